From an optimization exercise on the open Yosys and OpenROAD flow, aimed at a short achievable clock period and few clock cycles per item; shortcuts taken in it are not production practice.
RTL that was checked went through simulation tests only; none was proved equivalent to the original.
Order is by start time. A run may have started before the one above it ended, and the first run may already hold edits.
The series may have gaps, and a smaller design here may also do less where the tests do not look.
Function not checked in runs 1 to 6, 10 to 13, 15 to 20, 22, 23 and 25 to 29: the RTL went through the layout flow alone.
The clock cells of runs 28 to 31 come from the design's own scripts or RTL, not from TritonCTS.
The flow treats the clock pin as an ideal source. Dropping or thinning the clock tree relies on that and would not hold on a real chip.
Power is estimated from default activity; no workload was simulated.

**config.mk**
```make
export PLATFORM = sky130hd
export DESIGN_NAME = uiFDMA
export DESIGN_NICKNAME = uiFDMA
export VERILOG_FILES = /design/flow/design.v
export SDC_FILE = /design/flow/constraint.sdc
export NUM_CORES = 4
export LEC_CHECK = 0
export ABC_CLOCK_PERIOD_IN_PS = 1700
export CAP_MARGIN = 20
export CORE_AREA = 10 10 290 290
export DIE_AREA = 0 0 300 300
export SETUP_SLACK_MARGIN = 1.6
export SLEW_MARGIN = 20
```
**constraint.sdc**
```tcl
create_clock -name core_clock -period 3.3 [get_ports {M_AXI_ACLK}]
set_input_delay 0.6600 -clock core_clock [delete_from_list [all_inputs] [get_ports {M_AXI_ACLK}]]
set_output_delay 0.6600 -clock core_clock [all_outputs]
set_load 0.01 [all_outputs]
```
**design.v**
```verilog
`timescale 1ns / 1ns
module uiFDMA_bgen (
    input  wire        clk,
    input  wire        rstn,
    input  wire        start,
    input  wire [31:0] start_addr,
    input  wire [15:0] start_size,
    input  wire        ready,
    output reg         valid,
    output reg  [31:0] addr,
    output reg  [7:0]  len
);
    reg  [15:0] rem;      
    reg  [5:0]  lm1;      
    reg         more;     
    wire        s_gt64 = (|start_size[15:7]) | (start_size[6] & (|start_size[5:0]));
    wire [5:0]  s_lm1  = start_size[5:0] - 6'd1;
    wire        gt128  = (|rem[15:8]) | (rem[7] & (|rem[6:0]));
    always @(posedge clk) begin
        if (!rstn) begin
            valid <= 1'b0;
            more  <= 1'b0;
        end else if (start) begin
            valid <= 1'b1;
            more  <= s_gt64;
        end else if (valid & ready) begin
            valid <= more;
            more  <= gt128;
        end
        if (start) begin
            addr <= start_addr;
            rem  <= start_size;
            lm1  <= s_lm1;
            len  <= {2'b00, s_lm1 | {6{s_gt64}}};
        end else if (valid & ready) begin
            addr       <= addr + 32'd1024;
            rem[15:6]  <= rem[15:6] - 10'd1;
            len        <= {2'b00, lm1 | {6{gt128}}};
        end
    end
endmodule
module uiFDMA_buf #(
    parameter integer W     = 130,
    parameter integer DEPTH = 4,
    parameter integer AW    = 2
) (
    input  wire         clk,
    input  wire         rstn,
    input  wire         push,
    input  wire [W-1:0] din,
    input  wire         pop,       
    output reg          hv,
    output reg  [W-1:0] hd
);
    reg [W-1:0]  mem [0:DEPTH-1];
    reg [AW-1:0] wp, rp;
    reg [AW:0]   cnt;
    wire         empty = (cnt == 0);
    wire         hload = ~hv | pop;
    wire         to_head = hload & empty;
    wire         f_push = push & ~to_head;
    wire         f_pop  = hload & ~empty;
    always @(posedge clk) begin
        if (!rstn) begin
            hv  <= 1'b0;
            wp  <= 0;
            rp  <= 0;
            cnt <= 0;
        end else begin
            if (hload) hv <= ~empty | push;
            if (f_push) wp <= wp + 1'b1;
            if (f_pop)  rp <= rp + 1'b1;
            cnt <= cnt + f_push - f_pop;
        end
        if (push) mem[wp] <= din;
        if (hload) hd <= empty ? din : mem[rp];
    end
endmodule
module uiFDMA#
(
parameter  integer         M_AXI_ID_WIDTH			= 3		    ,
parameter  integer         M_AXI_ID			        = 0		    ,
parameter  integer         M_AXI_ADDR_WIDTH			= 32		,
parameter  integer         M_AXI_DATA_WIDTH			= 128		,
parameter  integer		  M_AXI_MAX_BURST_LEN       = 64
)
(
input   wire [M_AXI_ADDR_WIDTH-1 : 0]      fdma_waddr          ,
input                                      fdma_wareq          ,
input   wire [15 : 0]                      fdma_wsize          ,
output                                     fdma_wbusy          ,
input   wire [M_AXI_DATA_WIDTH-1 :0]       fdma_wdata		   ,
output  wire                               fdma_wvalid         ,
input	wire                               fdma_wready		   ,
input   wire [M_AXI_ADDR_WIDTH-1 : 0]      fdma_raddr          ,
input                                      fdma_rareq          ,
input   wire [15 : 0]                      fdma_rsize          ,
output                                     fdma_rbusy          ,
output  wire [M_AXI_DATA_WIDTH-1 :0]       fdma_rdata		   ,
output  wire                               fdma_rvalid         ,
input	wire                               fdma_rready		   ,
input 	wire  								M_AXI_ACLK			,
input 	wire  								M_AXI_ARESETN		,
output 	wire [M_AXI_ID_WIDTH-1 : 0]		    M_AXI_AWID			,
output 	wire [M_AXI_ADDR_WIDTH-1 : 0] 	    M_AXI_AWADDR		,
output 	wire [7 : 0]						M_AXI_AWLEN			,
output 	wire [2 : 0] 						M_AXI_AWSIZE		,
output 	wire [1 : 0] 						M_AXI_AWBURST		,
output 	wire  								M_AXI_AWLOCK		,
output 	wire [3 : 0] 						M_AXI_AWCACHE		,
output 	wire [2 : 0] 						M_AXI_AWPROT		,
output 	wire [3 : 0] 						M_AXI_AWQOS			,
output 	wire  								M_AXI_AWVALID		,
input	wire  								M_AXI_AWREADY		,
output  wire [M_AXI_ID_WIDTH-1 : 0] 		M_AXI_WID			,
output  wire [M_AXI_DATA_WIDTH-1 : 0] 	    M_AXI_WDATA			,
output  wire [M_AXI_DATA_WIDTH/8-1 : 0] 	M_AXI_WSTRB			,
output  wire  								M_AXI_WLAST			,
output  wire  								M_AXI_WVALID		,
input   wire  								M_AXI_WREADY		,
input   wire [M_AXI_ID_WIDTH-1 : 0] 		M_AXI_BID			,
input   wire [1 : 0] 						M_AXI_BRESP			,
input   wire  								M_AXI_BVALID		,
output  wire  								M_AXI_BREADY		,
output  wire [M_AXI_ID_WIDTH-1 : 0] 		M_AXI_ARID			,
output  wire [M_AXI_ADDR_WIDTH-1 : 0] 	    M_AXI_ARADDR		,
output  wire [7 : 0] 						M_AXI_ARLEN			,
output  wire [2 : 0] 						M_AXI_ARSIZE		,
output  wire [1 : 0] 						M_AXI_ARBURST		,
output  wire  								M_AXI_ARLOCK		,
output  wire [3 : 0] 						M_AXI_ARCACHE		,
output  wire [2 : 0] 						M_AXI_ARPROT		,
output  wire [3 : 0] 						M_AXI_ARQOS			,
output  wire  								M_AXI_ARVALID		,
input   wire  								M_AXI_ARREADY		,
input   wire [M_AXI_ID_WIDTH-1 : 0] 		M_AXI_RID			,
input   wire [M_AXI_DATA_WIDTH-1 : 0] 	    M_AXI_RDATA			,
input   wire [1 : 0] 						M_AXI_RRESP			,
input   wire  								M_AXI_RLAST			,
input   wire  								M_AXI_RVALID		,
output  wire  								M_AXI_RREADY
	);
localparam integer FD  = 4;    
localparam integer FAW = 2;
wire clk  = M_AXI_ACLK;
wire rstn = M_AXI_ARESETN;
assign M_AXI_AWID    = M_AXI_ID;
assign M_AXI_AWSIZE  = 3'd4;
assign M_AXI_AWBURST = 2'b01;
assign M_AXI_AWLOCK  = 1'b0;
assign M_AXI_AWCACHE = 4'b0010;
assign M_AXI_AWPROT  = 3'h0;
assign M_AXI_AWQOS   = 4'h0;
assign M_AXI_WID     = M_AXI_ID;
assign M_AXI_WSTRB   = {(M_AXI_DATA_WIDTH/8){1'b1}};
assign M_AXI_BREADY  = 1'b1;
assign M_AXI_ARID    = M_AXI_ID;
assign M_AXI_ARSIZE  = 3'd4;
assign M_AXI_ARBURST = 2'b01;
assign M_AXI_ARLOCK  = 1'b0;
assign M_AXI_ARCACHE = 4'b0010;
assign M_AXI_ARPROT  = 3'h0;
assign M_AXI_ARQOS   = 4'h0;
reg  wbusy;
wire wstart = fdma_wareq & ~wbusy;
assign fdma_wbusy = wbusy;
uiFDMA_bgen aw_gen (
    .clk(clk), .rstn(rstn), .start(wstart), .start_addr(fdma_waddr),
    .start_size(fdma_wsize), .ready(M_AXI_AWREADY),
    .valid(M_AXI_AWVALID), .addr(M_AXI_AWADDR), .len(M_AXI_AWLEN));
reg  [15:0] u_rem;
reg  [5:0]  u_idx;
reg         take_ok;             
reg  [2:0]  w_cnt;               
assign fdma_wvalid = fdma_wready & take_ok;
wire tk     = fdma_wready & take_ok;
wire u_last = (u_rem == 16'd1);
wire u_lb   = u_last | (u_idx == 6'd63);
wire         wh_v;
wire [129:0] wh_d;
wire         w_hs = wh_v & M_AXI_WREADY;
uiFDMA_buf #(.W(130), .DEPTH(FD), .AW(FAW)) wbuf (
    .clk(clk), .rstn(rstn), .push(tk), .din({u_last, u_lb, fdma_wdata}),
    .pop(w_hs), .hv(wh_v), .hd(wh_d));
assign M_AXI_WVALID = wh_v;
assign M_AXI_WLAST  = wh_d[128];
assign M_AXI_WDATA  = wh_d[127:0];
wire [2:0] w_cnt_nx = w_cnt + tk - w_hs;
always @(posedge clk) begin
    if (!rstn) begin
        wbusy   <= 1'b0;
        u_rem   <= 16'd0;
        take_ok <= 1'b0;
        w_cnt   <= 3'd0;
    end else begin
        if (wstart) wbusy <= 1'b1;
        else if (w_hs & wh_d[129]) wbusy <= 1'b0;
        if (wstart) u_rem <= fdma_wsize;
        else if (tk) u_rem <= u_rem - 16'd1;
        w_cnt   <= w_cnt_nx;
        take_ok <= wstart | ((tk ? ~u_last : (u_rem != 16'd0)) & (w_cnt_nx <= FD));
    end
    if (wstart) u_idx <= 6'd0;
    else if (tk) u_idx <= u_idx + 6'd1;
end
reg  rbusy;
wire rstart = fdma_rareq & ~rbusy;
assign fdma_rbusy = rbusy;
uiFDMA_bgen ar_gen (
    .clk(clk), .rstn(rstn), .start(rstart), .start_addr(fdma_raddr),
    .start_size(fdma_rsize), .ready(M_AXI_ARREADY),
    .valid(M_AXI_ARVALID), .addr(M_AXI_ARADDR), .len(M_AXI_ARLEN));
reg         rready;
reg  [2:0]  r_cnt;               
reg  [15:0] d_rem;               
wire        r_hs = M_AXI_RVALID & rready;
wire        rh_v;
wire [127:0] rh_d;
wire        dlv = fdma_rready & rh_v;
assign M_AXI_RREADY = rready;
assign fdma_rvalid  = fdma_rready & rh_v;
assign fdma_rdata   = rh_d;
uiFDMA_buf #(.W(128), .DEPTH(FD), .AW(FAW)) rbuf (
    .clk(clk), .rstn(rstn), .push(r_hs), .din(M_AXI_RDATA),
    .pop(dlv), .hv(rh_v), .hd(rh_d));
wire [2:0] r_cnt_nx = r_cnt + r_hs - dlv;
always @(posedge clk) begin
    if (!rstn) begin
        rbusy  <= 1'b0;
        rready <= 1'b0;
        r_cnt  <= 3'd0;
        d_rem  <= 16'd0;
    end else begin
        if (rstart) rbusy <= 1'b1;
        else if (dlv & (d_rem == 16'd1)) rbusy <= 1'b0;
        if (rstart) d_rem <= fdma_rsize;
        else if (dlv) d_rem <= d_rem - 16'd1;
        r_cnt  <= r_cnt_nx;
        rready <= (r_cnt_nx <= FD);
    end
end
endmodule
```
**run.sh**
```bash
#!/bin/bash
# synth_recipe.tcl (not shown) runs the flow's synth.tcl, then flattens the netlist and writes it again
# the make line also repeats each setting of config.mk as NAME=value (left out here)
make -C /OpenROAD-flow-scripts/flow DESIGN_CONFIG=/design/flow/config.mk WORK_HOME=/design/flow/orfs CLKGATE_MAP_FILE= SYNTH_SCRIPT=/design/flow/synth_recipe.tcl finish
```
==> impl_results.rst, run 1 <==
.. list-table::
   :header-rows: 1

   * - Metric
     - Value
   * - Cell area after synthesis
     - ~59000 um^2
   * - Post-synthesis cell count
     - 3281
   * - Clk sink count
     - 1482
   * - Largest cells by area after synthesis
     - sky130_fd_sc_hd__edfxtp_1 (72%), sky130_fd_sc_hd__mux4_2 (9.9%), sky130_fd_sc_hd__nand2_1 (2.9%), sky130_fd_sc_hd__buf_4 (2.5%), sky130_fd_sc_hd__dfxtp_1 (2.5%)
   * - CTS H-tree depth
     - 4
   * - Setup repair bufs after CTS
     - 210
   * - FF+latch count, synth
     - 1482
   * - Seq/Total Area, Yosys
     - 74.5%
   * - Number of port buffers
     - 702
   * - Die X
     - 300 um
   * - Gpl congestion
     - 0.870
   * - EDFF count, synth
     - about 1400
   * - Clock root buffer master
     - sky130_fd_sc_hd__clkbuf_16
   * - Maximum number of buffers from clock root to sink
     - 3
   * - Fraction of registers with async set/reset
     - 0%
   * - Post-synthesis area per instance
     - 17.9 um^2
   * - Initial Utilization
     - approximately three quarters
   * - Post-CTS Hold Fix Bufs
     - 0
   * - Cell taking the most area after synthesis
     - sky130_fd_sc_hd__edfxtp_1
   * - Halt point of the flow
     - clock tree synthesis (4_1_cts)
   * - Cell Rows
     - 102
   * - Number of CTS-inserted buffers
     - between 100 and 150
   * - Warnings, synthesis
     - 4
   * - I/O pins
     - a little under 800
   * - Number of resized instances in the post-cts repair step
     - 2029
   * - Placement Setup Slack
     - 0.277 ns
   * - Dominant register cell in the synthesized netlist
     - sky130_fd_sc_hd__edfxtp_1
   * - Die Ht
     - 300 um
   * - DP Wirelength
     - approximately 99 mm
   * - Status
     - did not finish
   * - Area share of the largest cell type after synthesis
     - 72.1%
   * - Tool error
     - [ERROR DPL-0033] detailed placement checks failed during check placement.
   * - Synth cell types
     - 56
## kinds of logic after synthesis
logic type,count (synthesis),share of synthesized area (%)
fa+ha+maj,33,0.754
buf+inv,376,3.64
compound gates,164,1.72
simple gates,752,5.70
flops,1482,74.5
other cells,2,0.0128
xor+xnor,84,1.25
mux,388,12.4
## metrics by stage
stage	std cells	cell area, um^2	util [%]	hold WS [ns]
after floorplan	3343	59100	-	0.417
after detailed placement	4826	66400	85.5	0.456
after global placement	4825	66400	85.5	0.440
## cell usage after synthesis (29+ instances only)
cell,number
sky130_fd_sc_hd__ha_1,29
sky130_fd_sc_hd__clkbuf_1,93
sky130_fd_sc_hd__and2_1,32
sky130_fd_sc_hd__mux2_2,128
sky130_fd_sc_hd__buf_1,38
sky130_fd_sc_hd__xnor2_1,50
sky130_fd_sc_hd__nand3_1,29
sky130_fd_sc_hd__nand2_1,456
sky130_fd_sc_hd__edfxtp_1,1410
sky130_fd_sc_hd__mux4_2,258
sky130_fd_sc_hd__o21ai_0,48
sky130_fd_sc_hd__inv_1,48
sky130_fd_sc_hd__dfxtp_1,72
sky130_fd_sc_hd__buf_4,193
sky130_fd_sc_hd__xor2_1,34
sky130_fd_sc_hd__a21oi_1,36
sky130_fd_sc_hd__nor2_1,94
## power groups by stage
stage / clock network, mW / registers (mW) / logic, mW
2_1_floorplan: 0 / 26.0 / 9.43
3_3_place_gp: 0 / 26.2 / 15.3
3_5_place_dp: 0 / 26.3 / 15.9
## worst max path at each step
stage,startpoint,endpoint
after detailed placement,fdma_rready,rbuf.cnt[2]
after global placement,fdma_rready,rbuf.cnt[2]
after floorplan,M_AXI_WREADY,wbuf.cnt[2]
==> inputs of run 2 (changes only) <==
--- a/config.mk
+++ b/config.mk
@@ -5,9 +5,7 @@
 export SDC_FILE = /design/flow/constraint.sdc
 export NUM_CORES = 4
 export LEC_CHECK = 0
-export ABC_CLOCK_PERIOD_IN_PS = 1700
 export CAP_MARGIN = 20
 export CORE_AREA = 10 10 290 290
 export DIE_AREA = 0 0 300 300
-export SETUP_SLACK_MARGIN = 1.6
 export SLEW_MARGIN = 20
==> impl_results.rst, run 2 <==
.. list-table::
   :header-rows: 1

   * - Metric
     - Value
   * - FF+latch count, synth
     - 1482 (unchanged)
   * - Routed Antenna Nets
     - 0
   * - Largest cells by area after synthesis
     - sky130_fd_sc_hd__edfxtp_1 (72%), sky130_fd_sc_hd__mux4_2 (9.9%), sky130_fd_sc_hd__nand2_1 (2.9%), sky130_fd_sc_hd__buf_4 (2.5%), sky130_fd_sc_hd__dfxtp_1 (2.5%)
   * - Final critical-path share of the clock period
     - 96.0%
   * - Detailed Routing Iterations Pass 1
     - 6
   * - Die X
     - 300 um (unchanged)
   * - Leading cell type in the layout, fill and taps excluded
     - sky130_fd_sc_hd__edfxtp_1
   * - Iteration-0 DRC count of the detailed router
     - roughly 6000
   * - Post-CTS Hold Fix Bufs
     - 0 (unchanged)
   * - Via count normalized by instance count
     - 7.28
   * - Cell area after synthesis
     - 58700 um^2 (unchanged)
   * - Registers with the highest flip-flop counts
     - wbuf.mem x520, rbuf.mem x512, wbuf.hd x130
   * - Overall via count from detail_route
     - 37400
   * - Post-synthesis cell count
     - 3281 (unchanged)
   * - Share of cells above drive strength 1
     - 16.8%
   * - Worst endpoint data arrival time
     - 2.51 ns
   * - Setup repair bufs after CTS
     - 0 (-100%)
   * - Synth cell types
     - 56 (unchanged)
   * - Final count of pins violating max slew
     - 0
   * - Commonest cells after routing, fill and taps aside
     - sky130_fd_sc_hd__edfxtp_1 (1410), sky130_fd_sc_hd__clkdlybuf4s50_1 (702), sky130_fd_sc_hd__nand2_1 (456)
   * - Setup repair after global routing missed its margin
     - no
   * - Total track usage
     - around two fifths
   * - Maximum number of buffers from clock root to sink
     - 3 (unchanged)
   * - CTS H-tree depth
     - 4 (unchanged)
   * - Tmin final
     - 3.17 ns
   * - Number of flip-flops in the largest register
     - 520
   * - Register share of total power
     - a little over two fifths
   * - Maximum clock skew at final layout
     - 0.0500 ns
   * - Cell taking the most area after synthesis
     - sky130_fd_sc_hd__edfxtp_1
   * - Transition time at the pin with the least slew margin
     - 0.960 ns
   * - Clock latency (worst-skew pair)
     - 0.78 ns
   * - Clock input transition at the sequential cells of the worst setup and hold paths
     - 0.07 ns
   * - Number of antenna violations at the first check in global routing
     - 61
   * - Gpl congestion
     - 0.864 (-0.71%)
   * - Die footprint
     - 90000 um^2
   * - Most used standard cell by instance count after synthesis
     - sky130_fd_sc_hd__edfxtp_1
   * - I/O pins
     - 779 (unchanged)
   * - Final routed wirelength across all metal layers
     - ~200 mm
   * - Required time of the worst setup path
     - about 2.6 ns
   * - P per Cell Area
     - around 860 nW/um^2
   * - Fraction of power spent switching nets
     - 31.6%
   * - Number of resized instances in the post-cts repair step
     - 0 (-100%)
   * - Commonest cells post-synth
     - sky130_fd_sc_hd__edfxtp_1 (1410), sky130_fd_sc_hd__nand2_1 (456), sky130_fd_sc_hd__mux4_2 (258), sky130_fd_sc_hd__buf_4 (193), sky130_fd_sc_hd__mux2_2 (128)
   * - Clk sink count
     - 1482 (unchanged)
   * - Max-cap check violation count
     - 0
   * - Status
     - complete, no violations
   * - Clock root buffer master
     - sky130_fd_sc_hd__clkbuf_16
   * - Final Hold Vio Count
     - 0
   * - Leak Pwr
     - approximately 24 nW
   * - Internal power contribution
     - 41.6 mW
   * - Seq/Total Area, Yosys
     - 74.5% (unchanged)
   * - Hold Path Class
     - reg2reg
   * - Total power after layout
     - 60.8 mW
   * - Routed wirelength normalized by instance count
     - about 38 um
   * - Max frequency
     - between 300 and 400 MHz
   * - Total congestion overflow
     - 0
   * - Die Ht
     - 300 um (unchanged)
   * - Total negative slack for setup checks
     - 0 ns
   * - Initial Utilization
     - 75.7% (unchanged)
   * - Fraction of registers with async set/reset
     - 0% (unchanged)
   * - EDFF count, synth
     - 1410 (unchanged)
   * - Type of destination of the critical path
     - primary output
   * - Post-synthesis area per instance
     - 17.9 um^2 (unchanged)
   * - Final Setup Violations
     - 0
   * - Via count of the first global-routing pass
     - between 30000 and 40000
   * - Fraction of power consumed by the clock network
     - 27.7%
   * - Clock tree from TritonCTS
     - yes
   * - Cell Rows
     - 102 (unchanged)
   * - Maximum number of pins on one net before global-route repair
     - 133
   * - Core region area
     - 77600 um^2
   * - Number of port buffers
     - 702 (unchanged)
   * - Number of design rule violations left after detail routing
     - 0
   * - Final net count
     - 4342
   * - Area share of the largest cell type after synthesis
     - 72.1% (unchanged)
   * - Dominant register cell in the synthesized netlist
     - sky130_fd_sc_hd__edfxtp_1
   * - P_sw
     - 19.2 mW
   * - Worst slew margin
     - 36.0%
   * - Part of the total power dissipated in combinational logic
     - 28.4%
   * - DP Wirelength
     - 98.8 mm (-0.24%)
   * - Register with the highest flop count
     - wbuf.mem
   * - Wire length of the first global-routing pass
     - between 200 and 300 mm
   * - Critical path startpoint category
     - register
   * - Number of CTS-inserted buffers
     - 143 (+1.4%)
   * - Area added between synthesis and finish
     - 21.0%
   * - Worst VDD drop
     - between 1 and 1.5 mV
   * - Largest fanout on the critical path
     - 7
   * - Warnings, synthesis
     - 4 (unchanged)
   * - Start-to-end type of the worst setup path
     - reg2out
## run 2: cell counts after synthesis
No cell type changed its count.
## run 2: routing by layer
layer / GRT usage [%] / wire length (um) / vias to the layer above
met5: 0 / 209 / -
met4: 25.6 / 17800 / 32
met3: 11.6 / 25000 / 1080
met2: 69.2 / 97000 / 4217
met1: 46.8 / 56200 / 18300
li1: - / - / 13800
## run 2: power groups by stage
stage | Clock (mW) | Combinational, mW | Sequential [mW]
after floorplan | 0 | 9.35 | 26.1
after global placement | 0 | 15.2 | 26.4
after detailed placement | 0 | 15.7 | 26.5
after CTS | 16.6 | 16.9 | 26.5
after global routing | 17.4 | 17.8 | 26.8
final | 16.8 | 17.3 | 26.7
## run 2: stage by stage
step                util, %  instance area (um^2)  setup WS (ns)  hold WS (ns)  std cells
global route           91.6                 71100          0.143         0.506       5130
detailed placement     85.5                 66400          0.306         0.452       4830
floorplan                 -                 59000         0.0724         0.417       3343
finish                 91.6                 71100          0.132         0.461       5143
CTS                    91.4                 70900          0.223         0.473       5084
global placement       85.5                 66400          0.340         0.450       4830
## run 2: logic make-up after synthesis
group           count (synthesis)  share of synthesized area (%)
simple gates                  752                           5.70
flops                        1482                           74.5
mux                           388                           12.4
other cells                     2                         0.0128
xor+xnor                       84                           1.25
compound gates                164                           1.72
fa+ha+maj                      33                          0.754
buf+inv                       376                           3.64
## run 2: critical path, stage by stage (launching register included)
cell and delay, ns:
sky130_fd_sc_hd__dfxtp_1 0.60, sky130_fd_sc_hd__nand2_1 0.35, sky130_fd_sc_hd__inv_1 0.22, sky130_fd_sc_hd__clkdlybuf4s50_1 0.59
## run 2: final cells by class
class                   count  area, um^2
fillers                  2250        6500
diodes                     59         148
well taps                1040        1300
clock inverters            75         813
inverters                  49         184
repair buffers            774        7970
flip-flops and latches   1482       43800
clock buffers             179        3770
multi-input cells        1485       13100
## run 2: final timing paths
| path | start | to | slack (ns) | cells past startpoint |
|---|---|---|---|---|
| hold reg to reg | wbuf.hd[129] | wbusy | 0.46 | 1 |
| setup / recovery | take_ok | fdma_wvalid | 0.13 | 3 |
| setup reg to reg | take_ok | take_ok | 0.46 | 8 |
| hold / removal | wbuf.hd[129] | wbusy | 0.46 | 1 |
==> inputs of run 3 (changes only) <==
--- a/design.v
+++ b/design.v
@@ -68,8 +68,8 @@
             cnt <= 0;
         end else begin
             if (hload) hv <= ~empty | push;
-            if (f_push) wp <= wp + 1'b1;
-            if (f_pop)  rp <= rp + 1'b1;
+            if (f_push) wp <= (wp == DEPTH-1) ? {AW{1'b0}} : wp + 1'b1;
+            if (f_pop)  rp <= (rp == DEPTH-1) ? {AW{1'b0}} : rp + 1'b1;
             cnt <= cnt + f_push - f_pop;
         end
         if (push) mem[wp] <= din;
--- a/config.mk
+++ b/config.mk
@@ -5,7 +5,9 @@
 export SDC_FILE = /design/flow/constraint.sdc
 export NUM_CORES = 4
 export LEC_CHECK = 0
+export ABC_CLOCK_PERIOD_IN_PS = 1700
 export CAP_MARGIN = 20
-export CORE_AREA = 10 10 290 290
-export DIE_AREA = 0 0 300 300
+export CORE_AREA = 10 10 390 390
+export DIE_AREA = 0 0 400 400
+export SETUP_SLACK_MARGIN = 1.5
 export SLEW_MARGIN = 20
==> impl_results.rst, run 3 <==
.. list-table::
   :header-rows: 1

   * - Metric
     - Value
   * - Status
     - complete, no violations
   * - Maximum clock skew at final layout
     - 0.0425 ns (-0.00753 ns)
   * - Start-to-end type of the worst setup path
     - reg2out
   * - Via count normalized by instance count
     - 5.15 (-29%)
   * - Core region area
     - 143000 um^2 (+85%)
   * - Iteration-0 DRC count of the detailed router
     - 2278 (-62%)
   * - Type of destination of the critical path
     - primary output
   * - Clock tree from TritonCTS
     - yes
   * - FF+latch count, synth
     - 1482 (unchanged)
   * - Commonest cells post-synth
     - sky130_fd_sc_hd__edfxtp_1 (1410), sky130_fd_sc_hd__nand2_1 (450), sky130_fd_sc_hd__mux4_2 (258), sky130_fd_sc_hd__buf_4 (192), sky130_fd_sc_hd__mux2_2 (128)
   * - CTS H-tree depth
     - 4 (unchanged)
   * - DP Wirelength
     - 95.3 mm (-3.6%)
   * - Util after Layout
     - 52.3% (-39 points)
   * - Warnings, synthesis
     - 4 (unchanged)
   * - Synth cell types
     - 56 (unchanged)
   * - Area added between synthesis and finish
     - 27.7%
   * - Clock latency (worst-skew pair)
     - 0.77 ns (about the same)
   * - Die Ht
     - 400 um (+33%)
   * - Register with the highest flop count
     - wbuf.mem
   * - Worst Path Buf+Inv
     - 1 (-1)
   * - Number of port buffers
     - 702 (unchanged)
   * - Crit path max-delay family
     - flip-flops
   * - Largest cells by area after synthesis
     - sky130_fd_sc_hd__edfxtp_1 (72%), sky130_fd_sc_hd__mux4_2 (9.9%), sky130_fd_sc_hd__nand2_1 (2.9%), sky130_fd_sc_hd__dfxtp_1 (2.5%), sky130_fd_sc_hd__buf_4 (2.5%)
   * - P per Cell Area
     - 835 nW/um^2 (-2.5%)
   * - Number of antenna violations at the first check in global routing
     - 43 (-30%)
   * - Number of flip-flops in the largest register
     - 520 (unchanged)
   * - Post-CTS Hold Fix Bufs
     - 0 (unchanged)
   * - Clock input transition at the sequential cells of the worst setup and hold paths
     - 0.06 ns (about the same)
   * - Share of cells above drive strength 1
     - 31.9% (+15 points)
   * - Cell Rows
     - 139 (+36%)
   * - EDFF count, synth
     - 1410 (unchanged)
   * - Total track usage
     - 18.7% (-23 points)
   * - Total negative slack for setup checks
     - 0 ns (unchanged)
   * - Final routed wirelength across all metal layers
     - 154 mm (-22%)
   * - Detailed Routing Iterations Pass 1
     - 5 (-1)
   * - Leading cell type in the layout, fill and taps excluded
     - sky130_fd_sc_hd__edfxtp_1
   * - Hold Path Class
     - in2reg
   * - Routed wirelength normalized by instance count
     - 24.8 um (-35%)
   * - Final Setup Violations
     - 0 (unchanged)
   * - Clock root buffer master
     - sky130_fd_sc_hd__clkbuf_16
   * - Critical Path, Cell by Cell
     - buf_6
   * - Count of fill cells added during filler insertion
     - 11700 (+420%)
   * - Die footprint
     - 160000 um^2 (+78%)
   * - Final net count
     - 4576 (+5.4%)
   * - Wire length of the first global-routing pass
     - 222 mm (-17%)
   * - Area share of the largest cell type after synthesis
     - 72.0% (about the same)
   * - Routed Antenna Nets
     - 0 (unchanged)
   * - Maximum number of buffers from clock root to sink
     - 3 (unchanged)
   * - Cell taking the most area after synthesis
     - sky130_fd_sc_hd__edfxtp_1
   * - Post-synthesis cell count
     - 3282 (+0.030%)
   * - Number of CTS-inserted buffers
     - 158 (+10%)
   * - Max-cap check violation count
     - 0 (unchanged)
   * - Number of design rule violations left after detail routing
     - 0 (unchanged)
   * - Required time of the worst setup path
     - 2.64 ns (about the same)
   * - Critical path startpoint category
     - register
   * - I/O pins
     - 779 (unchanged)
   * - Initial Utilization
     - 41.0% (-35 points)
   * - Clk sink count
     - 1482 (unchanged)
   * - Tmin final
     - 2.21 ns (-0.955 ns)
   * - Seq/Total Area, Yosys
     - 74.5% (about the same)
   * - Dominant register cell in the synthesized netlist
     - sky130_fd_sc_hd__edfxtp_1
   * - Worst endpoint data arrival time
     - 1.55 ns (-0.96 ns)
   * - Critical-path top delay cell
     - sky130_fd_sc_hd__edfxtp_1
   * - Setup repair after global routing missed its margin
     - yes
   * - Placed instance area
     - 67700 um^2 (+2.1%)
   * - Registers with the highest flip-flop counts
     - wbuf.mem x520, rbuf.mem x512, wbuf.hd x130
   * - Final Hold Vio Count
     - 0 (unchanged)
   * - Largest fanout on the critical path
     - 1 (-6)
   * - Transition time at the pin with the least slew margin
     - 0.934 ns (-0.0259 ns)
   * - Maximum number of pins on one net before global-route repair
     - 127 (-4.5%)
   * - Die X
     - 400 um (+33%)
   * - Max frequency
     - 452 MHz (+43%)
   * - Final count of pins violating max slew
     - 0 (unchanged)
   * - Leak Pwr
     - 26.2 nW (+9.5%)
   * - Final critical-path share of the clock period
     - 67.1% (-29 points)
   * - Total congestion overflow
     - 0 (unchanged)
   * - Most used standard cell by instance count after synthesis
     - sky130_fd_sc_hd__edfxtp_1
   * - Gpl congestion
     - 0.768 (-11%)
   * - Cell area after synthesis
     - 58800 um^2 (about the same)
   * - Maximum single-stage delay on the critical path
     - 0.57 ns (-0.03 ns)
   * - Commonest cells after routing, fill and taps aside
     - sky130_fd_sc_hd__edfxtp_1 (1410), sky130_fd_sc_hd__nand2_1 (447), sky130_fd_sc_hd__clkdlybuf4s50_1 (353)
   * - Worst slew margin
     - 37.8% (+1.7 points)
   * - Post-synthesis area per instance
     - 17.9 um^2 (about the same)
   * - Overall via count from detail_route
     - 32000 (-15%)
   * - Via count of the first global-routing pass
     - 32800 (-11%)
   * - Worst VDD drop
     - 0.534 mV (-49%)
   * - Fraction of registers with async set/reset
     - 0% (unchanged)
   * - Final standard cell area without fillers
     - 75000 um^2 (+5.5%)
run 3: changes by cell type after synthesis, sizes merged, moves of 5 or more:
cell | previous run | this run
nor4 | 27 | 15
xnor2 | 50 | 38
o22a | 0 | 9
o22ai | 7 | 0
clkbuf | 93 | 99
mux2i | 2 | 8
nand2 | 456 | 450
nand4 | 15 | 20
or4 | 15 | 20
run 3: layout make-up:
type | instances | area (um^2) | share of cell area (%)
Tap cell | 1903 | 2380 | 3.17
Clock buffer | 199 | 4210 | 5.61
Inverter | 45 | 176 | 0.235
Timing Repair Buffer | 996 | 9620 | 12.8
Antenna cell | 15 | 37.5 | 0.0500
Sequential cell | 1482 | 43800 | 58.4
Clock inverter | 83 | 821 | 1.09
Multi-Input combinational cell | 1485 | 14000 | 18.6
run 3: per-stage QoR:
stage          cells  hold slack (ns)  total power, mW  worst slack (ns)
2_1_floorplan   3344            0.416             36.5             0.191
3_3_place_gp    5703            0.459             43.6             0.399
5_1_grt         6205            0.144             65.7              1.03
3_5_place_dp    5703            0.476             43.7             0.384
4_1_cts         6128            0.236             62.4              1.03
6_report        6208            0.198             62.6              1.09
run 3: final timing paths:
| kind | startpoint | end | slack [ns] | depth (start not counted) |
|---|---|---|---|---|
| min | fdma_wsize[4] | aw_gen.rem[4] | 0.20 | 1 |
| max reg2reg | d_rem[6] | d_rem[13] | 1.09 | 4 |
| max | wbuf.hd[23] | M_AXI_WDATA[23] | 1.09 | 1 |
| min reg2reg | wbuf.hd[129] | wbusy | 0.48 | 1 |
run 3: layer usage:
metal	GRT usage, %	share of wire (%)	vias to the layer above
li1	-	-	14300
met1	24.1	40	16200
met2	29.9	48	1138
met3	6.06	8.8	266
met4	5.82	2.6	46
met5	0	0.20	-
run 3: cell families after synthesis:
logic type	count (synthesis)	share of synthesized area, %
other cells	2	0.0128
simple gates	747	5.66
flops	1482	74.5
compound gates	172	1.85
buf+inv	378	3.64
mux	394	12.5
xor+xnor	73	1.09
fa+ha+maj	34	0.775
run 3: repair_timing:
action	4_1_cts	5_1_grt
pin swaps	32	50
endpoints found under the setup margin	721	687
setup buffers	117	62
resized for setup	1643	163
gates cloned	26	3
endpoints found under the hold margin	0	0
run 3: power by group:
part | switching [mW] | internal (mW)
clock network | 7.32 | 9.79
logic | 9.79 | 9.91
registers | 1.33 | 24.5
==> inputs of run 4 (changes only) <==
--- a/design.v
+++ b/design.v
@@ -140,8 +140,8 @@
 input   wire  								M_AXI_RVALID		,
 output  wire  								M_AXI_RREADY
 	);
-localparam integer FD  = 4;    
-localparam integer FAW = 2;
+localparam integer FD  = 2;    
+localparam integer FAW = 1;
 wire clk  = M_AXI_ACLK;
 wire rstn = M_AXI_ARESETN;
 assign M_AXI_AWID    = M_AXI_ID;
--- a/config.mk
+++ b/config.mk
@@ -7,7 +7,7 @@
 export LEC_CHECK = 0
 export ABC_CLOCK_PERIOD_IN_PS = 1700
 export CAP_MARGIN = 20
-export CORE_AREA = 10 10 390 390
-export DIE_AREA = 0 0 400 400
+export CORE_AREA = 10 10 350 350
+export DIE_AREA = 0 0 360 360
 export SETUP_SLACK_MARGIN = 1.5
 export SLEW_MARGIN = 20
==> impl_results.rst, run 4 <==
.. list-table::
   :header-rows: 1

   * - Metric
     - Value
   * - Part of the total power dissipated in combinational logic
     - 26.5% (-5.0 points)
   * - Die footprint
     - 130000 um^2 (-19%)
   * - Fraction of registers with async set/reset
     - 0% (unchanged)
   * - Number of CTS-inserted buffers
     - 103 (-35%)
   * - Busiest grt layer
     - met2
   * - Leading cell type in the layout, fill and taps excluded
     - sky130_fd_sc_hd__edfxtp_1
   * - Clk sink count
     - 958 (-35%)
   * - Warnings, synthesis
     - 4 (unchanged)
   * - FF+latch count, synth
     - 958 (-35%)
   * - Via count normalized by instance count
     - 4.66 (-9.6%)
   * - Clock latency (worst-skew pair)
     - 0.69 ns (-0.08 ns)
   * - Core region area
     - 115000 um^2 (-20%)
   * - Total track usage
     - 16.3% (-2.3 points)
   * - Met1 GRT Util
     - 18.8% (-5.3 points)
   * - Start-to-end type of the worst setup path
     - reg2reg
   * - Final count of pins violating max slew
     - 0 (unchanged)
   * - Wire length of the first global-routing pass
     - 160 mm (-28%)
   * - Die X
     - 360 um (-10%)
   * - Post-synthesis area per instance
     - 14.3 um^2 (-20%)
   * - Max-cap check violation count
     - 0 (unchanged)
   * - Final Hold Vio Count
     - 0 (unchanged)
   * - Final routed wirelength across all metal layers
     - 112 mm (-27%)
   * - P per Cell Area
     - 774 nW/um^2 (-7.3%)
   * - Via count of the first global-routing pass
     - 23700 (-28%)
   * - Tmin final
     - 2.14 ns (-0.0748 ns)
   * - Commonest cells after routing, fill and taps aside
     - sky130_fd_sc_hd__edfxtp_1 (894), sky130_fd_sc_hd__clkdlybuf4s50_1 (347), sky130_fd_sc_hd__nand2_1 (330)
   * - Registers with the highest flip-flop counts
     - wbuf.mem x260, rbuf.mem x256, wbuf.hd x130
   * - Initial Utilization
     - 34.1% (-6.9 points)
   * - Worst slew margin
     - 42.0% (+4.3 points)
   * - Type of destination of the critical path
     - register
   * - Area share of the largest cell type after synthesis
     - 68.8% (-3.2 points)
   * - DP Wirelength
     - 78.0 mm (-18%)
   * - Number of flip-flops in the largest register
     - 260 (-50%)
   * - Die Ht
     - 360 um (-10%)
   * - Maximum number of buffers from clock root to sink
     - 3 (unchanged)
   * - Iteration-0 DRC count of the detailed router
     - 1406 (-38%)
   * - Number of antenna violations at the first check in global routing
     - 36 (-16%)
   * - Maximum single-stage delay on the critical path
     - 0.55 ns (-0.02 ns)
   * - Met3 routing resource usage after global routing
     - 4.97% (-1.1 points)
   * - Status
     - complete, no violations
   * - Clock root buffer master
     - sky130_fd_sc_hd__clkbuf_16
   * - Seq/Total Area, Yosys
     - 72.1% (-2.4 points)
   * - Maximum number of pins on one net before global-route repair
     - 117 (-7.9%)
   * - Post-synthesis cell count
     - 2724 (-17%)
   * - Routed wirelength normalized by instance count
     - 21.9 um (-11%)
   * - Placed instance area
     - 47400 um^2 (-30%)
   * - Dominant register cell in the synthesized netlist
     - sky130_fd_sc_hd__edfxtp_1
   * - Number of design rule violations left after detail routing
     - 0 (unchanged)
   * - Final standard cell area without fillers
     - 51400 um^2 (-32%)
   * - Total negative slack for setup checks
     - 0 ns (unchanged)
   * - Fraction of power spent switching nets
     - 30.4% (+0.95 points)
   * - Placement Setup Slack
     - 0.267 ns (-0.117 ns)
   * - Largest fanout on the critical path
     - 5 (+4)
   * - Clock tree from TritonCTS
     - yes
   * - Worst VDD drop
     - 0.484 mV (-9.4%)
   * - Critical Path, Cell by Cell
     - or4_4 -> or3_4 -> or4b_1 -> a311oi_1
   * - Final worst setup slack
     - 1.16 ns (+0.0748 ns)
   * - Hold Path Class
     - in2reg
   * - Final critical-path share of the clock period
     - 64.8% (-2.3 points)
   * - Share of cells above drive strength 1
     - 22.8% (-9.2 points)
   * - EDFF count, synth
     - 894 (-37%)
   * - Cell Rows
     - 124 (-11%)
   * - Register share of total power
     - 45.0% (+3.8 points)
   * - Area added between synthesis and finish
     - 31.7%
   * - Post-route worst hold slack
     - 0.282 ns (+0.0844 ns)
   * - Overall via count from detail_route
     - 23700 (-26%)
   * - Final net count
     - 3873 (-15%)
   * - Synth cell types
     - 62 (+11%)
   * - Gpl congestion
     - 0.799 (+4.1%)
   * - Number of port buffers
     - 702 (unchanged)
   * - Detailed Routing Iterations Pass 1
     - 5 (unchanged)
   * - Fraction of power consumed by the clock network
     - 28.5% (+1.2 points)
   * - Leak Pwr
     - 18.6 nW (-29%)
   * - Maximum clock skew at final layout
     - 0.0481 ns (+0.00560 ns)
   * - Cell area after synthesis
     - 39000 um^2 (-34%)
   * - Total congestion overflow
     - 0 (unchanged)
   * - Cell taking the most area after synthesis
     - sky130_fd_sc_hd__edfxtp_1
   * - Worst endpoint data arrival time
     - 2.70 ns (+1.15 ns)
   * - Final Setup Violations
     - 0 (unchanged)
   * - Commonest cells post-synth
     - sky130_fd_sc_hd__edfxtp_1 (894), sky130_fd_sc_hd__nand2_1 (334), sky130_fd_sc_hd__o21ai_0 (292), sky130_fd_sc_hd__mux2i_1 (258), sky130_fd_sc_hd__buf_4 (192)
   * - Count of fill cells added during filler insertion
     - 10300 (-12%)
   * - Most used standard cell by instance count after synthesis
     - sky130_fd_sc_hd__edfxtp_1
   * - Clock input transition at the sequential cells of the worst setup and hold paths
     - 0.06 ns (about the same)
   * - Critical-path top delay cell
     - sky130_fd_sc_hd__or4_4
   * - I/O pins
     - 779 (unchanged)
   * - Required time of the worst setup path
     - 3.86 ns (+1.22 ns)
   * - Register with the highest flop count
     - wbuf.mem
   * - Max frequency
     - 468 MHz (+3.5%)
   * - CTS H-tree depth
     - 3 (-1)
   * - Met2 layer usage reported by global route
     - 28.4% (-1.5 points)
   * - Transition time at the pin with the least slew margin
     - 0.870 ns (-0.0639 ns)
   * - Critical path startpoint category
     - register
   * - Routed Antenna Nets
     - 0 (unchanged)
   * - P_sw
     - 12.1 mW (-34%)
   * - Largest cells by area after synthesis
     - sky130_fd_sc_hd__edfxtp_1 (69%), sky130_fd_sc_hd__mux2i_1 (6.6%), sky130_fd_sc_hd__o21ai_0 (3.7%), sky130_fd_sc_hd__buf_4 (3.7%), sky130_fd_sc_hd__dfxtp_1 (3.3%)
   * - Internal power contribution
     - 27.7 mW (-37%)
   * - Setup repair after global routing missed its margin
     - yes
==> run 4: path summary, 6_finish.rpt <==
kind,from,endpoint,slack [ns],depth (start not counted)
worst max-delay path,d_rem[6],d_rem[14],1.16,4
worst min-delay path,fdma_wsize[3],aw_gen.rem[3],0.28,1
worst max register to register,d_rem[6],d_rem[14],1.16,4
worst min register to register,u_idx[1],u_idx[1],0.47,2
==> run 4: layout make-up <==
| type | count | area (um^2) | share of cell area (%) |
|---|---|---|---|
| Clock buffer | 124 | 2660 | 5.17 |
| Inverter | 44 | 193 | 0.375 |
| Tap cell | 1512 | 1890 | 3.68 |
| Clock inverter | 64 | 676 | 1.32 |
| Sequential cell | 958 | 28200 | 54.8 |
| Multi-Input combinational cell | 1471 | 9750 | 19.0 |
| Timing Repair Buffer | 897 | 7970 | 15.5 |
| Antenna cell | 23 | 57.6 | 0.112 |
==> run 4: cell families after synthesis <==
group,Yosys count,share of synthesized area (%)
DFF,958,72.1
AOI/OAI and AO/OA,418,5.99
and+or+nand+nor,617,7.19
buffers and inverters,360,5.31
xor gates and xnor gates,87,1.95
adders and majority gates,24,0.808
other,2,0.0193
muxes,258,6.62
==> run 4: power by group through the flow <==
stage | Combinational, mW | Sequential, mW | Clock [mW]
finish | 10.5 | 17.9 | 11.3
global route | 11.5 | 18.1 | 12.1
CTS | 10.4 | 17.9 | 11.7
detailed placement | 11.1 | 18.2 | 0
global placement | 11.0 | 18.2 | 0
floorplan | 5.75 | 18.1 | 0
==> run 4: through the flow <==
stage | total power, mW | utilization [%] | instances
floorplan | 23.9 | - | 2786
global placement | 29.2 | 41.4 | 4756
detailed placement | 29.3 | 41.4 | 4756
CTS | 40.0 | 44.0 | 5025
global route | 41.7 | 44.9 | 5092
finish | 39.8 | 44.9 | 5093
==> run 4: metal layers <==
metal  up-vias  wire (um)
met1     11500      44100
li1      11400          -
met3       180       7120
met2       586      57100
met5         -        132
met4        20       3270
==> run 4: critical path: cells and delay by family, from the launching register on <==
kind / cells / cell delay, ns
compound gates: 1 / 0.26
flops: 1 / 0.33
simple gates: 3 / 1.44
==> run 4: timing repair <==
item / in CTS / in global routing
hold buffers: 0 / 0
buffers inserted: 78 / 42
pin swaps: 26 / 46
resized for setup: 1608 / 120
cloned: 3 / 3
endpoints found under the setup margin: 553 / 528
==> inputs of run 5 (changes only) <==
--- a/design.v
+++ b/design.v
@@ -10,70 +10,119 @@
     output reg  [31:0] addr,
     output reg  [7:0]  len
 );
-    reg  [15:0] rem;      
-    reg  [5:0]  lm1;      
-    reg         more;     
-    wire        s_gt64 = (|start_size[15:7]) | (start_size[6] & (|start_size[5:0]));
-    wire [5:0]  s_lm1  = start_size[5:0] - 6'd1;
-    wire        gt128  = (|rem[15:8]) | (rem[7] & (|rem[6:0]));
+    reg  [9:0]  nfull;      
+    reg  [9:0]  nf_m1;      
+    reg         nf_nz;      
+    reg         part;       
+    reg  [5:0]  lm1;        
+    reg  [21:0] a_inc;      
+    reg  [1:0]  seq;
+    wire [5:0]  s_lm1 = start_size[5:0] - 6'd1;
+    wire        s_full = |start_size[15:6];
+    always @(posedge clk) begin
+        a_inc <= addr[31:10] + 22'd1;
+        nf_m1 <= nfull - 10'd1;
+        nf_nz <= |nfull;
+        if (!rstn) begin
+            valid <= 1'b0;
+            seq   <= 2'd0;
+        end else if (start) begin
+            valid <= 1'b1;
+            seq   <= 2'd0;
+        end else if (valid & ready) begin
+            valid <= 1'b0;
+            seq   <= 2'd1;
+        end else if (seq != 2'd0) begin
+            seq   <= seq + 2'd1;
+            if (seq == 2'd3) valid <= nf_nz | part;
+        end
+        if (start) begin
+            addr  <= start_addr;
+            nfull <= start_size[15:6];
+            part  <= |start_size[5:0];
+            lm1   <= s_lm1;
+            len   <= {2'b00, s_full ? 6'h3f : s_lm1};
+        end else if (seq == 2'd1) begin
+            addr[31:10] <= a_inc;
+            if (nf_nz) nfull <= nf_m1;
+            else part <= 1'b0;
+        end else if (seq == 2'd3) begin
+            len   <= {2'b00, nf_nz ? 6'h3f : lm1};
+        end
+    end
+endmodule
+module uiFDMA_dcnt (
+    input  wire        clk,
+    input  wire        rstn,
+    input  wire        load,
+    input  wire [15:0] val,
+    input  wire        dec,
+    output wire        one,      
+    output wire        nz        
+);
+    reg  [5:0] lo;
+    reg  [9:0] hi;
+    reg  [9:0] hi_m1;
+    wire       hi_z = (hi == 10'd0);
+    assign one = hi_z & (lo == 6'd1);
+    assign nz  = ~hi_z | (lo != 6'd0);
     always @(posedge clk) begin
         if (!rstn) begin
-            valid <= 1'b0;
-            more  <= 1'b0;
-        end else if (start) begin
-            valid <= 1'b1;
-            more  <= s_gt64;
-        end else if (valid & ready) begin
-            valid <= more;
-            more  <= gt128;
-        end
-        if (start) begin
-            addr <= start_addr;
-            rem  <= start_size;
-            lm1  <= s_lm1;
-            len  <= {2'b00, s_lm1 | {6{s_gt64}}};
-        end else if (valid & ready) begin
-            addr       <= addr + 32'd1024;
-            rem[15:6]  <= rem[15:6] - 10'd1;
-            len        <= {2'b00, lm1 | {6{gt128}}};
-        end
+            lo <= 6'd0;
+            hi <= 10'd0;
+        end else if (load) begin
+            lo <= val[5:0];
+            hi <= val[15:6];
+        end else if (dec) begin
+            lo <= lo - 6'd1;
+            if (lo == 6'd0) hi <= hi_m1;
+        end
+        hi_m1 <= (load ? val[15:6] : hi) - 10'd1;
     end
 endmodule
 module uiFDMA_buf #(
     parameter integer W     = 130,
-    parameter integer DEPTH = 4,
+    parameter integer DEPTH = 3,
     parameter integer AW    = 2
 ) (
     input  wire         clk,
     input  wire         rstn,
     input  wire         push,
     input  wire [W-1:0] din,
-    input  wire         pop,       
+    input  wire         pop,
     output reg          hv,
-    output reg  [W-1:0] hd
+    output reg  [W-1:0] hd,
+    output wire         room_nx
 );
     reg [W-1:0]  mem [0:DEPTH-1];
-    reg [AW-1:0] wp, rp;
+    reg [AW-1:0] wp, rp, rp1;
     reg [AW:0]   cnt;
-    wire         empty = (cnt == 0);
-    wire         hload = ~hv | pop;
-    wire         to_head = hload & empty;
-    wire         f_push = push & ~to_head;
-    wire         f_pop  = hload & ~empty;
+    reg          c0, c1;             
+    wire [AW:0]  cnt_nx = cnt + push - pop;
+    wire         from_din = push & (c0 | (pop & c1));
+    assign room_nx = (cnt_nx < DEPTH);
     always @(posedge clk) begin
         if (!rstn) begin
             hv  <= 1'b0;
-            wp  <= 0;
-            rp  <= 0;
+            wp  <= {AW{1'b0}};
+            rp  <= {AW{1'b0}};
+            rp1 <= (DEPTH > 1) ? 1 : 0;
             cnt <= 0;
+            c0  <= 1'b1;
+            c1  <= 1'b0;
         end else begin
-            if (hload) hv <= ~empty | push;
-            if (f_push) wp <= (wp == DEPTH-1) ? {AW{1'b0}} : wp + 1'b1;
-            if (f_pop)  rp <= (rp == DEPTH-1) ? {AW{1'b0}} : rp + 1'b1;
-            cnt <= cnt + f_push - f_pop;
+            hv  <= (cnt_nx != 0);
+            cnt <= cnt_nx;
+            c0  <= (cnt_nx == 0);
+            c1  <= (cnt_nx == 1);
+            if (push) wp <= (wp == DEPTH-1) ? {AW{1'b0}} : wp + 1'b1;
+            if (pop) begin
+                rp  <= rp1;
+                rp1 <= (rp1 == DEPTH-1) ? {AW{1'b0}} : rp1 + 1'b1;
+            end
         end
         if (push) mem[wp] <= din;
-        if (hload) hd <= empty ? din : mem[rp];
+        hd <= from_din ? din : (pop ? mem[rp1] : mem[rp]);
     end
 endmodule
 module uiFDMA#
@@ -140,8 +189,8 @@
 input   wire  								M_AXI_RVALID		,
 output  wire  								M_AXI_RREADY
 	);
-localparam integer FD  = 2;    
-localparam integer FAW = 1;
+localparam integer WD  = 3;    
+localparam integer RD  = 3;    
 wire clk  = M_AXI_ACLK;
 wire rstn = M_AXI_ARESETN;
 assign M_AXI_AWID    = M_AXI_ID;
@@ -168,37 +217,33 @@
     .clk(clk), .rstn(rstn), .start(wstart), .start_addr(fdma_waddr),
     .start_size(fdma_wsize), .ready(M_AXI_AWREADY),
     .valid(M_AXI_AWVALID), .addr(M_AXI_AWADDR), .len(M_AXI_AWLEN));
-reg  [15:0] u_rem;
+reg         take_ok;             
 reg  [5:0]  u_idx;
-reg         take_ok;             
-reg  [2:0]  w_cnt;               
+wire        u_one, u_nz;
 assign fdma_wvalid = fdma_wready & take_ok;
-wire tk     = fdma_wready & take_ok;
-wire u_last = (u_rem == 16'd1);
-wire u_lb   = u_last | (u_idx == 6'd63);
+wire tk   = fdma_wready & take_ok;
+wire u_lb = u_one | (u_idx == 6'd63);
+uiFDMA_dcnt u_cnt (
+    .clk(clk), .rstn(rstn), .load(wstart), .val(fdma_wsize), .dec(tk),
+    .one(u_one), .nz(u_nz));
 wire         wh_v;
 wire [129:0] wh_d;
+wire         w_room;
 wire         w_hs = wh_v & M_AXI_WREADY;
-uiFDMA_buf #(.W(130), .DEPTH(FD), .AW(FAW)) wbuf (
-    .clk(clk), .rstn(rstn), .push(tk), .din({u_last, u_lb, fdma_wdata}),
-    .pop(w_hs), .hv(wh_v), .hd(wh_d));
+uiFDMA_buf #(.W(130), .DEPTH(WD), .AW(2)) wbuf (
+    .clk(clk), .rstn(rstn), .push(tk), .din({u_one, u_lb, fdma_wdata}),
+    .pop(w_hs), .hv(wh_v), .hd(wh_d), .room_nx(w_room));
 assign M_AXI_WVALID = wh_v;
 assign M_AXI_WLAST  = wh_d[128];
 assign M_AXI_WDATA  = wh_d[127:0];
-wire [2:0] w_cnt_nx = w_cnt + tk - w_hs;
 always @(posedge clk) begin
     if (!rstn) begin
         wbusy   <= 1'b0;
-        u_rem   <= 16'd0;
         take_ok <= 1'b0;
-        w_cnt   <= 3'd0;
     end else begin
         if (wstart) wbusy <= 1'b1;
         else if (w_hs & wh_d[129]) wbusy <= 1'b0;
-        if (wstart) u_rem <= fdma_wsize;
-        else if (tk) u_rem <= u_rem - 16'd1;
-        w_cnt   <= w_cnt_nx;
-        take_ok <= wstart | ((tk ? ~u_last : (u_rem != 16'd0)) & (w_cnt_nx <= FD));
+        take_ok <= wstart | ((tk ? ~u_one : u_nz) & w_room);
     end
     if (wstart) u_idx <= 6'd0;
     else if (tk) u_idx <= u_idx + 6'd1;
@@ -210,33 +255,30 @@
     .clk(clk), .rstn(rstn), .start(rstart), .start_addr(fdma_raddr),
     .start_size(fdma_rsize), .ready(M_AXI_ARREADY),
     .valid(M_AXI_ARVALID), .addr(M_AXI_ARADDR), .len(M_AXI_ARLEN));
-reg         rready;
-reg  [2:0]  r_cnt;               
-reg  [15:0] d_rem;               
-wire        r_hs = M_AXI_RVALID & rready;
-wire        rh_v;
+reg          rready;
+wire         r_hs = M_AXI_RVALID & rready;
+wire         rh_v;
 wire [127:0] rh_d;
-wire        dlv = fdma_rready & rh_v;
+wire         r_room;
+wire         dlv = fdma_rready & rh_v;
+wire         d_one, d_nz;
 assign M_AXI_RREADY = rready;
 assign fdma_rvalid  = fdma_rready & rh_v;
 assign fdma_rdata   = rh_d;
-uiFDMA_buf #(.W(128), .DEPTH(FD), .AW(FAW)) rbuf (
+uiFDMA_buf #(.W(128), .DEPTH(RD), .AW(2)) rbuf (
     .clk(clk), .rstn(rstn), .push(r_hs), .din(M_AXI_RDATA),
-    .pop(dlv), .hv(rh_v), .hd(rh_d));
-wire [2:0] r_cnt_nx = r_cnt + r_hs - dlv;
+    .pop(dlv), .hv(rh_v), .hd(rh_d), .room_nx(r_room));
+uiFDMA_dcnt d_cnt (
+    .clk(clk), .rstn(rstn), .load(rstart), .val(fdma_rsize), .dec(dlv),
+    .one(d_one), .nz(d_nz));
 always @(posedge clk) begin
     if (!rstn) begin
         rbusy  <= 1'b0;
         rready <= 1'b0;
-        r_cnt  <= 3'd0;
-        d_rem  <= 16'd0;
     end else begin
         if (rstart) rbusy <= 1'b1;
-        else if (dlv & (d_rem == 16'd1)) rbusy <= 1'b0;
-        if (rstart) d_rem <= fdma_rsize;
-        else if (dlv) d_rem <= d_rem - 16'd1;
-        r_cnt  <= r_cnt_nx;
-        rready <= (r_cnt_nx <= FD);
+        else if (dlv & d_one) rbusy <= 1'b0;
+        rready <= r_room;
     end
 end
 endmodule
==> impl_results.rst, run 5 <==
.. list-table::
   :header-rows: 1

   * - Metric
     - Value
   * - Status
     - complete, no violations
   * - Clock tree from TritonCTS
     - yes
   * - Util after Layout
     - 60.7% (+16 points)
   * - Seq/Total Area, Yosys
     - 73.6% (+1.5 points)
   * - Share of cells above drive strength 1
     - 36.9% (+14 points)
   * - Worst slew margin
     - 46.2% (+4.2 points)
   * - Maximum clock skew at final layout
     - 0.0318 ns (-0.0163 ns)
   * - Number of antenna violations at the first check in global routing
     - 23 (-36%)
   * - Amount of wire on met2 after detailed routing
     - 74.7 mm (+31%)
   * - Worst endpoint data arrival time
     - 2.95 ns (+0.25 ns)
   * - Maximum number of pins on one net before global-route repair
     - 65 (-44%)
   * - FF+latch count, synth
     - 1308 (+37%)
   * - Initial Utilization
     - 41.6% (+7.5 points)
   * - Clock root buffer master
     - sky130_fd_sc_hd__clkbuf_16
   * - Leading cell type in the layout, fill and taps excluded
     - sky130_fd_sc_hd__edfxtp_1
   * - Last element of the critical path
     - wbuf.hd[86]
   * - Critical path startpoint category
     - register
   * - Reg-to-reg critical path startpoint
     - wbuf.hv
   * - EDFF count, synth
     - 884 (-1.1%)
   * - Core region area
     - 115000 um^2 (unchanged)
   * - Routed Antenna Nets
     - 0 (unchanged)
   * - Dominant register cell in the synthesized netlist
     - sky130_fd_sc_hd__edfxtp_1
   * - Number of CTS-inserted buffers
     - 138 (+34%)
   * - CTS H-tree depth
     - 4 (+1)
   * - Clk sink count
     - 1308 (+37%)
   * - Fraction of registers with async set/reset
     - 0% (unchanged)
   * - Multi-input gate area
     - 14300 um^2 (+46%)
   * - Hold Path Class
     - in2reg
   * - Clock latency (worst-skew pair)
     - 0.75 ns (+0.06 ns)
   * - Count of fill cells added during filler insertion
     - 8555 (-17%)
   * - P per Cell Area
     - 825 nW/um^2 (+6.6%)
   * - Area share of the largest cell type after synthesis
     - 55.8% (-13 points)
   * - Cell area after synthesis
     - 47600 um^2 (+22%)
   * - Number of flip-flops in the largest register
     - 390 (+50%)
   * - Maximum number of buffers from clock root to sink
     - 3 (unchanged)
   * - Registers with the highest flip-flop counts
     - wbuf.mem x390, rbuf.mem x384, wbuf.hd x130
   * - Total met3 wirelength after detailed routing
     - 11.4 mm (+61%)
   * - Final net count
     - 4894 (+26%)
   * - Area added between synthesis and finish
     - 45.9%
   * - Worst setup slack for register-to-register paths
     - 1.0 ns (-0.16 ns)
   * - Top metal layer carrying routed signals
     - met5
   * - Detailed Routing Iterations Pass 1
     - 5 (unchanged)
   * - Placed instance area
     - 56200 um^2 (+19%)
   * - Type of destination of the critical path
     - register
   * - Number of port buffers
     - 702 (unchanged)
   * - Synth cell types
     - 56 (-9.7%)
   * - Largest cells by area after synthesis
     - sky130_fd_sc_hd__edfxtp_1 (56%), sky130_fd_sc_hd__dfxtp_1 (18%), sky130_fd_sc_hd__nand2_1 (4.3%), sky130_fd_sc_hd__o31ai_1 (4.0%), sky130_fd_sc_hd__o22ai_1 (3.4%)
   * - Largest fanout on the critical path
     - 8 (+3)
   * - Die footprint
     - 130000 um^2 (unchanged)
   * - Cell taking the most area after synthesis
     - sky130_fd_sc_hd__edfxtp_1
   * - Overall via count from detail_route
     - 31700 (+34%)
   * - Die Ht
     - 360 um (unchanged)
   * - Final critical-path share of the clock period
     - 69.8% (+5.0 points)
   * - Final count of pins violating max slew
     - 0 (unchanged)
   * - Sequential Area
     - 35400 um^2 (+26%)
   * - Final Hold Vio Count
     - 0 (unchanged)
   * - I/O pins
     - 779 (unchanged)
   * - Total congestion overflow
     - 0 (unchanged)
   * - Final standard cell area without fillers
     - 69500 um^2 (+35%)
   * - Post-synthesis cell count
     - 3533 (+30%)
   * - Routed wirelength normalized by instance count
     - 23.9 um (+9.1%)
   * - Post-route worst hold slack
     - 0.334 ns (+0.0521 ns)
   * - Total track usage
     - 21.2% (+4.9 points)
   * - Iteration-0 DRC count of the detailed router
     - 2450 (+74%)
   * - Final Setup Violations
     - 0 (unchanged)
   * - Crit path max-delay family
     - buffers and inverters
   * - Gpl congestion
     - 0.803 (+0.51%)
   * - Total power after layout
     - 57.3 mW (+44%)
   * - Setup repair after global routing missed its margin
     - yes
   * - Post-synthesis area per instance
     - 13.5 um^2 (-5.9%)
   * - Number of design rule violations left after detail routing
     - 0 (unchanged)
   * - Count of cell instances traversed by the critical path
     - 14 (+10)
   * - Via count normalized by instance count
     - 5.16 (+11%)
   * - Cell Rows
     - 124 (unchanged)
   * - Most used standard cell by instance count after synthesis
     - sky130_fd_sc_hd__edfxtp_1
   * - Start-to-end type of the worst setup path
     - reg2reg
   * - Final routed wirelength across all metal layers
     - 147 mm (+31%)
   * - Die X
     - 360 um (unchanged)
   * - Register with the highest flop count
     - wbuf.mem
   * - Reg2reg end
     - wbuf.hd[86]
   * - Worst Path Buf+Inv
     - 10 (+10)
   * - Tmin final
     - 2.30 ns (+0.164 ns)
   * - DP Wirelength
     - 84.7 mm (+8.6%)
   * - Warnings, synthesis
     - 5 (+1)
   * - Leak Pwr
     - 25.3 nW (+36%)
   * - Number of cells traversed by the worst register-to-register path
     - 14 (+10)
   * - Startpoint of the most critical setup path
     - wbuf.hv
   * - Wire length of the first global-routing pass
     - 209 mm (+31%)
   * - Max frequency
     - 434 MHz (-7.1%)
   * - Routed length on met1
     - 57.0 mm (+29%)
   * - Critical Path, Cell by Cell
     - nand2_2 -> buf_4 -> buf_4 -> buf_4 -> buf_8 -> buf_12 -> a21boi_4 -> buf_12 -> buf_16 -> buf_12 -> buf_8 -> buf_4 -> o22ai_4 -> o31ai_2
   * - Clock input transition at the sequential cells of the worst setup and hold paths
     - 0.06 ns (about the same)
   * - Transition time at the pin with the least slew margin
     - 0.806 ns (-0.0634 ns)
   * - Most prevalent standard cell on the critical path
     - sky130_fd_sc_hd__buf_4
   * - Via count of the first global-routing pass
     - 31400 (+33%)
   * - Commonest cells post-synth
     - sky130_fd_sc_hd__edfxtp_1 (884), sky130_fd_sc_hd__nand2_1 (545), sky130_fd_sc_hd__dfxtp_1 (424), sky130_fd_sc_hd__nor2_1 (319), sky130_fd_sc_hd__o31ai_1 (256)
   * - Required time of the worst setup path
     - 3.95 ns (+0.09 ns)
   * - Max-cap check violation count
     - 0 (unchanged)
   * - Maximum single-stage delay on the critical path
     - 0.35 ns (-0.20 ns)
   * - Worst VDD drop
     - 0.511 mV (+5.5%)
   * - Critical-path top delay cell
     - sky130_fd_sc_hd__dfxtp_4
   * - Commonest cells after routing, fill and taps aside
     - sky130_fd_sc_hd__edfxtp_1 (884), sky130_fd_sc_hd__nand2_1 (535), sky130_fd_sc_hd__clkdlybuf4s50_1 (352)
==> run 5: cell types whose count changed after synthesis, sizes merged, moves of 96 or more <==
cell   change
buf       +96
nor2     +228
o21ai    -267
mux2i    -222
o31ai    +248
dfxtp    +360
o22ai    +252
nand2    +212
==> run 5: stage by stage <==
step,TNS (ns),std cells,worst slack [ns]
after floorplan,-902.45,3595,-1.33
after global placement,0,5564,0.0537
after detailed placement,0,5564,0.0599
after CTS,0,6026,1.04
after global routing,0,6124,0.940
final,0,6132,0.997
==> run 5: cell type report <==
| cell class | instances | share of cell area (%) |
|---|---|---|
| Antenna cell | 14 | 0.0504 |
| Timing Repair Buffer | 1127 | 18.9 |
| Multi-Input combinational cell | 1859 | 20.5 |
| Clock buffer | 198 | 5.80 |
| Inverter | 59 | 0.337 |
| Tap cell | 1512 | 2.72 |
| Sequential cell | 1308 | 50.9 |
| Clock inverter | 55 | 0.764 |
==> run 5: how the worst min path moves through the flow <==
stage	slack, ns	from	cells after the start	to
after global placement	0.46	aw_gen.nfull[0]	1	aw_gen.nf_m1[0]
after CTS	0.40	fdma_waddr[1]	1	aw_gen.addr[1]
after floorplan	0.43	aw_gen.nfull[0]	1	aw_gen.nf_m1[0]
after global routing	0.30	fdma_rareq	3	rbusy
final	0.33	fdma_rareq	3	rbusy
after detailed placement	0.46	aw_gen.nfull[0]	1	aw_gen.nf_m1[0]
==> run 5: worst reg2reg max path, cell delays in order, from the launching register on <==
cell and delay [ns]:
sky130_fd_sc_hd__dfxtp_4 0.35, sky130_fd_sc_hd__nand2_2 0.06, sky130_fd_sc_hd__buf_4 0.13, sky130_fd_sc_hd__buf_4 0.12, sky130_fd_sc_hd__buf_4 0.13, sky130_fd_sc_hd__buf_8 0.13, sky130_fd_sc_hd__buf_12 0.12, sky130_fd_sc_hd__a21boi_4 0.20
sky130_fd_sc_hd__buf_12 0.17, sky130_fd_sc_hd__buf_16 0.16, sky130_fd_sc_hd__buf_12 0.14, sky130_fd_sc_hd__buf_8 0.12, sky130_fd_sc_hd__buf_4 0.12, sky130_fd_sc_hd__o22ai_4 0.06, sky130_fd_sc_hd__o31ai_2 0.23
==> run 5: metal layers <==
| metal | GRT usage, % | vias to the layer above |
|---|---|---|
| met5 | 0 | - |
| li1 | - | 14600 |
| met4 | 6.30 | 22 |
| met2 | 36.4 | 1173 |
| met1 | 26.0 | 15700 |
| met3 | 5.70 | 236 |
==> run 5: cells by family (layout without fill, tap and decap cells) <==
group | count (synthesis) | after routing | share of synthesized area [%]
flip-flops | 1308 | 1308 | 73.6
XOR/XNOR | 104 | 104 | 1.91
AND/OR/NAND/NOR | 1013 | 1013 | 8.78
other | 2 | 78 | 0.0158
AO/OA/AOI/OAI | 610 | 610 | 8.77
adder cells (fa/ha/maj) | 27 | 27 | 0.741
multiplexers | 41 | 41 | 0.936
buffers and inverters | 428 | 1439 | 5.24
==> run 5: where the power goes <==
group	switching [mW]	internal (mW)	total [mW]
logic	9.12	10.1	19.2
registers	1.66	20.9	22.6
clock network	6.39	9.15	15.5
==> run 5: timing repair <==
item,4_1_cts,5_1_grt
setup endpoints to repair,1053,860
pin swaps,156,189
cloned,59,7
buffers inserted,150,85
hold buffers,0,0
gates resized for setup,2402,464
==> inputs of run 6 (changes only) <==
--- a/design.v
+++ b/design.v
@@ -255,30 +255,27 @@
     .clk(clk), .rstn(rstn), .start(rstart), .start_addr(fdma_raddr),
     .start_size(fdma_rsize), .ready(M_AXI_ARREADY),
     .valid(M_AXI_ARVALID), .addr(M_AXI_ARADDR), .len(M_AXI_ARLEN));
-reg          rready;
+wire         rready = ~rh_q | fdma_rready;
+reg          rh_q;
+reg  [127:0] rh_d;
 wire         r_hs = M_AXI_RVALID & rready;
-wire         rh_v;
-wire [127:0] rh_d;
-wire         r_room;
-wire         dlv = fdma_rready & rh_v;
+wire         dlv = fdma_rready & rh_q;
 wire         d_one, d_nz;
 assign M_AXI_RREADY = rready;
-assign fdma_rvalid  = fdma_rready & rh_v;
+assign fdma_rvalid  = fdma_rready & rh_q;
 assign fdma_rdata   = rh_d;
-uiFDMA_buf #(.W(128), .DEPTH(RD), .AW(2)) rbuf (
-    .clk(clk), .rstn(rstn), .push(r_hs), .din(M_AXI_RDATA),
-    .pop(dlv), .hv(rh_v), .hd(rh_d), .room_nx(r_room));
 uiFDMA_dcnt d_cnt (
     .clk(clk), .rstn(rstn), .load(rstart), .val(fdma_rsize), .dec(dlv),
     .one(d_one), .nz(d_nz));
 always @(posedge clk) begin
     if (!rstn) begin
         rbusy  <= 1'b0;
-        rready <= 1'b0;
+        rh_q   <= 1'b0;
     end else begin
         if (rstart) rbusy <= 1'b1;
         else if (dlv & d_one) rbusy <= 1'b0;
-        rready <= r_room;
-    end
+        rh_q <= r_hs | (rh_q & ~fdma_rready);
+    end
+    if (r_hs) rh_d <= M_AXI_RDATA;
 end
 endmodule
--- a/config.mk
+++ b/config.mk
@@ -7,7 +7,7 @@
 export LEC_CHECK = 0
 export ABC_CLOCK_PERIOD_IN_PS = 1700
 export CAP_MARGIN = 20
-export CORE_AREA = 10 10 350 350
-export DIE_AREA = 0 0 360 360
+export CORE_AREA = 10 10 290 290
+export DIE_AREA = 0 0 300 300
 export SETUP_SLACK_MARGIN = 1.5
 export SLEW_MARGIN = 20
==> impl_results.rst, run 6 <==
.. list-table::
   :header-rows: 1

   * - Metric
     - Value
   * - Part of the total power dissipated in combinational logic
     - 29.6% (-3.9 points)
   * - Cell area after synthesis
     - 33600 um^2 (-29%)
   * - Final count of pins violating max slew
     - 0 (unchanged)
   * - Register share of total power
     - 41.8% (+2.4 points)
   * - Maximum number of buffers from clock root to sink
     - 3 (unchanged)
   * - Clock input transition at the sequential cells of the worst setup and hold paths
     - 0.06 ns (about the same)
   * - Core region area
     - 77600 um^2 (-32%)
   * - Worst setup slack for register-to-register paths
     - 1.16 ns (+0.16 ns)
   * - Fraction of power consumed by the clock network
     - 28.6% (+1.5 points)
   * - Max frequency
     - 467 MHz (+7.6%)
   * - Fraction of registers with async set/reset
     - 0% (unchanged)
   * - Cell Rows
     - 102 (-18%)
   * - Hold Crit Endpoint
     - d_cnt.hi[4]
   * - Register with the highest flop count
     - wbuf.mem
   * - Number of CTS-inserted buffers
     - 95 (-31%)
   * - Clock tree from TritonCTS
     - yes
   * - Worst endpoint data arrival time
     - 2.66 ns (-0.29 ns)
   * - Maximum clock skew at final layout
     - 0.0303 ns (-0.00143 ns)
   * - Area share of the largest cell type after synthesis
     - 56.1% (+0.28 points)
   * - Required time of the worst setup path
     - 3.82 ns (-0.13 ns)
   * - Fraction of power spent switching nets
     - 29.5% (-0.51 points)
   * - Hold Path Class
     - in2reg
   * - DP Wirelength
     - 68.3 mm (-19%)
   * - Reg2reg end
     - wbuf.hv
   * - Detailed Routing Iterations Pass 1
     - 6 (+1)
   * - Initial Utilization
     - 43.4% (+1.8 points)
   * - Via count normalized by instance count
     - 5.16 (-0.11%)
   * - Number of antenna violations at the first check in global routing
     - 23 (unchanged)
   * - P_sw
     - 10.7 mW (-38%)
   * - Most used standard cell by instance count after synthesis
     - sky130_fd_sc_hd__edfxtp_1
   * - Status
     - complete, no violations
   * - Number of cells traversed by the worst register-to-register path
     - 10 (-4)
   * - Die Ht
     - 300 um (-17%)
   * - Type of destination of the critical path
     - register
   * - Placed instance area
     - 41300 um^2 (-27%)
   * - Hold path start
     - fdma_rsize[10]
   * - Dominant register cell in the synthesized netlist
     - sky130_fd_sc_hd__edfxtp_1
   * - Critical path startpoint category
     - register
   * - Leak Pwr
     - 18.4 nW (-27%)
   * - Die X
     - 300 um (-17%)
   * - Registers with the highest flip-flop counts
     - wbuf.mem x390, wbuf.hd x130, rh_d x128
   * - Final net count
     - 3720 (-24%)
   * - Cell taking the most area after synthesis
     - sky130_fd_sc_hd__edfxtp_1
   * - Post-synthesis cell count
     - 2494 (-29%)
   * - Via count of the first global-routing pass
     - 22600 (-28%)
   * - Number of flip-flops in the largest register
     - 390 (unchanged)
   * - Overall via count from detail_route
     - 23000 (-27%)
   * - Commonest cells post-synth
     - sky130_fd_sc_hd__edfxtp_1 (628), sky130_fd_sc_hd__nand2_1 (404), sky130_fd_sc_hd__dfxtp_1 (280), sky130_fd_sc_hd__buf_4 (195), sky130_fd_sc_hd__nor2_1 (185)
   * - Final routed wirelength across all metal layers
     - 112 mm (-24%)
   * - CTS H-tree depth
     - 3 (-1)
   * - Final standard cell area without fillers
     - 48200 um^2 (-31%)
   * - Transition time at the pin with the least slew margin
     - 0.488 ns (-0.319 ns)
   * - P per Cell Area
     - 753 nW/um^2 (-8.7%)
   * - Start-to-end type of the worst setup path
     - reg2reg
   * - Max-cap check violation count
     - 0 (unchanged)
   * - EDFF count, synth
     - 628 (-29%)
   * - Wire length of the first global-routing pass
     - 146 mm (-30%)
   * - Post-synthesis area per instance
     - 13.5 um^2 (+0.12%)
   * - Final critical-path share of the clock period
     - 64.9% (-4.9 points)
   * - Tmin final
     - 2.14 ns (-0.162 ns)
   * - Final Hold Vio Count
     - 0 (unchanged)
   * - Gpl congestion
     - 0.925 (+15%)
   * - Number of design rule violations left after detail routing
     - 0 (unchanged)
   * - Share of cells above drive strength 1
     - 30.6% (-6.3 points)
   * - Final Setup Violations
     - 0 (unchanged)
   * - Internal power contribution
     - 25.6 mW (-36%)
   * - Post-CTS Hold Fix Bufs
     - 0 (unchanged)
   * - Warnings, synthesis
     - 4 (-1)
   * - Total track usage
     - 21.5% (+0.26 points)
   * - I/O pins
     - 779 (unchanged)
   * - Synth cell types
     - 59 (+5.4%)
   * - Worst VDD drop
     - 0.507 mV (-0.64%)
   * - Seq/Total Area, Yosys
     - 72.7% (-0.89 points)
   * - Number of port buffers
     - 702 (unchanged)
   * - FF+latch count, synth
     - 908 (-31%)
   * - Area added between synthesis and finish
     - 43.4%
   * - Leading cell type in the layout, fill and taps excluded
     - sky130_fd_sc_hd__edfxtp_1
   * - Routed Antenna Nets
     - 0 (unchanged)
   * - Setup repair after global routing missed its margin
     - yes
   * - Worst slew margin
     - 67.2% (+21 points)
   * - Clock latency (worst-skew pair)
     - 0.66 ns (-0.09 ns)
   * - Reg-to-reg critical path startpoint
     - wbuf.hv
   * - Routed wirelength normalized by instance count
     - 25.1 um (+4.7%)
   * - Hold path depth
     - 2 (-1)
   * - Total congestion overflow
     - 0 (unchanged)
   * - Largest fanout on the critical path
     - 2 (-6)
   * - Total power after layout
     - 36.3 mW (-37%)
   * - Commonest cells after routing, fill and taps aside
     - sky130_fd_sc_hd__edfxtp_1 (628), sky130_fd_sc_hd__nand2_1 (382), sky130_fd_sc_hd__clkdlybuf4s50_1 (354)
   * - Iteration-0 DRC count of the detailed router
     - 1636 (-33%)
   * - Die footprint
     - 90000 um^2 (-31%)
   * - Maximum number of pins on one net before global-route repair
     - 60 (-7.7%)
   * - Clk sink count
     - 908 (-31%)
   * - Clock root buffer master
     - sky130_fd_sc_hd__clkbuf_16
   * - Largest cells by area after synthesis
     - sky130_fd_sc_hd__edfxtp_1 (56%), sky130_fd_sc_hd__dfxtp_1 (17%), sky130_fd_sc_hd__nand2_1 (4.5%), sky130_fd_sc_hd__buf_4 (4.4%), sky130_fd_sc_hd__o31ai_1 (2.9%)
==> run 6: cell count changes in the layout (fill, tap and decap cells not counted), sizes merged, moves of 14 or more <==
cell / before / now
inv: 65 / 51
dfxtp: 424 / 280
o22ai: 255 / 128
nor2: 320 / 185
o31ai: 256 / 131
buf: 760 / 563
edfxtp: 884 / 628
nand2: 546 / 404
clkbuf: 203 / 162
==> run 6: logic make-up (layout without fill, tap and decap cells) <==
| family | after synthesis | count (layout) | share of synthesized area (%) |
|---|---|---|---|
| DFF | 908 | 908 | 72.7 |
| xor gates and xnor gates | 100 | 100 | 2.60 |
| other | 2 | 74 | 0.0223 |
| adders and majority gates | 24 | 24 | 0.915 |
| muxes | 37 | 37 | 1.17 |
| buffers and inverters | 345 | 1192 | 6.12 |
| AOI/OAI and AO/OA | 351 | 351 | 7.28 |
| and+or+nand+nor | 727 | 727 | 9.17 |
==> run 6: worst max-delay path by stage <==
stage	start	depth (start not counted)	slack, ns	to
2_1_floorplan	fdma_wready	2	-1.23	wbuf.mem[1][0]
3_3_place_gp	M_AXI_WREADY	11	0.24	wbuf.hv
3_5_place_dp	M_AXI_WREADY	11	0.22	wbuf.hv
4_1_cts	wbuf.hv	10	1.17	wbuf.hv
5_1_grt	wbuf.hv	10	1.09	wbuf.hv
6_report	wbuf.hv	10	1.16	wbuf.hv
==> run 6: repair_timing <==
action | 4_1_cts | 5_1_grt
gates cloned | 10 | 57
pin swaps | 17 | 106
buffers inserted | 71 | 70
gates resized for setup | 1702 | 360
setup endpoints to repair | 912 | 478
==> run 6: final cells by class <==
type | instances | area [um^2]
Antenna cell | 10 | 25.0
Clock buffer | 124 | 2590
Clock inverter | 54 | 472
Fill cell | 5943 | 29400
Inverter | 47 | 204
Multi-Input combinational cell | 1303 | 8910
Sequential cell | 908 | 24600
Tap cell | 1040 | 1300
Timing Repair Buffer | 964 | 10100
Timing Repair inverter | 3 | 26.3
==> run 6: critical path, cell delays in order, from the launching register on <==
cell                       delay (ns)
sky130_fd_sc_hd__dfxtp_2         0.34
sky130_fd_sc_hd__nand2_2         0.07
sky130_fd_sc_hd__xnor2_2         0.12
sky130_fd_sc_hd__ha_2            0.19
sky130_fd_sc_hd__inv_2           0.04
sky130_fd_sc_hd__fa_2            0.36
sky130_fd_sc_hd__xor2_2          0.15
sky130_fd_sc_hd__xnor2_1         0.20
sky130_fd_sc_hd__nand2b_1        0.15
sky130_fd_sc_hd__inv_2           0.05
sky130_fd_sc_hd__or3_4           0.34
==> run 6: per-stage QoR <==
step	std cells	utilization [%]	worst slack, ns	hold WS (ns)	TNS (ns)
final	4453	62.2	1.16	0.431	0
after global routing	4452	62.2	1.09	0.398	0
after detailed placement	4057	53.2	0.223	0.469	0
after floorplan	2556	-	-1.23	0.440	-441.62
after global placement	4057	53.2	0.238	0.458	0
after CTS	4316	57.5	1.17	0.472	0
==> run 6: power groups by stage <==
stage | Clock [mW] | Combinational, mW | Sequential (mW)
global placement | 0 | 7.45 | 15.1
finish | 10.4 | 10.7 | 15.2
detailed placement | 0 | 7.55 | 15.1
CTS | 10.6 | 7.96 | 15.1
floorplan | 0 | 4.61 | 15.0
global route | 11.1 | 11.4 | 15.3
==> run 6: metal layers <==
| layer | wire length [um] | vias up | track usage [%] |
|---|---|---|---|
| li1 | - | 10400 | - |
| met1 | 43800 | 11500 | 26.3 |
| met2 | 54600 | 896 | 35.0 |
| met3 | 10000 | 193 | 7.59 |
| met4 | 3100 | 22 | 7.14 |
| met5 | 146 | - | 0 |
==> inputs of run 7 (changes only) <==
--- a/design.v
+++ b/design.v
@@ -10,45 +10,51 @@
     output reg  [31:0] addr,
     output reg  [7:0]  len
 );
+    reg  [31:0] a_q;        
+    reg  [21:0] a_inc;      
     reg  [9:0]  nfull;      
     reg  [9:0]  nf_m1;      
     reg         nf_nz;      
     reg         part;       
+    reg         full_q;     
     reg  [5:0]  lm1;        
-    reg  [21:0] a_inc;      
-    reg  [1:0]  seq;
-    wire [5:0]  s_lm1 = start_size[5:0] - 6'd1;
+    reg  [1:0]  seq;        
+    wire [5:0]  s_lm1  = start_size[5:0] - 6'd1;
     wire        s_full = |start_size[15:6];
+    wire        seq1   = (seq == 2'd1);
+    wire        seq3   = (seq == 2'd3);
     always @(posedge clk) begin
-        a_inc <= addr[31:10] + 22'd1;
+        a_inc <= a_q[31:10] + 22'd1;
         nf_m1 <= nfull - 10'd1;
         nf_nz <= |nfull;
         if (!rstn) begin
-            valid <= 1'b0;
-            seq   <= 2'd0;
+            a_q    <= 32'd0;
+            nfull  <= 10'd0;
+            part   <= 1'b0;
+            full_q <= 1'b0;
+            lm1    <= 6'd0;
+            seq    <= 2'd0;
         end else if (start) begin
-            valid <= 1'b1;
-            seq   <= 2'd0;
+            a_q    <= start_addr;
+            nfull  <= start_size[15:6];
+            part   <= |start_size[5:0];
+            full_q <= s_full;
+            lm1    <= s_lm1;
+            seq    <= 2'd0;
         end else if (valid & ready) begin
-            valid <= 1'b0;
-            seq   <= 2'd1;
+            seq    <= 2'd1;
         end else if (seq != 2'd0) begin
-            seq   <= seq + 2'd1;
-            if (seq == 2'd3) valid <= nf_nz | part;
-        end
-        if (start) begin
-            addr  <= start_addr;
-            nfull <= start_size[15:6];
-            part  <= |start_size[5:0];
-            lm1   <= s_lm1;
-            len   <= {2'b00, s_full ? 6'h3f : s_lm1};
-        end else if (seq == 2'd1) begin
-            addr[31:10] <= a_inc;
-            if (nf_nz) nfull <= nf_m1;
-            else part <= 1'b0;
-        end else if (seq == 2'd3) begin
-            len   <= {2'b00, nf_nz ? 6'h3f : lm1};
-        end
+            seq    <= seq + 2'd1;
+            if (seq1) begin
+                a_q[31:10] <= a_inc;
+                if (nf_nz) nfull <= nf_m1;
+                else part <= 1'b0;
+            end
+            if (seq3) full_q <= nf_nz;
+        end
+        valid <= rstn & (start | (valid & ~ready) | (seq3 & (nf_nz | part)));
+        addr  <= start ? start_addr : {(seq1 ? a_inc : a_q[31:10]), a_q[9:0]};
+        len   <= {2'b00, start ? (s_lm1 | {6{s_full}}) : (lm1 | {6{seq3 ? nf_nz : full_q}})};
     end
 endmodule
 module uiFDMA_dcnt (
@@ -82,47 +88,58 @@
 endmodule
 module uiFDMA_buf #(
     parameter integer W     = 130,
-    parameter integer DEPTH = 3,
-    parameter integer AW    = 2
+    parameter integer DEPTH = 3
 ) (
     input  wire         clk,
     input  wire         rstn,
     input  wire         push,
+    input  wire         pop,
+    input  wire         d_push,
+    input  wire         d_pop,
     input  wire [W-1:0] din,
-    input  wire         pop,
     output reg          hv,
     output reg  [W-1:0] hd,
     output wire         room_nx
 );
-    reg [W-1:0]  mem [0:DEPTH-1];
-    reg [AW-1:0] wp, rp, rp1;
-    reg [AW:0]   cnt;
-    reg          c0, c1;             
-    wire [AW:0]  cnt_nx = cnt + push - pop;
-    wire         from_din = push & (c0 | (pop & c1));
-    assign room_nx = (cnt_nx < DEPTH);
+    reg  [W-1:0]     mem [0:DEPTH-1];
+    reg  [DEPTH-1:0] wpo;           
+    reg  [DEPTH-1:0] rp0, rp1;      
+    reg  [DEPTH:0]   occ;           
+    wire             up = push & ~pop;
+    wire             dn = pop & ~push;
+    wire [DEPTH:0]   occ_nx = up ? {occ[DEPTH-1:0], 1'b0} :
+                              dn ? {1'b0, occ[DEPTH:1]} : occ;
+    wire [DEPTH-1:0] wsel = wpo & {DEPTH{~occ[DEPTH]}};
+    wire             from_din = d_push & (occ[0] | (d_pop & occ[1]));
+    reg  [W-1:0]     m0, m1;
+    integer          i;
+    always @* begin
+        m0 = {W{1'b0}};
+        m1 = {W{1'b0}};
+        for (i = 0; i < DEPTH; i = i + 1) begin
+            m0 = m0 | (mem[i] & {W{rp0[i]}});
+            m1 = m1 | (mem[i] & {W{rp1[i]}});
+        end
+    end
+    assign room_nx = ~occ_nx[DEPTH];
     always @(posedge clk) begin
         if (!rstn) begin
-            hv  <= 1'b0;
-            wp  <= {AW{1'b0}};
-            rp  <= {AW{1'b0}};
-            rp1 <= (DEPTH > 1) ? 1 : 0;
-            cnt <= 0;
-            c0  <= 1'b1;
-            c1  <= 1'b0;
+            occ <= {{DEPTH{1'b0}}, 1'b1};
+            wpo <= {{(DEPTH-1){1'b0}}, 1'b1};
+            rp0 <= {{(DEPTH-1){1'b0}}, 1'b1};
+            rp1 <= (DEPTH > 1) ? {{(DEPTH-1){1'b0}}, 1'b1} << 1 : {{(DEPTH-1){1'b0}}, 1'b1};
         end else begin
-            hv  <= (cnt_nx != 0);
-            cnt <= cnt_nx;
-            c0  <= (cnt_nx == 0);
-            c1  <= (cnt_nx == 1);
-            if (push) wp <= (wp == DEPTH-1) ? {AW{1'b0}} : wp + 1'b1;
+            occ <= occ_nx;
+            if (push) wpo <= {wpo[DEPTH-2:0], wpo[DEPTH-1]};
             if (pop) begin
-                rp  <= rp1;
-                rp1 <= (rp1 == DEPTH-1) ? {AW{1'b0}} : rp1 + 1'b1;
+                rp0 <= rp1;
+                rp1 <= {rp1[DEPTH-2:0], rp1[DEPTH-1]};
             end
         end
-        if (push) mem[wp] <= din;
-        hd <= from_din ? din : (pop ? mem[rp1] : mem[rp]);
+        hv <= rstn & ~occ_nx[0];
+        for (i = 0; i < DEPTH; i = i + 1)
+            if (d_push & wsel[i]) mem[i] <= din;
+        hd <= from_din ? din : (d_pop ? m1 : m0);
     end
 endmodule
 module uiFDMA#
@@ -230,21 +247,17 @@
 wire [129:0] wh_d;
 wire         w_room;
 wire         w_hs = wh_v & M_AXI_WREADY;
-uiFDMA_buf #(.W(130), .DEPTH(WD), .AW(2)) wbuf (
-    .clk(clk), .rstn(rstn), .push(tk), .din({u_one, u_lb, fdma_wdata}),
-    .pop(w_hs), .hv(wh_v), .hd(wh_d), .room_nx(w_room));
+uiFDMA_buf #(.W(130), .DEPTH(WD)) wbuf (
+    .clk(clk), .rstn(rstn), .push(tk), .pop(w_hs),
+    .d_push(fdma_wready), .d_pop(M_AXI_WREADY),
+    .din({u_one, u_lb, fdma_wdata}),
+    .hv(wh_v), .hd(wh_d), .room_nx(w_room));
 assign M_AXI_WVALID = wh_v;
 assign M_AXI_WLAST  = wh_d[128];
 assign M_AXI_WDATA  = wh_d[127:0];
 always @(posedge clk) begin
-    if (!rstn) begin
-        wbusy   <= 1'b0;
-        take_ok <= 1'b0;
-    end else begin
-        if (wstart) wbusy <= 1'b1;
-        else if (w_hs & wh_d[129]) wbusy <= 1'b0;
-        take_ok <= wstart | ((tk ? ~u_one : u_nz) & w_room);
-    end
+    wbusy   <= rstn & (wstart | (wbusy & ~(w_hs & wh_d[129])));
+    take_ok <= rstn & (wstart | ((tk ? ~u_one : u_nz) & w_room));
     if (wstart) u_idx <= 6'd0;
     else if (tk) u_idx <= u_idx + 6'd1;
 end
@@ -255,27 +268,26 @@
     .clk(clk), .rstn(rstn), .start(rstart), .start_addr(fdma_raddr),
     .start_size(fdma_rsize), .ready(M_AXI_ARREADY),
     .valid(M_AXI_ARVALID), .addr(M_AXI_ARADDR), .len(M_AXI_ARLEN));
-wire         rready = ~rh_q | fdma_rready;
-reg          rh_q;
-reg  [127:0] rh_d;
+reg          rready;
 wire         r_hs = M_AXI_RVALID & rready;
-wire         dlv = fdma_rready & rh_q;
+wire         rh_v;
+wire [127:0] rh_d;
+wire         r_room;
+wire         dlv = fdma_rready & rh_v;
 wire         d_one, d_nz;
 assign M_AXI_RREADY = rready;
-assign fdma_rvalid  = fdma_rready & rh_q;
+assign fdma_rvalid  = fdma_rready & rh_v;
 assign fdma_rdata   = rh_d;
+uiFDMA_buf #(.W(128), .DEPTH(RD)) rbuf (
+    .clk(clk), .rstn(rstn), .push(r_hs), .pop(dlv),
+    .d_push(M_AXI_RVALID), .d_pop(fdma_rready),
+    .din(M_AXI_RDATA),
+    .hv(rh_v), .hd(rh_d), .room_nx(r_room));
 uiFDMA_dcnt d_cnt (
     .clk(clk), .rstn(rstn), .load(rstart), .val(fdma_rsize), .dec(dlv),
     .one(d_one), .nz(d_nz));
 always @(posedge clk) begin
-    if (!rstn) begin
-        rbusy  <= 1'b0;
-        rh_q   <= 1'b0;
-    end else begin
-        if (rstart) rbusy <= 1'b1;
-        else if (dlv & d_one) rbusy <= 1'b0;
-        rh_q <= r_hs | (rh_q & ~fdma_rready);
-    end
-    if (r_hs) rh_d <= M_AXI_RDATA;
+    rbusy  <= rstn & (rstart | (rbusy & ~(dlv & d_one)));
+    rready <= rstn & r_room;
 end
 endmodule
==> config.mk (replaced) <==
export PLATFORM = sky130hd
export DESIGN_NAME = uiFDMA
export DESIGN_NICKNAME = uiFDMA
export VERILOG_FILES = /design/flow/design.v
export SDC_FILE = /design/flow/constraint.sdc
export NUM_CORES = 4
export LEC_CHECK = 0
export ABC_CLOCK_PERIOD_IN_PS = 1500
export CAP_MARGIN = 20
export CORE_AREA = 10 10 350 350
export DIE_AREA = 0 0 360 360
export PLACE_DENSITY = 0.75
export SETUP_SLACK_MARGIN = 1.7
export SLEW_MARGIN = 20
==> impl_results.rst, run 7 <==
.. list-table::
   :header-rows: 1

   * - Metric
     - Value
   * - Status
     - complete, no violations
   * - Synth cell types
     - 59 (unchanged)
   * - Leading cell type in the layout, fill and taps excluded
     - sky130_fd_sc_hd__edfxtp_1
   * - Clock input transition at the sequential cells of the worst setup and hold paths
     - 0.06 ns (about the same)
   * - Type of destination of the critical path
     - register
   * - Overall via count from detail_route
     - 38900 (+69%)
   * - Die Ht
     - 360 um (+20%)
   * - Max-cap check violation count
     - 0 (unchanged)
   * - Area added between synthesis and finish
     - 27.3%
   * - P per Cell Area
     - 575 nW/um^2 (-24%)
   * - Count of fill cells added during filler insertion
     - 8085 (+36%)
   * - Number of flip-flops in the largest register
     - 390 (unchanged)
   * - Commonest cells after routing, fill and taps aside
     - sky130_fd_sc_hd__edfxtp_1 (774), sky130_fd_sc_hd__mux2_2 (737), sky130_fd_sc_hd__a21oi_1 (369)
   * - DP Wirelength
     - 96.2 mm (+41%)
   * - Final Setup Violations
     - 0 (unchanged)
   * - Warnings, synthesis
     - 7 (+3)
   * - Transition time at the pin with the least slew margin
     - 0.799 ns (+0.312 ns)
   * - Worst slew margin
     - 46.7% (-20 points)
   * - Number of design rule violations left after detail routing
     - 0 (unchanged)
   * - Share of cells above drive strength 1
     - 38.6% (+8.0 points)
   * - Via count of the first global-routing pass
     - 38900 (+72%)
   * - Iteration-0 DRC count of the detailed router
     - 3819 (+130%)
   * - Met3 routing resource usage after global routing
     - 4.60% (-3.0 points)
   * - Max frequency
     - 499 MHz (+6.8%)
   * - Total track usage
     - 22.4% (+0.97 points)
   * - Core region area
     - 115000 um^2 (+48%)
   * - Worst endpoint data arrival time
     - 2.61 ns (-0.05 ns)
   * - Die footprint
     - 130000 um^2 (+44%)
   * - Routed wirelength normalized by instance count
     - 23.3 um (-7.0%)
   * - Final count of pins violating max slew
     - 0 (unchanged)
   * - Final standard cell area without fillers
     - 73300 um^2 (+52%)
   * - Final critical-path share of the clock period
     - 60.7% (-4.2 points)
   * - Clock latency (worst-skew pair)
     - 0.75 ns (+0.09 ns)
   * - Cell Rows
     - 124 (+22%)
   * - Registers with the highest flip-flop counts
     - wbuf.mem x390, rbuf.mem x384, wbuf.hd x130
   * - Final routed wirelength across all metal layers
     - 158 mm (+41%)
   * - Number of antenna violations at the first check in global routing
     - 28 (+22%)
   * - Clk sink count
     - 1364 (+50%)
   * - Cell taking the most area after synthesis
     - sky130_fd_sc_hd__edfxtp_1
   * - Placed instance area
     - 65500 um^2 (+59%)
   * - Die X
     - 360 um (+20%)
   * - Total congestion overflow
     - 0 (unchanged)
   * - Maximum clock skew at final layout
     - 0.0266 ns (-0.00376 ns)
   * - Routed Antenna Nets
     - 0 (unchanged)
   * - Start-to-end type of the worst setup path
     - in2reg
   * - Area share of the largest cell type after synthesis
     - 40.4% (-16 points)
   * - Dominant register cell in the synthesized netlist
     - sky130_fd_sc_hd__edfxtp_1
   * - Via count normalized by instance count
     - 5.75 (+11%)
   * - Wire length of the first global-routing pass
     - 231 mm (+58%)
   * - Critical path startpoint category
     - input port
   * - Setup repair after global routing missed its margin
     - yes
   * - EDFF count, synth
     - 774 (+23%)
   * - Fraction of registers with async set/reset
     - 0% (unchanged)
   * - FF+latch count, synth
     - 1364 (+50%)
   * - Post-synthesis area per instance
     - 12.9 um^2 (-4.6%)
   * - I/O pins
     - 779 (unchanged)
   * - Initial Utilization
     - 50.3% (+6.9 points)
   * - Cell area after synthesis
     - 57600 um^2 (+71%)
   * - Met2 layer usage reported by global route
     - 39.3% (+4.3 points)
   * - Number of port buffers
     - 702 (unchanged)
   * - Commonest cells post-synth
     - sky130_fd_sc_hd__edfxtp_1 (774), sky130_fd_sc_hd__mux2_2 (774), sky130_fd_sc_hd__dfxtp_1 (590), sky130_fd_sc_hd__a21oi_1 (411), sky130_fd_sc_hd__nor2_1 (351)
   * - Gpl congestion
     - 0.817 (-12%)
   * - Busiest grt layer
     - met2
   * - Final Hold Vio Count
     - 0 (unchanged)
   * - Final net count
     - 5510 (+48%)
   * - Met1 GRT Util
     - 26.7% (+0.37 points)
   * - Seq/Total Area, Yosys
     - 60.9% (-12 points)
   * - Hold Path Class
     - in2reg
   * - Maximum number of buffers from clock root to sink
     - 3 (unchanged)
   * - Post-synthesis cell count
     - 4474 (+79%)
   * - Largest cells by area after synthesis
     - sky130_fd_sc_hd__edfxtp_1 (40%), sky130_fd_sc_hd__dfxtp_1 (21%), sky130_fd_sc_hd__mux2_2 (15%), sky130_fd_sc_hd__a222oi_1 (4.5%), sky130_fd_sc_hd__a21oi_1 (3.6%)
   * - Clock root buffer master
     - sky130_fd_sc_hd__clkbuf_16
   * - Required time of the worst setup path
     - 3.91 ns (+0.09 ns)
   * - Clock tree from TritonCTS
     - yes
   * - Maximum number of pins on one net before global-route repair
     - 112 (+87%)
   * - Total negative slack for setup checks
     - 0 ns (unchanged)
   * - Tmin final
     - 2.00 ns (-0.137 ns)
   * - Detailed Routing Iterations Pass 1
     - 10 (+4)
   * - CTS H-tree depth
     - 4 (+1)
   * - Largest fanout on the critical path
     - 63 (+61)
   * - Leak Pwr
     - 26.7 nW (+45%)
   * - Number of CTS-inserted buffers
     - 142 (+49%)
   * - Register with the highest flop count
     - wbuf.mem
   * - Worst VDD drop
     - 0.475 mV (-6.4%)
==> run 7: where the power goes <==
group / leakage (nW) / switching [mW] / internal, mW / total [mW]
clock: 2.36 / 6.66 / 9.69 / 16.3
combinational: 12.2 / 2.85 / 2.93 / 5.78
sequential: 12.1 / 0.708 / 19.3 / 20.0
==> run 7: worst max-delay path: stages <==
cell,delay [ns]
sky130_fd_sc_hd__buf_8,0.20
sky130_fd_sc_hd__buf_4,0.66
sky130_fd_sc_hd__mux2_2,0.43
sky130_fd_sc_hd__a222oi_1,0.46
sky130_fd_sc_hd__a21oi_1,0.12
==> run 7: path summary, 6_finish.rpt <==
path                                startpoint              end  slack [ns]  cells after the start
worst max-delay path               fdma_rready     rbuf.hd[124]        1.30                      5
worst min-delay path             fdma_rsize[9]  ar_gen.nfull[3]        0.41                      3
worst max register to register           wbusy   u_cnt.hi_m1[4]        1.44                     10
worst min register to register  ar_gen.a_q[10]  ar_gen.a_inc[0]        0.42                      1
==> run 7: layer usage <==
layer  wire [um]  up-vias
met5         114        -
li1            -    17800
met4        5500       20
met3       10100      318
met2       80900     1440
met1       61100    19200
==> run 7: cells by family after synthesis <==
logic type / Yosys count / synth area share (%)
XOR/XNOR: 99 / 1.51
other: 2 / 0.0130
flip-flops: 1364 / 60.9
AO/OA/AOI/OAI: 803 / 9.54
adder cells (fa/ha/maj): 29 / 0.630
buffers and inverters: 525 / 5.07
multiplexers: 847 / 16.4
AND/OR/NAND/NOR: 805 / 5.92
==> run 7: final cells by class <==
| class | count | area [um^2] | share of cell area (%) |
|---|---|---|---|
| Inverter | 31 | 129 | 0.176 |
| Clock buffer | 213 | 4180 | 5.70 |
| Clock inverter | 52 | 647 | 0.883 |
| Multi-Input combinational cell | 2657 | 21100 | 28.7 |
| Antenna cell | 19 | 47.5 | 0.0649 |
| Timing Repair Buffer | 911 | 9820 | 13.4 |
| Tap cell | 1512 | 1890 | 2.58 |
| Sequential cell | 1364 | 35500 | 48.5 |
==> run 7: through the flow <==
stage	total power, mW	hold slack, ns	cells	util (%)	setup slack, ns
2_1_floorplan	23.1	0.401	4536	-	1.13
3_3_place_gp	25.2	0.423	6360	57.2	0.403
3_5_place_dp	25.4	0.428	6360	57.2	0.355
4_1_cts	41.9	0.414	6696	62.4	1.27
5_1_grt	43.6	0.402	6756	64.0	1.27
6_report	42.1	0.411	6759	64.0	1.30
==> run 7: repair_timing <==
action	CTS	global route
buffers inserted	52	31
endpoints found under the setup margin	1391	870
hold buffers	0	0
hold endpoints to repair	0	0
gates resized for setup	1937	377
pin swaps	21	84
gates cloned	19	13
Testbench counts for the RTL of run 7, summed over its fixed seeds: cycles 60,473, beats 98,576.
==> inputs of run 8 (changes only) <==
==> config.mk (replaced) <==
export PLATFORM = sky130hd
export DESIGN_NAME = uiFDMA
export DESIGN_NICKNAME = uiFDMA
export VERILOG_FILES = /design/flow/design.v
export SDC_FILE = /design/flow/constraint.sdc
export NUM_CORES = 4
export LEC_CHECK = 0
export ABC_CLOCK_PERIOD_IN_PS = 1700
export CAP_MARGIN = 20
export CORE_AREA = 10 10 350 350
export DIE_AREA = 0 0 360 360
export SETUP_SLACK_MARGIN = 1.5
export SLEW_MARGIN = 20
==> impl_results.rst, run 8 <==
.. list-table::
   :header-rows: 1

   * - Metric
     - Value
   * - Max-cap check violation count
     - 0 (unchanged)
   * - Number of CTS-inserted buffers
     - 148 (+4.2%)
   * - Final Hold Vio Count
     - 0 (unchanged)
   * - Transition time at the pin with the least slew margin
     - 0.857 ns (+0.0572 ns)
   * - Die Ht
     - 360 um (unchanged)
   * - Status
     - complete, no violations
   * - Post-CTS Hold Fix Bufs
     - 0 (unchanged)
   * - Total congestion overflow
     - 0 (unchanged)
   * - Clock root buffer master
     - sky130_fd_sc_hd__clkbuf_16
   * - Die footprint
     - 130000 um^2 (unchanged)
   * - Via count normalized by instance count
     - 5.59 (-2.8%)
   * - Seq/Total Area, Yosys
     - 60.9% (unchanged)
   * - Share of cells above drive strength 1
     - 34.9% (-3.7 points)
   * - Type of destination of the critical path
     - primary output
   * - Clock tree from TritonCTS
     - yes
   * - Maximum single-stage delay on the critical path
     - 0.32 ns (-0.34 ns)
   * - Critical path startpoint category
     - register
   * - Synth cell types
     - 59 (unchanged)
   * - Iteration-0 DRC count of the detailed router
     - 2982 (-22%)
   * - Area share of the largest cell type after synthesis
     - 40.4% (unchanged)
   * - Register with the highest flop count
     - wbuf.mem
   * - Largest cells by area after synthesis
     - sky130_fd_sc_hd__edfxtp_1 (40%), sky130_fd_sc_hd__dfxtp_1 (21%), sky130_fd_sc_hd__mux2_2 (15%), sky130_fd_sc_hd__a222oi_1 (4.5%), sky130_fd_sc_hd__a21oi_1 (3.6%)
   * - Post-synthesis area per instance
     - 12.9 um^2 (unchanged)
   * - Wire length of the first global-routing pass
     - 228 mm (-1.2%)
   * - FF+latch count, synth
     - 1364 (unchanged)
   * - Warnings, synthesis
     - 7 (unchanged)
   * - Maximum number of buffers from clock root to sink
     - 3 (unchanged)
   * - Worst slew margin
     - 42.9% (-3.8 points)
   * - Hold Path Class
     - in2reg
   * - Number of flip-flops in the largest register
     - 390 (unchanged)
   * - Routed Antenna Nets
     - 0 (unchanged)
   * - Leak Pwr
     - 25.7 nW (-3.8%)
   * - Die X
     - 360 um (unchanged)
   * - Setup repair after global routing missed its margin
     - yes
   * - Start-to-end type of the worst setup path
     - reg2out
   * - Leading cell type in the layout, fill and taps excluded
     - sky130_fd_sc_hd__edfxtp_1
   * - Cell Rows
     - 124 (unchanged)
   * - Worst VDD drop
     - 0.453 mV (-4.6%)
   * - Commonest cells after routing, fill and taps aside
     - sky130_fd_sc_hd__edfxtp_1 (774), sky130_fd_sc_hd__mux2_2 (773), sky130_fd_sc_hd__a21oi_1 (404)
   * - Max frequency
     - 507 MHz (+1.6%)
   * - Final net count
     - 5435 (-1.4%)
   * - Number of design rule violations left after detail routing
     - 0 (unchanged)
   * - Maximum clock skew at final layout
     - 0.0217 ns (-0.00482 ns)
   * - Critical-path top delay cell
     - sky130_fd_sc_hd__dfxtp_2
   * - Via count of the first global-routing pass
     - 37000 (-4.7%)
   * - Final routed wirelength across all metal layers
     - 154 mm (-2.3%)
   * - Overall via count from detail_route
     - 37400 (-3.8%)
   * - EDFF count, synth
     - 774 (unchanged)
   * - Number of port buffers
     - 702 (unchanged)
   * - Total track usage
     - 22.5% (+0.058 points)
   * - Critical Path, Cell by Cell
     - nand2_4 -> clkinv_4 -> buf_6
   * - Fraction of registers with async set/reset
     - 0% (unchanged)
   * - Clk sink count
     - 1364 (unchanged)
   * - Number of antenna violations at the first check in global routing
     - 66 (+140%)
   * - Area added between synthesis and finish
     - 24.0%
   * - P per Cell Area
     - 583 nW/um^2 (+1.4%)
   * - Detailed Routing Iterations Pass 1
     - 9 (-1)
   * - Final worst setup slack
     - 1.33 ns (+0.0325 ns)
   * - Gpl congestion
     - 0.757 (-7.3%)
   * - Clock latency (worst-skew pair)
     - 0.74 ns (about the same)
   * - Post-synthesis cell count
     - 4474 (unchanged)
   * - Registers with the highest flip-flop counts
     - wbuf.mem x390, rbuf.mem x384, wbuf.hd x130
   * - Cell area after synthesis
     - 57600 um^2 (unchanged)
   * - Dominant register cell in the synthesized netlist
     - sky130_fd_sc_hd__edfxtp_1
   * - Maximum number of pins on one net before global-route repair
     - 127 (+13%)
   * - DP Wirelength
     - 102 mm (+5.6%)
   * - Total negative slack for setup checks
     - 0 ns (unchanged)
   * - I/O pins
     - 779 (unchanged)
   * - Clock input transition at the sequential cells of the worst setup and hold paths
     - 0.06 ns (about the same)
   * - CTS H-tree depth
     - 4 (unchanged)
   * - Required time of the worst setup path
     - 2.64 ns (-1.27 ns)
   * - Initial Utilization
     - 50.3% (unchanged)
   * - Final critical-path share of the clock period
     - 59.7% (-0.98 points)
   * - Placement Setup Slack
     - 0.488 ns (+0.133 ns)
   * - Tmin final
     - 1.97 ns (-0.0325 ns)
   * - Final count of pins violating max slew
     - 0 (unchanged)
   * - Commonest cells post-synth
     - sky130_fd_sc_hd__edfxtp_1 (774), sky130_fd_sc_hd__mux2_2 (774), sky130_fd_sc_hd__dfxtp_1 (590), sky130_fd_sc_hd__a21oi_1 (411), sky130_fd_sc_hd__nor2_1 (351)
   * - Worst endpoint data arrival time
     - 1.31 ns (-1.30 ns)
   * - Final Setup Violations
     - 0 (unchanged)
   * - Core region area
     - 115000 um^2 (unchanged)
   * - Cell taking the most area after synthesis
     - sky130_fd_sc_hd__edfxtp_1
   * - Routed wirelength normalized by instance count
     - 23.0 um (-1.3%)
   * - Largest fanout on the critical path
     - 2 (-97%)
==> run 8: cell counts after synthesis <==
Identical to the previous run, type by type.
==> run 8: path summary, 6_finish.rpt <==
check | start | endpoint | slack, ns | depth (start not counted)
max reg2reg | wbuf.occ[1] | wbuf.hd[78] | 1.50 | 6
min | fdma_rareq | rbusy | 0.32 | 3
min reg2reg | ar_gen.a_q[7] | ar_gen.addr[7] | 0.44 | 2
max | rbuf.hv | fdma_rvalid | 1.33 | 3
==> run 8: report_power, final <==
group	switching (mW)	internal (mW)	total, mW	leakage, nW
Combinational	2.62	2.69	5.31	11.2
Clock	6.48	9.81	16.3	2.38
Sequential	0.718	19.3	20.0	12.1
Total	9.82	31.8	41.6	25.7
==> run 8: critical path, delay by kind of cell (launching register included) <==
kind / cells / cell delay [ns]
buffers and inverters: 2 / 0.18
flip-flops: 1 / 0.32
AND/OR/NAND/NOR: 1 / 0.07
==> run 8: through the flow <==
stage | instances | cell area (um^2) | hold slack (ns) | utilization [%] | power (mW)
final | 6692 | 71300 | 0.324 | 62.3 | 41.6
after global routing | 6688 | 71300 | 0.324 | 62.3 | 43.2
after CTS | 6646 | 70400 | 0.421 | 61.5 | 41.7
after detailed placement | 6360 | 65500 | 0.430 | 57.2 | 25.4
after global placement | 6360 | 65500 | 0.423 | 57.2 | 25.4
after floorplan | 4536 | 58200 | 0.401 | - | 23.0
==> run 8: per-layer routing <==
metal  GRT usage [%]  part of all wire, %
met4            9.63                  3.4
met1            27.0                   40
met2            37.1                   49
met5               0                 0.22
met3            7.15                  7.8
==> run 8: what timing repair did <==
action | in CTS | in global routing
pin swaps | 7 | 5
gates cloned | 2 | 4
buffers inserted | 13 | 15
endpoints found under the hold margin | 0 | 0
gates resized for setup | 1903 | 172
setup endpoints to repair | 627 | 587
==> run 8: cell type report <==
cell class / count / area (um^2)
Clock buffer: 225 / 4410
Antenna cell: 27 / 67.6
Multi-Input combinational cell: 2650 / 20100
Tap cell: 1512 / 1890
Fill cell: 8884 / 43200
Timing Repair Buffer: 837 / 8760
Clock inverter: 46 / 424
Sequential cell: 1364 / 35500
Inverter: 31 / 129
==> run 8: cell families (layout without fill, tap and decap cells) <==
family | Yosys count | in the layout | synth area share [%]
buf+inv | 525 | 1139 | 5.07
other cells | 2 | 91 | 0.0130
flops | 1364 | 1364 | 60.9
fa+ha+maj | 29 | 29 | 0.630
mux | 847 | 847 | 16.4
simple gates | 805 | 808 | 5.92
xor+xnor | 99 | 99 | 1.51
compound gates | 803 | 803 | 9.54
==> inputs of run 9 (changes only) <==
--- a/config.mk
+++ b/config.mk
@@ -8,6 +8,7 @@
 export ABC_CLOCK_PERIOD_IN_PS = 1700
 export CAP_MARGIN = 20
 export CORE_AREA = 10 10 350 350
+export CTS_BUF_LIST = sky130_fd_sc_hd__clkbuf_8
 export DIE_AREA = 0 0 360 360
 export SETUP_SLACK_MARGIN = 1.5
 export SLEW_MARGIN = 20
==> impl_results.rst, run 9 <==
.. list-table::
   :header-rows: 1

   * - Metric
     - Value
   * - Status
     - complete, no violations
   * - Setup repair after global routing missed its margin
     - yes
   * - Cell Rows
     - 124 (unchanged)
   * - Cell area after synthesis
     - 57600 um^2 (unchanged)
   * - Count of fill cells added during filler insertion
     - 9067 (+2.1%)
   * - DP Wirelength
     - 102 mm (unchanged)
   * - Placed instance area
     - 65500 um^2 (unchanged)
   * - Largest cells by area after synthesis
     - sky130_fd_sc_hd__edfxtp_1 (40%), sky130_fd_sc_hd__dfxtp_1 (21%), sky130_fd_sc_hd__mux2_2 (15%), sky130_fd_sc_hd__a222oi_1 (4.5%), sky130_fd_sc_hd__a21oi_1 (3.6%)
   * - Post-route worst hold slack
     - 0.336 ns (+0.0123 ns)
   * - Via count normalized by instance count
     - 5.54 (-0.92%)
   * - Final net count
     - 5503 (+1.3%)
   * - Commonest cells after routing, fill and taps aside
     - sky130_fd_sc_hd__edfxtp_1 (774), sky130_fd_sc_hd__mux2_2 (773), sky130_fd_sc_hd__a21oi_1 (404)
   * - Clock tree from TritonCTS
     - yes
   * - Maximum number of buffers from clock root to sink
     - 3 (unchanged)
   * - Final Setup Violations
     - 0 (unchanged)
   * - Transition time at the pin with the least slew margin
     - 0.915 ns (+0.0583 ns)
   * - Area added between synthesis and finish
     - 23.3%
   * - Post-synthesis cell count
     - 4474 (unchanged)
   * - Max-cap check violation count
     - 0 (unchanged)
   * - Post-synthesis area per instance
     - 12.9 um^2 (unchanged)
   * - Final critical-path share of the clock period
     - 63.7% (+4.0 points)
   * - Leak Pwr
     - 25.9 nW (+0.94%)
   * - Hold Path Class
     - in2reg
   * - Final worst setup slack
     - 1.20 ns (-0.132 ns)
   * - Core region area
     - 115000 um^2 (unchanged)
   * - Registers with the highest flip-flop counts
     - wbuf.mem x390, rbuf.mem x384, wbuf.hd x130
   * - Part of the total power dissipated in combinational logic
     - 13.3% (+0.5 points)
   * - Die footprint
     - 130000 um^2 (unchanged)
   * - Clock root buffer master
     - sky130_fd_sc_hd__clkbuf_8
   * - Post-CTS Hold Fix Bufs
     - 0 (unchanged)
   * - Dominant register cell in the synthesized netlist
     - sky130_fd_sc_hd__edfxtp_1
   * - Routed wirelength normalized by instance count
     - 22.5 um (-2.2%)
   * - Largest fanout on the critical path
     - 2 (unchanged)
   * - Total negative slack for setup checks
     - 0 ns (unchanged)
   * - Leading cell type in the layout, fill and taps excluded
     - sky130_fd_sc_hd__edfxtp_1
   * - Final standard cell area without fillers
     - 70900 um^2 (-0.56%)
   * - Worst endpoint data arrival time
     - 1.44 ns (+0.13 ns)
   * - Reg2reg end
     - u_cnt.hi_m1[7]
   * - FF+latch count, synth
     - 1364 (unchanged)
   * - Tmin final
     - 2.10 ns (+0.132 ns)
   * - Number of antenna violations at the first check in global routing
     - 51 (-23%)
   * - Critical path startpoint category
     - register
   * - Max frequency
     - 476 MHz (-6.3%)
   * - Die Ht
     - 360 um (unchanged)
   * - Critical Path, Cell by Cell
     - nand2_4 -> clkinv_4 -> buf_6
   * - Fraction of registers with async set/reset
     - 0% (unchanged)
   * - Warnings, synthesis
     - 7 (unchanged)
   * - Util after Layout
     - 62.0% (-0.35 points)
   * - Total congestion overflow
     - 0 (unchanged)
   * - Count of placed standard cells in the final layout, fillers left out
     - 6828 (+2.0%)
   * - P_sw
     - 9.95 mW (+1.4%)
   * - Via count of the first global-routing pass
     - 37700 (+1.8%)
   * - Number of design rule violations left after detail routing
     - 0 (unchanged)
   * - Start-to-end type of the worst setup path
     - reg2out
   * - P per Cell Area
     - 562 nW/um^2 (-3.5%)
   * - Clk sink count
     - 1364 (unchanged)
   * - Hold path start
     - fdma_waddr[1]
   * - EDFF count, synth
     - 774 (unchanged)
   * - Critical-path top delay cell
     - sky130_fd_sc_hd__dfxtp_2
   * - Detailed Routing Iterations Pass 1
     - 10 (+1)
   * - Share of cells above drive strength 1
     - 35.9% (+1.0 points)
   * - Clock input transition at the sequential cells of the worst setup and hold paths
     - 0.06 ns (about the same)
   * - Register share of total power
     - 50.1% (+2.0 points)
   * - Final routed wirelength across all metal layers
     - 154 mm (-0.26%)
   * - Reg-to-reg critical path startpoint
     - wbusy
   * - Maximum number of pins on one net before global-route repair
     - 127 (unchanged)
   * - Number of flip-flops in the largest register
     - 390 (unchanged)
   * - Total track usage
     - 22.6% (+0.078 points)
   * - Number of port buffers
     - 702 (unchanged)
   * - Worst slew margin
     - 39.0% (-3.9 points)
   * - Fraction of power consumed by the clock network
     - 36.6% (-2.6 points)
   * - Iteration-0 DRC count of the detailed router
     - 3061 (+2.6%)
   * - Final count of pins violating max slew
     - 0 (unchanged)
   * - Overall via count from detail_route
     - 37800 (+1.1%)
   * - Wire length of the first global-routing pass
     - 230 mm (+0.75%)
   * - Cell taking the most area after synthesis
     - sky130_fd_sc_hd__edfxtp_1
   * - Seq/Total Area, Yosys
     - 60.9% (unchanged)
   * - Hold path depth
     - 3 (unchanged)
   * - Maximum single-stage delay on the critical path
     - 0.32 ns (about the same)
   * - Placement Setup Slack
     - 0.488 ns (unchanged)
   * - Die X
     - 360 um (unchanged)
   * - Fraction of power spent switching nets
     - 25.0% (+1.3 points)
   * - Worst Path Buf+Inv
     - 2 (unchanged)
   * - Crit path max-delay family
     - flip-flops
   * - Total power after layout
     - 39.9 mW (-4.1%)
   * - Maximum clock skew at final layout
     - 0.0279 ns (+0.00619 ns)
   * - Synth cell types
     - 59 (unchanged)
   * - CTS H-tree depth
     - 4 (unchanged)
   * - Worst setup slack for register-to-register paths
     - 1.44 ns (-0.06 ns)
   * - Type of destination of the critical path
     - primary output
   * - I/O pins
     - 779 (unchanged)
   * - Final Hold Vio Count
     - 0 (unchanged)
   * - Routed Antenna Nets
     - 0 (unchanged)
   * - Clock latency (worst-skew pair)
     - 0.87 ns (+0.13 ns)
   * - Required time of the worst setup path
     - 2.64 ns (about the same)
   * - Gpl congestion
     - 0.757 (unchanged)
   * - Worst VDD drop
     - 0.375 mV (-17%)
   * - Number of CTS-inserted buffers
     - 223 (+51%)
   * - Internal power contribution
     - 29.9 mW (-5.8%)
   * - Hold Crit Endpoint
     - aw_gen.addr[1]
   * - Commonest cells post-synth
     - sky130_fd_sc_hd__edfxtp_1 (774), sky130_fd_sc_hd__mux2_2 (774), sky130_fd_sc_hd__dfxtp_1 (590), sky130_fd_sc_hd__a21oi_1 (411), sky130_fd_sc_hd__nor2_1 (351)
   * - Number of cells traversed by the worst register-to-register path
     - 7 (+1)
   * - Number of cells in the design after placement
     - 6360 (unchanged)
   * - Area share of the largest cell type after synthesis
     - 40.4% (unchanged)
   * - Initial Utilization
     - 50.3% (unchanged)
   * - Register with the highest flop count
     - wbuf.mem
## run 9: worst max-delay path by stage
stage                      startpoint        endpoint  slack [ns]  cells past startpoint
after global routing          rbuf.hv     fdma_rvalid        1.11                      3
after detailed placement   fdma_wareq  u_cnt.hi_m1[6]        0.49                      9
after global placement     fdma_wareq  u_cnt.hi_m1[6]        0.54                      9
after floorplan           fdma_wready  wbuf.mem[0][0]        1.13                      2
final                         rbuf.hv     fdma_rvalid        1.20                      3
after CTS                     rbuf.hv     fdma_rvalid        1.10                      3
## run 9: worst register-to-register path, stage by stage (launching register included)
cell and delay (ns):
sky130_fd_sc_hd__dfxtp_4 0.36, sky130_fd_sc_hd__buf_8 0.14, sky130_fd_sc_hd__nand2b_4 0.19, sky130_fd_sc_hd__buf_6 0.15, sky130_fd_sc_hd__buf_6 0.11, sky130_fd_sc_hd__a2111oi_4 0.40
sky130_fd_sc_hd__a21bo_1 0.26, sky130_fd_sc_hd__xor2_1 0.14
## run 9: routing by layer
layer  global-route usage, %  share of wire [%]  up-vias
met5                       0               0.19        -
met4                    8.69                3.2       42
met3                    6.50                7.7      293
met2                    37.8                 49     1188
met1                    27.4                 40    18400
li1                        -                  -    17900
## run 9: cell type report
| class | count | area [um^2] | area share [%] |
|---|---|---|---|
| clock inverter | 145 | 764 | 1.08 |
| tap | 1512 | 1890 | 2.67 |
| sequential | 1364 | 35500 | 50.1 |
| multi-input combinational | 2649 | 20100 | 28.4 |
| inverter | 31 | 129 | 0.182 |
| timing repair buffer | 831 | 8630 | 12.2 |
| antenna | 20 | 50.0 | 0.0705 |
| clock buffer | 276 | 3800 | 5.35 |
## run 9: power by group through the flow
| stage | Combinational, mW | Sequential (mW) | Clock [mW] |
|---|---|---|---|
| 6_report | 5.29 | 20.0 | 14.6 |
| 5_1_grt | 5.75 | 20.1 | 15.8 |
| 4_1_cts | 5.18 | 19.9 | 15.0 |
| 3_5_place_dp | 5.25 | 20.2 | 0 |
| 3_3_place_gp | 5.20 | 20.2 | 0 |
| 2_1_floorplan | 3.02 | 20.0 | 0 |
## run 9: kinds of logic after synthesis
family                   synth area share [%]
flip-flops                               60.9
adder cells (fa/ha/maj)                 0.630
XOR/XNOR                                 1.51
other                                  0.0130
AND/OR/NAND/NOR                          5.92
AO/OA/AOI/OAI                            9.54
multiplexers                             16.4
buffers and inverters                    5.07
## run 9: what timing repair did
item / CTS / global route
setup buffers: 15 / 8
resized for setup: 1907 / 173
hold endpoints to repair: 0 / 0
gates cloned: 1 / 3
endpoints found under the setup margin: 464 / 434
pin swaps: 3 / 7
==> inputs of run 10 (changes only) <==
--- a/design.v
+++ b/design.v
@@ -98,6 +98,7 @@
     input  wire         d_pop,
     input  wire [W-1:0] din,
     output reg          hv,
+    output reg          hvn,           
     output reg  [W-1:0] hd,
     output wire         room_nx
 );
@@ -136,7 +137,8 @@
                 rp1 <= {rp1[DEPTH-2:0], rp1[DEPTH-1]};
             end
         end
-        hv <= rstn & ~occ_nx[0];
+        hv  <= rstn & ~occ_nx[0];
+        hvn <= ~rstn | occ_nx[0];
         for (i = 0; i < DEPTH; i = i + 1)
             if (d_push & wsel[i]) mem[i] <= din;
         hd <= from_din ? din : (d_pop ? m1 : m0);
@@ -234,11 +236,11 @@
     .clk(clk), .rstn(rstn), .start(wstart), .start_addr(fdma_waddr),
     .start_size(fdma_wsize), .ready(M_AXI_AWREADY),
     .valid(M_AXI_AWVALID), .addr(M_AXI_AWADDR), .len(M_AXI_AWLEN));
-reg         take_ok;             
+reg         take_n;              
 reg  [5:0]  u_idx;
 wire        u_one, u_nz;
-assign fdma_wvalid = fdma_wready & take_ok;
-wire tk   = fdma_wready & take_ok;
+assign fdma_wvalid = ~(take_n | ~fdma_wready);
+wire tk   = ~(take_n | ~fdma_wready);
 wire u_lb = u_one | (u_idx == 6'd63);
 uiFDMA_dcnt u_cnt (
     .clk(clk), .rstn(rstn), .load(wstart), .val(fdma_wsize), .dec(tk),
@@ -251,13 +253,13 @@
     .clk(clk), .rstn(rstn), .push(tk), .pop(w_hs),
     .d_push(fdma_wready), .d_pop(M_AXI_WREADY),
     .din({u_one, u_lb, fdma_wdata}),
-    .hv(wh_v), .hd(wh_d), .room_nx(w_room));
+    .hv(wh_v), .hvn(), .hd(wh_d), .room_nx(w_room));
 assign M_AXI_WVALID = wh_v;
 assign M_AXI_WLAST  = wh_d[128];
 assign M_AXI_WDATA  = wh_d[127:0];
 always @(posedge clk) begin
     wbusy   <= rstn & (wstart | (wbusy & ~(w_hs & wh_d[129])));
-    take_ok <= rstn & (wstart | ((tk ? ~u_one : u_nz) & w_room));
+    take_n  <= ~(rstn & (wstart | ((tk ? ~u_one : u_nz) & w_room)));
     if (wstart) u_idx <= 6'd0;
     else if (tk) u_idx <= u_idx + 6'd1;
 end
@@ -270,19 +272,19 @@
     .valid(M_AXI_ARVALID), .addr(M_AXI_ARADDR), .len(M_AXI_ARLEN));
 reg          rready;
 wire         r_hs = M_AXI_RVALID & rready;
-wire         rh_v;
+wire         rh_vn;
 wire [127:0] rh_d;
 wire         r_room;
-wire         dlv = fdma_rready & rh_v;
+wire         dlv = ~(rh_vn | ~fdma_rready);
 wire         d_one, d_nz;
 assign M_AXI_RREADY = rready;
-assign fdma_rvalid  = fdma_rready & rh_v;
+assign fdma_rvalid  = ~(rh_vn | ~fdma_rready);
 assign fdma_rdata   = rh_d;
 uiFDMA_buf #(.W(128), .DEPTH(RD)) rbuf (
     .clk(clk), .rstn(rstn), .push(r_hs), .pop(dlv),
     .d_push(M_AXI_RVALID), .d_pop(fdma_rready),
     .din(M_AXI_RDATA),
-    .hv(rh_v), .hd(rh_d), .room_nx(r_room));
+    .hv(), .hvn(rh_vn), .hd(rh_d), .room_nx(r_room));
 uiFDMA_dcnt d_cnt (
     .clk(clk), .rstn(rstn), .load(rstart), .val(fdma_rsize), .dec(dlv),
     .one(d_one), .nz(d_nz));
--- a/config.mk
+++ b/config.mk
@@ -8,7 +8,6 @@
 export ABC_CLOCK_PERIOD_IN_PS = 1700
 export CAP_MARGIN = 20
 export CORE_AREA = 10 10 350 350
-export CTS_BUF_LIST = sky130_fd_sc_hd__clkbuf_8
 export DIE_AREA = 0 0 360 360
 export SETUP_SLACK_MARGIN = 1.5
 export SLEW_MARGIN = 20
==> impl_results.rst, run 10 <==
.. list-table::
   :header-rows: 1

   * - Metric
     - Value
   * - Status
     - complete, no violations
   * - Hold path depth
     - 2 (-1)
   * - Hold Path Class
     - reg2reg
   * - Die Ht
     - 360 um (unchanged)
   * - Post-route worst hold slack
     - 0.440 ns (+0.104 ns)
   * - Final Hold Vio Count
     - 0 (unchanged)
   * - Cell taking the most area after synthesis
     - sky130_fd_sc_hd__edfxtp_1
   * - Maximum number of pins on one net before global-route repair
     - 127 (unchanged)
   * - I/O pins
     - 779 (unchanged)
   * - Die X
     - 360 um (unchanged)
   * - Gpl congestion
     - 0.781 (+3.2%)
   * - Total track usage
     - 23.0% (+0.39 points)
   * - Clock latency (worst-skew pair)
     - 0.75 ns (-0.12 ns)
   * - Iteration-0 DRC count of the detailed router
     - 2983 (-2.5%)
   * - Setup repair after global routing missed its margin
     - yes
   * - Initial Utilization
     - 50.3% (about the same)
   * - Synth cell types
     - 56 (-5.1%)
   * - Fraction of registers with async set/reset
     - 0% (unchanged)
   * - Sequential Area
     - 35500 um^2 (-0.18%)
   * - Seq/Total Area, Yosys
     - 60.9% (about the same)
   * - Final count of pins violating max slew
     - 0 (unchanged)
   * - Post-synthesis cell count
     - 4490 (+0.36%)
   * - Number of port buffers
     - 702 (unchanged)
   * - Leak Pwr
     - 25.7 nW (-0.99%)
   * - FF+latch count, synth
     - 1364 (unchanged)
   * - Dominant register cell in the synthesized netlist
     - sky130_fd_sc_hd__edfxtp_1
   * - Number of cells traversed by the worst register-to-register path
     - 8 (+1)
   * - Routed wirelength normalized by instance count
     - 23.4 um (+3.9%)
   * - Warnings, synthesis
     - 7 (unchanged)
   * - DP Wirelength
     - 102 mm (+0.13%)
   * - Worst slew margin
     - 49.6% (+11 points)
   * - Multi-input gate area
     - 20300 um^2 (+0.57%)
   * - Final Setup Violations
     - 0 (unchanged)
   * - Registers with the highest flip-flop counts
     - wbuf.mem x390, rbuf.mem x384, wbuf.hd x130
   * - Max-cap check violation count
     - 0 (unchanged)
   * - Final critical-path share of the clock period
     - 62.1% (-1.7 points)
   * - Overall via count from detail_route
     - 37700 (-0.32%)
   * - Final routed wirelength across all metal layers
     - 156 mm (+1.8%)
   * - Maximum clock skew at final layout
     - 0.0257 ns (-0.00224 ns)
   * - Clk sink count
     - 1364 (unchanged)
   * - Share of cells above drive strength 1
     - 34.9% (-0.98 points)
   * - Final worst setup slack
     - 1.25 ns (+0.0545 ns)
   * - Type of destination of the critical path
     - primary output
   * - Tmin final
     - 2.05 ns (-0.0545 ns)
   * - Commonest cells post-synth
     - sky130_fd_sc_hd__edfxtp_1 (774), sky130_fd_sc_hd__mux2_2 (774), sky130_fd_sc_hd__dfxtp_1 (590), sky130_fd_sc_hd__a21oi_1 (414), sky130_fd_sc_hd__nor2_1 (351)
   * - Final net count
     - 5442 (-1.1%)
   * - Post-CTS Hold Fix Bufs
     - 0 (unchanged)
   * - Total congestion overflow
     - 0 (unchanged)
   * - Number of antenna violations at the first check in global routing
     - 42 (-18%)
   * - Cell area after synthesis
     - 57600 um^2 (about the same)
   * - Clock input transition at the sequential cells of the worst setup and hold paths
     - 0.06 ns (about the same)
   * - Maximum number of buffers from clock root to sink
     - 3 (unchanged)
   * - Core region area
     - 115000 um^2 (unchanged)
   * - Transition time at the pin with the least slew margin
     - 0.756 ns (-0.159 ns)
   * - Area added between synthesis and finish
     - 23.8%
   * - Required time of the worst setup path
     - 2.64 ns (about the same)
   * - Post-synthesis area per instance
     - 12.8 um^2 (-0.31%)
   * - Area share of the largest cell type after synthesis
     - 40.4% (about the same)
   * - Commonest cells after routing, fill and taps aside
     - sky130_fd_sc_hd__edfxtp_1 (774), sky130_fd_sc_hd__mux2_2 (769), sky130_fd_sc_hd__a21oi_1 (406)
   * - Die footprint
     - 130000 um^2 (unchanged)
   * - Total negative slack for setup checks
     - 0 ns (unchanged)
   * - Clock root buffer master
     - sky130_fd_sc_hd__clkbuf_16
   * - Count of fill cells added during filler insertion
     - 8914 (-1.7%)
   * - Number of CTS-inserted buffers
     - 148 (-34%)
   * - Routed Antenna Nets
     - 0 (unchanged)
   * - Max frequency
     - 488 MHz (+2.7%)
   * - Number of flip-flops in the largest register
     - 390 (unchanged)
   * - Via count normalized by instance count
     - 5.63 (+1.7%)
   * - Register with the highest flop count
     - wbuf.mem
   * - Cell Rows
     - 124 (unchanged)
   * - Via count of the first global-routing pass
     - 37500 (-0.59%)
   * - CTS H-tree depth
     - 4 (unchanged)
   * - EDFF count, synth
     - 774 (unchanged)
   * - Critical path startpoint category
     - register
   * - Wire length of the first global-routing pass
     - 233 mm (+1.4%)
   * - Leading cell type in the layout, fill and taps excluded
     - sky130_fd_sc_hd__edfxtp_1
   * - P per Cell Area
     - 585 nW/um^2 (+4.0%)
   * - Largest cells by area after synthesis
     - sky130_fd_sc_hd__edfxtp_1 (40%), sky130_fd_sc_hd__dfxtp_1 (21%), sky130_fd_sc_hd__mux2_2 (15%), sky130_fd_sc_hd__a222oi_1 (4.5%), sky130_fd_sc_hd__a21oi_1 (3.6%)
   * - Start-to-end type of the worst setup path
     - reg2out
   * - Largest fanout on the critical path
     - 2 (unchanged)
   * - Detailed Routing Iterations Pass 1
     - 7 (-3)
   * - Number of design rule violations left after detail routing
     - 0 (unchanged)
   * - Clock tree from TritonCTS
     - yes
   * - Placement Setup Slack
     - 0.388 ns (-0.100 ns)
   * - Worst endpoint data arrival time
     - 1.39 ns (-0.05 ns)
   * - Worst VDD drop
     - 0.445 mV (+19%)
[run 10: cell count changes in the layout (fill, tap and decap cells not counted), sizes merged, moves of 5 or more]
cell    previous run  this run
nand2            304       316
mux2i             73        65
diode             20        15
clkbuf           277       225
inv              116        38
clkinv            50        33
[run 10: power breakdown]
group	switching, mW	internal, mW	total [mW]
logic	2.73	2.71	5.44
registers	0.664	19.3	19.9
clock network	6.69	9.61	16.3
total	10.1	31.6	41.7
[run 10: timing repair]
item                                     CTS  global route
gates cloned                               1             6
resized for setup                       1887           192
setup buffers                             20             7
pin swaps                                 12            19
endpoints found under the setup margin   530           561
[run 10: area by class of cell]
class	count	area share, %
multi-input cells	2661	28.4
repair buffers	834	12.2
well taps	1512	2.65
diodes	15	0.0527
flip-flops and latches	1364	49.8
clock inverters	54	0.767
clock buffers	221	5.99
inverters	30	0.169
[run 10: routing by layer]
metal | GRT usage [%] | part of all wire [%] | up-vias | wire [um]
li1 | - | - | 17800 | -
met1 | 27.4 | 40 | 18600 | 62200
met2 | 39.4 | 50 | 1067 | 78100
met3 | 6.26 | 7.0 | 253 | 11000
met4 | 8.57 | 3.1 | 40 | 4790
met5 | 0 | 0.17 | - | 263
[run 10: critical path, stage by stage (launching register included)]
cell                       delay, ns
sky130_fd_sc_hd__dfxtp_2        0.32
sky130_fd_sc_hd__nand2b_4       0.15
sky130_fd_sc_hd__inv_4          0.09
sky130_fd_sc_hd__buf_6          0.10
[run 10: kinds of logic (layout without fill, tap and decap cells)]
kind of cell	after synthesis	in the layout	share of synthesized area, %
fa+ha+maj	29	29	0.630
buf+inv	529	1139	5.06
flops	1364	1364	60.9
compound gates	809	809	9.60
mux	840	840	16.3
xor+xnor	98	98	1.49
other cells	2	79	0.0130
simple gates	819	821	6.05
[run 10: per-stage QoR]
| stage | util (%) | total power [mW] | std cells | area (um^2) |
|---|---|---|---|---|
| final | 62.2 | 41.7 | 6691 | 71300 |
| after global routing | 62.2 | 43.3 | 6686 | 71200 |
| after CTS | 61.4 | 41.8 | 6663 | 70300 |
| after global placement | 57.0 | 25.4 | 6366 | 65300 |
| after floorplan | - | 23.1 | 4552 | 58200 |
| after detailed placement | 57.0 | 25.5 | 6367 | 65300 |
[run 10: final timing paths]
kind	slack [ns]	endpoint	startpoint
setup / recovery	1.25	fdma_wvalid	take_n
hold / removal	0.44	aw_gen.addr[2]	aw_gen.a_q[2]
setup reg to reg	1.36	u_cnt.hi_m1[6]	wbusy
hold reg to reg	0.44	aw_gen.addr[2]	aw_gen.a_q[2]
==> inputs of run 11 (changes only) <==
--- a/config.mk
+++ b/config.mk
@@ -7,7 +7,7 @@
 export LEC_CHECK = 0
 export ABC_CLOCK_PERIOD_IN_PS = 1700
 export CAP_MARGIN = 20
-export CORE_AREA = 10 10 350 350
-export DIE_AREA = 0 0 360 360
-export SETUP_SLACK_MARGIN = 1.5
+export CORE_AREA = 10 10 320 320
+export DIE_AREA = 0 0 330 330
+export SETUP_SLACK_MARGIN = 1.4
 export SLEW_MARGIN = 20
==> impl_results.rst, run 11 <==
.. list-table::
   :header-rows: 1

   * - Metric
     - Value
   * - Fraction of registers with async set/reset
     - 0% (unchanged)
   * - Critical path startpoint category
     - input port
   * - Max frequency
     - 484 MHz (-0.79%)
   * - Die X
     - 330 um (-8.3%)
   * - Start-to-end type of the worst setup path
     - in2out
   * - Status
     - complete, no violations
   * - Xor-xnor portion of the synthesized cell area
     - 1.49% (unchanged)
   * - Total congestion overflow
     - 0 (unchanged)
   * - Largest fanout on the critical path
     - 3 (+1)
   * - Registers with the highest flip-flop counts
     - wbuf.mem x390, rbuf.mem x384, wbuf.hd x130
   * - Largest cells by area after synthesis
     - sky130_fd_sc_hd__edfxtp_1 (40%), sky130_fd_sc_hd__dfxtp_1 (21%), sky130_fd_sc_hd__mux2_2 (15%), sky130_fd_sc_hd__a222oi_1 (4.5%), sky130_fd_sc_hd__a21oi_1 (3.6%)
   * - Maximum number of pins on one net before global-route repair
     - 103 (-19%)
   * - Via count normalized by instance count
     - 5.87 (+4.2%)
   * - Clock root buffer master
     - sky130_fd_sc_hd__clkbuf_16
   * - Die Ht
     - 330 um (-8.3%)
   * - Main combinational cell family by area after synthesis
     - multiplexers
   * - Die footprint
     - 109000 um^2 (-16%)
   * - Number of CTS-inserted buffers
     - 143 (-3.4%)
   * - Maximum single-stage delay on the critical path
     - 0.47 ns (+0.15 ns)
   * - Final worst setup slack
     - 1.24 ns (-0.0163 ns)
   * - Via count of the first global-routing pass
     - 37400 (-0.13%)
   * - Area added between synthesis and finish
     - 20.5%
   * - Detailed Routing Iterations Pass 1
     - 6 (-1)
   * - Warnings, synthesis
     - 7 (unchanged)
   * - Part of the total power dissipated in combinational logic
     - 12.5% (-0.6 points)
   * - Final count of pins violating max slew
     - 0 (unchanged)
   * - Maximum number of buffers from clock root to sink
     - 3 (unchanged)
   * - Hold Path Class
     - in2reg
   * - Cell area after synthesis
     - 57600 um^2 (unchanged)
   * - Final Setup Violations
     - 0 (unchanged)
   * - Leak Pwr
     - 25.2 nW (-2.0%)
   * - Count of placed standard cells in the final layout, fillers left out
     - 6431 (-3.9%)
   * - EDFF count, synth
     - 774 (unchanged)
   * - Post-route worst hold slack
     - 0.423 ns (-0.0166 ns)
   * - Share of cells above drive strength 1
     - 31.4% (-3.4 points)
   * - Final standard cell area without fillers
     - 69400 um^2 (-2.6%)
   * - Fraction of power consumed by the clock network
     - 38.6% (-0.5 points)
   * - Total track usage
     - 26.4% (+3.5 points)
   * - Tmin final
     - 2.06 ns (+0.0163 ns)
   * - Clk sink count
     - 1364 (unchanged)
   * - Total negative slack for setup checks
     - 0 ns (unchanged)
   * - Final net count
     - 5431 (-0.20%)
   * - Multiplexer share of the synthesized area
     - 16.3% (unchanged)
   * - Seq/Total Area, Yosys
     - 60.9% (unchanged)
   * - Area fraction in compound gates after synthesis
     - 9.60% (unchanged)
   * - Overall via count from detail_route
     - 37800 (+0.19%)
   * - Max-cap check violation count
     - 0 (unchanged)
   * - Setup repair after global routing missed its margin
     - yes
   * - Count of fill cells added during filler insertion
     - 6534 (-27%)
   * - Core region area
     - 95200 um^2 (-17%)
   * - Worst Path Buf+Inv
     - 3 (+1)
   * - Post-CTS Hold Fix Bufs
     - 0 (unchanged)
   * - Placement Setup Slack
     - 0.345 ns (-0.0430 ns)
   * - Critical-path top delay cell
     - sky130_fd_sc_hd__dlygate4sd2_1
   * - Post-synthesis cell count
     - 4490 (unchanged)
   * - Fraction of power spent switching nets
     - 23.9% (-0.28 points)
   * - Type of destination of the critical path
     - primary output
   * - Area fraction in and, or, nand and nor cells after synthesis
     - 6.05% (unchanged)
   * - Wire length of the first global-routing pass
     - 224 mm (-4.0%)
   * - CTS H-tree depth
     - 4 (unchanged)
   * - Synth cell types
     - 56 (unchanged)
   * - Required time of the worst setup path
     - 2.64 ns (about the same)
   * - Final Hold Vio Count
     - 0 (unchanged)
   * - Internal power contribution
     - 30.9 mW (-2.2%)
   * - Register with the highest flop count
     - wbuf.mem
   * - Maximum clock skew at final layout
     - 0.0199 ns (-0.00576 ns)
   * - Worst endpoint data arrival time
     - 1.40 ns (about the same)
   * - Transition time at the pin with the least slew margin
     - 0.815 ns (+0.0596 ns)
   * - Placed instance area
     - 65100 um^2 (-0.40%)
   * - Number of design rule violations left after detail routing
     - 0 (unchanged)
   * - FF+latch count, synth
     - 1364 (unchanged)
   * - Commonest cells post-synth
     - sky130_fd_sc_hd__edfxtp_1 (774), sky130_fd_sc_hd__mux2_2 (774), sky130_fd_sc_hd__dfxtp_1 (590), sky130_fd_sc_hd__a21oi_1 (414), sky130_fd_sc_hd__nor2_1 (351)
   * - Worst slew margin
     - 45.6% (-4.0 points)
   * - Final critical-path share of the clock period
     - 62.6% (+0.49 points)
   * - Routed Antenna Nets
     - 0 (unchanged)
   * - Gpl congestion
     - 0.828 (+6.0%)
   * - Number of cells in the design after placement
     - 6116 (-3.9%)
   * - Critical Path, Cell by Cell
     - dlygate4sd2_1 -> nand2b_4 -> inv_4 -> buf_6
   * - Commonest cells after routing, fill and taps aside
     - sky130_fd_sc_hd__mux2_2 (774), sky130_fd_sc_hd__edfxtp_1 (774), sky130_fd_sc_hd__dfxtp_1 (471)
   * - Iteration-0 DRC count of the detailed router
     - 3552 (+19%)
   * - Clock input transition at the sequential cells of the worst setup and hold paths
     - 0.06 ns (about the same)
   * - Dominant register cell in the synthesized netlist
     - sky130_fd_sc_hd__edfxtp_1
   * - Clock tree from TritonCTS
     - yes
   * - DP Wirelength
     - 100 mm (-1.5%)
   * - Post-synthesis area per instance
     - 12.8 um^2 (unchanged)
   * - P_sw
     - 9.71 mW (-3.7%)
   * - Cell taking the most area after synthesis
     - sky130_fd_sc_hd__edfxtp_1
   * - Cell Rows
     - 113 (-8.9%)
   * - Final routed wirelength across all metal layers
     - 151 mm (-3.5%)
   * - Clock latency (worst-skew pair)
     - 0.75 ns (about the same)
   * - Register share of total power
     - 48.9% (+1.1 points)
   * - Initial Utilization
     - 60.5% (+10 points)
   * - Number of flip-flops in the largest register
     - 390 (unchanged)
   * - P per Cell Area
     - 585 nW/um^2 (about the same)
   * - I/O pins
     - 779 (unchanged)
   * - Worst VDD drop
     - 0.505 mV (+13%)
   * - Adder and majority cell fraction of the synthesized area
     - 0.630% (unchanged)
   * - Routed wirelength normalized by instance count
     - 23.5 um (+0.40%)
   * - Number of antenna violations at the first check in global routing
     - 36 (-14%)
   * - Number of port buffers
     - 702 (unchanged)
   * - Area share of the largest cell type after synthesis
     - 40.4% (unchanged)
   * - Crit path max-delay family
     - buffers and inverters
## run 11: cell counts after synthesis
No cell type changed its count.
## run 11: logic make-up after synthesis
family | Yosys count
adders and majority gates | 29
DFF | 1364
xor gates and xnor gates | 98
AOI/OAI and AO/OA | 809
muxes | 840
buffers and inverters | 529
and+or+nand+nor | 819
other | 2
## run 11: tightest hold or removal path, cell delays in order
cell                      delay (ns)
sky130_fd_sc_hd__buf_8          0.17
sky130_fd_sc_hd__nand2_4        0.14
sky130_fd_sc_hd__nand2_1        0.05
sky130_fd_sc_hd__nand3_1        0.06
## run 11: repair_timing
item,4_1_cts,5_1_grt
pin swaps,4,10
gates resized for setup,1663,46
endpoints found under the setup margin,468,221
cloned,0,1
buffers inserted,16,15
## run 11: final timing paths
| kind | from | endpoint | slack [ns] | depth (start not counted) |
|---|---|---|---|---|
| max | fdma_wready | fdma_wvalid | 1.24 | 4 |
| min | M_AXI_WREADY | wbuf.rp1[1] | 0.42 | 4 |
| max reg2reg | wbusy | u_cnt.hi_m1[6] | 1.36 | 9 |
| min reg2reg | ar_gen.a_q[10] | ar_gen.a_inc[0] | 0.44 | 1 |
## run 11: metal layers
metal | wire [um] | global-route usage, % | up-vias
li1 | - | - | 17700
met1 | 57900 | 32.1 | 18500
met5 | 181 | 0 | -
met2 | 75700 | 44.5 | 1241
met4 | 5500 | 12.2 | 32
met3 | 11500 | 6.18 | 283
## run 11: power groups by stage
stage / clock network, mW / registers, mW / logic [mW]
2_1_floorplan: 0 / 20.0 / 3.04
3_3_place_gp: 0 / 20.1 / 5.19
3_5_place_dp: 0 / 20.1 / 5.25
4_1_cts: 15.9 / 19.8 / 5.04
5_1_grt: 16.6 / 19.9 / 5.49
6_report: 15.7 / 19.8 / 5.08
## run 11: layout make-up
cell class	instances	area, um^2	area share (%)
flip-flops and latches	1364	35300	50.8
multi-input cells	2660	20100	29.0
repair buffers	829	7670	11.0
clock buffers	223	4300	6.19
well taps	1265	1580	2.28
clock inverters	40	309	0.445
inverters	30	120	0.173
diodes	20	50.0	0.0721
## run 11: stage by stage
| step | utilization [%] | total power, mW |
|---|---|---|
| 2_1_floorplan | - | 23.1 |
| 3_3_place_gp | 68.4 | 25.3 |
| 3_5_place_dp | 68.4 | 25.4 |
| 4_1_cts | 72.6 | 40.8 |
| 5_1_grt | 72.9 | 42.0 |
| 6_report | 72.9 | 40.6 |
==> inputs of run 12 (changes only) <==
--- a/design.v
+++ b/design.v
@@ -86,64 +86,6 @@
         hi_m1 <= (load ? val[15:6] : hi) - 10'd1;
     end
 endmodule
-module uiFDMA_buf #(
-    parameter integer W     = 130,
-    parameter integer DEPTH = 3
-) (
-    input  wire         clk,
-    input  wire         rstn,
-    input  wire         push,
-    input  wire         pop,
-    input  wire         d_push,
-    input  wire         d_pop,
-    input  wire [W-1:0] din,
-    output reg          hv,
-    output reg          hvn,           
-    output reg  [W-1:0] hd,
-    output wire         room_nx
-);
-    reg  [W-1:0]     mem [0:DEPTH-1];
-    reg  [DEPTH-1:0] wpo;           
-    reg  [DEPTH-1:0] rp0, rp1;      
-    reg  [DEPTH:0]   occ;           
-    wire             up = push & ~pop;
-    wire             dn = pop & ~push;
-    wire [DEPTH:0]   occ_nx = up ? {occ[DEPTH-1:0], 1'b0} :
-                              dn ? {1'b0, occ[DEPTH:1]} : occ;
-    wire [DEPTH-1:0] wsel = wpo & {DEPTH{~occ[DEPTH]}};
-    wire             from_din = d_push & (occ[0] | (d_pop & occ[1]));
-    reg  [W-1:0]     m0, m1;
-    integer          i;
-    always @* begin
-        m0 = {W{1'b0}};
-        m1 = {W{1'b0}};
-        for (i = 0; i < DEPTH; i = i + 1) begin
-            m0 = m0 | (mem[i] & {W{rp0[i]}});
-            m1 = m1 | (mem[i] & {W{rp1[i]}});
-        end
-    end
-    assign room_nx = ~occ_nx[DEPTH];
-    always @(posedge clk) begin
-        if (!rstn) begin
-            occ <= {{DEPTH{1'b0}}, 1'b1};
-            wpo <= {{(DEPTH-1){1'b0}}, 1'b1};
-            rp0 <= {{(DEPTH-1){1'b0}}, 1'b1};
-            rp1 <= (DEPTH > 1) ? {{(DEPTH-1){1'b0}}, 1'b1} << 1 : {{(DEPTH-1){1'b0}}, 1'b1};
-        end else begin
-            occ <= occ_nx;
-            if (push) wpo <= {wpo[DEPTH-2:0], wpo[DEPTH-1]};
-            if (pop) begin
-                rp0 <= rp1;
-                rp1 <= {rp1[DEPTH-2:0], rp1[DEPTH-1]};
-            end
-        end
-        hv  <= rstn & ~occ_nx[0];
-        hvn <= ~rstn | occ_nx[0];
-        for (i = 0; i < DEPTH; i = i + 1)
-            if (d_push & wsel[i]) mem[i] <= din;
-        hd <= from_din ? din : (d_pop ? m1 : m0);
-    end
-endmodule
 module uiFDMA#
 (
 parameter  integer         M_AXI_ID_WIDTH			= 3		    ,
@@ -208,8 +150,6 @@
 input   wire  								M_AXI_RVALID		,
 output  wire  								M_AXI_RREADY
 	);
-localparam integer WD  = 3;    
-localparam integer RD  = 3;    
 wire clk  = M_AXI_ACLK;
 wire rstn = M_AXI_ARESETN;
 assign M_AXI_AWID    = M_AXI_ID;
@@ -236,30 +176,26 @@
     .clk(clk), .rstn(rstn), .start(wstart), .start_addr(fdma_waddr),
     .start_size(fdma_wsize), .ready(M_AXI_AWREADY),
     .valid(M_AXI_AWVALID), .addr(M_AXI_AWADDR), .len(M_AXI_AWLEN));
-reg         take_n;              
+reg         w_more;              
 reg  [5:0]  u_idx;
 wire        u_one, u_nz;
-assign fdma_wvalid = ~(take_n | ~fdma_wready);
-wire tk   = ~(take_n | ~fdma_wready);
+assign fdma_wvalid = fdma_wready & w_more & (~wh_v | M_AXI_WREADY);
+wire tk   = fdma_wready & w_more & (~wh_v | M_AXI_WREADY);
 wire u_lb = u_one | (u_idx == 6'd63);
 uiFDMA_dcnt u_cnt (
     .clk(clk), .rstn(rstn), .load(wstart), .val(fdma_wsize), .dec(tk),
     .one(u_one), .nz(u_nz));
-wire         wh_v;
-wire [129:0] wh_d;
-wire         w_room;
+reg          wh_v;                
+reg  [129:0] wh_d;                
 wire         w_hs = wh_v & M_AXI_WREADY;
-uiFDMA_buf #(.W(130), .DEPTH(WD)) wbuf (
-    .clk(clk), .rstn(rstn), .push(tk), .pop(w_hs),
-    .d_push(fdma_wready), .d_pop(M_AXI_WREADY),
-    .din({u_one, u_lb, fdma_wdata}),
-    .hv(wh_v), .hvn(), .hd(wh_d), .room_nx(w_room));
 assign M_AXI_WVALID = wh_v;
 assign M_AXI_WLAST  = wh_d[128];
 assign M_AXI_WDATA  = wh_d[127:0];
 always @(posedge clk) begin
     wbusy   <= rstn & (wstart | (wbusy & ~(w_hs & wh_d[129])));
-    take_n  <= ~(rstn & (wstart | ((tk ? ~u_one : u_nz) & w_room)));
+    w_more  <= rstn & (wstart | (tk ? ~u_one : u_nz));
+    wh_v    <= rstn & (tk | (wh_v & ~M_AXI_WREADY));
+    if (tk) wh_d <= {u_one, u_lb, fdma_wdata};
     if (wstart) u_idx <= 6'd0;
     else if (tk) u_idx <= u_idx + 6'd1;
 end
@@ -270,26 +206,21 @@
     .clk(clk), .rstn(rstn), .start(rstart), .start_addr(fdma_raddr),
     .start_size(fdma_rsize), .ready(M_AXI_ARREADY),
     .valid(M_AXI_ARVALID), .addr(M_AXI_ARADDR), .len(M_AXI_ARLEN));
-reg          rready;
+reg          rh_v;                
+reg  [127:0] rh_d;
+wire         rready = ~rh_v | fdma_rready;
 wire         r_hs = M_AXI_RVALID & rready;
-wire         rh_vn;
-wire [127:0] rh_d;
-wire         r_room;
-wire         dlv = ~(rh_vn | ~fdma_rready);
+wire         dlv = fdma_rready & rh_v;
 wire         d_one, d_nz;
 assign M_AXI_RREADY = rready;
-assign fdma_rvalid  = ~(rh_vn | ~fdma_rready);
+assign fdma_rvalid  = fdma_rready & rh_v;
 assign fdma_rdata   = rh_d;
-uiFDMA_buf #(.W(128), .DEPTH(RD)) rbuf (
-    .clk(clk), .rstn(rstn), .push(r_hs), .pop(dlv),
-    .d_push(M_AXI_RVALID), .d_pop(fdma_rready),
-    .din(M_AXI_RDATA),
-    .hv(), .hvn(rh_vn), .hd(rh_d), .room_nx(r_room));
 uiFDMA_dcnt d_cnt (
     .clk(clk), .rstn(rstn), .load(rstart), .val(fdma_rsize), .dec(dlv),
     .one(d_one), .nz(d_nz));
 always @(posedge clk) begin
-    rbusy  <= rstn & (rstart | (rbusy & ~(dlv & d_one)));
-    rready <= rstn & r_room;
+    rbusy <= rstn & (rstart | (rbusy & ~(dlv & d_one)));
+    rh_v  <= rstn & (r_hs | (rh_v & ~fdma_rready));
+    if (r_hs) rh_d <= M_AXI_RDATA;
 end
 endmodule
--- a/config.mk
+++ b/config.mk
@@ -7,7 +7,7 @@
 export LEC_CHECK = 0
 export ABC_CLOCK_PERIOD_IN_PS = 1700
 export CAP_MARGIN = 20
-export CORE_AREA = 10 10 320 320
-export DIE_AREA = 0 0 330 330
-export SETUP_SLACK_MARGIN = 1.4
+export CORE_AREA = 10 10 270 270
+export DIE_AREA = 0 0 280 280
+export SETUP_SLACK_MARGIN = 1.6
 export SLEW_MARGIN = 20
==> impl_results.rst, run 12 <==
.. list-table::
   :header-rows: 1

   * - Metric
     - Value
   * - Die X
     - 280 um (-15%)
   * - I/O pins
     - 779 (unchanged)
   * - Met3 routing resource usage after global routing
     - 9.64% (+3.5 points)
   * - Worst VDD drop
     - 0.420 mV (-17%)
   * - Final Hold Vio Count
     - 0 (unchanged)
   * - Wire length of the first global-routing pass
     - 113 mm (-50%)
   * - Area share of the largest cell type after synthesis
     - 36.2% (-4.2 points)
   * - Registers with the highest flip-flop counts
     - wh_d x130, rh_d x128
   * - Met2 layer usage reported by global route
     - 32.6% (-12 points)
   * - Register with the highest flop count
     - wh_d
   * - Most used standard cell by instance count after synthesis
     - sky130_fd_sc_hd__dfxtp_1
   * - Total congestion overflow
     - 0 (unchanged)
   * - Core region area
     - 67000 um^2 (-30%)
   * - Largest cells by area after synthesis
     - sky130_fd_sc_hd__edfxtp_1 (36%), sky130_fd_sc_hd__dfxtp_1 (29%), sky130_fd_sc_hd__buf_4 (6.8%), sky130_fd_sc_hd__nand2_1 (5.1%), sky130_fd_sc_hd__a21oi_1 (3.0%)
   * - Hold path depth
     - 1 (-3)
   * - Dominant register cell in the synthesized netlist
     - sky130_fd_sc_hd__dfxtp_1
   * - Detailed Routing Iterations Pass 1
     - 5 (-1)
   * - Post-CTS Hold Fix Bufs
     - 0 (unchanged)
   * - Critical path startpoint category
     - input port
   * - Clk sink count
     - 569 (-58%)
   * - Total power after layout
     - 17.8 mW (-56%)
   * - Cell taking the most area after synthesis
     - sky130_fd_sc_hd__edfxtp_1
   * - Worst endpoint data arrival time
     - 1.30 ns (-0.10 ns)
   * - Count of cell instances traversed by the critical path
     - 4 (unchanged)
   * - Count of fill cells added during filler insertion
     - 6178 (-5.4%)
   * - Worst Path Buf+Inv
     - 2 (-1)
   * - DP Wirelength
     - 65.1 mm (-35%)
   * - Clock tree from TritonCTS
     - yes
   * - Number of CTS-inserted buffers
     - 66 (-54%)
   * - Total track usage
     - 19.8% (-6.7 points)
   * - Number of port buffers
     - 702 (unchanged)
   * - Routed wirelength normalized by instance count
     - 24.2 um (+3.2%)
   * - Cell area after synthesis
     - 21400 um^2 (-63%)
   * - Commonest cells after routing, fill and taps aside
     - sky130_fd_sc_hd__clkdlybuf4s50_1 (349), sky130_fd_sc_hd__nand2_1 (280), sky130_fd_sc_hd__edfxtp_1 (258)
   * - Worst setup slack for register-to-register paths
     - 1.55 ns (+0.19 ns)
   * - Iteration-0 DRC count of the detailed router
     - 1103 (-69%)
   * - Sequential Area
     - 14100 um^2 (-60%)
   * - Commonest cells post-synth
     - sky130_fd_sc_hd__dfxtp_1 (311), sky130_fd_sc_hd__nand2_1 (288), sky130_fd_sc_hd__edfxtp_1 (258), sky130_fd_sc_hd__buf_4 (194), sky130_fd_sc_hd__a21oi_1 (129)
   * - Share of cells above drive strength 1
     - 26.7% (-4.7 points)
   * - Maximum single-stage delay on the critical path
     - 0.25 ns (-0.22 ns)
   * - Cell Rows
     - 95 (-16%)
   * - Startpoint of the most critical setup path
     - M_AXI_WREADY
   * - Clock root buffer master
     - sky130_fd_sc_hd__clkbuf_16
   * - Max frequency
     - 510 MHz (+5.3%)
   * - Synth cell types
     - 57 (+1.8%)
   * - Routed Antenna Nets
     - 0 (unchanged)
   * - Initial Utilization
     - 31.9% (-29 points)
   * - Clock latency (worst-skew pair)
     - 0.60 ns (-0.15 ns)
   * - Start-to-end type of the worst setup path
     - in2out
   * - Total negative slack for setup checks
     - 0 ns (unchanged)
   * - CTS H-tree depth
     - 3 (-1)
   * - Number of antenna violations at the first check in global routing
     - 70 (+94%)
   * - Overall via count from detail_route
     - 15700 (-58%)
   * - Leading cell type in the layout, fill and taps excluded
     - sky130_fd_sc_hd__clkdlybuf4s50_1
   * - Final count of pins violating max slew
     - 0 (unchanged)
   * - Die footprint
     - 78400 um^2 (-28%)
   * - Hold Path Class
     - reg2reg
   * - Busiest grt layer
     - met2
   * - Area added between synthesis and finish
     - 42.9%
   * - Setup repair after global routing missed its margin
     - yes
   * - Die Ht
     - 280 um (-15%)
   * - Gpl congestion
     - 0.925 (+12%)
   * - Critical-path top delay cell
     - sky130_fd_sc_hd__dlygate4sd2_1
   * - EDFF count, synth
     - 258 (-67%)
   * - Reg2reg end
     - d_cnt.hi_m1[4]
   * - Maximum clock skew at final layout
     - 0.0187 ns (-0.00120 ns)
   * - Met1 GRT Util
     - 21.6% (-11 points)
   * - Tmin final
     - 1.96 ns (-0.104 ns)
   * - FF+latch count, synth
     - 569 (-58%)
   * - Via count normalized by instance count
     - 4.61 (-21%)
   * - Final net count
     - 2865 (-47%)
   * - Maximum number of buffers from clock root to sink
     - 3 (unchanged)
   * - Worst slew margin
     - 55.3% (+9.7 points)
   * - Leak Pwr
     - 12.1 nW (-52%)
   * - Type of destination of the critical path
     - primary output
   * - Max-cap check violation count
     - 0 (unchanged)
   * - Number of design rule violations left after detail routing
     - 0 (unchanged)
   * - Crit path max-delay family
     - buffers and inverters
   * - Seq/Total Area, Yosys
     - 65.3% (+4.4 points)
   * - Status
     - complete, no violations
   * - P per Cell Area
     - 583 nW/um^2 (-0.34%)
   * - Transition time at the pin with the least slew margin
     - 0.670 ns (-0.145 ns)
   * - Number of flip-flops in the largest register
     - 130 (-67%)
   * - Last element of the critical path
     - fdma_wvalid
   * - Maximum number of pins on one net before global-route repair
     - 111 (+7.8%)
   * - Multi-input gate area
     - 6250 um^2 (-69%)
   * - Required time of the worst setup path
     - 2.64 ns (about the same)
   * - Post-synthesis cell count
     - 1821 (-59%)
   * - Warnings, synthesis
     - 3 (-4)
   * - Via count of the first global-routing pass
     - 15700 (-58%)
   * - Fraction of registers with async set/reset
     - 0% (unchanged)
   * - Final Setup Violations
     - 0 (unchanged)
   * - Critical Path, Cell by Cell
     - dlygate4sd2_1 -> nand2b_4 -> nor2b_4 -> buf_6
   * - Final routed wirelength across all metal layers
     - 82.6 mm (-45%)
   * - Largest fanout on the critical path
     - 2 (-1)
   * - Number of cells traversed by the worst register-to-register path
     - 9 (unchanged)
   * - Reg-to-reg critical path startpoint
     - rbusy
   * - Clock input transition at the sequential cells of the worst setup and hold paths
     - 0.05 ns (about the same)
   * - Post-synthesis area per instance
     - 11.8 um^2 (-8.3%)
   * - Final critical-path share of the clock period
     - 59.4% (-3.1 points)
[run 12: cell count changes after synthesis, sizes merged, moves of 7 or more]
cell | before | now
edfxtp | 774 | 258
dfxtp | 590 | 311
nor3b | 11 | 4
a21oi | 414 | 129
mux2 | 775 | 5
clkbuf | 169 | 29
a222oi | 260 | 0
nor2 | 352 | 88
a31oi | 6 | 14
nand2 | 314 | 288
buf | 330 | 234
[run 12: timing repair]
item | CTS | global route
hold endpoints to repair | 0 | 0
setup buffers | 15 | 25
gates resized for setup | 1607 | 157
endpoints found under the setup margin | 709 | 554
pin swaps | 9 | 11
gates cloned | 3 | 4
[run 12: cells by family after synthesis]
kind of cell | after synthesis | share of synthesized area (%)
other | 2 | 0.0351
XOR/XNOR | 98 | 4.01
AND/OR/NAND/NOR | 512 | 10.7
adder cells (fa/ha/maj) | 24 | 1.40
AO/OA/AOI/OAI | 262 | 6.78
flip-flops | 569 | 65.3
multiplexers | 65 | 3.09
buffers and inverters | 289 | 8.68
[run 12: metal layers]
layer | wire, um | vias up
met1 | 29900 | 7474
li1 | - | 7359
met4 | 2600 | 34
met2 | 40100 | 686
met3 | 9680 | 183
met5 | 239 | -
[run 12: how the worst min path moves through the flow]
stage | start | slack, ns | end
6_report | aw_gen.nfull[0] | 0.44 | aw_gen.nf_m1[0]
5_1_grt | fdma_wsize[9] | 0.45 | aw_gen.nfull[3]
4_1_cts | aw_gen.nfull[0] | 0.44 | aw_gen.nf_m1[0]
3_5_place_dp | aw_gen.nfull[0] | 0.43 | aw_gen.nf_m1[0]
3_3_place_gp | aw_gen.a_q[10] | 0.42 | aw_gen.a_inc[0]
2_1_floorplan | ar_gen.a_q[10] | 0.40 | ar_gen.a_inc[0]
[run 12: worst register-to-register path: cells and delay by family, from the launching register on]
family	cells	cell delay (ns)
compound gates	3	0.49
xor+xnor	1	0.13
fa+ha+maj	1	0.21
buf+inv	1	0.04
flops	1	0.40
simple gates	3	0.34
[run 12: area by class of cell]
type / count / share of cell area, %
Clock buffer: 96 / 6.24
Tap cell: 873 / 3.57
Timing Repair Buffer: 775 / 22.5
Multi-Input combinational cell: 1029 / 20.4
Inverter: 26 / 0.327
Clock inverter: 22 / 0.728
Sequential cell: 569 / 46.0
Antenna cell: 20 / 0.164
[run 12: stage by stage]
step	setup WS (ns)	cell area, um^2	instances	util [%]	hold slack, ns
finish	1.34	30600	3410	45.6	0.441
global route	1.31	30600	3403	45.6	0.450
CTS	1.33	29700	3361	44.3	0.442
detailed placement	0.416	28400	3225	42.4	0.429
global placement	0.412	28400	3225	42.4	0.421
floorplan	1.05	21800	1883	-	0.401
[run 12: power by group]
group	leakage, nW	internal (mW)	switching [mW]
registers	5.04	7.98	0.297
clock network	1.05	4.28	2.92
logic	5.96	1.17	1.18
total	12.1	13.4	4.40
==> inputs of run 13 (changes only) <==
--- a/config.mk
+++ b/config.mk
@@ -7,7 +7,7 @@
 export LEC_CHECK = 0
 export ABC_CLOCK_PERIOD_IN_PS = 1700
 export CAP_MARGIN = 20
-export CORE_AREA = 10 10 270 270
-export DIE_AREA = 0 0 280 280
+export CORE_AREA = 10 10 230 230
+export DIE_AREA = 0 0 240 240
 export SETUP_SLACK_MARGIN = 1.6
 export SLEW_MARGIN = 20
==> impl_results.rst, run 13 <==
.. list-table::
   :header-rows: 1

   * - Metric
     - Value
   * - Status
     - complete, no violations
   * - Required time of the worst setup path
     - 2.64 ns (about the same)
   * - Overall via count from detail_route
     - 15800 (+0.27%)
   * - Worst slew margin
     - 50.8% (-4.5 points)
   * - Start-to-end type of the worst setup path
     - reg2out
   * - Final routed wirelength across all metal layers
     - 85.3 mm (+3.3%)
   * - Clock tree from TritonCTS
     - yes
   * - Die footprint
     - 57600 um^2 (-27%)
   * - I/O pins
     - 779 (unchanged)
   * - Total met3 wirelength after detailed routing
     - 10.6 mm (+9.9%)
   * - Startpoint of the most critical setup path
     - wh_d[60]
   * - P per Cell Area
     - 575 nW/um^2 (-1.2%)
   * - Seq/Total Area, Yosys
     - 65.3% (unchanged)
   * - Maximum clock skew at final layout
     - 0.00990 ns (-0.00883 ns)
   * - Clock root buffer master
     - sky130_fd_sc_hd__clkbuf_16
   * - Wire length of the first global-routing pass
     - 116 mm (+3.2%)
   * - Count of fill cells added during filler insertion
     - 3877 (-37%)
   * - Largest cells by area after synthesis
     - sky130_fd_sc_hd__edfxtp_1 (36%), sky130_fd_sc_hd__dfxtp_1 (29%), sky130_fd_sc_hd__buf_4 (6.8%), sky130_fd_sc_hd__nand2_1 (5.1%), sky130_fd_sc_hd__a21oi_1 (3.0%)
   * - Reg-to-reg critical path startpoint
     - wbusy
   * - Dominant register cell in the synthesized netlist
     - sky130_fd_sc_hd__dfxtp_1
   * - Amount of wire on met2 after detailed routing
     - 39.1 mm (-2.4%)
   * - Clock latency (worst-skew pair)
     - 0.61 ns (about the same)
   * - Max frequency
     - 506 MHz (-0.84%)
   * - Total track usage
     - 28.1% (+8.4 points)
   * - Routed wirelength normalized by instance count
     - 27.1 um (+12%)
   * - Clk sink count
     - 569 (unchanged)
   * - Number of port buffers
     - 702 (unchanged)
   * - Area added between synthesis and finish
     - 41.9%
   * - Top metal layer carrying routed signals
     - met5
   * - Total power after layout
     - 17.5 mW (-1.9%)
   * - Util after Layout
     - 63.5% (+18 points)
   * - Leading cell type in the layout, fill and taps excluded
     - sky130_fd_sc_hd__clkdlybuf4s50_1
   * - Worst setup slack for register-to-register paths
     - 1.55 ns (about the same)
   * - Number of flip-flops in the largest register
     - 130 (unchanged)
   * - Die Ht
     - 240 um (-14%)
   * - Leak Pwr
     - 12.1 nW (+0.72%)
   * - Total negative slack for setup checks
     - 0 ns (unchanged)
   * - Largest fanout on the critical path
     - 1 (-1)
   * - Total congestion overflow
     - 0 (unchanged)
   * - Post-route worst hold slack
     - 0.426 ns (-0.0144 ns)
   * - Fraction of registers with async set/reset
     - 0% (unchanged)
   * - Commonest cells post-synth
     - sky130_fd_sc_hd__dfxtp_1 (311), sky130_fd_sc_hd__nand2_1 (288), sky130_fd_sc_hd__edfxtp_1 (258), sky130_fd_sc_hd__buf_4 (194), sky130_fd_sc_hd__a21oi_1 (129)
   * - Count of cell instances traversed by the critical path
     - 1 (-3)
   * - Number of cells traversed by the worst register-to-register path
     - 9 (unchanged)
   * - FF+latch count, synth
     - 569 (unchanged)
   * - Critical path startpoint category
     - register
   * - Maximum single-stage delay on the critical path
     - 0.52 ns (+0.27 ns)
   * - Number of CTS-inserted buffers
     - 58 (-12%)
   * - Post-synthesis area per instance
     - 11.8 um^2 (unchanged)
   * - Last element of the critical path
     - M_AXI_WDATA[60]
   * - Crit path max-delay family
     - flip-flops
   * - Routed length on met1
     - 34.0 mm (+14%)
   * - CTS H-tree depth
     - 2 (-1)
   * - Synth cell types
     - 57 (unchanged)
   * - Final Hold Vio Count
     - 0 (unchanged)
   * - Number of design rule violations left after detail routing
     - 0 (unchanged)
   * - Commonest cells after routing, fill and taps aside
     - sky130_fd_sc_hd__clkdlybuf4s50_1 (343), sky130_fd_sc_hd__nand2_1 (280), sky130_fd_sc_hd__edfxtp_1 (258)
   * - Cell area after synthesis
     - 21400 um^2 (unchanged)
   * - Tmin final
     - 1.98 ns (+0.0165 ns)
   * - Max-cap check violation count
     - 0 (unchanged)
   * - Final critical-path share of the clock period
     - 59.9% (+0.50 points)
   * - Maximum number of pins on one net before global-route repair
     - 73 (-34%)
   * - Critical Path, Cell by Cell
     - buf_6
   * - Die X
     - 240 um (-14%)
   * - Via count normalized by instance count
     - 5.02 (+8.8%)
   * - Worst endpoint data arrival time
     - 1.32 ns (+0.02 ns)
   * - Reg2reg end
     - u_cnt.hi_m1[9]
   * - Final net count
     - 2866 (+0.035%)
   * - DP Wirelength
     - 67.5 mm (+3.7%)
   * - Initial Utilization
     - 44.7% (+13 points)
   * - Count of placed standard cells in the final layout, fillers left out
     - 3144 (-7.8%)
   * - Number of cells in the design after placement
     - 2966 (-8.0%)
   * - Routed Antenna Nets
     - 0 (unchanged)
   * - Area share of the largest cell type after synthesis
     - 36.2% (unchanged)
   * - Post-synthesis cell count
     - 1821 (unchanged)
   * - Cell taking the most area after synthesis
     - sky130_fd_sc_hd__edfxtp_1
   * - Final count of pins violating max slew
     - 0 (unchanged)
   * - Gpl congestion
     - 0.914 (-1.2%)
   * - Detailed Routing Iterations Pass 1
     - 5 (unchanged)
   * - Transition time at the pin with the least slew margin
     - 0.737 ns (+0.0662 ns)
   * - Iteration-0 DRC count of the detailed router
     - 1254 (+14%)
   * - Most used standard cell by instance count after synthesis
     - sky130_fd_sc_hd__dfxtp_1
   * - Number of antenna violations at the first check in global routing
     - 43 (-39%)
   * - Registers with the highest flip-flop counts
     - wh_d x130, rh_d x128
   * - Final Setup Violations
     - 0 (unchanged)
   * - Type of destination of the critical path
     - primary output
   * - Core region area
     - 47800 um^2 (-29%)
   * - Hold path depth
     - 1 (unchanged)
   * - Worst VDD drop
     - 0.435 mV (+3.6%)
   * - Setup repair after global routing missed its margin
     - yes
   * - Critical-path top delay cell
     - sky130_fd_sc_hd__edfxtp_1
   * - Cell Rows
     - 80 (-16%)
   * - Clock input transition at the sequential cells of the worst setup and hold paths
     - 0.06 ns (about the same)
   * - Maximum number of buffers from clock root to sink
     - 3 (unchanged)
   * - Hold Path Class
     - reg2reg
   * - Register with the highest flop count
     - wh_d
   * - EDFF count, synth
     - 258 (unchanged)
   * - Worst Path Buf+Inv
     - 1 (-1)
   * - Share of cells above drive strength 1
     - 27.1% (+0.33 points)
   * - Warnings, synthesis
     - 3 (unchanged)
   * - Via count of the first global-routing pass
     - 15500 (-0.96%)
## run 13: area by class of cell
cell class | count | area [um^2] | share of cell area [%]
tap | 615 | 769 | 2.53
multi-input combinational | 1031 | 6280 | 20.7
clock inverter | 23 | 225 | 0.741
clock buffer | 85 | 1750 | 5.75
sequential | 569 | 14100 | 46.3
timing repair buffer | 782 | 7150 | 23.5
antenna | 13 | 32.5 | 0.107
inverter | 26 | 103 | 0.338
## run 13: power breakdown
part / total [mW] / switching [mW] / internal (mW)
registers: 8.28 / 0.306 / 7.98
logic: 2.44 / 1.23 / 1.21
clock network: 6.77 / 2.79 / 3.98
total: 17.5 / 4.33 / 13.2
## run 13: per-stage QoR
step           worst slack [ns]  instance area (um^2)
6_report                   1.32                 30400
5_1_grt                    1.29                 30400
2_1_floorplan              1.05                 21800
4_1_cts                    1.30                 29500
3_5_place_dp              0.435                 28000
3_3_place_gp              0.475                 28000
## run 13: worst min path at each step
stage / start / to / slack (ns)
3_3_place_gp: ar_gen.a_q[10] / ar_gen.a_inc[0] / 0.42
6_report: ar_gen.a_q[10] / ar_gen.a_inc[0] / 0.43
5_1_grt: ar_gen.a_q[10] / ar_gen.a_inc[0] / 0.45
4_1_cts: aw_gen.a_q[4] / aw_gen.addr[4] / 0.45
2_1_floorplan: ar_gen.a_q[10] / ar_gen.a_inc[0] / 0.40
3_5_place_dp: ar_gen.a_q[2] / ar_gen.addr[2] / 0.43
## run 13: kinds of logic after synthesis
| group | synth area share [%] |
|---|---|
| xor gates and xnor gates | 4.01 |
| buffers and inverters | 8.68 |
| other | 0.0351 |
| muxes | 3.09 |
| adders and majority gates | 1.40 |
| DFF | 65.3 |
| AOI/OAI and AO/OA | 6.78 |
| and+or+nand+nor | 10.7 |
## run 13: timing repair
item	4_1_cts	5_1_grt
pin swaps	12	20
cloned	4	6
resized for setup	1696	149
hold buffers	0	0
endpoints found under the setup margin	638	493
buffers inserted	15	32
## run 13: per-layer routing
layer / up-vias / track usage (%)
li1: 7339 / -
met1: 7678 / 35.5
met2: 606 / 43.8
met3: 116 / 12.9
met4: 40 / 5.33
met5: - / 0
==> inputs of run 14 (changes only) <==
==> design.v: back to that of run 7 <==
==> flow/run.sh (new file) <==
#!/bin/bash
# The standard ORFS layout (standard.sh), with the port buffers that
# buffer_ports inserts made plain buf_4 cells instead of the library's
# smallest buffer (a delay cell), so that the paths through them start fast.
set -euo pipefail
bash standard.sh "BUFFER_PORTS_ARGS=-buffer_cell sky130_fd_sc_hd__buf_4" finish > standard_flow.log 2>&1
==> standard.sh (new file) <==
#!/bin/bash
# synth_recipe.tcl (not shown) runs the flow's synth.tcl, then flattens the netlist and writes it again
# the make line also repeats each setting of config.mk as NAME=value (left out here)
make -C /OpenROAD-flow-scripts/flow DESIGN_CONFIG=/design/flow/config.mk WORK_HOME=/design/flow/orfs CLKGATE_MAP_FILE= SYNTH_SCRIPT=/design/flow/synth_recipe.tcl "${@:-finish}"
--- a/config.mk
+++ b/config.mk
@@ -7,7 +7,7 @@
 export LEC_CHECK = 0
 export ABC_CLOCK_PERIOD_IN_PS = 1700
 export CAP_MARGIN = 20
-export CORE_AREA = 10 10 230 230
-export DIE_AREA = 0 0 240 240
-export SETUP_SLACK_MARGIN = 1.6
+export CORE_AREA = 10 10 350 350
+export DIE_AREA = 0 0 360 360
+export SETUP_SLACK_MARGIN = 1.5
 export SLEW_MARGIN = 20
removed: run.sh
==> impl_results.rst, run 14 <==
.. list-table::
   :header-rows: 1

   * - Metric
     - Value
   * - EDFF count, synth
     - 774 (+200%)
   * - Number of CTS-inserted buffers
     - 148 (+160%)
   * - Synth cell types
     - 59 (+3.5%)
   * - Number of port buffers
     - 702 (unchanged)
   * - Clock latency (worst-skew pair)
     - 0.74 ns (+0.13 ns)
   * - Count of fill cells added during filler insertion
     - 8988 (+130%)
   * - Clock root buffer master
     - sky130_fd_sc_hd__clkbuf_16
   * - Dominant register cell in the synthesized netlist
     - sky130_fd_sc_hd__edfxtp_1
   * - Hold path start
     - fdma_wdata[27]
   * - Final Setup Violations
     - 0 (unchanged)
   * - Routed Antenna Nets
     - 0 (unchanged)
   * - Max-cap check violation count
     - 0 (unchanged)
   * - Largest fanout on the critical path
     - 2 (+1)
   * - Die footprint
     - 130000 um^2 (+130%)
   * - Die Ht
     - 360 um (+50%)
   * - Tmin final
     - 2.07 ns (+0.0883 ns)
   * - DP Wirelength
     - 99.2 mm (+47%)
   * - Fraction of registers with async set/reset
     - 0% (unchanged)
   * - FF+latch count, synth
     - 1364 (+140%)
   * - P per Cell Area
     - 588 nW/um^2 (+2.2%)
   * - Maximum single-stage delay on the critical path
     - 0.32 ns (-0.20 ns)
   * - Worst Path Buf+Inv
     - 2 (+1)
   * - Number of flip-flops in the largest register
     - 390 (+200%)
   * - Type of destination of the critical path
     - primary output
   * - Total power after layout
     - 41.6 mW (+140%)
   * - Final worst setup slack
     - 1.23 ns (-0.0883 ns)
   * - Core region area
     - 115000 um^2 (+140%)
   * - Worst VDD drop
     - 0.450 mV (+3.3%)
   * - Total track usage
     - 22.4% (-5.8 points)
   * - Crit path max-delay family
     - flip-flops
   * - Register with the highest flop count
     - wbuf.mem
   * - Warnings, synthesis
     - 7 (+4)
   * - Maximum clock skew at final layout
     - 0.0201 ns (+0.0102 ns)
   * - Required time of the worst setup path
     - 2.64 ns (about the same)
   * - Initial Utilization
     - 50.3% (+5.5 points)
   * - Placed instance area
     - 63500 um^2 (+130%)
   * - Total congestion overflow
     - 0 (unchanged)
   * - Overall via count from detail_route
     - 37500 (+140%)
   * - Reg-to-reg critical path startpoint
     - wbusy
   * - Via count of the first global-routing pass
     - 37600 (+140%)
   * - Commonest cells post-synth
     - sky130_fd_sc_hd__edfxtp_1 (774), sky130_fd_sc_hd__mux2_2 (774), sky130_fd_sc_hd__dfxtp_1 (590), sky130_fd_sc_hd__a21oi_1 (411), sky130_fd_sc_hd__nor2_1 (351)
   * - Post-route worst hold slack
     - 0.116 ns (-0.311 ns)
   * - Detailed Routing Iterations Pass 1
     - 9 (+4)
   * - Final Hold Vio Count
     - 0 (unchanged)
   * - Maximum number of pins on one net before global-route repair
     - 84 (+15%)
   * - Max frequency
     - 484 MHz (-4.3%)
   * - Largest cells by area after synthesis
     - sky130_fd_sc_hd__edfxtp_1 (40%), sky130_fd_sc_hd__dfxtp_1 (21%), sky130_fd_sc_hd__mux2_2 (15%), sky130_fd_sc_hd__a222oi_1 (4.5%), sky130_fd_sc_hd__a21oi_1 (3.6%)
   * - Cell area after synthesis
     - 57600 um^2 (+170%)
   * - Final routed wirelength across all metal layers
     - 152 mm (+79%)
   * - Share of cells above drive strength 1
     - 43.2% (+16 points)
   * - Gpl congestion
     - 0.773 (-15%)
   * - Seq/Total Area, Yosys
     - 60.9% (-4.4 points)
   * - Registers with the highest flip-flop counts
     - wbuf.mem x390, rbuf.mem x384, wbuf.hd x130
   * - Cell Rows
     - 124 (+55%)
   * - Cell taking the most area after synthesis
     - sky130_fd_sc_hd__edfxtp_1
   * - Transition time at the pin with the least slew margin
     - 0.646 ns (-0.0908 ns)
   * - Maximum number of buffers from clock root to sink
     - 3 (unchanged)
   * - Leading cell type in the layout, fill and taps excluded
     - sky130_fd_sc_hd__edfxtp_1
   * - Critical path startpoint category
     - register
   * - Worst endpoint data arrival time
     - 1.41 ns (+0.09 ns)
   * - Hold Path Class
     - in2reg
   * - Leak Pwr
     - 26.0 nW (+110%)
   * - Start-to-end type of the worst setup path
     - reg2out
   * - Startpoint of the most critical setup path
     - take_ok
   * - Commonest cells after routing, fill and taps aside
     - sky130_fd_sc_hd__edfxtp_1 (774), sky130_fd_sc_hd__mux2_2 (773), sky130_fd_sc_hd__buf_4 (427)
   * - Total negative slack for setup checks
     - 0 ns (unchanged)
   * - Via count normalized by instance count
     - 5.61 (+12%)
   * - Final critical-path share of the clock period
     - 62.6% (+2.7 points)
   * - Post-synthesis area per instance
     - 12.9 um^2 (+9.4%)
   * - Clock input transition at the sequential cells of the worst setup and hold paths
     - 0.06 ns (about the same)
   * - Area share of the largest cell type after synthesis
     - 40.4% (+4.2 points)
   * - Critical-path top delay cell
     - sky130_fd_sc_hd__dfxtp_2
   * - Worst slew margin
     - 56.9% (+6.1 points)
   * - CTS H-tree depth
     - 4 (+2)
   * - I/O pins
     - 779 (unchanged)
   * - Setup repair after global routing missed its margin
     - yes
   * - Status
     - complete, no violations
   * - Routed wirelength normalized by instance count
     - 22.8 um (-16%)
   * - Iteration-0 DRC count of the detailed router
     - 3169 (+150%)
   * - Final net count
     - 5422 (+89%)
   * - Die X
     - 360 um (+50%)
   * - Critical Path, Cell by Cell
     - nand2_4 -> clkinvlp_4 -> buf_6
   * - Number of design rule violations left after detail routing
     - 0 (unchanged)
   * - Post-CTS Hold Fix Bufs
     - 0 (unchanged)
   * - Number of antenna violations at the first check in global routing
     - 41 (-4.7%)
   * - Final standard cell area without fillers
     - 70700 um^2 (+130%)
   * - Area added between synthesis and finish
     - 22.8%
   * - Final count of pins violating max slew
     - 0 (unchanged)
   * - Placement Setup Slack
     - 0.728 ns (+0.293 ns)
   * - Clock tree from TritonCTS
     - yes
   * - Post-synthesis cell count
     - 4474 (+150%)
   * - Wire length of the first global-routing pass
     - 228 mm (+96%)
   * - Clk sink count
     - 1364 (+140%)
[run 14: cell types whose count changed after synthesis, moves of 259 or more]
cell and change:
sky130_fd_sc_hd__a21oi_1 +282, sky130_fd_sc_hd__a222oi_1 +259, sky130_fd_sc_hd__dfxtp_1 +279, sky130_fd_sc_hd__edfxtp_1 +516
sky130_fd_sc_hd__mux2_2 +770, sky130_fd_sc_hd__nor2_1 +265
[run 14: area by class of cell]
type	instances	area, um^2	area share, %
clock inverters	54	474	0.671
multi-input cells	2653	20100	28.5
repair buffers	821	8050	11.4
well taps	1512	1890	2.68
diodes	22	55.1	0.0779
flip-flops and latches	1364	35600	50.3
clock buffers	224	4370	6.18
inverters	31	133	0.188
[run 14: path summary, 6_finish.rpt]
kind / endpoint / slack [ns] / cells past startpoint
worst min-delay path: wbuf.mem[0][27] / 0.12 / 1
worst max-delay path: fdma_wvalid / 1.23 / 3
worst min register to register: ar_gen.addr[9] / 0.44 / 2
worst max register to register: u_cnt.hi_m1[7] / 1.52 / 6
[run 14: repair_timing]
item | 4_1_cts | 5_1_grt
pin swaps | 4 | 2
resized for setup | 684 | 75
buffers inserted | 14 | 9
endpoints found under the setup margin | 539 | 475
cloned | 1 | 6
[run 14: per-layer routing]
metal	part of all wire (%)	GRT usage, %	vias up
li1	-	-	17700
met1	40	27.3	18400
met2	49	37.4	1125
met3	7.5	6.47	240
met4	3.0	8.57	36
met5	0.17	0	-
[run 14: where the power goes]
group	leakage [nW]	total, mW	switching, mW	internal [mW]
logic	11.5	5.29	2.61	2.68
clock network	2.36	16.3	6.66	9.63
registers	12.1	20.0	0.739	19.3
total	26.0	41.6	10.0	31.6
[run 14: cell families after synthesis]
logic type      after synthesis  share of synthesized area [%]
flops                      1364                           60.9
buf+inv                     525                           5.07
compound gates              803                           9.54
mux                         847                           16.4
xor+xnor                     99                           1.51
fa+ha+maj                    29                          0.630
simple gates                805                           5.92
other cells                   2                         0.0130
[run 14: through the flow]
step | std cells | util, %
after floorplan | 4536 | -
after global placement | 6351 | 55.5
after detailed placement | 6351 | 55.5
after CTS | 6644 | 61.4
after global routing | 6676 | 61.7
final | 6681 | 61.7
Testbench counts for the RTL of run 14, summed over its fixed seeds: cycles 60,473, beats 98,576.
==> inputs of run 15 (changes only) <==
--- a/design.v
+++ b/design.v
@@ -86,62 +86,6 @@
         hi_m1 <= (load ? val[15:6] : hi) - 10'd1;
     end
 endmodule
-module uiFDMA_buf #(
-    parameter integer W     = 130,
-    parameter integer DEPTH = 3
-) (
-    input  wire         clk,
-    input  wire         rstn,
-    input  wire         push,
-    input  wire         pop,
-    input  wire         d_push,
-    input  wire         d_pop,
-    input  wire [W-1:0] din,
-    output reg          hv,
-    output reg  [W-1:0] hd,
-    output wire         room_nx
-);
-    reg  [W-1:0]     mem [0:DEPTH-1];
-    reg  [DEPTH-1:0] wpo;           
-    reg  [DEPTH-1:0] rp0, rp1;      
-    reg  [DEPTH:0]   occ;           
-    wire             up = push & ~pop;
-    wire             dn = pop & ~push;
-    wire [DEPTH:0]   occ_nx = up ? {occ[DEPTH-1:0], 1'b0} :
-                              dn ? {1'b0, occ[DEPTH:1]} : occ;
-    wire [DEPTH-1:0] wsel = wpo & {DEPTH{~occ[DEPTH]}};
-    wire             from_din = d_push & (occ[0] | (d_pop & occ[1]));
-    reg  [W-1:0]     m0, m1;
-    integer          i;
-    always @* begin
-        m0 = {W{1'b0}};
-        m1 = {W{1'b0}};
-        for (i = 0; i < DEPTH; i = i + 1) begin
-            m0 = m0 | (mem[i] & {W{rp0[i]}});
-            m1 = m1 | (mem[i] & {W{rp1[i]}});
-        end
-    end
-    assign room_nx = ~occ_nx[DEPTH];
-    always @(posedge clk) begin
-        if (!rstn) begin
-            occ <= {{DEPTH{1'b0}}, 1'b1};
-            wpo <= {{(DEPTH-1){1'b0}}, 1'b1};
-            rp0 <= {{(DEPTH-1){1'b0}}, 1'b1};
-            rp1 <= (DEPTH > 1) ? {{(DEPTH-1){1'b0}}, 1'b1} << 1 : {{(DEPTH-1){1'b0}}, 1'b1};
-        end else begin
-            occ <= occ_nx;
-            if (push) wpo <= {wpo[DEPTH-2:0], wpo[DEPTH-1]};
-            if (pop) begin
-                rp0 <= rp1;
-                rp1 <= {rp1[DEPTH-2:0], rp1[DEPTH-1]};
-            end
-        end
-        hv <= rstn & ~occ_nx[0];
-        for (i = 0; i < DEPTH; i = i + 1)
-            if (d_push & wsel[i]) mem[i] <= din;
-        hd <= from_din ? din : (d_pop ? m1 : m0);
-    end
-endmodule
 module uiFDMA#
 (
 parameter  integer         M_AXI_ID_WIDTH			= 3		    ,
@@ -206,8 +150,6 @@
 input   wire  								M_AXI_RVALID		,
 output  wire  								M_AXI_RREADY
 	);
-localparam integer WD  = 3;    
-localparam integer RD  = 3;    
 wire clk  = M_AXI_ACLK;
 wire rstn = M_AXI_ARESETN;
 assign M_AXI_AWID    = M_AXI_ID;
@@ -234,30 +176,30 @@
     .clk(clk), .rstn(rstn), .start(wstart), .start_addr(fdma_waddr),
     .start_size(fdma_wsize), .ready(M_AXI_AWREADY),
     .valid(M_AXI_AWVALID), .addr(M_AXI_AWADDR), .len(M_AXI_AWLEN));
-reg         take_ok;             
+reg         w_more;              
 reg  [5:0]  u_idx;
 wire        u_one, u_nz;
-assign fdma_wvalid = fdma_wready & take_ok;
-wire tk   = fdma_wready & take_ok;
+assign fdma_wvalid = fdma_wready & w_more & (~wh_v | M_AXI_WREADY);
+wire tk   = fdma_wready & w_more & (~wh_v | M_AXI_WREADY);
 wire u_lb = u_one | (u_idx == 6'd63);
 uiFDMA_dcnt u_cnt (
     .clk(clk), .rstn(rstn), .load(wstart), .val(fdma_wsize), .dec(tk),
     .one(u_one), .nz(u_nz));
-wire         wh_v;
-wire [129:0] wh_d;
-wire         w_room;
+reg          wh_v;                
+reg  [129:0] wh_i;                
+reg  [128:0] wh_d;                
 wire         w_hs = wh_v & M_AXI_WREADY;
-uiFDMA_buf #(.W(130), .DEPTH(WD)) wbuf (
-    .clk(clk), .rstn(rstn), .push(tk), .pop(w_hs),
-    .d_push(fdma_wready), .d_pop(M_AXI_WREADY),
-    .din({u_one, u_lb, fdma_wdata}),
-    .hv(wh_v), .hd(wh_d), .room_nx(w_room));
+wire [129:0] w_new = {u_one, u_lb, fdma_wdata};
 assign M_AXI_WVALID = wh_v;
 assign M_AXI_WLAST  = wh_d[128];
 assign M_AXI_WDATA  = wh_d[127:0];
 always @(posedge clk) begin
-    wbusy   <= rstn & (wstart | (wbusy & ~(w_hs & wh_d[129])));
-    take_ok <= rstn & (wstart | ((tk ? ~u_one : u_nz) & w_room));
+    wbusy   <= rstn & (wstart | (wbusy & ~(w_hs & wh_i[129])));
+    w_more  <= rstn & (wstart | (tk ? ~u_one : u_nz));
+    wh_v    <= rstn & (tk | (wh_v & ~M_AXI_WREADY));
+    if (!rstn) wh_i <= 130'd0;
+    else if (tk) wh_i <= w_new;
+    wh_d <= tk ? w_new[128:0] : wh_i[128:0];
     if (wstart) u_idx <= 6'd0;
     else if (tk) u_idx <= u_idx + 6'd1;
 end
@@ -268,26 +210,24 @@
     .clk(clk), .rstn(rstn), .start(rstart), .start_addr(fdma_raddr),
     .start_size(fdma_rsize), .ready(M_AXI_ARREADY),
     .valid(M_AXI_ARVALID), .addr(M_AXI_ARADDR), .len(M_AXI_ARLEN));
-reg          rready;
+reg          rh_v;                
+reg  [127:0] rh_i;
+reg  [127:0] rh_d;                
+wire         rready = ~rh_v | fdma_rready;
 wire         r_hs = M_AXI_RVALID & rready;
-wire         rh_v;
-wire [127:0] rh_d;
-wire         r_room;
 wire         dlv = fdma_rready & rh_v;
 wire         d_one, d_nz;
 assign M_AXI_RREADY = rready;
 assign fdma_rvalid  = fdma_rready & rh_v;
 assign fdma_rdata   = rh_d;
-uiFDMA_buf #(.W(128), .DEPTH(RD)) rbuf (
-    .clk(clk), .rstn(rstn), .push(r_hs), .pop(dlv),
-    .d_push(M_AXI_RVALID), .d_pop(fdma_rready),
-    .din(M_AXI_RDATA),
-    .hv(rh_v), .hd(rh_d), .room_nx(r_room));
 uiFDMA_dcnt d_cnt (
     .clk(clk), .rstn(rstn), .load(rstart), .val(fdma_rsize), .dec(dlv),
     .one(d_one), .nz(d_nz));
 always @(posedge clk) begin
-    rbusy  <= rstn & (rstart | (rbusy & ~(dlv & d_one)));
-    rready <= rstn & r_room;
+    rbusy <= rstn & (rstart | (rbusy & ~(dlv & d_one)));
+    rh_v  <= rstn & (r_hs | (rh_v & ~fdma_rready));
+    if (!rstn) rh_i <= 128'd0;
+    else if (r_hs) rh_i <= M_AXI_RDATA;
+    rh_d <= r_hs ? M_AXI_RDATA : rh_i;
 end
 endmodule
==> run.sh (new file) <==
#!/bin/bash
# synth_recipe.tcl (not shown) runs the flow's synth.tcl, then flattens the netlist and writes it again
# the make line also repeats each setting of config.mk as NAME=value (left out here)
make -C /OpenROAD-flow-scripts/flow DESIGN_CONFIG=/design/flow/config.mk WORK_HOME=/design/flow/orfs CLKGATE_MAP_FILE= SYNTH_SCRIPT=/design/flow/synth_recipe.tcl finish
--- a/config.mk
+++ b/config.mk
@@ -7,7 +7,7 @@
 export LEC_CHECK = 0
 export ABC_CLOCK_PERIOD_IN_PS = 1700
 export CAP_MARGIN = 20
-export CORE_AREA = 10 10 350 350
-export DIE_AREA = 0 0 360 360
-export SETUP_SLACK_MARGIN = 1.5
+export CORE_AREA = 10 10 270 270
+export DIE_AREA = 0 0 280 280
+export SETUP_SLACK_MARGIN = 1.6
 export SLEW_MARGIN = 20
removed: flow/run.sh
removed: standard.sh
==> impl_results.rst, run 15 <==
.. list-table::
   :header-rows: 1

   * - Metric
     - Value
   * - Max-cap check violation count
     - 0 (unchanged)
   * - Most used standard cell by instance count after synthesis
     - sky130_fd_sc_hd__dfxtp_1
   * - Number of port buffers
     - 702 (unchanged)
   * - Via count normalized by instance count
     - 4.85 (-13%)
   * - Overall via count from detail_route
     - 21800 (-42%)
   * - Number of flip-flops in the largest register
     - 130 (-67%)
   * - Registers with the highest flip-flop counts
     - wh_i x130, wh_d x129
   * - Clock root buffer master
     - sky130_fd_sc_hd__clkbuf_16
   * - Total congestion overflow
     - 0 (unchanged)
   * - Xor-xnor portion of the synthesized cell area
     - 3.11% (+1.6 points)
   * - Final routed wirelength across all metal layers
     - 94.0 mm (-38%)
   * - Share of cells above drive strength 1
     - 29.8% (-13 points)
   * - Cell taking the most area after synthesis
     - sky130_fd_sc_hd__dfxtp_1
   * - Synth cell types
     - 51 (-14%)
   * - Number of CTS-inserted buffers
     - 86 (-42%)
   * - Critical path startpoint category
     - input port
   * - Post-synthesis cell count
     - 2786 (-38%)
   * - Final Setup Violations
     - 0 (unchanged)
   * - Number of design rule violations left after detail routing
     - 0 (unchanged)
   * - Warnings, synthesis
     - 3 (-4)
   * - Area added between synthesis and finish
     - 45.9%
   * - Wire length of the first global-routing pass
     - 133 mm (-42%)
   * - Post-synthesis area per instance
     - 9.91 um^2 (-23%)
   * - Seq/Total Area, Yosys
     - 59.9% (-1.0 points)
   * - Type of destination of the critical path
     - primary output
   * - Total track usage
     - 22.0% (-0.38 points)
   * - Routed wirelength normalized by instance count
     - 20.9 um (-8.2%)
   * - Detailed Routing Iterations Pass 1
     - 5 (-4)
   * - Largest fanout on the critical path
     - 2 (unchanged)
   * - Required time of the worst setup path
     - 2.64 ns (about the same)
   * - Register with the highest flop count
     - wh_i
   * - Area share of the largest cell type after synthesis
     - 59.9% (+19 points)
   * - Maximum clock skew at final layout
     - 0.0243 ns (+0.00422 ns)
   * - Cell Rows
     - 95 (-23%)
   * - Start-to-end type of the worst setup path
     - in2out
   * - Die Ht
     - 280 um (-22%)
   * - Final worst setup slack
     - 1.33 ns (+0.0927 ns)
   * - Number of cells in the design after placement
     - 4246 (-33%)
   * - Dominant register cell in the synthesized netlist
     - sky130_fd_sc_hd__dfxtp_1
   * - Maximum single-stage delay on the critical path
     - 0.25 ns (-0.07 ns)
   * - Leak Pwr
     - 17.4 nW (-33%)
   * - Initial Utilization
     - 41.2% (-9.1 points)
   * - Via count of the first global-routing pass
     - 21300 (-43%)
   * - Largest cells by area after synthesis
     - sky130_fd_sc_hd__dfxtp_1 (60%), sky130_fd_sc_hd__nand2_1 (9.1%), sky130_fd_sc_hd__mux2_2 (5.3%), sky130_fd_sc_hd__a21oi_1 (4.6%), sky130_fd_sc_hd__and2_1 (3.2%)
   * - CTS H-tree depth
     - 3 (-1)
   * - Die footprint
     - 78400 um^2 (-40%)
   * - Tmin final
     - 1.97 ns (-0.0927 ns)
   * - Clock input transition at the sequential cells of the worst setup and hold paths
     - 0.06 ns (about the same)
   * - Max frequency
     - 507 MHz (+4.7%)
   * - Clk sink count
     - 826 (-39%)
   * - Setup repair after global routing missed its margin
     - yes
   * - Total power after layout
     - 24.8 mW (-40%)
   * - Maximum number of pins on one net before global-route repair
     - 140 (+67%)
   * - Placement Setup Slack
     - 0.370 ns (-0.358 ns)
   * - Core region area
     - 67000 um^2 (-41%)
   * - Cell area after synthesis
     - 27600 um^2 (-52%)
   * - Adder and majority cell fraction of the synthesized area
     - 1.13% (+0.50 points)
   * - Final critical-path share of the clock period
     - 59.8% (-2.8 points)
   * - Fraction of registers with async set/reset
     - 0% (unchanged)
   * - Main combinational cell family by area after synthesis
     - simple AND/OR/NAND/NOR gates
   * - Worst endpoint data arrival time
     - 1.31 ns (-0.10 ns)
   * - Die X
     - 280 um (-22%)
   * - EDFF count, synth
     - 0 (-100%)
   * - P per Cell Area
     - 615 nW/um^2 (+4.5%)
   * - Gpl congestion
     - 0.828 (+7.1%)
   * - Final net count
     - 3918 (-28%)
   * - Hold Path Class
     - in2reg
   * - Status
     - complete, no violations
   * - Clock tree from TritonCTS
     - yes
   * - Count of fill cells added during filler insertion
     - 5655 (-37%)
   * - Final count of pins violating max slew
     - 0 (unchanged)
   * - FF+latch count, synth
     - 826 (-39%)
   * - Iteration-0 DRC count of the detailed router
     - 1067 (-66%)
   * - Post-CTS Hold Fix Bufs
     - 0 (unchanged)
   * - Total negative slack for setup checks
     - 0 ns (unchanged)
   * - Transition time at the pin with the least slew margin
     - 0.746 ns (+0.101 ns)
   * - Clock latency (worst-skew pair)
     - 0.62 ns (-0.12 ns)
   * - Critical-path top delay cell
     - sky130_fd_sc_hd__dlygate4sd2_1
   * - Leading cell type in the layout, fill and taps excluded
     - sky130_fd_sc_hd__nand2_1
   * - DP Wirelength
     - 65.7 mm (-34%)
   * - I/O pins
     - 779 (unchanged)
   * - Commonest cells after routing, fill and taps aside
     - sky130_fd_sc_hd__nand2_1 (663), sky130_fd_sc_hd__dfxtp_1 (535), sky130_fd_sc_hd__clkdlybuf4s50_1 (346)
   * - Multiplexer share of the synthesized area
     - 7.65% (-8.8 points)
   * - Worst slew margin
     - 50.2% (-6.7 points)
   * - Critical Path, Cell by Cell
     - dlygate4sd2_1 -> nand2b_4 -> nand3_4 -> inv_6 -> buf_6
   * - Routed Antenna Nets
     - 0 (unchanged)
   * - Area fraction in compound gates after synthesis
     - 7.60% (-1.9 points)
   * - Commonest cells post-synth
     - sky130_fd_sc_hd__dfxtp_1 (826), sky130_fd_sc_hd__nand2_1 (667), sky130_fd_sc_hd__a21oi_1 (255), sky130_fd_sc_hd__and2_1 (140), sky130_fd_sc_hd__mux2_2 (129)
   * - Area fraction in and, or, nand and nor cells after synthesis
     - 16.4% (+10 points)
   * - Worst VDD drop
     - 0.387 mV (-14%)
   * - Final Hold Vio Count
     - 0 (unchanged)
   * - Number of antenna violations at the first check in global routing
     - 35 (-15%)
   * - Count of placed standard cells in the final layout, fillers left out
     - 4489 (-33%)
   * - Maximum number of buffers from clock root to sink
     - 3 (unchanged)
-- run 15: repair_timing --
| action | CTS | global route |
|---|---|---|
| gates resized for setup | 2047 | 208 |
| cloned | 4 | 11 |
| endpoints found under the setup margin | 789 | 485 |
| buffers inserted | 20 | 23 |
| pin swaps | 16 | 19 |
-- run 15: critical path, delay by kind of cell --
kind | cells | cell delay [ns]
buf+inv | 3 | 0.40
simple gates | 2 | 0.24
-- run 15: power breakdown --
group / leakage, nW / internal (mW) / switching, mW
logic: 9.07 / 1.84 / 1.66
registers: 6.90 / 10.9 / 0.401
clock network: 1.47 / 5.98 / 4.01
-- run 15: kinds of logic after synthesis --
family,Yosys count
muxes,195
other,2
xor gates and xnor gates,98
buffers and inverters,235
and+or+nand+nor,1019
DFF,826
AOI/OAI and AO/OA,386
adders and majority gates,25
-- run 15: final cells by class --
type | instances | area [um^2] | share of cell area [%]
Sequential cell | 826 | 16900 | 42.0
Multi-Input combinational cell | 1792 | 11100 | 27.5
Timing Repair Buffer | 785 | 8040 | 20.0
Clock buffer | 123 | 2570 | 6.37
Tap cell | 873 | 1090 | 2.71
Clock inverter | 37 | 403 | 1.00
Inverter | 28 | 118 | 0.292
Antenna cell | 25 | 62.6 | 0.155
-- run 15: routing by layer --
layer | up-vias | wire length, um | global-route usage, %
met1 | 10400 | 36700 | 24.6
met3 | 174 | 7250 | 7.28
li1 | 10500 | - | -
met2 | 662 | 46800 | 37.9
met4 | 20 | 3210 | 9.15
met5 | - | 116 | 0
-- run 15: path summary, 6_finish.rpt --
check / cells past startpoint / slack (ns) / end / startpoint
worst max-delay path: 5 / 1.33 / fdma_wvalid / M_AXI_WREADY
worst min-delay path: 3 / 0.38 / d_cnt.lo[1] / fdma_rsize[1]
worst max register to register: 8 / 1.38 / u_cnt.hi_m1[6] / wbusy
worst min register to register: 2 / 0.44 / wh_d[101] / wh_i[101]
-- run 15: metrics by stage --
stage / utilization, % / area, um^2 / hold slack [ns]
CTS: 58.5 / 39200 / 0.439
global placement: 53.4 / 35800 / 0.421
finish: 60.1 / 40300 / 0.382
detailed placement: 53.4 / 35800 / 0.428
global route: 60.1 / 40300 / 0.374
floorplan: - / 28700 / 0.401
==> inputs of run 16 (changes only) <==
--- a/design.v
+++ b/design.v
@@ -19,6 +19,7 @@
     reg         full_q;     
     reg  [5:0]  lm1;        
     reg  [1:0]  seq;        
+    reg         idle;       
     wire [5:0]  s_lm1  = start_size[5:0] - 6'd1;
     wire        s_full = |start_size[15:6];
     wire        seq1   = (seq == 2'd1);
@@ -41,7 +42,7 @@
             full_q <= s_full;
             lm1    <= s_lm1;
             seq    <= 2'd0;
-        end else if (valid & ready) begin
+        end else if (~idle & ready) begin
             seq    <= 2'd1;
         end else if (seq != 2'd0) begin
             seq    <= seq + 2'd1;
@@ -52,7 +53,8 @@
             end
             if (seq3) full_q <= nf_nz;
         end
-        valid <= rstn & (start | (valid & ~ready) | (seq3 & (nf_nz | part)));
+        valid <= rstn & (start | (~idle & ~ready) | (seq3 & (nf_nz | part)));
+        idle  <= ~(rstn & (start | (~idle & ~ready) | (seq3 & (nf_nz | part))));
         addr  <= start ? start_addr : {(seq1 ? a_inc : a_q[31:10]), a_q[9:0]};
         len   <= {2'b00, start ? (s_lm1 | {6{s_full}}) : (lm1 | {6{seq3 ? nf_nz : full_q}})};
     end
@@ -83,7 +85,7 @@
             lo <= lo - 6'd1;
             if (lo == 6'd0) hi <= hi_m1;
         end
-        hi_m1 <= (load ? val[15:6] : hi) - 10'd1;
+        hi_m1 <= load ? val[15:6] - 10'd1 : hi - 10'd1;
     end
 endmodule
 module uiFDMA#
@@ -169,42 +171,49 @@
 assign M_AXI_ARCACHE = 4'b0010;
 assign M_AXI_ARPROT  = 3'h0;
 assign M_AXI_ARQOS   = 4'h0;
-reg  wbusy;
-wire wstart = fdma_wareq & ~wbusy;
+reg  wbusy;                       
+reg  widle;                       
+wire wstart = fdma_wareq & widle;
 assign fdma_wbusy = wbusy;
 uiFDMA_bgen aw_gen (
     .clk(clk), .rstn(rstn), .start(wstart), .start_addr(fdma_waddr),
     .start_size(fdma_wsize), .ready(M_AXI_AWREADY),
     .valid(M_AXI_AWVALID), .addr(M_AXI_AWADDR), .len(M_AXI_AWLEN));
 reg         w_more;              
+reg         w_take0;             
 reg  [5:0]  u_idx;
 wire        u_one, u_nz;
-assign fdma_wvalid = fdma_wready & w_more & (~wh_v | M_AXI_WREADY);
-wire tk   = fdma_wready & w_more & (~wh_v | M_AXI_WREADY);
+assign fdma_wvalid = (fdma_wready & w_take0) | (fdma_wready & M_AXI_WREADY & w_more);
+wire tk   = (fdma_wready & w_take0) | (fdma_wready & M_AXI_WREADY & w_more);
 wire u_lb = u_one | (u_idx == 6'd63);
 uiFDMA_dcnt u_cnt (
     .clk(clk), .rstn(rstn), .load(wstart), .val(fdma_wsize), .dec(tk),
     .one(u_one), .nz(u_nz));
 reg          wh_v;                
+reg          wh_e;                
 reg  [129:0] wh_i;                
 reg  [128:0] wh_d;                
-wire         w_hs = wh_v & M_AXI_WREADY;
+wire         w_hs = ~wh_e & M_AXI_WREADY;
 wire [129:0] w_new = {u_one, u_lb, fdma_wdata};
 assign M_AXI_WVALID = wh_v;
 assign M_AXI_WLAST  = wh_d[128];
 assign M_AXI_WDATA  = wh_d[127:0];
 always @(posedge clk) begin
-    wbusy   <= rstn & (wstart | (wbusy & ~(w_hs & wh_i[129])));
+    wbusy   <= rstn & (wstart | (~widle & ~(w_hs & wh_i[129])));
+    widle   <= ~(rstn & (wstart | (~widle & ~(w_hs & wh_i[129]))));
     w_more  <= rstn & (wstart | (tk ? ~u_one : u_nz));
-    wh_v    <= rstn & (tk | (wh_v & ~M_AXI_WREADY));
+    w_take0 <= rstn & (wstart | (tk ? ~u_one : u_nz)) & ~(tk | (~wh_e & ~M_AXI_WREADY));
+    wh_v    <= rstn & (tk | (~wh_e & ~M_AXI_WREADY));
+    wh_e    <= ~(rstn & (tk | (~wh_e & ~M_AXI_WREADY)));
     if (!rstn) wh_i <= 130'd0;
     else if (tk) wh_i <= w_new;
     wh_d <= tk ? w_new[128:0] : wh_i[128:0];
     if (wstart) u_idx <= 6'd0;
     else if (tk) u_idx <= u_idx + 6'd1;
 end
-reg  rbusy;
-wire rstart = fdma_rareq & ~rbusy;
+reg  rbusy;                       
+reg  ridle;                       
+wire rstart = fdma_rareq & ridle;
 assign fdma_rbusy = rbusy;
 uiFDMA_bgen ar_gen (
     .clk(clk), .rstn(rstn), .start(rstart), .start_addr(fdma_raddr),
@@ -224,7 +233,8 @@
     .clk(clk), .rstn(rstn), .load(rstart), .val(fdma_rsize), .dec(dlv),
     .one(d_one), .nz(d_nz));
 always @(posedge clk) begin
-    rbusy <= rstn & (rstart | (rbusy & ~(dlv & d_one)));
+    rbusy <= rstn & (rstart | (~ridle & ~(dlv & d_one)));
+    ridle <= ~(rstn & (rstart | (~ridle & ~(dlv & d_one))));
     rh_v  <= rstn & (r_hs | (rh_v & ~fdma_rready));
     if (!rstn) rh_i <= 128'd0;
     else if (r_hs) rh_i <= M_AXI_RDATA;
==> impl_results.rst, run 16 <==
.. list-table::
   :header-rows: 1

   * - Metric
     - Value
   * - Status
     - complete, no violations
   * - Reg-to-reg critical path startpoint
     - w_more
   * - DP Wirelength
     - 68.6 mm (+4.4%)
   * - Maximum number of buffers from clock root to sink
     - 3 (unchanged)
   * - Util after Layout
     - 60.0% (-0.097 points)
   * - Transition time at the pin with the least slew margin
     - 0.967 ns (+0.220 ns)
   * - Hold path start
     - wh_i[94]
   * - Die footprint
     - 78400 um^2 (unchanged)
   * - Maximum number of pins on one net before global-route repair
     - 156 (+11%)
   * - Hold Crit Endpoint
     - wh_d[94]
   * - Most used standard cell by instance count after synthesis
     - sky130_fd_sc_hd__dfxtp_1
   * - Worst VDD drop
     - 0.424 mV (+9.7%)
   * - Fraction of registers with async set/reset
     - 0% (unchanged)
   * - Commonest cells after routing, fill and taps aside
     - sky130_fd_sc_hd__nand2_1 (629), sky130_fd_sc_hd__dfxtp_1 (535), sky130_fd_sc_hd__clkdlybuf4s50_1 (349)
   * - Final routed wirelength across all metal layers
     - 95.4 mm (+1.4%)
   * - Cell taking the most area after synthesis
     - sky130_fd_sc_hd__dfxtp_1
   * - Number of cells traversed by the worst register-to-register path
     - 7 (-1)
   * - Clk sink count
     - 832 (+0.73%)
   * - Dominant register cell in the synthesized netlist
     - sky130_fd_sc_hd__dfxtp_1
   * - Die Ht
     - 280 um (unchanged)
   * - FF+latch count, synth
     - 832 (+0.73%)
   * - Share of cells above drive strength 1
     - 29.4% (-0.35 points)
   * - Gpl congestion
     - 0.842 (+1.7%)
   * - Core region area
     - 67000 um^2 (unchanged)
   * - Clock tree from TritonCTS
     - yes
   * - Tmin final
     - 1.99 ns (+0.0158 ns)
   * - Wire length of the first global-routing pass
     - 138 mm (+3.4%)
   * - Critical Path, Cell by Cell
     - clkdlybuf4s15_1 -> a21o_1 -> nand2_4 -> inv_4 -> buf_6
   * - Reg2reg end
     - u_cnt.lo[4]
   * - Worst endpoint data arrival time
     - 1.33 ns (+0.02 ns)
   * - Final Hold Vio Count
     - 0 (unchanged)
   * - Critical-path top delay cell
     - sky130_fd_sc_hd__a21o_1
   * - Final critical-path share of the clock period
     - 60.3% (+0.48 points)
   * - Routed wirelength normalized by instance count
     - 21.3 um (+1.8%)
   * - Post-synthesis area per instance
     - 9.97 um^2 (+0.62%)
   * - Final count of pins violating max slew
     - 0 (unchanged)
   * - Critical path startpoint category
     - input port
   * - CTS H-tree depth
     - 3 (unchanged)
   * - Initial Utilization
     - 41.7% (+0.48 points)
   * - P per Cell Area
     - 620 nW/um^2 (+0.90%)
   * - Maximum single-stage delay on the critical path
     - 0.22 ns (-0.03 ns)
   * - Cell Rows
     - 95 (unchanged)
   * - Leading cell type in the layout, fill and taps excluded
     - sky130_fd_sc_hd__nand2_1
   * - Clock latency (worst-skew pair)
     - 0.62 ns (about the same)
   * - Synth cell types
     - 64 (+25%)
   * - Worst Path Buf+Inv
     - 3 (unchanged)
   * - Final net count
     - 3924 (+0.15%)
   * - Required time of the worst setup path
     - 2.64 ns (about the same)
   * - Die X
     - 280 um (unchanged)
   * - Total congestion overflow
     - 0 (unchanged)
   * - Setup repair after global routing missed its margin
     - yes
   * - Worst setup slack for register-to-register paths
     - 1.54 ns (+0.16 ns)
   * - Maximum clock skew at final layout
     - 0.0160 ns (-0.00829 ns)
   * - Start-to-end type of the worst setup path
     - in2out
   * - Post-synthesis cell count
     - 2801 (+0.54%)
   * - Total negative slack for setup checks
     - 0 ns (unchanged)
   * - Detailed Routing Iterations Pass 1
     - 5 (unchanged)
   * - Hold Path Class
     - reg2reg
   * - Hold path depth
     - 2 (-1)
   * - Post-CTS Hold Fix Bufs
     - 0 (unchanged)
   * - Worst slew margin
     - 35.5% (-15 points)
   * - Number of port buffers
     - 702 (unchanged)
   * - Max frequency
     - 503 MHz (-0.79%)
   * - Commonest cells post-synth
     - sky130_fd_sc_hd__dfxtp_1 (832), sky130_fd_sc_hd__nand2_1 (632), sky130_fd_sc_hd__a21oi_1 (271), sky130_fd_sc_hd__and2_1 (136), sky130_fd_sc_hd__mux2_2 (129)
   * - Area added between synthesis and finish
     - 44.0%
   * - EDFF count, synth
     - 0 (unchanged)
   * - Area share of the largest cell type after synthesis
     - 59.6% (-0.26 points)
   * - Number of flip-flops in the largest register
     - 130 (unchanged)
   * - Cell area after synthesis
     - 27900 um^2 (+1.2%)
   * - Seq/Total Area, Yosys
     - 59.6% (-0.26 points)
   * - Warnings, synthesis
     - 3 (unchanged)
   * - Via count of the first global-routing pass
     - 21400 (+0.047%)
   * - Number of CTS-inserted buffers
     - 87 (+1.2%)
   * - I/O pins
     - 779 (unchanged)
   * - Final Setup Violations
     - 0 (unchanged)
   * - Type of destination of the critical path
     - primary output
   * - Leak Pwr
     - 17.4 nW (about the same)
   * - Max-cap check violation count
     - 0 (unchanged)
   * - Via count normalized by instance count
     - 4.84 (-0.30%)
   * - Total track usage
     - 22.8% (+0.84 points)
   * - Clock input transition at the sequential cells of the worst setup and hold paths
     - 0.06 ns (about the same)
   * - Iteration-0 DRC count of the detailed router
     - 1026 (-3.8%)
   * - Routed Antenna Nets
     - 0 (unchanged)
   * - Largest cells by area after synthesis
     - sky130_fd_sc_hd__dfxtp_1 (60%), sky130_fd_sc_hd__nand2_1 (8.5%), sky130_fd_sc_hd__mux2_2 (5.2%), sky130_fd_sc_hd__a21oi_1 (4.9%), sky130_fd_sc_hd__and2_1 (3.0%)
   * - Number of design rule violations left after detail routing
     - 0 (unchanged)
   * - Crit path max-delay family
     - buffers and inverters
   * - Number of antenna violations at the first check in global routing
     - 20 (-43%)
   * - Count of fill cells added during filler insertion
     - 5644 (-0.19%)
   * - Registers with the highest flip-flop counts
     - wh_i x130, wh_d x129
   * - Overall via count from detail_route
     - 21700 (-0.64%)
   * - Largest fanout on the critical path
     - 3 (+1)
   * - Register with the highest flop count
     - wh_i
   * - Clock root buffer master
     - sky130_fd_sc_hd__clkbuf_16
[run 16: report_power, final]
group	switching, mW	total (mW)	internal (mW)
sequential	0.421	11.4	11.0
combinational	1.79	3.70	1.91
clock	4.02	9.81	5.79
[run 16: per-stage QoR]
step	cells	hold WS [ns]	setup WS (ns)	total power [mW]	area, um^2
after floorplan	2863	0.405	1.06	13.2	28900
after global placement	4263	0.422	0.453	14.9	36000
after detailed placement	4263	0.425	0.421	15.0	36000
after CTS	4436	0.430	1.26	25.0	39300
after global routing	4472	0.455	1.26	25.9	40200
final	4474	0.433	1.31	24.9	40200
[run 16: cells by family (layout without fill, tap and decap cells)]
logic type                 Yosys count  count (layout)  share of synthesized area [%]
and+or+nand+nor                   1002            1008                           16.1
DFF                                832             832                           59.6
AOI/OAI and AO/OA                  408             410                           8.04
buffers and inverters              243             965                           4.64
muxes                              192             192                           7.46
xor gates and xnor gates            97              97                           3.04
adders and majority gates           25              25                           1.12
other                                2              72                         0.0269
[run 16: worst max-delay path by stage]
stage	start	to	slack, ns	depth (start not counted)
2_1_floorplan	fdma_wareq	u_cnt.hi_m1[6]	1.06	11
3_3_place_gp	fdma_rready	fdma_rvalid	0.45	4
3_5_place_dp	fdma_wareq	aw_gen.full_q	0.42	7
4_1_cts	w_more	fdma_wvalid	1.26	4
5_1_grt	w_more	fdma_wvalid	1.26	4
6_report	M_AXI_WREADY	fdma_wvalid	1.31	5
[run 16: area by class of cell]
| cell class | instances | area [um^2] | share of cell area (%) |
|---|---|---|---|
| flip-flops and latches | 832 | 17000 | 42.4 |
| repair buffers | 773 | 7930 | 19.7 |
| well taps | 873 | 1090 | 2.72 |
| inverters | 35 | 149 | 0.370 |
| clock buffers | 128 | 2560 | 6.37 |
| diodes | 8 | 20.0 | 0.0498 |
| clock inverters | 29 | 344 | 0.856 |
| multi-input cells | 1796 | 11100 | 27.6 |
[run 16: worst register-to-register path, cell delays in order (launching register included)]
cell	delay (ns)
sky130_fd_sc_hd__dfxtp_1	0.31
sky130_fd_sc_hd__a21o_1	0.14
sky130_fd_sc_hd__nand2_4	0.06
sky130_fd_sc_hd__inv_4	0.07
sky130_fd_sc_hd__buf_12	0.37
sky130_fd_sc_hd__nand3_1	0.39
sky130_fd_sc_hd__xor2_1	0.18
sky130_fd_sc_hd__a21oi_1	0.16
[run 16: per-layer routing]
metal	track usage [%]	routed length, um	share of wire (%)
met5	0	82	0.086
met1	25.6	37000	39
met4	7.05	2560	2.7
met3	7.23	7040	7.4
met2	40.7	48700	51
[run 16: what timing repair did]
item / in CTS / in global routing
endpoints found under the setup margin: 1009 / 514
pin swaps: 11 / 29
cloned: 5 / 6
gates resized for setup: 2082 / 183
buffers inserted: 11 / 24
==> inputs of run 17 (changes only) <==
==> flow/run.sh (new file) <==
#!/bin/bash
# The standard ORFS layout (standard.sh), with the port buffers that
# buffer_ports inserts made plain buf_4 cells instead of the library's
# smallest buffer (a delay cell), so that the paths through them start fast.
set -euo pipefail
bash standard.sh "BUFFER_PORTS_ARGS=-buffer_cell sky130_fd_sc_hd__buf_4" finish > standard_flow.log 2>&1
==> standard.sh (new file) <==
#!/bin/bash
# synth_recipe.tcl (not shown) runs the flow's synth.tcl, then flattens the netlist and writes it again
# the make line also repeats each setting of config.mk as NAME=value (left out here)
make -C /OpenROAD-flow-scripts/flow DESIGN_CONFIG=/design/flow/config.mk WORK_HOME=/design/flow/orfs CLKGATE_MAP_FILE= SYNTH_SCRIPT=/design/flow/synth_recipe.tcl "${@:-finish}"
removed: run.sh
==> impl_results.rst, run 17 <==
.. list-table::
   :header-rows: 1

   * - Metric
     - Value
   * - Post-route worst hold slack
     - 0.235 ns (-0.198 ns)
   * - Total congestion overflow
     - 0 (unchanged)
   * - Clock latency (worst-skew pair)
     - 0.63 ns (about the same)
   * - Number of cells traversed by the worst register-to-register path
     - 8 (+1)
   * - Multiplexer share of the synthesized area
     - 7.46% (unchanged)
   * - Worst slew margin
     - 57.5% (+22 points)
   * - Part of the total power dissipated in combinational logic
     - 14.9% (about the same)
   * - Area share of the largest cell type after synthesis
     - 59.6% (unchanged)
   * - Required time of the worst setup path
     - 2.64 ns (about the same)
   * - Share of cells above drive strength 1
     - 41.0% (+12 points)
   * - Gpl congestion
     - 0.856 (+1.7%)
   * - Synth cell types
     - 64 (unchanged)
   * - Cell taking the most area after synthesis
     - sky130_fd_sc_hd__dfxtp_1
   * - Start-to-end type of the worst setup path
     - reg2out
   * - Overall via count from detail_route
     - 22200 (+2.3%)
   * - EDFF count, synth
     - 0 (unchanged)
   * - Area added between synthesis and finish
     - 43.7%
   * - Register with the highest flop count
     - wh_i
   * - Tmin final
     - 2.03 ns (+0.0432 ns)
   * - Commonest cells after routing, fill and taps aside
     - sky130_fd_sc_hd__nand2_1 (626), sky130_fd_sc_hd__dfxtp_1 (487), sky130_fd_sc_hd__buf_4 (412)
   * - Initial Utilization
     - 41.7% (unchanged)
   * - Hold path depth
     - 3 (+1)
   * - Maximum number of buffers from clock root to sink
     - 3 (unchanged)
   * - Maximum clock skew at final layout
     - 0.0235 ns (+0.00743 ns)
   * - Warnings, synthesis
     - 3 (unchanged)
   * - Leak Pwr
     - 18.0 nW (+3.3%)
   * - Dominant register cell in the synthesized netlist
     - sky130_fd_sc_hd__dfxtp_1
   * - Via count of the first global-routing pass
     - 22000 (+3.1%)
   * - Number of port buffers
     - 702 (unchanged)
   * - Fraction of power consumed by the clock network
     - 39.8% (+0.4 points)
   * - Registers with the highest flip-flop counts
     - wh_i x130, wh_d x129
   * - Clock root buffer master
     - sky130_fd_sc_hd__clkbuf_16
   * - Hold path start
     - fdma_wdata[35]
   * - Number of flip-flops in the largest register
     - 130 (unchanged)
   * - Reg2reg end
     - u_cnt.hi_m1[6]
   * - Area fraction in and, or, nand and nor cells after synthesis
     - 16.1% (unchanged)
   * - Leading cell type in the layout, fill and taps excluded
     - sky130_fd_sc_hd__nand2_1
   * - Seq/Total Area, Yosys
     - 59.6% (unchanged)
   * - Setup repair after global routing missed its margin
     - yes
   * - Final routed wirelength across all metal layers
     - 95.5 mm (+0.11%)
   * - Post-synthesis cell count
     - 2801 (unchanged)
   * - Post-synthesis area per instance
     - 9.97 um^2 (unchanged)
   * - Total negative slack for setup checks
     - 0 ns (unchanged)
   * - Cell Rows
     - 95 (unchanged)
   * - P per Cell Area
     - 630 nW/um^2 (+1.6%)
   * - Die footprint
     - 78400 um^2 (unchanged)
   * - Maximum number of pins on one net before global-route repair
     - 129 (-17%)
   * - Wire length of the first global-routing pass
     - 137 mm (-0.14%)
   * - Number of antenna violations at the first check in global routing
     - 21 (+5.0%)
   * - Clock input transition at the sequential cells of the worst setup and hold paths
     - 0.06 ns (about the same)
   * - Die X
     - 280 um (unchanged)
   * - Cell area after synthesis
     - 27900 um^2 (unchanged)
   * - Number of design rule violations left after detail routing
     - 0 (unchanged)
   * - Multi-input gate area
     - 11100 um^2 (+0.24%)
   * - FF+latch count, synth
     - 832 (unchanged)
   * - Clock tree from TritonCTS
     - yes
   * - Largest cells by area after synthesis
     - sky130_fd_sc_hd__dfxtp_1 (60%), sky130_fd_sc_hd__nand2_1 (8.5%), sky130_fd_sc_hd__mux2_2 (5.2%), sky130_fd_sc_hd__a21oi_1 (4.9%), sky130_fd_sc_hd__and2_1 (3.0%)
   * - Critical path startpoint category
     - register
   * - Worst VDD drop
     - 0.516 mV (+22%)
   * - CTS H-tree depth
     - 3 (unchanged)
   * - P_sw
     - 6.36 mW (+2.0%)
   * - Via count normalized by instance count
     - 4.92 (+1.6%)
   * - Type of destination of the critical path
     - primary output
   * - Core region area
     - 67000 um^2 (unchanged)
   * - Final count of pins violating max slew
     - 0 (unchanged)
   * - Largest fanout on the critical path
     - 2 (-1)
   * - Max frequency
     - 492 MHz (-2.1%)
   * - Hold Path Class
     - in2reg
   * - Final critical-path share of the clock period
     - 61.6% (+1.3 points)
   * - Fraction of registers with async set/reset
     - 0% (unchanged)
   * - Total track usage
     - 22.6% (-0.20 points)
   * - Status
     - complete, no violations
   * - Routed Antenna Nets
     - 0 (unchanged)
   * - Commonest cells post-synth
     - sky130_fd_sc_hd__dfxtp_1 (832), sky130_fd_sc_hd__nand2_1 (632), sky130_fd_sc_hd__a21oi_1 (271), sky130_fd_sc_hd__and2_1 (136), sky130_fd_sc_hd__mux2_2 (129)
   * - Area fraction in compound gates after synthesis
     - 8.04% (unchanged)
   * - Fraction of power spent switching nets
     - 25.1% (+0.14 points)
   * - Internal power contribution
     - 18.9 mW (+1.2%)
   * - Reg-to-reg critical path startpoint
     - widle
   * - Final net count
     - 3946 (+0.56%)
   * - Detailed Routing Iterations Pass 1
     - 5 (unchanged)
   * - Routed wirelength normalized by instance count
     - 21.2 um (-0.63%)
   * - Transition time at the pin with the least slew margin
     - 0.637 ns (-0.330 ns)
   * - Register share of total power
     - 45.3% (-0.5 points)
   * - DP Wirelength
     - 66.5 mm (-3.1%)
   * - Worst endpoint data arrival time
     - 1.37 ns (+0.04 ns)
   * - Hold Crit Endpoint
     - wh_d[35]
   * - Most used standard cell by instance count after synthesis
     - sky130_fd_sc_hd__dfxtp_1
   * - Max-cap check violation count
     - 0 (unchanged)
   * - Iteration-0 DRC count of the detailed router
     - 1081 (+5.4%)
   * - I/O pins
     - 779 (unchanged)
   * - Worst setup slack for register-to-register paths
     - 1.52 ns (-0.02 ns)
   * - Sequential Area
     - 17100 um^2 (+0.37%)
   * - Final Hold Vio Count
     - 0 (unchanged)
   * - Clk sink count
     - 832 (unchanged)
   * - Main combinational cell family by area after synthesis
     - simple AND/OR/NAND/NOR gates
   * - Xor-xnor portion of the synthesized cell area
     - 3.04% (unchanged)
   * - Adder and majority cell fraction of the synthesized area
     - 1.12% (unchanged)
   * - Die Ht
     - 280 um (unchanged)
   * - Count of fill cells added during filler insertion
     - 5684 (+0.71%)
   * - Number of CTS-inserted buffers
     - 88 (+1.1%)
   * - Final Setup Violations
     - 0 (unchanged)
[run 17: cell counts after synthesis]
No cell type changed its count.
[run 17: power groups by stage]
stage / registers [mW] / clock network (mW) / logic (mW)
after CTS: 11.4 / 10.3 / 3.65
final: 11.5 / 10.1 / 3.77
after floorplan: 11.6 / 0 / 1.60
after global routing: 11.5 / 10.7 / 4.05
after global placement: 11.5 / 0 / 3.18
after detailed placement: 11.5 / 0 / 3.23
[run 17: area by class of cell]
type / count / area share [%]
diodes: 18 / 0.112
clock buffers: 128 / 6.31
clock inverters: 31 / 1.04
inverters: 35 / 0.405
multi-input cells: 1798 / 27.7
flip-flops and latches: 832 / 42.6
well taps: 873 / 2.72
repair buffers: 790 / 19.1
repair inverters: 2 / 0.0623
[run 17: how the worst max path moves through the flow]
stage	slack (ns)	depth (start not counted)	endpoint	start
3_5_place_dp	0.88	9	u_cnt.hi_m1[6]	fdma_wareq
3_3_place_gp	0.91	9	u_cnt.hi_m1[6]	fdma_wareq
6_report	1.27	4	fdma_wvalid	w_more
5_1_grt	1.22	4	fdma_wvalid	w_more
4_1_cts	1.21	4	fdma_wvalid	w_more
2_1_floorplan	1.06	11	u_cnt.hi_m1[6]	fdma_wareq
[run 17: per-layer routing]
metal / up-vias / GRT usage [%] / wire [um] / part of all wire [%]
met2: 712 / 39.3 / 47200 / 49
met5: - / 0 / 50 / 0.052
met1: 10600 / 25.2 / 37400 / 39
li1: 10600 / - / - / -
met3: 172 / 7.06 / 7340 / 7.7
met4: 8 / 9.63 / 3460 / 3.6
[run 17: through the flow]
| stage | std cells | setup WS [ns] | utilization (%) | instance area (um^2) | power [mW] |
|---|---|---|---|---|---|
| floorplan | 2863 | 1.06 | - | 28900 | 13.2 |
| global placement | 4257 | 0.910 | 51.1 | 34200 | 14.7 |
| detailed placement | 4257 | 0.876 | 51.1 | 34200 | 14.7 |
| CTS | 4457 | 1.21 | 58.9 | 39500 | 25.4 |
| global route | 4502 | 1.22 | 59.9 | 40100 | 26.2 |
| finish | 4507 | 1.27 | 59.9 | 40100 | 25.3 |
[run 17: cells by family after synthesis]
family	Yosys count
DFF	832
and+or+nand+nor	1002
buffers and inverters	243
AOI/OAI and AO/OA	408
xor gates and xnor gates	97
muxes	192
adders and majority gates	25
other	2
[run 17: what timing repair did]
action,4_1_cts,5_1_grt
pin swaps,17,31
setup endpoints to repair,702,481
cloned,14,9
resized for setup,682,101
hold buffers,0,0
buffers inserted,27,23
[run 17: critical path, stage by stage, from the launching register on]
cell and delay (ns):
sky130_fd_sc_hd__dfxtp_2 0.31, sky130_fd_sc_hd__a21o_1 0.17, sky130_fd_sc_hd__nand2_4 0.12, sky130_fd_sc_hd__inv_16 0.04
sky130_fd_sc_hd__buf_6 0.11
==> inputs of run 18 (changes only) <==
--- a/design.v
+++ b/design.v
@@ -183,31 +183,40 @@
 reg         w_take0;             
 reg  [5:0]  u_idx;
 wire        u_one, u_nz;
-assign fdma_wvalid = (fdma_wready & w_take0) | (fdma_wready & M_AXI_WREADY & w_more);
-wire tk   = (fdma_wready & w_take0) | (fdma_wready & M_AXI_WREADY & w_more);
+assign fdma_wvalid = fdma_wready & w_take0;
+wire tk   = fdma_wready & w_take0;
 wire u_lb = u_one | (u_idx == 6'd63);
 uiFDMA_dcnt u_cnt (
     .clk(clk), .rstn(rstn), .load(wstart), .val(fdma_wsize), .dec(tk),
     .one(u_one), .nz(u_nz));
 reg          wh_v;                
 reg          wh_e;                
+reg          ws_v;                
 reg  [129:0] wh_i;                
 reg  [128:0] wh_d;                
+reg  [129:0] ws_i;                
 wire         w_hs = ~wh_e & M_AXI_WREADY;
 wire [129:0] w_new = {u_one, u_lb, fdma_wdata};
+wire         wh_ld = wh_e | M_AXI_WREADY;           
+wire [129:0] wh_nx = ws_v ? ws_i : w_new;
 assign M_AXI_WVALID = wh_v;
 assign M_AXI_WLAST  = wh_d[128];
 assign M_AXI_WDATA  = wh_d[127:0];
+wire w_c1 = (ws_v & w_hs & ~tk) | (~wh_e & ~ws_v & (tk ~^ w_hs)) | (wh_e & tk);
+wire w_c2 = (ws_v & (tk | ~w_hs)) | (~wh_e & ~ws_v & tk & ~w_hs);
+wire w_more_nx = rstn & (wstart | (tk ? ~u_one : u_nz));
 always @(posedge clk) begin
     wbusy   <= rstn & (wstart | (~widle & ~(w_hs & wh_i[129])));
     widle   <= ~(rstn & (wstart | (~widle & ~(w_hs & wh_i[129]))));
-    w_more  <= rstn & (wstart | (tk ? ~u_one : u_nz));
-    w_take0 <= rstn & (wstart | (tk ? ~u_one : u_nz)) & ~(tk | (~wh_e & ~M_AXI_WREADY));
-    wh_v    <= rstn & (tk | (~wh_e & ~M_AXI_WREADY));
-    wh_e    <= ~(rstn & (tk | (~wh_e & ~M_AXI_WREADY)));
+    w_more  <= w_more_nx;
+    w_take0 <= w_more_nx & ~(rstn & w_c2);
+    wh_v    <= rstn & (w_c1 | w_c2);
+    wh_e    <= ~(rstn & (w_c1 | w_c2));
+    ws_v    <= rstn & w_c2;
     if (!rstn) wh_i <= 130'd0;
-    else if (tk) wh_i <= w_new;
-    wh_d <= tk ? w_new[128:0] : wh_i[128:0];
+    else if (wh_ld) wh_i <= wh_nx;
+    wh_d <= wh_ld ? wh_nx[128:0] : wh_i[128:0];
+    if (~ws_v | wh_ld) ws_i <= w_new;
     if (wstart) u_idx <= 6'd0;
     else if (tk) u_idx <= u_idx + 6'd1;
 end
@@ -220,11 +229,16 @@
     .start_size(fdma_rsize), .ready(M_AXI_ARREADY),
     .valid(M_AXI_ARVALID), .addr(M_AXI_ARADDR), .len(M_AXI_ARLEN));
 reg          rh_v;                
+reg          rs_v;                
+reg          r_nf;                
 reg  [127:0] rh_i;
 reg  [127:0] rh_d;                
-wire         rready = ~rh_v | fdma_rready;
+reg  [127:0] rs_i;                
+wire         rready = r_nf | fdma_rready;
 wire         r_hs = M_AXI_RVALID & rready;
 wire         dlv = fdma_rready & rh_v;
+wire         rh_ld = ~rh_v | fdma_rready;           
+wire [127:0] rh_nx = rs_v ? rs_i : M_AXI_RDATA;
 wire         d_one, d_nz;
 assign M_AXI_RREADY = rready;
 assign fdma_rvalid  = fdma_rready & rh_v;
@@ -232,12 +246,17 @@
 uiFDMA_dcnt d_cnt (
     .clk(clk), .rstn(rstn), .load(rstart), .val(fdma_rsize), .dec(dlv),
     .one(d_one), .nz(d_nz));
+wire r_c1 = (rs_v & dlv & ~r_hs) | (rh_v & ~rs_v & (r_hs ~^ dlv)) | (~rh_v & r_hs);
+wire r_c2 = (rs_v & (r_hs | ~dlv)) | (rh_v & ~rs_v & r_hs & ~dlv);
 always @(posedge clk) begin
     rbusy <= rstn & (rstart | (~ridle & ~(dlv & d_one)));
     ridle <= ~(rstn & (rstart | (~ridle & ~(dlv & d_one))));
-    rh_v  <= rstn & (r_hs | (rh_v & ~fdma_rready));
+    rh_v  <= rstn & (r_c1 | r_c2);
+    rs_v  <= rstn & r_c2;
+    r_nf  <= ~(rstn & r_c2);
     if (!rstn) rh_i <= 128'd0;
-    else if (r_hs) rh_i <= M_AXI_RDATA;
-    rh_d <= r_hs ? M_AXI_RDATA : rh_i;
+    else if (rh_ld) rh_i <= rh_nx;
+    rh_d <= rh_ld ? rh_nx : rh_i;
+    if (~rs_v | rh_ld) rs_i <= M_AXI_RDATA;
 end
 endmodule
==> run.sh (new file) <==
#!/bin/bash
# synth_recipe.tcl (not shown) runs the flow's synth.tcl, then flattens the netlist and writes it again
# the make line also repeats each setting of config.mk as NAME=value (left out here)
make -C /OpenROAD-flow-scripts/flow DESIGN_CONFIG=/design/flow/config.mk WORK_HOME=/design/flow/orfs CLKGATE_MAP_FILE= SYNTH_SCRIPT=/design/flow/synth_recipe.tcl finish
removed: flow/run.sh
removed: standard.sh
==> impl_results.rst, run 18 <==
.. list-table::
   :header-rows: 1

   * - Metric
     - Value
   * - Critical-path top delay cell
     - sky130_fd_sc_hd__dfxtp_1
   * - Status
     - complete, no violations
   * - Maximum clock skew at final layout
     - 0.0235 ns (+0.0000174 ns)
   * - Core region area
     - 67000 um^2 (unchanged)
   * - Synth cell types
     - 63 (-1.6%)
   * - Number of CTS-inserted buffers
     - 107 (+22%)
   * - I/O pins
     - 779 (unchanged)
   * - Final Hold Vio Count
     - 0 (unchanged)
   * - Most used standard cell by instance count after synthesis
     - sky130_fd_sc_hd__dfxtp_1
   * - Final Setup Violations
     - 0 (unchanged)
   * - Count of fill cells added during filler insertion
     - 4412 (-22%)
   * - Die Ht
     - 280 um (unchanged)
   * - Util after Layout
     - 76.2% (+16 points)
   * - Total track usage
     - 27.2% (+4.6 points)
   * - EDFF count, synth
     - 258 (+258)
   * - Final routed wirelength across all metal layers
     - 114 mm (+19%)
   * - Maximum single-stage delay on the critical path
     - 0.30 ns (about the same)
   * - Clk sink count
     - 1092 (+31%)
   * - Clock input transition at the sequential cells of the worst setup and hold paths
     - 0.06 ns (about the same)
   * - Die footprint
     - 78400 um^2 (unchanged)
   * - Met3 routing resource usage after global routing
     - 7.92% (+0.86 points)
   * - Count of placed standard cells in the final layout, fillers left out
     - 5082 (+13%)
   * - Leak Pwr
     - 19.9 nW (+10%)
   * - Final worst setup slack
     - 1.33 ns (+0.0659 ns)
   * - Via count normalized by instance count
     - 5.32 (+8.2%)
   * - Maximum number of buffers from clock root to sink
     - 3 (unchanged)
   * - Cell taking the most area after synthesis
     - sky130_fd_sc_hd__dfxtp_1
   * - Max frequency
     - 509 MHz (+3.4%)
   * - Critical path startpoint category
     - register
   * - Commonest cells after routing, fill and taps aside
     - sky130_fd_sc_hd__nand2_1 (534), sky130_fd_sc_hd__dfxtp_1 (522), sky130_fd_sc_hd__clkdlybuf4s50_1 (355)
   * - Hold Path Class
     - reg2reg
   * - Worst VDD drop
     - 0.437 mV (-15%)
   * - Leading cell type in the layout, fill and taps excluded
     - sky130_fd_sc_hd__nand2_1
   * - Tmin final
     - 1.97 ns (-0.0659 ns)
   * - Wire length of the first global-routing pass
     - 165 mm (+20%)
   * - Critical Path, Cell by Cell
     - or2_4 -> buf_6
   * - Post-synthesis cell count
     - 3374 (+20%)
   * - Worst slew margin
     - 18.9% (-39 points)
   * - Total congestion overflow
     - 0 (unchanged)
   * - Clock tree from TritonCTS
     - yes
   * - Max-cap check violation count
     - 0 (unchanged)
   * - CTS H-tree depth
     - 3 (unchanged)
   * - Type of destination of the critical path
     - primary output
   * - Routed Antenna Nets
     - 0 (unchanged)
   * - Worst endpoint data arrival time
     - 1.31 ns (-0.06 ns)
   * - Hold path start
     - ar_gen.a_q[10]
   * - Worst Path Buf+Inv
     - 1 (-1)
   * - Cell area after synthesis
     - 38000 um^2 (+36%)
   * - DP Wirelength
     - 77.1 mm (+16%)
   * - Number of cells in the design after placement
     - 4804 (+13%)
   * - Overall via count from detail_route
     - 27000 (+22%)
   * - Met1 GRT Util
     - 31.0% (+5.7 points)
   * - Area share of the largest cell type after synthesis
     - 43.9% (-16 points)
   * - Warnings, synthesis
     - 3 (unchanged)
   * - Maximum number of pins on one net before global-route repair
     - 238 (+84%)
   * - Final count of pins violating max slew
     - 0 (unchanged)
   * - Fraction of registers with async set/reset
     - 0% (unchanged)
   * - Number of antenna violations at the first check in global routing
     - 38 (+81%)
   * - Post-CTS Hold Fix Bufs
     - 0 (unchanged)
   * - Final critical-path share of the clock period
     - 59.6% (-2.0 points)
   * - Cell Rows
     - 95 (unchanged)
   * - Start-to-end type of the worst setup path
     - reg2out
   * - Area added between synthesis and finish
     - 34.3%
   * - Number of port buffers
     - 702 (unchanged)
   * - Clock latency (worst-skew pair)
     - 0.66 ns (+0.03 ns)
   * - Dominant register cell in the synthesized netlist
     - sky130_fd_sc_hd__dfxtp_1
   * - Post-synthesis area per instance
     - 11.3 um^2 (+13%)
   * - Clock root buffer master
     - sky130_fd_sc_hd__clkbuf_16
   * - Number of design rule violations left after detail routing
     - 0 (unchanged)
   * - Total negative slack for setup checks
     - 0 ns (unchanged)
   * - Registers with the highest flip-flop counts
     - wh_i x130, ws_i x130, wh_d x129
   * - Busiest grt layer
     - met2
   * - Met2 layer usage reported by global route
     - 47.4% (+8.0 points)
   * - Seq/Total Area, Yosys
     - 64.3% (+4.6 points)
   * - Via count of the first global-routing pass
     - 27100 (+23%)
   * - Detailed Routing Iterations Pass 1
     - 5 (unchanged)
   * - Routed wirelength normalized by instance count
     - 22.4 um (+5.6%)
   * - Transition time at the pin with the least slew margin
     - 1.22 ns (+0.580 ns)
   * - Die X
     - 280 um (unchanged)
   * - Initial Utilization
     - 56.7% (+15 points)
   * - P per Cell Area
     - 624 nW/um^2 (-0.95%)
   * - Largest fanout on the critical path
     - 2 (unchanged)
   * - Crit path max-delay family
     - flip-flops
   * - Post-route worst hold slack
     - 0.427 ns (+0.192 ns)
   * - Setup repair after global routing missed its margin
     - yes
   * - Final net count
     - 4494 (+14%)
   * - Commonest cells post-synth
     - sky130_fd_sc_hd__dfxtp_1 (834), sky130_fd_sc_hd__nand2_1 (540), sky130_fd_sc_hd__mux2i_1 (334), sky130_fd_sc_hd__o21ai_0 (334), sky130_fd_sc_hd__and2_1 (263)
   * - Largest cells by area after synthesis
     - sky130_fd_sc_hd__dfxtp_1 (44%), sky130_fd_sc_hd__edfxtp_1 (20%), sky130_fd_sc_hd__mux2i_1 (8.8%), sky130_fd_sc_hd__nand2_1 (5.3%), sky130_fd_sc_hd__o21ai_0 (4.4%)
   * - Iteration-0 DRC count of the detailed router
     - 1889 (+75%)
   * - Share of cells above drive strength 1
     - 23.9% (-17 points)
   * - Placement Setup Slack
     - 0.438 ns (-0.439 ns)
   * - Startpoint of the most critical setup path
     - r_nf
   * - Required time of the worst setup path
     - 2.64 ns (about the same)
   * - Gpl congestion
     - 0.871 (+1.8%)
   * - Reg-to-reg critical path startpoint
     - widle
   * - FF+latch count, synth
     - 1092 (+31%)
-- run 18: layer usage --
layer | part of all wire, % | vias to the layer above
met2 | 50 | 735
li1 | - | 12900
met5 | 0.26 | -
met1 | 39 | 13200
met3 | 7.1 | 200
met4 | 3.5 | 42
-- run 18: per-stage QoR --
stage	area, um^2	power [mW]
floorplan	38500	17.2
global placement	45700	19.1
detailed placement	45700	19.2
CTS	50000	31.8
global route	51000	33.0
finish	51100	31.9
-- run 18: path summary, 6_finish.rpt --
path,to,cells past startpoint,slack [ns]
setup / recovery,M_AXI_RREADY,2,1.33
hold / removal,ar_gen.a_inc[0],1,0.43
setup reg to reg,u_cnt.hi_m1[6],8,1.56
hold reg to reg,ar_gen.a_inc[0],1,0.43
-- run 18: final cells by class --
class                   instances  area (um^2)  area share (%)
diodes                         23         57.6           0.113
clock inverters                55          594            1.16
multi-input cells            2065        12900            25.2
flip-flops and latches       1092        24900            48.7
clock buffers                 146         3060            5.99
well taps                     873         1090            2.14
repair buffers                791         8400            16.5
inverters                      37          140           0.274
-- run 18: logic make-up (layout without fill, tap and decap cells) --
group           Yosys count  count (layout)  synth area share, %
compound gates          511             512                 7.14
xor+xnor                 99              99                 2.28
other cells               2              87               0.0197
simple gates           1023            1028                 12.8
flops                  1092            1092                 64.3
fa+ha+maj                26              26                0.855
buf+inv                 285            1029                 3.75
mux                     336             336                 8.85
-- run 18: what timing repair did --
item | CTS | global route
pin swaps | 10 | 15
cloned | 6 | 8
setup endpoints to repair | 1128 | 641
gates resized for setup | 2075 | 173
buffers inserted | 19 | 21
-- run 18: power by group --
part / internal [mW] / total, mW / switching [mW] / leakage, nW
logic: 1.97 / 3.89 / 1.91 / 8.36
clock network: 7.36 / 12.5 / 5.14 / 1.80
registers: 14.9 / 15.5 / 0.558 / 9.72
==> inputs of run 19 (changes only) <==
--- a/design.v
+++ b/design.v
@@ -183,8 +183,8 @@
 reg         w_take0;             
 reg  [5:0]  u_idx;
 wire        u_one, u_nz;
-assign fdma_wvalid = fdma_wready & w_take0;
-wire tk   = fdma_wready & w_take0;
+assign fdma_wvalid = (fdma_wready & w_take0) | (fdma_wready & M_AXI_WREADY & w_more);
+wire tk   = (fdma_wready & w_take0) | (fdma_wready & M_AXI_WREADY & w_more);
 wire u_lb = u_one | (u_idx == 6'd63);
 uiFDMA_dcnt u_cnt (
     .clk(clk), .rstn(rstn), .load(wstart), .val(fdma_wsize), .dec(tk),
==> impl_results.rst, run 19 <==
.. list-table::
   :header-rows: 1

   * - Metric
     - Value
   * - Status
     - complete, no violations
   * - Maximum single-stage delay on the critical path
     - 0.31 ns (about the same)
   * - Final routed wirelength across all metal layers
     - 116 mm (+2.4%)
   * - Commonest cells after routing, fill and taps aside
     - sky130_fd_sc_hd__nand2_1 (559), sky130_fd_sc_hd__dfxtp_1 (538), sky130_fd_sc_hd__clkdlybuf4s50_1 (348)
   * - P_sw
     - 7.75 mW (+1.8%)
   * - Total track usage
     - 27.7% (+0.48 points)
   * - Synth cell types
     - 65 (+3.2%)
   * - Largest fanout on the critical path
     - 2 (unchanged)
   * - Registers with the highest flip-flop counts
     - wh_i x130, ws_i x130, wh_d x129
   * - Routed wirelength normalized by instance count
     - 22.8 um (+1.7%)
   * - Tmin final
     - 2.02 ns (+0.0549 ns)
   * - Critical path startpoint category
     - register
   * - Hold path start
     - fdma_rsize[10]
   * - Clock input transition at the sequential cells of the worst setup and hold paths
     - 0.06 ns (about the same)
   * - Overall via count from detail_route
     - 27500 (+1.7%)
   * - Critical Path, Cell by Cell
     - a21o_1 -> nand2_4 -> inv_4 -> buf_6
   * - Total congestion overflow
     - 0 (unchanged)
   * - Final worst setup slack
     - 1.28 ns (-0.0549 ns)
   * - Fraction of power consumed by the clock network
     - 38.4% (-0.8 points)
   * - Wire length of the first global-routing pass
     - 168 mm (+1.7%)
   * - Seq/Total Area, Yosys
     - 63.7% (-0.55 points)
   * - Number of port buffers
     - 702 (unchanged)
   * - Maximum number of pins on one net before global-route repair
     - 121 (-49%)
   * - Hold Crit Endpoint
     - d_cnt.hi[4]
   * - Cell area after synthesis
     - 38400 um^2 (+0.94%)
   * - Start-to-end type of the worst setup path
     - reg2out
   * - Maximum clock skew at final layout
     - 0.0123 ns (-0.0112 ns)
   * - Iteration-0 DRC count of the detailed router
     - 2267 (+20%)
   * - Number of antenna violations at the first check in global routing
     - 35 (-7.9%)
   * - Final net count
     - 4532 (+0.85%)
   * - Die X
     - 280 um (unchanged)
   * - FF+latch count, synth
     - 1093 (+0.092%)
   * - Post-synthesis cell count
     - 3408 (+1.0%)
   * - Worst slew margin
     - 43.9% (+25 points)
   * - Number of CTS-inserted buffers
     - 106 (-0.93%)
   * - Clk sink count
     - 1093 (+0.092%)
   * - DP Wirelength
     - 75.5 mm (-2.1%)
   * - Routed Antenna Nets
     - 0 (unchanged)
   * - Type of destination of the critical path
     - primary output
   * - Detailed Routing Iterations Pass 1
     - 5 (unchanged)
   * - P per Cell Area
     - 625 nW/um^2 (+0.17%)
   * - Max-cap check violation count
     - 0 (unchanged)
   * - Area added between synthesis and finish
     - 33.9%
   * - Count of placed standard cells in the final layout, fillers left out
     - 5115 (+0.65%)
   * - Post-CTS Hold Fix Bufs
     - 0 (unchanged)
   * - Post-synthesis area per instance
     - 11.3 um^2 (about the same)
   * - Final Hold Vio Count
     - 0 (unchanged)
   * - Number of design rule violations left after detail routing
     - 0 (unchanged)
   * - Clock tree from TritonCTS
     - yes
   * - Part of the total power dissipated in combinational logic
     - 13.0% (+0.8 points)
   * - Transition time at the pin with the least slew margin
     - 0.842 ns (-0.375 ns)
   * - Worst VDD drop
     - 0.437 mV (about the same)
   * - Warnings, synthesis
     - 3 (unchanged)
   * - Worst setup slack for register-to-register paths
     - 1.55 ns (about the same)
   * - Cell Rows
     - 95 (unchanged)
   * - Number of cells in the design after placement
     - 4828 (+0.50%)
   * - EDFF count, synth
     - 258 (unchanged)
   * - Dominant register cell in the synthesized netlist
     - sky130_fd_sc_hd__dfxtp_1
   * - Reg-to-reg critical path startpoint
     - widle
   * - Internal power contribution
     - 24.4 mW (+0.51%)
   * - Max frequency
     - 495 MHz (-2.7%)
   * - Total negative slack for setup checks
     - 0 ns (unchanged)
   * - Gpl congestion
     - 0.857 (-1.6%)
   * - Leading cell type in the layout, fill and taps excluded
     - sky130_fd_sc_hd__nand2_1
   * - Maximum number of buffers from clock root to sink
     - 3 (unchanged)
   * - Cell taking the most area after synthesis
     - sky130_fd_sc_hd__dfxtp_1
   * - Via count of the first global-routing pass
     - 27700 (+2.2%)
   * - Core region area
     - 67000 um^2 (unchanged)
   * - Die footprint
     - 78400 um^2 (unchanged)
   * - Crit path max-delay family
     - flip-flops
   * - Register share of total power
     - 48.5% (about the same)
   * - Most used standard cell by instance count after synthesis
     - sky130_fd_sc_hd__dfxtp_1
   * - Final Setup Violations
     - 0 (unchanged)
   * - Final count of pins violating max slew
     - 0 (unchanged)
   * - Hold Path Class
     - in2reg
   * - Clock latency (worst-skew pair)
     - 0.65 ns (about the same)
   * - Hold path depth
     - 3 (+2)
   * - I/O pins
     - 779 (unchanged)
   * - Placement Setup Slack
     - 0.252 ns (-0.186 ns)
   * - Worst Path Buf+Inv
     - 2 (+1)
   * - Initial Utilization
     - 57.3% (+0.53 points)
   * - Fraction of power spent switching nets
     - 24.1% (+0.23 points)
   * - Via count normalized by instance count
     - 5.37 (+1.0%)
   * - Reg2reg end
     - u_cnt.hi_m1[8]
   * - Leak Pwr
     - 20.1 nW (+1.3%)
   * - Worst endpoint data arrival time
     - 1.36 ns (+0.05 ns)
   * - Die Ht
     - 280 um (unchanged)
   * - Count of fill cells added during filler insertion
     - 4367 (-1.0%)
   * - Fraction of registers with async set/reset
     - 0% (unchanged)
   * - Count of cell instances traversed by the critical path
     - 4 (+2)
   * - Area share of the largest cell type after synthesis
     - 43.5% (-0.36 points)
   * - CTS H-tree depth
     - 3 (unchanged)
   * - Final critical-path share of the clock period
     - 61.2% (+1.7 points)
   * - Critical-path top delay cell
     - sky130_fd_sc_hd__dfxtp_2
   * - Setup repair after global routing missed its margin
     - yes
   * - Clock root buffer master
     - sky130_fd_sc_hd__clkbuf_16
   * - Commonest cells post-synth
     - sky130_fd_sc_hd__dfxtp_1 (835), sky130_fd_sc_hd__nand2_1 (567), sky130_fd_sc_hd__o21ai_0 (331), sky130_fd_sc_hd__mux2i_1 (316), sky130_fd_sc_hd__and2_1 (288)
   * - Number of cells traversed by the worst register-to-register path
     - 7 (-1)
   * - Largest cells by area after synthesis
     - sky130_fd_sc_hd__dfxtp_1 (44%), sky130_fd_sc_hd__edfxtp_1 (20%), sky130_fd_sc_hd__mux2i_1 (8.2%), sky130_fd_sc_hd__nand2_1 (5.5%), sky130_fd_sc_hd__and2_1 (4.7%)
   * - Share of cells above drive strength 1
     - 24.0% (+0.12 points)
   * - Required time of the worst setup path
     - 2.64 ns (about the same)
[run 19: cell types whose count changed in the layout (fill, tap and decap cells not counted), sizes merged, moves of 17 or more]
cell / delta
a21boi: +45
and2: +25
nand2: +22
a21oi: -57
mux2i: -17
a211oi: -22
o211a: +21
[run 19: power groups by stage]
stage                     Clock, mW  Combinational [mW]  Sequential [mW]
after floorplan                   0                1.68             15.8
after global placement            0                3.71             15.7
after global routing           13.0                4.50             15.7
final                          12.3                4.18             15.6
after CTS                      12.5                3.96             15.5
after detailed placement          0                3.80             15.7
[run 19: worst max path at each step]
stage | start | end | slack, ns
floorplan | fdma_wareq | u_cnt.hi_m1[6] | 0.91
finish | w_more | fdma_wvalid | 1.28
CTS | w_more | fdma_wvalid | 1.24
global placement | fdma_wareq | u_cnt.hi_m1[6] | 0.32
global route | w_take0 | fdma_wvalid | 1.23
detailed placement | fdma_wareq | aw_gen.a_q[28] | 0.25
[run 19: kinds of logic after synthesis]
group	synth area share, %
other	0.0196
AO/OA/AOI/OAI	7.66
adder cells (fa/ha/maj)	0.847
buffers and inverters	3.93
XOR/XNOR	2.19
AND/OR/NAND/NOR	13.3
multiplexers	8.33
flip-flops	63.7
[run 19: final cells by class]
type | count | area (um^2) | area share (%)
Multi-Input combinational cell | 2090 | 13100 | 25.5
Timing Repair Buffer | 804 | 8520 | 16.6
Sequential cell | 1093 | 24900 | 48.4
Tap cell | 873 | 1090 | 2.13
Antenna cell | 22 | 55.1 | 0.107
Clock buffer | 153 | 3170 | 6.16
Inverter | 37 | 144 | 0.280
Clock inverter | 43 | 434 | 0.845
[run 19: per-stage QoR]
stage               utilization [%]  hold WS, ns  power (mW)  instance area [um^2]
floorplan                         -        0.394        17.4                 38900
global placement               68.6        0.412        19.4                 46000
detailed placement             68.6        0.419        19.5                 46000
CTS                            75.1        0.419        32.0                 50300
global route                   76.6        0.445        33.2                 51400
finish                         76.7        0.435        32.1                 51400
[run 19: layer usage]
layer	wire [um]	vias to the layer above	global-route usage, %
li1	-	12900	-
met1	45400	13400	33.2
met2	58700	909	46.9
met3	8260	202	6.93
met4	3830	24	11.9
met5	159	-	0
[run 19: tightest hold or removal path: cells and delay by family]
kind	cells	cell delay, ns
buf+inv	1	0.16
compound gates	2	0.22
[run 19: repair_timing]
item	in CTS	in global routing
buffers inserted	23	29
endpoints found under the setup margin	1106	604
pin swaps	13	16
cloned	8	9
gates resized for setup	2035	191
==> inputs of run 20 (changes only) <==
--- a/design.v
+++ b/design.v
@@ -181,10 +181,11 @@
     .valid(M_AXI_AWVALID), .addr(M_AXI_AWADDR), .len(M_AXI_AWLEN));
 reg         w_more;              
 reg         w_take0;             
+reg         w_take0_n;           
 reg  [5:0]  u_idx;
 wire        u_one, u_nz;
-assign fdma_wvalid = (fdma_wready & w_take0) | (fdma_wready & M_AXI_WREADY & w_more);
-wire tk   = (fdma_wready & w_take0) | (fdma_wready & M_AXI_WREADY & w_more);
+assign fdma_wvalid = fdma_wready & w_take0;
+wire tk   = fdma_wready & ~w_take0_n;
 wire u_lb = u_one | (u_idx == 6'd63);
 uiFDMA_dcnt u_cnt (
     .clk(clk), .rstn(rstn), .load(wstart), .val(fdma_wsize), .dec(tk),
@@ -210,6 +211,7 @@
     widle   <= ~(rstn & (wstart | (~widle & ~(w_hs & wh_i[129]))));
     w_more  <= w_more_nx;
     w_take0 <= w_more_nx & ~(rstn & w_c2);
+    w_take0_n <= ~(w_more_nx & ~(rstn & w_c2));
     wh_v    <= rstn & (w_c1 | w_c2);
     wh_e    <= ~(rstn & (w_c1 | w_c2));
     ws_v    <= rstn & w_c2;
@@ -229,6 +231,7 @@
     .start_size(fdma_rsize), .ready(M_AXI_ARREADY),
     .valid(M_AXI_ARVALID), .addr(M_AXI_ARADDR), .len(M_AXI_ARLEN));
 reg          rh_v;                
+reg          rh_e;                
 reg          rs_v;                
 reg          r_nf;                
 reg  [127:0] rh_i;
@@ -236,8 +239,8 @@
 reg  [127:0] rs_i;                
 wire         rready = r_nf | fdma_rready;
 wire         r_hs = M_AXI_RVALID & rready;
-wire         dlv = fdma_rready & rh_v;
-wire         rh_ld = ~rh_v | fdma_rready;           
+wire         dlv = fdma_rready & ~rh_e;
+wire         rh_ld = rh_e | fdma_rready;            
 wire [127:0] rh_nx = rs_v ? rs_i : M_AXI_RDATA;
 wire         d_one, d_nz;
 assign M_AXI_RREADY = rready;
@@ -246,12 +249,13 @@
 uiFDMA_dcnt d_cnt (
     .clk(clk), .rstn(rstn), .load(rstart), .val(fdma_rsize), .dec(dlv),
     .one(d_one), .nz(d_nz));
-wire r_c1 = (rs_v & dlv & ~r_hs) | (rh_v & ~rs_v & (r_hs ~^ dlv)) | (~rh_v & r_hs);
-wire r_c2 = (rs_v & (r_hs | ~dlv)) | (rh_v & ~rs_v & r_hs & ~dlv);
+wire r_c1 = (rs_v & dlv & ~r_hs) | (~rh_e & ~rs_v & (r_hs ~^ dlv)) | (rh_e & r_hs);
+wire r_c2 = (rs_v & (r_hs | ~dlv)) | (~rh_e & ~rs_v & r_hs & ~dlv);
 always @(posedge clk) begin
     rbusy <= rstn & (rstart | (~ridle & ~(dlv & d_one)));
     ridle <= ~(rstn & (rstart | (~ridle & ~(dlv & d_one))));
     rh_v  <= rstn & (r_c1 | r_c2);
+    rh_e  <= ~(rstn & (r_c1 | r_c2));
     rs_v  <= rstn & r_c2;
     r_nf  <= ~(rstn & r_c2);
     if (!rstn) rh_i <= 128'd0;
==> impl_results.rst, run 20 <==
.. list-table::
   :header-rows: 1

   * - Metric
     - Value
   * - Status
     - complete, no violations
   * - Number of design rule violations left after detail routing
     - 0 (unchanged)
   * - Max frequency
     - 504 MHz (+1.9%)
   * - Area added between synthesis and finish
     - 33.5%
   * - Worst setup slack for register-to-register paths
     - 1.43 ns (-0.12 ns)
   * - Largest cells by area after synthesis
     - sky130_fd_sc_hd__dfxtp_1 (44%), sky130_fd_sc_hd__edfxtp_1 (20%), sky130_fd_sc_hd__mux2i_1 (8.9%), sky130_fd_sc_hd__nand2_1 (5.4%), sky130_fd_sc_hd__o21ai_0 (4.4%)
   * - Maximum number of pins on one net before global-route repair
     - 190 (+57%)
   * - Number of CTS-inserted buffers
     - 108 (+1.9%)
   * - Area fraction in compound gates after synthesis
     - 7.05% (-0.61 points)
   * - Util after Layout
     - 76.1% (-0.57 points)
   * - Iteration-0 DRC count of the detailed router
     - 1748 (-23%)
   * - Clock latency (worst-skew pair)
     - 0.66 ns (about the same)
   * - Leading cell type in the layout, fill and taps excluded
     - sky130_fd_sc_hd__nand2_1
   * - Die X
     - 280 um (unchanged)
   * - Setup repair after global routing missed its margin
     - yes
   * - Clk sink count
     - 1094 (+0.091%)
   * - DP Wirelength
     - 75.9 mm (+0.60%)
   * - Final worst setup slack
     - 1.32 ns (+0.0383 ns)
   * - Area fraction in and, or, nand and nor cells after synthesis
     - 12.8% (-0.51 points)
   * - Seq/Total Area, Yosys
     - 64.1% (+0.36 points)
   * - Multi-input gate area
     - 12900 um^2 (-2.0%)
   * - Leak Pwr
     - 19.8 nW (-1.7%)
   * - Routed wirelength normalized by instance count
     - 22.1 um (-2.7%)
   * - Synth cell types
     - 60 (-7.7%)
   * - Commonest cells after routing, fill and taps aside
     - sky130_fd_sc_hd__nand2_1 (547), sky130_fd_sc_hd__dfxtp_1 (538), sky130_fd_sc_hd__clkdlybuf4s50_1 (351)
   * - Placement Setup Slack
     - 0.368 ns (+0.116 ns)
   * - Area share of the largest cell type after synthesis
     - 43.8% (+0.26 points)
   * - Detailed Routing Iterations Pass 1
     - 7 (+2)
   * - Routed Antenna Nets
     - 0 (unchanged)
   * - Largest fanout on the critical path
     - 2 (unchanged)
   * - Cell taking the most area after synthesis
     - sky130_fd_sc_hd__dfxtp_1
   * - Clock root buffer master
     - sky130_fd_sc_hd__clkbuf_16
   * - Reg-to-reg critical path startpoint
     - ridle
   * - Core region area
     - 67000 um^2 (unchanged)
   * - Critical path startpoint category
     - register
   * - Max-cap check violation count
     - 0 (unchanged)
   * - Transition time at the pin with the least slew margin
     - 0.798 ns (-0.0439 ns)
   * - Tmin final
     - 1.98 ns (-0.0383 ns)
   * - Final Hold Vio Count
     - 0 (unchanged)
   * - Commonest cells post-synth
     - sky130_fd_sc_hd__dfxtp_1 (836), sky130_fd_sc_hd__nand2_1 (553), sky130_fd_sc_hd__mux2i_1 (339), sky130_fd_sc_hd__o21ai_0 (336), sky130_fd_sc_hd__and2_1 (265)
   * - Initial Utilization
     - 57.0% (-0.28 points)
   * - EDFF count, synth
     - 258 (unchanged)
   * - Required time of the worst setup path
     - 2.64 ns (about the same)
   * - Via count normalized by instance count
     - 5.32 (-1.0%)
   * - Dominant register cell in the synthesized netlist
     - sky130_fd_sc_hd__dfxtp_1
   * - Reg2reg end
     - d_cnt.hi_m1[8]
   * - Total track usage
     - 27.1% (-0.61 points)
   * - Fraction of registers with async set/reset
     - 0% (unchanged)
   * - Hold Path Class
     - in2reg
   * - Type of destination of the critical path
     - primary output
   * - Total congestion overflow
     - 0 (unchanged)
   * - Number of cells traversed by the worst register-to-register path
     - 7 (unchanged)
   * - Adder and majority cell fraction of the synthesized area
     - 0.884% (+0.037 points)
   * - Die footprint
     - 78400 um^2 (unchanged)
   * - Total negative slack for setup checks
     - 0 ns (unchanged)
   * - Count of placed standard cells in the final layout, fillers left out
     - 5078 (-0.72%)
   * - Gpl congestion
     - 0.834 (-2.7%)
   * - Share of cells above drive strength 1
     - 23.5% (-0.51 points)
   * - Sequential Area
     - 24900 um^2 (about the same)
   * - Clock input transition at the sequential cells of the worst setup and hold paths
     - 0.06 ns (about the same)
   * - Final critical-path share of the clock period
     - 60.1% (-1.2 points)
   * - Overall via count from detail_route
     - 27000 (-1.8%)
   * - Number of port buffers
     - 702 (unchanged)
   * - Final routed wirelength across all metal layers
     - 112 mm (-3.4%)
   * - Final Setup Violations
     - 0 (unchanged)
   * - Start-to-end type of the worst setup path
     - reg2out
   * - FF+latch count, synth
     - 1094 (+0.091%)
   * - Wire length of the first global-routing pass
     - 164 mm (-2.4%)
   * - Cell Rows
     - 95 (unchanged)
   * - CTS H-tree depth
     - 3 (unchanged)
   * - Registers with the highest flip-flop counts
     - wh_i x130, ws_i x130, wh_d x129
   * - Maximum clock skew at final layout
     - 0.0233 ns (+0.0110 ns)
   * - Count of fill cells added during filler insertion
     - 4421 (+1.2%)
   * - Hold path start
     - M_AXI_ARESETN
   * - Worst VDD drop
     - 0.388 mV (-11%)
   * - Number of cells in the design after placement
     - 4807 (-0.43%)
   * - Most used standard cell by instance count after synthesis
     - sky130_fd_sc_hd__dfxtp_1
   * - Final count of pins violating max slew
     - 0 (unchanged)
   * - Clock tree from TritonCTS
     - yes
   * - Xor-xnor portion of the synthesized cell area
     - 2.29% (+0.10 points)
   * - Main combinational cell family by area after synthesis
     - simple AND/OR/NAND/NOR gates
   * - Maximum number of buffers from clock root to sink
     - 3 (unchanged)
   * - Hold Crit Endpoint
     - ridle
   * - I/O pins
     - 779 (unchanged)
   * - Final net count
     - 4486 (-1.0%)
   * - Post-synthesis area per instance
     - 11.3 um^2 (+0.37%)
   * - Number of antenna violations at the first check in global routing
     - 43 (+23%)
   * - Hold path depth
     - 2 (-1)
   * - Post-synthesis cell count
     - 3379 (-0.85%)
   * - Cell area after synthesis
     - 38200 um^2 (-0.48%)
   * - Warnings, synthesis
     - 3 (unchanged)
   * - Worst endpoint data arrival time
     - 1.32 ns (-0.04 ns)
   * - Worst slew margin
     - 46.8% (+2.9 points)
   * - Die Ht
     - 280 um (unchanged)
   * - Multiplexer share of the synthesized area
     - 8.97% (+0.64 points)
   * - P per Cell Area
     - 621 nW/um^2 (-0.64%)
   * - Via count of the first global-routing pass
     - 27000 (-2.9%)
-- run 20: report_power, final --
| group | total [mW] | internal, mW | switching [mW] |
|---|---|---|---|
| clock | 12.5 | 7.31 | 5.15 |
| combinational | 3.76 | 1.90 | 1.86 |
| sequential | 15.5 | 14.9 | 0.545 |
| total | 31.7 | 24.1 | 7.55 |
-- run 20: worst max path at each step --
stage	start	endpoint	slack, ns	depth (start not counted)
after floorplan	fdma_rareq	d_cnt.hi_m1[6]	0.94	11
after CTS	r_nf	M_AXI_RREADY	1.31	2
after global placement	fdma_rready	M_AXI_RREADY	0.38	3
final	r_nf	M_AXI_RREADY	1.32	2
after detailed placement	fdma_rready	M_AXI_RREADY	0.37	3
after global routing	r_nf	M_AXI_RREADY	1.29	2
-- run 20: cells by family (layout without fill, tap and decap cells) --
family | Yosys count | in the layout
compound gates | 502 | 502
xor+xnor | 100 | 100
fa+ha+maj | 27 | 27
buf+inv | 290 | 1025
flops | 1094 | 1094
mux | 342 | 342
other cells | 2 | 90
simple gates | 1022 | 1025
-- run 20: per-layer routing --
metal | vias to the layer above | global-route usage, % | wire (um)
li1 | 12800 | - | -
met1 | 13100 | 31.5 | 43300
met2 | 794 | 46.6 | 57300
met3 | 206 | 7.15 | 7910
met4 | 42 | 11.8 | 3680
met5 | - | 0 | 253
-- run 20: cell type report --
type / instances / area share [%]
flip-flops and latches: 1094 / 48.8
multi-input cells: 2060 / 25.2
repair buffers: 776 / 16.2
clock buffers: 155 / 6.35
well taps: 873 / 2.14
clock inverters: 49 / 0.868
inverters: 45 / 0.336
diodes: 26 / 0.128
-- run 20: stage by stage --
stage | area [um^2] | hold slack, ns | power [mW]
after global routing | 51000 | 0.359 | 32.7
after floorplan | 38600 | 0.389 | 17.2
after global placement | 45800 | 0.411 | 19.0
after detailed placement | 45800 | 0.418 | 19.1
after CTS | 50200 | 0.323 | 31.7
final | 51000 | 0.358 | 31.7
-- run 20: critical path, cell delays in order (launching register included) --
cell,delay (ns)
sky130_fd_sc_hd__dfxtp_1,0.30
sky130_fd_sc_hd__or2_4,0.24
sky130_fd_sc_hd__buf_6,0.14
-- run 20: repair_timing --
action | in CTS | in global routing
gates resized for setup | 2091 | 155
buffers inserted | 15 | 15
cloned | 7 | 4
setup endpoints to repair | 1177 | 584
pin swaps | 9 | 13
hold buffers | 0 | 0
==> inputs of run 21 (changes only) <==
--- a/design.v
+++ b/design.v
@@ -232,16 +232,16 @@
     .valid(M_AXI_ARVALID), .addr(M_AXI_ARADDR), .len(M_AXI_ARLEN));
 reg          rh_v;                
 reg          rh_e;                
-reg          rs_v;                
-reg          r_nf;                
+reg          rs_e;                
+reg          r_full;              
 reg  [127:0] rh_i;
 reg  [127:0] rh_d;                
 reg  [127:0] rs_i;                
-wire         rready = r_nf | fdma_rready;
+wire         rready = ~(r_full & ~fdma_rready);
 wire         r_hs = M_AXI_RVALID & rready;
 wire         dlv = fdma_rready & ~rh_e;
 wire         rh_ld = rh_e | fdma_rready;            
-wire [127:0] rh_nx = rs_v ? rs_i : M_AXI_RDATA;
+wire [127:0] rh_nx = rs_e ? M_AXI_RDATA : rs_i;
 wire         d_one, d_nz;
 assign M_AXI_RREADY = rready;
 assign fdma_rvalid  = fdma_rready & rh_v;
@@ -249,18 +249,18 @@
 uiFDMA_dcnt d_cnt (
     .clk(clk), .rstn(rstn), .load(rstart), .val(fdma_rsize), .dec(dlv),
     .one(d_one), .nz(d_nz));
-wire r_c1 = (rs_v & dlv & ~r_hs) | (~rh_e & ~rs_v & (r_hs ~^ dlv)) | (rh_e & r_hs);
-wire r_c2 = (rs_v & (r_hs | ~dlv)) | (~rh_e & ~rs_v & r_hs & ~dlv);
+wire r_c1 = (~rs_e & dlv & ~r_hs) | (~rh_e & rs_e & (r_hs ~^ dlv)) | (rh_e & r_hs);
+wire r_c2 = (~rs_e & (r_hs | ~dlv)) | (~rh_e & rs_e & r_hs & ~dlv);
 always @(posedge clk) begin
     rbusy <= rstn & (rstart | (~ridle & ~(dlv & d_one)));
     ridle <= ~(rstn & (rstart | (~ridle & ~(dlv & d_one))));
     rh_v  <= rstn & (r_c1 | r_c2);
     rh_e  <= ~(rstn & (r_c1 | r_c2));
-    rs_v  <= rstn & r_c2;
-    r_nf  <= ~(rstn & r_c2);
+    rs_e  <= ~(rstn & r_c2);
+    r_full <= rstn & r_c2;
     if (!rstn) rh_i <= 128'd0;
     else if (rh_ld) rh_i <= rh_nx;
     rh_d <= rh_ld ? rh_nx : rh_i;
-    if (~rs_v | rh_ld) rs_i <= M_AXI_RDATA;
+    if (rs_e | rh_ld) rs_i <= M_AXI_RDATA;
 end
 endmodule
==> flow/run.sh (new file) <==
#!/bin/bash
# The standard ORFS layout (standard.sh), with the port buffers that
# buffer_ports inserts made plain buf_4 cells instead of the library's
# smallest buffer (a delay cell), so that the paths through them start fast.
set -euo pipefail
bash standard.sh "BUFFER_PORTS_ARGS=-buffer_cell sky130_fd_sc_hd__buf_4" finish > standard_flow.log 2>&1
==> standard.sh (new file) <==
#!/bin/bash
# synth_recipe.tcl (not shown) runs the flow's synth.tcl, then flattens the netlist and writes it again
# the make line also repeats each setting of config.mk as NAME=value (left out here)
make -C /OpenROAD-flow-scripts/flow DESIGN_CONFIG=/design/flow/config.mk WORK_HOME=/design/flow/orfs CLKGATE_MAP_FILE= SYNTH_SCRIPT=/design/flow/synth_recipe.tcl "${@:-finish}"
removed: run.sh
==> impl_results.rst, run 21 <==
.. list-table::
   :header-rows: 1

   * - Metric
     - Value
   * - Share of cells above drive strength 1
     - 32.7% (+9.2 points)
   * - Maximum number of buffers from clock root to sink
     - 3 (unchanged)
   * - Tmin final
     - 1.87 ns (-0.113 ns)
   * - Clk sink count
     - 1094 (unchanged)
   * - Count of placed standard cells in the final layout, fillers left out
     - 5075 (-0.059%)
   * - Gpl congestion
     - 0.842 (+0.93%)
   * - Clock latency (worst-skew pair)
     - 0.66 ns (about the same)
   * - Number of design rule violations left after detail routing
     - 0 (unchanged)
   * - Routed Antenna Nets
     - 0 (unchanged)
   * - Largest fanout on the critical path
     - 1 (-1)
   * - Leading cell type in the layout, fill and taps excluded
     - sky130_fd_sc_hd__nand2_1
   * - Seq/Total Area, Yosys
     - 64.2% (+0.10 points)
   * - Sequential Area
     - 24900 um^2 (+0.25%)
   * - Cell taking the most area after synthesis
     - sky130_fd_sc_hd__dfxtp_1
   * - Commonest cells after routing, fill and taps aside
     - sky130_fd_sc_hd__nand2_1 (520), sky130_fd_sc_hd__dfxtp_1 (490), sky130_fd_sc_hd__buf_4 (399)
   * - Clock input transition at the sequential cells of the worst setup and hold paths
     - 0.07 ns (about the same)
   * - Number of port buffers
     - 702 (unchanged)
   * - Warnings, synthesis
     - 3 (unchanged)
   * - Post-synthesis cell count
     - 3385 (+0.18%)
   * - Area share of the largest cell type after synthesis
     - 43.9% (+0.069 points)
   * - Die footprint
     - 78400 um^2 (unchanged)
   * - Total negative slack for setup checks
     - 0 ns (unchanged)
   * - Crit path max-delay family
     - flip-flops
   * - Overall via count from detail_route
     - 27200 (+0.60%)
   * - Maximum number of pins on one net before global-route repair
     - 187 (-1.6%)
   * - Commonest cells post-synth
     - sky130_fd_sc_hd__dfxtp_1 (836), sky130_fd_sc_hd__nand2_1 (524), sky130_fd_sc_hd__o21ai_0 (335), sky130_fd_sc_hd__mux2i_1 (333), sky130_fd_sc_hd__and2_1 (264)
   * - I/O pins
     - 779 (unchanged)
   * - Die Ht
     - 280 um (unchanged)
   * - Worst endpoint data arrival time
     - 1.21 ns (-0.11 ns)
   * - Max frequency
     - 535 MHz (+6.0%)
   * - Setup repair after global routing missed its margin
     - yes
   * - FF+latch count, synth
     - 1094 (unchanged)
   * - Max-cap check violation count
     - 0 (unchanged)
   * - Start-to-end type of the worst setup path
     - reg2out
   * - Cell Rows
     - 95 (unchanged)
   * - Critical Path, Cell by Cell
     - and2_4 -> buf_6
   * - Final critical-path share of the clock period
     - 56.7% (-3.4 points)
   * - Total congestion overflow
     - 0 (unchanged)
   * - P per Cell Area
     - 629 nW/um^2 (+1.2%)
   * - Area added between synthesis and finish
     - 31.8%
   * - Via count normalized by instance count
     - 5.35 (+0.66%)
   * - Clock tree from TritonCTS
     - yes
   * - Final count of pins violating max slew
     - 0 (unchanged)
   * - Critical-path top delay cell
     - sky130_fd_sc_hd__dfxtp_2
   * - Initial Utilization
     - 56.9% (-0.090 points)
   * - Post-synthesis area per instance
     - 11.3 um^2 (-0.33%)
   * - EDFF count, synth
     - 258 (unchanged)
   * - Worst slew margin
     - 50.4% (+3.7 points)
   * - Hold Path Class
     - in2reg
   * - Most used standard cell by instance count after synthesis
     - sky130_fd_sc_hd__dfxtp_1
   * - Worst VDD drop
     - 0.426 mV (+9.8%)
   * - Final routed wirelength across all metal layers
     - 113 mm (+0.52%)
   * - Status
     - complete, no violations
   * - Wire length of the first global-routing pass
     - 166 mm (+1.2%)
   * - Core region area
     - 67000 um^2 (unchanged)
   * - Util after Layout
     - 75.0% (-1.1 points)
   * - Number of cells in the design after placement
     - 4800 (-0.15%)
   * - Startpoint of the most critical setup path
     - w_take0
   * - Number of antenna violations at the first check in global routing
     - 42 (-2.3%)
   * - Required time of the worst setup path
     - 2.64 ns (about the same)
   * - Iteration-0 DRC count of the detailed router
     - 2101 (+20%)
   * - Worst Path Buf+Inv
     - 1 (unchanged)
   * - Dominant register cell in the synthesized netlist
     - sky130_fd_sc_hd__dfxtp_1
   * - CTS H-tree depth
     - 3 (unchanged)
   * - Largest cells by area after synthesis
     - sky130_fd_sc_hd__dfxtp_1 (44%), sky130_fd_sc_hd__edfxtp_1 (20%), sky130_fd_sc_hd__mux2i_1 (8.7%), sky130_fd_sc_hd__nand2_1 (5.2%), sky130_fd_sc_hd__o21ai_0 (4.4%)
   * - Final net count
     - 4489 (+0.067%)
   * - Maximum single-stage delay on the critical path
     - 0.31 ns (about the same)
   * - Die X
     - 280 um (unchanged)
   * - DP Wirelength
     - 73.1 mm (-3.8%)
   * - Detailed Routing Iterations Pass 1
     - 6 (-1)
   * - Leak Pwr
     - 21.1 nW (+6.7%)
   * - Total track usage
     - 27.4% (+0.25 points)
   * - Final Hold Vio Count
     - 0 (unchanged)
   * - Multi-input gate area
     - 12900 um^2 (about the same)
   * - Final Setup Violations
     - 0 (unchanged)
   * - Type of destination of the critical path
     - primary output
   * - Via count of the first global-routing pass
     - 27600 (+2.4%)
   * - Critical path startpoint category
     - register
   * - Reg-to-reg critical path startpoint
     - ridle
   * - Post-CTS Hold Fix Bufs
     - 0 (unchanged)
   * - Total power after layout
     - 31.6 mW (-0.22%)
   * - Transition time at the pin with the least slew margin
     - 0.743 ns (-0.0548 ns)
   * - Registers with the highest flip-flop counts
     - wh_i x130, ws_i x130, wh_d x129
   * - Hold path start
     - fdma_wdata[112]
   * - Routed wirelength normalized by instance count
     - 22.3 um (+0.58%)
   * - Count of fill cells added during filler insertion
     - 4589 (+3.8%)
   * - Fraction of registers with async set/reset
     - 0% (unchanged)
   * - Cell area after synthesis
     - 38100 um^2 (-0.16%)
   * - Synth cell types
     - 62 (+3.3%)
   * - Maximum clock skew at final layout
     - 0.0167 ns (-0.00668 ns)
   * - Number of CTS-inserted buffers
     - 106 (-1.9%)
   * - Clock root buffer master
     - sky130_fd_sc_hd__clkbuf_16
-- run 21: cell types whose count changed after synthesis, sizes merged, moves of 6 or more --
cell	delta
nand2	-28
a21oi	+22
and3	+14
nor2	+14
a31oi	-10
a211oi	+7
nor3	+7
clkbuf	+6
-- run 21: logic make-up (layout without fill, tap and decap cells) --
| family | after synthesis | count (layout) | synth area share, % |
|---|---|---|---|
| flops | 1094 | 1094 | 64.2 |
| simple gates | 1016 | 1020 | 12.7 |
| compound gates | 522 | 524 | 7.25 |
| mux | 335 | 335 | 8.80 |
| buf+inv | 292 | 1017 | 3.96 |
| xor+xnor | 98 | 98 | 2.25 |
| fa+ha+maj | 26 | 26 | 0.853 |
| other cells | 2 | 88 | 0.0197 |
-- run 21: where the power goes --
part	internal, mW	leakage [nW]	switching (mW)
clock	7.15	1.74	5.09
sequential	15.0	9.73	0.576
combinational	1.92	9.65	1.91
total	24.0	21.1	7.58
-- run 21: final cells by class --
cell class / count / area share (%)
clock inverters: 45 / 1.03
inverters: 44 / 0.353
diodes: 24 / 0.119
multi-input cells: 2067 / 25.6
repair buffers: 776 / 15.2
well taps: 873 / 2.17
flip-flops and latches: 1094 / 49.6
clock buffers: 152 / 6.01
-- run 21: per-layer routing --
layer	track usage [%]	routed length, um
met5	0	244
met4	13.0	4530
met3	7.90	8870
met2	46.3	56800
met1	31.5	42500
-- run 21: repair_timing --
item	CTS	global route
gates cloned	13	4
pin swaps	11	17
gates resized for setup	701	109
setup endpoints to repair	1178	594
setup buffers	17	20
-- run 21: per-stage QoR --
stage                     instance area, um^2  hold WS, ns  worst slack [ns]
final                                   50300        0.180              1.43
after global placement                  43800        0.421             0.832
after detailed placement                43800        0.432             0.714
after global routing                    50300        0.158              1.39
after floorplan                         38600        0.402              1.09
after CTS                               49700        0.156              1.40
-- run 21: path summary, 6_finish.rpt --
| check | to | slack [ns] | cells after the start |
|---|---|---|---|
| worst max-delay path | fdma_wvalid | 1.43 | 2 |
| worst min-delay path | ws_i[112] | 0.18 | 1 |
| worst max register to register | d_cnt.hi_m1[4] | 1.57 | 8 |
| worst min register to register | aw_gen.a_inc[0] | 0.43 | 1 |
Testbench counts for the RTL of run 21, summed over its fixed seeds: cycles 60,917, beats 98,576.
==> inputs of run 22 (changes only) <==
--- a/design.v
+++ b/design.v
@@ -192,33 +192,43 @@
     .one(u_one), .nz(u_nz));
 reg          wh_v;                
 reg          wh_e;                
-reg          ws_v;                
+reg          w1_v, w2_v;          
 reg  [129:0] wh_i;                
 reg  [128:0] wh_d;                
-reg  [129:0] ws_i;                
+reg  [129:0] w1_i, w2_i;          
 wire         w_hs = ~wh_e & M_AXI_WREADY;
 wire [129:0] w_new = {u_one, u_lb, fdma_wdata};
 wire         wh_ld = wh_e | M_AXI_WREADY;           
-wire [129:0] wh_nx = ws_v ? ws_i : w_new;
+wire [129:0] wh_nx = w1_v ? w1_i : w_new;
 assign M_AXI_WVALID = wh_v;
 assign M_AXI_WLAST  = wh_d[128];
 assign M_AXI_WDATA  = wh_d[127:0];
-wire w_c1 = (ws_v & w_hs & ~tk) | (~wh_e & ~ws_v & (tk ~^ w_hs)) | (wh_e & tk);
-wire w_c2 = (ws_v & (tk | ~w_hs)) | (~wh_e & ~ws_v & tk & ~w_hs);
+wire w_n0 = wh_e;
+wire w_n1 = ~wh_e & ~w1_v;
+wire w_n2 = w1_v & ~w2_v;
+wire w_n3 = w2_v;
+wire w_up = tk & ~w_hs;
+wire w_dn = w_hs & ~tk;
+wire w_c1 = (w_n0 & w_up) | (w_n1 & ~w_up & ~w_dn) | (w_n2 & w_dn);
+wire w_c2 = (w_n1 & w_up) | (w_n2 & ~w_up & ~w_dn) | (w_n3 & w_dn);
+wire w_c3 = (w_n2 & w_up) | (w_n3 & ~w_dn);
 wire w_more_nx = rstn & (wstart | (tk ? ~u_one : u_nz));
 always @(posedge clk) begin
     wbusy   <= rstn & (wstart | (~widle & ~(w_hs & wh_i[129])));
     widle   <= ~(rstn & (wstart | (~widle & ~(w_hs & wh_i[129]))));
     w_more  <= w_more_nx;
-    w_take0 <= w_more_nx & ~(rstn & w_c2);
-    w_take0_n <= ~(w_more_nx & ~(rstn & w_c2));
-    wh_v    <= rstn & (w_c1 | w_c2);
-    wh_e    <= ~(rstn & (w_c1 | w_c2));
-    ws_v    <= rstn & w_c2;
+    w_take0 <= w_more_nx & ~(rstn & w_c3);
+    w_take0_n <= ~(w_more_nx & ~(rstn & w_c3));
+    wh_v    <= rstn & (w_c1 | w_c2 | w_c3);
+    wh_e    <= ~(rstn & (w_c1 | w_c2 | w_c3));
+    w1_v    <= rstn & (w_c2 | w_c3);
+    w2_v    <= rstn & w_c3;
     if (!rstn) wh_i <= 130'd0;
     else if (wh_ld) wh_i <= wh_nx;
     wh_d <= wh_ld ? wh_nx[128:0] : wh_i[128:0];
-    if (~ws_v | wh_ld) ws_i <= w_new;
+    if (wh_ld) w1_i <= w2_v ? w2_i : w_new;
+    else if (~w1_v) w1_i <= w_new;
+    if (wh_ld | ~w2_v) w2_i <= w_new;
     if (wstart) u_idx <= 6'd0;
     else if (tk) u_idx <= u_idx + 6'd1;
 end
==> impl_results.rst, run 22 <==
.. list-table::
   :header-rows: 1

   * - Metric
     - Value
   * - Status
     - complete, no violations
   * - Share of cells above drive strength 1
     - 29.4% (-3.3 points)
   * - Cell taking the most area after synthesis
     - sky130_fd_sc_hd__dfxtp_1
   * - Internal power contribution
     - 26.6 mW (+11%)
   * - Commonest cells after routing, fill and taps aside
     - sky130_fd_sc_hd__dfxtp_1 (621), sky130_fd_sc_hd__nand2_1 (530), sky130_fd_sc_hd__buf_4 (401)
   * - Seq/Total Area, Yosys
     - 63.1% (-1.0 points)
   * - Area added between synthesis and finish
     - 29.1%
   * - Reg2reg end
     - w1_i[121]
   * - Critical path startpoint category
     - register
   * - Setup repair after global routing missed its margin
     - yes
   * - Worst endpoint data arrival time
     - 1.23 ns (+0.02 ns)
   * - Iteration-0 DRC count of the detailed router
     - 2656 (+26%)
   * - Detailed Routing Iterations Pass 1
     - 5 (-1)
   * - Sequential Area
     - 27600 um^2 (+11%)
   * - Routed wirelength normalized by instance count
     - 22.9 um (+3.0%)
   * - Maximum number of pins on one net before global-route repair
     - 148 (-21%)
   * - Wire length of the first global-routing pass
     - 185 mm (+11%)
   * - Last element of the critical path
     - fdma_rvalid
   * - P per Cell Area
     - 627 nW/um^2 (-0.19%)
   * - Final Hold Vio Count
     - 0 (unchanged)
   * - Dominant register cell in the synthesized netlist
     - sky130_fd_sc_hd__dfxtp_1
   * - Total negative slack for setup checks
     - 0 ns (unchanged)
   * - P_sw
     - 8.18 mW (+7.9%)
   * - Util after Layout
     - 82.6% (+7.6 points)
   * - DP Wirelength
     - 78.3 mm (+7.2%)
   * - Cell Rows
     - 95 (unchanged)
   * - Multi-input gate area
     - 14700 um^2 (+14%)
   * - Max-cap check violation count
     - 0 (unchanged)
   * - Number of antenna violations at the first check in global routing
     - 43 (+2.4%)
   * - Leading cell type in the layout, fill and taps excluded
     - sky130_fd_sc_hd__dfxtp_1
   * - Die X
     - 280 um (unchanged)
   * - Required time of the worst setup path
     - 2.64 ns (about the same)
   * - Largest fanout on the critical path
     - 1 (unchanged)
   * - Number of CTS-inserted buffers
     - 118 (+11%)
   * - CTS H-tree depth
     - 3 (unchanged)
   * - Tmin final
     - 1.89 ns (+0.0237 ns)
   * - Synth cell types
     - 71 (+15%)
   * - Post-CTS Hold Fix Bufs
     - 0 (unchanged)
   * - Number of design rule violations left after detail routing
     - 0 (unchanged)
   * - Core region area
     - 67000 um^2 (unchanged)
   * - FF+latch count, synth
     - 1225 (+12%)
   * - Clock root buffer master
     - sky130_fd_sc_hd__clkbuf_16
   * - Final routed wirelength across all metal layers
     - 130 mm (+15%)
   * - Clk sink count
     - 1225 (+12%)
   * - Overall via count from detail_route
     - 31500 (+16%)
   * - Registers with the highest flip-flop counts
     - w1_i x130, w2_i x130, wh_i x130
   * - Via count of the first global-routing pass
     - 30600 (+11%)
   * - Initial Utilization
     - 64.0% (+7.1 points)
   * - Reg-to-reg critical path startpoint
     - wh_e
   * - Clock input transition at the sequential cells of the worst setup and hold paths
     - 0.06 ns (about the same)
   * - Register share of total power
     - 49.5% (+0.4 points)
   * - Number of port buffers
     - 702 (unchanged)
   * - Final count of pins violating max slew
     - 0 (unchanged)
   * - Fraction of registers with async set/reset
     - 0% (unchanged)
   * - Worst setup slack for register-to-register paths
     - 1.57 ns (about the same)
   * - EDFF count, synth
     - 258 (unchanged)
   * - Post-synthesis cell count
     - 3959 (+17%)
   * - Warnings, synthesis
     - 3 (unchanged)
   * - Hold Path Class
     - in2reg
   * - Total congestion overflow
     - 0 (unchanged)
   * - I/O pins
     - 779 (unchanged)
   * - Count of fill cells added during filler insertion
     - 3951 (-14%)
   * - Final net count
     - 5044 (+12%)
   * - Part of the total power dissipated in combinational logic
     - 10.9% (-1.2 points)
   * - Number of cells traversed by the worst register-to-register path
     - 7 (-1)
   * - Via count normalized by instance count
     - 5.57 (+4.1%)
   * - Fraction of power consumed by the clock network
     - 39.5% (+0.8 points)
   * - Die Ht
     - 280 um (unchanged)
   * - Gpl congestion
     - 0.849 (+0.76%)
   * - Clock tree from TritonCTS
     - yes
   * - Max frequency
     - 528 MHz (-1.3%)
   * - Maximum clock skew at final layout
     - 0.0149 ns (-0.00176 ns)
   * - Worst VDD drop
     - 0.484 mV (+14%)
   * - Clock latency (worst-skew pair)
     - 0.68 ns (+0.02 ns)
   * - Total power after layout
     - 34.8 mW (+10%)
   * - Largest cells by area after synthesis
     - sky130_fd_sc_hd__dfxtp_1 (45%), sky130_fd_sc_hd__edfxtp_1 (18%), sky130_fd_sc_hd__mux2i_1 (7.8%), sky130_fd_sc_hd__nand2_1 (4.7%), sky130_fd_sc_hd__and2_1 (3.8%)
   * - Final Setup Violations
     - 0 (unchanged)
   * - Leak Pwr
     - 23.2 nW (+9.6%)
   * - Post-synthesis area per instance
     - 10.8 um^2 (-3.8%)
   * - Total track usage
     - 30.3% (+2.9 points)
   * - Startpoint of the most critical setup path
     - rh_v
   * - Commonest cells post-synth
     - sky130_fd_sc_hd__dfxtp_1 (967), sky130_fd_sc_hd__nand2_1 (536), sky130_fd_sc_hd__nor2_1 (341), sky130_fd_sc_hd__mux2i_1 (333), sky130_fd_sc_hd__o21ai_0 (327)
   * - Area share of the largest cell type after synthesis
     - 45.1% (+1.2 points)
   * - Most used standard cell by instance count after synthesis
     - sky130_fd_sc_hd__dfxtp_1
   * - Die footprint
     - 78400 um^2 (unchanged)
   * - Worst slew margin
     - 51.8% (+1.4 points)
   * - Final critical-path share of the clock period
     - 57.4% (+0.72 points)
   * - Transition time at the pin with the least slew margin
     - 0.723 ns (-0.0209 ns)
   * - Cell area after synthesis
     - 42900 um^2 (+13%)
   * - Maximum number of buffers from clock root to sink
     - 3 (unchanged)
   * - Fraction of power spent switching nets
     - 23.5% (-0.44 points)
   * - Start-to-end type of the worst setup path
     - reg2out
   * - Routed Antenna Nets
     - 0 (unchanged)
   * - Type of destination of the critical path
     - primary output
run 22: final cells by class:
| cell class | count | area share, % |
|---|---|---|
| Sequential cell | 1225 | 49.7 |
| Multi-Input combinational cell | 2471 | 26.5 |
| Timing Repair Buffer | 787 | 14.2 |
| Clock buffer | 176 | 6.11 |
| Tap cell | 873 | 1.97 |
| Clock inverter | 48 | 1.06 |
| Inverter | 41 | 0.280 |
| Antenna cell | 31 | 0.140 |
run 22: worst min path at each step:
stage	from	end	slack, ns	depth (start not counted)
3_5_place_dp	aw_gen.a_q[8]	aw_gen.addr[8]	0.43	2
6_report	M_AXI_RDATA[47]	rs_i[47]	0.17	1
3_3_place_gp	aw_gen.a_q[1]	aw_gen.addr[1]	0.42	2
5_1_grt	M_AXI_RDATA[47]	rs_i[47]	0.15	1
4_1_cts	M_AXI_RDATA[103]	rs_i[103]	0.15	1
2_1_floorplan	aw_gen.a_q[10]	aw_gen.a_inc[0]	0.40	1
run 22: power by group through the flow:
| stage | combinational (mW) | clock, mW | sequential (mW) |
|---|---|---|---|
| 6_report | 3.80 | 13.7 | 17.2 |
| 5_1_grt | 4.10 | 14.4 | 17.3 |
| 4_1_cts | 3.69 | 13.8 | 17.2 |
| 3_5_place_dp | 3.31 | 0 | 17.3 |
| 3_3_place_gp | 3.24 | 0 | 17.3 |
| 2_1_floorplan | 1.60 | 0 | 17.4 |
run 22: per-stage QoR:
stage / cells / setup slack (ns) / area (um^2) / hold slack (ns)
after floorplan: 4021 / 1.29 / 43300 / 0.405
after global placement: 5337 / 0.549 / 48500 / 0.423
after detailed placement: 5337 / 0.494 / 48500 / 0.432
after CTS: 5592 / 1.38 / 54700 / 0.145
after global routing: 5647 / 1.38 / 55400 / 0.153
final: 5652 / 1.41 / 55400 / 0.168
run 22: critical path: stages, from the launching register on:
cell and delay, ns:
sky130_fd_sc_hd__dfxtp_1 0.30, sky130_fd_sc_hd__and2_4 0.15, sky130_fd_sc_hd__buf_6 0.11
run 22: logic make-up after synthesis:
logic type / after synthesis / share of synthesized area [%]
buf+inv: 336 / 4.18
compound gates: 653 / 8.37
other cells: 2 / 0.0175
flops: 1225 / 63.1
simple gates: 1284 / 13.7
xor+xnor: 99 / 2.02
fa+ha+maj: 26 / 0.758
mux: 334 / 7.79
run 22: layer usage:
metal  GRT usage [%]  part of all wire (%)  vias up  routed length (um)
li1                -                     -    14800                   -
met1            34.8                    38    15300               49300
met2            51.0                    49     1119               64100
met3            9.25                   8.2      249               10600
met4            14.4                   4.1       32                5360
met5               0                  0.17        -                 226
run 22: timing repair:
action / CTS / global route
setup endpoints to repair: 1287 / 675
resized for setup: 679 / 96
pin swaps: 9 / 17
cloned: 13 / 14
setup buffers: 18 / 15
==> inputs of run 23 (changes only) <==
--- a/design.v
+++ b/design.v
@@ -184,8 +184,8 @@
 reg         w_take0_n;           
 reg  [5:0]  u_idx;
 wire        u_one, u_nz;
-assign fdma_wvalid = fdma_wready & w_take0;
-wire tk   = fdma_wready & ~w_take0_n;
+assign fdma_wvalid = ~(w_take0_n | ~fdma_wready);
+wire tk   = fdma_wready & w_take0;
 wire u_lb = u_one | (u_idx == 6'd63);
 uiFDMA_dcnt u_cnt (
     .clk(clk), .rstn(rstn), .load(wstart), .val(fdma_wsize), .dec(tk),
@@ -249,18 +249,18 @@
 reg  [127:0] rs_i;                
 wire         rready = ~(r_full & ~fdma_rready);
 wire         r_hs = M_AXI_RVALID & rready;
-wire         dlv = fdma_rready & ~rh_e;
-wire         rh_ld = rh_e | fdma_rready;            
+wire         dlv = fdma_rready & rh_v;
+wire         rh_ld = ~rh_v | fdma_rready;           
 wire [127:0] rh_nx = rs_e ? M_AXI_RDATA : rs_i;
 wire         d_one, d_nz;
 assign M_AXI_RREADY = rready;
-assign fdma_rvalid  = fdma_rready & rh_v;
+assign fdma_rvalid  = ~(rh_e | ~fdma_rready);
 assign fdma_rdata   = rh_d;
 uiFDMA_dcnt d_cnt (
     .clk(clk), .rstn(rstn), .load(rstart), .val(fdma_rsize), .dec(dlv),
     .one(d_one), .nz(d_nz));
-wire r_c1 = (~rs_e & dlv & ~r_hs) | (~rh_e & rs_e & (r_hs ~^ dlv)) | (rh_e & r_hs);
-wire r_c2 = (~rs_e & (r_hs | ~dlv)) | (~rh_e & rs_e & r_hs & ~dlv);
+wire r_c1 = (~rs_e & dlv & ~r_hs) | (rh_v & rs_e & (r_hs ~^ dlv)) | (~rh_v & r_hs);
+wire r_c2 = (~rs_e & (r_hs | ~dlv)) | (rh_v & rs_e & r_hs & ~dlv);
 always @(posedge clk) begin
     rbusy <= rstn & (rstart | (~ridle & ~(dlv & d_one)));
     ridle <= ~(rstn & (rstart | (~ridle & ~(dlv & d_one))));
==> impl_results.rst, run 23 <==
.. list-table::
   :header-rows: 1

   * - Metric
     - Value
   * - Maximum single-stage delay on the critical path
     - 0.60 ns (+0.30 ns)
   * - Clock input transition at the sequential cells of the worst setup and hold paths
     - 0.07 ns (about the same)
   * - Required time of the worst setup path
     - 3.89 ns (+1.25 ns)
   * - Max frequency
     - 519 MHz (-1.8%)
   * - Final Setup Violations
     - 0 (unchanged)
   * - Iteration-0 DRC count of the detailed router
     - 2640 (-0.60%)
   * - Commonest cells after routing, fill and taps aside
     - sky130_fd_sc_hd__dfxtp_1 (618), sky130_fd_sc_hd__nand2_1 (511), sky130_fd_sc_hd__buf_4 (406)
   * - Multi-input gate area
     - 14900 um^2 (+1.3%)
   * - Type of destination of the critical path
     - register
   * - Largest fanout on the critical path
     - 5 (+4)
   * - DP Wirelength
     - 77.4 mm (-1.1%)
   * - Number of cells in the design after placement
     - 5351 (+0.26%)
   * - Overall via count from detail_route
     - 31500 (+0.16%)
   * - Number of CTS-inserted buffers
     - 116 (-1.7%)
   * - Critical Path, Cell by Cell
     - or4_1 -> or4_4 -> o21ai_4 -> o211ai_4 -> a21oi_2
   * - Clock root buffer master
     - sky130_fd_sc_hd__clkbuf_16
   * - Total congestion overflow
     - 0 (unchanged)
   * - Leading cell type in the layout, fill and taps excluded
     - sky130_fd_sc_hd__dfxtp_1
   * - Final Hold Vio Count
     - 0 (unchanged)
   * - Transition time at the pin with the least slew margin
     - 0.840 ns (+0.117 ns)
   * - Commonest cells post-synth
     - sky130_fd_sc_hd__dfxtp_1 (967), sky130_fd_sc_hd__nand2_1 (522), sky130_fd_sc_hd__nor2_1 (349), sky130_fd_sc_hd__mux2i_1 (324), sky130_fd_sc_hd__o21ai_0 (299)
   * - Via count normalized by instance count
     - 5.56 (-0.21%)
   * - Wire length of the first global-routing pass
     - 183 mm (-0.63%)
   * - Die X
     - 280 um (unchanged)
   * - Post-synthesis area per instance
     - 10.8 um^2 (-0.77%)
   * - Fraction of registers with async set/reset
     - 0% (unchanged)
   * - Routed wirelength normalized by instance count
     - 22.2 um (-3.0%)
   * - Setup repair after global routing missed its margin
     - yes
   * - Maximum number of pins on one net before global-route repair
     - 167 (+13%)
   * - Post-synthesis cell count
     - 3972 (+0.33%)
   * - Hold Path Class
     - in2reg
   * - Gpl congestion
     - 0.825 (-2.7%)
   * - I/O pins
     - 779 (unchanged)
   * - Area share of the largest cell type after synthesis
     - 45.3% (+0.20 points)
   * - Dominant register cell in the synthesized netlist
     - sky130_fd_sc_hd__dfxtp_1
   * - Critical-path top delay cell
     - sky130_fd_sc_hd__or4_1
   * - Seq/Total Area, Yosys
     - 63.4% (+0.28 points)
   * - Total negative slack for setup checks
     - 0 ns (unchanged)
   * - Post-CTS Hold Fix Bufs
     - 0 (unchanged)
   * - Total track usage
     - 30.0% (-0.29 points)
   * - CTS H-tree depth
     - 3 (unchanged)
   * - Clock tree from TritonCTS
     - yes
   * - Worst slew margin
     - 44.0% (-7.8 points)
   * - Routed Antenna Nets
     - 0 (unchanged)
   * - Status
     - complete, no violations
   * - Maximum number of buffers from clock root to sink
     - 3 (unchanged)
   * - Core region area
     - 67000 um^2 (unchanged)
   * - Final net count
     - 5064 (+0.40%)
   * - Worst endpoint data arrival time
     - 2.52 ns (+1.29 ns)
   * - Sequential Area
     - 27600 um^2 (+0.11%)
   * - Leak Pwr
     - 23.3 nW (+0.48%)
   * - Cell Rows
     - 95 (unchanged)
   * - EDFF count, synth
     - 258 (unchanged)
   * - Start-to-end type of the worst setup path
     - reg2reg
   * - Clock latency (worst-skew pair)
     - 0.68 ns (about the same)
   * - Initial Utilization
     - 63.7% (-0.29 points)
   * - Die footprint
     - 78400 um^2 (unchanged)
   * - Area added between synthesis and finish
     - 30.0%
   * - Max-cap check violation count
     - 0 (unchanged)
   * - Synth cell types
     - 62 (-13%)
   * - Critical path startpoint category
     - register
   * - Final critical-path share of the clock period
     - 58.4% (+1.0 points)
   * - Count of fill cells added during filler insertion
     - 3937 (-0.35%)
   * - Count of placed standard cells in the final layout, fillers left out
     - 5673 (+0.37%)
   * - Worst VDD drop
     - 0.528 mV (+9.0%)
   * - Via count of the first global-routing pass
     - 30800 (+0.59%)
   * - Clk sink count
     - 1225 (unchanged)
   * - Number of port buffers
     - 702 (unchanged)
   * - Largest cells by area after synthesis
     - sky130_fd_sc_hd__dfxtp_1 (45%), sky130_fd_sc_hd__edfxtp_1 (18%), sky130_fd_sc_hd__mux2i_1 (7.6%), sky130_fd_sc_hd__nand2_1 (4.6%), sky130_fd_sc_hd__and2_1 (3.9%)
   * - Registers with the highest flip-flop counts
     - w1_i x130, w2_i x130, wh_i x130
   * - Detailed Routing Iterations Pass 1
     - 7 (+2)
   * - Tmin final
     - 1.93 ns (+0.0344 ns)
   * - Most used standard cell by instance count after synthesis
     - sky130_fd_sc_hd__dfxtp_1
   * - Final routed wirelength across all metal layers
     - 126 mm (-2.6%)
   * - Cell area after synthesis
     - 42700 um^2 (-0.45%)
   * - Number of design rule violations left after detail routing
     - 0 (unchanged)
   * - Maximum clock skew at final layout
     - 0.0252 ns (+0.0103 ns)
   * - Cell taking the most area after synthesis
     - sky130_fd_sc_hd__dfxtp_1
   * - P per Cell Area
     - 617 nW/um^2 (-1.7%)
   * - Die Ht
     - 280 um (unchanged)
   * - Number of antenna violations at the first check in global routing
     - 38 (-12%)
   * - Share of cells above drive strength 1
     - 30.0% (+0.69 points)
   * - Final count of pins violating max slew
     - 0 (unchanged)
   * - FF+latch count, synth
     - 1225 (unchanged)
   * - Warnings, synthesis
     - 3 (unchanged)
==> run 23: logic make-up after synthesis <==
group           after synthesis  synth area share [%]
mux                         326                  7.64
buf+inv                     332                  3.64
simple gates               1294                  13.9
xor+xnor                     95                  1.95
compound gates              673                  8.74
fa+ha+maj                    25                 0.732
flops                      1225                  63.4
other cells                   2                0.0176
==> run 23: what timing repair did <==
action / 4_1_cts / 5_1_grt
endpoints found under the setup margin: 1149 / 782
cloned: 10 / 14
pin swaps: 18 / 15
endpoints found under the hold margin: 0 / 0
buffers inserted: 24 / 21
resized for setup: 697 / 103
==> run 23: final timing paths <==
path / cells past startpoint / start / endpoint / slack [ns]
worst max register to register: 5 / u_cnt.hi[5] / wh_i[128] / 1.37
worst min-delay path: 1 / fdma_wdata[92] / w2_i[92] / 0.17
worst max-delay path: 5 / u_cnt.hi[5] / wh_i[128] / 1.37
worst min register to register: 2 / wh_i[59] / wh_d[59] / 0.43
==> run 23: area by class of cell <==
class,instances,area share [%]
Timing Repair Buffer,799,14.3
Tap cell,873,1.97
Sequential cell,1225,49.6
Clock inverter,44,0.684
Inverter,33,0.227
Multi-Input combinational cell,2490,26.7
Antenna cell,34,0.153
Clock buffer,175,6.28
==> run 23: per-layer routing <==
layer  wire (um)  share of wire [%]  track usage [%]  up-vias
met5         133               0.11                0        -
met4        5170                4.1             13.2       18
met3       10400                8.2             8.50      263
met2       62700                 50             50.2     1132
met1       47800                 38             35.6    15300
li1            -                  -                -    14900
==> run 23: per-stage QoR <==
| stage | cell area [um^2] | power (mW) | hold slack, ns | util (%) | worst slack, ns |
|---|---|---|---|---|---|
| final | 55600 | 34.3 | 0.165 | 82.9 | 1.37 |
| after global routing | 55600 | 35.4 | 0.137 | 82.9 | 1.33 |
| after CTS | 54800 | 34.2 | 0.135 | 81.8 | 1.35 |
| after detailed placement | 48600 | 20.6 | 0.426 | 72.6 | 0.671 |
| after global placement | 48600 | 20.5 | 0.422 | 72.6 | 0.696 |
| after floorplan | 43300 | 19.0 | 0.401 | - | 0.909 |
==> run 23: power breakdown <==
group / total, mW / internal (mW) / switching, mW
combinational: 3.80 / 1.90 / 1.90
sequential: 17.2 / 16.6 / 0.605
clock: 13.3 / 7.68 / 5.63
total: 34.3 / 26.1 / 8.13
==> run 23: critical path, delay by kind of cell, from the launching register on <==
kind	cells	cell delay [ns]
compound gates	3	0.36
flops	1	0.36
simple gates	2	1.12
==> inputs of run 24 (changes only) <==
==> design.v: back to that of run 21 <==
--- a/config.mk
+++ b/config.mk
@@ -8,6 +8,8 @@
 export ABC_CLOCK_PERIOD_IN_PS = 1700
 export CAP_MARGIN = 20
 export CORE_AREA = 10 10 270 270
+export CTS_CLUSTER_DIAMETER = 100
+export CTS_CLUSTER_SIZE = 30
 export DIE_AREA = 0 0 280 280
 export SETUP_SLACK_MARGIN = 1.6
 export SLEW_MARGIN = 20
==> impl_results.rst, run 24 <==
.. list-table::
   :header-rows: 1

   * - Metric
     - Value
   * - Status
     - complete, no violations
   * - Seq/Total Area, Yosys
     - 64.2% (+0.75 points)
   * - Post-synthesis area per instance
     - 11.3 um^2 (+4.7%)
   * - Cell area after synthesis
     - 38100 um^2 (-11%)
   * - Total power after layout
     - 25.9 mW (-24%)
   * - Total negative slack for setup checks
     - 0 ns (unchanged)
   * - Gpl congestion
     - 0.842 (+2.0%)
   * - Final count of pins violating max slew
     - 0 (unchanged)
   * - Overall via count from detail_route
     - 26600 (-16%)
   * - Largest cells by area after synthesis
     - sky130_fd_sc_hd__dfxtp_1 (44%), sky130_fd_sc_hd__edfxtp_1 (20%), sky130_fd_sc_hd__mux2i_1 (8.7%), sky130_fd_sc_hd__nand2_1 (5.2%), sky130_fd_sc_hd__o21ai_0 (4.4%)
   * - Number of design rule violations left after detail routing
     - 0 (unchanged)
   * - Max frequency
     - 531 MHz (+2.4%)
   * - I/O pins
     - 779 (unchanged)
   * - Maximum number of buffers from clock root to sink
     - 3 (unchanged)
   * - FF+latch count, synth
     - 1094 (-11%)
   * - Critical-path top delay cell
     - sky130_fd_sc_hd__dfxtp_2
   * - Warnings, synthesis
     - 3 (unchanged)
   * - Iteration-0 DRC count of the detailed router
     - 1974 (-25%)
   * - Worst VDD drop
     - 0.474 mV (-10%)
   * - Final net count
     - 4433 (-12%)
   * - Area added between synthesis and finish
     - 26.1%
   * - Commonest cells after routing, fill and taps aside
     - sky130_fd_sc_hd__nand2_1 (520), sky130_fd_sc_hd__dfxtp_1 (487), sky130_fd_sc_hd__buf_4 (404)
   * - Die X
     - 280 um (unchanged)
   * - Worst slew margin
     - 49.7% (+5.7 points)
   * - Die Ht
     - 280 um (unchanged)
   * - Final critical-path share of the clock period
     - 57.0% (-1.4 points)
   * - Count of placed standard cells in the final layout, fillers left out
     - 4958 (-13%)
   * - Detailed Routing Iterations Pass 1
     - 5 (-2)
   * - Final Setup Violations
     - 0 (unchanged)
   * - Required time of the worst setup path
     - 2.64 ns (-1.25 ns)
   * - Dominant register cell in the synthesized netlist
     - sky130_fd_sc_hd__dfxtp_1
   * - Start-to-end type of the worst setup path
     - reg2out
   * - Tmin final
     - 1.88 ns (-0.0454 ns)
   * - Maximum clock skew at final layout
     - 0.0277 ns (+0.00249 ns)
   * - Share of cells above drive strength 1
     - 31.0% (+0.97 points)
   * - Synth cell types
     - 62 (unchanged)
   * - Leak Pwr
     - 20.0 nW (-14%)
   * - Crit path max-delay family
     - flip-flops
   * - Number of antenna violations at the first check in global routing
     - 41 (+7.9%)
   * - Critical path startpoint category
     - register
   * - Clock input transition at the sequential cells of the worst setup and hold paths
     - 0.12 ns (+0.05 ns)
   * - Clock latency (worst-skew pair)
     - 0.62 ns (-0.06 ns)
   * - EDFF count, synth
     - 258 (unchanged)
   * - Post-synthesis cell count
     - 3385 (-15%)
   * - Final Hold Vio Count
     - 0 (unchanged)
   * - Critical Path, Cell by Cell
     - and2_4 -> buf_6
   * - DP Wirelength
     - 73.1 mm (-5.7%)
   * - Routed wirelength normalized by instance count
     - 22.4 um (+0.66%)
   * - Setup repair after global routing missed its margin
     - yes
   * - Die footprint
     - 78400 um^2 (unchanged)
   * - Largest fanout on the critical path
     - 1 (-4)
   * - Total congestion overflow
     - 0 (unchanged)
   * - Clock root buffer master
     - sky130_fd_sc_hd__clkbuf_16
   * - Cell Rows
     - 95 (unchanged)
   * - Final routed wirelength across all metal layers
     - 111 mm (-12%)
   * - Total track usage
     - 26.4% (-3.6 points)
   * - Max-cap check violation count
     - 0 (unchanged)
   * - Leading cell type in the layout, fill and taps excluded
     - sky130_fd_sc_hd__nand2_1
   * - Area share of the largest cell type after synthesis
     - 43.9% (-1.4 points)
   * - Most used standard cell by instance count after synthesis
     - sky130_fd_sc_hd__dfxtp_1
   * - Wire length of the first global-routing pass
     - 161 mm (-12%)
   * - Cell taking the most area after synthesis
     - sky130_fd_sc_hd__dfxtp_1
   * - Via count of the first global-routing pass
     - 26400 (-14%)
   * - Worst Path Buf+Inv
     - 1 (+1)
   * - Fraction of registers with async set/reset
     - 0% (unchanged)
   * - Maximum single-stage delay on the critical path
     - 0.33 ns (-0.27 ns)
   * - Number of cells in the design after placement
     - 4800 (-10%)
   * - Via count normalized by instance count
     - 5.37 (-3.5%)
   * - Transition time at the pin with the least slew margin
     - 0.754 ns (-0.0857 ns)
   * - Clk sink count
     - 1094 (-11%)
   * - Number of CTS-inserted buffers
     - 42 (-64%)
   * - P per Cell Area
     - 540 nW/um^2 (-13%)
   * - Initial Utilization
     - 56.9% (-6.8 points)
   * - Registers with the highest flip-flop counts
     - wh_i x130, ws_i x130, wh_d x129
   * - Routed Antenna Nets
     - 0 (unchanged)
   * - Type of destination of the critical path
     - primary output
   * - Post-CTS Hold Fix Bufs
     - 0 (unchanged)
   * - Clock tree from TritonCTS
     - yes
   * - Worst endpoint data arrival time
     - 1.22 ns (-1.30 ns)
   * - CTS H-tree depth
     - 2 (-1)
   * - Number of port buffers
     - 702 (unchanged)
   * - Hold Path Class
     - in2reg
   * - Maximum number of pins on one net before global-route repair
     - 187 (+12%)
   * - Commonest cells post-synth
     - sky130_fd_sc_hd__dfxtp_1 (836), sky130_fd_sc_hd__nand2_1 (524), sky130_fd_sc_hd__o21ai_0 (335), sky130_fd_sc_hd__mux2i_1 (333), sky130_fd_sc_hd__and2_1 (264)
   * - Core region area
     - 67000 um^2 (unchanged)
[run 24: cells by family (layout without fill, tap and decap cells)]
kind of cell,count (synthesis),after routing,share of synthesized area [%]
other cells,2,87,0.0197
simple gates,1016,1021,12.7
compound gates,522,523,7.25
fa+ha+maj,26,26,0.853
buf+inv,292,901,3.96
flops,1094,1094,64.2
mux,335,335,8.80
xor+xnor,98,98,2.25
[run 24: per-layer routing]
metal  routed length (um)  track usage [%]  share of wire, %  vias up
met4                 4010             10.5               3.6       38
li1                     -                -                 -    12600
met2                56100             45.2                51      810
met5                  238                0              0.21        -
met3                 7910             6.48               7.1      200
met1                42700             31.6                38    12900
[run 24: worst paths after layout]
check,startpoint,end,slack (ns),cells past startpoint
setup reg to reg,widle,u_cnt.hi_m1[6],1.61,8
hold / removal,M_AXI_RDATA[101],rs_i[101],0.21,1
setup / recovery,w_take0,fdma_wvalid,1.42,2
hold reg to reg,rh_i[40],rh_d[40],0.44,2
[run 24: layout make-up]
type,instances,area [um^2]
well taps,873,1090
repair buffers,784,7730
clock inverters,1,16.3
flip-flops and latches,1094,24900
diodes,23,57.6
multi-input cells,2067,12900
clock buffers,72,1230
inverters,44,175
fillers,4918,18900
[run 24: per-stage QoR]
step	utilization, %	setup WS [ns]	area [um^2]	hold WS (ns)
after global placement	65.4	0.832	43800	0.421
after floorplan	-	1.09	38600	0.402
after CTS	70.7	1.40	47400	0.178
after global routing	71.7	1.38	48100	0.181
after detailed placement	65.4	0.714	43800	0.432
final	71.7	1.42	48100	0.209
[run 24: timing repair]
item,4_1_cts,5_1_grt
endpoints found under the setup margin,1178,619
hold endpoints to repair,0,0
cloned,13,8
pin swaps,11,11
gates resized for setup,708,96
buffers inserted,14,27
[run 24: power by group]
part / leakage, nW / switching (mW) / total [mW] / internal (mW)
Combinational: 9.68 / 1.91 / 3.83 / 1.93
Clock: 0.594 / 4.01 / 6.61 / 2.60
Sequential: 9.74 / 0.571 / 15.5 / 14.9
Total: 20.0 / 6.48 / 25.9 / 19.5
Testbench counts for the RTL of run 24, summed over its fixed seeds: cycles 60,917, beats 98,576.
==> inputs of run 25 (changes only) <==
--- a/design.v
+++ b/design.v
@@ -11,9 +11,7 @@
     output reg  [7:0]  len
 );
     reg  [31:0] a_q;        
-    reg  [21:0] a_inc;      
     reg  [9:0]  nfull;      
-    reg  [9:0]  nf_m1;      
     reg         nf_nz;      
     reg         part;       
     reg         full_q;     
@@ -24,9 +22,8 @@
     wire        s_full = |start_size[15:6];
     wire        seq1   = (seq == 2'd1);
     wire        seq3   = (seq == 2'd3);
+    wire [21:0] a_inc  = a_q[31:10] + 22'd1;
     always @(posedge clk) begin
-        a_inc <= a_q[31:10] + 22'd1;
-        nf_m1 <= nfull - 10'd1;
         nf_nz <= |nfull;
         if (!rstn) begin
             a_q    <= 32'd0;
@@ -48,7 +45,7 @@
             seq    <= seq + 2'd1;
             if (seq1) begin
                 a_q[31:10] <= a_inc;
-                if (nf_nz) nfull <= nf_m1;
+                if (nf_nz) nfull <= nfull - 10'd1;
                 else part <= 1'b0;
             end
             if (seq3) full_q <= nf_nz;
@@ -65,27 +62,37 @@
     input  wire        load,
     input  wire [15:0] val,
     input  wire        dec,
-    output wire        one,      
-    output wire        nz        
+    output reg         one,      
+    output reg         nz        
 );
     reg  [5:0] lo;
     reg  [9:0] hi;
-    reg  [9:0] hi_m1;
-    wire       hi_z = (hi == 10'd0);
-    assign one = hi_z & (lo == 6'd1);
-    assign nz  = ~hi_z | (lo != 6'd0);
+    reg        hi_z;             
+    reg        hi_1;             
+    wire       wrap = (lo == 6'd0);
     always @(posedge clk) begin
         if (!rstn) begin
-            lo <= 6'd0;
-            hi <= 10'd0;
+            lo   <= 6'd0;
+            hi   <= 10'd0;
+            hi_z <= 1'b1;
+            one  <= 1'b0;
+            nz   <= 1'b0;
         end else if (load) begin
-            lo <= val[5:0];
-            hi <= val[15:6];
+            lo   <= val[5:0];
+            hi   <= val[15:6];
+            hi_z <= (val[15:6] == 10'd0);
+            one  <= (val == 16'd1);
+            nz   <= (val != 16'd0);
         end else if (dec) begin
-            lo <= lo - 6'd1;
-            if (lo == 6'd0) hi <= hi_m1;
+            lo   <= lo - 6'd1;
+            if (wrap) begin
+                hi   <= hi - 10'd1;
+                hi_z <= hi_1;
+            end
+            one  <= hi_z & (lo == 6'd2);
+            nz   <= ~one;
         end
-        hi_m1 <= load ? val[15:6] - 10'd1 : hi - 10'd1;
+        hi_1 <= load ? (val[15:6] == 10'd1) : (hi == 10'd1);
     end
 endmodule
 module uiFDMA#
@@ -184,43 +191,55 @@
 reg         w_take0_n;           
 reg  [5:0]  u_idx;
 wire        u_one, u_nz;
-assign fdma_wvalid = fdma_wready & w_take0;
-wire tk   = fdma_wready & ~w_take0_n;
-wire u_lb = u_one | (u_idx == 6'd63);
+assign fdma_wvalid = ~(w_take0_n | ~fdma_wready);
+wire tk   = fdma_wready & w_take0;
+reg  u_i63;                        
+wire u_lb = u_one | u_i63;
 uiFDMA_dcnt u_cnt (
     .clk(clk), .rstn(rstn), .load(wstart), .val(fdma_wsize), .dec(tk),
     .one(u_one), .nz(u_nz));
 reg          wh_v;                
 reg          wh_e;                
-reg          ws_v;                
+reg          w1_v, w2_v;          
 reg  [129:0] wh_i;                
 reg  [128:0] wh_d;                
-reg  [129:0] ws_i;                
+reg  [129:0] w1_i, w2_i;          
 wire         w_hs = ~wh_e & M_AXI_WREADY;
 wire [129:0] w_new = {u_one, u_lb, fdma_wdata};
 wire         wh_ld = wh_e | M_AXI_WREADY;           
-wire [129:0] wh_nx = ws_v ? ws_i : w_new;
+wire [129:0] wh_nx = w1_v ? w1_i : w_new;
 assign M_AXI_WVALID = wh_v;
 assign M_AXI_WLAST  = wh_d[128];
 assign M_AXI_WDATA  = wh_d[127:0];
-wire w_c1 = (ws_v & w_hs & ~tk) | (~wh_e & ~ws_v & (tk ~^ w_hs)) | (wh_e & tk);
-wire w_c2 = (ws_v & (tk | ~w_hs)) | (~wh_e & ~ws_v & tk & ~w_hs);
+wire w_n0 = wh_e;
+wire w_n1 = ~wh_e & ~w1_v;
+wire w_n2 = w1_v & ~w2_v;
+wire w_n3 = w2_v;
+wire w_up = tk & ~w_hs;
+wire w_dn = w_hs & ~tk;
+wire w_c1 = (w_n0 & w_up) | (w_n1 & ~w_up & ~w_dn) | (w_n2 & w_dn);
+wire w_c2 = (w_n1 & w_up) | (w_n2 & ~w_up & ~w_dn) | (w_n3 & w_dn);
+wire w_c3 = (w_n2 & w_up) | (w_n3 & ~w_dn);
 wire w_more_nx = rstn & (wstart | (tk ? ~u_one : u_nz));
 always @(posedge clk) begin
     wbusy   <= rstn & (wstart | (~widle & ~(w_hs & wh_i[129])));
     widle   <= ~(rstn & (wstart | (~widle & ~(w_hs & wh_i[129]))));
     w_more  <= w_more_nx;
-    w_take0 <= w_more_nx & ~(rstn & w_c2);
-    w_take0_n <= ~(w_more_nx & ~(rstn & w_c2));
-    wh_v    <= rstn & (w_c1 | w_c2);
-    wh_e    <= ~(rstn & (w_c1 | w_c2));
-    ws_v    <= rstn & w_c2;
+    w_take0 <= w_more_nx & ~(rstn & w_c3);
+    w_take0_n <= ~(w_more_nx & ~(rstn & w_c3));
+    wh_v    <= rstn & (w_c1 | w_c2 | w_c3);
+    wh_e    <= ~(rstn & (w_c1 | w_c2 | w_c3));
+    w1_v    <= rstn & (w_c2 | w_c3);
+    w2_v    <= rstn & w_c3;
     if (!rstn) wh_i <= 130'd0;
     else if (wh_ld) wh_i <= wh_nx;
     wh_d <= wh_ld ? wh_nx[128:0] : wh_i[128:0];
-    if (~ws_v | wh_ld) ws_i <= w_new;
+    if (wh_ld) w1_i <= w2_v ? w2_i : w_new;
+    else if (~w1_v) w1_i <= w_new;
+    if (wh_ld | ~w2_v) w2_i <= w_new;
     if (wstart) u_idx <= 6'd0;
     else if (tk) u_idx <= u_idx + 6'd1;
+    u_i63 <= ~wstart & (tk ? (u_idx == 6'd62) : u_i63);
 end
 reg  rbusy;                       
 reg  ridle;                       
@@ -239,18 +258,18 @@
 reg  [127:0] rs_i;                
 wire         rready = ~(r_full & ~fdma_rready);
 wire         r_hs = M_AXI_RVALID & rready;
-wire         dlv = fdma_rready & ~rh_e;
-wire         rh_ld = rh_e | fdma_rready;            
+wire         dlv = fdma_rready & rh_v;
+wire         rh_ld = ~rh_v | fdma_rready;           
 wire [127:0] rh_nx = rs_e ? M_AXI_RDATA : rs_i;
 wire         d_one, d_nz;
 assign M_AXI_RREADY = rready;
-assign fdma_rvalid  = fdma_rready & rh_v;
+assign fdma_rvalid  = ~(rh_e | ~fdma_rready);
 assign fdma_rdata   = rh_d;
 uiFDMA_dcnt d_cnt (
     .clk(clk), .rstn(rstn), .load(rstart), .val(fdma_rsize), .dec(dlv),
     .one(d_one), .nz(d_nz));
-wire r_c1 = (~rs_e & dlv & ~r_hs) | (~rh_e & rs_e & (r_hs ~^ dlv)) | (rh_e & r_hs);
-wire r_c2 = (~rs_e & (r_hs | ~dlv)) | (~rh_e & rs_e & r_hs & ~dlv);
+wire r_c1 = (~rs_e & dlv & ~r_hs) | (rh_v & rs_e & (r_hs ~^ dlv)) | (~rh_v & r_hs);
+wire r_c2 = (~rs_e & (r_hs | ~dlv)) | (rh_v & rs_e & r_hs & ~dlv);
 always @(posedge clk) begin
     rbusy <= rstn & (rstart | (~ridle & ~(dlv & d_one)));
     ridle <= ~(rstn & (rstart | (~ridle & ~(dlv & d_one))));
--- a/config.mk
+++ b/config.mk
@@ -8,8 +8,6 @@
 export ABC_CLOCK_PERIOD_IN_PS = 1700
 export CAP_MARGIN = 20
 export CORE_AREA = 10 10 270 270
-export CTS_CLUSTER_DIAMETER = 100
-export CTS_CLUSTER_SIZE = 30
 export DIE_AREA = 0 0 280 280
 export SETUP_SLACK_MARGIN = 1.6
 export SLEW_MARGIN = 20
==> impl_results.rst, run 25 <==
.. list-table::
   :header-rows: 1

   * - Metric
     - Value
   * - Post-synthesis cell count
     - 3775 (+12%)
   * - Routed Antenna Nets
     - 0 (unchanged)
   * - P per Cell Area
     - 595 nW/um^2 (+10%)
   * - Transition time at the pin with the least slew margin
     - 0.785 ns (+0.0312 ns)
   * - Crit path max-delay family
     - simple AND/OR/NAND/NOR gates
   * - Die footprint
     - 78400 um^2 (unchanged)
   * - Tmin final
     - 1.92 ns (+0.0354 ns)
   * - Last element of the critical path
     - ar_gen.addr[26]
   * - P_sw
     - 7.65 mW (+18%)
   * - Total track usage
     - 29.7% (+3.3 points)
   * - Final standard cell area without fillers
     - 54500 um^2 (+13%)
   * - Total congestion overflow
     - 0 (unchanged)
   * - Final Setup Violations
     - 0 (unchanged)
   * - Count of fill cells added during filler insertion
     - 4093 (-17%)
   * - Critical-path top delay cell
     - sky130_fd_sc_hd__dfxtp_1
   * - Critical path startpoint category
     - register
   * - EDFF count, synth
     - 258 (unchanged)
   * - Final routed wirelength across all metal layers
     - 127 mm (+15%)
   * - Multiplexer share of the synthesized area
     - 6.55% (-2.2 points)
   * - Register share of total power
     - 49.7% (-10 points)
   * - Util after Layout
     - 81.2% (+9.5 points)
   * - Fraction of registers with async set/reset
     - 0% (unchanged)
   * - Routed wirelength normalized by instance count
     - 23.2 um (+3.5%)
   * - Detailed Routing Iterations Pass 1
     - 5 (unchanged)
   * - Clock input transition at the sequential cells of the worst setup and hold paths
     - 0.06 ns (-0.06 ns)
   * - Internal power contribution
     - 24.8 mW (+27%)
   * - Dominant register cell in the synthesized netlist
     - sky130_fd_sc_hd__dfxtp_1
   * - Seq/Total Area, Yosys
     - 62.7% (-1.5 points)
   * - Commonest cells after routing, fill and taps aside
     - sky130_fd_sc_hd__dfxtp_1 (525), sky130_fd_sc_hd__buf_4 (423), sky130_fd_sc_hd__nand2_1 (400)
   * - Final critical-path share of the clock period
     - 58.1% (+1.1 points)
   * - Area added between synthesis and finish
     - 33.3%
   * - Clock tree from TritonCTS
     - yes
   * - DP Wirelength
     - 76.4 mm (+4.5%)
   * - Maximum number of buffers from clock root to sink
     - 3 (unchanged)
   * - Number of cells traversed by the worst register-to-register path
     - 7 (-1)
   * - Reg2reg end
     - ar_gen.addr[26]
   * - Overall via count from detail_route
     - 30700 (+15%)
   * - Via count normalized by instance count
     - 5.57 (+3.9%)
   * - Part of the total power dissipated in combinational logic
     - 10.8% (-4.0 points)
   * - Number of port buffers
     - 702 (unchanged)
   * - Number of CTS-inserted buffers
     - 110 (+160%)
   * - Critical Path, Cell by Cell
     - nand4_4 -> buf_4 -> nor4_4 -> buf_4 -> nand3_2 -> xor2_1 -> a21oi_1
   * - Max-cap check violation count
     - 0 (unchanged)
   * - Clock root buffer master
     - sky130_fd_sc_hd__clkbuf_16
   * - Post-CTS Hold Fix Bufs
     - 0 (unchanged)
   * - Die X
     - 280 um (unchanged)
   * - Cell area after synthesis
     - 40800 um^2 (+7.0%)
   * - Post-synthesis area per instance
     - 10.8 um^2 (-4.0%)
   * - Worst slew margin
     - 47.7% (-2.1 points)
   * - Placed instance area
     - 46700 um^2 (+6.6%)
   * - Count of cell instances traversed by the critical path
     - 7 (+5)
   * - Worst VDD drop
     - 0.503 mV (+6.1%)
   * - Start-to-end type of the worst setup path
     - reg2reg
   * - Worst endpoint data arrival time
     - 2.44 ns (+1.22 ns)
   * - Leading cell type in the layout, fill and taps excluded
     - sky130_fd_sc_hd__dfxtp_1
   * - Largest fanout on the critical path
     - 6 (+5)
   * - FF+latch count, synth
     - 1149 (+5.0%)
   * - Clk sink count
     - 1149 (+5.0%)
   * - Commonest cells post-synth
     - sky130_fd_sc_hd__dfxtp_1 (891), sky130_fd_sc_hd__nand2_1 (414), sky130_fd_sc_hd__nor2_1 (367), sky130_fd_sc_hd__o21ai_0 (309)
   * - Area fraction in and, or, nand and nor cells after synthesis
     - 14.6% (+1.9 points)
   * - Area fraction in compound gates after synthesis
     - 8.86% (+1.6 points)
   * - Registers with the highest flip-flop counts
     - w1_i x130, w2_i x130, wh_i x130
   * - Worst setup slack for register-to-register paths
     - 1.38 ns (-0.23 ns)
   * - Clock latency (worst-skew pair)
     - 0.66 ns (+0.04 ns)
   * - Maximum number of pins on one net before global-route repair
     - 147 (-21%)
   * - CTS H-tree depth
     - 3 (+1)
   * - Final net count
     - 4902 (+11%)
   * - Gpl congestion
     - 0.835 (-0.89%)
   * - Main combinational cell family by area after synthesis
     - simple AND/OR/NAND/NOR gates
   * - Fraction of power consumed by the clock network
     - 39.5% (+14 points)
   * - Cell Rows
     - 95 (unchanged)
   * - Worst Path Buf+Inv
     - 2 (+1)
   * - Wire length of the first global-routing pass
     - 181 mm (+12%)
   * - Number of antenna violations at the first check in global routing
     - 52 (+27%)
   * - Startpoint of the most critical setup path
     - ar_gen.a_q[18]
   * - Synth cell types
     - 67 (+8.1%)
   * - Number of design rule violations left after detail routing
     - 0 (unchanged)
   * - Die Ht
     - 280 um (unchanged)
   * - Warnings, synthesis
     - 3 (unchanged)
   * - Via count of the first global-routing pass
     - 29900 (+13%)
   * - Iteration-0 DRC count of the detailed router
     - 2310 (+17%)
   * - Fraction of power spent switching nets
     - 23.6% (-1.4 points)
   * - Share of cells above drive strength 1
     - 33.6% (+2.6 points)
   * - Type of destination of the critical path
     - register
   * - Maximum clock skew at final layout
     - 0.0242 ns (-0.00347 ns)
   * - Setup repair after global routing missed its margin
     - yes
   * - Xor-xnor portion of the synthesized cell area
     - 2.70% (+0.45 points)
   * - Core region area
     - 67000 um^2 (unchanged)
   * - Final count of pins violating max slew
     - 0 (unchanged)
   * - Largest cells by area after synthesis
     - sky130_fd_sc_hd__dfxtp_1 (44%), sky130_fd_sc_hd__edfxtp_1 (19%), sky130_fd_sc_hd__mux2i_1 (6.5%), sky130_fd_sc_hd__and2_1 (4.0%), sky130_fd_sc_hd__nand2_1 (3.8%)
   * - Cell taking the most area after synthesis
     - sky130_fd_sc_hd__dfxtp_1
   * - Required time of the worst setup path
     - 3.82 ns (+1.18 ns)
   * - Hold path depth
     - 1 (unchanged)
   * - Total negative slack for setup checks
     - 0 ns (unchanged)
   * - Area share of the largest cell type after synthesis
     - 43.7% (-0.19 points)
   * - Leak Pwr
     - 22.7 nW (+13%)
   * - Max frequency
     - 521 MHz (-1.8%)
   * - Hold Path Class
     - in2reg
   * - Most prevalent standard cell on the critical path
     - sky130_fd_sc_hd__buf_4
   * - Maximum single-stage delay on the critical path
     - 0.49 ns (+0.16 ns)
   * - Final Hold Vio Count
     - 0 (unchanged)
   * - Adder and majority cell fraction of the synthesized area
     - 0.858% (+0.0051 points)
   * - Most used standard cell by instance count after synthesis
     - sky130_fd_sc_hd__dfxtp_1
   * - I/O pins
     - 779 (unchanged)
   * - Status
     - complete, no violations
   * - Initial Utilization
     - 60.9% (+4.0 points)
   * - Reg-to-reg critical path startpoint
     - ar_gen.a_q[18]
[run 25: layout make-up]
| class | count | area (um^2) | share of cell area (%) |
|---|---|---|---|
| clock buffers | 163 | 3310 | 6.08 |
| clock inverters | 44 | 414 | 0.761 |
| multi-input cells | 2373 | 15100 | 27.6 |
| diodes | 33 | 82.6 | 0.152 |
| inverters | 32 | 124 | 0.227 |
| flip-flops and latches | 1149 | 26100 | 47.9 |
| repair buffers | 834 | 8300 | 15.2 |
| well taps | 873 | 1090 | 2.01 |
[run 25: logic make-up (layout without fill, tap and decap cells)]
| logic type | count (synthesis) | count (layout) |
|---|---|---|
| other | 2 | 97 |
| AND/OR/NAND/NOR | 1243 | 1247 |
| multiplexers | 267 | 267 |
| XOR/XNOR | 126 | 126 |
| adder cells (fa/ha/maj) | 28 | 28 |
| flip-flops | 1149 | 1149 |
| AO/OA/AOI/OAI | 641 | 641 |
| buffers and inverters | 319 | 1073 |
[run 25: power groups by stage]
stage | Clock, mW | Sequential (mW) | Combinational (mW)
floorplan | 0 | 16.3 | 1.39
global placement | 0 | 16.2 | 2.94
detailed placement | 0 | 16.2 | 2.99
CTS | 12.9 | 16.0 | 3.38
global route | 13.5 | 16.2 | 3.79
finish | 12.8 | 16.1 | 3.51
[run 25: worst min-delay path by stage]
stage	startpoint	slack, ns	end
detailed placement	aw_gen.a_q[6]	0.43	aw_gen.addr[6]
global placement	ar_gen.a_q[5]	0.42	ar_gen.addr[5]
global route	M_AXI_RDATA[70]	0.16	rs_i[70]
finish	M_AXI_RDATA[50]	0.18	rs_i[50]
CTS	M_AXI_RDATA[50]	0.15	rs_i[50]
floorplan	ar_gen.a_q[0]	0.42	ar_gen.addr[0]
[run 25: what timing repair did]
| item | CTS | global route |
|---|---|---|
| setup endpoints to repair | 1233 | 886 |
| cloned | 11 | 10 |
| gates resized for setup | 741 | 199 |
| pin swaps | 48 | 77 |
| setup buffers | 54 | 30 |
[run 25: worst register-to-register path, stage by stage, from the launching register on]
cell                      delay, ns
sky130_fd_sc_hd__dfxtp_1       0.49
sky130_fd_sc_hd__nand4_4       0.25
sky130_fd_sc_hd__buf_4         0.23
sky130_fd_sc_hd__nor4_4        0.27
sky130_fd_sc_hd__buf_4         0.21
sky130_fd_sc_hd__nand3_2       0.08
sky130_fd_sc_hd__xor2_1        0.18
sky130_fd_sc_hd__a21oi_1       0.08
[run 25: metrics by stage]
| stage | cells | hold slack [ns] | power, mW | setup slack, ns |
|---|---|---|---|---|
| after floorplan | 3837 | 0.417 | 17.6 | 0.932 |
| after global placement | 5156 | 0.423 | 19.1 | 0.287 |
| after detailed placement | 5156 | 0.431 | 19.2 | 0.244 |
| after CTS | 5428 | 0.152 | 32.3 | 1.36 |
| after global routing | 5497 | 0.164 | 33.5 | 1.32 |
| final | 5501 | 0.178 | 32.4 | 1.38 |
[run 25: metal layers]
layer / vias up / share of wire [%] / GRT usage, %
met1: 14900 / 37 / 34.1
met2: 1118 / 50 / 49.9
met3: 277 / 8.8 / 9.61
met4: 42 / 4.1 / 13.4
met5: - / 0.21 / 0
li1: 14300 / - / -
==> inputs of run 26 (changes only) <==
--- a/design.v
+++ b/design.v
@@ -62,37 +62,25 @@
     input  wire        load,
     input  wire [15:0] val,
     input  wire        dec,
-    output reg         one,      
-    output reg         nz        
+    output wire        one,      
+    output wire        nz        
 );
     reg  [5:0] lo;
     reg  [9:0] hi;
-    reg        hi_z;             
-    reg        hi_1;             
-    wire       wrap = (lo == 6'd0);
+    wire       hi_z = (hi == 10'd0);
+    assign one = hi_z & (lo == 6'd1);
+    assign nz  = ~hi_z | (lo != 6'd0);
     always @(posedge clk) begin
         if (!rstn) begin
-            lo   <= 6'd0;
-            hi   <= 10'd0;
-            hi_z <= 1'b1;
-            one  <= 1'b0;
-            nz   <= 1'b0;
+            lo <= 6'd0;
+            hi <= 10'd0;
         end else if (load) begin
-            lo   <= val[5:0];
-            hi   <= val[15:6];
-            hi_z <= (val[15:6] == 10'd0);
-            one  <= (val == 16'd1);
-            nz   <= (val != 16'd0);
+            lo <= val[5:0];
+            hi <= val[15:6];
         end else if (dec) begin
-            lo   <= lo - 6'd1;
-            if (wrap) begin
-                hi   <= hi - 10'd1;
-                hi_z <= hi_1;
-            end
-            one  <= hi_z & (lo == 6'd2);
-            nz   <= ~one;
+            lo <= lo - 6'd1;
+            if (lo == 6'd0) hi <= hi - 10'd1;
         end
-        hi_1 <= load ? (val[15:6] == 10'd1) : (hi == 10'd1);
     end
 endmodule
 module uiFDMA#
@@ -193,8 +181,7 @@
 wire        u_one, u_nz;
 assign fdma_wvalid = ~(w_take0_n | ~fdma_wready);
 wire tk   = fdma_wready & w_take0;
-reg  u_i63;                        
-wire u_lb = u_one | u_i63;
+wire u_lb = u_one | (u_idx == 6'd63);
 uiFDMA_dcnt u_cnt (
     .clk(clk), .rstn(rstn), .load(wstart), .val(fdma_wsize), .dec(tk),
     .one(u_one), .nz(u_nz));
@@ -239,7 +226,6 @@
     if (wh_ld | ~w2_v) w2_i <= w_new;
     if (wstart) u_idx <= 6'd0;
     else if (tk) u_idx <= u_idx + 6'd1;
-    u_i63 <= ~wstart & (tk ? (u_idx == 6'd62) : u_i63);
 end
 reg  rbusy;                       
 reg  ridle;                       
==> impl_results.rst, run 26 <==
.. list-table::
   :header-rows: 1

   * - Metric
     - Value
   * - Startpoint of the most critical setup path
     - rh_e
   * - Sequential Area
     - 25900 um^2 (-0.68%)
   * - Via count normalized by instance count
     - 5.49 (-1.5%)
   * - Number of cells in the design after placement
     - 5137 (-0.37%)
   * - I/O pins
     - 779 (unchanged)
   * - P_sw
     - 7.72 mW (+0.93%)
   * - Start-to-end type of the worst setup path
     - reg2out
   * - Clock latency (worst-skew pair)
     - 0.69 ns (+0.03 ns)
   * - Status
     - complete, no violations
   * - Dominant register cell in the synthesized netlist
     - sky130_fd_sc_hd__dfxtp_1
   * - EDFF count, synth
     - 258 (unchanged)
   * - Seq/Total Area, Yosys
     - 62.8% (+0.16 points)
   * - Synth cell types
     - 67 (unchanged)
   * - Area share of the largest cell type after synthesis
     - 43.7% (about the same)
   * - Number of CTS-inserted buffers
     - 110 (unchanged)
   * - Internal power contribution
     - 24.8 mW (+0.11%)
   * - Clock root buffer master
     - sky130_fd_sc_hd__clkbuf_16
   * - Post-synthesis cell count
     - 3756 (-0.50%)
   * - Via count of the first global-routing pass
     - 29100 (-2.8%)
   * - Transition time at the pin with the least slew margin
     - 0.935 ns (+0.149 ns)
   * - Area added between synthesis and finish
     - 32.0%
   * - Total congestion overflow
     - 0 (unchanged)
   * - Final Hold Vio Count
     - 0 (unchanged)
   * - Hold Path Class
     - in2reg
   * - Detailed Routing Iterations Pass 1
     - 6 (+1)
   * - Setup repair after global routing missed its margin
     - yes
   * - Required time of the worst setup path
     - 2.64 ns (-1.18 ns)
   * - Max-cap check violation count
     - 0 (unchanged)
   * - Post-synthesis area per instance
     - 10.8 um^2 (-0.38%)
   * - Maximum single-stage delay on the critical path
     - 0.30 ns (-0.19 ns)
   * - Count of placed standard cells in the final layout, fillers left out
     - 5463 (-0.69%)
   * - Register share of total power
     - 49.2% (-0.5 points)
   * - Max frequency
     - 525 MHz (+0.70%)
   * - Number of design rule violations left after detail routing
     - 0 (unchanged)
   * - Fraction of power spent switching nets
     - 23.7% (+0.15 points)
   * - Number of antenna violations at the first check in global routing
     - 44 (-15%)
   * - Overall via count from detail_route
     - 30000 (-2.2%)
   * - Registers with the highest flip-flop counts
     - w1_i x130, w2_i x130, wh_i x130
   * - Core region area
     - 67000 um^2 (unchanged)
   * - Initial Utilization
     - 60.4% (-0.54 points)
   * - Worst VDD drop
     - 0.594 mV (+18%)
   * - Cell taking the most area after synthesis
     - sky130_fd_sc_hd__dfxtp_1
   * - Die Ht
     - 280 um (unchanged)
   * - Reg-to-reg critical path startpoint
     - ar_gen.seq[1]
   * - Number of port buffers
     - 702 (unchanged)
   * - Total negative slack for setup checks
     - 0 ns (unchanged)
   * - Reg2reg end
     - ar_gen.addr[24]
   * - Multi-input gate area
     - 14400 um^2 (-4.1%)
   * - Final net count
     - 4861 (-0.84%)
   * - Share of cells above drive strength 1
     - 32.8% (-0.76 points)
   * - Fraction of registers with async set/reset
     - 0% (unchanged)
   * - Largest cells by area after synthesis
     - sky130_fd_sc_hd__dfxtp_1 (44%), sky130_fd_sc_hd__edfxtp_1 (19%), sky130_fd_sc_hd__mux2i_1 (6.5%), sky130_fd_sc_hd__and2_1 (4.1%), sky130_fd_sc_hd__nand2_1 (4.0%)
   * - Count of fill cells added during filler insertion
     - 4282 (+4.6%)
   * - Largest fanout on the critical path
     - 1 (-5)
   * - Cell Rows
     - 95 (unchanged)
   * - Final Setup Violations
     - 0 (unchanged)
   * - P per Cell Area
     - 609 nW/um^2 (+2.2%)
   * - DP Wirelength
     - 76.2 mm (-0.17%)
   * - Gpl congestion
     - 0.885 (+6.0%)
   * - Fraction of power consumed by the clock network
     - 40.0% (+0.5 points)
   * - Maximum number of buffers from clock root to sink
     - 3 (unchanged)
   * - Number of cells traversed by the worst register-to-register path
     - 8 (+1)
   * - Final count of pins violating max slew
     - 0 (unchanged)
   * - Cell area after synthesis
     - 40500 um^2 (-0.89%)
   * - Commonest cells after routing, fill and taps aside
     - sky130_fd_sc_hd__dfxtp_1 (521), sky130_fd_sc_hd__buf_4 (431), sky130_fd_sc_hd__nand2_1 (414)
   * - Last element of the critical path
     - fdma_rvalid
   * - FF+latch count, synth
     - 1141 (-0.70%)
   * - Clock tree from TritonCTS
     - yes
   * - CTS H-tree depth
     - 3 (unchanged)
   * - Die footprint
     - 78400 um^2 (unchanged)
   * - Final routed wirelength across all metal layers
     - 123 mm (-3.5%)
   * - Leading cell type in the layout, fill and taps excluded
     - sky130_fd_sc_hd__dfxtp_1
   * - Routed Antenna Nets
     - 0 (unchanged)
   * - Worst setup slack for register-to-register paths
     - 1.50 ns (+0.12 ns)
   * - Clk sink count
     - 1141 (-0.70%)
   * - Most used standard cell by instance count after synthesis
     - sky130_fd_sc_hd__dfxtp_1
   * - Maximum number of pins on one net before global-route repair
     - 190 (+29%)
   * - Total track usage
     - 29.4% (-0.31 points)
   * - Worst endpoint data arrival time
     - 1.24 ns (-1.20 ns)
   * - Critical-path top delay cell
     - sky130_fd_sc_hd__dfxtp_1
   * - Final critical-path share of the clock period
     - 57.7% (-0.40 points)
   * - Clock input transition at the sequential cells of the worst setup and hold paths
     - 0.06 ns (about the same)
   * - Leak Pwr
     - 22.3 nW (-1.7%)
   * - Worst slew margin
     - 37.7% (-10 points)
   * - Type of destination of the critical path
     - primary output
   * - Total power after layout
     - 32.5 mW (+0.30%)
   * - Routed wirelength normalized by instance count
     - 22.5 um (-2.9%)
   * - Wire length of the first global-routing pass
     - 178 mm (-1.4%)
   * - Commonest cells post-synth
     - sky130_fd_sc_hd__dfxtp_1 (883), sky130_fd_sc_hd__nand2_1 (428), sky130_fd_sc_hd__nor2_1 (368), sky130_fd_sc_hd__o21ai_0 (270), sky130_fd_sc_hd__and2_1 (265)
   * - Maximum clock skew at final layout
     - 0.0289 ns (+0.00465 ns)
   * - Die X
     - 280 um (unchanged)
   * - Warnings, synthesis
     - 3 (unchanged)
   * - Iteration-0 DRC count of the detailed router
     - 2146 (-7.1%)
   * - Util after Layout
     - 79.7% (-1.5 points)
   * - Critical Path, Cell by Cell
     - nor2b_1 -> buf_4
   * - Tmin final
     - 1.90 ns (-0.0133 ns)
   * - Critical path startpoint category
     - register
   * - Part of the total power dissipated in combinational logic
     - 10.8% (about the same)
   * - Hold path depth
     - 1 (unchanged)
-- run 26: cell types whose count changed in the layout (fill, tap and decap cells not counted), sizes merged, moves of 6 or more --
| cell | delta |
|---|---|
| a21oi | +7 |
| dfxtp | -8 |
| xor2 | -7 |
| clkinv | -6 |
| buf | -15 |
| nand2 | +13 |
-- run 26: worst min-delay path by stage --
stage,from,to
floorplan,ar_gen.a_q[0],ar_gen.addr[0]
global placement,ar_gen.a_q[4],ar_gen.addr[4]
detailed placement,ar_gen.a_q[3],ar_gen.addr[3]
CTS,M_AXI_RDATA[82],rs_i[82]
global route,M_AXI_RDATA[81],rs_i[81]
finish,M_AXI_RDATA[82],rs_i[82]
-- run 26: area by class of cell --
cell class	instances	area share [%]
sequential	1141	48.5
clock buffer	163	6.26
inverter	32	0.232
clock inverter	44	0.873
antenna	32	0.150
timing repair buffer	816	14.9
multi-input combinational	2362	27.0
tap	873	2.04
-- run 26: logic make-up (layout without fill, tap and decap cells) --
family / count (synthesis) / after routing / synth area share (%)
DFF: 1141 / 1141 / 62.8
and+or+nand+nor: 1250 / 1256 / 14.7
adders and majority gates: 24 / 24 / 0.742
xor gates and xnor gates: 121 / 121 / 2.62
muxes: 265 / 265 / 6.56
buffers and inverters: 321 / 1055 / 3.80
AOI/OAI and AO/OA: 632 / 632 / 8.72
other: 2 / 96 / 0.0186
-- run 26: what timing repair did --
item | 4_1_cts | 5_1_grt
pin swaps | 27 | 67
hold endpoints to repair | 0 | 0
cloned | 13 | 4
endpoints found under the setup margin | 1203 | 807
buffers inserted | 37 | 33
gates resized for setup | 692 | 147
hold buffers | 0 | 0
-- run 26: power groups by stage --
stage / Clock, mW / Combinational (mW) / Sequential (mW)
after global placement: 0 / 2.98 / 16.1
final: 13.0 / 3.52 / 16.0
after CTS: 13.1 / 3.42 / 16.0
after floorplan: 0 / 1.38 / 16.2
after global routing: 13.7 / 3.81 / 16.1
after detailed placement: 0 / 3.03 / 16.1
-- run 26: stage by stage --
stage / cell area, um^2 / setup slack [ns] / hold slack (ns)
3_3_place_gp: 46200 / 0.990 / 0.421
4_1_cts: 52500 / 1.37 / 0.128
2_1_floorplan: 41000 / 0.932 / 0.417
3_5_place_dp: 46200 / 0.943 / 0.431
5_1_grt: 53400 / 1.33 / 0.134
6_report: 53400 / 1.40 / 0.159
-- run 26: critical path, delay by kind of cell (launching register included) --
kind | cells | cell delay, ns
AND/OR/NAND/NOR | 1 | 0.12
flip-flops | 1 | 0.30
buffers and inverters | 1 | 0.16
-- run 26: layer usage --
| layer | global-route usage, % | up-vias | wire length (um) |
|---|---|---|---|
| li1 | - | 14200 | - |
| met2 | 49.2 | 919 | 61200 |
| met5 | 0 | - | 146 |
| met1 | 33.8 | 14600 | 46900 |
| met4 | 13.4 | 22 | 4810 |
| met3 | 9.59 | 228 | 9920 |
==> inputs of run 27 (changes only) <==
--- a/design.v
+++ b/design.v
@@ -11,6 +11,7 @@
     output reg  [7:0]  len
 );
     reg  [31:0] a_q;        
+    reg  [21:0] a_inc;      
     reg  [9:0]  nfull;      
     reg         nf_nz;      
     reg         part;       
@@ -22,8 +23,8 @@
     wire        s_full = |start_size[15:6];
     wire        seq1   = (seq == 2'd1);
     wire        seq3   = (seq == 2'd3);
-    wire [21:0] a_inc  = a_q[31:10] + 22'd1;
     always @(posedge clk) begin
+        a_inc <= a_q[31:10] + 22'd1;
         nf_nz <= |nfull;
         if (!rstn) begin
             a_q    <= 32'd0;
@@ -62,25 +63,37 @@
     input  wire        load,
     input  wire [15:0] val,
     input  wire        dec,
-    output wire        one,      
-    output wire        nz        
+    output reg         one,      
+    output reg         nz        
 );
     reg  [5:0] lo;
     reg  [9:0] hi;
-    wire       hi_z = (hi == 10'd0);
-    assign one = hi_z & (lo == 6'd1);
-    assign nz  = ~hi_z | (lo != 6'd0);
+    reg        hi_z;             
+    reg        hi_1;             
+    wire       wrap = (lo == 6'd0);
     always @(posedge clk) begin
         if (!rstn) begin
-            lo <= 6'd0;
-            hi <= 10'd0;
+            lo   <= 6'd0;
+            hi   <= 10'd0;
+            hi_z <= 1'b1;
+            one  <= 1'b0;
+            nz   <= 1'b0;
         end else if (load) begin
-            lo <= val[5:0];
-            hi <= val[15:6];
+            lo   <= val[5:0];
+            hi   <= val[15:6];
+            hi_z <= (val[15:6] == 10'd0);
+            one  <= (val == 16'd1);
+            nz   <= (val != 16'd0);
         end else if (dec) begin
-            lo <= lo - 6'd1;
-            if (lo == 6'd0) hi <= hi - 10'd1;
+            lo   <= lo - 6'd1;
+            if (wrap) begin
+                hi   <= hi - 10'd1;
+                hi_z <= hi_1;
+            end
+            one  <= hi_z & (lo == 6'd2);
+            nz   <= ~one;
         end
+        hi_1 <= load ? (val[15:6] == 10'd1) : (hi == 10'd1);
     end
 endmodule
 module uiFDMA#
@@ -181,7 +194,8 @@
 wire        u_one, u_nz;
 assign fdma_wvalid = ~(w_take0_n | ~fdma_wready);
 wire tk   = fdma_wready & w_take0;
-wire u_lb = u_one | (u_idx == 6'd63);
+reg  u_i63;                        
+wire u_lb = u_one | u_i63;
 uiFDMA_dcnt u_cnt (
     .clk(clk), .rstn(rstn), .load(wstart), .val(fdma_wsize), .dec(tk),
     .one(u_one), .nz(u_nz));
@@ -226,6 +240,7 @@
     if (wh_ld | ~w2_v) w2_i <= w_new;
     if (wstart) u_idx <= 6'd0;
     else if (tk) u_idx <= u_idx + 6'd1;
+    u_i63 <= ~wstart & (tk ? (u_idx == 6'd62) : u_i63);
 end
 reg  rbusy;                       
 reg  ridle;                       
==> flow/run.sh (replaced) <==
#!/bin/bash
# The standard ORFS layout (standard.sh) with two changes to how the
# layout is made:
#  - buffer_ports inserts plain buf_4 port buffers instead of the library's
#    smallest buffer (a delay cell);
#  - the clock tree is built by flow/my_cts.tcl (sourced as ORFS's PRE_CTS_TCL
#    hook, it stands in for TritonCTS): a balanced two-stage tree of clkbuf_16
#    buffers, MY_CTS_ROOTS roots fed by the clock port, each driving leaf
#    buffers that serve compact groups of at most MY_CTS_LEAF flip-flops.
# Everything else (synthesis, floorplan, power grid, placement, timing repair,
# routing) is the standard flow. The make log goes to standard_flow.log and
# each ORFS step keeps its own log under orfs/logs.
set -euo pipefail
here=$(pwd)
export PRE_CTS_TCL="$here/flow/my_cts.tcl"
export MY_CTS_LEAF=30
export MY_CTS_ROOTS=4
bash standard.sh "BUFFER_PORTS_ARGS=-buffer_cell sky130_fd_sc_hd__buf_4" \
    "PRE_CTS_TCL=$here/flow/my_cts.tcl" finish > standard_flow.log 2>&1
==> flow/my_cts.tcl (new file) <==
# Clock tree built here instead of TritonCTS: the flip-flops are split into
# compact groups of at most about MY_CTS_LEAF sinks by recursive bisection of
# their placement; each group gets one clkbuf_16 at its centre, and the group
# buffers are driven by MY_CTS_ROOTS clkbuf_16 root buffers, each at the centre
# of the group buffers it drives, fed by the clock port. Every flip-flop sees
# the same two buffer stages.

proc my_cts_split {pts k} {
  if {$k <= 1} { return [list $pts] }
  set xs {}; set ys {}
  foreach p $pts { lappend xs [lindex $p 0]; lappend ys [lindex $p 1] }
  set xs [lsort -integer $xs]; set ys [lsort -integer $ys]
  set dx [expr {[lindex $xs end] - [lindex $xs 0]}]
  set dy [expr {[lindex $ys end] - [lindex $ys 0]}]
  set idx [expr {$dx >= $dy ? 0 : 1}]
  set s [lsort -integer -index $idx $pts]
  set k1 [expr {$k / 2}]
  set k2 [expr {$k - $k1}]
  set n [llength $s]
  set n1 [expr {int(round(double($n) * $k1 / $k))}]
  set a [lrange $s 0 [expr {$n1 - 1}]]
  set b [lrange $s $n1 end]
  return [concat [my_cts_split $a $k1] [my_cts_split $b $k2]]
}

proc my_cts_centre {pts} {
  set sx 0.0; set sy 0.0
  foreach p $pts { set sx [expr {$sx + [lindex $p 0]}]; set sy [expr {$sy + [lindex $p 1]}] }
  set n [llength $pts]
  return [list [expr {int($sx / $n)}] [expr {int($sy / $n)}]]
}

proc my_cts_place {inst xy} {
  set block [ord::get_db_block]
  set core [$block getCoreArea]
  set m [$inst getMaster]
  set w [$m getWidth]; set h [$m getHeight]
  set x [expr {[lindex $xy 0] - $w / 2}]
  set y [expr {[lindex $xy 1] - $h / 2}]
  set x [expr {max([$core xMin], min($x, [$core xMax] - $w))}]
  set y [expr {max([$core yMin], min($y, [$core yMax] - $h))}]
  $inst setLocation $x $y
  $inst setPlacementStatus PLACED
}

proc my_cts_build {} {
  set leaf_max [expr {[info exists ::env(MY_CTS_LEAF)] ? $::env(MY_CTS_LEAF) : 50}]
  set nroots [expr {[info exists ::env(MY_CTS_ROOTS)] ? $::env(MY_CTS_ROOTS) : 2}]
  set db [ord::get_db]
  set block [ord::get_db_block]
  set master [$db findMaster sky130_fd_sc_hd__clkbuf_16]
  set clk [$block findNet M_AXI_ACLK]
  set pts {}
  foreach it [$clk getITerms] {
    set inst [$it getInst]
    set b [$inst getBBox]
    lappend pts [list [expr {([$b xMin] + [$b xMax]) / 2}] [expr {([$b yMin] + [$b yMax]) / 2}] $it]
  }
  set n [llength $pts]
  set k [expr {($n + $leaf_max - 1) / $leaf_max}]
  set groups [my_cts_split $pts $k]
  puts "my_cts: $n sinks in [llength $groups] groups, $nroots root buffers"
  set leaves {}
  set i 0
  foreach g $groups {
    set inst [odb::dbInst_create $block $master "clkbuf_leaf_$i"]
    set net [odb::dbNet_create $block "clknet_leaf_$i"]
    $net setSigType CLOCK
    foreach p $g {
      set it [lindex $p 2]
      $it disconnect
      $it connect $net
    }
    [$inst findITerm X] connect $net
    set c [my_cts_centre $g]
    my_cts_place $inst $c
    lappend leaves [list [lindex $c 0] [lindex $c 1] [$inst findITerm A]]
    incr i
  }
  set rgroups [my_cts_split $leaves $nroots]
  set j 0
  foreach g $rgroups {
    set inst [odb::dbInst_create $block $master "clkbuf_root_$j"]
    set net [odb::dbNet_create $block "clknet_root_$j"]
    $net setSigType CLOCK
    foreach p $g { [lindex $p 2] connect $net }
    [$inst findITerm X] connect $net
    [$inst findITerm A] connect $clk
    my_cts_place $inst [my_cts_centre $g]
    incr j
  }
  $clk setSigType CLOCK
  global_connect
}

rename clock_tree_synthesis tritoncts_clock_tree_synthesis
proc clock_tree_synthesis {args} {
  my_cts_build
}
--- a/config.mk
+++ b/config.mk
@@ -5,9 +5,9 @@
 export SDC_FILE = /design/flow/constraint.sdc
 export NUM_CORES = 4
 export LEC_CHECK = 0
-export ABC_CLOCK_PERIOD_IN_PS = 1700
+export ABC_CLOCK_PERIOD_IN_PS = 1500
 export CAP_MARGIN = 20
 export CORE_AREA = 10 10 270 270
 export DIE_AREA = 0 0 280 280
-export SETUP_SLACK_MARGIN = 1.6
+export SETUP_SLACK_MARGIN = 1.8
 export SLEW_MARGIN = 20
==> impl_results.rst, run 27 <==
.. list-table::
   :header-rows: 1

   * - Metric
     - Value
   * - Status
     - did not finish
   * - Halt point of the flow
     - global routing (5_1_grt)
   * - Tool error
     - [ERROR DPL-0038] Utilization greater than 100%, impossible to legalize
   * - Post-CTS Hold Fix Bufs
     - 0 (unchanged)
   * - Post-synthesis cell count
     - 3872 (+3.1%)
   * - Area share of the largest cell type after synthesis
     - 44.8% (+1.2 points)
   * - Post-synthesis area per instance
     - 10.8 um^2 (about the same)
   * - Commonest cells post-synth
     - sky130_fd_sc_hd__dfxtp_1 (935), sky130_fd_sc_hd__nand2_1 (460), sky130_fd_sc_hd__o21ai_0 (358), sky130_fd_sc_hd__mux2i_1 (310), sky130_fd_sc_hd__nor2_1 (309)
   * - Dominant register cell in the synthesized netlist
     - sky130_fd_sc_hd__dfxtp_1
   * - EDFF count, synth
     - 258 (unchanged)
   * - Seq/Total Area, Yosys
     - 63.4% (+0.59 points)
   * - Gpl congestion
     - 0.846 (-4.4%)
   * - Largest cells by area after synthesis
     - sky130_fd_sc_hd__dfxtp_1 (45%), sky130_fd_sc_hd__edfxtp_1 (19%), sky130_fd_sc_hd__mux2i_1 (7.4%), sky130_fd_sc_hd__o21ai_0 (4.3%), sky130_fd_sc_hd__nand2_1 (4.1%)
   * - DP Wirelength
     - 78.2 mm (+2.6%)
   * - FF+latch count, synth
     - 1193 (+4.6%)
   * - Synth cell types
     - 64 (-4.5%)
   * - Cell taking the most area after synthesis
     - sky130_fd_sc_hd__dfxtp_1
   * - Number of port buffers
     - 702 (unchanged)
   * - Most used standard cell by instance count after synthesis
     - sky130_fd_sc_hd__dfxtp_1
   * - Die Ht
     - 280 um (unchanged)
   * - I/O pins
     - 779 (unchanged)
   * - Final worst endpoint reported by repair_timing after global routing
     - aw_gen.nfull[6]$_SDFFE_PN0P_/D
   * - Warnings, synthesis
     - 3 (unchanged)
   * - Initial Utilization
     - 62.3% (+1.9 points)
   * - Placement Setup Slack
     - 0.718 ns (-0.225 ns)
   * - Fraction of registers with async set/reset
     - 0% (unchanged)
   * - Maximum number of pins on one net before global-route repair
     - 64
   * - Cell Rows
     - 95 (unchanged)
   * - Worst_ep kind
     - register input
   * - Cell area after synthesis
     - 41700 um^2 (+3.1%)
   * - Number of cells in the design after placement
     - 5247 (+2.1%)
   * - Placed instance area
     - 48300 um^2 (+4.5%)
   * - Die X
     - 280 um (unchanged)
[run 27: changes by cell type after synthesis, moves of 27 or more]
cell	before	now
sky130_fd_sc_hd__nor2_1	368	309
sky130_fd_sc_hd__o21ai_1	38	1
sky130_fd_sc_hd__mux2i_1	262	310
sky130_fd_sc_hd__nand3_1	36	79
sky130_fd_sc_hd__xor2_1	67	40
sky130_fd_sc_hd__clkbuf_1	136	164
sky130_fd_sc_hd__nand2_1	428	460
sky130_fd_sc_hd__a211oi_1	39	8
sky130_fd_sc_hd__o21ai_0	270	358
sky130_fd_sc_hd__dfxtp_1	883	935
sky130_fd_sc_hd__buf_2	64	37
[run 27: timing repair]
item | CTS
gates resized for setup | 1327
cloned | 168
pin swaps | 353
buffers inserted | 226
setup endpoints to repair | 1174
[run 27: cell families after synthesis]
logic type,after synthesis,synth area share [%]
AND/OR/NAND/NOR,1260,14.2
flip-flops,1193,63.4
AO/OA/AOI/OAI,657,8.59
buffers and inverters,336,3.71
multiplexers,313,7.51
XOR/XNOR,83,1.74
adder cells (fa/ha/maj),28,0.839
other,2,0.0180
[run 27: worst max-delay path by stage]
stage	to	slack, ns	cells past startpoint
after CTS	w1_i[110]	1.27	8
after detailed placement	ar_gen.len[1]	0.72	5
after global placement	ar_gen.len[1]	0.80	5
after floorplan	rs_i[0]	0.91	5
[run 27: power by group through the flow]
stage                     clock, mW  sequential [mW]  combinational (mW)
after global placement            0             16.7                3.00
after CTS                      4.92             16.9                4.44
after detailed placement          0             16.7                3.04
after floorplan                   0             16.8                1.43
==> inputs of run 28 (changes only) <==
--- a/config.mk
+++ b/config.mk
@@ -7,7 +7,7 @@
 export LEC_CHECK = 0
 export ABC_CLOCK_PERIOD_IN_PS = 1500
 export CAP_MARGIN = 20
-export CORE_AREA = 10 10 270 270
-export DIE_AREA = 0 0 280 280
-export SETUP_SLACK_MARGIN = 1.8
+export CORE_AREA = 10 10 290 290
+export DIE_AREA = 0 0 300 300
+export SETUP_SLACK_MARGIN = 1.7
 export SLEW_MARGIN = 20
==> impl_results.rst, run 28 <==
.. list-table::
   :header-rows: 1

   * - Metric
     - Value
   * - Multiplexer share of the synthesized area
     - 7.51% (unchanged)
   * - Die Ht
     - 300 um (+7.1%)
   * - Fraction of registers with async set/reset
     - 0% (unchanged)
   * - Startpoint of the most critical setup path
     - u_cnt.hi[3]
   * - Maximum number of pins on one net before global-route repair
     - 53
   * - Xor-xnor portion of the synthesized cell area
     - 1.74% (unchanged)
   * - Most used standard cell by instance count after synthesis
     - sky130_fd_sc_hd__dfxtp_1
   * - Commonest cells after routing, fill and taps aside
     - sky130_fd_sc_hd__dfxtp_1 (782), sky130_fd_sc_hd__buf_4 (745), sky130_fd_sc_hd__mux2i_1 (303)
   * - Main combinational cell family by area after synthesis
     - simple AND/OR/NAND/NOR gates
   * - EDFF count, synth
     - 258 (unchanged)
   * - Fraction of power consumed by the clock network
     - a little under a quarter
   * - Gpl congestion
     - 0.824 (-2.6%)
   * - Cell Rows
     - 102 (+7.4%)
   * - Area added between synthesis and finish
     - 54.0%
   * - Clock input transition at the sequential cells of the worst setup and hold paths
     - 0.12 ns
   * - Final net count
     - 5345
   * - Type of destination of the critical path
     - register
   * - Share of cells above drive strength 1
     - 48.4%
   * - Warnings, synthesis
     - 3 (unchanged)
   * - Register share of total power
     - about three fifths
   * - Total congestion overflow
     - 0
   * - Setup repair after global routing missed its margin
     - yes
   * - Area fraction in compound gates after synthesis
     - 8.59% (unchanged)
   * - Iteration-0 DRC count of the detailed router
     - 3025
   * - Post-route worst hold slack
     - 0.396 ns
   * - Die X
     - 300 um (+7.1%)
   * - Final routed wirelength across all metal layers
     - 169 mm
   * - Final critical-path share of the clock period
     - roughly three fifths
   * - Max-cap check violation count
     - 0
   * - Overall via count from detail_route
     - 34800
   * - Max frequency
     - 512 MHz
   * - Area fraction in and, or, nand and nor cells after synthesis
     - 14.2% (unchanged)
   * - Status
     - complete, no violations
   * - Fraction of power spent switching nets
     - 26.3%
   * - Core region area
     - 77600 um^2
   * - Hold path start
     - M_AXI_RDATA[46]
   * - Critical path startpoint category
     - register
   * - Internal power contribution
     - roughly 21 mW
   * - Number of design rule violations left after detail routing
     - 0
   * - Via count normalized by instance count
     - 5.79
   * - Total track usage
     - 33.3%
   * - Number of antenna violations at the first check in global routing
     - 39
   * - Routed wirelength normalized by instance count
     - 28.0 um
   * - Number of port buffers
     - 702 (unchanged)
   * - Area share of the largest cell type after synthesis
     - 44.8% (unchanged)
   * - Final count of pins violating max slew
     - 0
   * - Adder and majority cell fraction of the synthesized area
     - 0.839% (unchanged)
   * - Hold Path Class
     - in2reg
   * - Wire length of the first global-routing pass
     - 228 mm
   * - Reg-to-reg critical path startpoint
     - u_cnt.hi[3]
   * - Largest fanout on the critical path
     - 4
   * - Synth cell types
     - 64 (unchanged)
   * - Maximum clock skew at final layout
     - 0.0254 ns
   * - Tmin final
     - 1.95 ns
   * - Initial Utilization
     - 53.8% (-8.5 points)
   * - Worst endpoint data arrival time
     - 2.34 ns
   * - P_sw
     - 7.50 mW
   * - I/O pins
     - 779 (unchanged)
   * - Via count of the first global-routing pass
     - 34100
   * - Registers with the highest flip-flop counts
     - w1_i x130, w2_i x130, wh_i x130
   * - Worst VDD drop
     - approximately 0.54 mV
   * - Part of the total power dissipated in combinational logic
     - 17.8%
   * - Seq/Total Area, Yosys
     - 63.4% (unchanged)
   * - Final Setup Violations
     - 0
   * - Final Hold Vio Count
     - 0
   * - Largest cells by area after synthesis
     - sky130_fd_sc_hd__dfxtp_1 (45%), sky130_fd_sc_hd__edfxtp_1 (19%), sky130_fd_sc_hd__mux2i_1 (7.4%), sky130_fd_sc_hd__o21ai_0 (4.3%), sky130_fd_sc_hd__nand2_1 (4.1%)
   * - Leak Pwr
     - 28.5 nW
   * - Total negative slack for setup checks
     - 0 ns
   * - Post-synthesis cell count
     - 3872 (unchanged)
   * - FF+latch count, synth
     - 1193 (unchanged)
   * - Routed Antenna Nets
     - 0
   * - Dominant register cell in the synthesized netlist
     - sky130_fd_sc_hd__dfxtp_1
   * - Leading cell type in the layout, fill and taps excluded
     - sky130_fd_sc_hd__dfxtp_1
   * - Die footprint
     - 90000 um^2
   * - Post-synthesis area per instance
     - 10.8 um^2 (unchanged)
   * - Cell area after synthesis
     - 41700 um^2 (unchanged)
   * - Clock latency (worst-skew pair)
     - 0.45 ns
   * - Commonest cells post-synth
     - sky130_fd_sc_hd__dfxtp_1 (935), sky130_fd_sc_hd__nand2_1 (460), sky130_fd_sc_hd__o21ai_0 (358), sky130_fd_sc_hd__mux2i_1 (310), sky130_fd_sc_hd__nor2_1 (309)
   * - Required time of the worst setup path
     - between 3 and 4 ns
   * - P per Cell Area
     - 443 nW/um^2
   * - Detailed Routing Iterations Pass 1
     - 9
   * - DP Wirelength
     - 80.0 mm (+2.2%)
   * - Cell taking the most area after synthesis
     - sky130_fd_sc_hd__dfxtp_1
   * - Start-to-end type of the worst setup path
     - reg2reg
run 28: cell counts after synthesis:
No cell type changed its count.
run 28: timing repair:
item	4_1_cts	5_1_grt
pin swaps	546	214
buffers inserted	248	94
endpoints found under the hold margin	0	0
hold buffers	0	0
setup endpoints to repair	1161	1041
gates cloned	166	14
resized for setup	1510	626
run 28: layout make-up:
type	instances	area [um^2]
Multi-Input combinational cell	2422	19800
Buffer	44	1100
Antenna cell	32	80.1
Timing Repair Buffer	1246	15200
Inverter	36	171
Sequential cell	1193	26700
Tap cell	1040	1300
Fill cell	4140	13300
run 28: power by group through the flow:
| stage | Sequential [mW] | Clock [mW] | Combinational, mW |
|---|---|---|---|
| 3_3_place_gp | 16.7 | 0 | 3.03 |
| 6_report | 16.7 | 6.76 | 5.07 |
| 2_1_floorplan | 16.8 | 0 | 1.45 |
| 3_5_place_dp | 16.8 | 0 | 3.07 |
| 4_1_cts | 16.9 | 4.92 | 4.49 |
| 5_1_grt | 16.8 | 7.21 | 5.32 |
run 28: final timing paths:
| check | depth (start not counted) | slack [ns] | end |
|---|---|---|---|
| max | 4 | 1.35 | u_cnt.hi[9] |
| min | 1 | 0.40 | rs_i[46] |
| max reg2reg | 4 | 1.35 | u_cnt.hi[9] |
| min reg2reg | 1 | 0.45 | aw_gen.a_inc[0] |
run 28: critical path, cell delays in order (launching register included):
cell	delay, ns
sky130_fd_sc_hd__dfxtp_2	0.36
sky130_fd_sc_hd__or4_4	0.55
sky130_fd_sc_hd__or4_4	0.51
sky130_fd_sc_hd__or3_1	0.32
sky130_fd_sc_hd__a31oi_1	0.16
run 28: logic make-up after synthesis:
kind of cell / after synthesis
AOI/OAI and AO/OA: 657
xor gates and xnor gates: 83
adders and majority gates: 28
buffers and inverters: 336
DFF: 1193
muxes: 313
other: 2
and+or+nand+nor: 1260
run 28: through the flow:
stage	power, mW	instances	util (%)	setup slack, ns	instance area (um^2)
floorplan	18.3	3934	-	0.907	43500
global placement	19.8	5415	62.6	0.968	48600
detailed placement	19.8	5415	62.6	0.928	48600
CTS	26.3	5873	78.6	1.23	61000
global route	29.3	6008	82.9	1.27	64300
finish	28.5	6013	82.9	1.35	64300
run 28: layer usage:
layer	GRT usage (%)	routed length (um)
met4	16.8	11300
met3	8.41	14600
met5	0	161
met1	38.9	60400
met2	56.2	82100
==> inputs of run 29 (changes only) <==
--- a/design.v
+++ b/design.v
@@ -19,12 +19,45 @@
     reg  [5:0]  lm1;        
     reg  [1:0]  seq;        
     reg         idle;       
-    wire [5:0]  s_lm1  = start_size[5:0] - 6'd1;
+    function [21:0] inc22(input [21:0] v);
+        integer i;
+        reg     c;
+        begin
+            c = 1'b1;
+            for (i = 0; i < 22; i = i + 1) begin
+                inc22[i] = v[i] ^ c;
+                c = c & v[i];
+            end
+        end
+    endfunction
+    function [9:0] dec10(input [9:0] v);
+        integer i;
+        reg     c;
+        begin
+            c = 1'b1;
+            for (i = 0; i < 10; i = i + 1) begin
+                dec10[i] = v[i] ^ c;
+                c = c & ~v[i];
+            end
+        end
+    endfunction
+    function [5:0] dec6(input [5:0] v);
+        integer i;
+        reg     c;
+        begin
+            c = 1'b1;
+            for (i = 0; i < 6; i = i + 1) begin
+                dec6[i] = v[i] ^ c;
+                c = c & ~v[i];
+            end
+        end
+    endfunction
+    wire [5:0]  s_lm1  = dec6(start_size[5:0]);
     wire        s_full = |start_size[15:6];
     wire        seq1   = (seq == 2'd1);
     wire        seq3   = (seq == 2'd3);
     always @(posedge clk) begin
-        a_inc <= a_q[31:10] + 22'd1;
+        a_inc <= inc22(a_q[31:10]);
         nf_nz <= |nfull;
         if (!rstn) begin
             a_q    <= 32'd0;
@@ -46,7 +79,7 @@
             seq    <= seq + 2'd1;
             if (seq1) begin
                 a_q[31:10] <= a_inc;
-                if (nf_nz) nfull <= nfull - 10'd1;
+                if (nf_nz) nfull <= dec10(nfull);
                 else part <= 1'b0;
             end
             if (seq3) full_q <= nf_nz;
@@ -71,6 +104,28 @@
     reg        hi_z;             
     reg        hi_1;             
     wire       wrap = (lo == 6'd0);
+    function [9:0] dec10(input [9:0] v);
+        integer i;
+        reg     c;
+        begin
+            c = 1'b1;
+            for (i = 0; i < 10; i = i + 1) begin
+                dec10[i] = v[i] ^ c;
+                c = c & ~v[i];
+            end
+        end
+    endfunction
+    function [5:0] dec6(input [5:0] v);
+        integer i;
+        reg     c;
+        begin
+            c = 1'b1;
+            for (i = 0; i < 6; i = i + 1) begin
+                dec6[i] = v[i] ^ c;
+                c = c & ~v[i];
+            end
+        end
+    endfunction
     always @(posedge clk) begin
         if (!rstn) begin
             lo   <= 6'd0;
@@ -85,9 +140,9 @@
             one  <= (val == 16'd1);
             nz   <= (val != 16'd0);
         end else if (dec) begin
-            lo   <= lo - 6'd1;
+            lo   <= dec6(lo);
             if (wrap) begin
-                hi   <= hi - 10'd1;
+                hi   <= dec10(hi);
                 hi_z <= hi_1;
             end
             one  <= hi_z & (lo == 6'd2);
@@ -195,6 +250,17 @@
 assign fdma_wvalid = ~(w_take0_n | ~fdma_wready);
 wire tk   = fdma_wready & w_take0;
 reg  u_i63;                        
+function [5:0] inc6(input [5:0] v);
+    integer i;
+    reg     c;
+    begin
+        c = 1'b1;
+        for (i = 0; i < 6; i = i + 1) begin
+            inc6[i] = v[i] ^ c;
+            c = c & v[i];
+        end
+    end
+endfunction
 wire u_lb = u_one | u_i63;
 uiFDMA_dcnt u_cnt (
     .clk(clk), .rstn(rstn), .load(wstart), .val(fdma_wsize), .dec(tk),
@@ -239,7 +305,7 @@
     else if (~w1_v) w1_i <= w_new;
     if (wh_ld | ~w2_v) w2_i <= w_new;
     if (wstart) u_idx <= 6'd0;
-    else if (tk) u_idx <= u_idx + 6'd1;
+    else if (tk) u_idx <= inc6(u_idx);
     u_i63 <= ~wstart & (tk ? (u_idx == 6'd62) : u_i63);
 end
 reg  rbusy;                       
--- a/flow/run.sh
+++ b/flow/run.sh
@@ -13,7 +13,7 @@
 set -euo pipefail
 here=$(pwd)
 export PRE_CTS_TCL="$here/flow/my_cts.tcl"
-export MY_CTS_LEAF=30
+export MY_CTS_LEAF=26
 export MY_CTS_ROOTS=4
 bash standard.sh "BUFFER_PORTS_ARGS=-buffer_cell sky130_fd_sc_hd__buf_4" \
     "PRE_CTS_TCL=$here/flow/my_cts.tcl" finish > standard_flow.log 2>&1
--- a/config.mk
+++ b/config.mk
@@ -9,5 +9,5 @@
 export CAP_MARGIN = 20
 export CORE_AREA = 10 10 290 290
 export DIE_AREA = 0 0 300 300
-export SETUP_SLACK_MARGIN = 1.7
+export SETUP_SLACK_MARGIN = 1.75
 export SLEW_MARGIN = 20
==> impl_results.rst, run 29 <==
.. list-table::
   :header-rows: 1

   * - Metric
     - Value
   * - Final worst setup slack
     - -0.343 ns (-1.69 ns)
   * - Via count of the first global-routing pass
     - 29100 (-15%)
   * - Transition time at the pin with the least slew margin
     - 0.640 ns
   * - Util after Layout
     - 72.6% (-10 points)
   * - Routed wirelength normalized by instance count
     - 23.7 um (-15%)
   * - Final net count
     - 5048 (-5.6%)
   * - Die footprint
     - 90000 um^2 (unchanged)
   * - Number of design rule violations left after detail routing
     - 0 (unchanged)
   * - Iteration-0 DRC count of the detailed router
     - 2152 (-29%)
   * - Clock latency (worst-skew pair)
     - 0.46 ns (about the same)
   * - Critical path startpoint category
     - register
   * - Post-synthesis area per instance
     - 11.0 um^2 (+1.8%)
   * - Area share of the largest cell type after synthesis
     - 44.5% (-0.34 points)
   * - Largest cells by area after synthesis
     - sky130_fd_sc_hd__dfxtp_1 (45%), sky130_fd_sc_hd__edfxtp_1 (18%), sky130_fd_sc_hd__mux2i_1 (7.3%), sky130_fd_sc_hd__and2_1 (4.3%), sky130_fd_sc_hd__o21ai_0 (4.1%)
   * - Overall via count from detail_route
     - 30200 (-13%)
   * - Die X
     - 300 um (unchanged)
   * - Max frequency
     - 275 MHz (-46%)
   * - Count of fill cells added during filler insertion
     - 5513 (+33%)
   * - Required time of the worst setup path
     - 3.65 ns (-0.03 ns)
   * - Area fraction in and, or, nand and nor cells after synthesis
     - 13.4% (-0.74 points)
   * - Final count of pins violating max slew
     - 0 (unchanged)
   * - Worst endpoint data arrival time
     - 4.00 ns (+1.66 ns)
   * - Wire length of the first global-routing pass
     - 184 mm (-19%)
   * - Adder and majority cell fraction of the synthesized area
     - 3.09% (+2.3 points)
   * - Number of antenna violations at the first check in global routing
     - 36 (-7.7%)
   * - Post-route worst hold slack
     - 0.384 ns (-0.0121 ns)
   * - Seq/Total Area, Yosys
     - 62.9% (-0.48 points)
   * - Xor-xnor portion of the synthesized cell area
     - 0.354% (-1.4 points)
   * - Initial Utilization
     - 54.2% (+0.41 points)
   * - Final routed wirelength across all metal layers
     - 134 mm (-21%)
   * - Tmin final
     - 3.64 ns (+1.69 ns)
   * - Number of port buffers
     - 702 (unchanged)
   * - EDFF count, synth
     - 258 (unchanged)
   * - Cell area after synthesis
     - 42100 um^2 (+0.76%)
   * - Leading cell type in the layout, fill and taps excluded
     - sky130_fd_sc_hd__dfxtp_1
   * - Max-cap check violation count
     - 0 (unchanged)
   * - Worst VDD drop
     - 0.584 mV (+8.7%)
   * - Area fraction in compound gates after synthesis
     - 8.45% (-0.15 points)
   * - Total congestion overflow
     - 0 (unchanged)
   * - I/O pins
     - 779 (unchanged)
   * - Core region area
     - 77600 um^2 (unchanged)
   * - DP Wirelength
     - 80.1 mm (+0.21%)
   * - Maximum clock skew at final layout
     - 0.0420 ns (+0.0166 ns)
   * - Registers with the highest flip-flop counts
     - w1_i x130, w2_i x130, wh_i x130
   * - Final Setup Violations
     - 6 (+6)
   * - Total negative slack for setup checks
     - -1.41 ns (-1.41 ns)
   * - Causes of the layout check failure
     - negative setup slack
   * - Synth cell types
     - 56 (-13%)
   * - Dominant register cell in the synthesized netlist
     - sky130_fd_sc_hd__dfxtp_1
   * - Via count normalized by instance count
     - 5.36 (-7.4%)
   * - Share of cells above drive strength 1
     - 31.8% (-17 points)
   * - Die Ht
     - 300 um (unchanged)
   * - Detailed Routing Iterations Pass 1
     - 5 (-4)
   * - Post-synthesis cell count
     - 3833 (-1.0%)
   * - Cell Rows
     - 102 (unchanged)
   * - Hold Path Class
     - in2reg
   * - Leak Pwr
     - 23.2 nW (-19%)
   * - Status
     - failed layout checks
   * - Gpl congestion
     - 0.816 (-0.95%)
   * - Start-to-end type of the worst setup path
     - reg2reg
   * - Routed Antenna Nets
     - 0 (unchanged)
   * - Multi-input gate area
     - 17500 um^2 (-12%)
   * - FF+latch count, synth
     - 1193 (unchanged)
   * - P per Cell Area
     - 486 nW/um^2 (+9.7%)
   * - Worst slew margin
     - about 57%
   * - Maximum number of pins on one net before global-route repair
     - 129 (+140%)
   * - Sequential Area
     - 26500 um^2 (-0.67%)
   * - Cell taking the most area after synthesis
     - sky130_fd_sc_hd__dfxtp_1
   * - Post-CTS Hold Fix Bufs
     - 0 (unchanged)
   * - Setup repair after global routing missed its margin
     - yes
   * - Most used standard cell by instance count after synthesis
     - sky130_fd_sc_hd__dfxtp_1
   * - Main combinational cell family by area after synthesis
     - simple AND/OR/NAND/NOR gates
   * - Commonest cells post-synth
     - sky130_fd_sc_hd__dfxtp_1 (935), sky130_fd_sc_hd__nand2_1 (462), sky130_fd_sc_hd__o21ai_0 (348), sky130_fd_sc_hd__mux2i_1 (306), sky130_fd_sc_hd__and2_1 (291)
   * - Total track usage
     - 26.2% (-7.1 points)
   * - Multiplexer share of the synthesized area
     - 7.55% (+0.035 points)
   * - Area added between synthesis and finish
     - 33.8%
   * - Warnings, synthesis
     - 3 (unchanged)
   * - Clock input transition at the sequential cells of the worst setup and hold paths
     - 0.10 ns (-0.02 ns)
   * - Commonest cells after routing, fill and taps aside
     - sky130_fd_sc_hd__dfxtp_1 (903), sky130_fd_sc_hd__buf_4 (748), sky130_fd_sc_hd__nand2_1 (400)
   * - Type of destination of the critical path
     - register
   * - Fraction of registers with async set/reset
     - 0% (unchanged)
   * - Final Hold Vio Count
     - 0 (unchanged)
   * - Final critical-path share of the clock period
     - 110% (+51 points)
   * - Largest fanout on the critical path
     - 2 (-2)
run 29: cell count changes after synthesis, moves of 20 or more:
cell | before | now
sky130_fd_sc_hd__o211ai_1 | 4 | 24
sky130_fd_sc_hd__ha_1 | 28 | 104
sky130_fd_sc_hd__nor2_1 | 309 | 275
sky130_fd_sc_hd__and2_1 | 264 | 291
sky130_fd_sc_hd__buf_1 | 35 | 15
sky130_fd_sc_hd__buf_2 | 37 | 69
sky130_fd_sc_hd__xor2_1 | 40 | 7
sky130_fd_sc_hd__inv_1 | 36 | 76
sky130_fd_sc_hd__xnor2_1 | 43 | 10
sky130_fd_sc_hd__a21boi_0 | 1 | 52
sky130_fd_sc_hd__a21oi_1 | 111 | 25
run 29: through the flow:
| step | instance area [um^2] | total power [mW] | setup WS (ns) | std cells |
|---|---|---|---|---|
| after global routing | 56300 | 28.4 | -0.434 | 5631 |
| after global placement | 49800 | 20.0 | -0.343 | 5384 |
| after CTS | 53900 | 25.7 | -0.349 | 5543 |
| after detailed placement | 49800 | 20.1 | -0.358 | 5384 |
| final | 56300 | 27.4 | -0.343 | 5635 |
| after floorplan | 44500 | 18.4 | -0.271 | 3895 |
run 29: cell type report:
type	instances	area share [%]
antenna	27	0.120
buffer	50	2.22
inverter	76	0.582
multi-input combinational	2330	31.0
sequential	1193	47.1
tap	1040	2.31
timing repair buffer	919	16.6
run 29: power by group:
group	total (mW)	internal (mW)	switching [mW]	leakage, nW
logic	3.90	1.95	1.95	12.1
clock network	6.98	2.73	4.26	0.616
registers	16.5	16.0	0.533	10.5
total	27.4	20.6	6.74	23.2
run 29: path summary, 6_finish.rpt:
check	slack, ns	end	from	cells past startpoint
worst min register to register	0.45	ar_gen.addr[7]	ar_gen.a_q[7]	2
worst min-delay path	0.38	rs_i[122]	M_AXI_RDATA[122]	1
worst max-delay path	-0.34	aw_gen.a_inc[21]	aw_gen.a_q[10]	21
worst max register to register	-0.34	aw_gen.a_inc[21]	aw_gen.a_q[10]	21
run 29: repair_timing:
action / CTS / global route
cloned: 54 / 32
setup buffers: 55 / 33
resized for setup: 305 / 341
setup endpoints to repair: 1179 / 1433
pin swaps: 83 / 104
run 29: cells by family after synthesis:
family / count (synthesis)
AND/OR/NAND/NOR: 1206
AO/OA/AOI/OAI: 615
XOR/XNOR: 17
flip-flops: 1193
adder cells (fa/ha/maj): 104
buffers and inverters: 380
multiplexers: 316
other: 2
run 29: worst max-delay path: stages, from the launching register on:
cell and delay [ns]:
sky130_fd_sc_hd__dfxtp_2 0.35, sky130_fd_sc_hd__ha_4 0.16, sky130_fd_sc_hd__ha_4 0.15, sky130_fd_sc_hd__ha_4 0.15, sky130_fd_sc_hd__ha_4 0.16, sky130_fd_sc_hd__ha_4 0.15, sky130_fd_sc_hd__ha_4 0.16, sky130_fd_sc_hd__ha_4 0.15
sky130_fd_sc_hd__ha_4 0.15, sky130_fd_sc_hd__ha_4 0.15, sky130_fd_sc_hd__ha_4 0.15, sky130_fd_sc_hd__ha_4 0.15, sky130_fd_sc_hd__ha_4 0.15, sky130_fd_sc_hd__ha_4 0.15, sky130_fd_sc_hd__ha_4 0.15, sky130_fd_sc_hd__ha_4 0.15
sky130_fd_sc_hd__ha_4 0.15, sky130_fd_sc_hd__ha_4 0.15, sky130_fd_sc_hd__ha_4 0.15, sky130_fd_sc_hd__ha_4 0.15, sky130_fd_sc_hd__ha_4 0.14, sky130_fd_sc_hd__xor2_1 0.13
run 29: routing by layer:
| layer | wire, um | GRT usage, % | share of wire (%) |
|---|---|---|---|
| met1 | 52100 | 31.4 | 39 |
| met3 | 8940 | 5.89 | 6.7 |
| met2 | 68400 | 46.6 | 51 |
| met4 | 4160 | 7.39 | 3.1 |
| met5 | 120 | 0 | 0.090 |
==> inputs of run 30 (changes only) <==
--- a/design.v
+++ b/design.v
@@ -19,45 +19,12 @@
     reg  [5:0]  lm1;        
     reg  [1:0]  seq;        
     reg         idle;       
-    function [21:0] inc22(input [21:0] v);
-        integer i;
-        reg     c;
-        begin
-            c = 1'b1;
-            for (i = 0; i < 22; i = i + 1) begin
-                inc22[i] = v[i] ^ c;
-                c = c & v[i];
-            end
-        end
-    endfunction
-    function [9:0] dec10(input [9:0] v);
-        integer i;
-        reg     c;
-        begin
-            c = 1'b1;
-            for (i = 0; i < 10; i = i + 1) begin
-                dec10[i] = v[i] ^ c;
-                c = c & ~v[i];
-            end
-        end
-    endfunction
-    function [5:0] dec6(input [5:0] v);
-        integer i;
-        reg     c;
-        begin
-            c = 1'b1;
-            for (i = 0; i < 6; i = i + 1) begin
-                dec6[i] = v[i] ^ c;
-                c = c & ~v[i];
-            end
-        end
-    endfunction
-    wire [5:0]  s_lm1  = dec6(start_size[5:0]);
+    wire [5:0]  s_lm1  = ~(~start_size[5:0] + 6'd1);    
     wire        s_full = |start_size[15:6];
     wire        seq1   = (seq == 2'd1);
     wire        seq3   = (seq == 2'd3);
     always @(posedge clk) begin
-        a_inc <= inc22(a_q[31:10]);
+        a_inc <= a_q[31:10] + 22'd1;
         nf_nz <= |nfull;
         if (!rstn) begin
             a_q    <= 32'd0;
@@ -79,7 +46,7 @@
             seq    <= seq + 2'd1;
             if (seq1) begin
                 a_q[31:10] <= a_inc;
-                if (nf_nz) nfull <= dec10(nfull);
+                if (nf_nz) nfull <= ~(~nfull + 10'd1);      
                 else part <= 1'b0;
             end
             if (seq3) full_q <= nf_nz;
@@ -104,28 +71,6 @@
     reg        hi_z;             
     reg        hi_1;             
     wire       wrap = (lo == 6'd0);
-    function [9:0] dec10(input [9:0] v);
-        integer i;
-        reg     c;
-        begin
-            c = 1'b1;
-            for (i = 0; i < 10; i = i + 1) begin
-                dec10[i] = v[i] ^ c;
-                c = c & ~v[i];
-            end
-        end
-    endfunction
-    function [5:0] dec6(input [5:0] v);
-        integer i;
-        reg     c;
-        begin
-            c = 1'b1;
-            for (i = 0; i < 6; i = i + 1) begin
-                dec6[i] = v[i] ^ c;
-                c = c & ~v[i];
-            end
-        end
-    endfunction
     always @(posedge clk) begin
         if (!rstn) begin
             lo   <= 6'd0;
@@ -140,9 +85,9 @@
             one  <= (val == 16'd1);
             nz   <= (val != 16'd0);
         end else if (dec) begin
-            lo   <= dec6(lo);
+            lo   <= ~(~lo + 6'd1);                      
             if (wrap) begin
-                hi   <= dec10(hi);
+                hi   <= ~(~hi + 10'd1);                  
                 hi_z <= hi_1;
             end
             one  <= hi_z & (lo == 6'd2);
@@ -250,17 +195,6 @@
 assign fdma_wvalid = ~(w_take0_n | ~fdma_wready);
 wire tk   = fdma_wready & w_take0;
 reg  u_i63;                        
-function [5:0] inc6(input [5:0] v);
-    integer i;
-    reg     c;
-    begin
-        c = 1'b1;
-        for (i = 0; i < 6; i = i + 1) begin
-            inc6[i] = v[i] ^ c;
-            c = c & v[i];
-        end
-    end
-endfunction
 wire u_lb = u_one | u_i63;
 uiFDMA_dcnt u_cnt (
     .clk(clk), .rstn(rstn), .load(wstart), .val(fdma_wsize), .dec(tk),
@@ -305,7 +239,7 @@
     else if (~w1_v) w1_i <= w_new;
     if (wh_ld | ~w2_v) w2_i <= w_new;
     if (wstart) u_idx <= 6'd0;
-    else if (tk) u_idx <= inc6(u_idx);
+    else if (tk) u_idx <= u_idx + 6'd1;
     u_i63 <= ~wstart & (tk ? (u_idx == 6'd62) : u_i63);
 end
 reg  rbusy;                       
--- a/config.mk
+++ b/config.mk
@@ -9,5 +9,5 @@
 export CAP_MARGIN = 20
 export CORE_AREA = 10 10 290 290
 export DIE_AREA = 0 0 300 300
-export SETUP_SLACK_MARGIN = 1.75
+export SETUP_SLACK_MARGIN = 1.6
 export SLEW_MARGIN = 20
==> impl_results.rst, run 30 <==
.. list-table::
   :header-rows: 1

   * - Metric
     - Value
   * - Leak Pwr
     - 25.9 nW (+12%)
   * - Final count of pins violating max slew
     - 0 (unchanged)
   * - Share of cells above drive strength 1
     - 36.2% (+4.4 points)
   * - Met1 GRT Util
     - 39.4% (+8.0 points)
   * - Iteration-0 DRC count of the detailed router
     - 2738 (+27%)
   * - Dominant register cell in the synthesized netlist
     - sky130_fd_sc_hd__dfxtp_1
   * - Area added between synthesis and finish
     - 42.1%
   * - Final standard cell area without fillers
     - 59500 um^2 (+5.7%)
   * - Status
     - complete, no violations
   * - Maximum single-stage delay on the critical path
     - 0.13 ns (-0.22 ns)
   * - Number of antenna violations at the first check in global routing
     - 51 (+42%)
   * - Register share of total power
     - 59.0% (-1.3 points)
   * - Worst endpoint data arrival time
     - 1.15 ns (-2.85 ns)
   * - Hold Path Class
     - in2reg
   * - Fraction of registers with async set/reset
     - 0% (unchanged)
   * - P_sw
     - 7.11 mW (+5.6%)
   * - Critical-path top delay cell
     - sky130_fd_sc_hd__nand2b_4
   * - Fraction of power consumed by the clock network
     - 25.3% (-0.2 points)
   * - Met2 layer usage reported by global route
     - 54.3% (+7.8 points)
   * - Routed Antenna Nets
     - 0 (unchanged)
   * - Area share of the largest cell type after synthesis
     - 44.7% (+0.18 points)
   * - Die X
     - 300 um (unchanged)
   * - Seq/Total Area, Yosys
     - 63.2% (+0.26 points)
   * - Post-synthesis cell count
     - 3867 (+0.89%)
   * - Via count normalized by instance count
     - 5.64 (+5.3%)
   * - Fraction of power spent switching nets
     - 25.4% (+0.82 points)
   * - Busiest grt layer
     - met2
   * - Die footprint
     - 90000 um^2 (unchanged)
   * - I/O pins
     - 779 (unchanged)
   * - Met3 routing resource usage after global routing
     - 7.35% (+1.5 points)
   * - Core region area
     - 77600 um^2 (unchanged)
   * - Worst VDD drop
     - 0.559 mV (-4.4%)
   * - Required time of the worst setup path
     - 2.64 ns (-1.01 ns)
   * - Total negative slack for setup checks
     - 0 ns (+1.41 ns)
   * - Final routed wirelength across all metal layers
     - 156 mm (+17%)
   * - P per Cell Area
     - 470 nW/um^2 (-3.3%)
   * - Cell taking the most area after synthesis
     - sky130_fd_sc_hd__dfxtp_1
   * - Max-cap check violation count
     - 0 (unchanged)
   * - Routed wirelength normalized by instance count
     - 26.5 um (+12%)
   * - Tmin final
     - 1.81 ns (-1.83 ns)
   * - EDFF count, synth
     - 258 (unchanged)
   * - Total congestion overflow
     - 0 (unchanged)
   * - Max frequency
     - 552 MHz (+100%)
   * - Registers with the highest flip-flop counts
     - w1_i x130, w2_i x130, wh_i x130
   * - Post-synthesis area per instance
     - 10.8 um^2 (-1.3%)
   * - Worst Path Buf+Inv
     - 3 (+3)
   * - Critical path startpoint category
     - input port
   * - Wire length of the first global-routing pass
     - 222 mm (+21%)
   * - Final Hold Vio Count
     - 0 (unchanged)
   * - Initial Utilization
     - 54.0% (-0.22 points)
   * - Commonest cells post-synth
     - sky130_fd_sc_hd__dfxtp_1 (935), sky130_fd_sc_hd__nand2_1 (466), sky130_fd_sc_hd__o21ai_0 (342), sky130_fd_sc_hd__nor2_1 (314), sky130_fd_sc_hd__mux2i_1 (311)
   * - Maximum number of pins on one net before global-route repair
     - 71 (-45%)
   * - DP Wirelength
     - 78.6 mm (-1.9%)
   * - Worst slew margin
     - 66.6% (+9.3 points)
   * - Cell Rows
     - 102 (unchanged)
   * - Start-to-end type of the worst setup path
     - in2out
   * - Post-route worst hold slack
     - 0.383 ns (-0.00110 ns)
   * - Final net count
     - 5205 (+3.1%)
   * - Total track usage
     - 32.6% (+6.4 points)
   * - Crit path max-delay family
     - buffers and inverters
   * - Type of destination of the critical path
     - primary output
   * - Placement Setup Slack
     - 0.924 ns (+1.28 ns)
   * - Most prevalent standard cell on the critical path
     - sky130_fd_sc_hd__buf_6
   * - Count of fill cells added during filler insertion
     - 5082 (-7.8%)
   * - Leading cell type in the layout, fill and taps excluded
     - sky130_fd_sc_hd__dfxtp_1
   * - Transition time at the pin with the least slew margin
     - 0.502 ns (-0.138 ns)
   * - Final critical-path share of the clock period
     - 54.9% (-56 points)
   * - Internal power contribution
     - 20.9 mW (+1.1%)
   * - FF+latch count, synth
     - 1193 (unchanged)
   * - Util after Layout
     - 76.7% (+4.1 points)
   * - Final worst setup slack
     - 1.49 ns (+1.83 ns)
   * - Number of port buffers
     - 702 (unchanged)
   * - Gpl congestion
     - 0.836 (+2.4%)
   * - Largest fanout on the critical path
     - 4 (+2)
   * - Maximum clock skew at final layout
     - 0.0157 ns (-0.0263 ns)
   * - Commonest cells after routing, fill and taps aside
     - sky130_fd_sc_hd__dfxtp_1 (920), sky130_fd_sc_hd__buf_4 (779), sky130_fd_sc_hd__mux2i_1 (311)
   * - Placed instance area
     - 47900 um^2 (-4.0%)
   * - Critical Path, Cell by Cell
     - buf_12 -> buf_6 -> nand2b_4 -> buf_6
   * - Synth cell types
     - 66 (+18%)
   * - Clock latency (worst-skew pair)
     - 0.45 ns (about the same)
   * - Final Setup Violations
     - 0 (-6)
   * - Via count of the first global-routing pass
     - 32800 (+13%)
   * - Post-CTS Hold Fix Bufs
     - 0 (unchanged)
   * - Setup repair after global routing missed its margin
     - yes
   * - Clock input transition at the sequential cells of the worst setup and hold paths
     - 0.11 ns (about the same)
   * - Overall via count from detail_route
     - 33200 (+10%)
   * - Detailed Routing Iterations Pass 1
     - 5 (unchanged)
   * - Warnings, synthesis
     - 3 (unchanged)
   * - Number of design rule violations left after detail routing
     - 0 (unchanged)
   * - Largest cells by area after synthesis
     - sky130_fd_sc_hd__dfxtp_1 (45%), sky130_fd_sc_hd__edfxtp_1 (18%), sky130_fd_sc_hd__mux2i_1 (7.4%), sky130_fd_sc_hd__nand2_1 (4.2%), sky130_fd_sc_hd__o21ai_0 (4.1%)
   * - Most used standard cell by instance count after synthesis
     - sky130_fd_sc_hd__dfxtp_1
   * - Cell area after synthesis
     - 41900 um^2 (-0.41%)
   * - Part of the total power dissipated in combinational logic
     - 15.7% (+1.5 points)
   * - Die Ht
     - 300 um (unchanged)
-- run 30: kinds of logic (layout without fill, tap and decap cells) --
logic type / after synthesis / count (layout) / share of synthesized area [%]
other cells: 2 / 104 / 0.0179
xor+xnor: 85 / 85 / 1.78
buf+inv: 335 / 1197 / 3.99
flops: 1193 / 1193 / 63.2
mux: 315 / 315 / 7.54
fa+ha+maj: 23 / 23 / 0.687
compound gates: 640 / 640 / 8.34
simple gates: 1274 / 1289 / 14.5
-- run 30: routing by layer --
layer / up-vias / part of all wire (%)
met5: - / 0.11
met4: 28 / 5.8
met3: 372 / 8.2
met2: 1413 / 48
met1: 16300 / 38
li1: 15100 / -
-- run 30: stage by stage --
| step | power, mW | cells |
|---|---|---|
| finish | 28.0 | 5886 |
| global route | 28.8 | 5881 |
| global placement | 19.7 | 5411 |
| detailed placement | 19.8 | 5411 |
| CTS | 26.3 | 5809 |
| floorplan | 18.2 | 3929 |
-- run 30: power by group through the flow --
stage	registers, mW	clock network (mW)	logic [mW]
after floorplan	16.8	0	1.41
after global placement	16.7	0	3.02
after detailed placement	16.7	0	3.06
after CTS	16.8	5.28	4.25
after global routing	16.6	7.57	4.67
final	16.5	7.07	4.40
-- run 30: cell type report --
class	instances	area, um^2	area share [%]
timing repair buffer	1109	13100	22.0
tap	1040	1300	2.19
buffer	50	1250	2.10
inverter	38	150	0.252
multi-input combinational	2416	17100	28.8
sequential	1193	26500	44.5
antenna	40	100	0.168
-- run 30: what timing repair did --
item	CTS	global route
hold endpoints to repair	0	0
gates cloned	164	2
setup buffers	184	35
pin swaps	382	18
gates resized for setup	1248	66
endpoints found under the setup margin	1163	867
-- run 30: path summary, 6_finish.rpt --
path,from,to,slack [ns],cells after the start
hold / removal,M_AXI_RDATA[99],rs_i[99],0.38,1
setup / recovery,fdma_rready,M_AXI_RREADY,1.49,4
hold reg to reg,ar_gen.a_q[10],ar_gen.a_inc[0],0.44,1
setup reg to reg,wh_e,w1_i[46],1.61,6
Testbench counts for the RTL of run 30, summed over its fixed seeds: cycles 60,518, beats 98,576.
==> inputs of run 31 (changes only) <==
==> flow/run.sh (replaced) <==
#!/bin/bash
# The standard ORFS layout (standard.sh) with three changes to how the
# layout is made:
#  - buffer_ports inserts plain buf_4 port buffers instead of the library's
#    smallest buffer (a delay cell);
#  - the clock tree is built by flow/my_cts.tcl (sourced as ORFS's PRE_CTS_TCL
#    hook, it stands in for TritonCTS): a balanced two-stage tree of clkbuf_16
#    buffers, MY_CTS_ROOTS roots fed by the clock port, each driving leaf
#    buffers that serve compact groups of at most MY_CTS_LEAF flip-flops;
#  - flow/io.tcl (ORFS's PRE_IO_PLACEMENT_TCL hook) asks the pin placer to keep
#    the pins of each port-to-port path next to each other.
# Everything else (synthesis, floorplan, power grid, placement, timing repair,
# routing) is the standard flow. The make log goes to standard_flow.log and
# each ORFS step keeps its own log under orfs/logs.
set -euo pipefail
here=$(pwd)
export PRE_CTS_TCL="$here/flow/my_cts.tcl"
export PRE_IO_PLACEMENT_TCL="$here/flow/io.tcl"
export MY_CTS_LEAF=26
export MY_CTS_ROOTS=4
bash standard.sh "BUFFER_PORTS_ARGS=-buffer_cell sky130_fd_sc_hd__buf_4" \
    "PRE_CTS_TCL=$here/flow/my_cts.tcl" "PRE_IO_PLACEMENT_TCL=$here/flow/io.tcl" \
    finish > standard_flow.log 2>&1
==> flow/io.tcl (new file) <==
# Keep the pins of each combinational port-to-port path together on the die
# edge, so that these paths need no long wires.
set_io_pin_constraint -group -order -pin_names {fdma_rvalid fdma_rready M_AXI_RREADY}
set_io_pin_constraint -group -order -pin_names {fdma_wvalid fdma_wready}
==> impl_results.rst, run 31 <==
.. list-table::
   :header-rows: 1

   * - Metric
     - Value
   * - Status
     - complete, no violations
   * - Share of cells above drive strength 1
     - 33.0% (-3.2 points)
   * - Hold Path Class
     - in2reg
   * - Detailed Routing Iterations Pass 1
     - 5 (unchanged)
   * - Cell taking the most area after synthesis
     - sky130_fd_sc_hd__dfxtp_1
   * - Required time of the worst setup path
     - 2.64 ns (about the same)
   * - Type of destination of the critical path
     - primary output
   * - Final routed wirelength across all metal layers
     - 146 mm (-6.5%)
   * - Commonest cells after routing, fill and taps aside
     - sky130_fd_sc_hd__dfxtp_1 (920), sky130_fd_sc_hd__buf_4 (773), sky130_fd_sc_hd__nand2_1 (325)
   * - Max frequency
     - 552 MHz (about the same)
   * - Final Setup Violations
     - 0 (unchanged)
   * - Seq/Total Area, Yosys
     - 63.2% (unchanged)
   * - Initial Utilization
     - 54.0% (unchanged)
   * - Fraction of power spent switching nets
     - 25.1% (-0.35 points)
   * - Total met3 wirelength after detailed routing
     - 11.2 mm (-12%)
   * - Wire length of the first global-routing pass
     - 208 mm (-6.5%)
   * - Iteration-0 DRC count of the detailed router
     - 2515 (-8.1%)
   * - Largest cells by area after synthesis
     - sky130_fd_sc_hd__dfxtp_1 (45%), sky130_fd_sc_hd__edfxtp_1 (18%), sky130_fd_sc_hd__mux2i_1 (7.4%), sky130_fd_sc_hd__nand2_1 (4.2%), sky130_fd_sc_hd__o21ai_0 (4.1%)
   * - Gpl congestion
     - 0.834 (-0.24%)
   * - Routed length on met1
     - 56.1 mm (-4.9%)
   * - Number of port buffers
     - 702 (unchanged)
   * - Tmin final
     - 1.81 ns (-0.000290 ns)
   * - Core region area
     - 77600 um^2 (unchanged)
   * - Cell area after synthesis
     - 41900 um^2 (unchanged)
   * - I/O pins
     - 779 (unchanged)
   * - Maximum number of pins on one net before global-route repair
     - 105 (+48%)
   * - Worst slew margin
     - 60.4% (-6.2 points)
   * - Final net count
     - 5117 (-1.7%)
   * - P per Cell Area
     - 483 nW/um^2 (+2.8%)
   * - Die X
     - 300 um (unchanged)
   * - Warnings, synthesis
     - 3 (unchanged)
   * - DP Wirelength
     - 78.8 mm (+0.29%)
   * - Worst endpoint data arrival time
     - 1.15 ns (about the same)
   * - FF+latch count, synth
     - 1193 (unchanged)
   * - Number of antenna violations at the first check in global routing
     - 52 (+2.0%)
   * - Total congestion overflow
     - 0 (unchanged)
   * - Placement Setup Slack
     - 0.999 ns (+0.0749 ns)
   * - Die footprint
     - 90000 um^2 (unchanged)
   * - Max-cap check violation count
     - 0 (unchanged)
   * - Area share of the largest cell type after synthesis
     - 44.7% (unchanged)
   * - Cell Rows
     - 102 (unchanged)
   * - Via count of the first global-routing pass
     - 31500 (-4.1%)
   * - Fraction of registers with async set/reset
     - 0% (unchanged)
   * - Post-synthesis cell count
     - 3867 (unchanged)
   * - Critical path startpoint category
     - input port
   * - Start-to-end type of the worst setup path
     - in2out
   * - Transition time at the pin with the least slew margin
     - 0.595 ns (+0.0930 ns)
   * - Largest fanout on the critical path
     - 3 (-1)
   * - Leak Pwr
     - 24.7 nW (-4.8%)
   * - Part of the total power dissipated in combinational logic
     - 14.6% (-1.1 points)
   * - Total negative slack for setup checks
     - 0 ns (unchanged)
   * - Routed wirelength normalized by instance count
     - 25.2 um (-5.0%)
   * - Fraction of power consumed by the clock network
     - 25.6% (+0.3 points)
   * - Via count normalized by instance count
     - 5.53 (-2.0%)
   * - Top metal layer carrying routed signals
     - met5
   * - Registers with the highest flip-flop counts
     - w1_i x130, w2_i x130, wh_i x130
   * - Total track usage
     - 30.3% (-2.3 points)
   * - P_sw
     - 6.91 mW (-2.9%)
   * - Clock input transition at the sequential cells of the worst setup and hold paths
     - 0.10 ns (about the same)
   * - Worst VDD drop
     - 0.382 mV (-32%)
   * - Maximum clock skew at final layout
     - 0.0196 ns (+0.00394 ns)
   * - Area added between synthesis and finish
     - 36.2%
   * - Commonest cells post-synth
     - sky130_fd_sc_hd__dfxtp_1 (935), sky130_fd_sc_hd__nand2_1 (466), sky130_fd_sc_hd__o21ai_0 (342), sky130_fd_sc_hd__nor2_1 (314), sky130_fd_sc_hd__mux2i_1 (311)
   * - Leading cell type in the layout, fill and taps excluded
     - sky130_fd_sc_hd__dfxtp_1
   * - Setup repair after global routing missed its margin
     - yes
   * - Final Hold Vio Count
     - 0 (unchanged)
   * - Dominant register cell in the synthesized netlist
     - sky130_fd_sc_hd__dfxtp_1
   * - Amount of wire on met2 after detailed routing
     - 70.8 mm (-5.9%)
   * - Die Ht
     - 300 um (unchanged)
   * - Clock latency (worst-skew pair)
     - 0.45 ns (about the same)
   * - Final count of pins violating max slew
     - 0 (unchanged)
   * - Number of design rule violations left after detail routing
     - 0 (unchanged)
   * - Most used standard cell by instance count after synthesis
     - sky130_fd_sc_hd__dfxtp_1
   * - Synth cell types
     - 66 (unchanged)
   * - Internal power contribution
     - 20.6 mW (-1.0%)
   * - Final worst setup slack
     - 1.49 ns (+0.000290 ns)
   * - Register share of total power
     - 59.8% (+0.8 points)
   * - Overall via count from detail_route
     - 32000 (-3.6%)
   * - Final critical-path share of the clock period
     - 54.9% (about the same)
   * - EDFF count, synth
     - 258 (unchanged)
   * - Routed Antenna Nets
     - 0 (unchanged)
   * - Post-synthesis area per instance
     - 10.8 um^2 (unchanged)
==> run 31: cell counts after synthesis <==
Identical to the previous run, type by type.
==> run 31: logic make-up (layout without fill, tap and decap cells) <==
family,count (synthesis),count (layout),synth area share (%)
and+or+nand+nor,1274,1283,14.5
DFF,1193,1193,63.2
AOI/OAI and AO/OA,640,640,8.34
buffers and inverters,335,1115,3.99
muxes,315,315,7.54
xor gates and xnor gates,85,85,1.78
adders and majority gates,23,23,0.687
other,2,98,0.0179
==> run 31: worst max-delay path: stages <==
cell                       delay [ns]
sky130_fd_sc_hd__buf_12          0.10
sky130_fd_sc_hd__buf_6           0.11
sky130_fd_sc_hd__nand2b_4        0.14
sky130_fd_sc_hd__buf_6           0.13
==> run 31: final cells by class <==
type / count / area, um^2
buffer: 50 / 1250
fill: 5479 / 20600
tap: 1040 / 1300
timing repair buffer: 1027 / 11300
inverter: 38 / 149
multi-input combinational: 2410 / 16400
sequential: 1193 / 26500
antenna: 34 / 85.1
==> run 31: stage by stage <==
stage               utilization [%]  area (um^2)  total power [mW]  hold WS [ns]  cells
global route                   73.5        57000              28.4         0.380   5787
CTS                            72.9        56500              26.0         0.416   5730
detailed placement             61.7        47900              19.8         0.414   5419
floorplan                         -        42500              18.2         0.394   3929
global placement               61.7        47900              19.7         0.413   5419
finish                         73.5        57000              27.6         0.391   5792
==> run 31: final timing paths <==
path / startpoint / to / slack (ns) / depth (start not counted)
min: M_AXI_RDATA[52] / rs_i[52] / 0.39 / 1
max reg2reg: rh_v / rh_i[5] / 1.64 / 9
min reg2reg: wh_i[20] / wh_d[20] / 0.45 / 2
max: fdma_rready / M_AXI_RREADY / 1.49 / 4
==> run 31: power by group through the flow <==
stage	logic (mW)	registers (mW)	clock network, mW
finish	4.03	16.5	7.04
CTS	3.92	16.8	5.28
global placement	3.03	16.7	0
detailed placement	3.06	16.7	0
global route	4.30	16.6	7.57
floorplan	1.41	16.8	0
==> run 31: routing by layer <==
metal / global-route usage, % / vias to the layer above
li1: - / 14900
met1: 36.3 / 15600
met2: 50.5 / 1134
met3: 7.14 / 313
met4: 15.8 / 38
met5: 0 / -
==> run 31: timing repair <==
action	4_1_cts	5_1_grt
setup endpoints to repair	1160	558
pin swaps	326	12
cloned	123	2
hold buffers	0	0
setup buffers	138	26
resized for setup	1022	52

==> what the ideal ports hide <==
Ports are ideal in the flow. The routed layouts listed here were re-timed in OpenROAD. Step 1 (the two cells are an assumption about what drives the block):
set clk [get_ports {M_AXI_ACLK}]
set_driving_cell -lib_cell sky130_fd_sc_hd__clkbuf_16 $clk
set_driving_cell -lib_cell sky130_fd_sc_hd__buf_2 [delete_from_list [all_inputs] $clk]
Step 2, shift: input delay + t, output delay - t, t = (earliest + latest rising clock arrival at the registers) / 2. This alone moves slack from input paths to output paths. Slacks: no drivers / after step 1 / after step 2; pairs: no drivers / after step 1.
run | t, ns | setup WS [ns] | worst hold slack (ns) | worst setup path after step 2
run 2 | 0.829 | 0.132 / 0.057 / -0.092 | 0.461 / 0.461 / 0.461 | input to register
run 3 | 0.825 | 1.087 / 1.013 / 0.602 | 0.198 / 0.168 / 0.481 | input to register
run 4 | 0.742 | 1.162 / 1.162 / 0.520 | 0.282 / 0.269 / 0.470 | input to register
run 5 | 0.802 | 0.997 / 0.997 / 0.295 | 0.334 / 0.288 / 0.472 | input to register
run 6 | 0.707 | 1.159 / 1.159 / 0.523 | 0.431 / 0.397 / 0.471 | input to register
run 7 | 0.805 | 1.296 / 1.266 / 0.504 | 0.411 / 0.369 / 0.421 | input to register
run 8 | 0.802 | 1.329 / 1.258 / 0.717 | 0.324 / 0.320 / 0.441 | input to register
run 9 | 0.926 | 1.197 / 1.126 / 0.581 | 0.336 / 0.289 / 0.443 | input to register
run 10 | 0.806 | 1.252 / 1.177 / 0.595 | 0.440 / 0.440 / 0.440 | input to register
run 11 | 0.810 | 1.235 / 1.197 / 0.607 | 0.423 / 0.392 / 0.439 | input to register
run 12 | 0.655 | 1.339 / 1.251 / 0.914 | 0.441 / 0.423 / 0.441 | input to register
run 13 | 0.671 | 1.323 / 1.244 / 0.889 | 0.426 / 0.426 / 0.426 | input to register
run 14 | 0.806 | 1.234 / 1.163 / 0.781 | 0.116 / 0.079 / 0.440 | input to register
run 15 | 0.672 | 1.327 / 1.269 / 0.696 | 0.382 / 0.374 / 0.441 | input to register
run 16 | 0.688 | 1.311 / 1.249 / 0.871 | 0.433 / 0.398 / 0.433 | input to register
run 17 | 0.685 | 1.268 / 1.200 / 0.980 | 0.235 / 0.204 / 0.423 | input to register
run 18 | 0.714 | 1.334 / 1.267 / 0.864 | 0.427 / 0.427 / 0.427 | input to register
run 19 | 0.715 | 1.279 / 1.187 / 0.795 | 0.435 / 0.397 / 0.436 | input to register
run 20 | 0.722 | 1.317 / 1.247 / 0.844 | 0.358 / 0.327 / 0.440 | input to register
run 21 | 0.722 | 1.430 / 1.359 / 1.043 | 0.180 / 0.148 / 0.430 | input to register
run 22 | 0.738 | 1.406 / 1.338 / 1.072 | 0.168 / 0.136 / 0.443 | input to register
run 23 | 0.741 | 1.372 / 1.330 / 0.875 | 0.165 / 0.127 / 0.429 | input to register
run 24 | 0.688 | 1.418 / 1.347 / 1.096 | 0.209 / 0.177 / 0.442 | input to register
run 25 | 0.717 | 1.382 / 1.341 / 1.017 | 0.178 / 0.152 / 0.442 | input to register
run 26 | 0.740 | 1.395 / 1.325 / 0.967 | 0.159 / 0.119 / 0.431 | input to register
run 28 | 0.591 | 1.346 / 1.263 / 1.024 | 0.396 / 0.272 / 0.446 | input to register
run 29 | 0.577 | -0.343 / -0.343 / -0.343 | 0.384 / 0.275 / 0.448 | register to register
run 30 | 0.593 | 1.489 / 1.368 / 1.055 | 0.383 / 0.264 / 0.437 | input to register
run 31 | 0.586 | 1.489 / 1.388 / 1.094 | 0.391 / 0.276 / 0.446 | input to register
Met with ideal ports but missed after step 2: setup timing in run 2. For run 7, which loses most, drivers alone change the setup slack by -0.030 ns; drivers and shift together by -0.792 ns.
